From an optimization exercise on the open Yosys and OpenROAD flow, aimed at small area and a short achievable clock period; shortcuts taken in it are not production practice.
At most, simulation tests tie the RTL to the original design; equivalence was not proved.
Runs are listed by start time; runs that overlapped did not see each other's results, and the first one shown may already differ from the original design.
Some runs may be left out. An edit can pass the tests and still lose a function that they never use.
Only the layout flow was run in runs 2, 3, 12 to 14, 18, 19, 26, 28 to 30 and 33; the RTL was not checked for function there.

==> flow/design.v <==
`timescale 1ns/10ps
module CTE ( clk, reset, op_mode, in_en, yuv_in, rgb_in, busy, out_valid, rgb_out, yuv_out);
input   clk ;
input   reset ;
input   op_mode;
input   in_en;
output  busy;
output  out_valid;
input   [7:0]   yuv_in;
output  [23:0]  rgb_out;
input   [23:0]  rgb_in;
output  [7:0]   yuv_out;
parameter signed [5 -1:0] r_v_coef = 5'b01101;  
parameter signed [5 -1:0] g_u_coef = 5'b11110;  
parameter signed [5 -1:0] g_v_coef = 5'b11010;  
wire signed [13 -1:0] r_nxt;
wire signed [13 -1:0] g_u_nxt;
wire signed [13 -1:0] g_v_nxt;
wire signed [13 -1:0] b_nxt;
wire signed [13 -1:0] r_result, g_result, b_result;
wire [8 -1:0] r_out, g_out, b_out;
reg signed [13 -1:0] y;
reg signed [13 -1:0] r, g, b;
reg [1:0] cnt_yuv2rgb;  
reg busy_reg;
reg out_valid_reg;
assign r_nxt = r_v_coef * $signed(yuv_in);
assign g_u_nxt = g + g_u_coef * $signed(yuv_in);
assign g_v_nxt = g + g_v_coef * $signed(yuv_in);
assign b_nxt = b + $signed({yuv_in, 4'b0000});
assign r_result = r + y;
assign g_result = g + y;
assign b_result = b + y;
assign rgb_out = {r_out, g_out, b_out};
round_bound R_ROUND_BOUND(.x(r_result), .out_x(r_out));
round_bound G_ROUND_BOUND(.x(g_result), .out_x(g_out));
round_bound B_ROUND_BOUND(.x(b_result), .out_x(b_out));
always @(posedge clk or posedge reset) begin
    if (reset) begin
        y <= 0;
        r <= 0;
        g <= 0;
        b <= 0;
        cnt_yuv2rgb <= 0;
        busy_reg <= 0;
        out_valid_reg <= 0;
    end
    else if (~op_mode && busy_reg && out_valid_reg) begin
        busy_reg <= 0;
        out_valid_reg <= 0;
        r <= 0;
        g <= 0;
        b <= 0;
    end
    else if (~op_mode && busy_reg && cnt_yuv2rgb == 2'b00) begin
        out_valid_reg <= 1;
    end
    else if (busy_reg) begin
        busy_reg <= 0;
        out_valid_reg <= 1;
    end
    else if (~op_mode && in_en && cnt_yuv2rgb == 2'b00) begin
        g <= g_u_nxt;
        b <= b_nxt;
        cnt_yuv2rgb <= cnt_yuv2rgb + 1;
    end
    else if (~op_mode && in_en && cnt_yuv2rgb == 2'b01) begin
        y <= {1'b0, yuv_in, 3'b0};
        cnt_yuv2rgb <= cnt_yuv2rgb + 1;
    end
    else if (~op_mode && in_en && cnt_yuv2rgb == 2'b10) begin
        r <= r_nxt;
        g <= g_v_nxt;
        cnt_yuv2rgb <= cnt_yuv2rgb + 1;
        busy_reg <= 1;
    end
    else if (~op_mode && in_en && cnt_yuv2rgb == 2'b11) begin
        y <= {1'b0, yuv_in, 3'b0};
        cnt_yuv2rgb <= cnt_yuv2rgb + 1;
        busy_reg <= 1;
        out_valid_reg <= 0;
    end
end
parameter signed [5 -1:0] coef_1_3 = 5'b01101;
parameter signed [6 -1:0] coef_2_1 = 6'b101000;
parameter signed [7 -1:0] coef_2_2 = 7'b1001100;
parameter signed [8 -1:0] coef_2_3 = 8'b01001100;
parameter signed [8 -1:0] coef_3_1 = 8'b01001000;
parameter signed [8 -1:0] coef_3_2 = 8'b11000000;
parameter signed [5 -1:0] coef_3_3 = 5'b11000;
parameter signed [9 -1:0] divisor_pos  = 9'b010100101;  
parameter signed [9 -1:0] divisor_neg  = 9'b101011011;  
wire signed [8 -1:0] yuv_out_nxt;
wire signed [18 -1:0] y_r_g_nxt;
wire signed [18 -1:0] y_b_nxt;
wire signed [18 -1:0] y_nxt;
wire signed [18 -1:0] u_r_g_nxt;
wire signed [18 -1:0] u_b_nxt;
wire signed [18 -1:0] u_nxt;
wire signed [18 -1:0] v_nxt;
wire signed [9 -1:0] divisor;
wire signed [18 -1:0] yuv_aft;  
reg signed [8 -1:0] yuv_out_reg;
reg [1:0] cnt_rgb2yuv;
reg out_valid_reg_2;
reg busy_reg_2;
reg [23:0] rgb_in_reg;
reg [18 -1:0] u_r_g_reg;
assign y_r_g_nxt = -(u_r_g_reg<<<1);
assign y_b_nxt = coef_1_3 * $signed({1'b0, rgb_in_reg[7 :0]});
assign y_nxt = (y_r_g_nxt + y_b_nxt)<<<1;
assign u_r_g_nxt = coef_2_1 * $signed({1'b0, rgb_in[23 :16]}) + coef_2_2 * $signed({1'b0, rgb_in[15 :8]});
assign u_b_nxt = coef_2_3 * $signed({1'b0, rgb_in[7 :0]});
assign u_nxt = (u_r_g_nxt + u_b_nxt)<<<1;
assign v_nxt = ((coef_3_1 * $signed({1'b0, rgb_in_reg[23 :16]}) + coef_3_2 * $signed({1'b0, rgb_in_reg[15 :8]})) + coef_3_3 * $signed({1'b0, rgb_in_reg[7 :0]}))<<<1;
assign yuv_aft = (cnt_rgb2yuv == 2'b00) ? u_nxt :
                 (cnt_rgb2yuv == 2'b01) ? y_nxt :
                 (cnt_rgb2yuv == 2'b10) ? v_nxt :
                 (cnt_rgb2yuv == 2'b11) ? y_nxt : 18'bx;
assign divisor = (yuv_aft[18 -1]) ? divisor_neg : divisor_pos;
assign yuv_out_nxt = (yuv_aft + divisor) / (divisor_pos<<<1);
assign yuv_out = yuv_out_reg;
assign out_valid = out_valid_reg || out_valid_reg_2;
assign busy = busy_reg || busy_reg_2;
always @(posedge clk or posedge reset) begin
    if (reset) begin
        cnt_rgb2yuv <= 0;
        busy_reg_2 <= 0;
        out_valid_reg_2 <= 0;
        rgb_in_reg <= 0;
        yuv_out_reg <= 0;
    end
    else if (op_mode && in_en && cnt_rgb2yuv == 2'b00) begin
        rgb_in_reg <= rgb_in;
        u_r_g_reg <= u_r_g_nxt;
        cnt_rgb2yuv <= cnt_rgb2yuv + 1;
        out_valid_reg_2 <= 1;
        busy_reg_2 <= 1;
        yuv_out_reg <= yuv_out_nxt;
    end
    else if (op_mode && in_en && cnt_rgb2yuv == 2'b01) begin
        cnt_rgb2yuv <= cnt_rgb2yuv + 1;
        busy_reg_2 <= 0;
        yuv_out_reg <= yuv_out_nxt;
    end
    else if (op_mode && in_en && cnt_rgb2yuv == 2'b10) begin
        rgb_in_reg <= rgb_in;
        u_r_g_reg <= u_r_g_nxt;
        cnt_rgb2yuv <= cnt_rgb2yuv + 1;
        busy_reg_2 <= 1;
        yuv_out_reg <= yuv_out_nxt;
    end
    else if (op_mode && in_en && cnt_rgb2yuv == 2'b11) begin
        cnt_rgb2yuv <= cnt_rgb2yuv + 1;
        busy_reg_2 <= 0;
        yuv_out_reg <= yuv_out_nxt;
    end
end
endmodule
module round_bound (x, out_x);
input signed [13 -1:0] x;
output [8 -1:0] out_x;
wire [13-3 -1:0] x_shift;
wire [13-3 -1:0] rounded_x;
wire carry_bit;
wire sign;
wire upperbound;
assign x_shift = x>>>3;
assign carry_bit = x[3 -1];
assign rounded_x = x_shift + carry_bit;
assign upperbound = rounded_x[9 - 1];  
assign sign = rounded_x[13-3 -1];
assign out_x = (sign) ? 8'b00000000 : 
                (upperbound) ? 8'b11111111 : rounded_x;
endmodule
==> flow/run.sh <==
#!/bin/bash
# synth_recipe.tcl (not shown) runs the flow's synth.tcl, then flattens the netlist and writes it again
# the make line also repeats each setting of config.mk as NAME=value (left out here)
make -C /OpenROAD-flow-scripts/flow DESIGN_CONFIG=/design/flow/config.mk WORK_HOME=/design/flow/orfs CLKGATE_MAP_FILE= SYNTH_SCRIPT=/design/flow/synth_recipe.tcl finish
==> flow/config.mk <==
export PLATFORM = sky130hd
export DESIGN_NAME = CTE
export DESIGN_NICKNAME = CTE
export VERILOG_FILES = /design/flow/design.v
export SDC_FILE = /design/flow/constraint.sdc
export NUM_CORES = 4
export LEC_CHECK = 0
export CAP_MARGIN = 20
export CORE_MARGIN = 2
export CORE_UTILIZATION = 40
export SLEW_MARGIN = 20
==> flow/constraint.sdc <==
create_clock -name core_clock -period 25.0 [get_ports {clk}]
set_input_delay 5.0000 -clock core_clock [delete_from_list [all_inputs] [get_ports {clk}]]
set_output_delay 5.0000 -clock core_clock [all_outputs]
set_load 0.01 [all_outputs]
==> results of run 1 <==
metal layers:
layer  part of all wire  track usage
met2               0.47        0.357
met1               0.48        0.288
met3              0.036       0.0192
met4              0.018       0.0464
met5                  0            0
critical path, delay by kind of cell:
kind,cells,cell delay (ps)
AOI/OAI and AO/OA,29,7770
buffers and inverters,2,930
xor gates and xnor gates,4,1280
and+or+nand+nor,14,4220
muxes,3,960
adders and majority gates,9,3010
cell usage after synthesis, types with 19 or more instances:
library cell	number
ha_1	266
inv_1	227
a21oi_1	181
nand2_1	170
xnor2_1	149
o21ai_0	135
nor2_1	127
dfrtp_1	80
nand3_1	68
xor2_1	58
fa_1	42
o21bai_1	42
nor3_1	39
clkbuf_1	38
a21o_1	37
o21a_1	37
o211ai_1	27
and2_1	25
or3_1	24
a211oi_1	22
a31oi_1	22
mux2i_1	21
nand2b_1	20
mux2_2	19
cell families after synthesis:
kind of cell,share of synthesized area
other cells,0.000210
fa+ha+maj,0.236
simple gates,0.164
flops,0.136
buf+inv,0.0611
xor+xnor,0.102
compound gates,0.274
mux,0.0266
final timing paths:
kind | startpoint | to
min in group asynchronous | reset | rgb_in_reg[6]
min | g[1] | g[1]
min reg2reg | g[1] | g[1]
max in group asynchronous | reset | r[2]
max | rgb_in[13] | yuv_out_reg[4]
max reg2reg | rgb_in_reg[2] | yuv_out_reg[4]
through the flow:
stage / instances / area [µm²] / utilization / setup WS [ps] / hold slack [ps]
global placement: 2854 / 19100 / 0.433 / 2400 / 466
CTS: 2870 / 19500 / 0.441 / 2060 / 501
floorplan: 2239 / 17800 / - / 6030 / 434
detailed placement: 2854 / 19100 / 0.433 / 1740 / 485
global route: 2871 / 19500 / 0.442 / 645 / 512
finish: 2871 / 19500 / 0.442 / 2010 / 494
layout make-up:
cell class / instances / area (µm²) / area share
Inverter: 230 / 865 / 0.0443
Multi-Input combinational cell: 1861 / 14300 / 0.736
Sequential cell: 94 / 2420 / 0.124
Timing Repair Buffer: 78 / 762 / 0.0391
Clock inverter: 4 / 72.6 / 0.00372
Tap cell: 592 / 741 / 0.0380
Clock buffer: 12 / 289 / 0.0148
==> reports/metrics.cfg, run 1 <==
[setup_path]
critPathSlowestCell=o41ai_4
critPathKind=primary input to flip-flop
max_stage_delay_ps=830
cp_common_cell=ha_1
start_kind=primary input
cp.arrival_ps=23220
critPathRequiredTime_ps=25230
cp_max_fo=18
r2r_slack_ps=7780
crit_path_end_kind=flip-flop
reg2reg_depth=59

[detailed_routing]
wl_per_cell_um=16.8
drc=0
drt-initial-drc-count=942
vias=16400
postRouteWirelength_um=48300
drtAntennaViolNets=0
dr.pass1.iters=5
routed_via_density=5.70

[die]
die-area_um2=46300
dieHeight_um=215
start_util=0.404
ios=70
die_w_um=215
core_um2=44100
rows=77

[clocking]
worst_skew_pair.late_latency_ps=360
path_clk_slew_ps=70
numCtsBuffers=9
clock_sinks=94
clockBufferDepth=2
cts.repair.resized=0
postCtsHoldBufs=0
htree_levels=3
cts_setup_buffers=0
cts_tree=built
cts_root_buffer=clkbuf_16

[synth]
ys_seq_elements=94
yosysTopAreaCell=ha_1
syn_area_um2=17800
synth-main-ff-cell=dfrtp_1
ys_seq_area_frac=0.136
synthCells=2239
ys_top_cells_by_area=ha_1, dfrtp_1, xnor2_1
synth.distinct_cells=120
synth_top_area_share=0.186
synth_warnings=1
synth_edf_count=14
syn_avg_cell_area_um2=7.97
async_flop_share=0.851

[layout]
diodes=0
final_nets=2618
fillCellCount=4478
final_cell_mix=ha_1, inv_1, a21oi_1, nand2_1, xnor2_1
final_common_cell=ha_1
drive_gt1_frac=0.0553
largest_register_ffs=24
syn_to_final_growth_pct=9.23

[sta]
fin_crit_sh=0.920
fmax_ghz=0.0435
slew_headroom=0.291
tightest_slew_ps=1060
setup_viol=0
fin_crit_ps=22990
report.final.hold_viol_count=0
slew_violations=0
rsz0062_at_grt=no
finalSetupTns_ps=0
fin_skew_ps=7.67

[min_path]
hold_class=flip-flop to flip-flop
whs_path_depth=2

[grt]
grt_usage=0.210
grt_pass1_vias=16100
antenna_found_initial=0
grt_pass1_wl_um=81000
grt_max_degree=81
grt_overflow=0

[status]
run_status=no timing/DRC/antenna violations

[placement]
dp_hpwl_um=39500
port_buffers=69
gp_congestion=0.917

[job]
drv_cap=0

Power of run 1 is left out: the tool's default activity adds up to more than one toggle a clock period on the data nets, which glitch-free logic cannot reach.
==> inputs of run 2 (changes only) <==
==> flow/design.v (replaced) <==
`timescale 1ns/10ps
module CTE ( clk, reset, op_mode, in_en, yuv_in, rgb_in, busy, out_valid, rgb_out, yuv_out);
input   clk ;
input   reset ;
input   op_mode;
input   in_en;
output  busy;
output  out_valid;
input   [7:0]   yuv_in;
output  [23:0]  rgb_out;
input   [23:0]  rgb_in;
output  [7:0]   yuv_out;
reg [1:0] cnt;
reg busy_r, valid_r;
reg [23:0] d;
reg [7:0] q;
assign busy = busy_r;
assign out_valid = valid_r;
assign yuv_out = q;
CTE_m0 M0 (.yy(q), .uu(d[23:16]), .vv(d[15:8]), .rgb(rgb_out));
wire [23:0] x = (cnt == 2'd0) ? rgb_in : d;
wire [7:0] e_q;
CTE_eng ENG (.xr(x[23:16]), .xg(x[15:8]), .xb(x[7:0]), .su(cnt == 2'd0), .sy(cnt[0]), .sv(cnt == 2'd2), .q(e_q));
always @(posedge clk or posedge reset) begin
    if (reset) begin
        cnt <= 2'd0;
        busy_r <= 1'b0;
        valid_r <= 1'b0;
    end else if (op_mode) begin
        if (in_en) begin
            cnt <= cnt + 2'd1;
            busy_r <= ~cnt[0];
            valid_r <= 1'b1;
        end
    end else begin
        if (busy_r && valid_r) begin
            busy_r <= 1'b0;
            valid_r <= 1'b0;
        end else if (busy_r && cnt == 2'd0) begin
            valid_r <= 1'b1;
        end else if (busy_r) begin
            busy_r <= 1'b0;
            valid_r <= 1'b1;
        end else if (in_en) begin
            cnt <= cnt + 2'd1;
            if (cnt[1]) busy_r <= 1'b1;
            if (cnt == 2'd3) valid_r <= 1'b0;
        end
    end
end
always @(posedge clk) begin
    if (op_mode) begin
        if (in_en && !cnt[0]) d <= rgb_in;
        if (in_en) q <= e_q;
    end else if (in_en && !busy_r) begin
        if (cnt == 2'd0) d[23:16] <= yuv_in;
        if (cnt == 2'd2) d[15:8] <= yuv_in;
        if (cnt[0]) q <= yuv_in;
    end
end
endmodule
module CTE_eng (xr, xg, xb, su, sy, sv, q);
input [7:0] xr, xg, xb;
input su, sy, sv;
output [7:0] q;
wire ea_0 = ((su|sv) & xr[0]);
wire ea_1 = ((su|sv) & xr[1]) | (sy & xr[0]);
wire ea_2 = ((su|sv) & xr[2]) | (sy & xr[1]);
wire ea_3 = ((su|sv) & xr[3]) | (sy & xr[2]);
wire ea_4 = ((su|sv) & xr[4]) | (sy & xr[3]);
wire ea_5 = ((su|sv) & xr[5]) | (sy & xr[4]);
wire ea_6 = ((su|sv) & xr[6]) | (sy & xr[5]);
wire ea_7 = ((su|sv) & xr[7]) | (sy & xr[6]);
wire ea_8 = (sy & xr[7]);
wire ea_9 = (su & ~xr[0]) | (sy & xr[0]);
wire ea_10 = (su & ~xr[1]) | (sy & xr[1]) | (sv & xr[0]);
wire ea_11 = (su & ~xr[2]) | (sy & xr[2]) | (sv & xr[1]);
wire ea_12 = (su & ~xr[3]) | (sy & xr[3]) | (sv & xr[2]);
wire ea_13 = (su & ~xr[4]) | (sy & xr[4]) | (sv & xr[3]);
wire ea_14 = (su & ~xr[5]) | (sy & xr[5]) | (sv & xr[4]);
wire ea_15 = (su & ~xr[6]) | (sy & xr[6]) | (sv & xr[5]);
wire ea_16 = (su & ~xr[7]) | (sy & xr[7]) | (sv & xr[6]);
wire ea_17 = (sv & xr[7]);
wire ea_18 = (sy & xg[0]) | ((su|sv) & ~xg[0]);
wire ea_19 = (sy & xg[1]) | ((su|sv) & ~xg[1]);
wire ea_20 = (sy & xg[2]) | ((su|sv) & ~xg[2]);
wire ea_21 = (sy & xg[3]) | ((su|sv) & ~xg[3]);
wire ea_22 = (sy & xg[4]) | ((su|sv) & ~xg[4]);
wire ea_23 = (sy & xg[5]) | ((su|sv) & ~xg[5]);
wire ea_24 = (sy & xg[6]) | ((su|sv) & ~xg[6]);
wire ea_25 = (sy & xg[7]) | ((su|sv) & ~xg[7]);
wire ea_26 = ((su|sy) & xg[0]);
wire ea_27 = ((su|sy) & xg[1]);
wire ea_28 = ((su|sy) & xg[2]);
wire ea_29 = ((su|sy) & xg[3]);
wire ea_30 = ((su|sy) & xg[4]);
wire ea_31 = ((su|sy) & xg[5]);
wire ea_32 = ((su|sy) & xg[6]);
wire ea_33 = ((su|sy) & xg[7]);
wire ea_34 = (su & xg[0]);
wire ea_35 = (su & xg[1]);
wire ea_36 = (su & xg[2]);
wire ea_37 = (su & xg[3]) | (sy & xg[0]);
wire ea_38 = (su & xg[4]) | (sy & xg[1]);
wire ea_39 = (su & xg[5]) | (sy & xg[2]);
wire ea_40 = (su & xg[6]) | (sy & xg[3]);
wire ea_41 = (su & xg[7]) | (sy & xg[4]);
wire ea_42 = (sy & xg[5]);
wire ea_43 = (sy & xg[6]);
wire ea_44 = (sy & xg[7]);
wire ea_45 = ((su|sy) & xb[0]) | (sv & ~xb[0]);
wire ea_46 = ((su|sy) & xb[1]) | (sv & ~xb[1]);
wire ea_47 = ((su|sy) & xb[2]) | (sv & ~xb[2]);
wire ea_48 = ((su|sy) & xb[3]) | (sv & ~xb[3]);
wire ea_49 = ((su|sy) & xb[4]) | (sv & ~xb[4]);
wire ea_50 = ((su|sy) & xb[5]) | (sv & ~xb[5]);
wire ea_51 = ((su|sy) & xb[6]) | (sv & ~xb[6]);
wire ea_52 = ((su|sy) & xb[7]) | (sv & ~xb[7]);
wire ea_53 = ((su|sy) & xb[0]);
wire ea_54 = ((su|sy) & xb[1]);
wire ea_55 = ((su|sy) & xb[2]);
wire ea_56 = ((su|sy) & xb[3]);
wire ea_57 = ((su|sy) & xb[4]);
wire ea_58 = ((su|sy) & xb[5]);
wire ea_59 = ((su|sy) & xb[6]);
wire ea_60 = ((su|sy) & xb[7]);
wire ea_61 = (sy & xb[0]);
wire ea_62 = (sy & xb[1]);
wire ea_63 = (sy & xb[2]);
wire ea_64 = (sy & xb[3]);
wire ea_65 = (sy & xb[4]);
wire ea_66 = (sy & xb[5]);
wire ea_67 = (su & xb[0]) | (sy & xb[6]);
wire ea_68 = (su & xb[1]) | (sy & xb[7]);
wire ea_69 = (su & xb[2]);
wire ea_70 = (su & xb[3]);
wire ea_71 = (su & xb[4]);
wire ea_72 = (su & xb[5]);
wire ea_73 = (su & xb[6]);
wire ea_74 = (su & xb[7]);
wire ea_75 = sv;
wire ea_76 = su;
wire ea_77 = sy;
wire ea_78 = sy;
wire ea_79 = su|sv;
wire ea_80 = sv;
wire ea_81 = su|sy;
wire ea_82 = su;
wire ea_83 = su|sy;
wire ea_84 = su;
wire ea_85 = ea_0 ^ ea_26;
wire ea_86 = ea_0 & ea_26;
wire ea_87 = 1'b1 ^ ea_1 ^ ea_27;
wire ea_88 = (1'b1 & ea_1) | (1'b1 & ea_27) | (ea_1 & ea_27);
wire ea_89 = ea_2 ^ ea_9 ^ ea_28;
wire ea_90 = (ea_2 & ea_9) | (ea_2 & ea_28) | (ea_9 & ea_28);
wire ea_91 = ea_37 ^ ea_47;
wire ea_92 = ea_37 & ea_47;
wire ea_93 = ea_3 ^ ea_10 ^ ea_18;
wire ea_94 = (ea_3 & ea_10) | (ea_3 & ea_18) | (ea_10 & ea_18);
wire ea_95 = ea_29 ^ ea_38 ^ ea_48;
wire ea_96 = (ea_29 & ea_38) | (ea_29 & ea_48) | (ea_38 & ea_48);
wire ea_97 = ea_57 ^ ea_67;
wire ea_98 = ea_57 & ea_67;
wire ea_99 = ea_4 ^ ea_11 ^ ea_19;
wire ea_100 = (ea_4 & ea_11) | (ea_4 & ea_19) | (ea_11 & ea_19);
wire ea_101 = ea_30 ^ ea_39 ^ ea_49;
wire ea_102 = (ea_30 & ea_39) | (ea_30 & ea_49) | (ea_39 & ea_49);
wire ea_103 = ea_58 ^ ea_68 ^ ea_78;
wire ea_104 = (ea_58 & ea_68) | (ea_58 & ea_78) | (ea_68 & ea_78);
wire ea_105 = ea_5 ^ ea_12 ^ ea_20;
wire ea_106 = (ea_5 & ea_12) | (ea_5 & ea_20) | (ea_12 & ea_20);
wire ea_107 = ea_31 ^ ea_40 ^ ea_50;
wire ea_108 = (ea_31 & ea_40) | (ea_31 & ea_50) | (ea_40 & ea_50);
wire ea_109 = ea_59 ^ ea_69 ^ ea_79;
wire ea_110 = (ea_59 & ea_69) | (ea_59 & ea_79) | (ea_69 & ea_79);
wire ea_111 = 1'b1 ^ ea_6 ^ ea_13;
wire ea_112 = (1'b1 & ea_6) | (1'b1 & ea_13) | (ea_6 & ea_13);
wire ea_113 = ea_21 ^ ea_32 ^ ea_41;
wire ea_114 = (ea_21 & ea_32) | (ea_21 & ea_41) | (ea_32 & ea_41);
wire ea_115 = ea_51 ^ ea_60 ^ ea_70;
wire ea_116 = (ea_51 & ea_60) | (ea_51 & ea_70) | (ea_60 & ea_70);
wire ea_117 = ea_7 ^ ea_14 ^ ea_22;
wire ea_118 = (ea_7 & ea_14) | (ea_7 & ea_22) | (ea_14 & ea_22);
wire ea_119 = ea_33 ^ ea_42 ^ ea_52;
wire ea_120 = (ea_33 & ea_42) | (ea_33 & ea_52) | (ea_42 & ea_52);
wire ea_121 = ea_8 ^ ea_15 ^ ea_23;
wire ea_122 = (ea_8 & ea_15) | (ea_8 & ea_23) | (ea_15 & ea_23);
wire ea_123 = ea_35 ^ ea_45 ^ ea_54;
wire ea_124 = (ea_35 & ea_45) | (ea_35 & ea_54) | (ea_45 & ea_54);
wire ea_125 = ea_36 ^ ea_46 ^ ea_55;
wire ea_126 = (ea_36 & ea_46) | (ea_36 & ea_55) | (ea_46 & ea_55);
wire ea_127 = ea_65 ^ ea_86;
wire ea_128 = ea_65 & ea_86;
wire ea_129 = ea_56 ^ ea_66 ^ ea_76;
wire ea_130 = (ea_56 & ea_66) | (ea_56 & ea_76) | (ea_66 & ea_76);
wire ea_131 = ea_88 ^ ea_89 ^ ea_91;
wire ea_132 = (ea_88 & ea_89) | (ea_88 & ea_91) | (ea_89 & ea_91);
wire ea_133 = ea_77 ^ ea_90 ^ ea_92;
wire ea_134 = (ea_77 & ea_90) | (ea_77 & ea_92) | (ea_90 & ea_92);
wire ea_135 = ea_93 ^ ea_95 ^ ea_97;
wire ea_136 = (ea_93 & ea_95) | (ea_93 & ea_97) | (ea_95 & ea_97);
wire ea_137 = ea_94 ^ ea_96 ^ ea_98;
wire ea_138 = (ea_94 & ea_96) | (ea_94 & ea_98) | (ea_96 & ea_98);
wire ea_139 = ea_99 ^ ea_101 ^ ea_103;
wire ea_140 = (ea_99 & ea_101) | (ea_99 & ea_103) | (ea_101 & ea_103);
wire ea_141 = ea_100 ^ ea_102 ^ ea_104;
wire ea_142 = (ea_100 & ea_102) | (ea_100 & ea_104) | (ea_102 & ea_104);
wire ea_143 = ea_105 ^ ea_107 ^ ea_109;
wire ea_144 = (ea_105 & ea_107) | (ea_105 & ea_109) | (ea_107 & ea_109);
wire ea_145 = ea_106 ^ ea_108 ^ ea_110;
wire ea_146 = (ea_106 & ea_108) | (ea_106 & ea_110) | (ea_108 & ea_110);
wire ea_147 = ea_111 ^ ea_113 ^ ea_115;
wire ea_148 = (ea_111 & ea_113) | (ea_111 & ea_115) | (ea_113 & ea_115);
wire ea_149 = ea_71 ^ ea_112 ^ ea_114;
wire ea_150 = (ea_71 & ea_112) | (ea_71 & ea_114) | (ea_112 & ea_114);
wire ea_151 = ea_116 ^ ea_117 ^ ea_119;
wire ea_152 = (ea_116 & ea_117) | (ea_116 & ea_119) | (ea_117 & ea_119);
wire ea_153 = ea_43 ^ ea_72 ^ ea_80;
wire ea_154 = (ea_43 & ea_72) | (ea_43 & ea_80) | (ea_72 & ea_80);
wire ea_155 = ea_118 ^ ea_120 ^ ea_121;
wire ea_156 = (ea_118 & ea_120) | (ea_118 & ea_121) | (ea_120 & ea_121);
wire ea_157 = ea_16 ^ ea_24 ^ ea_44;
wire ea_158 = (ea_16 & ea_24) | (ea_16 & ea_44) | (ea_24 & ea_44);
wire ea_159 = ea_73 ^ ea_81 ^ ea_122;
wire ea_160 = (ea_73 & ea_81) | (ea_73 & ea_122) | (ea_81 & ea_122);
wire ea_161 = ea_17 ^ ea_25 ^ ea_74;
wire ea_162 = (ea_17 & ea_25) | (ea_17 & ea_74) | (ea_25 & ea_74);
wire ea_163 = ea_64 ^ ea_75;
wire ea_164 = ea_64 & ea_75;
wire ea_165 = ea_124 ^ ea_87 ^ ea_125;
wire ea_166 = (ea_124 & ea_87) | (ea_124 & ea_125) | (ea_87 & ea_125);
wire ea_167 = ea_126 ^ ea_129 ^ ea_128;
wire ea_168 = (ea_126 & ea_129) | (ea_126 & ea_128) | (ea_129 & ea_128);
wire ea_169 = ea_130 ^ ea_132 ^ ea_133;
wire ea_170 = (ea_130 & ea_132) | (ea_130 & ea_133) | (ea_132 & ea_133);
wire ea_171 = ea_134 ^ ea_136 ^ ea_137;
wire ea_172 = (ea_134 & ea_136) | (ea_134 & ea_137) | (ea_136 & ea_137);
wire ea_173 = ea_138 ^ ea_140 ^ ea_141;
wire ea_174 = (ea_138 & ea_140) | (ea_138 & ea_141) | (ea_140 & ea_141);
wire ea_175 = ea_142 ^ ea_144 ^ ea_145;
wire ea_176 = (ea_142 & ea_144) | (ea_142 & ea_145) | (ea_144 & ea_145);
wire ea_177 = ea_146 ^ ea_148 ^ ea_149;
wire ea_178 = (ea_146 & ea_148) | (ea_146 & ea_149) | (ea_148 & ea_149);
wire ea_179 = ea_153 ^ ea_150 ^ ea_152;
wire ea_180 = (ea_153 & ea_150) | (ea_153 & ea_152) | (ea_150 & ea_152);
wire ea_181 = ea_154 ^ ea_157 ^ ea_156;
wire ea_182 = (ea_154 & ea_157) | (ea_154 & ea_156) | (ea_157 & ea_156);
wire ea_183 = ea_82 ^ ea_158 ^ ea_161;
wire ea_184 = (ea_82 & ea_158) | (ea_82 & ea_161) | (ea_158 & ea_161);
wire ea_185 = ea_34 ^ ea_53;
wire ea_186 = ea_34 & ea_53;
wire ea_187 = ea_85 ^ ea_123 ^ ea_163;
wire ea_188 = (ea_85 & ea_123) | (ea_85 & ea_163) | (ea_123 & ea_163);
wire ea_189 = ea_164 ^ ea_127 ^ ea_165;
wire ea_190 = (ea_164 & ea_127) | (ea_164 & ea_165) | (ea_127 & ea_165);
wire ea_191 = ea_166 ^ ea_131 ^ ea_167;
wire ea_192 = (ea_166 & ea_131) | (ea_166 & ea_167) | (ea_131 & ea_167);
wire ea_193 = ea_135 ^ ea_168 ^ ea_169;
wire ea_194 = (ea_135 & ea_168) | (ea_135 & ea_169) | (ea_168 & ea_169);
wire ea_195 = ea_139 ^ ea_170 ^ ea_171;
wire ea_196 = (ea_139 & ea_170) | (ea_139 & ea_171) | (ea_170 & ea_171);
wire ea_197 = ea_143 ^ ea_172 ^ ea_173;
wire ea_198 = (ea_143 & ea_172) | (ea_143 & ea_173) | (ea_172 & ea_173);
wire ea_199 = ea_147 ^ ea_174 ^ ea_175;
wire ea_200 = (ea_147 & ea_174) | (ea_147 & ea_175) | (ea_174 & ea_175);
wire ea_201 = ea_151 ^ ea_176 ^ ea_177;
wire ea_202 = (ea_151 & ea_176) | (ea_151 & ea_177) | (ea_176 & ea_177);
wire ea_203 = ea_155 ^ ea_178 ^ ea_179;
wire ea_204 = (ea_155 & ea_178) | (ea_155 & ea_179) | (ea_178 & ea_179);
wire ea_205 = ea_159 ^ ea_180 ^ ea_181;
wire ea_206 = (ea_159 & ea_180) | (ea_159 & ea_181) | (ea_180 & ea_181);
wire ea_207 = ea_160 ^ ea_183 ^ ea_182;
wire ea_208 = (ea_160 & ea_183) | (ea_160 & ea_182) | (ea_183 & ea_182);
wire ea_209 = ea_83 ^ ea_162 ^ ea_184;
wire ea_210 = (ea_83 & ea_162) | (ea_83 & ea_184) | (ea_162 & ea_184);
wire ea_211 = 1'b1 ^ ea_61;
wire ea_212 = 1'b1 & ea_61;
wire ea_213 = 1'b1 ^ ea_62;
wire ea_214 = 1'b1 & ea_62;
wire ea_215 = ea_63 ^ ea_185;
wire ea_216 = ea_63 & ea_185;
wire ea_217 = ea_186 ^ ea_187;
wire ea_218 = ea_186 & ea_187;
wire ea_219 = ea_188 ^ ea_189;
wire ea_220 = ea_188 & ea_189;
wire ea_221 = ea_190 ^ ea_191;
wire ea_222 = ea_190 & ea_191;
wire ea_223 = ea_192 ^ ea_193;
wire ea_224 = ea_192 & ea_193;
wire ea_225 = ea_194 ^ ea_195;
wire ea_226 = ea_194 & ea_195;
wire ea_227 = ea_196 ^ ea_197;
wire ea_228 = ea_196 & ea_197;
wire ea_229 = ea_198 ^ ea_199;
wire ea_230 = ea_198 & ea_199;
wire ea_231 = ea_200 ^ ea_201;
wire ea_232 = ea_200 & ea_201;
wire ea_233 = ea_202 ^ ea_203;
wire ea_234 = ea_202 & ea_203;
wire ea_235 = ea_204 ^ ea_205;
wire ea_236 = ea_204 & ea_205;
wire ea_237 = ea_206 ^ ea_207;
wire ea_238 = ea_206 & ea_207;
wire ea_239 = ea_208 ^ ea_209;
wire ea_240 = ea_208 & ea_209;
wire ea_241 = ea_210 ^ ea_84;
wire ea_242 = ea_210 & ea_84;
wire ea_243 = ea_214 | (ea_213 & ea_212);
wire ea_244 = ea_213 & ea_211;
wire ea_245 = ea_216 | (ea_215 & ea_214);
wire ea_246 = ea_215 & ea_213;
wire ea_247 = ea_218 | (ea_217 & ea_216);
wire ea_248 = ea_217 & ea_215;
wire ea_249 = ea_220 | (ea_219 & ea_218);
wire ea_250 = ea_219 & ea_217;
wire ea_251 = ea_222 | (ea_221 & ea_220);
wire ea_252 = ea_221 & ea_219;
wire ea_253 = ea_224 | (ea_223 & ea_222);
wire ea_254 = ea_223 & ea_221;
wire ea_255 = ea_226 | (ea_225 & ea_224);
wire ea_256 = ea_225 & ea_223;
wire ea_257 = ea_228 | (ea_227 & ea_226);
wire ea_258 = ea_227 & ea_225;
wire ea_259 = ea_230 | (ea_229 & ea_228);
wire ea_260 = ea_229 & ea_227;
wire ea_261 = ea_232 | (ea_231 & ea_230);
wire ea_262 = ea_231 & ea_229;
wire ea_263 = ea_234 | (ea_233 & ea_232);
wire ea_264 = ea_233 & ea_231;
wire ea_265 = ea_236 | (ea_235 & ea_234);
wire ea_266 = ea_235 & ea_233;
wire ea_267 = ea_238 | (ea_237 & ea_236);
wire ea_268 = ea_237 & ea_235;
wire ea_269 = ea_240 | (ea_239 & ea_238);
wire ea_270 = ea_239 & ea_237;
wire ea_271 = ea_242 | (ea_241 & ea_240);
wire ea_272 = ea_241 & ea_239;
wire ea_273 = ea_245 | (ea_246 & ea_212);
wire ea_274 = ea_246 & ea_211;
wire ea_275 = ea_247 | (ea_248 & ea_243);
wire ea_276 = ea_248 & ea_244;
wire ea_277 = ea_249 | (ea_250 & ea_245);
wire ea_278 = ea_250 & ea_246;
wire ea_279 = ea_251 | (ea_252 & ea_247);
wire ea_280 = ea_252 & ea_248;
wire ea_281 = ea_253 | (ea_254 & ea_249);
wire ea_282 = ea_254 & ea_250;
wire ea_283 = ea_255 | (ea_256 & ea_251);
wire ea_284 = ea_256 & ea_252;
wire ea_285 = ea_257 | (ea_258 & ea_253);
wire ea_286 = ea_258 & ea_254;
wire ea_287 = ea_259 | (ea_260 & ea_255);
wire ea_288 = ea_260 & ea_256;
wire ea_289 = ea_261 | (ea_262 & ea_257);
wire ea_290 = ea_262 & ea_258;
wire ea_291 = ea_263 | (ea_264 & ea_259);
wire ea_292 = ea_264 & ea_260;
wire ea_293 = ea_265 | (ea_266 & ea_261);
wire ea_294 = ea_266 & ea_262;
wire ea_295 = ea_267 | (ea_268 & ea_263);
wire ea_296 = ea_268 & ea_264;
wire ea_297 = ea_269 | (ea_270 & ea_265);
wire ea_298 = ea_270 & ea_266;
wire ea_299 = ea_271 | (ea_272 & ea_267);
wire ea_300 = ea_272 & ea_268;
wire ea_301 = ea_277 | (ea_278 & ea_212);
wire ea_302 = ea_278 & ea_211;
wire ea_303 = ea_279 | (ea_280 & ea_243);
wire ea_304 = ea_280 & ea_244;
wire ea_305 = ea_281 | (ea_282 & ea_273);
wire ea_306 = ea_282 & ea_274;
wire ea_307 = ea_283 | (ea_284 & ea_275);
wire ea_308 = ea_284 & ea_276;
wire ea_309 = ea_285 | (ea_286 & ea_277);
wire ea_310 = ea_286 & ea_278;
wire ea_311 = ea_287 | (ea_288 & ea_279);
wire ea_312 = ea_288 & ea_280;
wire ea_313 = ea_289 | (ea_290 & ea_281);
wire ea_314 = ea_290 & ea_282;
wire ea_315 = ea_291 | (ea_292 & ea_283);
wire ea_316 = ea_292 & ea_284;
wire ea_317 = ea_293 | (ea_294 & ea_285);
wire ea_318 = ea_294 & ea_286;
wire ea_319 = ea_295 | (ea_296 & ea_287);
wire ea_320 = ea_296 & ea_288;
wire ea_321 = ea_297 | (ea_298 & ea_289);
wire ea_322 = ea_298 & ea_290;
wire ea_323 = ea_299 | (ea_300 & ea_291);
wire ea_324 = ea_300 & ea_292;
wire ea_325 = ea_309 | (ea_310 & ea_212);
wire ea_326 = ea_310 & ea_211;
wire ea_327 = ea_311 | (ea_312 & ea_243);
wire ea_328 = ea_312 & ea_244;
wire ea_329 = ea_313 | (ea_314 & ea_273);
wire ea_330 = ea_314 & ea_274;
wire ea_331 = ea_315 | (ea_316 & ea_275);
wire ea_332 = ea_316 & ea_276;
wire ea_333 = ea_317 | (ea_318 & ea_301);
wire ea_334 = ea_318 & ea_302;
wire ea_335 = ea_319 | (ea_320 & ea_303);
wire ea_336 = ea_320 & ea_304;
wire ea_337 = ea_321 | (ea_322 & ea_305);
wire ea_338 = ea_322 & ea_306;
wire ea_339 = ea_323 | (ea_324 & ea_307);
wire ea_340 = ea_324 & ea_308;
wire ea_341 = ea_213 ^ ea_212;
wire ea_342 = ea_215 ^ ea_243;
wire ea_343 = ea_217 ^ ea_273;
wire ea_344 = ea_219 ^ ea_275;
wire ea_345 = ea_221 ^ ea_301;
wire ea_346 = ea_223 ^ ea_303;
wire ea_347 = ea_225 ^ ea_305;
wire ea_348 = ea_227 ^ ea_307;
wire ea_349 = ea_229 ^ ea_325;
wire ea_350 = ea_231 ^ ea_327;
wire ea_351 = ea_233 ^ ea_329;
wire ea_352 = ea_235 ^ ea_331;
wire ea_353 = ea_237 ^ ea_333;
wire ea_354 = ea_239 ^ ea_335;
wire ea_355 = ea_241 ^ ea_337;
wire eb_0 = 1'b1 ^ ea_211;
wire eb_1 = 1'b1 & ea_211;
wire eb_2 = 1'b1 ^ ea_211 ^ ea_341;
wire eb_3 = (1'b1 & ea_211) | (1'b1 & ea_341) | (ea_211 & ea_341);
wire eb_4 = ea_345 ^ ea_346;
wire eb_5 = ea_345 & ea_346;
wire eb_6 = 1'b1 ^ ea_341 ^ ea_342;
wire eb_7 = (1'b1 & ea_341) | (1'b1 & ea_342) | (ea_341 & ea_342);
wire eb_8 = ea_346 ^ ea_347 ^ ea_349;
wire eb_9 = (ea_346 & ea_347) | (ea_346 & ea_349) | (ea_347 & ea_349);
wire eb_10 = 1'b1 ^ ea_342 ^ ea_343;
wire eb_11 = (1'b1 & ea_342) | (1'b1 & ea_343) | (ea_342 & ea_343);
wire eb_12 = ea_347 ^ ea_348 ^ ea_350;
wire eb_13 = (ea_347 & ea_348) | (ea_347 & ea_350) | (ea_348 & ea_350);
wire eb_14 = 1'b1 ^ ea_343 ^ ea_344;
wire eb_15 = (1'b1 & ea_343) | (1'b1 & ea_344) | (ea_343 & ea_344);
wire eb_16 = ea_348 ^ ea_349 ^ ea_351;
wire eb_17 = (ea_348 & ea_349) | (ea_348 & ea_351) | (ea_349 & ea_351);
wire eb_18 = 1'b1 ^ ea_344 ^ ea_345;
wire eb_19 = (1'b1 & ea_344) | (1'b1 & ea_345) | (ea_344 & ea_345);
wire eb_20 = ea_349 ^ ea_350;
wire eb_21 = ea_349 & ea_350;
wire eb_22 = 1'b1 ^ ea_345 ^ ea_346;
wire eb_23 = (1'b1 & ea_345) | (1'b1 & ea_346) | (ea_345 & ea_346);
wire eb_24 = 1'b1 ^ ea_346;
wire eb_25 = 1'b1 & ea_346;
wire eb_26 = 1'b1 ^ ea_347;
wire eb_27 = 1'b1 & ea_347;
wire eb_28 = 1'b1 ^ ea_343 ^ ea_344;
wire eb_29 = (1'b1 & ea_343) | (1'b1 & ea_344) | (ea_343 & ea_344);
wire eb_30 = eb_0 ^ ea_344 ^ ea_345;
wire eb_31 = (eb_0 & ea_344) | (eb_0 & ea_345) | (ea_344 & ea_345);
wire eb_32 = ea_347 ^ ea_350;
wire eb_33 = ea_347 & ea_350;
wire eb_34 = eb_1 ^ eb_2 ^ ea_348;
wire eb_35 = (eb_1 & eb_2) | (eb_1 & ea_348) | (eb_2 & ea_348);
wire eb_36 = ea_351 ^ ea_352 ^ eb_4;
wire eb_37 = (ea_351 & ea_352) | (ea_351 & eb_4) | (ea_352 & eb_4);
wire eb_38 = eb_3 ^ eb_6 ^ eb_5;
wire eb_39 = (eb_3 & eb_6) | (eb_3 & eb_5) | (eb_6 & eb_5);
wire eb_40 = ea_352 ^ ea_353 ^ eb_8;
wire eb_41 = (ea_352 & ea_353) | (ea_352 & eb_8) | (ea_353 & eb_8);
wire eb_42 = eb_7 ^ eb_10 ^ ea_353;
wire eb_43 = (eb_7 & eb_10) | (eb_7 & ea_353) | (eb_10 & ea_353);
wire eb_44 = ea_354 ^ eb_9 ^ eb_12;
wire eb_45 = (ea_354 & eb_9) | (ea_354 & eb_12) | (eb_9 & eb_12);
wire eb_46 = eb_11 ^ eb_14 ^ ea_354;
wire eb_47 = (eb_11 & eb_14) | (eb_11 & ea_354) | (eb_14 & ea_354);
wire eb_48 = ea_355 ^ eb_13 ^ eb_16;
wire eb_49 = (ea_355 & eb_13) | (ea_355 & eb_16) | (eb_13 & eb_16);
wire eb_50 = eb_15 ^ eb_18 ^ ea_352;
wire eb_51 = (eb_15 & eb_18) | (eb_15 & ea_352) | (eb_18 & ea_352);
wire eb_52 = ea_355 ^ eb_17 ^ eb_20;
wire eb_53 = (ea_355 & eb_17) | (ea_355 & eb_20) | (eb_17 & eb_20);
wire eb_54 = eb_19 ^ ea_350 ^ ea_351;
wire eb_55 = (eb_19 & ea_350) | (eb_19 & ea_351) | (ea_350 & ea_351);
wire eb_56 = ea_353 ^ eb_22 ^ eb_21;
wire eb_57 = (ea_353 & eb_22) | (ea_353 & eb_21) | (eb_22 & eb_21);
wire eb_58 = ea_347 ^ eb_23 ^ ea_351;
wire eb_59 = (ea_347 & eb_23) | (ea_347 & ea_351) | (eb_23 & ea_351);
wire eb_60 = ea_352 ^ ea_354 ^ eb_24;
wire eb_61 = (ea_352 & ea_354) | (ea_352 & eb_24) | (ea_354 & eb_24);
wire eb_62 = ea_348 ^ eb_25 ^ ea_352;
wire eb_63 = (ea_348 & eb_25) | (ea_348 & ea_352) | (eb_25 & ea_352);
wire eb_64 = ea_353 ^ ea_355 ^ eb_26;
wire eb_65 = (ea_353 & ea_355) | (ea_353 & eb_26) | (ea_355 & eb_26);
wire eb_66 = 1'b1 ^ ea_348 ^ eb_27;
wire eb_67 = (1'b1 & ea_348) | (1'b1 & eb_27) | (ea_348 & eb_27);
wire eb_68 = ea_349 ^ ea_353 ^ ea_354;
wire eb_69 = (ea_349 & ea_353) | (ea_349 & ea_354) | (ea_353 & ea_354);
wire eb_70 = 1'b1 ^ ea_349 ^ ea_350;
wire eb_71 = (1'b1 & ea_349) | (1'b1 & ea_350) | (ea_349 & ea_350);
wire eb_72 = ea_354 ^ ea_355;
wire eb_73 = ea_354 & ea_355;
wire eb_74 = 1'b1 ^ ea_350 ^ ea_351;
wire eb_75 = (1'b1 & ea_350) | (1'b1 & ea_351) | (ea_350 & ea_351);
wire eb_76 = eb_28 ^ ea_346;
wire eb_77 = eb_28 & ea_346;
wire eb_78 = eb_29 ^ eb_30 ^ ea_351;
wire eb_79 = (eb_29 & eb_30) | (eb_29 & ea_351) | (eb_30 & ea_351);
wire eb_80 = eb_31 ^ eb_34 ^ eb_33;
wire eb_81 = (eb_31 & eb_34) | (eb_31 & eb_33) | (eb_34 & eb_33);
wire eb_82 = eb_35 ^ eb_37 ^ eb_38;
wire eb_83 = (eb_35 & eb_37) | (eb_35 & eb_38) | (eb_37 & eb_38);
wire eb_84 = eb_39 ^ eb_42 ^ eb_41;
wire eb_85 = (eb_39 & eb_42) | (eb_39 & eb_41) | (eb_42 & eb_41);
wire eb_86 = eb_43 ^ eb_46 ^ eb_45;
wire eb_87 = (eb_43 & eb_46) | (eb_43 & eb_45) | (eb_46 & eb_45);
wire eb_88 = eb_47 ^ eb_50 ^ eb_49;
wire eb_89 = (eb_47 & eb_50) | (eb_47 & eb_49) | (eb_50 & eb_49);
wire eb_90 = eb_51 ^ eb_54 ^ eb_53;
wire eb_91 = (eb_51 & eb_54) | (eb_51 & eb_53) | (eb_54 & eb_53);
wire eb_92 = eb_55 ^ eb_58 ^ eb_60;
wire eb_93 = (eb_55 & eb_58) | (eb_55 & eb_60) | (eb_58 & eb_60);
wire eb_94 = eb_59 ^ eb_61 ^ eb_62;
wire eb_95 = (eb_59 & eb_61) | (eb_59 & eb_62) | (eb_61 & eb_62);
wire eb_96 = eb_63 ^ eb_65 ^ eb_66;
wire eb_97 = (eb_63 & eb_65) | (eb_63 & eb_66) | (eb_65 & eb_66);
wire eb_98 = eb_67 ^ eb_69 ^ eb_70;
wire eb_99 = (eb_67 & eb_69) | (eb_67 & eb_70) | (eb_69 & eb_70);
wire eb_100 = ea_355 ^ eb_71 ^ eb_73;
wire eb_101 = (ea_355 & eb_71) | (ea_355 & eb_73) | (eb_71 & eb_73);
wire eb_102 = 1'b1 ^ ea_351 ^ ea_352;
wire eb_103 = (1'b1 & ea_351) | (1'b1 & ea_352) | (ea_351 & ea_352);
wire eb_104 = 1'b1 ^ ea_352;
wire eb_105 = 1'b1 & ea_352;
wire eb_106 = 1'b1 ^ ea_353;
wire eb_107 = 1'b1 & ea_353;
wire eb_108 = 1'b1 ^ ea_354;
wire eb_109 = 1'b1 & ea_354;
wire eb_110 = ea_349 ^ ea_350;
wire eb_111 = ea_349 & ea_350;
wire eb_112 = eb_77 ^ eb_32 ^ eb_78;
wire eb_113 = (eb_77 & eb_32) | (eb_77 & eb_78) | (eb_32 & eb_78);
wire eb_114 = eb_79 ^ eb_36 ^ eb_80;
wire eb_115 = (eb_79 & eb_36) | (eb_79 & eb_80) | (eb_36 & eb_80);
wire eb_116 = eb_81 ^ eb_40 ^ eb_82;
wire eb_117 = (eb_81 & eb_40) | (eb_81 & eb_82) | (eb_40 & eb_82);
wire eb_118 = eb_83 ^ eb_44 ^ eb_84;
wire eb_119 = (eb_83 & eb_44) | (eb_83 & eb_84) | (eb_44 & eb_84);
wire eb_120 = eb_48 ^ eb_85 ^ eb_86;
wire eb_121 = (eb_48 & eb_85) | (eb_48 & eb_86) | (eb_85 & eb_86);
wire eb_122 = eb_52 ^ eb_87 ^ eb_88;
wire eb_123 = (eb_52 & eb_87) | (eb_52 & eb_88) | (eb_87 & eb_88);
wire eb_124 = eb_56 ^ eb_89 ^ eb_90;
wire eb_125 = (eb_56 & eb_89) | (eb_56 & eb_90) | (eb_89 & eb_90);
wire eb_126 = eb_57 ^ eb_92 ^ eb_91;
wire eb_127 = (eb_57 & eb_92) | (eb_57 & eb_91) | (eb_92 & eb_91);
wire eb_128 = eb_64 ^ eb_93 ^ eb_94;
wire eb_129 = (eb_64 & eb_93) | (eb_64 & eb_94) | (eb_93 & eb_94);
wire eb_130 = eb_68 ^ eb_95 ^ eb_96;
wire eb_131 = (eb_68 & eb_95) | (eb_68 & eb_96) | (eb_95 & eb_96);
wire eb_132 = eb_72 ^ eb_97 ^ eb_98;
wire eb_133 = (eb_72 & eb_97) | (eb_72 & eb_98) | (eb_97 & eb_98);
wire eb_134 = eb_74 ^ eb_99 ^ eb_100;
wire eb_135 = (eb_74 & eb_99) | (eb_74 & eb_100) | (eb_99 & eb_100);
wire eb_136 = eb_75 ^ eb_102 ^ eb_101;
wire eb_137 = (eb_75 & eb_102) | (eb_75 & eb_101) | (eb_102 & eb_101);
wire eb_138 = ea_353 ^ eb_103 ^ eb_104;
wire eb_139 = (ea_353 & eb_103) | (ea_353 & eb_104) | (eb_103 & eb_104);
wire eb_140 = ea_354 ^ eb_105 ^ eb_106;
wire eb_141 = (ea_354 & eb_105) | (ea_354 & eb_106) | (eb_105 & eb_106);
wire eb_142 = ea_355 ^ eb_107 ^ eb_108;
wire eb_143 = (ea_355 & eb_107) | (ea_355 & eb_108) | (eb_107 & eb_108);
wire eb_144 = 1'b1 ^ ea_355 ^ eb_109;
wire eb_145 = (1'b1 & ea_355) | (1'b1 & eb_109) | (ea_355 & eb_109);
wire eb_146 = eb_76 ^ eb_110;
wire eb_147 = eb_76 & eb_110;
wire eb_148 = eb_111 ^ eb_112;
wire eb_149 = eb_111 & eb_112;
wire eb_150 = eb_113 ^ eb_114;
wire eb_151 = eb_113 & eb_114;
wire eb_152 = eb_115 ^ eb_116;
wire eb_153 = eb_115 & eb_116;
wire eb_154 = eb_117 ^ eb_118;
wire eb_155 = eb_117 & eb_118;
wire eb_156 = eb_119 ^ eb_120;
wire eb_157 = eb_119 & eb_120;
wire eb_158 = eb_121 ^ eb_122;
wire eb_159 = eb_121 & eb_122;
wire eb_160 = eb_123 ^ eb_124;
wire eb_161 = eb_123 & eb_124;
wire eb_162 = eb_125 ^ eb_126;
wire eb_163 = eb_125 & eb_126;
wire eb_164 = eb_127 ^ eb_128;
wire eb_165 = eb_127 & eb_128;
wire eb_166 = eb_129 ^ eb_130;
wire eb_167 = eb_129 & eb_130;
wire eb_168 = eb_131 ^ eb_132;
wire eb_169 = eb_131 & eb_132;
wire eb_170 = eb_133 ^ eb_134;
wire eb_171 = eb_133 & eb_134;
wire eb_172 = eb_135 ^ eb_136;
wire eb_173 = eb_135 & eb_136;
wire eb_174 = eb_137 ^ eb_138;
wire eb_175 = eb_137 & eb_138;
wire eb_176 = eb_139 ^ eb_140;
wire eb_177 = eb_139 & eb_140;
wire eb_178 = eb_141 ^ eb_142;
wire eb_179 = eb_141 & eb_142;
wire eb_180 = eb_143 ^ eb_144;
wire eb_181 = eb_143 & eb_144;
wire eb_182 = eb_149 | (eb_148 & eb_147);
wire eb_183 = eb_148 & eb_146;
wire eb_184 = eb_151 | (eb_150 & eb_149);
wire eb_185 = eb_150 & eb_148;
wire eb_186 = eb_153 | (eb_152 & eb_151);
wire eb_187 = eb_152 & eb_150;
wire eb_188 = eb_155 | (eb_154 & eb_153);
wire eb_189 = eb_154 & eb_152;
wire eb_190 = eb_157 | (eb_156 & eb_155);
wire eb_191 = eb_156 & eb_154;
wire eb_192 = eb_159 | (eb_158 & eb_157);
wire eb_193 = eb_158 & eb_156;
wire eb_194 = eb_161 | (eb_160 & eb_159);
wire eb_195 = eb_160 & eb_158;
wire eb_196 = eb_163 | (eb_162 & eb_161);
wire eb_197 = eb_162 & eb_160;
wire eb_198 = eb_165 | (eb_164 & eb_163);
wire eb_199 = eb_164 & eb_162;
wire eb_200 = eb_167 | (eb_166 & eb_165);
wire eb_201 = eb_166 & eb_164;
wire eb_202 = eb_169 | (eb_168 & eb_167);
wire eb_203 = eb_168 & eb_166;
wire eb_204 = eb_171 | (eb_170 & eb_169);
wire eb_205 = eb_170 & eb_168;
wire eb_206 = eb_173 | (eb_172 & eb_171);
wire eb_207 = eb_172 & eb_170;
wire eb_208 = eb_175 | (eb_174 & eb_173);
wire eb_209 = eb_174 & eb_172;
wire eb_210 = eb_177 | (eb_176 & eb_175);
wire eb_211 = eb_176 & eb_174;
wire eb_212 = eb_179 | (eb_178 & eb_177);
wire eb_213 = eb_178 & eb_176;
wire eb_214 = eb_181 | (eb_180 & eb_179);
wire eb_215 = eb_180 & eb_178;
wire eb_216 = eb_184 | (eb_185 & eb_147);
wire eb_217 = eb_185 & eb_146;
wire eb_218 = eb_186 | (eb_187 & eb_182);
wire eb_219 = eb_187 & eb_183;
wire eb_220 = eb_188 | (eb_189 & eb_184);
wire eb_221 = eb_189 & eb_185;
wire eb_222 = eb_190 | (eb_191 & eb_186);
wire eb_223 = eb_191 & eb_187;
wire eb_224 = eb_192 | (eb_193 & eb_188);
wire eb_225 = eb_193 & eb_189;
wire eb_226 = eb_194 | (eb_195 & eb_190);
wire eb_227 = eb_195 & eb_191;
wire eb_228 = eb_196 | (eb_197 & eb_192);
wire eb_229 = eb_197 & eb_193;
wire eb_230 = eb_198 | (eb_199 & eb_194);
wire eb_231 = eb_199 & eb_195;
wire eb_232 = eb_200 | (eb_201 & eb_196);
wire eb_233 = eb_201 & eb_197;
wire eb_234 = eb_202 | (eb_203 & eb_198);
wire eb_235 = eb_203 & eb_199;
wire eb_236 = eb_204 | (eb_205 & eb_200);
wire eb_237 = eb_205 & eb_201;
wire eb_238 = eb_206 | (eb_207 & eb_202);
wire eb_239 = eb_207 & eb_203;
wire eb_240 = eb_208 | (eb_209 & eb_204);
wire eb_241 = eb_209 & eb_205;
wire eb_242 = eb_210 | (eb_211 & eb_206);
wire eb_243 = eb_211 & eb_207;
wire eb_244 = eb_212 | (eb_213 & eb_208);
wire eb_245 = eb_213 & eb_209;
wire eb_246 = eb_214 | (eb_215 & eb_210);
wire eb_247 = eb_215 & eb_211;
wire eb_248 = eb_220 | (eb_221 & eb_147);
wire eb_249 = eb_221 & eb_146;
wire eb_250 = eb_222 | (eb_223 & eb_182);
wire eb_251 = eb_223 & eb_183;
wire eb_252 = eb_224 | (eb_225 & eb_216);
wire eb_253 = eb_225 & eb_217;
wire eb_254 = eb_226 | (eb_227 & eb_218);
wire eb_255 = eb_227 & eb_219;
wire eb_256 = eb_228 | (eb_229 & eb_220);
wire eb_257 = eb_229 & eb_221;
wire eb_258 = eb_230 | (eb_231 & eb_222);
wire eb_259 = eb_231 & eb_223;
wire eb_260 = eb_232 | (eb_233 & eb_224);
wire eb_261 = eb_233 & eb_225;
wire eb_262 = eb_234 | (eb_235 & eb_226);
wire eb_263 = eb_235 & eb_227;
wire eb_264 = eb_236 | (eb_237 & eb_228);
wire eb_265 = eb_237 & eb_229;
wire eb_266 = eb_238 | (eb_239 & eb_230);
wire eb_267 = eb_239 & eb_231;
wire eb_268 = eb_240 | (eb_241 & eb_232);
wire eb_269 = eb_241 & eb_233;
wire eb_270 = eb_242 | (eb_243 & eb_234);
wire eb_271 = eb_243 & eb_235;
wire eb_272 = eb_244 | (eb_245 & eb_236);
wire eb_273 = eb_245 & eb_237;
wire eb_274 = eb_246 | (eb_247 & eb_238);
wire eb_275 = eb_247 & eb_239;
wire eb_276 = eb_256 | (eb_257 & eb_147);
wire eb_277 = eb_257 & eb_146;
wire eb_278 = eb_258 | (eb_259 & eb_182);
wire eb_279 = eb_259 & eb_183;
wire eb_280 = eb_260 | (eb_261 & eb_216);
wire eb_281 = eb_261 & eb_217;
wire eb_282 = eb_262 | (eb_263 & eb_218);
wire eb_283 = eb_263 & eb_219;
wire eb_284 = eb_264 | (eb_265 & eb_248);
wire eb_285 = eb_265 & eb_249;
wire eb_286 = eb_266 | (eb_267 & eb_250);
wire eb_287 = eb_267 & eb_251;
wire eb_288 = eb_268 | (eb_269 & eb_252);
wire eb_289 = eb_269 & eb_253;
wire eb_290 = eb_270 | (eb_271 & eb_254);
wire eb_291 = eb_271 & eb_255;
wire eb_292 = eb_272 | (eb_273 & eb_256);
wire eb_293 = eb_273 & eb_257;
wire eb_294 = eb_274 | (eb_275 & eb_258);
wire eb_295 = eb_275 & eb_259;
wire eb_296 = eb_292 | (eb_293 & eb_147);
wire eb_297 = eb_293 & eb_146;
wire eb_298 = eb_294 | (eb_295 & eb_182);
wire eb_299 = eb_295 & eb_183;
wire eb_300 = eb_148 ^ eb_147;
wire eb_301 = eb_150 ^ eb_182;
wire eb_302 = eb_152 ^ eb_216;
wire eb_303 = eb_154 ^ eb_218;
wire eb_304 = eb_156 ^ eb_248;
wire eb_305 = eb_158 ^ eb_250;
wire eb_306 = eb_160 ^ eb_252;
wire eb_307 = eb_162 ^ eb_254;
wire eb_308 = eb_164 ^ eb_276;
wire eb_309 = eb_166 ^ eb_278;
wire eb_310 = eb_168 ^ eb_280;
wire eb_311 = eb_170 ^ eb_282;
wire eb_312 = eb_172 ^ eb_284;
wire eb_313 = eb_174 ^ eb_286;
wire eb_314 = eb_176 ^ eb_288;
wire eb_315 = eb_178 ^ eb_290;
wire eb_316 = eb_180 ^ eb_296;
assign q = {~eb_316, eb_315, eb_314, eb_313, eb_312, eb_311, eb_310, eb_309};
endmodule
module CTE_m0 (yy, uu, vv, rgb);
input [7:0] yy, uu, vv;
output [23:0] rgb;
wire m0_0 = ~vv[7];
wire m0_1 = ~vv[7];
wire m0_2 = ~vv[7];
wire m0_3 = yy[4] ^ vv[4];
wire m0_4 = yy[4] & vv[4];
wire m0_5 = yy[5] ^ vv[5];
wire m0_6 = yy[5] & vv[5];
wire m0_7 = yy[0] ^ vv[0];
wire m0_8 = yy[0] & vv[0];
wire m0_9 = yy[1] ^ vv[1] ^ vv[2];
wire m0_10 = (yy[1] & vv[1]) | (yy[1] & vv[2]) | (vv[1] & vv[2]);
wire m0_11 = yy[2] ^ vv[2] ^ vv[3];
wire m0_12 = (yy[2] & vv[2]) | (yy[2] & vv[3]) | (vv[2] & vv[3]);
wire m0_13 = yy[3] ^ vv[3] ^ vv[4];
wire m0_14 = (yy[3] & vv[3]) | (yy[3] & vv[4]) | (vv[3] & vv[4]);
wire m0_15 = vv[5] ^ m0_2 ^ 1'b1;
wire m0_16 = (vv[5] & m0_2) | (vv[5] & 1'b1) | (m0_2 & 1'b1);
wire m0_17 = vv[6] ^ 1'b1 ^ m0_4;
wire m0_18 = (vv[6] & 1'b1) | (vv[6] & m0_4) | (1'b1 & m0_4);
wire m0_19 = yy[6] ^ vv[6] ^ m0_1;
wire m0_20 = (yy[6] & vv[6]) | (yy[6] & m0_1) | (vv[6] & m0_1);
wire m0_21 = vv[0] ^ vv[2];
wire m0_22 = vv[0] & vv[2];
wire m0_23 = vv[1] ^ vv[3] ^ m0_7;
wire m0_24 = (vv[1] & vv[3]) | (vv[1] & m0_7) | (vv[3] & m0_7);
wire m0_25 = vv[4] ^ m0_8 ^ m0_9;
wire m0_26 = (vv[4] & m0_8) | (vv[4] & m0_9) | (m0_8 & m0_9);
wire m0_27 = vv[5] ^ m0_10 ^ m0_11;
wire m0_28 = (vv[5] & m0_10) | (vv[5] & m0_11) | (m0_10 & m0_11);
wire m0_29 = vv[6] ^ m0_12 ^ m0_13;
wire m0_30 = (vv[6] & m0_12) | (vv[6] & m0_13) | (m0_12 & m0_13);
wire m0_31 = m0_14 ^ m0_3 ^ m0_15;
wire m0_32 = (m0_14 & m0_3) | (m0_14 & m0_15) | (m0_3 & m0_15);
wire m0_33 = m0_16 ^ m0_5 ^ m0_17;
wire m0_34 = (m0_16 & m0_5) | (m0_16 & m0_17) | (m0_5 & m0_17);
wire m0_35 = m0_6 ^ m0_19 ^ m0_18;
wire m0_36 = (m0_6 & m0_19) | (m0_6 & m0_18) | (m0_19 & m0_18);
wire m0_37 = yy[7] ^ m0_0 ^ m0_20;
wire m0_38 = (yy[7] & m0_0) | (yy[7] & m0_20) | (m0_0 & m0_20);
wire m0_39 = 1'b1 ^ m0_21;
wire m0_40 = 1'b1 & m0_21;
wire m0_41 = m0_22 ^ m0_23;
wire m0_42 = m0_22 & m0_23;
wire m0_43 = m0_24 ^ m0_25;
wire m0_44 = m0_24 & m0_25;
wire m0_45 = m0_26 ^ m0_27;
wire m0_46 = m0_26 & m0_27;
wire m0_47 = m0_28 ^ m0_29;
wire m0_48 = m0_28 & m0_29;
wire m0_49 = m0_30 ^ m0_31;
wire m0_50 = m0_30 & m0_31;
wire m0_51 = m0_32 ^ m0_33;
wire m0_52 = m0_32 & m0_33;
wire m0_53 = m0_34 ^ m0_35;
wire m0_54 = m0_34 & m0_35;
wire m0_55 = m0_36 ^ m0_37;
wire m0_56 = m0_36 & m0_37;
wire m0_57 = m0_38 ^ 1'b1;
wire m0_58 = m0_38 & 1'b1;
wire m0_59 = m0_42 | (m0_41 & m0_40);
wire m0_60 = m0_44 | (m0_43 & m0_59);
wire m0_61 = m0_46 | (m0_45 & m0_60);
wire m0_62 = m0_48 | (m0_47 & m0_61);
wire m0_63 = m0_50 | (m0_49 & m0_62);
wire m0_64 = m0_52 | (m0_51 & m0_63);
wire m0_65 = m0_54 | (m0_53 & m0_64);
wire m0_66 = m0_56 | (m0_55 & m0_65);
wire m0_67 = m0_58 | (m0_57 & m0_66);
wire m0_68 = 1'b1 & m0_67;
wire m0_69 = m0_41 ^ m0_40;
wire m0_70 = m0_43 ^ m0_59;
wire m0_71 = m0_45 ^ m0_60;
wire m0_72 = m0_47 ^ m0_61;
wire m0_73 = m0_49 ^ m0_62;
wire m0_74 = m0_51 ^ m0_63;
wire m0_75 = m0_53 ^ m0_64;
wire m0_76 = m0_55 ^ m0_65;
wire m0_77 = m0_57 ^ m0_66;
wire m0_78 = 1'b1 ^ m0_67;
wire m0_79 = ~m0_78 & (m0_77 | m0_69);
wire m0_80 = ~m0_78 & (m0_77 | m0_70);
wire m0_81 = ~m0_78 & (m0_77 | m0_71);
wire m0_82 = ~m0_78 & (m0_77 | m0_72);
wire m0_83 = ~m0_78 & (m0_77 | m0_73);
wire m0_84 = ~m0_78 & (m0_77 | m0_74);
wire m0_85 = ~m0_78 & (m0_77 | m0_75);
wire m0_86 = ~m0_78 & (m0_77 | m0_76);
wire m0_87 = ~uu[0];
wire m0_88 = ~uu[1];
wire m0_89 = ~uu[2];
wire m0_90 = ~uu[3];
wire m0_91 = ~uu[4];
wire m0_92 = ~uu[5];
wire m0_93 = ~uu[6];
wire m0_94 = ~vv[0];
wire m0_95 = ~vv[1];
wire m0_96 = ~vv[2];
wire m0_97 = ~vv[3];
wire m0_98 = ~vv[4];
wire m0_99 = ~vv[5];
wire m0_100 = ~vv[6];
wire m0_101 = ~vv[7];
wire m0_102 = yy[0] ^ m0_89;
wire m0_103 = yy[0] & m0_89;
wire m0_104 = yy[1] ^ m0_90;
wire m0_105 = yy[1] & m0_90;
wire m0_106 = yy[2] ^ m0_91;
wire m0_107 = yy[2] & m0_91;
wire m0_108 = yy[3] ^ m0_92;
wire m0_109 = yy[3] & m0_92;
wire m0_110 = yy[4] ^ m0_93;
wire m0_111 = yy[4] & m0_93;
wire m0_112 = yy[5] ^ uu[7];
wire m0_113 = yy[5] & uu[7];
wire m0_114 = m0_94 ^ vv[2];
wire m0_115 = m0_94 & vv[2];
wire m0_116 = m0_95 ^ vv[3] ^ m0_103;
wire m0_117 = (m0_95 & vv[3]) | (m0_95 & m0_103) | (vv[3] & m0_103);
wire m0_118 = m0_96 ^ vv[4] ^ m0_105;
wire m0_119 = (m0_96 & vv[4]) | (m0_96 & m0_105) | (vv[4] & m0_105);
wire m0_120 = m0_97 ^ vv[5] ^ m0_107;
wire m0_121 = (m0_97 & vv[5]) | (m0_97 & m0_107) | (vv[5] & m0_107);
wire m0_122 = m0_98 ^ vv[6] ^ m0_109;
wire m0_123 = (m0_98 & vv[6]) | (m0_98 & m0_109) | (vv[6] & m0_109);
wire m0_124 = m0_99 ^ m0_101 ^ m0_111;
wire m0_125 = (m0_99 & m0_101) | (m0_99 & m0_111) | (m0_101 & m0_111);
wire m0_126 = yy[6] ^ m0_100 ^ 1'b1;
wire m0_127 = (yy[6] & m0_100) | (yy[6] & 1'b1) | (m0_100 & 1'b1);
wire m0_128 = m0_87 ^ vv[0];
wire m0_129 = m0_87 & vv[0];
wire m0_130 = m0_88 ^ vv[1] ^ 1'b1;
wire m0_131 = (m0_88 & vv[1]) | (m0_88 & 1'b1) | (vv[1] & 1'b1);
wire m0_132 = 1'b1 ^ m0_102 ^ m0_114;
wire m0_133 = (1'b1 & m0_102) | (1'b1 & m0_114) | (m0_102 & m0_114);
wire m0_134 = m0_115 ^ m0_104 ^ m0_116;
wire m0_135 = (m0_115 & m0_104) | (m0_115 & m0_116) | (m0_104 & m0_116);
wire m0_136 = m0_106 ^ m0_117 ^ m0_118;
wire m0_137 = (m0_106 & m0_117) | (m0_106 & m0_118) | (m0_117 & m0_118);
wire m0_138 = m0_108 ^ m0_119 ^ m0_120;
wire m0_139 = (m0_108 & m0_119) | (m0_108 & m0_120) | (m0_119 & m0_120);
wire m0_140 = m0_110 ^ m0_121 ^ m0_122;
wire m0_141 = (m0_110 & m0_121) | (m0_110 & m0_122) | (m0_121 & m0_122);
wire m0_142 = m0_112 ^ m0_123 ^ m0_124;
wire m0_143 = (m0_112 & m0_123) | (m0_112 & m0_124) | (m0_123 & m0_124);
wire m0_144 = m0_113 ^ m0_126 ^ m0_125;
wire m0_145 = (m0_113 & m0_126) | (m0_113 & m0_125) | (m0_126 & m0_125);
wire m0_146 = yy[7] ^ vv[7] ^ m0_127;
wire m0_147 = (yy[7] & vv[7]) | (yy[7] & m0_127) | (vv[7] & m0_127);
wire m0_148 = 1'b1 ^ m0_128;
wire m0_149 = 1'b1 & m0_128;
wire m0_150 = m0_129 ^ m0_130;
wire m0_151 = m0_129 & m0_130;
wire m0_152 = m0_131 ^ m0_132;
wire m0_153 = m0_131 & m0_132;
wire m0_154 = m0_133 ^ m0_134;
wire m0_155 = m0_133 & m0_134;
wire m0_156 = m0_135 ^ m0_136;
wire m0_157 = m0_135 & m0_136;
wire m0_158 = m0_137 ^ m0_138;
wire m0_159 = m0_137 & m0_138;
wire m0_160 = m0_139 ^ m0_140;
wire m0_161 = m0_139 & m0_140;
wire m0_162 = m0_141 ^ m0_142;
wire m0_163 = m0_141 & m0_142;
wire m0_164 = m0_143 ^ m0_144;
wire m0_165 = m0_143 & m0_144;
wire m0_166 = m0_145 ^ m0_146;
wire m0_167 = m0_145 & m0_146;
wire m0_168 = m0_147 ^ 1'b1;
wire m0_169 = m0_147 & 1'b1;
wire m0_170 = m0_151 | (m0_150 & m0_149);
wire m0_171 = m0_153 | (m0_152 & m0_170);
wire m0_172 = m0_155 | (m0_154 & m0_171);
wire m0_173 = m0_157 | (m0_156 & m0_172);
wire m0_174 = m0_159 | (m0_158 & m0_173);
wire m0_175 = m0_161 | (m0_160 & m0_174);
wire m0_176 = m0_163 | (m0_162 & m0_175);
wire m0_177 = m0_165 | (m0_164 & m0_176);
wire m0_178 = m0_167 | (m0_166 & m0_177);
wire m0_179 = m0_169 | (m0_168 & m0_178);
wire m0_180 = 1'b1 & m0_179;
wire m0_181 = m0_150 ^ m0_149;
wire m0_182 = m0_152 ^ m0_170;
wire m0_183 = m0_154 ^ m0_171;
wire m0_184 = m0_156 ^ m0_172;
wire m0_185 = m0_158 ^ m0_173;
wire m0_186 = m0_160 ^ m0_174;
wire m0_187 = m0_162 ^ m0_175;
wire m0_188 = m0_164 ^ m0_176;
wire m0_189 = m0_166 ^ m0_177;
wire m0_190 = m0_168 ^ m0_178;
wire m0_191 = 1'b1 ^ m0_179;
wire m0_192 = ~m0_191 & (m0_190 | m0_182);
wire m0_193 = ~m0_191 & (m0_190 | m0_183);
wire m0_194 = ~m0_191 & (m0_190 | m0_184);
wire m0_195 = ~m0_191 & (m0_190 | m0_185);
wire m0_196 = ~m0_191 & (m0_190 | m0_186);
wire m0_197 = ~m0_191 & (m0_190 | m0_187);
wire m0_198 = ~m0_191 & (m0_190 | m0_188);
wire m0_199 = ~m0_191 & (m0_190 | m0_189);
wire m0_200 = ~uu[7];
wire m0_201 = yy[1] ^ uu[0];
wire m0_202 = yy[1] & uu[0];
wire m0_203 = yy[2] ^ uu[1];
wire m0_204 = yy[2] & uu[1];
wire m0_205 = yy[3] ^ uu[2];
wire m0_206 = yy[3] & uu[2];
wire m0_207 = yy[4] ^ uu[3];
wire m0_208 = yy[4] & uu[3];
wire m0_209 = yy[5] ^ uu[4];
wire m0_210 = yy[5] & uu[4];
wire m0_211 = yy[6] ^ uu[5];
wire m0_212 = yy[6] & uu[5];
wire m0_213 = yy[7] ^ uu[6];
wire m0_214 = yy[7] & uu[6];
wire m0_215 = m0_200 ^ 1'b1;
wire m0_216 = m0_200 & 1'b1;
wire m0_217 = m0_204 | (m0_203 & m0_202);
wire m0_218 = m0_206 | (m0_205 & m0_217);
wire m0_219 = m0_208 | (m0_207 & m0_218);
wire m0_220 = m0_210 | (m0_209 & m0_219);
wire m0_221 = m0_212 | (m0_211 & m0_220);
wire m0_222 = m0_214 | (m0_213 & m0_221);
wire m0_223 = m0_216 | (m0_215 & m0_222);
wire m0_224 = 1'b1 & m0_223;
wire m0_225 = m0_203 ^ m0_202;
wire m0_226 = m0_205 ^ m0_217;
wire m0_227 = m0_207 ^ m0_218;
wire m0_228 = m0_209 ^ m0_219;
wire m0_229 = m0_211 ^ m0_220;
wire m0_230 = m0_213 ^ m0_221;
wire m0_231 = m0_215 ^ m0_222;
wire m0_232 = 1'b1 ^ m0_223;
wire m0_233 = ~m0_232 & (m0_231 | yy[0]);
wire m0_234 = ~m0_232 & (m0_231 | m0_201);
wire m0_235 = ~m0_232 & (m0_231 | m0_225);
wire m0_236 = ~m0_232 & (m0_231 | m0_226);
wire m0_237 = ~m0_232 & (m0_231 | m0_227);
wire m0_238 = ~m0_232 & (m0_231 | m0_228);
wire m0_239 = ~m0_232 & (m0_231 | m0_229);
wire m0_240 = ~m0_232 & (m0_231 | m0_230);
assign rgb = {m0_86, m0_85, m0_84, m0_83, m0_82, m0_81, m0_80, m0_79, m0_199, m0_198, m0_197, m0_196, m0_195, m0_194, m0_193, m0_192, m0_240, m0_239, m0_238, m0_237, m0_236, m0_235, m0_234, m0_233};
endmodule
==> reports/metrics.cfg, run 2 <==
[layout]
syn_to_final_growth_pct=10.6
final_util=0.446
drive_gt1_frac=0.0324
final_cell_mix=inv_1, fa_1, ha_1, nand2_1, a21oi_1
final_common_cell=inv_1
diodes=0
final_nets=1257
layout.cells.non_filler=1269
finish.instance_area_um2=9650
largest_register_ffs=24

[setup_path]
crit_path_end_kind=flip-flop
critPathKind=primary input to flip-flop
reg2reg_depth=28
r2r_slack_ps=15540
cp-startpoint=rgb_in[17]
crit_buf_inv=3
start_kind=primary input
r2r_end=q[3]
max_stage_delay_ps=590
critPathRequiredTime_ps=25130
cp.arrival_ps=13290
cp_max_fo=6
critPathSlowestCell=xor2_1
path_delay_family=adder cells
reg2reg_from=cnt[0]
cp_common_cell=fa_1

[clocking]
cts_root_buffer=clkbuf_16
worst_skew_pair.late_latency_ps=310
cts_tree=built
cts.repair.resized=0
cts_setup_buffers=0
htree_levels=2
clock_sinks=36
path_clk_slew_ps=70
clockBufferDepth=2
numCtsBuffers=5
postCtsHoldBufs=0

[placement]
gp_congestion=0.895
post_dp_cell_area_um2=9500
dp_hpwl_um=19300
post-place-cells=1261
port_buffers=69

[detailed_routing]
wl_per_cell_um=17.7
drc=0
routed_via_density=5.18
vias=6578
drt-initial-drc-count=484
dr.pass1.iters=6
drtAntennaViolNets=0
postRouteWirelength_um=22400

[sta]
fin_skew_ps=13.9
fmax_ghz=0.0760
fin_crit_sh=0.526
report.final.hold_viol_count=0
finalSetupTns_ps=0
rsz0062_at_grt=no
fin_crit_ps=13160
slew_headroom=0.429
slew_violations=0
setup_viol=0
tightest_slew_ps=850

[synth]
yosysTopAreaCell=fa_1
syn_area_um2=8730
async_flop_share=0.111
ys_seq_area_frac=0.122
synth.distinct_cells=69
synth-main-ff-cell=edfxtp_1
synth_warnings=1
ys_seq_elements=36
synth_top_area_share=0.333
netlist_top_cells_count=inv_1, fa_1, ha_1
synth_edf_count=32
syn_avg_cell_area_um2=9.07
synthCells=962
ys_top_cells_by_area=fa_1, ha_1, edfxtp_1
yosysMostFrequentCell=inv_1

[status]
run_status=no timing/DRC/antenna violations

[grt]
grt_max_degree=44
grt_pass1_wl_um=36300
grt_usage=0.208
grt_overflow=0
grt_pass1_vias=6704
antenna_found_initial=0

[min_path]
min_to=cnt[1]
hold_class=flip-flop to flip-flop
whs_path_depth=1
min_from=cnt[1]

[die]
core_um2=21600
ios=70
rows=54
die_w_um=152
dieHeight_um=152
start_util=0.404
die-area_um2=23000

[job]
drv_cap=0

-- run 2: area by class of cell --
type                       instances  area (µm²)
sequential                        36        1060
clock buffer                       5         125
fill                            2167       12000
multi-input combinational        664        6580
clock inverter                     3        21.3
timing repair buffer              76         743
inverter                         205         769
tap                              280         350
-- run 2: kinds of logic after synthesis --
logic type	after synthesis	synth area share
buffers and inverters	262	0.125
adders and majority gates	234	0.460
and+or+nand+nor	193	0.103
AOI/OAI and AO/OA	192	0.142
DFF	36	0.122
xor gates and xnor gates	33	0.0347
muxes	12	0.0140
-- run 2: worst max path at each step --
| stage | end | slack (ps) | cells past startpoint |
|---|---|---|---|
| final | q[3] | 11840 | 27 |
| after global routing | q[5] | 11340 | 27 |
| after CTS | q[3] | 11810 | 27 |
| after detailed placement | q[3] | 11510 | 27 |
| after global placement | q[7] | 11520 | 27 |
| after floorplan | q[5] | 12760 | 23 |
-- run 2: routing by layer --
metal / vias to the layer above / track usage / share of wire
li1: 3130 / - / -
met1: 3226 / 0.304 / 0.46
met2: 203 / 0.333 / 0.47
met3: 19 / 0.0302 / 0.058
met4: 0 / 0.0361 / 0.014
met5: - / 0 / 0
-- run 2: metrics by stage --
step	hold slack [ps]	setup WS [ps]
after CTS	620	11810
after global placement	614	11520
after global routing	674	11340
final	613	11840
after detailed placement	604	11510
after floorplan	559	12760
Power of run 2 is left out for the same reason.
==> inputs of run 3 (changes only) <==
--- a/flow/design.v
+++ b/flow/design.v
@@ -14,12 +14,12 @@
 reg busy_r, valid_r;
 reg [23:0] d;
-reg [7:0] q;
+reg [15:0] np;
 assign busy = busy_r;
 assign out_valid = valid_r;
-assign yuv_out = q;
-CTE_m0 M0 (.yy(q), .uu(d[23:16]), .vv(d[15:8]), .rgb(rgb_out));
+CTE_m0 M0 (.yy(np[7:0]), .uu(d[23:16]), .vv(d[15:8]), .rgb(rgb_out));
 wire [23:0] x = (cnt == 2'd0) ? rgb_in : d;
-wire [7:0] e_q;
-CTE_eng ENG (.xr(x[23:16]), .xg(x[15:8]), .xb(x[7:0]), .su(cnt == 2'd0), .sy(cnt[0]), .sv(cnt == 2'd2), .q(e_q));
+wire [15:0] na;
+CTE_engA ENGA (.xr(x[23:16]), .xg(x[15:8]), .xb(x[7:0]), .su(cnt == 2'd0), .sy(cnt[0]), .sv(cnt == 2'd2), .n(na));
+CTE_engB ENGB (.n(np), .q(yuv_out));
 always @(posedge clk or posedge reset) begin
     if (reset) begin
@@ -52,16 +52,16 @@
     if (op_mode) begin
         if (in_en && !cnt[0]) d <= rgb_in;
-        if (in_en) q <= e_q;
+        if (in_en) np <= na;
     end else if (in_en && !busy_r) begin
         if (cnt == 2'd0) d[23:16] <= yuv_in;
         if (cnt == 2'd2) d[15:8] <= yuv_in;
-        if (cnt[0]) q <= yuv_in;
+        if (cnt[0]) np[7:0] <= yuv_in;
     end
 end
 endmodule
-module CTE_eng (xr, xg, xb, su, sy, sv, q);
+module CTE_engA (xr, xg, xb, su, sy, sv, n);
 input [7:0] xr, xg, xb;
 input su, sy, sv;
-output [7:0] q;
+output [15:0] n;
 wire ea_0 = ((su|sv) & xr[0]);
 wire ea_1 = ((su|sv) & xr[1]) | (sy & xr[0]);
@@ -420,4 +420,25 @@
 wire ea_354 = ea_239 ^ ea_335;
 wire ea_355 = ea_241 ^ ea_337;
+assign n = {ea_355, ea_354, ea_353, ea_352, ea_351, ea_350, ea_349, ea_348, ea_347, ea_346, ea_345, ea_344, ea_343, ea_342, ea_341, ea_211};
+endmodule
+module CTE_engB (n, q);
+input [15:0] n;
+output [7:0] q;
+wire ea_211 = n[0];
+wire ea_341 = n[1];
+wire ea_342 = n[2];
+wire ea_343 = n[3];
+wire ea_344 = n[4];
+wire ea_345 = n[5];
+wire ea_346 = n[6];
+wire ea_347 = n[7];
+wire ea_348 = n[8];
+wire ea_349 = n[9];
+wire ea_350 = n[10];
+wire ea_351 = n[11];
+wire ea_352 = n[12];
+wire ea_353 = n[13];
+wire ea_354 = n[14];
+wire ea_355 = n[15];
 wire eb_0 = 1'b1 ^ ea_211;
 wire eb_1 = 1'b1 & ea_211;
==> reports/metrics.cfg, run 3 <==
[grt]
grt_pass1_vias=6481
grt_overflow=0
grt_max_degree=45
antenna_found_initial=0
grt_pass1_wl_um=33400
grt_usage=0.191

[sta]
slew_headroom=0.410
fmax_ghz=0.0906
slew_violations=0
tightest_slew_ps=875
finalSetupTns_ps=0
fin_crit_sh=0.441
setup_viol=0
fin_crit_ps=11040
report.final.hold_viol_count=0
fin_skew_ps=7.57
rsz0062_at_grt=no

[detailed_routing]
vias=6062
drtAntennaViolNets=0
postRouteWirelength_um=19800
dr_wl_met2_um=9440
top_layer=met4
wl_met3_um=845
wl_per_cell_um=16.0
dr.pass1.iters=6
drt-initial-drc-count=297
drt-met1-wl_um=9170
drc=0
routed_via_density=4.91

[clocking]
clockBufferDepth=2
postCtsHoldBufs=0
path_clk_slew_ps=60
cts_root_buffer=clkbuf_16
cts.repair.resized=0
cts_tree=built
numCtsBuffers=5
worst_skew_pair.late_latency_ps=300
cts_setup_buffers=0
clock_sinks=44
htree_levels=2

[synth]
synth_warnings=1
yosysMostFrequentCell=inv_1
synth-adder-area-share=0.463
ys_top_cells_by_area=fa_1, edfxtp_1, ha_1
yosysTopAreaCell=fa_1
synth_top_family_by_area=adder cells
ys_seq_elements=44
netlist_top_cells_count=inv_1, fa_1, ha_1
synth_top_area_share=0.337
async_flop_share=0.0909
synth-simple-area-share=0.0834
synthXorXnorAreaFrac=0.0335
syn_avg_cell_area_um2=9.22
synthCells=934
synth.distinct_cells=53
ys_seq_area_frac=0.151
synth_compound_area_frac=0.119
syn_area_um2=8620
synth_edf_count=40
synthMuxAreaShare=0.00958
synth-main-ff-cell=edfxtp_1

[placement]
dp_hpwl_um=17000
port_buffers=69
gp_congestion=0.896

[layout]
largest_register_ffs=24
final_nets=1226
final_common_cell=inv_1
diodes=0
multi_input_area_um2=6100
fillCellCount=2081
final_cell_mix=inv_1, fa_1, ha_1, nand2_1, clkdlybuf4s50_1
drive_gt1_frac=0.0261
seq_area_um2=1300
syn_to_final_growth_pct=10.2

[die]
core_um2=21100
rows=53
die_w_um=151
ios=70
die-area_um2=22700
dieHeight_um=151
start_util=0.409

[setup_path]
r2r_end=np[14]
crit_path_end_kind=output pin
reg2reg_depth=20
critPathRequiredTime_ps=20000
cp.arrival_ps=6040
start_kind=flip-flop
reg2reg_from=cnt[0]
critPathKind=flip-flop to output pin
r2r_slack_ps=18100
cp_max_fo=8

[min_path]
whs_path_depth=2
min_from=valid_r
min_to=valid_r
hold_class=flip-flop to flip-flop

[status]
run_status=no timing/DRC/antenna violations

[job]
drv_cap=0

-- run 3: worst max path at each step --
stage | startpoint | to | slack, ps | depth (start not counted)
final | np[0] | rgb_out[23] | 13960 | 16
after global routing | np[0] | rgb_out[23] | 13680 | 16
after CTS | np[0] | rgb_out[23] | 13930 | 16
after detailed placement | np[0] | rgb_out[23] | 14250 | 16
after global placement | np[0] | rgb_out[23] | 14240 | 16
after floorplan | np[0] | rgb_out[16] | 14860 | 17
-- run 3: layout make-up --
class,count,area share
inverter,236,0.0933
timing repair buffer,74,0.0764
multi-input combinational,598,0.642
clock buffer,5,0.0132
clock inverter,2,0.00132
sequential,44,0.137
tap,275,0.0362
-- run 3: cells by family after synthesis --
logic type | Yosys count
AOI/OAI and AO/OA | 164
xor gates and xnor gates | 33
adders and majority gates | 232
buffers and inverters | 292
DFF | 44
muxes | 8
and+or+nand+nor | 161
-- run 3: worst max-delay path, stage by stage (launching register included) --
cell and delay [ps]:
edfxtp_1 530, ha_1 340, inv_1 50, fa_1 520
inv_1 50, fa_1 400, fa_1 390, fa_1 390
fa_1 400, fa_1 420, fa_1 390, fa_1 400
fa_1 370, inv_1 60, ha_1 300, a21oi_1 180
clkdlybuf4s50_1 550
-- run 3: metal layers --
| layer | track usage | vias to the layer above |
|---|---|---|
| li1 | - | 2948 |
| met1 | 0.268 | 2954 |
| met2 | 0.322 | 142 |
| met3 | 0.0185 | 18 |
| met4 | 0.0388 | 0 |
| met5 | 0 | - |
-- run 3: through the flow --
| stage | instances | util | area, µm² | hold slack (ps) | setup WS, ps |
|---|---|---|---|---|---|
| floorplan | 934 | - | 8620 | 559 | 14860 |
| global placement | 1226 | 0.443 | 9350 | 588 | 14240 |
| detailed placement | 1227 | 0.444 | 9360 | 585 | 14250 |
| CTS | 1234 | 0.450 | 9490 | 595 | 13930 |
| global route | 1234 | 0.450 | 9490 | 635 | 13680 |
| finish | 1234 | 0.450 | 9490 | 589 | 13960 |
Power of run 3 is left out for the same reason.
--- run 4: outline of the changes from run 3 ---
flow/design.v: 1007 -> 1055 lines; modules unchanged: 1
  CTE_engA: edited, 362 -> 362 lines, shown in part
  CTE_engB: edited, 338 -> 304 lines, not shown
  CTE_m0: edited, 246 -> 318 lines, not shown
  CTE_fa: new, 5 lines
  CTE_ha: new, 5 lines
==> module CTE_engA as of run 4, first 43 of 362 lines <==
module CTE_engA (xr, xg, xb, su, sy, sv, n);
input [7:0] xr, xg, xb;
input su, sy, sv;
output [15:0] n;
wire ea_0 = ((su|sv) & xr[0]);
wire ea_1 = ((su|sv) & xr[1]) | (sy & xr[0]);
wire ea_2 = ((su|sv) & xr[2]) | (sy & xr[1]);
wire ea_3 = ((su|sv) & xr[3]) | (sy & xr[2]);
wire ea_4 = ((su|sv) & xr[4]) | (sy & xr[3]);
wire ea_5 = ((su|sv) & xr[5]) | (sy & xr[4]);
wire ea_6 = ((su|sv) & xr[6]) | (sy & xr[5]);
wire ea_7 = ((su|sv) & xr[7]) | (sy & xr[6]);
wire ea_8 = (sy & xr[7]);
wire ea_9 = (su & ~xr[0]) | (sy & xr[0]);
wire ea_10 = (su & ~xr[1]) | (sy & xr[1]) | (sv & xr[0]);
wire ea_11 = (su & ~xr[2]) | (sy & xr[2]) | (sv & xr[1]);
wire ea_12 = (su & ~xr[3]) | (sy & xr[3]) | (sv & xr[2]);
wire ea_13 = (su & ~xr[4]) | (sy & xr[4]) | (sv & xr[3]);
wire ea_14 = (su & ~xr[5]) | (sy & xr[5]) | (sv & xr[4]);
wire ea_15 = (su & ~xr[6]) | (sy & xr[6]) | (sv & xr[5]);
wire ea_16 = (su & ~xr[7]) | (sy & xr[7]) | (sv & xr[6]);
wire ea_17 = (sv & xr[7]);
wire ea_18 = (sy & xg[0]) | ((su|sv) & ~xg[0]);
wire ea_19 = (sy & xg[1]) | ((su|sv) & ~xg[1]);
wire ea_20 = (sy & xg[2]) | ((su|sv) & ~xg[2]);
wire ea_21 = (sy & xg[3]) | ((su|sv) & ~xg[3]);
wire ea_22 = (sy & xg[4]) | ((su|sv) & ~xg[4]);
wire ea_23 = (sy & xg[5]) | ((su|sv) & ~xg[5]);
wire ea_24 = (sy & xg[6]) | ((su|sv) & ~xg[6]);
wire ea_25 = (sy & xg[7]) | ((su|sv) & ~xg[7]);
wire ea_26 = ((su|sy) & xg[0]);
wire ea_27 = ((su|sy) & xg[1]);
wire ea_28 = ((su|sy) & xg[2]);
wire ea_29 = ((su|sy) & xg[3]);
wire ea_30 = ((su|sy) & xg[4]);
wire ea_31 = ((su|sy) & xg[5]);
wire ea_32 = ((su|sy) & xg[6]);
wire ea_33 = ((su|sy) & xg[7]);
wire ea_34 = (su & xg[0]);
wire ea_35 = (su & xg[1]);
wire ea_36 = (su & xg[2]);
wire ea_37 = (su & xg[3]) | (sy & xg[0]);
wire ea_38 = (su & xg[4]) | (sy & xg[1]);
==> module CTE_fa as of run 4 <==
module CTE_fa (a, b, c, s, co);
input a, b, c; output s, co;
assign s = a ^ b ^ c;
assign co = (a & b) | (a & c) | (b & c);
endmodule
==> module CTE_ha as of run 4 <==
module CTE_ha (a, b, s, co);
input a, b; output s, co;
assign s = a ^ b;
assign co = a & b;
endmodule
==> reports/metrics.cfg, run 4 <==
[synth]
netlist_top_cells_count=inv_1, fa_1, ha_1
yosysMostFrequentCell=inv_1
synth.distinct_cells=53
synth_top_area_share=0.297
synth_warnings=1
synth_edf_count=40
syn_area_um2=8550
ys_seq_elements=44
synthCells=911
ys_top_cells_by_area=fa_1, ha_1, edfxtp_1
async_flop_share=0.0909
ys_seq_area_frac=0.152
syn_avg_cell_area_um2=9.38
yosysTopAreaCell=fa_1
synth-main-ff-cell=edfxtp_1

[setup_path]
reg2reg_depth=19
critPathKind=flip-flop to output pin
critPathRequiredTime_ps=20000
reg2reg_from=cnt[0]
cp.arrival_ps=5240
cp_max_fo=8
r2r_slack_ps=18210
r2r_end=np[15]
start_kind=flip-flop
crit_path_end_kind=output pin

[placement]
gp_congestion=0.891
dp_hpwl_um=16900
port_buffers=69
post-place-ws_ps=14980

[grt]
grt_max_degree=40
antenna_found_initial=0
grt_overflow=0
grt_pass1_wl_um=32800
grt_pass1_vias=6390
grt_usage=0.188

[detailed_routing]
drtAntennaViolNets=0
wl_per_cell_um=16.2
drt-initial-drc-count=287
drc=0
vias=6093
routed_via_density=5.04
dr.pass1.iters=5
postRouteWirelength_um=19600

[min_path]
hold_class=flip-flop to flip-flop
min_from=cnt[1]
min_to=cnt[1]
whs_path_depth=1

[sta]
slew_violations=0
tightest_slew_ps=1000
fin_crit_sh=0.410
report.final.hold_viol_count=0
finalSetupTns_ps=0
hold_slack_ps=601
fin_crit_ps=10240
fmax_ghz=0.0977
setup_viol=0
layout_setup_ws_ps=14760
slew_headroom=0.329
fin_skew_ps=7.73
rsz0062_at_grt=no

[clocking]
cts_setup_buffers=0
htree_levels=2
postCtsHoldBufs=0
cts_root_buffer=clkbuf_16
clock_sinks=44
clockBufferDepth=2
path_clk_slew_ps=60
cts.repair.resized=0
numCtsBuffers=5
cts_tree=built
worst_skew_pair.late_latency_ps=290

[layout]
final_common_cell=inv_1
final_cell_mix=inv_1, fa_1, ha_1, nand2_1, clkdlybuf4s50_1
syn_to_final_growth_pct=9.97
final_util=0.447
multi_input_area_um2=6260
largest_register_ffs=24
final_nets=1194
drive_gt1_frac=0.0268
seq_area_um2=1300
diodes=0
fillCellCount=2059

[die]
dieHeight_um=150
rows=53
die_w_um=150
core_um2=21000
die-area_um2=22600
start_util=0.407
ios=70

[status]
run_status=no timing/DRC/antenna violations

[job]
drv_cap=0

## run 4: changes by cell type after synthesis, moves of 7 or more
cell      before  now
ha_1          86   98
o21ai_0       26   36
inv_1        235  172
a21oi_1       67   48
maj3_1         1   15
nand2b_1       6   13
fa_1         145  127
## run 4: layout make-up
| type | instances | area share |
|---|---|---|
| timing repair buffer | 72 | 0.0759 |
| multi-input combinational | 637 | 0.666 |
| tap | 275 | 0.0366 |
| sequential | 44 | 0.138 |
| clock buffer | 5 | 0.0133 |
| inverter | 173 | 0.0691 |
| clock inverter | 2 | 0.000799 |
## run 4: logic make-up (layout without fill, tap and decap cells)
logic type	count (synthesis)	in the layout	share of synthesized area
fa+ha+maj	240	240	0.458
buf+inv	230	252	0.116
simple gates	186	186	0.101
compound gates	164	164	0.123
flops	44	44	0.152
xor+xnor	41	41	0.0420
mux	6	6	0.00732
## run 4: worst max path at each step
stage | startpoint | endpoint
2_1_floorplan | rgb_in[10] | np[15]
3_3_place_gp | np[6] | yuv_out[7]
3_5_place_dp | np[6] | yuv_out[7]
4_1_cts | np[6] | yuv_out[7]
5_1_grt | np[6] | yuv_out[7]
6_report | np[6] | yuv_out[7]
## run 4: metrics by stage
stage | std cells | instance area (µm²)
final | 1208 | 9400
after global routing | 1208 | 9400
after CTS | 1208 | 9400
after detailed placement | 1201 | 9270
after global placement | 1201 | 9270
after floorplan | 911 | 8550
## run 4: routing by layer
layer,wire [µm],track usage,share of wire
met1,8850,0.250,0.45
met2,9660,0.331,0.49
met3,698,0.0206,0.036
met4,369,0.0429,0.019
met5,0,0,0
## run 4: worst max-delay path: stages (launching register included)
cell	delay [ps]
edfxtp_1	580
fa_1	570
fa_1	460
fa_1	530
fa_1	410
ha_1	290
inv_1	30
a2111oi_0	590
a31oi_1	310
o21a_1	310
a311oi_1	290
clkdlybuf4s50_1	580
Power of run 4 is left out for the same reason.
==> inputs of run 5 (changes only) <==
==> flow/flow/run.sh (new file) <==
#!/bin/bash
# Standard layout (standard.sh: standard synthesis and ORFS flow), with the
# port buffers made from buf_2 instead of the default delay buffer, and timing repair aiming 15 ns above zero slack.
set -euo pipefail
bash standard.sh "BUFFER_PORTS_ARGS=-buffer_cell sky130_fd_sc_hd__buf_2" "SETUP_SLACK_MARGIN=15" finish > standard_flow.log 2>&1
==> flow/standard.sh (new file) <==
#!/bin/bash
# synth_recipe.tcl (not shown) runs the flow's synth.tcl, then flattens the netlist and writes it again
# the make line also repeats each setting of config.mk as NAME=value (left out here)
make -C /OpenROAD-flow-scripts/flow DESIGN_CONFIG=/design/flow/config.mk WORK_HOME=/design/flow/orfs CLKGATE_MAP_FILE= SYNTH_SCRIPT=/design/flow/synth_recipe.tcl "${@:-finish}"
removed: flow/run.sh
==> reports/metrics.cfg, run 5 <==
[status]
run_status=no timing/DRC/antenna violations

[sta]
fmax_ghz=0.103
report.final.hold_viol_count=0
fin_crit_ps=9720
fin_skew_ps=6.70
tightest_slew_ps=994
finalSetupTns_ps=0
setup_viol=0
slew_headroom=0.337
slew_violations=0
fin_crit_sh=0.389
rsz0062_at_grt=no

[layout]
final_cell_mix=inv_1, fa_1, ha_1, nand2_1, buf_2
seq_area_um2=1300
final_util=0.432
multi_input_area_um2=6260
syn_to_final_growth_pct=6.13
largest_register_ffs=24
drive_gt1_frac=0.104
final_nets=1196
layout.cells.non_filler=1210
diodes=0
fillCellCount=2087
final_common_cell=inv_1

[synth]
synth-main-ff-cell=edfxtp_1
synthMuxAreaShare=0.00732
ys_seq_area_frac=0.152
async_flop_share=0.0909
synth-adder-area-share=0.458
synthCells=911
synth.distinct_cells=53
synth_edf_count=40
yosysTopAreaCell=fa_1
netlist_top_cells_count=inv_1, fa_1, ha_1
synth_warnings=1
ys_seq_elements=44
synth_top_area_share=0.297
yosysMostFrequentCell=inv_1
ys_top_cells_by_area=fa_1, ha_1, edfxtp_1
synth_top_family_by_area=adder cells
synth_compound_area_frac=0.123
syn_area_um2=8550
syn_avg_cell_area_um2=9.38
synthXorXnorAreaFrac=0.0420
synth-simple-area-share=0.101

[die]
ios=70
rows=53
core_um2=21000
start_util=0.407
die-area_um2=22600
die_w_um=150
dieHeight_um=150

[setup_path]
max_stage_delay_ps=580
cp_common_cell=fa_1
start_kind=flip-flop
cp.arrival_ps=4720
critPathRequiredTime_ps=20000
reg2reg_from=cnt[0]
cp_cell_sequence=fa_1, fa_1, fa_1, fa_1, ha_1, a21o_1, a221o_1, a31oi_1, o21a_1, nor4b_1, a311oi_1, buf_2
critPathSlowestCell=fa_1
cp-startpoint=np[6]
r2r_slack_ps=17650
crit_path_end_kind=output pin
cp_max_fo=8
critPathKind=flip-flop to output pin

[placement]
dp_hpwl_um=17100
post-place-cells=1200
gp_congestion=0.878
port_buffers=69

[detailed_routing]
routed_via_density=5.08
vias=6144
postRouteWirelength_um=20000
dr.pass1.iters=5
drt-initial-drc-count=286
drtAntennaViolNets=0
drc=0
wl_per_cell_um=16.5

[grt]
grt_pass1_vias=6276
antenna_found_initial=0
grt_overflow=0
grt_pass1_wl_um=32700
grt_usage=0.188
grt_max_degree=40

[min_path]
min_from=cnt[1]
hold_class=flip-flop to flip-flop

[job]
drv_cap=0

[clocking]
clock_sinks=44
htree_levels=2
numCtsBuffers=5
cts_tree=built
clockBufferDepth=2
path_clk_slew_ps=60
worst_skew_pair.late_latency_ps=290
cts_root_buffer=clkbuf_16

run 5: through the flow:
| stage | hold slack, ps | cell area [µm²] | setup slack [ps] |
|---|---|---|---|
| 5_1_grt | 643 | 9070 | 15010 |
| 3_3_place_gp | 596 | 8910 | 15450 |
| 3_5_place_dp | 595 | 8910 | 15400 |
| 4_1_cts | 611 | 9050 | 15110 |
| 6_report | 605 | 9070 | 15280 |
| 2_1_floorplan | 554 | 8550 | 15830 |
run 5: what timing repair did:
action / CTS / global route
hold buffers: 0 / 0
setup endpoints to repair: 0 / 3
setup buffers: 0 / 3
resized for setup: 0 / 1
run 5: final timing paths:
check,end,cells past startpoint
worst max-delay path,yuv_out[7],12
worst min-delay path,cnt[1],1
worst max register to register,np[15],19
worst min register to register,cnt[1],1
max in group asynchronous,busy_r,2
min in group asynchronous,cnt[1],2
run 5: logic make-up after synthesis:
| kind of cell | after synthesis |
|---|---|
| buffers and inverters | 230 |
| flip-flops | 44 |
| XOR/XNOR | 41 |
| AO/OA/AOI/OAI | 164 |
| multiplexers | 6 |
| adder cells (fa/ha/maj) | 240 |
| AND/OR/NAND/NOR | 186 |
run 5: area by class of cell:
type / instances / area share
Sequential cell: 44 / 0.143
Clock inverter: 1 / 0.000552
Multi-Input combinational cell: 637 / 0.690
Timing Repair Buffer: 74 / 0.0422
Inverter: 173 / 0.0716
Tap cell: 275 / 0.0379
Clock buffer: 6 / 0.0142
run 5: layer usage:
layer | track usage | up-vias | routed length (µm)
met1 | 0.252 | 3010 | 8870
met2 | 0.327 | 126 | 9910
met3 | 0.0188 | 26 | 803
li1 | - | 2982 | -
met4 | 0.0453 | 0 | 392
met5 | 0 | - | 0
run 5: critical path: cells and delay by family (launching register included):
kind | cells | cell delay [ps]
DFF | 1 | 570
buffers and inverters | 1 | 180
and+or+nand+nor | 1 | 80
AOI/OAI and AO/OA | 5 | 1320
adders and majority gates | 5 | 2310
Power of run 5 is left out for the same reason.
==> inputs of run 6 (changes only) <==
==> flow/flow/run.sh (replaced) <==
#!/bin/bash
# Standard layout (standard.sh: standard synthesis and ORFS flow), with the
# port buffers made from buf_2 instead of the default delay buffer.
set -euo pipefail
bash standard.sh "BUFFER_PORTS_ARGS=-buffer_cell sky130_fd_sc_hd__buf_2" finish > standard_flow.log 2>&1
==> reports/metrics.cfg, run 6 <==
[status]
run_status=no timing/DRC/antenna violations

[layout]
largest_register_ffs=24
diodes=0
drive_gt1_frac=0.101
final_cell_mix=inv_1, fa_1, ha_1, nand2_1, buf_2
seq_area_um2=1300
final_common_cell=inv_1
syn_to_final_growth_pct=5.86
fillCellCount=2090
final_nets=1193
multi_input_area_um2=6260

[synth]
netlist_top_cells_count=inv_1, fa_1, ha_1
async_flop_share=0.0909
synth_edf_count=40
synth_top_area_share=0.297
syn_avg_cell_area_um2=9.38
syn_area_um2=8550
synth.distinct_cells=53
yosysMostFrequentCell=inv_1
ys_seq_area_frac=0.152
synthCells=911
yosysTopAreaCell=fa_1
synth_warnings=1
ys_top_cells_by_area=fa_1, ha_1, edfxtp_1
ys_seq_elements=44
synth-main-ff-cell=edfxtp_1

[placement]
dp_hpwl_um=17100
port_buffers=69
gp_congestion=0.878

[setup_path]
start_kind=flip-flop
cp-startpoint=np[6]
cp.arrival_ps=4820
reg2reg_from=cnt[0]
r2r_end=np[15]
r2r_slack_ps=17670
reg2reg_depth=19
critPathRequiredTime_ps=20000
critPathKind=flip-flop to output pin
cp_max_fo=8
crit_path_end_kind=output pin

[min_path]
whs_path_depth=1
min_to=cnt[1]
hold_class=flip-flop to flip-flop
min_from=cnt[1]

[clocking]
numCtsBuffers=5
cts_setup_buffers=0
worst_skew_pair.late_latency_ps=290
htree_levels=2
clock_sinks=44
postCtsHoldBufs=0
cts_root_buffer=clkbuf_16
cts_tree=built
cts.repair.resized=0
path_clk_slew_ps=60
clockBufferDepth=2

[detailed_routing]
routed_via_density=5.08
dr.pass1.iters=5
wl_per_cell_um=16.5
vias=6129
drc=0
drt-initial-drc-count=291
drtAntennaViolNets=0
postRouteWirelength_um=19900

[sta]
slew_headroom=0.332
fin_skew_ps=7.64
fmax_ghz=0.102
tightest_slew_ps=1000
finalSetupTns_ps=0
rsz0062_at_grt=no
fin_crit_ps=9820
setup_viol=0
slew_violations=0
report.final.hold_viol_count=0
fin_crit_sh=0.393

[die]
rows=53
die-area_um2=22600
dieHeight_um=150
core_um2=21000
die_w_um=150
ios=70
start_util=0.407

[grt]
grt_overflow=0
grt_max_degree=40
grt_pass1_vias=6276
grt_usage=0.188
antenna_found_initial=0
grt_pass1_wl_um=32700

[job]
drv_cap=0

-- run 6: cell counts after synthesis --
Identical to the previous run, type by type.
-- run 6: critical path, stage by stage (launching register included) --
cell,delay (ps)
edfxtp_1,570
fa_1,570
fa_1,460
fa_1,540
fa_1,410
ha_1,280
inv_1,30
a2111oi_0,570
a31oi_1,290
o21a_1,320
nor4b_1,260
a311oi_1,80
buf_2,150
-- run 6: layer usage --
layer  vias to the layer above  track usage  share of wire
met5                         -            0              0
met3                        24       0.0188          0.037
li1                       2977            -              -
met2                       115        0.327           0.50
met1                      3013        0.252           0.45
met4                         0       0.0453          0.019
-- run 6: metrics by stage --
step | setup WS (ps) | cells | instance area (µm²) | utilization | hold WS (ps)
2_1_floorplan | 15830 | 911 | 8550 | - | 554
3_3_place_gp | 15450 | 1200 | 8910 | 0.424 | 596
3_5_place_dp | 15400 | 1200 | 8910 | 0.424 | 595
4_1_cts | 15110 | 1207 | 9050 | 0.430 | 611
5_1_grt | 14870 | 1207 | 9050 | 0.430 | 643
6_report | 15180 | 1207 | 9050 | 0.430 | 605
-- run 6: final cells by class --
| cell class | count | share of cell area |
|---|---|---|
| Tap cell | 275 | 0.0380 |
| Multi-Input combinational cell | 637 | 0.692 |
| Clock buffer | 6 | 0.0142 |
| Clock inverter | 1 | 0.000553 |
| Inverter | 173 | 0.0718 |
| Timing Repair Buffer | 71 | 0.0398 |
| Sequential cell | 44 | 0.144 |
-- run 6: worst max-delay path by stage --
| stage | end | slack (ps) | cells past startpoint |
|---|---|---|---|
| floorplan | np[15] | 15830 | 15 |
| global placement | yuv_out[7] | 15450 | 12 |
| detailed placement | np[15] | 15400 | 16 |
| CTS | yuv_out[7] | 15110 | 12 |
| global route | yuv_out[7] | 14870 | 12 |
| finish | yuv_out[7] | 15180 | 12 |
-- run 6: logic make-up after synthesis --
group / after synthesis / synth area share
buf+inv: 230 / 0.116
simple gates: 186 / 0.101
fa+ha+maj: 240 / 0.458
compound gates: 164 / 0.123
mux: 6 / 0.00732
flops: 44 / 0.152
xor+xnor: 41 / 0.0420
Power of run 6 is left out for the same reason.
==> inputs of run 7 (changes only) <==
==> flow/flow/run.sh (replaced) <==
#!/bin/bash
# Standard layout (standard.sh: standard synthesis and ORFS flow), with the
# port buffers made from buf_2 instead of the default delay buffer, and timing repair aiming 18 ns above zero slack.
set -euo pipefail
bash standard.sh "BUFFER_PORTS_ARGS=-buffer_cell sky130_fd_sc_hd__buf_2" "SETUP_SLACK_MARGIN=18" finish > standard_flow.log 2>&1
==> reports/metrics.cfg, run 7 <==
[status]
run_status=no timing/DRC/antenna violations

[synth]
ys_seq_elements=44
netlist_top_cells_count=inv_1, fa_1, ha_1
ys_top_cells_by_area=fa_1, ha_1, edfxtp_1
synth.distinct_cells=53
async_flop_share=0.0909
synth_edf_count=40
synth_warnings=1
syn_area_um2=8550
yosysTopAreaCell=fa_1
synth_top_area_share=0.297
ys_seq_area_frac=0.152
syn_avg_cell_area_um2=9.38
yosysMostFrequentCell=inv_1
synthCells=911
synth-main-ff-cell=edfxtp_1

[setup_path]
start_kind=flip-flop
reg2reg_from=cnt[0]
r2r_end=np[15]
worstSetupPathDepth=13
path_delay_family=adder cells
cp-startpoint=np[3]
cp.arrival_ps=4320
crit_path_end_kind=output pin
r2r_slack_ps=18320
max_stage_delay_ps=550
crit_buf_inv=2
cp_cell_sequence=fa_2, fa_2, fa_1, fa_1, ha_4, and3_4, a221o_1, a31oi_4, o21a_4, buf_6, o21bai_1, a21oi_2, buf_2
reg2reg_depth=20
critPathRequiredTime_ps=20000
critPathSlowestCell=fa_2
critPathKind=flip-flop to output pin
cp_max_fo=4
cp-endpoint=yuv_out[6]

[detailed_routing]
routed_via_density=5.07
drtAntennaViolNets=0
drt-initial-drc-count=214
wl_per_cell_um=16.9
vias=6471
dr.pass1.iters=4
postRouteWirelength_um=21600
drc=0

[clocking]
cts_root_buffer=clkbuf_16
postCtsHoldBufs=0
numCtsBuffers=5
htree_levels=2
cts_tree=built
clockBufferDepth=2
worst_skew_pair.late_latency_ps=300
path_clk_slew_ps=70
clock_sinks=44

[sta]
rsz0062_at_grt=yes
slew_headroom=0.405
fin_crit_ps=9320
finalSetupTns_ps=0
fmax_ghz=0.107
tightest_slew_ps=891
report.final.hold_viol_count=0
fin_skew_ps=10.3
setup_viol=0
fin_crit_sh=0.373
slew_violations=0

[die]
die_w_um=150
dieHeight_um=150
ios=70
core_um2=21000
die-area_um2=22600
start_util=0.407
rows=53

[layout]
largest_register_ffs=24
final_common_cell=inv_1
syn_to_final_growth_pct=26.8
final_cell_mix=inv_1, fa_1, ha_1, nand2_1, buf_4
drive_gt1_frac=0.339
final_nets=1262
diodes=0

[min_path]
hold_class=flip-flop to flip-flop

[grt]
grt_pass1_vias=6930
grt_pass1_wl_um=35100
grt_overflow=0
grt_usage=0.202
grt_max_degree=46
antenna_found_initial=0

[placement]
gp_congestion=0.907
dp_hpwl_um=17400
port_buffers=69

[job]
drv_cap=0

## run 7: kinds of logic after synthesis
group                      synth area share
AOI/OAI and AO/OA                     0.123
xor gates and xnor gates             0.0420
adders and majority gates             0.458
buffers and inverters                 0.116
DFF                                   0.152
muxes                               0.00732
and+or+nand+nor                       0.101
## run 7: metal layers
metal	wire length (µm)	track usage	up-vias
met2	10800	0.350	104
met3	631	0.0191	36
met5	0	0	-
met1	9560	0.267	3203
li1	-	-	3128
met4	596	0.0632	0
## run 7: worst min path at each step
stage	to	slack, ps	startpoint	depth (start not counted)
after floorplan	cnt[1]	550	cnt[1]	1
after global placement	cnt[1]	590	cnt[1]	1
after detailed placement	cnt[1]	590	cnt[1]	1
after CTS	cnt[1]	610	cnt[1]	1
after global routing	cnt[1]	660	cnt[1]	1
final	valid_r	620	valid_r	2
## run 7: metrics by stage
stage / util / hold slack, ps / setup slack (ps) / instances / area, µm²
2_1_floorplan: - / 554 / 16040 / 911 / 8980
3_3_place_gp: 0.441 / 590 / 15570 / 1200 / 9270
3_5_place_dp: 0.441 / 591 / 15530 / 1200 / 9270
4_1_cts: 0.493 / 607 / 15670 / 1255 / 10400
5_1_grt: 0.516 / 662 / 15570 / 1277 / 10800
6_report: 0.516 / 615 / 15680 / 1277 / 10800
## run 7: layout make-up
cell class / instances / area (µm²)
Clock buffer: 6 / 129
Inverter: 173 / 652
Sequential cell: 44 / 1300
Tap cell: 275 / 344
Timing Repair Buffer: 140 / 1070
Multi-Input combinational cell: 637 / 7310
Fill cell: 1909 / 10200
Clock inverter: 2 / 35.0
## run 7: worst reg2reg max path, stage by stage (launching register included)
cell and delay [ps]:
dfrtp_1 360, buf_4 250, inv_1 700, ha_4 770, inv_1 480, buf_16 300
a21oi_4 220, xnor2_1 170, ha_1 200, inv_2 40, fa_1 490, fa_1 500
inv_1 50, fa_1 520, ha_4 210, o21a_1 130, or2_4 250, a32oi_4 230
o21ai_4 90, or4b_1 500, nand3_1 90
## run 7: what timing repair did
action	4_1_cts	5_1_grt
setup buffers	47	21
setup endpoints to repair	45	61
pin swaps	75	40
resized for setup	111	63
Power of run 7 is left out for the same reason.
==> inputs of run 8 (changes only) <==
==> flow/flow/run.sh (replaced) <==
#!/bin/bash
# Standard layout (standard.sh: standard synthesis and ORFS flow), with the
# port buffers made from buf_2 instead of the default delay buffer, and timing repair aiming 16.5 ns above zero slack.
set -euo pipefail
bash standard.sh "BUFFER_PORTS_ARGS=-buffer_cell sky130_fd_sc_hd__buf_2" "SETUP_SLACK_MARGIN=16.5" finish > standard_flow.log 2>&1
==> reports/metrics.cfg, run 8 <==
[layout]
final_cell_mix=inv_1, fa_1, ha_1, nand2_1, buf_2
final_nets=1255
drive_gt1_frac=0.299
largest_register_ffs=24
layout.cells.non_filler=1270
final_util=0.496
diodes=0
syn_to_final_growth_pct=22.1
final_common_cell=inv_1

[die]
rows=53
core_um2=21000
start_util=0.407
die-area_um2=22600
die_w_um=150
dieHeight_um=150
ios=70

[setup_path]
start_kind=flip-flop
cp_max_fo=3
critPathRequiredTime_ps=20000
r2r_slack_ps=17710
crit_path_end_kind=output pin
reg2reg_depth=21
reg2reg_from=cnt[0]
critPathKind=flip-flop to output pin
cp.arrival_ps=4310
r2r_end=np[15]

[sta]
fin_crit_ps=9310
fmax_ghz=0.107
setup_viol=0
hold_slack_ps=602
slew_headroom=0.250
slew_violations=0
report.final.hold_viol_count=0
finalSetupTns_ps=0
tightest_slew_ps=1120
fin_skew_ps=16.7
rsz0062_at_grt=yes
fin_crit_sh=0.372

[placement]
port_buffers=69
dp_hpwl_um=16900
post-place-cells=1201
gp_congestion=0.863

[grt]
grt_pass1_wl_um=35300
grt_max_degree=40
grt_usage=0.203
grt_pass1_vias=6843
grt_overflow=0
antenna_found_initial=0

[synth]
synth_warnings=1
synthCells=911
synth_top_area_share=0.297
ys_seq_area_frac=0.152
ys_top_cells_by_area=fa_1, ha_1, edfxtp_1
yosysTopAreaCell=fa_1
synth_edf_count=40
syn_avg_cell_area_um2=9.38
yosysMostFrequentCell=inv_1
synth-main-ff-cell=edfxtp_1
async_flop_share=0.0909
netlist_top_cells_count=inv_1, fa_1, ha_1
synth.distinct_cells=53
ys_seq_elements=44
syn_area_um2=8550

[clocking]
numCtsBuffers=5
htree_levels=2
postCtsHoldBufs=0
worst_skew_pair.late_latency_ps=310
path_clk_slew_ps=80
clockBufferDepth=2
clock_sinks=44
cts_root_buffer=clkbuf_16
cts_tree=built

[min_path]
hold_class=flip-flop to flip-flop
whs_path_depth=1
min_from=cnt[1]
min_to=cnt[1]

[detailed_routing]
drc=0
drtAntennaViolNets=0
wl_per_cell_um=16.8
routed_via_density=5.06
vias=6421
drt-initial-drc-count=321
dr.pass1.iters=5
postRouteWirelength_um=21400

[job]
drv_cap=0

[status]
run_status=no timing/DRC/antenna violations

-- run 8: cell counts after synthesis --
No cell type changed its count.
-- run 8: routing by layer --
layer / share of wire / up-vias / track usage
li1: - / 3114 / -
met1: 0.44 / 3168 / 0.267
met2: 0.50 / 110 / 0.354
met3: 0.036 / 29 / 0.0267
met4: 0.022 / 0 / 0.0528
met5: 0 / - / 0
-- run 8: cell type report --
| cell class | instances | area [µm²] |
|---|---|---|
| fillers | 1928 | 10600 |
| repair buffers | 133 | 931 |
| flip-flops and latches | 44 | 1300 |
| clock buffers | 5 | 125 |
| multi-input cells | 637 | 7060 |
| well taps | 275 | 344 |
| inverters | 173 | 649 |
| clock inverters | 3 | 18.8 |
-- run 8: worst max-delay path, cell delays in order (launching register included) --
cell	delay, ps
edfxtp_1	460
buf_6	160
ha_4	230
fa_2	570
fa_1	420
fa_1	540
ha_4	180
nor3_4	50
a2111oi_4	420
a31oi_4	160
o21a_2	270
buf_6	130
o21a_1	180
a21oi_2	100
buf_2	140
-- run 8: cells by family (layout without fill, tap and decap cells) --
| logic type | count (synthesis) | count (layout) | share of synthesized area |
|---|---|---|---|
| muxes | 6 | 6 | 0.00732 |
| AOI/OAI and AO/OA | 164 | 164 | 0.123 |
| and+or+nand+nor | 186 | 186 | 0.101 |
| adders and majority gates | 240 | 240 | 0.458 |
| xor gates and xnor gates | 41 | 41 | 0.0420 |
| DFF | 44 | 44 | 0.152 |
| buffers and inverters | 230 | 314 | 0.116 |
-- run 8: worst max path at each step --
| stage | start | cells after the start | slack (ps) | to |
|---|---|---|---|---|
| after detailed placement | rgb_in[22] | 16 | 15590 | np[15] |
| after floorplan | np[7] | 11 | 16040 | yuv_out[7] |
| final | np[0] | 14 | 15690 | yuv_out[6] |
| after global routing | np[0] | 14 | 15510 | yuv_out[6] |
| after CTS | np[3] | 12 | 15660 | yuv_out[7] |
| after global placement | np[4] | 14 | 15610 | yuv_out[7] |
-- run 8: metrics by stage --
step                setup WS, ps  cell area (µm²)
floorplan                  16040             8750
global placement           15610             9130
detailed placement         15590             9130
CTS                        15660            10200
global route               15510            10400
finish                     15690            10400
-- run 8: repair_timing --
item | in CTS | in global routing
pin swaps | 69 | 20
resized for setup | 120 | 40
buffers inserted | 51 | 10
setup endpoints to repair | 32 | 33
Power of run 8 is left out for the same reason.
==> inputs of run 9 (changes only) <==
==> flow/flow/run.sh (replaced) <==
#!/bin/bash
# Standard layout (standard.sh: standard synthesis and ORFS flow), with the
# port buffers made from buf_2 instead of the default delay buffer.
set -euo pipefail
bash standard.sh "BUFFER_PORTS_ARGS=-buffer_cell sky130_fd_sc_hd__buf_2" finish > standard_flow.log 2>&1
--- a/flow/config.mk
+++ b/flow/config.mk
@@ -10,2 +10,3 @@
 export CORE_UTILIZATION = 40
 export SLEW_MARGIN = 20
+export SYNTH_HIERARCHICAL = 1
==> reports/metrics.cfg, run 9 <==
[status]
run_status=no timing/DRC/antenna violations

[clocking]
cts_setup_buffers=0
cts_root_buffer=clkbuf_16
path_clk_slew_ps=60
cts.repair.resized=0
worst_skew_pair.late_latency_ps=290
htree_levels=2
clockBufferDepth=2
clock_sinks=44
postCtsHoldBufs=0
cts_tree=built
numCtsBuffers=5

[sta]
tightest_slew_ps=1020
fin_skew_ps=7.16
fmax_ghz=0.106
setup_viol=0
finalSetupTns_ps=0
slew_headroom=0.317
report.final.hold_viol_count=0
fin_crit_ps=9440
slew_violations=0
fin_crit_sh=0.377
rsz0062_at_grt=no

[setup_path]
start_kind=primary input
critPathKind=primary input to flip-flop
reg2reg_from=cnt[0]
cp-startpoint=rgb_in[5]
cp_max_fo=4
max_stage_delay_ps=530
cp_common_cell=fa_1
cp.arrival_ps=9540
cp_cell_sequence=buf_2, mux2_1, and2_1, or2_2, o21bai_1, fa_1, fa_1, fa_1, fa_1, ha_1, and3_1, and2_1, nand4_1, a31oi_1, nor4_1, a311oi_1
crit_path_end_kind=flip-flop
critPathSlowestCell=fa_1
critPathRequiredTime_ps=25100

[die]
rows=54
dieHeight_um=152
die_w_um=152
die-area_um2=23200
start_util=0.406
core_um2=21700
ios=70

[detailed_routing]
drtAntennaViolNets=0
routed_via_density=5.33
postRouteWirelength_um=19200
drc=0
dr.pass1.iters=4
vias=5972
drt-initial-drc-count=275
wl_per_cell_um=17.2

[synth]
async_flop_share=0.0909
syn_avg_cell_area_um2=10.6
synth_warnings=7
ys_seq_area_frac=0.148
yosysMostFrequentCell=fa_1
syn_area_um2=8800
netlist_top_cells_count=fa_1, ha_1, nand2_1
synth_top_area_share=0.312
yosysTopAreaCell=fa_1
ys_seq_elements=44
synth_edf_count=40
synth.distinct_cells=76
synth-main-ff-cell=edfxtp_1
ys_top_cells_by_area=fa_1, edfxtp_1, ha_1
synthCells=828

[grt]
grt_max_degree=50
grt_pass1_vias=6240
antenna_found_initial=0
grt_pass1_wl_um=32700
grt_overflow=0
grt_usage=0.172

[min_path]
min_from=valid_r
hold_class=flip-flop to flip-flop

[placement]
port_buffers=69
gp_congestion=0.837
dp_hpwl_um=16400

[layout]
final_nets=1099
drive_gt1_frac=0.163
final_cell_mix=fa_1, ha_1, buf_2, nand2_1, inv_1
final_common_cell=fa_1
largest_register_ffs=24
diodes=0
syn_to_final_growth_pct=4.56

[job]
drv_cap=0

==> run 9: changes by cell type after synthesis, sizes merged, moves of 9 or more <==
| cell | change |
|---|---|
| buf | +24 |
| clkbuf | -9 |
| a22o | +14 |
| nor2 | -15 |
| ha | -11 |
| inv | -125 |
| mux2 | +32 |
| nor2b | +24 |
| fa | +10 |
| o21ai | -13 |
| and2 | +13 |
==> run 9: critical path: cells and delay by family <==
| family | cells | cell delay, ps |
|---|---|---|
| compound gates | 3 | 720 |
| buf+inv | 1 | 100 |
| mux | 1 | 340 |
| simple gates | 6 | 1150 |
| fa+ha+maj | 5 | 2220 |
==> run 9: worst paths after layout <==
kind,endpoint,slack [ps],cells after the start
max,np[15],15560,16
min,valid_r,570,2
max reg2reg,np[15],18670,17
min reg2reg,valid_r,570,2
max in group asynchronous,cnt[1],20260,2
min in group asynchronous,cnt[0],4580,2
==> run 9: area by class of cell <==
type	instances	area [µm²]
clock inverters	2	35.0
fillers	2084	12500
well taps	280	350
multi-input cells	669	6850
clock buffers	6	129
inverters	48	180
repair buffers	71	360
flip-flops and latches	44	1300
==> run 9: kinds of logic (layout without fill, tap and decap cells) <==
logic type,Yosys count,in the layout,share of synthesized area
mux,36,36,0.0458
buf+inv,120,127,0.0766
flops,44,44,0.148
compound gates,161,161,0.137
fa+ha+maj,235,235,0.449
simple gates,201,201,0.114
other cells,2,7,0.000853
xor+xnor,29,29,0.0289
==> run 9: Yosys stat by module, one instance, submodules excluded <==
module    flip-flops and latches  cells
CTE_m0                         0    185
CTE_engA                       0    216
CTE_ha                         0      1
CTE_fa                         0      1
CTE                           44    161
CTE_engB                       0    106
==> run 9: through the flow <==
step           cell area (µm²)   util  hold slack [ps]  std cells  setup slack (ps)
3_5_place_dp              9040  0.417              564       1112             15270
4_1_cts                   9200  0.424              573       1120             15550
6_report                  9200  0.424              569       1120             15560
5_1_grt                   9200  0.424              616       1120             15310
2_1_floorplan             8820      -              539        833             15540
3_3_place_gp              9040  0.417              553       1112             15380
==> run 9: routing by layer <==
metal | part of all wire | GRT usage | up-vias
li1 | - | - | 2860
met1 | 0.47 | 0.242 | 2992
met2 | 0.49 | 0.296 | 103
met3 | 0.032 | 0.0148 | 17
met4 | 0.014 | 0.0289 | 0
met5 | 0 | 0 | -
Power of run 9 is left out for the same reason.
==> run 10: too many edits to list; what changed since run 9 <==
flow/design.v: 1055 -> 1046 lines; modules unchanged: 2
  CTE: edited, 60 -> 1035 lines, shown in part
  removed: CTE_engA, CTE_engB, CTE_m0
==> module CTE, changes in run 10, first 43 of 988 lines <==
@@ -16,9 +16,984 @@
 assign busy = busy_r;
 assign out_valid = valid_r;
-CTE_m0 M0 (.yy(np[7:0]), .uu(d[23:16]), .vv(d[15:8]), .rgb(rgb_out));
+wire [7:0] yy = np[7:0], uu = d[23:16], vv = d[15:8];
+wire [23:0] rgb;
+assign rgb_out = rgb;
+wire m0_0 = ~vv[7];
+wire m0_1 = ~vv[7];
+wire m0_2 = ~vv[7];
+wire m0_3, m0_4;
+CTE_ha m0_i5 (.a(yy[4]), .b(vv[4]), .s(m0_3), .co(m0_4));
+wire m0_5, m0_6;
+CTE_ha m0_i7 (.a(yy[5]), .b(vv[5]), .s(m0_5), .co(m0_6));
+wire m0_7, m0_8;
+CTE_ha m0_i9 (.a(yy[0]), .b(vv[0]), .s(m0_7), .co(m0_8));
+wire m0_9, m0_10;
+CTE_fa m0_i11 (.a(yy[1]), .b(vv[1]), .c(vv[2]), .s(m0_9), .co(m0_10));
+wire m0_11, m0_12;
+CTE_fa m0_i13 (.a(yy[2]), .b(vv[2]), .c(vv[3]), .s(m0_11), .co(m0_12));
+wire m0_13, m0_14;
+CTE_fa m0_i15 (.a(yy[3]), .b(vv[3]), .c(vv[4]), .s(m0_13), .co(m0_14));
+wire m0_15, m0_16;
+CTE_fa m0_i17 (.a(vv[5]), .b(m0_2), .c(1'b1), .s(m0_15), .co(m0_16));
+wire m0_17, m0_18;
+CTE_fa m0_i19 (.a(vv[6]), .b(1'b1), .c(m0_4), .s(m0_17), .co(m0_18));
+wire m0_19, m0_20;
+CTE_fa m0_i21 (.a(yy[6]), .b(vv[6]), .c(m0_1), .s(m0_19), .co(m0_20));
+wire m0_21, m0_22;
+CTE_ha m0_i23 (.a(vv[0]), .b(vv[2]), .s(m0_21), .co(m0_22));
+wire m0_23, m0_24;
+CTE_fa m0_i25 (.a(vv[1]), .b(vv[3]), .c(m0_7), .s(m0_23), .co(m0_24));
+wire m0_25, m0_26;
+CTE_fa m0_i27 (.a(vv[4]), .b(m0_8), .c(m0_9), .s(m0_25), .co(m0_26));
+wire m0_27, m0_28;
+CTE_fa m0_i29 (.a(vv[5]), .b(m0_10), .c(m0_11), .s(m0_27), .co(m0_28));
+wire m0_29, m0_30;
+CTE_fa m0_i31 (.a(vv[6]), .b(m0_12), .c(m0_13), .s(m0_29), .co(m0_30));
+wire m0_31, m0_32;
+CTE_fa m0_i33 (.a(m0_14), .b(m0_3), .c(m0_15), .s(m0_31), .co(m0_32));
+wire m0_33, m0_34;
+CTE_fa m0_i35 (.a(m0_16), .b(m0_5), .c(m0_17), .s(m0_33), .co(m0_34));
+wire m0_35, m0_36;
==> reports/metrics.cfg, run 10 <==
[status]
run_status=no timing/DRC/antenna violations

[sta]
fin_crit_sh=0.392
fmax_ghz=0.102
fin_crit_ps=9800
report.final.hold_viol_count=0
slew_violations=0
finalSetupTns_ps=0
rsz0062_at_grt=no
setup_viol=0
tightest_slew_ps=940
slew_headroom=0.373
fin_skew_ps=8.20

[setup_path]
critPathKind=flip-flop to output pin
reg2reg_from=cnt[0]
crit_path_end_kind=output pin
cp_max_fo=8
start_kind=flip-flop
r2r_slack_ps=17400
reg2reg_depth=17
critPathRequiredTime_ps=20000
cp.arrival_ps=4800
r2r_end=np[15]

[die]
core_um2=20100
rows=52
dieHeight_um=147
start_util=0.406
ios=70
die_w_um=147
die-area_um2=21600

[detailed_routing]
drt-initial-drc-count=485
drtAntennaViolNets=0
routed_via_density=5.40
wl_per_cell_um=17.8
vias=6012
dr.pass1.iters=5
drc=0
postRouteWirelength_um=19800

[synth]
yosysTopAreaCell=fa_1
yosysMostFrequentCell=fa_1
synth_warnings=7
async_flop_share=0.0909
ys_top_cells_by_area=fa_1, edfxtp_1, ha_1
ys_seq_elements=44
synth_edf_count=40
ys_seq_area_frac=0.159
synth-main-ff-cell=edfxtp_1
synth_top_area_share=0.336
syn_avg_cell_area_um2=10.0
synthCells=814
syn_area_um2=8170
netlist_top_cells_count=fa_1, ha_1, nand2_1
synth.distinct_cells=57

[min_path]
hold_class=flip-flop to flip-flop
min_to=valid_r
whs_path_depth=2
min_from=valid_r

[clocking]
clockBufferDepth=2
cts_setup_buffers=0
htree_levels=2
cts.repair.resized=0
clock_sinks=44
postCtsHoldBufs=0
cts_root_buffer=clkbuf_16
numCtsBuffers=5
worst_skew_pair.late_latency_ps=300
path_clk_slew_ps=70
cts_tree=built

[layout]
seq_area_um2=1300
syn_to_final_growth_pct=6.44
drive_gt1_frac=0.0985
final_cell_mix=fa_1, nand2_1, ha_1, buf_2, o21ai_0
largest_register_ffs=24
multi_input_area_um2=6400
fillCellCount=1972
diodes=0
final_common_cell=fa_1
final_nets=1103

[placement]
port_buffers=69
dp_hpwl_um=16700
gp_congestion=0.901

[job]
drv_cap=0

[grt]
grt_pass1_vias=6151
grt_usage=0.196
grt_overflow=0
grt_max_degree=35
antenna_found_initial=0
grt_pass1_wl_um=33100

==> run 10: worst max-delay path by stage <==
stage	cells past startpoint	end	slack, ps	startpoint
global placement	15	np[14]	15490	rgb_in[12]
detailed placement	10	yuv_out[4]	15530	np[7]
finish	12	yuv_out[7]	15200	np[7]
CTS	10	yuv_out[4]	15180	np[7]
global route	10	yuv_out[4]	14820	np[7]
floorplan	12	yuv_out[5]	16050	np[7]
==> run 10: area by class of cell <==
| class | instances | share of cell area |
|---|---|---|
| Clock buffer | 7 | 0.0153 |
| Clock inverter | 1 | 0.000432 |
| Inverter | 44 | 0.0190 |
| Multi-Input combinational cell | 677 | 0.736 |
| Sequential cell | 44 | 0.150 |
| Tap cell | 270 | 0.0389 |
| Timing Repair Buffer | 70 | 0.0406 |
==> run 10: layer usage <==
| metal | up-vias | wire [µm] | GRT usage |
|---|---|---|---|
| met5 | - | 0 | 0 |
| met2 | 188 | 8750 | 0.300 |
| met3 | 24 | 1140 | 0.0286 |
| met4 | 0 | 433 | 0.0471 |
| met1 | 2961 | 9510 | 0.294 |
| li1 | 2839 | - | - |
==> run 10: critical path, stage by stage (launching register included) <==
cell and delay, ps:
edfxtp_1 760, fa_1 550, fa_1 400, fa_1 530, fa_1 420, ha_1 300
a21oi_1 190, o211ai_1 100, o21bai_1 200, a221oi_1 530, o21ai_0 210, xnor2_1 170
buf_2 150
==> run 10: stage by stage <==
stage               hold WS (ps)   util  area, µm²  setup WS, ps  cells
detailed placement           612  0.426       8550         15530   1105
CTS                          622  0.432       8690         15180   1113
floorplan                    580      -       8190         16050    820
finish                       619  0.432       8690         15200   1113
global placement             609  0.426       8550         15490   1105
global route                 656  0.432       8690         14820   1113
==> run 10: cells by family (layout without fill, tap and decap cells) <==
group                    after synthesis  count (layout)  synth area share
AND/OR/NAND/NOR                      202             202             0.109
AO/OA/AOI/OAI                        197             197             0.150
buffers and inverters                 99             122            0.0599
flip-flops                            44              44             0.159
XOR/XNOR                              36              36            0.0386
multiplexers                           2               2           0.00260
adder cells (fa/ha/maj)              233             233             0.481
other                                  1               7          0.000459
==> run 10: modules after synthesis, one instance, submodules excluded <==
module / cell area, µm² / cells inside
CTE: 5190 / 654
CTE_fa: 20.0 / 1
CTE_ha: 12.5 / 1
Power of run 10 is left out for the same reason.
==> inputs of run 11 (changes only) <==
--- a/flow/config.mk
+++ b/flow/config.mk
@@ -8,5 +8,5 @@
 export CAP_MARGIN = 20
 export CORE_MARGIN = 2
-export CORE_UTILIZATION = 40
+export CORE_UTILIZATION = 65
 export SLEW_MARGIN = 20
 export SYNTH_HIERARCHICAL = 1
==> reports/metrics.cfg, run 11 <==
[clocking]
clockBufferDepth=2
worst_skew_pair.late_latency_ps=300
cts_setup_buffers=0
cts_root_buffer=clkbuf_16
cts_tree=built
cts.repair.resized=0
htree_levels=2
clock_sinks=44
postCtsHoldBufs=0
numCtsBuffers=5
path_clk_slew_ps=60

[synth]
syn_area_um2=8170
synth.distinct_cells=57
synthCells=814
async_flop_share=0.0909
ys_top_cells_by_area=fa_1, edfxtp_1, ha_1
synth_top_area_share=0.336
synth_warnings=7
netlist_top_cells_count=fa_1, ha_1, nand2_1
ys_seq_area_frac=0.159
synth_edf_count=40
yosysMostFrequentCell=fa_1
synth-main-ff-cell=edfxtp_1
syn_avg_cell_area_um2=10.0
ys_seq_elements=44
yosysTopAreaCell=fa_1

[sta]
finalSetupTns_ps=0
setup_viol=0
fmax_ghz=0.103
slew_headroom=0.417
rsz0062_at_grt=no
fin_skew_ps=8.51
fin_crit_sh=0.390
report.final.hold_viol_count=0
tightest_slew_ps=875
fin_crit_ps=9740
slew_violations=0

[setup_path]
critPathSlowestCell=edfxtp_1
critPathRequiredTime_ps=20000
path_delay_family=adder cells
cp_common_cell=fa_1
reg2reg_depth=17
worstSetupPathDepth=12
critPathKind=flip-flop to output pin
cp_cell_sequence=fa_1, fa_1, fa_1, fa_1, ha_1, a21oi_1, o211ai_1, o21ai_0, o311ai_1, or3_1, o211ai_1, buf_2
start_kind=flip-flop
cp.arrival_ps=4740
max_stage_delay_ps=760
crit_path_end_kind=output pin
crit_buf_inv=1
cp_max_fo=8

[layout]
final_cell_mix=fa_1, nand2_1, ha_1, buf_2, o21ai_0
largest_register_ffs=24
final_common_cell=fa_1
diodes=0
final_nets=1103
syn_to_final_growth_pct=5.26
drive_gt1_frac=0.101

[detailed_routing]
postRouteWirelength_um=19600
drt-initial-drc-count=601
vias=6070
drc=0
drtAntennaViolNets=0
routed_via_density=6.00
dr.pass1.iters=5
wl_per_cell_um=19.4

[grt]
grt_usage=0.315
grt_overflow=0
grt_pass1_wl_um=31900
antenna_found_initial=0
grt_max_degree=34
grt_pass1_vias=6316

[die]
die-area_um2=13500
core_um2=12200
dieHeight_um=116
rows=40
start_util=0.671
ios=70
die_w_um=116

[placement]
port_buffers=69
gp_congestion=0.946
dp_hpwl_um=16700

[min_path]
whs_path_depth=2
hold_class=flip-flop to flip-flop

[status]
run_status=no timing/DRC/antenna violations

[job]
drv_cap=0

## run 11: cell counts after synthesis
Identical to the previous run, type by type.
## run 11: worst paths after layout
path	end	slack, ps	from
worst max-delay path	yuv_out[5]	15260	np[7]
max in group asynchronous	valid_r	20280	reset
worst min register to register	valid_r	630	valid_r
min in group asynchronous	cnt[1]	4570	reset
worst max register to register	np[15]	17500	cnt[0]
worst min-delay path	valid_r	630	valid_r
## run 11: layout make-up
cell class                 count  area (µm²)
clock buffer                   5         125
clock inverter                 3        42.5
fill                         969        3570
inverter                      44         165
multi-input combinational    677        6400
sequential                    44        1300
tap                          168         210
timing repair buffer          70         353
## run 11: routing by layer
metal,GRT usage,routed length [µm]
met1,0.422,8270
met2,0.542,9840
met3,0.0314,881
met4,0.111,635
met5,0,0
## run 11: logic make-up (layout without fill, tap and decap cells)
group | after synthesis | count (layout) | synth area share
other | 1 | 7 | 0.000459
adder cells (fa/ha/maj) | 233 | 233 | 0.481
multiplexers | 2 | 2 | 0.00260
AND/OR/NAND/NOR | 202 | 202 | 0.109
buffers and inverters | 99 | 122 | 0.0599
flip-flops | 44 | 44 | 0.159
AO/OA/AOI/OAI | 197 | 197 | 0.150
XOR/XNOR | 36 | 36 | 0.0386
## run 11: stage by stage
| stage | hold slack, ps | area [µm²] | setup slack [ps] | utilization | std cells |
|---|---|---|---|---|---|
| final | 634 | 8590 | 15260 | 0.707 | 1011 |
| after CTS | 633 | 8590 | 15220 | 0.707 | 1011 |
| after global placement | 590 | 8430 | 15600 | 0.693 | 1003 |
| after global routing | 668 | 8590 | 15040 | 0.707 | 1011 |
| after detailed placement | 623 | 8430 | 15520 | 0.693 | 1003 |
| after floorplan | 580 | 8190 | 16050 | - | 820 |
## run 11: modules after synthesis, one instance, submodules excluded
module	area, µm²	copies in the design
CTE	5190	1
CTE_fa	20.0	130
CTE_ha	12.5	30
## run 11: tightest hold or removal path: cells and delay by family (launching register included)
kind / cells / cell delay, ps
AND/OR/NAND/NOR: 1 / 110
flip-flops: 1 / 420
AO/OA/AOI/OAI: 1 / 70
Power of run 11 is left out for the same reason.
==> inputs of run 12 (changes only) <==
--- a/flow/design.v
+++ b/flow/design.v
@@ -17,5 +17,5 @@
 assign busy = busy_r;
 assign out_valid = valid_r;
-wire [7:0] yy = np[7:0], uu = d[23:16], vv = d[15:8];
+wire [7:0] yy = d[7:0], uu = d[23:16], vv = d[15:8];
 wire [23:0] rgb;
 assign rgb_out = rgb;
@@ -1031,5 +1031,5 @@
         if (cnt == 2'd0) d[23:16] <= yuv_in;
         if (cnt == 2'd2) d[15:8] <= yuv_in;
-        if (cnt[0]) np[7:0] <= yuv_in;
+        if (cnt[0]) d[7:0] <= yuv_in;
     end
 end
--- a/flow/config.mk
+++ b/flow/config.mk
@@ -8,5 +8,5 @@
 export CAP_MARGIN = 20
 export CORE_MARGIN = 2
-export CORE_UTILIZATION = 65
+export CORE_UTILIZATION = 40
 export SLEW_MARGIN = 20
 export SYNTH_HIERARCHICAL = 1
==> reports/metrics.cfg, run 12 <==
[detailed_routing]
routed_via_density=5.29
drt-initial-drc-count=383
wl_per_cell_um=16.5
drc=0
drtAntennaViolNets=0
postRouteWirelength_um=18700
vias=5994
dr.pass1.iters=5

[synth]
synth_top_area_share=0.333
ys_seq_area_frac=0.158
synth_edf_count=40
netlist_top_cells_count=fa_1, nand2_1, ha_1
syn_area_um2=8240
yosysTopAreaCell=fa_1
syn_avg_cell_area_um2=9.90
synth.distinct_cells=51
synth-main-ff-cell=edfxtp_1
ys_top_cells_by_area=fa_1, edfxtp_1, ha_1
synth_warnings=7
synthCells=833
async_flop_share=0.0909
ys_seq_elements=44
yosysMostFrequentCell=fa_1

[sta]
rsz0062_at_grt=no
report.final.hold_viol_count=0
fin_crit_ps=9310
finalSetupTns_ps=0
tightest_slew_ps=1030
fin_crit_sh=0.372
slew_headroom=0.310
fin_skew_ps=8.80
slew_violations=0
fmax_ghz=0.107
setup_viol=0

[clocking]
cts_root_buffer=clkbuf_16
path_clk_slew_ps=60
postCtsHoldBufs=0
cts.repair.resized=0
clockBufferDepth=2
numCtsBuffers=5
worst_skew_pair.late_latency_ps=300
clock_sinks=44
cts_tree=built
cts_setup_buffers=0
htree_levels=2

[layout]
fillCellCount=1981
multi_input_area_um2=6470
syn_to_final_growth_pct=6.82
largest_register_ffs=24
diodes=0
seq_area_um2=1300
final_nets=1123
drive_gt1_frac=0.105
final_common_cell=fa_1
final_cell_mix=fa_1, nand2_1, ha_1, buf_2, a21oi_1

[min_path]
min_to=valid_r
min_from=valid_r
whs_path_depth=2
hold_class=flip-flop to flip-flop

[setup_path]
reg2reg_depth=18
reg2reg_from=cnt[0]
r2r_end=np[15]
cp.arrival_ps=4310
critPathKind=flip-flop to output pin
cp_max_fo=5
r2r_slack_ps=18370
crit_path_end_kind=output pin
start_kind=flip-flop
critPathRequiredTime_ps=20000

[placement]
dp_hpwl_um=15800
port_buffers=69
gp_congestion=0.866

[die]
die-area_um2=21800
core_um2=20200
dieHeight_um=148
start_util=0.407
die_w_um=148
ios=70
rows=52

[job]
drv_cap=0

[grt]
grt_usage=0.181
antenna_found_initial=1
grt_pass1_wl_um=31300
grt_pass1_vias=6012
grt_max_degree=47
grt_overflow=0

[status]
run_status=no timing/DRC/antenna violations

run 12: changes by cell type after synthesis, moves of 6 or more:
cell	previous run	this run
nand2b_1	5	16
nand2_1	88	97
xnor2_1	24	16
a21oi_1	59	66
maj3_2	0	7
o21ai_0	61	54
maj3_1	8	2
run 12: modules after synthesis (local to each module, per instance):
| module | flops+latches | times used | area (µm²) | cells |
|---|---|---|---|---|
| CTE | 44 | 1 | 5270 | 673 |
| CTE_ha | 0 | 30 | 12.5 | 1 |
| CTE_fa | 0 | 130 | 20.0 | 1 |
run 12: cell families (layout without fill, tap and decap cells):
kind of cell               after synthesis  after routing  share of synthesized area
and+or+nand+nor                        233            233                      0.128
DFF                                     44             44                      0.158
muxes                                    5              5                    0.00622
xor gates and xnor gates                32             32                     0.0340
AOI/OAI and AO/OA                      186            186                      0.135
buffers and inverters                   98            122                     0.0597
adders and majority gates              234            234                      0.478
other                                    1              7                   0.000455
run 12: critical path, cell delays in order, from the launching register on:
cell and delay [ps]:
edfxtp_1 530, fa_1 450, fa_1 560, fa_1 430, fa_1 450, ha_1 310
a21oi_1 230, o211ai_1 150, o2111ai_1 130, nand3_1 160, or2_2 330, xor2_1 140
buf_2 130
run 12: through the flow:
step	setup WS, ps	instances	util	hold slack [ps]	area (µm²)
4_1_cts	15650	1133	0.435	626	8800
3_5_place_dp	15680	1125	0.427	616	8640
3_3_place_gp	15770	1125	0.427	615	8640
2_1_floorplan	16100	839	-	580	8270
6_report	15690	1133	0.435	622	8800
5_1_grt	15400	1133	0.435	698	8800
run 12: layer usage:
metal	GRT usage	share of wire	vias up
met5	0	0.00070	-
met4	0.0351	0.011	2
met3	0.0207	0.046	18
met2	0.286	0.46	148
met1	0.272	0.48	2941
li1	-	-	2885
run 12: layout make-up:
cell class,count,area share
Timing Repair Buffer,72,0.0418
Multi-Input combinational cell,697,0.735
Tap cell,270,0.0384
Inverter,42,0.0179
Sequential cell,44,0.148
Clock inverter,3,0.00483
Clock buffer,5,0.0142
run 12: worst max-delay path by stage:
stage / start / to / slack (ps) / depth (start not counted)
after floorplan: rgb_in[4] / np[12] / 16100 / 16
after global placement: rgb_in[9] / np[15] / 15770 / 16
after detailed placement: rgb_in[3] / np[12] / 15680 / 16
after CTS: np[7] / yuv_out[1] / 15650 / 12
after global routing: np[7] / yuv_out[1] / 15400 / 12
final: np[7] / yuv_out[6] / 15690 / 12
Power of run 12 is left out for the same reason.
==> inputs of run 13 (changes only) <==
--- a/flow/design.v
+++ b/flow/design.v
@@ -334,85 +334,85 @@
 wire m0_312 = ~m0_304 & (m0_303 | m0_302);
 assign rgb = {m0_117, m0_116, m0_115, m0_114, m0_113, m0_112, m0_111, m0_110, m0_250, m0_249, m0_248, m0_247, m0_246, m0_245, m0_244, m0_243, m0_312, m0_311, m0_310, m0_309, m0_308, m0_307, m0_306, m0_305};
-wire [23:0] x = (cnt == 2'd0) ? rgb_in : d;
-wire [7:0] xr = x[23:16], xg = x[15:8], xb = x[7:0];
+wire [7:0] ir = rgb_in[23:16], ig = rgb_in[15:8], ib = rgb_in[7:0];
+wire [7:0] dr = d[23:16], dg = d[15:8], db = d[7:0];
 wire su = (cnt == 2'd0), sy = cnt[0], sv = (cnt == 2'd2);
 wire [15:0] na;
 wire [7:0] q;
 assign yuv_out = q;
-wire ea_0 = ((su|sv) & xr[0]);
-wire ea_1 = ((su|sv) & xr[1]) | (sy & xr[0]);
-wire ea_2 = ((su|sv) & xr[2]) | (sy & xr[1]);
-wire ea_3 = ((su|sv) & xr[3]) | (sy & xr[2]);
-wire ea_4 = ((su|sv) & xr[4]) | (sy & xr[3]);
-wire ea_5 = ((su|sv) & xr[5]) | (sy & xr[4]);
-wire ea_6 = ((su|sv) & xr[6]) | (sy & xr[5]);
-wire ea_7 = ((su|sv) & xr[7]) | (sy & xr[6]);
-wire ea_8 = (sy & xr[7]);
-wire ea_9 = (su & ~xr[0]) | (sy & xr[0]);
-wire ea_10 = (su & ~xr[1]) | (sy & xr[1]) | (sv & xr[0]);
-wire ea_11 = (su & ~xr[2]) | (sy & xr[2]) | (sv & xr[1]);
-wire ea_12 = (su & ~xr[3]) | (sy & xr[3]) | (sv & xr[2]);
-wire ea_13 = (su & ~xr[4]) | (sy & xr[4]) | (sv & xr[3]);
-wire ea_14 = (su & ~xr[5]) | (sy & xr[5]) | (sv & xr[4]);
-wire ea_15 = (su & ~xr[6]) | (sy & xr[6]) | (sv & xr[5]);
-wire ea_16 = (su & ~xr[7]) | (sy & xr[7]) | (sv & xr[6]);
-wire ea_17 = (sv & xr[7]);
-wire ea_18 = (sy & xg[0]) | ((su|sv) & ~xg[0]);
-wire ea_19 = (sy & xg[1]) | ((su|sv) & ~xg[1]);
-wire ea_20 = (sy & xg[2]) | ((su|sv) & ~xg[2]);
-wire ea_21 = (sy & xg[3]) | ((su|sv) & ~xg[3]);
-wire ea_22 = (sy & xg[4]) | ((su|sv) & ~xg[4]);
-wire ea_23 = (sy & xg[5]) | ((su|sv) & ~xg[5]);
-wire ea_24 = (sy & xg[6]) | ((su|sv) & ~xg[6]);
-wire ea_25 = (sy & xg[7]) | ((su|sv) & ~xg[7]);
-wire ea_26 = ((su|sy) & xg[0]);
-wire ea_27 = ((su|sy) & xg[1]);
-wire ea_28 = ((su|sy) & xg[2]);
-wire ea_29 = ((su|sy) & xg[3]);
-wire ea_30 = ((su|sy) & xg[4]);
-wire ea_31 = ((su|sy) & xg[5]);
-wire ea_32 = ((su|sy) & xg[6]);
-wire ea_33 = ((su|sy) & xg[7]);
-wire ea_34 = (su & xg[0]);
-wire ea_35 = (su & xg[1]);
-wire ea_36 = (su & xg[2]);
-wire ea_37 = (su & xg[3]) | (sy & xg[0]);
-wire ea_38 = (su & xg[4]) | (sy & xg[1]);
-wire ea_39 = (su & xg[5]) | (sy & xg[2]);
-wire ea_40 = (su & xg[6]) | (sy & xg[3]);
-wire ea_41 = (su & xg[7]) | (sy & xg[4]);
-wire ea_42 = (sy & xg[5]);
-wire ea_43 = (sy & xg[6]);
-wire ea_44 = (sy & xg[7]);
-wire ea_45 = ((su|sy) & xb[0]) | (sv & ~xb[0]);
-wire ea_46 = ((su|sy) & xb[1]) | (sv & ~xb[1]);
-wire ea_47 = ((su|sy) & xb[2]) | (sv & ~xb[2]);
-wire ea_48 = ((su|sy) & xb[3]) | (sv & ~xb[3]);
-wire ea_49 = ((su|sy) & xb[4]) | (sv & ~xb[4]);
-wire ea_50 = ((su|sy) & xb[5]) | (sv & ~xb[5]);
-wire ea_51 = ((su|sy) & xb[6]) | (sv & ~xb[6]);
-wire ea_52 = ((su|sy) & xb[7]) | (sv & ~xb[7]);
-wire ea_53 = ((su|sy) & xb[0]);
-wire ea_54 = ((su|sy) & xb[1]);
-wire ea_55 = ((su|sy) & xb[2]);
-wire ea_56 = ((su|sy) & xb[3]);
-wire ea_57 = ((su|sy) & xb[4]);
-wire ea_58 = ((su|sy) & xb[5]);
-wire ea_59 = ((su|sy) & xb[6]);
-wire ea_60 = ((su|sy) & xb[7]);
-wire ea_61 = (sy & xb[0]);
-wire ea_62 = (sy & xb[1]);
-wire ea_63 = (sy & xb[2]);
-wire ea_64 = (sy & xb[3]);
-wire ea_65 = (sy & xb[4]);
-wire ea_66 = (sy & xb[5]);
-wire ea_67 = (su & xb[0]) | (sy & xb[6]);
-wire ea_68 = (su & xb[1]) | (sy & xb[7]);
-wire ea_69 = (su & xb[2]);
-wire ea_70 = (su & xb[3]);
-wire ea_71 = (su & xb[4]);
-wire ea_72 = (su & xb[5]);
-wire ea_73 = (su & xb[6]);
-wire ea_74 = (su & xb[7]);
+wire ea_0 = (su & ir[0]) | (sv & dr[0]);
+wire ea_1 = (su & ir[1]) | (sv & dr[1]) | (sy & dr[0]);
+wire ea_2 = (su & ir[2]) | (sv & dr[2]) | (sy & dr[1]);
+wire ea_3 = (su & ir[3]) | (sv & dr[3]) | (sy & dr[2]);
+wire ea_4 = (su & ir[4]) | (sv & dr[4]) | (sy & dr[3]);
+wire ea_5 = (su & ir[5]) | (sv & dr[5]) | (sy & dr[4]);
+wire ea_6 = (su & ir[6]) | (sv & dr[6]) | (sy & dr[5]);
+wire ea_7 = (su & ir[7]) | (sv & dr[7]) | (sy & dr[6]);
+wire ea_8 = (sy & dr[7]);
+wire ea_9 = (su & ~ir[0]) | (sy & dr[0]);
+wire ea_10 = (su & ~ir[1]) | (sy & dr[1]) | (sv & dr[0]);
+wire ea_11 = (su & ~ir[2]) | (sy & dr[2]) | (sv & dr[1]);
+wire ea_12 = (su & ~ir[3]) | (sy & dr[3]) | (sv & dr[2]);
+wire ea_13 = (su & ~ir[4]) | (sy & dr[4]) | (sv & dr[3]);
+wire ea_14 = (su & ~ir[5]) | (sy & dr[5]) | (sv & dr[4]);
+wire ea_15 = (su & ~ir[6]) | (sy & dr[6]) | (sv & dr[5]);
+wire ea_16 = (su & ~ir[7]) | (sy & dr[7]) | (sv & dr[6]);
+wire ea_17 = (sv & dr[7]);
+wire ea_18 = (sy & dg[0]) | (su & ~ig[0]) | (sv & ~dg[0]);
+wire ea_19 = (sy & dg[1]) | (su & ~ig[1]) | (sv & ~dg[1]);
+wire ea_20 = (sy & dg[2]) | (su & ~ig[2]) | (sv & ~dg[2]);
+wire ea_21 = (sy & dg[3]) | (su & ~ig[3]) | (sv & ~dg[3]);
+wire ea_22 = (sy & dg[4]) | (su & ~ig[4]) | (sv & ~dg[4]);
+wire ea_23 = (sy & dg[5]) | (su & ~ig[5]) | (sv & ~dg[5]);
+wire ea_24 = (sy & dg[6]) | (su & ~ig[6]) | (sv & ~dg[6]);
+wire ea_25 = (sy & dg[7]) | (su & ~ig[7]) | (sv & ~dg[7]);
+wire ea_26 = (su & ig[0]) | (sy & dg[0]);
+wire ea_27 = (su & ig[1]) | (sy & dg[1]);
+wire ea_28 = (su & ig[2]) | (sy & dg[2]);
+wire ea_29 = (su & ig[3]) | (sy & dg[3]);
+wire ea_30 = (su & ig[4]) | (sy & dg[4]);
+wire ea_31 = (su & ig[5]) | (sy & dg[5]);
+wire ea_32 = (su & ig[6]) | (sy & dg[6]);
+wire ea_33 = (su & ig[7]) | (sy & dg[7]);
+wire ea_34 = (su & ig[0]);
+wire ea_35 = (su & ig[1]);
+wire ea_36 = (su & ig[2]);
+wire ea_37 = (su & ig[3]) | (sy & dg[0]);
+wire ea_38 = (su & ig[4]) | (sy & dg[1]);
+wire ea_39 = (su & ig[5]) | (sy & dg[2]);
+wire ea_40 = (su & ig[6]) | (sy & dg[3]);
+wire ea_41 = (su & ig[7]) | (sy & dg[4]);
+wire ea_42 = (sy & dg[5]);
+wire ea_43 = (sy & dg[6]);
+wire ea_44 = (sy & dg[7]);
+wire ea_45 = (su & ib[0]) | (sy & db[0]) | (sv & ~db[0]);
+wire ea_46 = (su & ib[1]) | (sy & db[1]) | (sv & ~db[1]);
+wire ea_47 = (su & ib[2]) | (sy & db[2]) | (sv & ~db[2]);
+wire ea_48 = (su & ib[3]) | (sy & db[3]) | (sv & ~db[3]);
+wire ea_49 = (su & ib[4]) | (sy & db[4]) | (sv & ~db[4]);
+wire ea_50 = (su & ib[5]) | (sy & db[5]) | (sv & ~db[5]);
+wire ea_51 = (su & ib[6]) | (sy & db[6]) | (sv & ~db[6]);
+wire ea_52 = (su & ib[7]) | (sy & db[7]) | (sv & ~db[7]);
+wire ea_53 = (su & ib[0]) | (sy & db[0]);
+wire ea_54 = (su & ib[1]) | (sy & db[1]);
+wire ea_55 = (su & ib[2]) | (sy & db[2]);
+wire ea_56 = (su & ib[3]) | (sy & db[3]);
+wire ea_57 = (su & ib[4]) | (sy & db[4]);
+wire ea_58 = (su & ib[5]) | (sy & db[5]);
+wire ea_59 = (su & ib[6]) | (sy & db[6]);
+wire ea_60 = (su & ib[7]) | (sy & db[7]);
+wire ea_61 = (sy & db[0]);
+wire ea_62 = (sy & db[1]);
+wire ea_63 = (sy & db[2]);
+wire ea_64 = (sy & db[3]);
+wire ea_65 = (sy & db[4]);
+wire ea_66 = (sy & db[5]);
+wire ea_67 = (su & ib[0]) | (sy & db[6]);
+wire ea_68 = (su & ib[1]) | (sy & db[7]);
+wire ea_69 = (su & ib[2]);
+wire ea_70 = (su & ib[3]);
+wire ea_71 = (su & ib[4]);
+wire ea_72 = (su & ib[5]);
+wire ea_73 = (su & ib[6]);
+wire ea_74 = (su & ib[7]);
 wire ea_75 = sv;
 wire ea_76 = su;
==> reports/metrics.cfg, run 13 <==
[detailed_routing]
vias=5511
wl_per_cell_um=17.4
postRouteWirelength_um=18400
drc=0
dr.pass1.iters=5
routed_via_density=5.21
drt-initial-drc-count=256
drtAntennaViolNets=0

[min_path]
min_from=valid_r
hold_class=flip-flop to flip-flop

[sta]
slew_violations=0
fin_crit_ps=9370
tightest_slew_ps=900
report.final.hold_viol_count=0
rsz0062_at_grt=no
fin_crit_sh=0.375
slew_headroom=0.399
finalSetupTns_ps=0
fin_skew_ps=9.41
fmax_ghz=0.107
setup_viol=0

[grt]
grt_pass1_wl_um=30300
grt_max_degree=40
antenna_found_initial=0
grt_usage=0.179
grt_overflow=0
grt_pass1_vias=5775

[layout]
final_nets=1053
syn_to_final_growth_pct=7.00
fillCellCount=1897
drive_gt1_frac=0.125
final_common_cell=fa_1
diodes=0
final_cell_mix=fa_1, nand2_1, ha_1, buf_2
largest_register_ffs=24

[synth]
syn_avg_cell_area_um2=10.5
synth-main-ff-cell=edfxtp_1
synth.distinct_cells=57
yosysTopAreaCell=fa_1
ys_seq_elements=44
async_flop_share=0.0909
netlist_top_cells_count=fa_1, nand2_1, ha_1
synthCells=759
synth_warnings=7
ys_top_cells_by_area=fa_1, edfxtp_1, ha_1
syn_area_um2=7990
synth_top_area_share=0.343
synth_edf_count=40
yosysMostFrequentCell=fa_1
ys_seq_area_frac=0.163

[clocking]
worst_skew_pair.late_latency_ps=290
cts_root_buffer=clkbuf_16
clockBufferDepth=2
clock_sinks=44
postCtsHoldBufs=0
htree_levels=2
cts.repair.resized=0
path_clk_slew_ps=70
numCtsBuffers=5
cts_setup_buffers=0
cts_tree=built

[setup_path]
critPathRequiredTime_ps=20000
crit_path_end_kind=output pin
reg2reg_from=cnt[0]
cp.arrival_ps=4370
cp-startpoint=np[7]
cp_max_fo=5
critPathKind=flip-flop to output pin
start_kind=flip-flop

[placement]
port_buffers=69
dp_hpwl_um=15800
gp_congestion=0.872

[die]
core_um2=19500
start_util=0.409
die_w_um=145
ios=70
rows=51
die-area_um2=21100
dieHeight_um=145

[status]
run_status=no timing/DRC/antenna violations

[job]
drv_cap=0

## run 13: changes by cell type in the layout (fill, tap and decap cells not counted), sizes merged, moves of 7 or more
cell and change:
nor3 -7, nand2 +16, o21ai -33, a21boi -8
a21oi -25, o221ai +10, nor2 -38
## run 13: final timing paths
check	endpoint	slack [ps]	depth (start not counted)
setup / recovery	yuv_out[7]	15630	12
setup reg to reg	np[13]	18820	16
hold / removal	busy_r	610	2
max in group asynchronous	cnt[0]	20270	2
hold reg to reg	busy_r	610	2
min in group asynchronous	cnt[1]	4580	2
## run 13: per-stage QoR
stage	std cells	worst slack [ps]	utilization	hold WS (ps)	instance area, µm²
after floorplan	765	16080	-	585	8010
after global placement	1050	15800	0.429	593	8380
after detailed placement	1050	15740	0.429	602	8380
after CTS	1058	15610	0.438	610	8540
after global routing	1058	15340	0.438	673	8540
final	1058	15630	0.438	612	8540
## run 13: layer usage
metal,vias to the layer above,share of wire,GRT usage
met2,153,0.48,0.299
met5,-,0,0
li1,2653,-,-
met4,0,0.0072,0.0245
met1,2697,0.47,0.260
met3,8,0.042,0.0179
## run 13: cell families after synthesis
kind of cell             share of synthesized area
AO/OA/AOI/OAI                                0.119
XOR/XNOR                                    0.0384
adder cells (fa/ha/maj)                      0.500
buffers and inverters                       0.0602
flip-flops                                   0.163
multiplexers                               0.00141
other                                     0.000470
AND/OR/NAND/NOR                              0.118
## run 13: modules after synthesis, one instance, submodules excluded
module | flops+latches | times used | cell area [µm²] | cells
CTE_fa | 0 | 130 | 20.0 | 1
CTE_ha | 0 | 30 | 12.5 | 1
CTE | 44 | 1 | 5010 | 599
## run 13: critical path: stages, from the launching register on
cell and delay [ps]:
edfxtp_1 540, fa_1 460, fa_1 560, fa_1 420
fa_1 450, ha_1 300, a211o_1 260, o2111ai_1 120
o21ai_0 180, a211oi_1 290, o21ai_0 160, xnor2_1 180
buf_2 150
## run 13: final cells by class
cell class / count / area [µm²] / area share
timing repair buffer: 71 / 360 / 0.0422
tap: 265 / 332 / 0.0388
clock inverter: 2 / 35.0 / 0.00410
sequential: 44 / 1300 / 0.152
clock buffer: 6 / 129 / 0.0151
inverter: 43 / 161 / 0.0189
multi-input combinational: 627 / 6230 / 0.729
Power of run 13 is left out for the same reason.
--- run 14: outline of the changes from run 13 ---
flow/design.v: 1046 -> 965 lines; modules unchanged: 2
  CTE: edited, 1035 -> 954 lines, shown in part
==> module CTE, changes in run 14, first 53 of 1397 lines <==
@@ -17,323 +17,214 @@
 assign out_valid = valid_r;
 wire [7:0] yy = d[7:0], uu = d[23:16], vv = d[15:8];
+wire [12:0] zz = np[12:0];
 wire [23:0] rgb;
 assign rgb_out = rgb;
-wire m0_0 = ~vv[7];
-wire m0_1 = ~vv[7];
-wire m0_2 = ~vv[7];
-wire m0_3, m0_4;
-CTE_ha m0_i5 (.a(yy[4]), .b(vv[4]), .s(m0_3), .co(m0_4));
-wire m0_5, m0_6;
-CTE_ha m0_i7 (.a(yy[5]), .b(vv[5]), .s(m0_5), .co(m0_6));
-wire m0_7, m0_8;
-CTE_ha m0_i9 (.a(yy[0]), .b(vv[0]), .s(m0_7), .co(m0_8));
-wire m0_9, m0_10;
-CTE_fa m0_i11 (.a(yy[1]), .b(vv[1]), .c(vv[2]), .s(m0_9), .co(m0_10));
-wire m0_11, m0_12;
-CTE_fa m0_i13 (.a(yy[2]), .b(vv[2]), .c(vv[3]), .s(m0_11), .co(m0_12));
-wire m0_13, m0_14;
-CTE_fa m0_i15 (.a(yy[3]), .b(vv[3]), .c(vv[4]), .s(m0_13), .co(m0_14));
-wire m0_15, m0_16;
-CTE_fa m0_i17 (.a(vv[5]), .b(m0_2), .c(1'b1), .s(m0_15), .co(m0_16));
-wire m0_17, m0_18;
-CTE_fa m0_i19 (.a(vv[6]), .b(1'b1), .c(m0_4), .s(m0_17), .co(m0_18));
-wire m0_19, m0_20;
-CTE_fa m0_i21 (.a(yy[6]), .b(vv[6]), .c(m0_1), .s(m0_19), .co(m0_20));
-wire m0_21, m0_22;
-CTE_ha m0_i23 (.a(vv[0]), .b(vv[2]), .s(m0_21), .co(m0_22));
+wire m0_0 = ~zz[12] & (zz[11] | zz[3]);
+wire m0_1 = ~zz[12] & (zz[11] | zz[4]);
+wire m0_2 = ~zz[12] & (zz[11] | zz[5]);
+wire m0_3 = ~zz[12] & (zz[11] | zz[6]);
+wire m0_4 = ~zz[12] & (zz[11] | zz[7]);
+wire m0_5 = ~zz[12] & (zz[11] | zz[8]);
+wire m0_6 = ~zz[12] & (zz[11] | zz[9]);
+wire m0_7 = ~zz[12] & (zz[11] | zz[10]);
+wire m0_8 = ~uu[0];
+wire m0_9 = ~uu[1];
+wire m0_10 = ~uu[2];
+wire m0_11 = ~uu[3];
+wire m0_12 = ~uu[4];
+wire m0_13 = ~uu[5];
+wire m0_14 = ~uu[6];
+wire m0_15 = ~vv[0];
+wire m0_16 = ~vv[1];
+wire m0_17 = ~vv[2];
+wire m0_18 = ~vv[3];
+wire m0_19 = ~vv[4];
+wire m0_20 = ~vv[5];
+wire m0_21 = ~vv[6];
+wire m0_22 = ~vv[7];
 wire m0_23, m0_24;
==> reports/metrics.cfg, run 14 <==
[detailed_routing]
drtAntennaViolNets=0
wl_per_cell_um=17.8
vias=5630
dr.pass1.iters=5
drt-initial-drc-count=456
postRouteWirelength_um=18000
routed_via_density=5.56
drc=0

[clocking]
clockBufferDepth=2
cts_root_buffer=clkbuf_16
worst_skew_pair.late_latency_ps=300
path_clk_slew_ps=70
numCtsBuffers=5
cts.repair.resized=0
postCtsHoldBufs=0
htree_levels=2
clock_sinks=44
cts_tree=built
cts_setup_buffers=0

[synth]
synth_edf_count=16
syn_area_um2=7620
netlist_top_cells_count=fa_1, ha_1, nand2_1
synth.distinct_cells=60
ys_top_cells_by_area=fa_1, ha_1, dfxtp_1
synth_top_area_share=0.336
yosysTopAreaCell=fa_1
synthCells=756
ys_seq_elements=44
yosysMostFrequentCell=fa_1
synth_warnings=7
ys_seq_area_frac=0.139
synth-main-ff-cell=dfxtp_1
syn_avg_cell_area_um2=10.1
async_flop_share=0.0909

[sta]
slew_headroom=0.447
fin_crit_ps=10270
rsz0062_at_grt=no
slew_violations=0
fin_skew_ps=9.08
tightest_slew_ps=829
report.final.hold_viol_count=0
finalSetupTns_ps=0
fin_crit_sh=0.411
setup_viol=0
fmax_ghz=0.0974

[die]
rows=50
ios=70
die-area_um2=20200
die_w_um=142
dieHeight_um=142
core_um2=18700
start_util=0.407

[grt]
grt_max_degree=33
grt_overflow=0
antenna_found_initial=0
grt_pass1_wl_um=30200
grt_pass1_vias=5741
grt_usage=0.191

[setup_path]
reg2reg_from=cnt[0]
cp.arrival_ps=10320
r2r_slack_ps=18520
reg2reg_depth=17
cp_max_fo=32
r2r_end=np[12]
cp-startpoint=op_mode
critPathRequiredTime_ps=25050
start_kind=primary input
crit_path_end_kind=flip-flop
critPathKind=primary input to flip-flop

[placement]
port_buffers=69
gp_congestion=0.912
dp_hpwl_um=14900

[layout]
final_nets=1019
drive_gt1_frac=0.128
syn_to_final_growth_pct=6.24
largest_register_ffs=24
final_cell_mix=fa_1, nand2_1, ha_1, buf_2, nor2_1
final_common_cell=fa_1
diodes=0

[min_path]
whs_path_depth=1
hold_class=flip-flop to flip-flop
min_to=valid_r
min_from=valid_r

[job]
drv_cap=0

[status]
run_status=no timing/DRC/antenna violations

## run 14: cell count changes after synthesis, moves of 9 or more
cell	delta
nor2_1	+27
xor2_1	-9
and3_1	+13
edfxtp_1	-24
dfxtp_1	+24
ha_1	-11
mux2i_1	+24
a211o_1	+9
o21ai_0	+17
nand2_1	-36
fa_1	-9
and2_1	-12
## run 14: area by class of cell
cell class,count,area (µm²)
Clock inverter,2,12.5
Multi-Input combinational cell,621,6090
Sequential cell,44,1060
Inverter,36,135
Tap cell,234,293
Clock buffer,6,150
Timing Repair Buffer,70,353
Fill cell,1825,10600
## run 14: how the worst max path moves through the flow
stage / endpoint / slack, ps
detailed placement: np[12] / 14500
floorplan: np[12] / 15880
finish: np[12] / 14730
global placement: np[15] / 14560
global route: np[12] / 14400
CTS: np[12] / 14800
## run 14: modules after synthesis, one instance, submodules excluded
module  copies in the design  cell area, µm²  cells inside  flip-flops and latches
CTE_ha                    26            12.5             1                       0
CTE                        1            4830           607                      44
CTE_fa                   123            20.0             1                       0
## run 14: kinds of logic after synthesis
kind of cell,after synthesis,synth area share
xor+xnor,31,0.0356
flops,44,0.139
mux,25,0.0330
buf+inv,93,0.0624
other cells,1,0.000492
compound gates,170,0.152
simple gates,180,0.105
fa+ha+maj,212,0.473
## run 14: stage by stage
step / utilization / hold slack, ps / instances / setup slack, ps / cell area, µm²
final: 0.433 / 554 / 1013 / 14730 / 8100
after global routing: 0.433 / 607 / 1013 / 14400 / 8100
after CTS: 0.433 / 554 / 1013 / 14800 / 8100
after detailed placement: 0.424 / 536 / 1005 / 14500 / 7940
after global placement: 0.424 / 545 / 1005 / 14560 / 7940
after floorplan: - / 545 / 758 / 15880 / 7630
## run 14: critical path, stage by stage
cell and delay [ps]:
buf_2 280, nand2_1 540, clkinv_1 780, nand2_1 260
o21ai_0 150, fa_1 480, fa_1 450, fa_1 550
fa_1 430, ha_1 250, a211o_1 260, a31oi_1 220
o211ai_1 180, a31o_1 250, a21oi_2 140, xnor2_1 80
## run 14: metal layers
metal  vias up  GRT usage  part of all wire  routed length, µm
met4         0     0.0505             0.019                348
met5         -          0                 0                  0
met2       149      0.305              0.46               8340
met1      2799      0.275              0.48               8640
li1       2653          -                 -                  -
met3        29     0.0239             0.038                694
Power of run 14 is left out for the same reason.
==> inputs of run 15 (changes only) <==
--- a/flow/design.v
+++ b/flow/design.v
@@ -227,5 +227,6 @@
 wire [7:0] ir = rgb_in[23:16], ig = rgb_in[15:8], ib = rgb_in[7:0];
 wire [7:0] dr = d[23:16], dg = d[15:8], db = d[7:0];
-wire su = op_mode & (cnt == 2'd0), sy = op_mode & cnt[0], sv = op_mode & (cnt == 2'd2), sz = ~op_mode;
+wire sz = ((cnt == 2'd3) & ~(busy_r & valid_r)) | ((cnt == 2'd0) & busy_r);
+wire su = (cnt == 2'd0) & ~busy_r, sy = cnt[0] & ~sz, sv = (cnt == 2'd2);
 wire [15:0] na;
 wire [7:0] q;
@@ -941,11 +942,8 @@
 end
 always @(posedge clk) begin
+    if (in_en || sz) np <= na;
     if (op_mode) begin
         if (in_en && !cnt[0]) d <= rgb_in;
-        if (in_en) np <= na;
-    end else begin
-        np <= na;
-    end
-    if (!op_mode && in_en && !busy_r) begin
+    end else if (in_en && !busy_r) begin
         if (cnt == 2'd0) d[23:16] <= yuv_in;
         if (cnt == 2'd2) d[15:8] <= yuv_in;
==> reports/metrics.cfg, run 15 <==
[status]
run_status=no timing/DRC/antenna violations

[synth]
netlist_top_cells_count=fa_1, nand2_1, ha_1
syn_area_um2=7620
synth_top_area_share=0.336
yosysTopAreaCell=fa_1
synth-main-ff-cell=edfxtp_1
synth_edf_count=40
synth.distinct_cells=55
ys_top_cells_by_area=fa_1, edfxtp_1, ha_1
synth_warnings=7
async_flop_share=0.0909
syn_avg_cell_area_um2=10.3
ys_seq_elements=44
synthCells=738
ys_seq_area_frac=0.171
yosysMostFrequentCell=fa_1

[sta]
layout_setup_ws_ps=15610
rsz0062_at_grt=no
fin_crit_ps=9390
setup_viol=0
fin_crit_sh=0.375
fin_skew_ps=4.76
report.final.hold_viol_count=0
slew_violations=0
tightest_slew_ps=1060
fmax_ghz=0.107
slew_headroom=0.291
finalSetupTns_ps=0

[layout]
final_cell_mix=fa_1, nand2_1, ha_1, buf_2, edfxtp_1
syn_to_final_growth_pct=6.37
seq_area_um2=1300
multi_input_area_um2=5860
final_common_cell=fa_1
final_nets=1006
fillCellCount=1805
drive_gt1_frac=0.111
largest_register_ffs=24
diodes=0
final_util=0.433

[clocking]
clock_sinks=44
cts_root_buffer=clkbuf_16
cts.repair.resized=0
postCtsHoldBufs=0
worst_skew_pair.late_latency_ps=290
cts_tree=built
path_clk_slew_ps=70
htree_levels=2
clockBufferDepth=2
numCtsBuffers=5
cts_setup_buffers=0

[die]
die_w_um=142
ios=70
die-area_um2=20200
dieHeight_um=142
start_util=0.407
rows=50
core_um2=18700

[grt]
grt_pass1_wl_um=28200
grt_busiest_layer=met2
use_met3=0.0242
antenna_found_initial=0
grt_overflow=0
grt_usage=0.177
grt_max_degree=41
met1_usage=0.266
use_met2=0.284
grt_pass1_vias=5402

[detailed_routing]
drc=0
postRouteWirelength_um=17100
dr.pass1.iters=5
routed_via_density=5.35
drt-initial-drc-count=342
drtAntennaViolNets=0
vias=5349
wl_per_cell_um=17.1

[min_path]
hold_class=flip-flop to flip-flop

[placement]
port_buffers=69
post-place-ws_ps=15900
dp_hpwl_um=14400
gp_congestion=0.851

[setup_path]
critPathRequiredTime_ps=20000
cp.arrival_ps=4390
critPathKind=flip-flop to output pin
crit_path_end_kind=output pin
cp_max_fo=6
start_kind=flip-flop

[job]
drv_cap=0

## run 15: cell types whose count changed after synthesis, moves of 8 or more
cell      previous run  this run
nand2_1             77       115
o21ai_0             36         2
dfxtp_1             24         0
edfxtp_1            16        40
mux2i_1             24         0
nor2_1              47        32
and3_1              15         1
and2_1               3        14
nand2b_1             8        17
buf_2                8         0
## run 15: final cells by class
class | count | share of cell area
timing repair buffer | 71 | 0.0445
tap | 234 | 0.0361
clock buffer | 6 | 0.0159
inverter | 40 | 0.0185
clock inverter | 2 | 0.00139
sequential | 44 | 0.161
multi-input combinational | 603 | 0.723
## run 15: cell families after synthesis
family | count (synthesis) | share of synthesized area
AND/OR/NAND/NOR | 215 | 0.126
adder cells (fa/ha/maj) | 212 | 0.472
AO/OA/AOI/OAI | 139 | 0.130
buffers and inverters | 93 | 0.0611
flip-flops | 44 | 0.171
XOR/XNOR | 32 | 0.0368
multiplexers | 2 | 0.00295
other | 1 | 0.000492
## run 15: final timing paths
| check | start | endpoint | slack, ps | cells after the start |
|---|---|---|---|---|
| worst max-delay path | np[8] | yuv_out[7] | 15610 | 12 |
| worst min-delay path | cnt[0] | cnt[0] | 600 | 1 |
| worst max register to register | cnt[0] | np[13] | 18830 | 16 |
| worst min register to register | cnt[0] | cnt[0] | 600 | 1 |
| max in group asynchronous | reset | cnt[1] | 20260 | 2 |
| min in group asynchronous | reset | busy_r | 4590 | 2 |
## run 15: modules after synthesis (local to each module, per instance)
module	cells inside	copies in the design	area (µm²)
CTE_ha	1	26	12.5
CTE	589	1	4830
CTE_fa	1	123	20.0
## run 15: per-stage QoR
step	instance area (µm²)	cells	hold WS [ps]
after floorplan	7630	740	529
after global routing	8110	1000	650
after detailed placement	7970	992	583
after global placement	7970	992	578
final	8110	1000	598
after CTS	8110	1000	592
## run 15: per-layer routing
layer,vias to the layer above,wire length (µm)
li1,2573,-
met1,2635,8200
met2,134,7980
met3,7,818
met4,0,69
met5,-,0
## run 15: critical path: stages (launching register included)
cell and delay (ps):
edfxtp_1 590, fa_1 500, fa_1 400, fa_1 540, fa_1 410, ha_1 320, a21oi_1 130, o21ai_1 90
o21ai_1 280, a21oi_1 160, a2111oi_0 430, a221oi_1 80, buf_2 160
Power of run 15 is left out for the same reason.
==> inputs of run 16 (changes only) <==
--- a/flow/config.mk
+++ b/flow/config.mk
@@ -6,4 +6,5 @@
 export NUM_CORES = 4
 export LEC_CHECK = 0
+export ABC_CLOCK_PERIOD_IN_PS = 4500
 export CAP_MARGIN = 20
 export CORE_MARGIN = 2
==> reports/metrics.cfg, run 16 <==
[layout]
syn_to_final_growth_pct=6.37
final_nets=1006
final_cell_mix=fa_1, nand2_1, ha_1, buf_2, edfxtp_1
drive_gt1_frac=0.111
largest_register_ffs=24
diodes=0
layout.cells.non_filler=1000
final_common_cell=fa_1

[synth]
ys_seq_elements=44
synth-main-ff-cell=edfxtp_1
yosysMostFrequentCell=fa_1
synth_top_family_by_area=adder cells
synth.distinct_cells=55
synth_edf_count=40
synthCells=738
ys_seq_area_frac=0.171
ys_top_cells_by_area=fa_1, edfxtp_1, ha_1
netlist_top_cells_count=fa_1, nand2_1, ha_1
synth_top_area_share=0.336
synthMuxAreaShare=0.00296
syn_avg_cell_area_um2=10.3
yosysTopAreaCell=fa_1
synth_compound_area_frac=0.130
synth-adder-area-share=0.472
synth_warnings=7
synthXorXnorAreaFrac=0.0368
syn_area_um2=7620
async_flop_share=0.0909
synth-simple-area-share=0.126

[sta]
fin_crit_ps=9390
slew_headroom=0.291
fin_crit_sh=0.375
fin_skew_ps=4.76
tightest_slew_ps=1060
rsz0062_at_grt=no
slew_violations=0
fmax_ghz=0.107
finalSetupTns_ps=0
setup_viol=0
report.final.hold_viol_count=0

[clocking]
postCtsHoldBufs=0
cts_tree=built
htree_levels=2
clock_sinks=44
cts_root_buffer=clkbuf_16
cts.repair.resized=0
worst_skew_pair.late_latency_ps=290
clockBufferDepth=2
numCtsBuffers=5
path_clk_slew_ps=70
cts_setup_buffers=0

[grt]
grt_max_degree=41
grt_overflow=0
grt_usage=0.177
grt_pass1_vias=5402
grt_pass1_wl_um=28200
antenna_found_initial=0

[min_path]
hold_class=flip-flop to flip-flop

[detailed_routing]
drtAntennaViolNets=0
drc=0
wl_per_cell_um=17.1
postRouteWirelength_um=17100
drt-initial-drc-count=342
routed_via_density=5.35
dr.pass1.iters=5
vias=5349

[die]
die-area_um2=20200
dieHeight_um=142
rows=50
core_um2=18700
ios=70
start_util=0.407
die_w_um=142

[setup_path]
critPathKind=flip-flop to output pin
crit_path_end_kind=output pin
start_kind=flip-flop
cp_max_fo=6
critPathRequiredTime_ps=20000
cp.arrival_ps=4390

[placement]
port_buffers=69
gp_congestion=0.851
post-place-cells=992
dp_hpwl_um=14400

[status]
run_status=no timing/DRC/antenna violations

[job]
drv_cap=0

-- run 16: path summary, 6_finish.rpt --
path | start | endpoint | slack, ps | cells after the start
min in group asynchronous | reset | busy_r | 4590 | 2
hold reg to reg | cnt[0] | cnt[0] | 600 | 1
setup reg to reg | cnt[0] | np[13] | 18830 | 16
max in group asynchronous | reset | cnt[1] | 20260 | 2
hold / removal | cnt[0] | cnt[0] | 600 | 1
setup / recovery | np[8] | yuv_out[7] | 15610 | 12
-- run 16: area by class of cell --
class / count / area (µm²)
multi-input combinational: 603 / 5860
inverter: 40 / 150
clock inverter: 2 / 11.3
tap: 234 / 293
clock buffer: 6 / 129
timing repair buffer: 71 / 360
fill: 1805 / 10600
sequential: 44 / 1300
-- run 16: kinds of logic after synthesis --
group | after synthesis
other cells | 1
fa+ha+maj | 212
xor+xnor | 32
buf+inv | 93
compound gates | 139
mux | 2
flops | 44
simple gates | 215
-- run 16: critical path: stages, from the launching register on --
cell       delay [ps]
edfxtp_1          590
fa_1              500
fa_1              400
fa_1              540
fa_1              410
ha_1              320
a21oi_1           130
o21ai_1            90
o21ai_1           280
a21oi_1           160
a2111oi_0         430
a221oi_1           80
buf_2             160
-- run 16: routing by layer --
layer	global-route usage	vias to the layer above	wire length (µm)
met3	0.0242	7	818
met1	0.266	2635	8200
met5	0	-	0
met2	0.284	134	7980
met4	0.0184	0	69
li1	-	2573	-
-- run 16: modules after synthesis (local to each module, per instance) --
module  cell area, µm²  times used
CTE_ha            12.5          26
CTE               4830           1
CTE_fa            20.0         123
-- run 16: stage by stage --
step / util / cell area (µm²) / hold slack [ps] / setup WS (ps)
2_1_floorplan: - / 7630 / 529 / 16250
3_3_place_gp: 0.426 / 7970 / 578 / 15990
3_5_place_dp: 0.426 / 7970 / 583 / 15900
4_1_cts: 0.433 / 8110 / 592 / 15550
5_1_grt: 0.433 / 8110 / 650 / 15310
6_report: 0.433 / 8110 / 598 / 15610
Power of run 16 is left out for the same reason.
==> inputs of run 17 (changes only) <==
--- a/flow/config.mk
+++ b/flow/config.mk
@@ -6,5 +6,5 @@
 export NUM_CORES = 4
 export LEC_CHECK = 0
-export ABC_CLOCK_PERIOD_IN_PS = 4500
+export ABC_AREA = 1
 export CAP_MARGIN = 20
 export CORE_MARGIN = 2
==> reports/metrics.cfg, run 17 <==
[die]
core_um2=20000
ios=70
rows=52
start_util=0.405
dieHeight_um=146
die_w_um=146
die-area_um2=21400

[layout]
fillCellCount=2072
final_nets=1212
multi_input_area_um2=6080
largest_register_ffs=24
drive_gt1_frac=0.0977
diodes=0
seq_area_um2=1300
final_common_cell=nand2_1
final_cell_mix=nand2_1, fa_1, inv_1, nor2_1, ha_1
syn_to_final_growth_pct=6.40

[setup_path]
r2r_slack_ps=19360
cp.arrival_ps=4000
cp_max_fo=6
critPathRequiredTime_ps=20000
critPathKind=flip-flop to output pin
crit_path_end_kind=output pin
start_kind=flip-flop

[detailed_routing]
drt-initial-drc-count=438
drtAntennaViolNets=0
drc=0
dr.pass1.iters=5
routed_via_density=5.19
postRouteWirelength_um=20600
vias=6447
wl_per_cell_um=16.6

[grt]
grt_overflow=0
grt_max_degree=44
antenna_found_initial=0
grt_pass1_wl_um=33400
grt_pass1_vias=6323
grt_usage=0.198

[clocking]
numCtsBuffers=5
path_clk_slew_ps=70
clockBufferDepth=2
cts_root_buffer=clkbuf_16
htree_levels=2
cts_tree=built
worst_skew_pair.late_latency_ps=290
cts_setup_buffers=0
clock_sinks=44
postCtsHoldBufs=0
cts.repair.resized=0

[sta]
tightest_slew_ps=1120
report.final.hold_viol_count=0
fin_crit_sh=0.360
slew_violations=0
fin_skew_ps=6.61
setup_viol=0
rsz0062_at_grt=no
slew_headroom=0.256
fmax_ghz=0.111
fin_crit_ps=9000
finalSetupTns_ps=0

[placement]
port_buffers=69
gp_congestion=0.926
dp_hpwl_um=17700

[synth]
async_flop_share=0.0909
ys_seq_elements=44
synth-main-ff-cell=edfxtp_1
ys_seq_area_frac=0.160
yosysMostFrequentCell=nand2_1
synth_warnings=7
synthCells=939
netlist_top_cells_count=nand2_1, fa_1, inv_1
syn_avg_cell_area_um2=8.64
synth.distinct_cells=39
ys_top_cells_by_area=fa_1, edfxtp_1, ha_1
yosysTopAreaCell=fa_1
synth_top_area_share=0.316
syn_area_um2=8110
synth_edf_count=40

[job]
drv_cap=0

[min_path]
hold_class=flip-flop to flip-flop

[status]
run_status=no timing/DRC/antenna violations

-- run 17: per-module statistics from Yosys (local to each module, per instance) --
module | cells inside | area, µm² | copies in the design
CTE | 790 | 5320 | 1
CTE_fa | 1 | 20.0 | 123
CTE_ha | 1 | 12.5 | 26
-- run 17: critical path: stages (launching register included) --
cell      delay (ps)
edfxtp_1         630
fa_1             530
fa_1             410
fa_1             440
fa_1             470
ha_1             320
a21oi_1          230
o21ai_0          150
a21oi_1          230
nand2_1           80
nand2_1           50
nand2_1           40
buf_2            130
-- run 17: worst paths after layout --
kind                          from          to  cells after the start
max in group asynchronous    reset      busy_r                      2
min                        valid_r     valid_r                      1
min in group asynchronous    reset     valid_r                      2
max reg2reg                 cnt[0]      np[11]                     19
min reg2reg                valid_r     valid_r                      1
max                          np[8]  yuv_out[4]                     12
-- run 17: stage by stage --
step / instance area [µm²] / utilization / instances / hold slack, ps / setup slack [ps]
floorplan: 8120 / - / 941 / 568 / 16650
finish: 8630 / 0.431 / 1242 / 568 / 16000
global route: 8630 / 0.431 / 1242 / 584 / 15730
detailed placement: 8490 / 0.424 / 1234 / 556 / 16170
CTS: 8630 / 0.431 / 1242 / 574 / 15980
global placement: 8490 / 0.424 / 1234 / 561 / 16190
-- run 17: cells by family after synthesis --
logic type      count (synthesis)  share of synthesized area
compound gates                149                      0.108
xor+xnor                       17                     0.0184
fa+ha+maj                     205                      0.435
buf+inv                       160                     0.0912
flops                          44                      0.160
other cells                     1                   0.000462
simple gates                  363                      0.187
-- run 17: per-layer routing --
layer	global-route usage	vias to the layer above	share of wire
met5	0	-	0
met3	0.0225	10	0.056
met1	0.298	3141	0.48
li1	-	3116	-
met4	0.0306	0	0.0093
met2	0.316	180	0.46
-- run 17: layout make-up --
type | count | area share
Multi-Input combinational cell | 737 | 0.704
Sequential cell | 44 | 0.151
Inverter | 114 | 0.0496
Timing Repair Buffer | 69 | 0.0400
Tap cell | 270 | 0.0391
Clock buffer | 6 | 0.0149
Clock inverter | 2 | 0.00130
Power of run 17 is left out for the same reason.
==> inputs of run 18 (changes only) <==
--- a/flow/design.v
+++ b/flow/design.v
@@ -68,12 +68,12 @@
 wire m0_45, m0_46;
 CTE_fa m0_i47 (.a(m0_20), .b(m0_22), .c(m0_32), .s(m0_45), .co(m0_46));
-wire m0_47, m0_48;
-CTE_fa m0_i49 (.a(yy[6]), .b(m0_21), .c(1'b1), .s(m0_47), .co(m0_48));
+wire m0_47 = ~(yy[6] ^ m0_21);
+wire m0_48 = yy[6] | m0_21;
 wire m0_49, m0_50;
 CTE_ha m0_i51 (.a(m0_8), .b(vv[0]), .s(m0_49), .co(m0_50));
-wire m0_51, m0_52;
-CTE_fa m0_i53 (.a(m0_9), .b(vv[1]), .c(1'b1), .s(m0_51), .co(m0_52));
-wire m0_53, m0_54;
-CTE_fa m0_i55 (.a(1'b1), .b(m0_23), .c(m0_35), .s(m0_53), .co(m0_54));
+wire m0_51 = ~(m0_9 ^ vv[1]);
+wire m0_52 = m0_9 | vv[1];
+wire m0_53 = ~(m0_23 ^ m0_35);
+wire m0_54 = m0_23 | m0_35;
 wire m0_55, m0_56;
 CTE_fa m0_i57 (.a(m0_36), .b(m0_25), .c(m0_37), .s(m0_55), .co(m0_56));
@@ -502,192 +502,158 @@
 wire ea_268 = ea_239 | (ea_238 & ea_237);
 wire ea_269 = ea_238 & ea_236;
-wire ea_270 = ea_241 | (ea_240 & ea_239);
-wire ea_271 = ea_240 & ea_238;
-wire ea_272 = ea_243 | (ea_242 & ea_241);
-wire ea_273 = ea_242 & ea_240;
-wire ea_274 = ea_245 | (ea_244 & ea_243);
-wire ea_275 = ea_244 & ea_242;
-wire ea_276 = ea_247 | (ea_246 & ea_245);
-wire ea_277 = ea_246 & ea_244;
-wire ea_278 = ea_249 | (ea_248 & ea_247);
-wire ea_279 = ea_248 & ea_246;
-wire ea_280 = ea_251 | (ea_250 & ea_249);
-wire ea_281 = ea_250 & ea_248;
-wire ea_282 = ea_253 | (ea_252 & ea_251);
-wire ea_283 = ea_252 & ea_250;
-wire ea_284 = ea_255 | (ea_254 & ea_253);
-wire ea_285 = ea_254 & ea_252;
-wire ea_286 = ea_257 | (ea_256 & ea_255);
-wire ea_287 = ea_256 & ea_254;
-wire ea_288 = ea_259 | (ea_258 & ea_257);
-wire ea_289 = ea_258 & ea_256;
-wire ea_290 = ea_261 | (ea_260 & ea_259);
-wire ea_291 = ea_260 & ea_258;
-wire ea_292 = ea_263 | (ea_262 & ea_261);
-wire ea_293 = ea_262 & ea_260;
-wire ea_294 = ea_265 | (ea_264 & ea_263);
-wire ea_295 = ea_264 & ea_262;
-wire ea_296 = ea_267 | (ea_266 & ea_265);
-wire ea_297 = ea_266 & ea_264;
-wire ea_298 = ea_270 | (ea_271 & ea_237);
-wire ea_299 = ea_271 & ea_236;
-wire ea_300 = ea_272 | (ea_273 & ea_268);
-wire ea_301 = ea_273 & ea_269;
-wire ea_302 = ea_274 | (ea_275 & ea_270);
-wire ea_303 = ea_275 & ea_271;
-wire ea_304 = ea_276 | (ea_277 & ea_272);
-wire ea_305 = ea_277 & ea_273;
-wire ea_306 = ea_278 | (ea_279 & ea_274);
-wire ea_307 = ea_279 & ea_275;
-wire ea_308 = ea_280 | (ea_281 & ea_276);
-wire ea_309 = ea_281 & ea_277;
-wire ea_310 = ea_282 | (ea_283 & ea_278);
-wire ea_311 = ea_283 & ea_279;
-wire ea_312 = ea_284 | (ea_285 & ea_280);
-wire ea_313 = ea_285 & ea_281;
-wire ea_314 = ea_286 | (ea_287 & ea_282);
-wire ea_315 = ea_287 & ea_283;
-wire ea_316 = ea_288 | (ea_289 & ea_284);
-wire ea_317 = ea_289 & ea_285;
-wire ea_318 = ea_290 | (ea_291 & ea_286);
-wire ea_319 = ea_291 & ea_287;
-wire ea_320 = ea_292 | (ea_293 & ea_288);
-wire ea_321 = ea_293 & ea_289;
-wire ea_322 = ea_294 | (ea_295 & ea_290);
-wire ea_323 = ea_295 & ea_291;
-wire ea_324 = ea_296 | (ea_297 & ea_292);
-wire ea_325 = ea_297 & ea_293;
-wire ea_326 = ea_302 | (ea_303 & ea_237);
-wire ea_327 = ea_303 & ea_236;
-wire ea_328 = ea_304 | (ea_305 & ea_268);
-wire ea_329 = ea_305 & ea_269;
-wire ea_330 = ea_306 | (ea_307 & ea_298);
-wire ea_331 = ea_307 & ea_299;
-wire ea_332 = ea_308 | (ea_309 & ea_300);
-wire ea_333 = ea_309 & ea_301;
-wire ea_334 = ea_310 | (ea_311 & ea_302);
-wire ea_335 = ea_311 & ea_303;
-wire ea_336 = ea_312 | (ea_313 & ea_304);
-wire ea_337 = ea_313 & ea_305;
-wire ea_338 = ea_314 | (ea_315 & ea_306);
-wire ea_339 = ea_315 & ea_307;
-wire ea_340 = ea_316 | (ea_317 & ea_308);
-wire ea_341 = ea_317 & ea_309;
-wire ea_342 = ea_318 | (ea_319 & ea_310);
-wire ea_343 = ea_319 & ea_311;
-wire ea_344 = ea_320 | (ea_321 & ea_312);
-wire ea_345 = ea_321 & ea_313;
-wire ea_346 = ea_322 | (ea_323 & ea_314);
-wire ea_347 = ea_323 & ea_315;
-wire ea_348 = ea_324 | (ea_325 & ea_316);
-wire ea_349 = ea_325 & ea_317;
-wire ea_350 = ea_334 | (ea_335 & ea_237);
-wire ea_351 = ea_335 & ea_236;
-wire ea_352 = ea_336 | (ea_337 & ea_268);
-wire ea_353 = ea_337 & ea_269;
-wire ea_354 = ea_338 | (ea_339 & ea_298);
-wire ea_355 = ea_339 & ea_299;
-wire ea_356 = ea_340 | (ea_341 & ea_300);
-wire ea_357 = ea_341 & ea_301;
-wire ea_358 = ea_342 | (ea_343 & ea_326);
-wire ea_359 = ea_343 & ea_327;
-wire ea_360 = ea_344 | (ea_345 & ea_328);
-wire ea_361 = ea_345 & ea_329;
-wire ea_362 = ea_346 | (ea_347 & ea_330);
-wire ea_363 = ea_347 & ea_331;
-wire ea_364 = ea_348 | (ea_349 & ea_332);
-wire ea_365 = ea_349 & ea_333;
-wire ea_366 = ea_238 ^ ea_237;
-wire ea_367 = ea_240 ^ ea_268;
-wire ea_368 = ea_242 ^ ea_298;
-wire ea_369 = ea_244 ^ ea_300;
-wire ea_370 = ea_246 ^ ea_326;
-wire ea_371 = ea_248 ^ ea_328;
-wire ea_372 = ea_250 ^ ea_330;
-wire ea_373 = ea_252 ^ ea_332;
-wire ea_374 = ea_254 ^ ea_350;
-wire ea_375 = ea_256 ^ ea_352;
-wire ea_376 = ea_258 ^ ea_354;
-wire ea_377 = ea_260 ^ ea_356;
-wire ea_378 = ea_262 ^ ea_358;
-wire ea_379 = ea_264 ^ ea_360;
-wire ea_380 = ea_266 ^ ea_362;
-assign na = {ea_380, ea_379, ea_378, ea_377, ea_376, ea_375, ea_374, ea_373, ea_372, ea_371, ea_370, ea_369, ea_368, ea_367, ea_366, ea_236};
+wire ea_270 = ea_243 | (ea_242 & ea_241);
+wire ea_271 = ea_242 & ea_240;
+wire ea_272 = ea_247 | (ea_246 & ea_245);
+wire ea_273 = ea_246 & ea_244;
+wire ea_274 = ea_251 | (ea_250 & ea_249);
+wire ea_275 = ea_250 & ea_248;
+wire ea_276 = ea_255 | (ea_254 & ea_253);
+wire ea_277 = ea_254 & ea_252;
+wire ea_278 = ea_259 | (ea_258 & ea_257);
+wire ea_279 = ea_258 & ea_256;
+wire ea_280 = ea_263 | (ea_262 & ea_261);
+wire ea_281 = ea_262 & ea_260;
+wire ea_282 = ea_267 | (ea_266 & ea_265);
+wire ea_283 = ea_266 & ea_264;
+wire ea_284 = ea_241 | (ea_240 & ea_268);
+wire ea_285 = ea_240 & ea_269;
+wire ea_286 = ea_270 | (ea_271 & ea_268);
+wire ea_287 = ea_271 & ea_269;
+wire ea_288 = ea_249 | (ea_248 & ea_272);
+wire ea_289 = ea_248 & ea_273;
+wire ea_290 = ea_274 | (ea_275 & ea_272);
+wire ea_291 = ea_275 & ea_273;
+wire ea_292 = ea_257 | (ea_256 & ea_276);
+wire ea_293 = ea_256 & ea_277;
+wire ea_294 = ea_278 | (ea_279 & ea_276);
+wire ea_295 = ea_279 & ea_277;
+wire ea_296 = ea_265 | (ea_264 & ea_280);
+wire ea_297 = ea_264 & ea_281;
+wire ea_298 = ea_282 | (ea_283 & ea_280);
+wire ea_299 = ea_283 & ea_281;
+wire ea_300 = ea_245 | (ea_244 & ea_286);
+wire ea_301 = ea_244 & ea_287;
+wire ea_302 = ea_272 | (ea_273 & ea_286);
+wire ea_303 = ea_273 & ea_287;
+wire ea_304 = ea_288 | (ea_289 & ea_286);
+wire ea_305 = ea_289 & ea_287;
+wire ea_306 = ea_290 | (ea_291 & ea_286);
+wire ea_307 = ea_291 & ea_287;
+wire ea_308 = ea_261 | (ea_260 & ea_294);
+wire ea_309 = ea_260 & ea_295;
+wire ea_310 = ea_280 | (ea_281 & ea_294);
+wire ea_311 = ea_281 & ea_295;
+wire ea_312 = ea_296 | (ea_297 & ea_294);
+wire ea_313 = ea_297 & ea_295;
+wire ea_314 = ea_298 | (ea_299 & ea_294);
+wire ea_315 = ea_299 & ea_295;
+wire ea_316 = ea_253 | (ea_252 & ea_306);
+wire ea_317 = ea_252 & ea_307;
+wire ea_318 = ea_276 | (ea_277 & ea_306);
+wire ea_319 = ea_277 & ea_307;
+wire ea_320 = ea_292 | (ea_293 & ea_306);
+wire ea_321 = ea_293 & ea_307;
+wire ea_322 = ea_294 | (ea_295 & ea_306);
+wire ea_323 = ea_295 & ea_307;
+wire ea_324 = ea_308 | (ea_309 & ea_306);
+wire ea_325 = ea_309 & ea_307;
+wire ea_326 = ea_310 | (ea_311 & ea_306);
+wire ea_327 = ea_311 & ea_307;
+wire ea_328 = ea_312 | (ea_313 & ea_306);
+wire ea_329 = ea_313 & ea_307;
+wire ea_330 = ea_314 | (ea_315 & ea_306);
+wire ea_331 = ea_315 & ea_307;
+wire ea_332 = ea_238 ^ ea_237;
+wire ea_333 = ea_240 ^ ea_268;
+wire ea_334 = ea_242 ^ ea_284;
+wire ea_335 = ea_244 ^ ea_286;
+wire ea_336 = ea_246 ^ ea_300;
+wire ea_337 = ea_248 ^ ea_302;
+wire ea_338 = ea_250 ^ ea_304;
+wire ea_339 = ea_252 ^ ea_306;
+wire ea_340 = ea_254 ^ ea_316;
+wire ea_341 = ea_256 ^ ea_318;
+wire ea_342 = ea_258 ^ ea_320;
+wire ea_343 = ea_260 ^ ea_322;
+wire ea_344 = ea_262 ^ ea_324;
+wire ea_345 = ea_264 ^ ea_326;
+wire ea_346 = ea_266 ^ ea_328;
+assign na = {ea_346, ea_345, ea_344, ea_343, ea_342, ea_341, ea_340, ea_339, ea_338, ea_337, ea_336, ea_335, ea_334, ea_333, ea_332, ea_236};
 wire eb_n236 = np[0];
-wire eb_n366 = np[1];
-wire eb_n367 = np[2];
-wire eb_n368 = np[3];
-wire eb_n369 = np[4];
-wire eb_n370 = np[5];
-wire eb_n371 = np[6];
-wire eb_n372 = np[7];
-wire eb_n373 = np[8];
-wire eb_n374 = np[9];
-wire eb_n375 = np[10];
-wire eb_n376 = np[11];
-wire eb_n377 = np[12];
-wire eb_n378 = np[13];
-wire eb_n379 = np[14];
-wire eb_n380 = np[15];
+wire eb_n332 = np[1];
+wire eb_n333 = np[2];
+wire eb_n334 = np[3];
+wire eb_n335 = np[4];
+wire eb_n336 = np[5];
+wire eb_n337 = np[6];
+wire eb_n338 = np[7];
+wire eb_n339 = np[8];
+wire eb_n340 = np[9];
+wire eb_n341 = np[10];
+wire eb_n342 = np[11];
+wire eb_n343 = np[12];
+wire eb_n344 = np[13];
+wire eb_n345 = np[14];
+wire eb_n346 = np[15];
 wire eb_0, eb_1;
-CTE_ha eb_i2 (.a(eb_n236), .b(eb_n366), .s(eb_0), .co(eb_1));
+CTE_ha eb_i2 (.a(eb_n236), .b(eb_n332), .s(eb_0), .co(eb_1));
 wire eb_2, eb_3;
-CTE_fa eb_i4 (.a(eb_n366), .b(eb_n367), .c(eb_n371), .s(eb_2), .co(eb_3));
+CTE_fa eb_i4 (.a(eb_n332), .b(eb_n333), .c(eb_n337), .s(eb_2), .co(eb_3));
 wire eb_4, eb_5;
-CTE_fa eb_i6 (.a(eb_n367), .b(eb_n368), .c(eb_n372), .s(eb_4), .co(eb_5));
+CTE_fa eb_i6 (.a(eb_n333), .b(eb_n334), .c(eb_n338), .s(eb_4), .co(eb_5));
 wire eb_6, eb_7;
-CTE_fa eb_i8 (.a(eb_n368), .b(eb_n369), .c(eb_n373), .s(eb_6), .co(eb_7));
+CTE_fa eb_i8 (.a(eb_n334), .b(eb_n335), .c(eb_n339), .s(eb_6), .co(eb_7));
 wire eb_8, eb_9;
-CTE_ha eb_i10 (.a(eb_n369), .b(eb_n370), .s(eb_8), .co(eb_9));
+CTE_ha eb_i10 (.a(eb_n335), .b(eb_n336), .s(eb_8), .co(eb_9));
 wire eb_10, eb_11;
-CTE_ha eb_i12 (.a(eb_n368), .b(eb_n369), .s(eb_10), .co(eb_11));
+CTE_ha eb_i12 (.a(eb_n334), .b(eb_n335), .s(eb_10), .co(eb_11));
 wire eb_12, eb_13;
-CTE_fa eb_i14 (.a(eb_n236), .b(eb_n369), .c(eb_n370), .s(eb_12), .co(eb_13));
+CTE_fa eb_i14 (.a(eb_n236), .b(eb_n335), .c(eb_n336), .s(eb_12), .co(eb_13));
 wire eb_14, eb_15;
-CTE_ha eb_i16 (.a(eb_n372), .b(eb_n375), .s(eb_14), .co(eb_15));
+CTE_ha eb_i16 (.a(eb_n338), .b(eb_n341), .s(eb_14), .co(eb_15));
 wire eb_16, eb_17;
-CTE_fa eb_i18 (.a(eb_0), .b(eb_n370), .c(eb_n371), .s(eb_16), .co(eb_17));
+CTE_fa eb_i18 (.a(eb_0), .b(eb_n336), .c(eb_n337), .s(eb_16), .co(eb_17));
 wire eb_18, eb_19;
-CTE_fa eb_i20 (.a(eb_n373), .b(eb_n376), .c(eb_n377), .s(eb_18), .co(eb_19));
+CTE_fa eb_i20 (.a(eb_n339), .b(eb_n342), .c(eb_n343), .s(eb_18), .co(eb_19));
 wire eb_20, eb_21;
-CTE_fa eb_i22 (.a(eb_1), .b(eb_n372), .c(eb_n374), .s(eb_20), .co(eb_21));
+CTE_fa eb_i22 (.a(eb_1), .b(eb_n338), .c(eb_2), .s(eb_20), .co(eb_21));
 wire eb_22, eb_23;
-CTE_fa eb_i24 (.a(eb_n377), .b(eb_n378), .c(eb_2), .s(eb_22), .co(eb_23));
+CTE_fa eb_i24 (.a(eb_n340), .b(eb_n343), .c(eb_n344), .s(eb_22), .co(eb_23));
 wire eb_24, eb_25;
-CTE_fa eb_i26 (.a(eb_n373), .b(eb_3), .c(eb_n375), .s(eb_24), .co(eb_25));
+CTE_fa eb_i26 (.a(eb_3), .b(eb_n339), .c(eb_n341), .s(eb_24), .co(eb_25));
 wire eb_26, eb_27;
-CTE_fa eb_i28 (.a(eb_n378), .b(eb_n379), .c(eb_4), .s(eb_26), .co(eb_27));
+CTE_fa eb_i28 (.a(eb_n344), .b(eb_n345), .c(eb_4), .s(eb_26), .co(eb_27));
 wire eb_28, eb_29;
-CTE_fa eb_i30 (.a(eb_5), .b(eb_n374), .c(eb_n376), .s(eb_28), .co(eb_29));
+CTE_fa eb_i30 (.a(eb_5), .b(eb_n340), .c(eb_n342), .s(eb_28), .co(eb_29));
 wire eb_30, eb_31;
-CTE_fa eb_i32 (.a(eb_n379), .b(eb_n380), .c(eb_6), .s(eb_30), .co(eb_31));
+CTE_fa eb_i32 (.a(eb_n345), .b(eb_n346), .c(eb_6), .s(eb_30), .co(eb_31));
 wire eb_32, eb_33;
-CTE_fa eb_i34 (.a(eb_8), .b(eb_7), .c(eb_n374), .s(eb_32), .co(eb_33));
+CTE_fa eb_i34 (.a(eb_8), .b(eb_7), .c(eb_n340), .s(eb_32), .co(eb_33));
 wire eb_34, eb_35;
-CTE_fa eb_i36 (.a(eb_n375), .b(eb_n377), .c(eb_n380), .s(eb_34), .co(eb_35));
+CTE_fa eb_i36 (.a(eb_n341), .b(eb_n343), .c(eb_n346), .s(eb_34), .co(eb_35));
 wire eb_36, eb_37;
-CTE_fa eb_i38 (.a(eb_n370), .b(eb_9), .c(eb_n371), .s(eb_36), .co(eb_37));
+CTE_fa eb_i38 (.a(eb_n336), .b(eb_n337), .c(eb_9), .s(eb_36), .co(eb_37));
 wire eb_38, eb_39;
-CTE_fa eb_i40 (.a(eb_n375), .b(eb_n376), .c(eb_n378), .s(eb_38), .co(eb_39));
+CTE_fa eb_i40 (.a(eb_n341), .b(eb_n342), .c(eb_n344), .s(eb_38), .co(eb_39));
 wire eb_40, eb_41;
-CTE_fa eb_i42 (.a(eb_n371), .b(eb_n372), .c(eb_n376), .s(eb_40), .co(eb_41));
+CTE_fa eb_i42 (.a(eb_n337), .b(eb_n338), .c(eb_n342), .s(eb_40), .co(eb_41));
 wire eb_42, eb_43;
-CTE_ha eb_i44 (.a(eb_n377), .b(eb_n379), .s(eb_42), .co(eb_43));
+CTE_ha eb_i44 (.a(eb_n343), .b(eb_n345), .s(eb_42), .co(eb_43));
 wire eb_44, eb_45;
-CTE_fa eb_i46 (.a(eb_n372), .b(eb_n373), .c(eb_n377), .s(eb_44), .co(eb_45));
+CTE_fa eb_i46 (.a(eb_n338), .b(eb_n339), .c(eb_n343), .s(eb_44), .co(eb_45));
 wire eb_46, eb_47;
-CTE_ha eb_i48 (.a(eb_n378), .b(eb_n380), .s(eb_46), .co(eb_47));
+CTE_ha eb_i48 (.a(eb_n344), .b(eb_n346), .s(eb_46), .co(eb_47));
 wire eb_48, eb_49;
-CTE_fa eb_i50 (.a(eb_n373), .b(eb_n374), .c(eb_n378), .s(eb_48), .co(eb_49));
+CTE_fa eb_i50 (.a(eb_n339), .b(eb_n340), .c(eb_n344), .s(eb_48), .co(eb_49));
 wire eb_50, eb_51;
-CTE_ha eb_i52 (.a(eb_n374), .b(eb_n375), .s(eb_50), .co(eb_51));
+CTE_ha eb_i52 (.a(eb_n340), .b(eb_n341), .s(eb_50), .co(eb_51));
 wire eb_52, eb_53;
-CTE_ha eb_i54 (.a(eb_10), .b(eb_n371), .s(eb_52), .co(eb_53));
+CTE_ha eb_i54 (.a(eb_n337), .b(eb_10), .s(eb_52), .co(eb_53));
 wire eb_54, eb_55;
-CTE_fa eb_i56 (.a(eb_11), .b(eb_12), .c(eb_n376), .s(eb_54), .co(eb_55));
+CTE_fa eb_i56 (.a(eb_11), .b(eb_12), .c(eb_n342), .s(eb_54), .co(eb_55));
 wire eb_56, eb_57;
 CTE_fa eb_i58 (.a(eb_13), .b(eb_16), .c(eb_15), .s(eb_56), .co(eb_57));
 wire eb_58, eb_59;
-CTE_fa eb_i60 (.a(eb_17), .b(eb_19), .c(eb_20), .s(eb_58), .co(eb_59));
+CTE_fa eb_i60 (.a(eb_17), .b(eb_20), .c(eb_19), .s(eb_58), .co(eb_59));
 wire eb_60, eb_61;
 CTE_fa eb_i62 (.a(eb_21), .b(eb_23), .c(eb_24), .s(eb_60), .co(eb_61));
@@ -703,11 +669,11 @@
 CTE_fa eb_i72 (.a(eb_41), .b(eb_43), .c(eb_44), .s(eb_70), .co(eb_71));
 wire eb_72, eb_73;
-CTE_fa eb_i74 (.a(eb_n379), .b(eb_45), .c(eb_47), .s(eb_72), .co(eb_73));
+CTE_fa eb_i74 (.a(eb_n345), .b(eb_45), .c(eb_47), .s(eb_72), .co(eb_73));
 wire eb_74, eb_75;
-CTE_fa eb_i76 (.a(eb_n379), .b(eb_n380), .c(eb_49), .s(eb_74), .co(eb_75));
+CTE_fa eb_i76 (.a(eb_n345), .b(eb_n346), .c(eb_49), .s(eb_74), .co(eb_75));
 wire eb_76, eb_77;
-CTE_fa eb_i78 (.a(eb_n375), .b(eb_n376), .c(eb_n380), .s(eb_76), .co(eb_77));
+CTE_fa eb_i78 (.a(eb_n341), .b(eb_n342), .c(eb_n346), .s(eb_76), .co(eb_77));
 wire eb_78, eb_79;
-CTE_ha eb_i80 (.a(eb_n374), .b(eb_n375), .s(eb_78), .co(eb_79));
+CTE_ha eb_i80 (.a(eb_52), .b(eb_n340), .s(eb_78), .co(eb_79));
 wire eb_80, eb_81;
 CTE_fa eb_i82 (.a(eb_53), .b(eb_14), .c(eb_54), .s(eb_80), .co(eb_81));
@@ -735,13 +701,13 @@
 CTE_fa eb_i104 (.a(eb_51), .b(eb_76), .c(eb_75), .s(eb_102), .co(eb_103));
 wire eb_104, eb_105;
-CTE_fa eb_i106 (.a(eb_n376), .b(eb_n377), .c(eb_77), .s(eb_104), .co(eb_105));
+CTE_fa eb_i106 (.a(eb_n342), .b(eb_n343), .c(eb_77), .s(eb_104), .co(eb_105));
 wire eb_106, eb_107;
-CTE_ha eb_i108 (.a(eb_n377), .b(eb_n378), .s(eb_106), .co(eb_107));
+CTE_ha eb_i108 (.a(eb_n343), .b(eb_n344), .s(eb_106), .co(eb_107));
 wire eb_108, eb_109;
-CTE_ha eb_i110 (.a(eb_n378), .b(eb_n379), .s(eb_108), .co(eb_109));
+CTE_ha eb_i110 (.a(eb_n344), .b(eb_n345), .s(eb_108), .co(eb_109));
 wire eb_110, eb_111;
-CTE_ha eb_i112 (.a(eb_n379), .b(eb_n380), .s(eb_110), .co(eb_111));
-wire eb_112 = eb_52 ^ eb_78;
-wire eb_113 = eb_52 & eb_78;
+CTE_ha eb_i112 (.a(eb_n345), .b(eb_n346), .s(eb_110), .co(eb_111));
+wire eb_112 = eb_n341 ^ eb_78;
+wire eb_113 = eb_n341 & eb_78;
 wire eb_114 = eb_79 ^ eb_80;
 wire eb_115 = eb_79 & eb_80;
@@ -776,6 +742,6 @@
 wire eb_144 = eb_109 ^ eb_110;
 wire eb_145 = eb_109 & eb_110;
-wire eb_146 = eb_111 ^ eb_n380;
-wire eb_147 = eb_111 & eb_n380;
+wire eb_146 = eb_111 ^ eb_n346;
+wire eb_147 = eb_111 & eb_n346;
 wire eb_148 = eb_115 | (eb_114 & eb_113);
 wire eb_149 = eb_114 & eb_112;
--- a/flow/config.mk
+++ b/flow/config.mk
@@ -6,5 +6,4 @@
 export NUM_CORES = 4
 export LEC_CHECK = 0
-export ABC_AREA = 1
 export CAP_MARGIN = 20
 export CORE_MARGIN = 2
==> reports/metrics.cfg, run 18 <==
[synth]
ys_top_cells_by_area=fa_1, edfxtp_1, ha_1
synthCells=740
synth_edf_count=40
synth_top_area_share=0.342
yosysMostFrequentCell=fa_1
synth.distinct_cells=52
yosysTopAreaCell=fa_1
syn_area_um2=7490
synth_warnings=7
synth-main-ff-cell=edfxtp_1
ys_seq_elements=44
ys_seq_area_frac=0.174
netlist_top_cells_count=fa_1, nand2_1, ha_1
syn_avg_cell_area_um2=10.1
async_flop_share=0.0909

[grt]
antenna_found_initial=0
grt_overflow=0
grt_max_degree=41
grt_pass1_vias=5367
grt_pass1_wl_um=28300
grt_usage=0.183

[layout]
final_cell_mix=fa_1, nand2_1, ha_1, buf_2, inv_1
final_nets=1008
finish.instance_area_um2=8010
syn_to_final_growth_pct=6.98
final_common_cell=fa_1
layout.cells.non_filler=1000
multi_input_area_um2=5640
largest_register_ffs=24
diodes=0
drive_gt1_frac=0.110
seq_area_um2=1300
fillCellCount=1831

[die]
die-area_um2=19800
dieHeight_um=141
die_w_um=141
rows=50
ios=70
core_um2=18500
start_util=0.404

[sta]
layout_setup_ws_ps=15290
fin_skew_ps=3.74
fmax_ghz=0.103
slew_headroom=0.460
fin_crit_ps=9710
setup_viol=0
tightest_slew_ps=808
finalSetupTns_ps=0
fin_crit_sh=0.388
report.final.hold_viol_count=0
rsz0062_at_grt=no
slew_violations=0

[detailed_routing]
top_layer=met4
wl_per_cell_um=17.5
drt-met1-wl_um=7730
dr_wl_met2_um=8280
drt-initial-drc-count=275
wl_met3_um=928
drtAntennaViolNets=0
dr.pass1.iters=5
vias=5222
postRouteWirelength_um=17500
routed_via_density=5.22
drc=0

[status]
run_status=no timing/DRC/antenna violations

[clocking]
cts_tree=built
cts.repair.resized=0
htree_levels=2
numCtsBuffers=5
worst_skew_pair.late_latency_ps=290
path_clk_slew_ps=60
cts_setup_buffers=0
clockBufferDepth=2
postCtsHoldBufs=0
cts_root_buffer=clkbuf_16
clock_sinks=44

[min_path]
whs_path_depth=1
hold_class=flip-flop to flip-flop

[placement]
post-place-ws_ps=15570
post-place-cells=992
dp_hpwl_um=15000
port_buffers=69
post_dp_cell_area_um2=7820
gp_congestion=0.930

[setup_path]
reg2reg_depth=14
critPathKind=flip-flop to output pin
cp_max_fo=6
cp.arrival_ps=4710
r2r_slack_ps=18750
critPathRequiredTime_ps=20000
start_kind=flip-flop
crit_path_end_kind=output pin

[job]
drv_cap=0

## run 18: cell count changes after synthesis, sizes merged, moves of 15 or more
cell	before	now
nand2b	0	16
nand3	38	12
a21oi	54	39
o21ai	48	13
nand2	219	120
inv	114	61
nor2	83	40
xnor2	4	23
## run 18: metrics by stage
stage                util  hold WS, ps
floorplan               -          529
global placement    0.422          595
detailed placement  0.422          595
CTS                 0.433          612
global route        0.433          624
finish              0.433          608
## run 18: final timing paths
| kind | startpoint | endpoint |
|---|---|---|
| min in group asynchronous | reset | busy_r |
| worst max register to register | cnt[0] | np[15] |
| max in group asynchronous | reset | cnt[1] |
| worst min-delay path | cnt[1] | cnt[1] |
| worst min register to register | cnt[1] | cnt[1] |
| worst max-delay path | np[6] | yuv_out[7] |
## run 18: area by class of cell
class                   instances  area share
multi-input cells             582       0.704
clock buffers                   6      0.0161
well taps                     234      0.0365
clock inverters                 2     0.00750
inverters                      62      0.0290
repair buffers                 70      0.0440
flip-flops and latches         44       0.162
## run 18: modules after synthesis (local to each module, per instance)
module / flip-flops and latches / cells / cell area [µm²] / times used
CTE_ha: 0 / 1 / 12.5 / 26
CTE_fa: 0 / 1 / 20.0 / 120
CTE: 44 / 594 / 4760 / 1
## run 18: kinds of logic after synthesis
kind of cell	count (synthesis)	share of synthesized area
AND/OR/NAND/NOR	221	0.129
adder cells (fa/ha/maj)	211	0.480
AO/OA/AOI/OAI	118	0.108
buffers and inverters	114	0.0727
flip-flops	44	0.174
XOR/XNOR	31	0.0363
multiplexers	1	0.00150
## run 18: per-layer routing
metal / vias to the layer above / global-route usage
li1: 2506 / -
met1: 2521 / 0.250
met4: 0 / 0.0568
met5: - / 0
met2: 165 / 0.309
met3: 30 / 0.0194
## run 18: critical path: stages (launching register included)
cell      delay, ps
edfxtp_1        530
fa_1            550
fa_1            430
fa_1            550
fa_1            430
ha_1            210
nor3_1          180
a22oi_1         120
a221o_1         380
a21oi_1         250
nand2_1         150
a221oi_1        330
xnor2_1         150
buf_2           140
Power of run 18 is left out for the same reason.
==> inputs of run 19 (changes only) <==
--- a/flow/design.v
+++ b/flow/design.v
@@ -746,138 +746,90 @@
 wire eb_148 = eb_115 | (eb_114 & eb_113);
 wire eb_149 = eb_114 & eb_112;
-wire eb_150 = eb_117 | (eb_116 & eb_115);
-wire eb_151 = eb_116 & eb_114;
-wire eb_152 = eb_119 | (eb_118 & eb_117);
-wire eb_153 = eb_118 & eb_116;
-wire eb_154 = eb_121 | (eb_120 & eb_119);
-wire eb_155 = eb_120 & eb_118;
-wire eb_156 = eb_123 | (eb_122 & eb_121);
-wire eb_157 = eb_122 & eb_120;
-wire eb_158 = eb_125 | (eb_124 & eb_123);
-wire eb_159 = eb_124 & eb_122;
-wire eb_160 = eb_127 | (eb_126 & eb_125);
-wire eb_161 = eb_126 & eb_124;
-wire eb_162 = eb_129 | (eb_128 & eb_127);
-wire eb_163 = eb_128 & eb_126;
-wire eb_164 = eb_131 | (eb_130 & eb_129);
-wire eb_165 = eb_130 & eb_128;
-wire eb_166 = eb_133 | (eb_132 & eb_131);
-wire eb_167 = eb_132 & eb_130;
-wire eb_168 = eb_135 | (eb_134 & eb_133);
-wire eb_169 = eb_134 & eb_132;
-wire eb_170 = eb_137 | (eb_136 & eb_135);
-wire eb_171 = eb_136 & eb_134;
-wire eb_172 = eb_139 | (eb_138 & eb_137);
-wire eb_173 = eb_138 & eb_136;
-wire eb_174 = eb_141 | (eb_140 & eb_139);
-wire eb_175 = eb_140 & eb_138;
-wire eb_176 = eb_143 | (eb_142 & eb_141);
-wire eb_177 = eb_142 & eb_140;
-wire eb_178 = eb_145 | (eb_144 & eb_143);
-wire eb_179 = eb_144 & eb_142;
-wire eb_180 = eb_147 | (eb_146 & eb_145);
-wire eb_181 = eb_146 & eb_144;
-wire eb_182 = eb_150 | (eb_151 & eb_113);
-wire eb_183 = eb_151 & eb_112;
-wire eb_184 = eb_152 | (eb_153 & eb_148);
-wire eb_185 = eb_153 & eb_149;
-wire eb_186 = eb_154 | (eb_155 & eb_150);
-wire eb_187 = eb_155 & eb_151;
-wire eb_188 = eb_156 | (eb_157 & eb_152);
-wire eb_189 = eb_157 & eb_153;
-wire eb_190 = eb_158 | (eb_159 & eb_154);
-wire eb_191 = eb_159 & eb_155;
-wire eb_192 = eb_160 | (eb_161 & eb_156);
-wire eb_193 = eb_161 & eb_157;
-wire eb_194 = eb_162 | (eb_163 & eb_158);
-wire eb_195 = eb_163 & eb_159;
-wire eb_196 = eb_164 | (eb_165 & eb_160);
-wire eb_197 = eb_165 & eb_161;
-wire eb_198 = eb_166 | (eb_167 & eb_162);
-wire eb_199 = eb_167 & eb_163;
-wire eb_200 = eb_168 | (eb_169 & eb_164);
-wire eb_201 = eb_169 & eb_165;
-wire eb_202 = eb_170 | (eb_171 & eb_166);
-wire eb_203 = eb_171 & eb_167;
-wire eb_204 = eb_172 | (eb_173 & eb_168);
-wire eb_205 = eb_173 & eb_169;
-wire eb_206 = eb_174 | (eb_175 & eb_170);
-wire eb_207 = eb_175 & eb_171;
-wire eb_208 = eb_176 | (eb_177 & eb_172);
-wire eb_209 = eb_177 & eb_173;
-wire eb_210 = eb_178 | (eb_179 & eb_174);
-wire eb_211 = eb_179 & eb_175;
-wire eb_212 = eb_180 | (eb_181 & eb_176);
-wire eb_213 = eb_181 & eb_177;
-wire eb_214 = eb_186 | (eb_187 & eb_113);
-wire eb_215 = eb_187 & eb_112;
-wire eb_216 = eb_188 | (eb_189 & eb_148);
-wire eb_217 = eb_189 & eb_149;
-wire eb_218 = eb_190 | (eb_191 & eb_182);
-wire eb_219 = eb_191 & eb_183;
-wire eb_220 = eb_192 | (eb_193 & eb_184);
-wire eb_221 = eb_193 & eb_185;
-wire eb_222 = eb_194 | (eb_195 & eb_186);
-wire eb_223 = eb_195 & eb_187;
-wire eb_224 = eb_196 | (eb_197 & eb_188);
-wire eb_225 = eb_197 & eb_189;
-wire eb_226 = eb_198 | (eb_199 & eb_190);
-wire eb_227 = eb_199 & eb_191;
-wire eb_228 = eb_200 | (eb_201 & eb_192);
-wire eb_229 = eb_201 & eb_193;
-wire eb_230 = eb_202 | (eb_203 & eb_194);
-wire eb_231 = eb_203 & eb_195;
-wire eb_232 = eb_204 | (eb_205 & eb_196);
-wire eb_233 = eb_205 & eb_197;
-wire eb_234 = eb_206 | (eb_207 & eb_198);
-wire eb_235 = eb_207 & eb_199;
-wire eb_236 = eb_208 | (eb_209 & eb_200);
-wire eb_237 = eb_209 & eb_201;
-wire eb_238 = eb_210 | (eb_211 & eb_202);
-wire eb_239 = eb_211 & eb_203;
-wire eb_240 = eb_212 | (eb_213 & eb_204);
-wire eb_241 = eb_213 & eb_205;
-wire eb_242 = eb_222 | (eb_223 & eb_113);
-wire eb_243 = eb_223 & eb_112;
-wire eb_244 = eb_224 | (eb_225 & eb_148);
-wire eb_245 = eb_225 & eb_149;
-wire eb_246 = eb_226 | (eb_227 & eb_182);
-wire eb_247 = eb_227 & eb_183;
-wire eb_248 = eb_228 | (eb_229 & eb_184);
-wire eb_249 = eb_229 & eb_185;
-wire eb_250 = eb_230 | (eb_231 & eb_214);
-wire eb_251 = eb_231 & eb_215;
-wire eb_252 = eb_232 | (eb_233 & eb_216);
-wire eb_253 = eb_233 & eb_217;
-wire eb_254 = eb_234 | (eb_235 & eb_218);
-wire eb_255 = eb_235 & eb_219;
-wire eb_256 = eb_236 | (eb_237 & eb_220);
-wire eb_257 = eb_237 & eb_221;
-wire eb_258 = eb_238 | (eb_239 & eb_222);
-wire eb_259 = eb_239 & eb_223;
-wire eb_260 = eb_240 | (eb_241 & eb_224);
-wire eb_261 = eb_241 & eb_225;
-wire eb_262 = eb_258 | (eb_259 & eb_113);
-wire eb_263 = eb_259 & eb_112;
-wire eb_264 = eb_260 | (eb_261 & eb_148);
-wire eb_265 = eb_261 & eb_149;
-wire eb_266 = eb_114 ^ eb_113;
-wire eb_267 = eb_116 ^ eb_148;
-wire eb_268 = eb_118 ^ eb_182;
-wire eb_269 = eb_120 ^ eb_184;
-wire eb_270 = eb_122 ^ eb_214;
-wire eb_271 = eb_124 ^ eb_216;
-wire eb_272 = eb_126 ^ eb_218;
-wire eb_273 = eb_128 ^ eb_220;
-wire eb_274 = eb_130 ^ eb_242;
-wire eb_275 = eb_132 ^ eb_244;
-wire eb_276 = eb_134 ^ eb_246;
-wire eb_277 = eb_136 ^ eb_248;
-wire eb_278 = eb_138 ^ eb_250;
-wire eb_279 = eb_140 ^ eb_252;
-wire eb_280 = eb_142 ^ eb_254;
-wire eb_281 = eb_144 ^ eb_256;
-wire eb_282 = eb_146 ^ eb_262;
-assign q = {~eb_282, eb_281, eb_280, eb_279, eb_278, eb_277, eb_276, eb_275};
+wire eb_150 = eb_119 | (eb_118 & eb_117);
+wire eb_151 = eb_118 & eb_116;
+wire eb_152 = eb_123 | (eb_122 & eb_121);
+wire eb_153 = eb_122 & eb_120;
+wire eb_154 = eb_127 | (eb_126 & eb_125);
+wire eb_155 = eb_126 & eb_124;
+wire eb_156 = eb_131 | (eb_130 & eb_129);
+wire eb_157 = eb_130 & eb_128;
+wire eb_158 = eb_135 | (eb_134 & eb_133);
+wire eb_159 = eb_134 & eb_132;
+wire eb_160 = eb_139 | (eb_138 & eb_137);
+wire eb_161 = eb_138 & eb_136;
+wire eb_162 = eb_143 | (eb_142 & eb_141);
+wire eb_163 = eb_142 & eb_140;
+wire eb_164 = eb_147 | (eb_146 & eb_145);
+wire eb_165 = eb_146 & eb_144;
+wire eb_166 = eb_117 | (eb_116 & eb_148);
+wire eb_167 = eb_116 & eb_149;
+wire eb_168 = eb_150 | (eb_151 & eb_148);
+wire eb_169 = eb_151 & eb_149;
+wire eb_170 = eb_125 | (eb_124 & eb_152);
+wire eb_171 = eb_124 & eb_153;
+wire eb_172 = eb_154 | (eb_155 & eb_152);
+wire eb_173 = eb_155 & eb_153;
+wire eb_174 = eb_133 | (eb_132 & eb_156);
+wire eb_175 = eb_132 & eb_157;
+wire eb_176 = eb_158 | (eb_159 & eb_156);
+wire eb_177 = eb_159 & eb_157;
+wire eb_178 = eb_141 | (eb_140 & eb_160);
+wire eb_179 = eb_140 & eb_161;
+wire eb_180 = eb_162 | (eb_163 & eb_160);
+wire eb_181 = eb_163 & eb_161;
+wire eb_182 = eb_121 | (eb_120 & eb_168);
+wire eb_183 = eb_120 & eb_169;
+wire eb_184 = eb_152 | (eb_153 & eb_168);
+wire eb_185 = eb_153 & eb_169;
+wire eb_186 = eb_170 | (eb_171 & eb_168);
+wire eb_187 = eb_171 & eb_169;
+wire eb_188 = eb_172 | (eb_173 & eb_168);
+wire eb_189 = eb_173 & eb_169;
+wire eb_190 = eb_137 | (eb_136 & eb_176);
+wire eb_191 = eb_136 & eb_177;
+wire eb_192 = eb_160 | (eb_161 & eb_176);
+wire eb_193 = eb_161 & eb_177;
+wire eb_194 = eb_178 | (eb_179 & eb_176);
+wire eb_195 = eb_179 & eb_177;
+wire eb_196 = eb_180 | (eb_181 & eb_176);
+wire eb_197 = eb_181 & eb_177;
+wire eb_198 = eb_129 | (eb_128 & eb_188);
+wire eb_199 = eb_128 & eb_189;
+wire eb_200 = eb_156 | (eb_157 & eb_188);
+wire eb_201 = eb_157 & eb_189;
+wire eb_202 = eb_174 | (eb_175 & eb_188);
+wire eb_203 = eb_175 & eb_189;
+wire eb_204 = eb_176 | (eb_177 & eb_188);
+wire eb_205 = eb_177 & eb_189;
+wire eb_206 = eb_190 | (eb_191 & eb_188);
+wire eb_207 = eb_191 & eb_189;
+wire eb_208 = eb_192 | (eb_193 & eb_188);
+wire eb_209 = eb_193 & eb_189;
+wire eb_210 = eb_194 | (eb_195 & eb_188);
+wire eb_211 = eb_195 & eb_189;
+wire eb_212 = eb_196 | (eb_197 & eb_188);
+wire eb_213 = eb_197 & eb_189;
+wire eb_214 = eb_145 | (eb_144 & eb_212);
+wire eb_215 = eb_144 & eb_213;
+wire eb_216 = eb_164 | (eb_165 & eb_212);
+wire eb_217 = eb_165 & eb_213;
+wire eb_218 = eb_114 ^ eb_113;
+wire eb_219 = eb_116 ^ eb_148;
+wire eb_220 = eb_118 ^ eb_166;
+wire eb_221 = eb_120 ^ eb_168;
+wire eb_222 = eb_122 ^ eb_182;
+wire eb_223 = eb_124 ^ eb_184;
+wire eb_224 = eb_126 ^ eb_186;
+wire eb_225 = eb_128 ^ eb_188;
+wire eb_226 = eb_130 ^ eb_198;
+wire eb_227 = eb_132 ^ eb_200;
+wire eb_228 = eb_134 ^ eb_202;
+wire eb_229 = eb_136 ^ eb_204;
+wire eb_230 = eb_138 ^ eb_206;
+wire eb_231 = eb_140 ^ eb_208;
+wire eb_232 = eb_142 ^ eb_210;
+wire eb_233 = eb_144 ^ eb_212;
+wire eb_234 = eb_146 ^ eb_214;
+assign q = {~eb_234, eb_233, eb_232, eb_231, eb_230, eb_229, eb_228, eb_227};
 always @(posedge clk or posedge reset) begin
     if (reset) begin
==> reports/metrics.cfg, run 19 <==
[grt]
grt_max_degree=41
grt_usage=0.187
grt_pass1_wl_um=28800
grt_pass1_vias=5541
grt_overflow=0
antenna_found_initial=0

[synth]
yosysMostFrequentCell=fa_1
synth_edf_count=40
ys_top_cells_by_area=fa_1, edfxtp_1, ha_1
ys_seq_area_frac=0.173
netlist_top_cells_count=fa_1, nand2_1, ha_1
async_flop_share=0.0909
ys_seq_elements=44
syn_avg_cell_area_um2=10.3
synth_top_area_share=0.344
synth-main-ff-cell=edfxtp_1
synthCells=728
yosysTopAreaCell=fa_1
syn_area_um2=7500
synth_warnings=7
synth.distinct_cells=55

[sta]
fin_crit_sh=0.391
report.final.hold_viol_count=0
finalSetupTns_ps=0
hold_slack_ps=590
tightest_slew_ps=1070
fmax_ghz=0.102
setup_viol=0
fin_crit_ps=9780
slew_violations=0
fin_skew_ps=12.7
rsz0062_at_grt=no
slew_headroom=0.289

[clocking]
cts_setup_buffers=0
clockBufferDepth=2
postCtsHoldBufs=0
worst_skew_pair.late_latency_ps=310
cts.repair.resized=0
cts_root_buffer=clkbuf_16
numCtsBuffers=5
clock_sinks=44
cts_tree=built
path_clk_slew_ps=70
htree_levels=2

[die]
core_um2=18600
die-area_um2=19900
die_w_um=141
rows=50
start_util=0.404
ios=70
dieHeight_um=141

[layout]
fillCellCount=1802
largest_register_ffs=24
seq_area_um2=1300
multi_input_area_um2=5660
final_common_cell=fa_1
syn_to_final_growth_pct=6.72
layout.cells.non_filler=988
final_nets=996
drive_gt1_frac=0.123
final_cell_mix=fa_1, nand2_1, ha_1, buf_2, inv_1
finish.instance_area_um2=8010
diodes=0

[setup_path]
critPathKind=flip-flop to output pin
critPathSlowestCell=edfxtp_1
cp_common_cell=fa_1
cp-startpoint=np[7]
crit_buf_inv=1
reg2reg_from=cnt[0]
crit_path_end_kind=output pin
cp_cell_sequence=fa_1, fa_1, fa_1, fa_1, ha_1, a211oi_1, o21ai_0, o211ai_1, a21oi_1, nand2b_1, a211o_1, fa_1, xnor2_1, buf_2
cp_max_fo=6
path_delay_family=adder cells
cp.arrival_ps=4780
max_stage_delay_ps=540
start_kind=flip-flop
critPathRequiredTime_ps=20000

[min_path]
min_from=cnt[0]
hold_class=flip-flop to flip-flop

[job]
drv_cap=0

[detailed_routing]
routed_via_density=5.30
postRouteWirelength_um=17500
wl_per_cell_um=17.7
vias=5237
drt-initial-drc-count=286
drc=0
drtAntennaViolNets=0
dr.pass1.iters=5

[placement]
dp_hpwl_um=14900
post-place-cells=980
post_dp_cell_area_um2=7840
gp_congestion=0.903
port_buffers=69

[status]
run_status=no timing/DRC/antenna violations

==> run 19: cell types whose count changed in the layout (fill, tap and decap cells not counted), sizes merged, moves of 2 or more <==
cell	before	now
nand2	120	112
maj3	4	7
o22ai	1	3
o21a	1	7
o211ai	14	17
o21ai	13	10
nand2b	16	19
a21oi	39	29
xnor2	23	20
a31oi	0	2
nand3	12	7
==> run 19: cell type report <==
| type | count | area share |
|---|---|---|
| clock buffer | 5 | 0.0156 |
| clock inverter | 3 | 0.00578 |
| inverter | 61 | 0.0286 |
| multi-input combinational | 571 | 0.707 |
| sequential | 44 | 0.162 |
| tap | 234 | 0.0366 |
| timing repair buffer | 70 | 0.0441 |
==> run 19: worst reg2reg max path, cell delays in order, from the launching register on <==
cell and delay, ps:
dfrtp_1 450, inv_1 320, ha_1 280, nand2_1 410
inv_1 960, nand2_1 270, o211ai_1 210, fa_1 490
fa_1 450, fa_1 530, fa_1 410, ha_1 200
or4_1 540, o21ai_1 290, a21boi_1 190, a31oi_1 240
xnor2_1 90
==> run 19: worst paths after layout <==
| kind | end | slack (ps) | cells after the start |
|---|---|---|---|
| setup reg to reg | np[13] | 18430 | 16 |
| setup / recovery | yuv_out[7] | 15220 | 14 |
| min in group asynchronous | busy_r | 4560 | 2 |
| max in group asynchronous | cnt[0] | 20290 | 2 |
| hold reg to reg | cnt[0] | 590 | 1 |
| hold / removal | cnt[0] | 590 | 1 |
==> run 19: cell families (layout without fill, tap and decap cells) <==
family          count (synthesis)  after routing  synth area share
flops                          44             44             0.173
fa+ha+maj                     214            214             0.485
buf+inv                       113            139            0.0722
compound gates                115            115             0.109
xor+xnor                       28             28            0.0327
simple gates                  213            213             0.127
mux                             1              1           0.00150
==> run 19: through the flow <==
| stage | worst slack (ps) | util |
|---|---|---|
| floorplan | 15810 | - |
| global placement | 15570 | 0.422 |
| detailed placement | 15510 | 0.422 |
| CTS | 15180 | 0.431 |
| global route | 14920 | 0.431 |
| finish | 15220 | 0.431 |
==> run 19: metal layers <==
| layer | share of wire | up-vias | global-route usage | routed length, µm |
|---|---|---|---|---|
| met5 | 0 | - | 0 | 0 |
| met4 | 0.023 | 0 | 0.0542 | 405 |
| met3 | 0.048 | 22 | 0.0228 | 850 |
| met2 | 0.50 | 159 | 0.325 | 8730 |
| met1 | 0.43 | 2585 | 0.246 | 7540 |
| li1 | - | 2471 | - | - |
==> run 19: per-module statistics from Yosys (local to each module, per instance) <==
| module | flip-flops and latches | cells |
|---|---|---|
| CTE | 44 | 582 |
| CTE_fa | 0 | 1 |
| CTE_ha | 0 | 1 |
Power of run 19 is left out for the same reason.
==> inputs of run 20 (changes only) <==
==> flow/design.v: back to that of run 15 <==
==> flow/flow/run.sh (replaced) <==
#!/bin/bash
# Standard layout (standard.sh: standard synthesis and ORFS flow), with the
# port buffers made from buf_2 instead of the default delay buffer.
set -euo pipefail
bash standard.sh "BUFFER_PORTS_ARGS=-buffer_cell sky130_fd_sc_hd__buf_2" "SETUP_SLACK_MARGIN=15.8" finish > standard_flow.log 2>&1
==> reports/metrics.cfg, run 20 <==
[detailed_routing]
dr_wl_met2_um=8180
routed_via_density=5.37
drc=0
wl_per_cell_um=17.1
drt-met1-wl_um=8350
postRouteWirelength_um=17300
vias=5461
top_layer=met4
drt-initial-drc-count=431
drtAntennaViolNets=0
dr.pass1.iters=5
wl_met3_um=735

[sta]
slew_violations=0
hold_slack_ps=598
slew_headroom=0.297
tightest_slew_ps=1050
fin_crit_ps=9100
setup_viol=0
fin_crit_sh=0.364
fin_skew_ps=2.91
report.final.hold_viol_count=0
rsz0062_at_grt=yes
fmax_ghz=0.110
finalSetupTns_ps=0

[synth]
yosysMostFrequentCell=fa_1
netlist_top_cells_count=fa_1, nand2_1, ha_1
syn_area_um2=7620
yosysTopAreaCell=fa_1
synth.distinct_cells=55
ys_seq_area_frac=0.171
syn_avg_cell_area_um2=10.3
synthCells=738
ys_top_cells_by_area=fa_1, edfxtp_1, ha_1
synth-main-ff-cell=edfxtp_1
synth_warnings=7
ys_seq_elements=44
async_flop_share=0.0909
synth_top_area_share=0.336
synth_edf_count=40

[setup_path]
crit_path_end_kind=output pin
start_kind=flip-flop
cp.arrival_ps=4100
cp_max_fo=3
critPathKind=flip-flop to output pin
critPathRequiredTime_ps=20000

[layout]
final_common_cell=fa_1
diodes=0
final_nets=1023
largest_register_ffs=24
drive_gt1_frac=0.146
final_cell_mix=fa_1, nand2_1, ha_1, buf_2, edfxtp_1
syn_to_final_growth_pct=9.13

[clocking]
worst_skew_pair.late_latency_ps=290
clockBufferDepth=2
clock_sinks=44
numCtsBuffers=5
cts_tree=built
cts_root_buffer=clkbuf_16
postCtsHoldBufs=0
path_clk_slew_ps=70
htree_levels=2

[die]
core_um2=18700
start_util=0.407
die_w_um=142
rows=50
ios=70
dieHeight_um=142
die-area_um2=20200

[grt]
grt_overflow=0
grt_max_degree=41
grt_usage=0.179
grt_pass1_vias=5447
grt_pass1_wl_um=28500
antenna_found_initial=0

[placement]
port_buffers=69
dp_hpwl_um=14400
gp_congestion=0.851

[job]
drv_cap=0

[status]
run_status=no timing/DRC/antenna violations

[min_path]
hold_class=flip-flop to flip-flop

==> run 20: cell count changes after synthesis, moves of 6 or more <==
| cell | previous run | this run |
|---|---|---|
| maj3_1 | 0 | 7 |
| a21oi_1 | 28 | 39 |
| inv_1 | 60 | 37 |
| a21o_1 | 13 | 22 |
| maj3_2 | 7 | 0 |
| xor2_1 | 8 | 14 |
| nor2_1 | 39 | 32 |
| o21ai_0 | 9 | 2 |
| o21ai_1 | 1 | 11 |
==> run 20: final timing paths <==
kind                            startpoint  depth (start not counted)          to  slack (ps)
worst max-delay path                 np[8]                         13  yuv_out[4]       15900
worst min-delay path                cnt[0]                          1      cnt[0]         600
worst max register to register      cnt[0]                         16      np[13]       18820
worst min register to register      cnt[0]                          1      cnt[0]         600
max in group asynchronous            reset                          2      cnt[1]       20260
min in group asynchronous            reset                          2      busy_r        4590
==> run 20: per-stage QoR <==
step                      instance area, µm²  utilization  setup WS (ps)  instances
final                                   8320        0.445          15900       1017
after global routing                    8320        0.445          15720       1017
after CTS                               8190        0.438          15780       1009
after detailed placement                7970        0.426          15900        992
after global placement                  7970        0.426          15990        992
after floorplan                         7630            -          16250        740
==> run 20: layer usage <==
metal / vias to the layer above / global-route usage
li1: 2609 / -
met1: 2710 / 0.269
met2: 133 / 0.288
met3: 9 / 0.0242
met4: 0 / 0.0184
met5: - / 0
==> run 20: repair_timing <==
item | in CTS | in global routing
setup buffers | 9 | 8
gates resized for setup | 4 | 10
setup endpoints to repair | 3 | 6
pin swaps | 1 | 12
==> run 20: layout make-up <==
cell class | count | area [µm²]
well taps | 234 | 293
clock inverters | 2 | 11.3
multi-input cells | 603 | 5930
clock buffers | 6 | 129
flip-flops and latches | 44 | 1300
fillers | 1792 | 10400
repair buffers | 88 | 500
inverters | 40 | 150
==> run 20: cells by family (layout without fill, tap and decap cells) <==
family | after synthesis | in the layout | share of synthesized area
buffers and inverters | 93 | 136 | 0.0611
and+or+nand+nor | 215 | 215 | 0.126
adders and majority gates | 212 | 212 | 0.472
DFF | 44 | 44 | 0.171
xor gates and xnor gates | 32 | 32 | 0.0368
AOI/OAI and AO/OA | 139 | 139 | 0.130
muxes | 2 | 2 | 0.00295
other | 1 | 3 | 0.000492
==> run 20: Yosys stat by module (local to each module, per instance) <==
| module | cells | flops+latches | copies in the design | area [µm²] |
|---|---|---|---|---|
| CTE | 589 | 44 | 1 | 4830 |
| CTE_fa | 1 | 0 | 123 | 20.0 |
| CTE_ha | 1 | 0 | 26 | 12.5 |
==> run 20: critical path, cell delays in order, from the launching register on <==
cell	delay (ps)
edfxtp_1	430
fa_2	410
fa_1	530
fa_1	440
fa_1	510
ha_4	300
nand4_1	120
a21oi_2	180
o21ai_2	100
buf_4	150
o211ai_1	210
buf_4	160
xor2_1	130
buf_2	140
Power of run 20 is left out for the same reason.
==> inputs of run 21 (changes only) <==
==> flow/flow/run.sh (replaced) <==
#!/bin/bash
# Standard layout (standard.sh: standard synthesis and ORFS flow), with the
# port buffers made from buf_2 instead of the default delay buffer.
set -euo pipefail
bash standard.sh "BUFFER_PORTS_ARGS=-buffer_cell sky130_fd_sc_hd__buf_2" "SETUP_SLACK_MARGIN=16.1" finish > standard_flow.log 2>&1
==> reports/metrics.cfg, run 21 <==
[setup_path]
reg2reg_from=cnt[0]
critPathKind=flip-flop to output pin
start_kind=flip-flop
crit_path_end_kind=output pin
critPathRequiredTime_ps=20000
cp.arrival_ps=4130
r2r_end=np[12]
cp_max_fo=3
reg2reg_depth=14
r2r_slack_ps=18910

[grt]
grt_max_degree=41
grt_pass1_wl_um=28500
grt_overflow=0
grt_usage=0.179
grt_pass1_vias=5464
antenna_found_initial=0

[clocking]
cts_root_buffer=clkbuf_16
numCtsBuffers=5
worst_skew_pair.late_latency_ps=290
postCtsHoldBufs=0
path_clk_slew_ps=70
clock_sinks=44
cts_tree=built
htree_levels=2
clockBufferDepth=2

[sta]
fin_crit_ps=9130
fmax_ghz=0.109
rsz0062_at_grt=yes
fin_skew_ps=2.30
hold_slack_ps=589
slew_violations=0
finalSetupTns_ps=0
tightest_slew_ps=1060
fin_crit_sh=0.365
setup_viol=0
slew_headroom=0.295
report.final.hold_viol_count=0

[detailed_routing]
routed_via_density=5.35
wl_per_cell_um=17.0
wl_met3_um=805
drc=0
top_layer=met4
drtAntennaViolNets=0
dr_wl_met2_um=8260
drt-met1-wl_um=8300
vias=5491
dr.pass1.iters=6
postRouteWirelength_um=17400
drt-initial-drc-count=342

[layout]
syn_to_final_growth_pct=10.9
diodes=0
largest_register_ffs=24
layout.cells.non_filler=1026
fillCellCount=1786
drive_gt1_frac=0.178
final_cell_mix=fa_1, nand2_1, ha_1, buf_2, edfxtp_1
final_nets=1032
final_util=0.452
final_common_cell=fa_1

[synth]
synth_edf_count=40
yosysTopAreaCell=fa_1
netlist_top_cells_count=fa_1, nand2_1, ha_1
async_flop_share=0.0909
syn_area_um2=7620
synth.distinct_cells=55
syn_avg_cell_area_um2=10.3
synth_top_area_share=0.336
ys_seq_elements=44
synthCells=738
ys_top_cells_by_area=fa_1, edfxtp_1, ha_1
ys_seq_area_frac=0.171
synth_warnings=7
yosysMostFrequentCell=fa_1
synth-main-ff-cell=edfxtp_1

[min_path]
min_from=cnt[0]
min_to=cnt[0]
hold_class=flip-flop to flip-flop
whs_path_depth=1

[die]
core_um2=18700
die-area_um2=20200
start_util=0.407
die_w_um=142
rows=50
dieHeight_um=142
ios=70

[placement]
gp_congestion=0.851
dp_hpwl_um=14400
port_buffers=69
post-place-cells=992

[job]
drv_cap=0

[status]
run_status=no timing/DRC/antenna violations

run 21: cell types whose count changed in the layout (fill, tap and decap cells not counted), sizes merged:
cell / change
buf: +9
run 21: what timing repair did:
action,CTS,global route
hold endpoints to repair,0,0
pin swaps,12,12
buffers inserted,11,15
gates resized for setup,15,20
endpoints found under the setup margin,8,18
run 21: per-stage QoR:
stage	setup WS [ps]	cell area, µm²
after floorplan	16250	7630
after global routing	15730	8450
after detailed placement	15900	7970
after CTS	15890	8250
final	15870	8450
after global placement	15990	7970
run 21: critical path: stages, from the launching register on:
cell	delay, ps
edfxtp_1	470
fa_2	420
fa_2	540
fa_1	440
fa_1	510
ha_4	290
nand4_1	100
a21oi_2	190
o21ai_2	110
buf_6	130
o211ai_1	210
buf_4	150
xor2_1	140
buf_2	140
run 21: how the worst max path moves through the flow:
stage                     start  slack [ps]  depth (start not counted)          to
after global placement    np[7]       15990                         12  yuv_out[7]
after CTS                 np[8]       15890                         13  yuv_out[5]
after detailed placement  np[8]       15900                         12  yuv_out[7]
after floorplan           np[7]       16250                         11  yuv_out[7]
after global routing      np[3]       15730                         13  yuv_out[4]
final                     np[3]       15870                         13  yuv_out[4]
run 21: cells by family (layout without fill, tap and decap cells):
kind of cell / after synthesis / in the layout / synth area share
simple gates: 215 / 215 / 0.126
buf+inv: 93 / 145 / 0.0611
xor+xnor: 32 / 32 / 0.0368
other cells: 1 / 3 / 0.000492
fa+ha+maj: 212 / 212 / 0.472
compound gates: 139 / 139 / 0.130
flops: 44 / 44 / 0.171
mux: 2 / 2 / 0.00295
run 21: modules after synthesis (local to each module, per instance):
module | cells | area, µm² | flip-flops and latches
CTE | 589 | 4830 | 44
CTE_fa | 1 | 20.0 | 0
CTE_ha | 1 | 12.5 | 0
run 21: layout make-up:
cell class	instances	area, µm²	share of cell area
Tap cell	234	293	0.0346
Inverter	40	150	0.0178
Multi-Input combinational cell	603	6010	0.711
Timing Repair Buffer	97	559	0.0662
Clock inverter	2	11.3	0.00133
Clock buffer	6	129	0.0152
Sequential cell	44	1300	0.154
run 21: per-layer routing:
layer  vias to the layer above  track usage
met5                         -            0
met4                         0       0.0184
met3                         7       0.0242
met2                       129        0.288
met1                      2738        0.269
li1                       2617            -
Power of run 21 is left out for the same reason.
==> run 22: too many edits to list; what changed since run 21 <==
flow/design.v: 963 -> 994 lines; modules unchanged: 2
  CTE: edited, 952 -> 983 lines, shown in part
==> module CTE, changes in run 22, first 45 of 1368 lines <==
@@ -13,5 +13,5 @@
 reg busy_r, valid_r;
 reg [23:0] d;
-reg [15:0] np;
+reg [18:0] np;
 assign busy = busy_r;
 assign out_valid = valid_r;
@@ -67,12 +67,12 @@
 wire m0_45, m0_46;
 CTE_fa m0_i47 (.a(m0_20), .b(m0_22), .c(m0_32), .s(m0_45), .co(m0_46));
-wire m0_47, m0_48;
-CTE_fa m0_i49 (.a(yy[6]), .b(m0_21), .c(1'b1), .s(m0_47), .co(m0_48));
+wire m0_47 = ~(yy[6] ^ m0_21);
+wire m0_48 = yy[6] | m0_21;
 wire m0_49, m0_50;
 CTE_ha m0_i51 (.a(m0_8), .b(vv[0]), .s(m0_49), .co(m0_50));
-wire m0_51, m0_52;
-CTE_fa m0_i53 (.a(m0_9), .b(vv[1]), .c(1'b1), .s(m0_51), .co(m0_52));
-wire m0_53, m0_54;
-CTE_fa m0_i55 (.a(1'b1), .b(m0_23), .c(m0_35), .s(m0_53), .co(m0_54));
+wire m0_51 = ~(m0_9 ^ vv[1]);
+wire m0_52 = m0_9 | vv[1];
+wire m0_53 = ~(m0_23 ^ m0_35);
+wire m0_54 = m0_23 | m0_35;
 wire m0_55, m0_56;
 CTE_fa m0_i57 (.a(m0_36), .b(m0_25), .c(m0_37), .s(m0_55), .co(m0_56));
@@ -228,689 +228,720 @@
 wire sz = ((cnt == 2'd3) & ~(busy_r & valid_r)) | ((cnt == 2'd0) & busy_r);
 wire su = (cnt == 2'd0) & ~busy_r, sy = cnt[0] & ~sz, sv = (cnt == 2'd2);
-wire [15:0] na;
+wire [18:0] na;
 wire [7:0] q;
 assign yuv_out = q;
-wire ea_0 = (su & ir[0]) | (sv & dr[0]);
-wire ea_1 = (su & ir[1]) | (sv & dr[1]) | (sy & dr[0]);
-wire ea_2 = (su & ir[2]) | (sv & dr[2]) | (sy & dr[1]);
-wire ea_3 = (su & ir[3]) | (sv & dr[3]) | (sy & dr[2]);
-wire ea_4 = (su & ir[4]) | (sv & dr[4]) | (sy & dr[3]);
-wire ea_5 = (su & ir[5]) | (sv & dr[5]) | (sy & dr[4]);
-wire ea_6 = (su & ir[6]) | (sv & dr[6]) | (sy & dr[5]);
-wire ea_7 = (su & ir[7]) | (sv & dr[7]) | (sy & dr[6]);
-wire ea_8 = (sy & dr[7]);
-wire ea_9 = (su & ~ir[0]) | (sy & dr[0]);
-wire ea_10 = (su & ~ir[1]) | (sy & dr[1]) | (sv & dr[0]);
-wire ea_11 = (su & ~ir[2]) | (sy & dr[2]) | (sv & dr[1]);
==> flow/flow/run.sh (replaced) <==
#!/bin/bash
# Standard layout (standard.sh: standard synthesis and ORFS flow), with the
# port buffers made from buf_2 instead of the default delay buffer.
set -euo pipefail
bash standard.sh "BUFFER_PORTS_ARGS=-buffer_cell sky130_fd_sc_hd__buf_2" finish > standard_flow.log 2>&1
==> reports/metrics.cfg, run 22 <==
[setup_path]
cp_cell_sequence=buf_2, nand2_1, o21ai_0, fa_1, fa_1, fa_1, fa_1, fa_1, ha_1, nand2_1, nor2_1, a221o_1, a31oi_4, a2111o_1, o311ai_2
reg2reg_from=cnt[0]
crit_path_end_kind=flip-flop
r2r_slack_ps=18170
crit_buf_inv=1
critPathSlowestCell=fa_1
max_stage_delay_ps=570
cp_max_fo=4
cp_common_cell=fa_1
critPathKind=primary input to flip-flop
r2r_end=np[15]
critPathRequiredTime_ps=25130
reg2reg_depth=20
start_kind=primary input
cp.arrival_ps=9030
path_delay_family=adder cells

[clocking]
cts_setup_buffers=0
cts_root_buffer=clkbuf_16
cts.repair.resized=0
postCtsHoldBufs=0
worst_skew_pair.late_latency_ps=300
clockBufferDepth=2
cts_tree=built
htree_levels=2
clock_sinks=46
path_clk_slew_ps=70
numCtsBuffers=5

[sta]
finalSetupTns_ps=0
fin_skew_ps=4.06
hold_slack_ps=608
slew_violations=0
report.final.hold_viol_count=0
tightest_slew_ps=1000
fin_crit_ps=8900
slew_headroom=0.332
fin_crit_sh=0.356
fmax_ghz=0.112
setup_viol=0
rsz0062_at_grt=no

[synth]
synth.distinct_cells=60
syn_area_um2=7710
synthCells=813
ys_seq_elements=46
yosysMostFrequentCell=fa_1
ys_top_cells_by_area=fa_1, edfxtp_1, ha_1
synth_edf_count=42
ys_seq_area_frac=0.176
netlist_top_cells_count=fa_1, nand2_1, ha_1
synth-main-ff-cell=edfxtp_1
yosysTopAreaCell=fa_1
synth_top_area_share=0.283
async_flop_share=0.0870
syn_avg_cell_area_um2=9.49
synth_warnings=7

[layout]
final_cell_mix=fa_1, nand2_1, ha_1, inv_1, buf_2
final_common_cell=fa_1
diodes=0
final_nets=1068
final_util=0.438
syn_to_final_growth_pct=6.93
largest_register_ffs=24
drive_gt1_frac=0.118

[min_path]
min_to=valid_r
whs_path_depth=2
hold_class=flip-flop to flip-flop
min_from=valid_r

[detailed_routing]
wl_per_cell_um=17.7
routed_via_density=5.39
dr.pass1.iters=6
vias=5933
drt-initial-drc-count=452
drtAntennaViolNets=0
drc=0
postRouteWirelength_um=19400

[grt]
use_met3=0.0386
antenna_found_initial=0
grt_pass1_vias=6065
grt_busiest_layer=met2
grt_overflow=0
use_met2=0.332
grt_usage=0.202
grt_max_degree=40
met1_usage=0.266
grt_pass1_wl_um=31500

[die]
die-area_um2=20400
die_w_um=143
core_um2=18800
rows=50
dieHeight_um=143
start_util=0.410
ios=70

[placement]
gp_congestion=0.964
port_buffers=69
dp_hpwl_um=16300

[job]
drv_cap=0

[status]
run_status=no timing/DRC/antenna violations

## run 22: cell types whose count changed after synthesis, moves of 9 or more
cell,previous run,this run
o22ai_1,1,10
nor2_1,32,67
a21oi_1,39,57
inv_1,37,76
nand2_1,115,94
o21ai_1,11,0
fa_1,128,109
o21ai_0,2,48
## run 22: how the worst max path moves through the flow
stage                    start          to  slack, ps  depth (start not counted)
global placement    rgb_in[22]      np[15]      15860                         15
detailed placement  rgb_in[22]      np[15]      15830                         15
floorplan           rgb_in[22]      np[15]      16160                         14
finish              rgb_in[22]      np[15]      16100                         15
global route            np[12]  yuv_out[1]      15900                         11
CTS                     np[12]  yuv_out[1]      16130                         11
## run 22: routing by layer
metal | wire, µm | part of all wire
met2 | 8840 | 0.45
met3 | 1410 | 0.072
met5 | 0 | 0
met1 | 8440 | 0.43
met4 | 747 | 0.038
## run 22: worst reg2reg max path: stages (launching register included)
cell	delay, ps
dfrtp_1	510
inv_2	200
ha_1	340
a21oi_2	160
buf_4	280
inv_2	190
nor2_2	590
nor2_2	330
nor2_1	240
fa_1	460
fa_1	550
fa_1	440
fa_1	530
fa_1	410
ha_1	360
nand2_1	80
nor2_1	220
a221o_1	240
a31oi_4	60
a2111o_1	390
o311ai_2	70
## run 22: logic make-up after synthesis
family                   synth area share
adder cells (fa/ha/maj)             0.419
flip-flops                          0.176
AO/OA/AOI/OAI                       0.157
multiplexers                      0.00146
AND/OR/NAND/NOR                     0.130
buffers and inverters              0.0801
XOR/XNOR                           0.0363
## run 22: cell type report
type	instances	area (µm²)
inverters	78	293
fillers	1827	10600
clock inverters	2	37.5
repair buffers	72	368
multi-input cells	636	5740
flip-flops and latches	46	1360
well taps	260	325
clock buffers	6	129
## run 22: through the flow
stage               worst slack [ps]  std cells  cell area (µm²)
floorplan                      16160        813             7710
global placement               15860       1092             8080
detailed placement             15830       1092             8080
CTS                            16130       1100             8250
global route                   15900       1100             8250
finish                         16100       1100             8250
## run 22: modules after synthesis (local to each module, per instance)
module,cells inside,flops+latches,copies in the design
CTE_ha,1,0,22
CTE,687,46,1
CTE_fa,1,0,104
Power of run 22 is left out for the same reason.
==> inputs of run 23 (changes only) <==
--- a/flow/design.v
+++ b/flow/design.v
@@ -345,77 +345,77 @@
 wire ea_111 = su|sz;
 wire ea_112, ea_113;
-CTE_ha ea_i114 (.a(ea_28), .b(ea_101), .s(ea_112), .co(ea_113));
+CTE_ha ea_i114 (.a(ea_5), .b(ea_9), .s(ea_112), .co(ea_113));
 wire ea_114, ea_115;
-CTE_fa ea_i116 (.a(ea_29), .b(ea_102), .c(ea_6), .s(ea_114), .co(ea_115));
+CTE_fa ea_i116 (.a(ea_6), .b(ea_10), .c(ea_17), .s(ea_114), .co(ea_115));
 wire ea_116, ea_117;
-CTE_fa ea_i118 (.a(ea_30), .b(ea_40), .c(ea_75), .s(ea_116), .co(ea_117));
+CTE_fa ea_i118 (.a(ea_7), .b(ea_11), .c(ea_18), .s(ea_116), .co(ea_117));
 wire ea_118, ea_119;
-CTE_ha ea_i120 (.a(ea_24), .b(ea_44), .s(ea_118), .co(ea_119));
+CTE_ha ea_i120 (.a(ea_1), .b(ea_24), .s(ea_118), .co(ea_119));
 wire ea_120, ea_121;
-CTE_fa ea_i122 (.a(ea_25), .b(ea_45), .c(ea_62), .s(ea_120), .co(ea_121));
+CTE_fa ea_i122 (.a(ea_2), .b(ea_25), .c(ea_35), .s(ea_120), .co(ea_121));
 wire ea_122, ea_123;
-CTE_ha ea_i124 (.a(ea_76), .b(ea_99), .s(ea_122), .co(ea_123));
+CTE_ha ea_i124 (.a(ea_45), .b(ea_62), .s(ea_122), .co(ea_123));
 wire ea_124, ea_125;
-CTE_fa ea_i126 (.a(ea_26), .b(ea_46), .c(ea_63), .s(ea_124), .co(ea_125));
+CTE_fa ea_i126 (.a(ea_3), .b(ea_26), .c(ea_36), .s(ea_124), .co(ea_125));
 wire ea_126, ea_127;
-CTE_ha ea_i128 (.a(ea_77), .b(ea_3), .s(ea_126), .co(ea_127));
+CTE_ha ea_i128 (.a(ea_46), .b(ea_63), .s(ea_126), .co(ea_127));
 wire ea_128, ea_129;
-CTE_fa ea_i130 (.a(ea_27), .b(ea_47), .c(ea_64), .s(ea_128), .co(ea_129));
+CTE_fa ea_i130 (.a(ea_4), .b(ea_8), .c(ea_27), .s(ea_128), .co(ea_129));
 wire ea_130, ea_131;
-CTE_fa ea_i132 (.a(ea_100), .b(ea_4), .c(ea_8), .s(ea_130), .co(ea_131));
+CTE_fa ea_i132 (.a(ea_37), .b(ea_47), .c(ea_64), .s(ea_130), .co(ea_131));
 wire ea_132, ea_133;
-CTE_ha ea_i134 (.a(ea_37), .b(ea_72), .s(ea_132), .co(ea_133));
+CTE_ha ea_i134 (.a(ea_72), .b(ea_78), .s(ea_132), .co(ea_133));
 wire ea_134, ea_135;
-CTE_fa ea_i136 (.a(ea_112), .b(ea_5), .c(ea_9), .s(ea_134), .co(ea_135));
+CTE_fa ea_i136 (.a(ea_16), .b(ea_28), .c(ea_38), .s(ea_134), .co(ea_135));
 wire ea_136, ea_137;
-CTE_fa ea_i138 (.a(ea_16), .b(ea_38), .c(ea_48), .s(ea_136), .co(ea_137));
+CTE_fa ea_i138 (.a(ea_48), .b(ea_73), .c(ea_79), .s(ea_136), .co(ea_137));
 wire ea_138, ea_139;
-CTE_fa ea_i140 (.a(ea_73), .b(ea_79), .c(ea_86), .s(ea_138), .co(ea_139));
+CTE_fa ea_i140 (.a(ea_86), .b(ea_101), .c(ea_112), .s(ea_138), .co(ea_139));
 wire ea_140, ea_141;
-CTE_fa ea_i142 (.a(ea_113), .b(ea_10), .c(ea_17), .s(ea_140), .co(ea_141));
+CTE_fa ea_i142 (.a(ea_29), .b(ea_39), .c(ea_49), .s(ea_140), .co(ea_141));
 wire ea_142, ea_143;
-CTE_fa ea_i144 (.a(ea_39), .b(ea_49), .c(ea_74), .s(ea_142), .co(ea_143));
+CTE_fa ea_i144 (.a(ea_74), .b(ea_80), .c(ea_87), .s(ea_142), .co(ea_143));
 wire ea_144, ea_145;
-CTE_fa ea_i146 (.a(ea_80), .b(ea_87), .c(ea_114), .s(ea_144), .co(ea_145));
+CTE_fa ea_i146 (.a(ea_102), .b(ea_113), .c(ea_114), .s(ea_144), .co(ea_145));
 wire ea_146, ea_147;
-CTE_fa ea_i148 (.a(ea_103), .b(ea_116), .c(ea_7), .s(ea_146), .co(ea_147));
+CTE_fa ea_i148 (.a(ea_30), .b(ea_40), .c(ea_50), .s(ea_146), .co(ea_147));
 wire ea_148, ea_149;
-CTE_fa ea_i150 (.a(ea_11), .b(ea_18), .c(ea_50), .s(ea_148), .co(ea_149));
+CTE_fa ea_i150 (.a(ea_75), .b(ea_81), .c(ea_88), .s(ea_148), .co(ea_149));
 wire ea_150, ea_151;
-CTE_fa ea_i152 (.a(ea_81), .b(ea_88), .c(ea_115), .s(ea_150), .co(ea_151));
+CTE_fa ea_i152 (.a(ea_103), .b(ea_115), .c(ea_116), .s(ea_150), .co(ea_151));
 wire ea_152, ea_153;
-CTE_fa ea_i154 (.a(ea_31), .b(ea_41), .c(ea_104), .s(ea_152), .co(ea_153));
+CTE_fa ea_i154 (.a(ea_12), .b(ea_19), .c(ea_31), .s(ea_152), .co(ea_153));
 wire ea_154, ea_155;
-CTE_fa ea_i156 (.a(ea_117), .b(ea_12), .c(ea_19), .s(ea_154), .co(ea_155));
+CTE_fa ea_i156 (.a(ea_41), .b(ea_51), .c(ea_82), .s(ea_154), .co(ea_155));
 wire ea_156, ea_157;
-CTE_fa ea_i158 (.a(ea_51), .b(ea_82), .c(ea_89), .s(ea_156), .co(ea_157));
+CTE_fa ea_i158 (.a(ea_89), .b(ea_104), .c(ea_117), .s(ea_156), .co(ea_157));
 wire ea_158, ea_159;
-CTE_fa ea_i160 (.a(ea_42), .b(ea_105), .c(ea_13), .s(ea_158), .co(ea_159));
+CTE_fa ea_i160 (.a(ea_13), .b(ea_20), .c(ea_42), .s(ea_158), .co(ea_159));
 wire ea_160, ea_161;
-CTE_fa ea_i162 (.a(ea_20), .b(ea_52), .c(ea_83), .s(ea_160), .co(ea_161));
+CTE_fa ea_i162 (.a(ea_52), .b(ea_83), .c(ea_90), .s(ea_160), .co(ea_161));
 wire ea_162, ea_163;
-CTE_fa ea_i164 (.a(ea_43), .b(ea_106), .c(ea_14), .s(ea_162), .co(ea_163));
+CTE_fa ea_i164 (.a(ea_14), .b(ea_21), .c(ea_43), .s(ea_162), .co(ea_163));
 wire ea_164, ea_165;
-CTE_ha ea_i166 (.a(ea_21), .b(ea_53), .s(ea_164), .co(ea_165));
+CTE_ha ea_i166 (.a(ea_53), .b(ea_84), .s(ea_164), .co(ea_165));
 wire ea_166, ea_167;
-CTE_fa ea_i168 (.a(ea_107), .b(ea_15), .c(ea_22), .s(ea_166), .co(ea_167));
+CTE_fa ea_i168 (.a(ea_15), .b(ea_22), .c(ea_54), .s(ea_166), .co(ea_167));
 wire ea_168, ea_169;
-CTE_ha ea_i170 (.a(ea_60), .b(ea_97), .s(ea_168), .co(ea_169));
+CTE_ha ea_i170 (.a(ea_0), .b(ea_33), .s(ea_168), .co(ea_169));
 wire ea_170, ea_171;
-CTE_fa ea_i172 (.a(ea_61), .b(ea_98), .c(ea_118), .s(ea_170), .co(ea_171));
+CTE_fa ea_i172 (.a(ea_34), .b(ea_44), .c(ea_61), .s(ea_170), .co(ea_171));
 wire ea_172, ea_173;
-CTE_ha ea_i174 (.a(ea_1), .b(ea_34), .s(ea_172), .co(ea_173));
+CTE_ha ea_i174 (.a(ea_69), .b(ea_98), .s(ea_172), .co(ea_173));
 wire ea_174, ea_175;
-CTE_fa ea_i176 (.a(ea_119), .b(ea_120), .c(ea_122), .s(ea_174), .co(ea_175));
+CTE_fa ea_i176 (.a(ea_70), .b(ea_76), .c(ea_99), .s(ea_174), .co(ea_175));
 wire ea_176, ea_177;
-CTE_fa ea_i178 (.a(ea_2), .b(ea_35), .c(ea_70), .s(ea_176), .co(ea_177));
+CTE_fa ea_i178 (.a(ea_119), .b(ea_120), .c(ea_122), .s(ea_176), .co(ea_177));
 wire ea_178, ea_179;
-CTE_fa ea_i180 (.a(ea_121), .b(ea_123), .c(ea_124), .s(ea_178), .co(ea_179));
+CTE_fa ea_i180 (.a(ea_71), .b(ea_77), .c(ea_121), .s(ea_178), .co(ea_179));
 wire ea_180, ea_181;
-CTE_fa ea_i182 (.a(ea_36), .b(ea_71), .c(ea_126), .s(ea_180), .co(ea_181));
+CTE_fa ea_i182 (.a(ea_123), .b(ea_124), .c(ea_126), .s(ea_180), .co(ea_181));
 wire ea_182, ea_183;
-CTE_fa ea_i184 (.a(ea_125), .b(ea_128), .c(ea_78), .s(ea_182), .co(ea_183));
+CTE_fa ea_i184 (.a(ea_100), .b(ea_125), .c(ea_127), .s(ea_182), .co(ea_183));
 wire ea_184, ea_185;
-CTE_fa ea_i186 (.a(ea_127), .b(ea_130), .c(ea_132), .s(ea_184), .co(ea_185));
+CTE_fa ea_i186 (.a(ea_128), .b(ea_130), .c(ea_132), .s(ea_184), .co(ea_185));
 wire ea_186, ea_187;
 CTE_fa ea_i188 (.a(ea_129), .b(ea_131), .c(ea_133), .s(ea_186), .co(ea_187));
@@ -423,7 +423,7 @@
 CTE_fa ea_i190 (.a(ea_134), .b(ea_136), .c(ea_138), .s(ea_188), .co(ea_189));
 wire ea_190, ea_191;
-CTE_fa ea_i192 (.a(ea_135), .b(ea_137), .c(ea_139), .s(ea_190), .co(ea_191));
+CTE_fa ea_i192 (.a(ea_135), .b(ea_137), .c(ea_140), .s(ea_190), .co(ea_191));
 wire ea_192, ea_193;
-CTE_fa ea_i194 (.a(ea_140), .b(ea_142), .c(ea_144), .s(ea_192), .co(ea_193));
+CTE_fa ea_i194 (.a(ea_142), .b(ea_139), .c(ea_144), .s(ea_192), .co(ea_193));
 wire ea_194, ea_195;
 CTE_fa ea_i196 (.a(ea_141), .b(ea_143), .c(ea_146), .s(ea_194), .co(ea_195));
@@ -431,39 +431,39 @@
 CTE_fa ea_i198 (.a(ea_148), .b(ea_145), .c(ea_150), .s(ea_196), .co(ea_197));
 wire ea_198, ea_199;
-CTE_fa ea_i200 (.a(ea_152), .b(ea_147), .c(ea_149), .s(ea_198), .co(ea_199));
+CTE_fa ea_i200 (.a(ea_147), .b(ea_149), .c(ea_152), .s(ea_198), .co(ea_199));
 wire ea_200, ea_201;
-CTE_fa ea_i202 (.a(ea_154), .b(ea_156), .c(ea_151), .s(ea_200), .co(ea_201));
+CTE_fa ea_i202 (.a(ea_154), .b(ea_151), .c(ea_156), .s(ea_200), .co(ea_201));
 wire ea_202, ea_203;
-CTE_fa ea_i204 (.a(ea_153), .b(ea_90), .c(ea_155), .s(ea_202), .co(ea_203));
+CTE_fa ea_i204 (.a(ea_105), .b(ea_153), .c(ea_155), .s(ea_202), .co(ea_203));
 wire ea_204, ea_205;
-CTE_fa ea_i206 (.a(ea_157), .b(ea_158), .c(ea_160), .s(ea_204), .co(ea_205));
+CTE_fa ea_i206 (.a(ea_158), .b(ea_160), .c(ea_157), .s(ea_204), .co(ea_205));
 wire ea_206, ea_207;
-CTE_fa ea_i208 (.a(ea_84), .b(ea_91), .c(ea_159), .s(ea_206), .co(ea_207));
+CTE_fa ea_i208 (.a(ea_91), .b(ea_106), .c(ea_159), .s(ea_206), .co(ea_207));
 wire ea_208, ea_209;
 CTE_fa ea_i210 (.a(ea_161), .b(ea_162), .c(ea_164), .s(ea_208), .co(ea_209));
 wire ea_210, ea_211;
-CTE_fa ea_i212 (.a(ea_54), .b(ea_85), .c(ea_92), .s(ea_210), .co(ea_211));
+CTE_fa ea_i212 (.a(ea_85), .b(ea_92), .c(ea_107), .s(ea_210), .co(ea_211));
 wire ea_212, ea_213;
 CTE_fa ea_i214 (.a(ea_163), .b(ea_165), .c(ea_166), .s(ea_212), .co(ea_213));
 wire ea_214, ea_215;
-CTE_fa ea_i216 (.a(ea_108), .b(ea_23), .c(ea_55), .s(ea_214), .co(ea_215));
+CTE_fa ea_i216 (.a(ea_23), .b(ea_55), .c(ea_93), .s(ea_214), .co(ea_215));
 wire ea_216, ea_217;
-CTE_ha ea_i218 (.a(ea_93), .b(ea_167), .s(ea_216), .co(ea_217));
+CTE_ha ea_i218 (.a(ea_108), .b(ea_167), .s(ea_216), .co(ea_217));
 wire ea_218, ea_219;
-CTE_ha ea_i220 (.a(ea_59), .b(ea_96), .s(ea_218), .co(ea_219));
+CTE_ha ea_i220 (.a(ea_32), .b(ea_59), .s(ea_218), .co(ea_219));
 wire ea_220, ea_221;
-CTE_fa ea_i222 (.a(ea_168), .b(ea_0), .c(ea_33), .s(ea_220), .co(ea_221));
+CTE_fa ea_i222 (.a(ea_60), .b(ea_68), .c(ea_97), .s(ea_220), .co(ea_221));
 wire ea_222, ea_223;
-CTE_fa ea_i224 (.a(ea_169), .b(ea_170), .c(ea_69), .s(ea_222), .co(ea_223));
+CTE_fa ea_i224 (.a(ea_169), .b(ea_118), .c(ea_170), .s(ea_222), .co(ea_223));
 wire ea_224, ea_225;
-CTE_fa ea_i226 (.a(ea_171), .b(ea_174), .c(ea_173), .s(ea_224), .co(ea_225));
+CTE_fa ea_i226 (.a(ea_171), .b(ea_173), .c(ea_174), .s(ea_224), .co(ea_225));
 wire ea_226, ea_227;
-CTE_fa ea_i228 (.a(ea_175), .b(ea_178), .c(ea_177), .s(ea_226), .co(ea_227));
+CTE_fa ea_i228 (.a(ea_175), .b(ea_177), .c(ea_178), .s(ea_226), .co(ea_227));
 wire ea_228, ea_229;
-CTE_fa ea_i230 (.a(ea_179), .b(ea_182), .c(ea_181), .s(ea_228), .co(ea_229));
+CTE_fa ea_i230 (.a(ea_179), .b(ea_181), .c(ea_182), .s(ea_228), .co(ea_229));
 wire ea_230, ea_231;
 CTE_fa ea_i232 (.a(ea_183), .b(ea_185), .c(ea_186), .s(ea_230), .co(ea_231));
 wire ea_232, ea_233;
-CTE_fa ea_i234 (.a(ea_187), .b(ea_189), .c(ea_190), .s(ea_232), .co(ea_233));
+CTE_fa ea_i234 (.a(ea_187), .b(ea_190), .c(ea_189), .s(ea_232), .co(ea_233));
 wire ea_234, ea_235;
 CTE_fa ea_i236 (.a(ea_191), .b(ea_194), .c(ea_193), .s(ea_234), .co(ea_235));
@@ -471,7 +471,7 @@
 CTE_fa ea_i238 (.a(ea_195), .b(ea_198), .c(ea_197), .s(ea_236), .co(ea_237));
 wire ea_238, ea_239;
-CTE_fa ea_i240 (.a(ea_199), .b(ea_202), .c(ea_204), .s(ea_238), .co(ea_239));
+CTE_fa ea_i240 (.a(ea_199), .b(ea_202), .c(ea_201), .s(ea_238), .co(ea_239));
 wire ea_240, ea_241;
-CTE_fa ea_i242 (.a(ea_203), .b(ea_205), .c(ea_206), .s(ea_240), .co(ea_241));
+CTE_fa ea_i242 (.a(ea_203), .b(ea_206), .c(ea_208), .s(ea_240), .co(ea_241));
 wire ea_242, ea_243;
 CTE_fa ea_i244 (.a(ea_210), .b(ea_207), .c(ea_209), .s(ea_242), .co(ea_243));
@@ -485,7 +485,7 @@
 CTE_fa ea_i252 (.a(ea_58), .b(ea_66), .c(ea_95), .s(ea_250), .co(ea_251));
 wire ea_252, ea_253;
-CTE_fa ea_i254 (.a(ea_218), .b(ea_32), .c(ea_67), .s(ea_252), .co(ea_253));
+CTE_fa ea_i254 (.a(ea_67), .b(ea_96), .c(ea_218), .s(ea_252), .co(ea_253));
 wire ea_254, ea_255;
-CTE_fa ea_i256 (.a(ea_219), .b(ea_68), .c(ea_220), .s(ea_254), .co(ea_255));
+CTE_fa ea_i256 (.a(ea_219), .b(ea_168), .c(ea_220), .s(ea_254), .co(ea_255));
 wire ea_256, ea_257;
 CTE_fa ea_i258 (.a(ea_221), .b(ea_172), .c(ea_222), .s(ea_256), .co(ea_257));
@@ -495,17 +495,17 @@
 CTE_fa ea_i262 (.a(ea_225), .b(ea_180), .c(ea_226), .s(ea_260), .co(ea_261));
 wire ea_262, ea_263;
-CTE_fa ea_i264 (.a(ea_227), .b(ea_184), .c(ea_228), .s(ea_262), .co(ea_263));
+CTE_fa ea_i264 (.a(ea_184), .b(ea_227), .c(ea_228), .s(ea_262), .co(ea_263));
 wire ea_264, ea_265;
-CTE_fa ea_i266 (.a(ea_188), .b(ea_229), .c(ea_230), .s(ea_264), .co(ea_265));
+CTE_fa ea_i266 (.a(ea_229), .b(ea_188), .c(ea_230), .s(ea_264), .co(ea_265));
 wire ea_266, ea_267;
 CTE_fa ea_i268 (.a(ea_231), .b(ea_192), .c(ea_232), .s(ea_266), .co(ea_267));
 wire ea_268, ea_269;
-CTE_fa ea_i270 (.a(ea_233), .b(ea_196), .c(ea_234), .s(ea_268), .co(ea_269));
+CTE_fa ea_i270 (.a(ea_196), .b(ea_233), .c(ea_234), .s(ea_268), .co(ea_269));
 wire ea_270, ea_271;
 CTE_fa ea_i272 (.a(ea_200), .b(ea_235), .c(ea_236), .s(ea_270), .co(ea_271));
 wire ea_272, ea_273;
-CTE_fa ea_i274 (.a(ea_201), .b(ea_238), .c(ea_237), .s(ea_272), .co(ea_273));
+CTE_fa ea_i274 (.a(ea_204), .b(ea_237), .c(ea_238), .s(ea_272), .co(ea_273));
 wire ea_274, ea_275;
-CTE_fa ea_i276 (.a(ea_208), .b(ea_239), .c(ea_240), .s(ea_274), .co(ea_275));
+CTE_fa ea_i276 (.a(ea_205), .b(ea_240), .c(ea_239), .s(ea_274), .co(ea_275));
 wire ea_276, ea_277;
 CTE_fa ea_i278 (.a(ea_212), .b(ea_241), .c(ea_242), .s(ea_276), .co(ea_277));
@@ -766,7 +766,7 @@
 CTE_fa eb_i45 (.a(eb_20), .b(eb_n457), .c(eb_21), .s(eb_43), .co(eb_44));
 wire eb_45, eb_46;
-CTE_fa eb_i47 (.a(eb_22), .b(eb_23), .c(eb_n458), .s(eb_45), .co(eb_46));
+CTE_fa eb_i47 (.a(eb_22), .b(eb_n458), .c(eb_23), .s(eb_45), .co(eb_46));
 wire eb_47, eb_48;
-CTE_fa eb_i49 (.a(eb_24), .b(eb_n459), .c(eb_25), .s(eb_47), .co(eb_48));
+CTE_fa eb_i49 (.a(eb_24), .b(eb_25), .c(eb_n459), .s(eb_47), .co(eb_48));
 wire eb_49, eb_50;
 CTE_fa eb_i51 (.a(eb_26), .b(eb_n460), .c(eb_27), .s(eb_49), .co(eb_50));
@@ -774,5 +774,5 @@
 CTE_fa eb_i53 (.a(eb_28), .b(eb_n461), .c(eb_29), .s(eb_51), .co(eb_52));
 wire eb_53, eb_54;
-CTE_fa eb_i55 (.a(eb_30), .b(eb_n462), .c(eb_31), .s(eb_53), .co(eb_54));
+CTE_fa eb_i55 (.a(eb_n462), .b(eb_30), .c(eb_31), .s(eb_53), .co(eb_54));
 wire eb_55, eb_56;
 CTE_fa eb_i57 (.a(eb_n461), .b(eb_n463), .c(eb_32), .s(eb_55), .co(eb_56));
==> reports/metrics.cfg, run 23 <==
[status]
run_status=no timing/DRC/antenna violations

[layout]
final_cell_mix=fa_1, nand2_1, ha_1, inv_1, buf_2
final_nets=1067
syn_to_final_growth_pct=6.62
largest_register_ffs=24
fillCellCount=1872
multi_input_area_um2=5740
diodes=0
seq_area_um2=1360
finish.instance_area_um2=8230
drive_gt1_frac=0.118
final_common_cell=fa_1

[grt]
grt_max_degree=40
antenna_found_initial=0
grt_usage=0.206
grt_pass1_wl_um=32200
grt_pass1_vias=6059
grt_overflow=0

[synth]
yosysTopAreaCell=fa_1
netlist_top_cells_count=fa_1, nand2_1, ha_1
synth.distinct_cells=60
async_flop_share=0.0870
synth_compound_area_frac=0.157
synth-adder-area-share=0.419
ys_seq_elements=46
synth-main-ff-cell=edfxtp_1
synth_warnings=7
synth_top_family_by_area=adder cells
synthMuxAreaShare=0.00146
synth_edf_count=42
synthXorXnorAreaFrac=0.0363
synth_top_area_share=0.283
yosysMostFrequentCell=fa_1
synthCells=813
syn_avg_cell_area_um2=9.49
ys_top_cells_by_area=fa_1, edfxtp_1, ha_1
ys_seq_area_frac=0.176
synth-simple-area-share=0.130
syn_area_um2=7710

[detailed_routing]
dr_wl_met2_um=8960
drt-initial-drc-count=565
routed_via_density=5.47
top_layer=met4
dr.pass1.iters=5
drt-met1-wl_um=8800
postRouteWirelength_um=19800
wl_met3_um=1520
vias=6016
drtAntennaViolNets=0
drc=0
wl_per_cell_um=18.0

[job]
drv_cap=0

[placement]
post_dp_cell_area_um2=8080
dp_hpwl_um=16400
gp_congestion=0.963
port_buffers=69

[die]
rows=50
start_util=0.410
core_um2=18800
die-area_um2=20400
die_w_um=143
dieHeight_um=143
ios=70

[sta]
finalSetupTns_ps=0
fin_crit_sh=0.361
fmax_ghz=0.111
fin_crit_ps=9020
fin_skew_ps=10.5
slew_headroom=0.270
slew_violations=0
setup_viol=0
report.final.hold_viol_count=0
rsz0062_at_grt=no
tightest_slew_ps=1090

[setup_path]
crit_path_end_kind=flip-flop
critPathRequiredTime_ps=25130
cp_max_fo=6
critPathKind=primary input to flip-flop
start_kind=primary input
cp.arrival_ps=9150

[clocking]
htree_levels=2
clockBufferDepth=2
cts_root_buffer=clkbuf_16
path_clk_slew_ps=70
worst_skew_pair.late_latency_ps=300
clock_sinks=46
postCtsHoldBufs=0
cts_tree=built
numCtsBuffers=5
cts.repair.resized=0
cts_setup_buffers=0

[min_path]
hold_class=flip-flop to flip-flop

==> run 23: cell counts after synthesis <==
Identical to the previous run, type by type.
==> run 23: cell type report <==
type	count	share of cell area
well taps	260	0.0395
clock inverters	3	0.00304
multi-input cells	636	0.697
inverters	78	0.0356
repair buffers	71	0.0438
flip-flops and latches	46	0.166
clock buffers	5	0.0152
==> run 23: path summary, 6_finish.rpt <==
path,startpoint,cells after the start,to,slack (ps)
min reg2reg,valid_r,2,valid_r,610
max,rgb_in[13],15,np[15],15980
min,valid_r,2,valid_r,610
min in group asynchronous,reset,2,valid_r,4560
max in group asynchronous,reset,2,busy_r,20300
max reg2reg,cnt[0],20,np[15],18220
==> run 23: per-module statistics from Yosys, one instance, submodules excluded <==
module  cells inside  flip-flops and latches  times used
CTE              687                      46           1
CTE_ha             1                       0          22
CTE_fa             1                       0         104
==> run 23: stage by stage <==
step           hold slack (ps)   util  instances  setup slack, ps
3_3_place_gp               598  0.429       1091            15760
6_report                   614  0.437       1099            15980
3_5_place_dp               607  0.429       1091            15720
4_1_cts                    618  0.437       1099            16030
5_1_grt                    657  0.437       1099            15810
2_1_floorplan              533      -        813            16080
==> run 23: worst max-delay path, cell delays in order <==
cell and delay (ps):
buf_2 100, nor2_1 50, a21oi_1 250, o211ai_1 220
fa_1 530, fa_1 430, fa_1 530, fa_1 410
ha_1 370, a21oi_1 190, o21bai_1 90, a221o_1 380
a31oi_4 220, a21oi_2 110, o311ai_2 250
==> run 23: metal layers <==
metal  up-vias  GRT usage
met4         0     0.0610
li1       2799          -
met3        41     0.0335
met1      2919      0.291
met2       257      0.325
met5         -          0
==> run 23: kinds of logic after synthesis <==
family                   after synthesis
AND/OR/NAND/NOR                      225
adder cells (fa/ha/maj)              193
AO/OA/AOI/OAI                        185
buffers and inverters                131
flip-flops                            46
XOR/XNOR                              32
multiplexers                           1
Power of run 23 is left out for the same reason.
==> inputs of run 24 (changes only) <==
==> flow/design.v: back to that of run 22 <==
==> flow/flow/run.sh (replaced) <==
#!/bin/bash
# Standard layout (standard.sh: standard synthesis and ORFS flow), with the
# port buffers made from buf_1 instead of the default delay buffer.
set -euo pipefail
bash standard.sh "BUFFER_PORTS_ARGS=-buffer_cell sky130_fd_sc_hd__buf_1" finish > standard_flow.log 2>&1
==> reports/metrics.cfg, run 24 <==
[status]
run_status=no timing/DRC/antenna violations

[grt]
grt_pass1_wl_um=31800
met1_usage=0.266
grt_busiest_layer=met2
grt_usage=0.203
antenna_found_initial=0
grt_overflow=0
grt_pass1_vias=6141
use_met2=0.341
grt_max_degree=40
use_met3=0.0392

[die]
dieHeight_um=143
rows=50
die_w_um=143
start_util=0.410
die-area_um2=20400
ios=70
core_um2=18800

[synth]
synthCells=813
yosysMostFrequentCell=fa_1
synth_top_area_share=0.283
ys_top_cells_by_area=fa_1, edfxtp_1, ha_1
synth_top_family_by_area=adder cells
syn_avg_cell_area_um2=9.49
ys_seq_area_frac=0.176
synth_compound_area_frac=0.157
yosysTopAreaCell=fa_1
ys_seq_elements=46
async_flop_share=0.0870
synthXorXnorAreaFrac=0.0363
syn_area_um2=7710
synth_warnings=7
synth_edf_count=42
synth-simple-area-share=0.130
synthMuxAreaShare=0.00146
synth-adder-area-share=0.419
synth.distinct_cells=60
netlist_top_cells_count=fa_1, nand2_1, ha_1
synth-main-ff-cell=edfxtp_1

[clocking]
htree_levels=2
cts_root_buffer=clkbuf_16
cts.repair.resized=0
clockBufferDepth=2
cts_setup_buffers=0
cts_tree=built
numCtsBuffers=5
worst_skew_pair.late_latency_ps=300
clock_sinks=46
path_clk_slew_ps=70
postCtsHoldBufs=0

[sta]
hold_slack_ps=619
fin_skew_ps=9.61
tightest_slew_ps=1010
finalSetupTns_ps=0
setup_viol=0
slew_headroom=0.329
fin_crit_ps=8910
rsz0062_at_grt=no
report.final.hold_viol_count=0
fmax_ghz=0.112
fin_crit_sh=0.356
slew_violations=0

[detailed_routing]
routed_via_density=5.42
drc=0
dr.pass1.iters=6
drt-initial-drc-count=354
wl_per_cell_um=17.6
vias=5963
postRouteWirelength_um=19400
drtAntennaViolNets=0

[setup_path]
max_stage_delay_ps=540
reg2reg_from=cnt[0]
cp_max_fo=5
start_kind=primary input
critPathKind=primary input to flip-flop
cp-startpoint=rgb_in[14]
critPathSlowestCell=fa_1
cp_cell_sequence=buf_1, nor2_1, a21oi_1, o211ai_1, fa_1, fa_1, fa_1, fa_1, ha_1, inv_1, o21bai_1, a221o_1, a31oi_4, a21oi_2, o311ai_2
critPathRequiredTime_ps=25120
crit_path_end_kind=flip-flop
cp.arrival_ps=9030
cp_common_cell=fa_1

[layout]
drive_gt1_frac=0.0357
syn_to_final_growth_pct=5.53
final_cell_mix=fa_1, nand2_1, ha_1, inv_1, buf_1
final_nets=1069
largest_register_ffs=24
layout.cells.non_filler=1101
fillCellCount=1897
final_common_cell=fa_1
diodes=0

[placement]
dp_hpwl_um=16400
gp_congestion=0.949
post-place-cells=1093
port_buffers=69

[job]
drv_cap=0

[min_path]
hold_class=flip-flop to flip-flop
min_from=valid_r

[run 24: cell types whose count changed in the layout (fill, tap and decap cells not counted)]
cell	change
buf_1	+69
buf_2	-69
buf_4	+2
clkbuf_1	+1
clkinv_1	+1
clkinv_2	+1
clkinv_4	-1
clkinvlp_4	-1
inv_6	-1
[run 24: final cells by class]
class | instances | area, µm² | share of cell area
Timing Repair Buffer | 73 | 289 | 0.0355
Multi-Input combinational cell | 636 | 5740 | 0.704
Clock inverter | 2 | 8.76 | 0.00108
Clock buffer | 6 | 129 | 0.0158
Tap cell | 260 | 325 | 0.0400
Sequential cell | 46 | 1360 | 0.167
Inverter | 78 | 293 | 0.0360
[run 24: layer usage]
layer  vias to the layer above  part of all wire
met1                      2875              0.44
met2                       229              0.46
met3                        44             0.062
li1                       2815                 -
met4                         0             0.031
met5                         -                 0
[run 24: cell families (layout without fill, tap and decap cells)]
kind of cell / count (synthesis) / count (layout)
AOI/OAI and AO/OA: 185 / 185
buffers and inverters: 131 / 159
xor gates and xnor gates: 32 / 32
DFF: 46 / 46
muxes: 1 / 1
adders and majority gates: 193 / 193
and+or+nand+nor: 225 / 225
[run 24: Yosys stat by module (local to each module, per instance)]
| module | times used | flip-flops and latches |
|---|---|---|
| CTE | 1 | 46 |
| CTE_fa | 104 | 0 |
| CTE_ha | 22 | 0 |
[run 24: final timing paths]
path	endpoint	slack, ps	depth (start not counted)
max	np[15]	16090	15
min	valid_r	620	2
max reg2reg	np[15]	18220	20
min reg2reg	valid_r	620	2
max in group asynchronous	busy_r	20320	2
min in group asynchronous	valid_r	4540	2
[run 24: through the flow]
stage,setup WS (ps),util,area (µm²)
2_1_floorplan,16160,-,7710
3_3_place_gp,15860,0.425,8000
3_5_place_dp,15810,0.425,8000
4_1_cts,16110,0.432,8140
5_1_grt,15850,0.432,8140
6_report,16090,0.432,8140
[run 24: worst max-delay path: cells and delay by family]
kind	cells	cell delay [ps]
buffers and inverters	2	210
AOI/OAI and AO/OA	7	1540
adders and majority gates	5	2230
and+or+nand+nor	1	60
Power of run 24 is left out for the same reason.
==> inputs of run 25 (changes only) <==
==> flow/flow/run.sh (replaced) <==
#!/bin/bash
# Standard layout (standard.sh: standard synthesis and ORFS flow), with the
# port buffers made from buf_1 instead of the default delay buffer, and timing repair aiming 16.25 ns above zero slack.
set -euo pipefail
bash standard.sh "BUFFER_PORTS_ARGS=-buffer_cell sky130_fd_sc_hd__buf_1" "SETUP_SLACK_MARGIN=16.25" finish > standard_flow.log 2>&1
==> reports/metrics.cfg, run 25 <==
[layout]
final_cell_mix=fa_1, nand2_1, ha_1, inv_1, nor2_1
layout.cells.non_filler=1123
syn_to_final_growth_pct=10.1
final_nets=1091
drive_gt1_frac=0.104
diodes=0
largest_register_ffs=24
final_common_cell=fa_1

[sta]
rsz0062_at_grt=yes
tightest_slew_ps=1230
finalSetupTns_ps=0
layout_setup_ws_ps=16180
fin_skew_ps=17.8
slew_headroom=0.178
fin_crit_sh=0.353
fmax_ghz=0.113
report.final.hold_viol_count=0
setup_viol=0
slew_violations=0
fin_crit_ps=8820

[placement]
port_buffers=69
dp_hpwl_um=16500
post-place-cells=1092
post-place-ws_ps=15840
gp_congestion=0.942

[grt]
grt_pass1_vias=6136
grt_usage=0.204
antenna_found_initial=0
grt_pass1_wl_um=32200
grt_max_degree=40
grt_overflow=0

[synth]
yosysTopAreaCell=fa_1
syn_avg_cell_area_um2=9.49
ys_top_cells_by_area=fa_1, edfxtp_1, ha_1
yosysMostFrequentCell=fa_1
synth-main-ff-cell=edfxtp_1
ys_seq_area_frac=0.176
synth_edf_count=42
synth_top_area_share=0.283
ys_seq_elements=46
synth.distinct_cells=60
synthCells=813
synth_warnings=7
syn_area_um2=7710
async_flop_share=0.0870
netlist_top_cells_count=fa_1, nand2_1, ha_1

[die]
core_um2=18800
ios=70
rows=50
die-area_um2=20400
dieHeight_um=143
die_w_um=143
start_util=0.410

[setup_path]
start_kind=primary input
r2r_slack_ps=18230
cp.arrival_ps=8940
max_stage_delay_ps=570
critPathRequiredTime_ps=25130
reg2reg_depth=20
r2r_end=np[15]
cp_max_fo=4
cp_cell_sequence=buf_1, nor2_1, a21oi_2, o211ai_1, fa_2, fa_1, fa_1, fa_1, ha_4, inv_2, o21bai_1, a221o_1, a31oi_4, a21oi_4, o311ai_2
crit_path_end_kind=flip-flop
cp-endpoint=np[15]
critPathSlowestCell=fa_1
cp_common_cell=fa_1
cp-startpoint=rgb_in[14]
critPathKind=primary input to flip-flop
reg2reg_from=cnt[0]

[detailed_routing]
drt-initial-drc-count=613
postRouteWirelength_um=20000
drc=0
routed_via_density=5.45
vias=6115
dr.pass1.iters=6
wl_per_cell_um=17.8
drtAntennaViolNets=0

[clocking]
worst_skew_pair.late_latency_ps=310
clock_sinks=46
cts_root_buffer=clkbuf_16
cts_tree=built
path_clk_slew_ps=80
numCtsBuffers=5
clockBufferDepth=2
htree_levels=2

[min_path]
hold_class=flip-flop to flip-flop
min_from=cnt[0]

[status]
run_status=no timing/DRC/antenna violations

[job]
drv_cap=0

==> run 25: cell counts after synthesis <==
No cell type changed its count.
==> run 25: metal layers <==
metal	GRT usage	vias up	part of all wire
li1	-	2856	-
met1	0.275	2925	0.44
met2	0.336	280	0.46
met3	0.0366	54	0.072
met4	0.0631	0	0.029
met5	0	-	0
==> run 25: Yosys stat by module, one instance, submodules excluded <==
module,cells,times used
CTE_ha,1,22
CTE,687,1
CTE_fa,1,104
==> run 25: logic make-up (layout without fill, tap and decap cells) <==
logic type	Yosys count	in the layout	share of synthesized area
fa+ha+maj	193	193	0.419
buf+inv	131	181	0.0801
simple gates	225	225	0.130
compound gates	185	185	0.157
mux	1	1	0.00146
xor+xnor	32	32	0.0363
flops	46	46	0.176
==> run 25: area by class of cell <==
cell class	instances	area (µm²)
clock buffer	5	125
clock inverter	3	21.3
fill	1806	10300
inverter	78	293
multi-input combinational	636	5890
sequential	46	1360
tap	260	325
timing repair buffer	95	473
==> run 25: metrics by stage <==
| stage | hold WS [ps] | instance area (µm²) | utilization |
|---|---|---|---|
| floorplan | 533 | 7730 | - |
| global placement | 594 | 8010 | 0.426 |
| detailed placement | 601 | 8010 | 0.426 |
| CTS | 612 | 8210 | 0.436 |
| global route | 648 | 8490 | 0.451 |
| finish | 606 | 8490 | 0.451 |
==> run 25: critical path, delay by kind of cell <==
family	cells	cell delay (ps)
adders and majority gates	5	2200
AOI/OAI and AO/OA	7	1480
buffers and inverters	2	190
and+or+nand+nor	1	80
==> run 25: what timing repair did <==
item,CTS,global route
pin swaps,1,15
setup buffers,5,18
resized for setup,5,47
hold buffers,0,0
endpoints found under the setup margin,7,20
==> run 25: how the worst min path moves through the flow <==
| stage | endpoint | slack [ps] | depth (start not counted) |
|---|---|---|---|
| 4_1_cts | valid_r | 610 | 2 |
| 3_5_place_dp | valid_r | 600 | 2 |
| 5_1_grt | cnt[0] | 650 | 1 |
| 3_3_place_gp | valid_r | 590 | 2 |
| 6_report | cnt[0] | 610 | 1 |
| 2_1_floorplan | cnt[0] | 530 | 1 |
Power of run 25 is left out for the same reason.
## Run 26: large edit since run 25, in outline
flow/design.v: 994 -> 987 lines; modules unchanged: 2
  CTE: edited, 983 -> 976 lines, shown in part
==> module CTE, changes in run 26, first 53 of 927 lines <==
@@ -326,195 +326,195 @@
 wire ea_93 = (su & ib[7]);
 wire ea_94 = su|sy|sv;
-wire ea_95 = su|sy|sv;
-wire ea_96 = su|sy|sv;
-wire ea_97 = sy|sv|sz;
-wire ea_98 = sv;
-wire ea_99 = su|sy;
-wire ea_100 = sv|sz;
-wire ea_101 = sv|sz;
+wire ea_95 = sy|sv|sz;
+wire ea_96 = su|sy;
+wire ea_97 = su|sy|sv;
+wire ea_98 = su|sy|sz;
+wire ea_99 = sz;
+wire ea_100 = sy;
+wire ea_101 = su|sv|sz;
 wire ea_102 = sy|sv;
-wire ea_103 = sy|sv|sz;
-wire ea_104 = su|sy|sv;
-wire ea_105 = su|sv|sz;
-wire ea_106 = sz;
-wire ea_107 = sz;
-wire ea_108 = su|sy|sz;
-wire ea_109 = su|sy|sz;
-wire ea_110 = su|sz;
-wire ea_111 = su|sz;
+wire ea_103 = sy|sz;
+wire ea_104 = sy|sz;
+wire ea_105 = sy|sz;
+wire ea_106 = su|sz;
+wire ea_107 = su|sy|sz;
+wire ea_108 = su|sz;
+wire ea_109 = su|sz;
+wire ea_110, ea_111;
+CTE_ha ea_i112 (.a(ea_28), .b(ea_99), .s(ea_110), .co(ea_111));
 wire ea_112, ea_113;
-CTE_ha ea_i114 (.a(ea_28), .b(ea_101), .s(ea_112), .co(ea_113));
+CTE_fa ea_i114 (.a(ea_29), .b(ea_100), .c(ea_6), .s(ea_112), .co(ea_113));
 wire ea_114, ea_115;
-CTE_fa ea_i116 (.a(ea_29), .b(ea_102), .c(ea_6), .s(ea_114), .co(ea_115));
+CTE_fa ea_i116 (.a(ea_30), .b(ea_40), .c(ea_75), .s(ea_114), .co(ea_115));
 wire ea_116, ea_117;
-CTE_fa ea_i118 (.a(ea_30), .b(ea_40), .c(ea_75), .s(ea_116), .co(ea_117));
+CTE_ha ea_i118 (.a(ea_24), .b(ea_44), .s(ea_116), .co(ea_117));
 wire ea_118, ea_119;
-CTE_ha ea_i120 (.a(ea_24), .b(ea_44), .s(ea_118), .co(ea_119));
+CTE_fa ea_i120 (.a(ea_25), .b(ea_45), .c(ea_62), .s(ea_118), .co(ea_119));
 wire ea_120, ea_121;
-CTE_fa ea_i122 (.a(ea_25), .b(ea_45), .c(ea_62), .s(ea_120), .co(ea_121));
+CTE_fa ea_i122 (.a(ea_26), .b(ea_46), .c(ea_63), .s(ea_120), .co(ea_121));
 wire ea_122, ea_123;
-CTE_ha ea_i124 (.a(ea_76), .b(ea_99), .s(ea_122), .co(ea_123));
==> flow/flow/run.sh (replaced) <==
#!/bin/bash
# Standard layout (standard.sh: standard synthesis and ORFS flow), with the
# port buffers made from buf_1 instead of the default delay buffer.
set -euo pipefail
bash standard.sh "BUFFER_PORTS_ARGS=-buffer_cell sky130_fd_sc_hd__buf_1" finish > standard_flow.log 2>&1
==> reports/metrics.cfg, run 26 <==
[layout]
largest_register_ffs=24
final_common_cell=fa_1
syn_to_final_growth_pct=5.39
drive_gt1_frac=0.0311
final_nets=1061
diodes=0
final_cell_mix=fa_1, nand2_1, ha_1, buf_1

[detailed_routing]
vias=5889
drtAntennaViolNets=0
drc=0
postRouteWirelength_um=19500
drt-initial-drc-count=521
routed_via_density=5.51
wl_per_cell_um=18.3
dr.pass1.iters=5

[clocking]
cts.repair.resized=0
cts_tree=built
worst_skew_pair.late_latency_ps=310
htree_levels=2
cts_setup_buffers=0
numCtsBuffers=5
path_clk_slew_ps=70
cts_root_buffer=clkbuf_16
clockBufferDepth=2
clock_sinks=46
postCtsHoldBufs=0

[synth]
synth_compound_area_frac=0.160
yosysMostFrequentCell=fa_1
synth.distinct_cells=57
syn_area_um2=7690
synthMuxAreaShare=0.00147
ys_seq_elements=46
syn_avg_cell_area_um2=9.49
async_flop_share=0.0870
synth_top_area_share=0.279
synthCells=810
synth-main-ff-cell=edfxtp_1
ys_top_cells_by_area=fa_1, edfxtp_1, ha_1
synth-simple-area-share=0.128
synth-adder-area-share=0.418
synthXorXnorAreaFrac=0.0387
synth_edf_count=42
synth_top_family_by_area=adder cells
yosysTopAreaCell=fa_1
synth_warnings=7
ys_seq_area_frac=0.177
netlist_top_cells_count=fa_1, nand2_1, ha_1

[setup_path]
critPathRequiredTime_ps=25050
cp_max_fo=8
start_kind=primary input
cp.arrival_ps=9170
crit_path_end_kind=flip-flop
reg2reg_depth=19
critPathKind=primary input to flip-flop

[grt]
grt_overflow=0
grt_pass1_vias=5999
grt_usage=0.204
antenna_found_initial=0
grt_pass1_wl_um=31700
grt_max_degree=41

[sta]
fin_crit_sh=0.365
finalSetupTns_ps=0
slew_violations=0
fin_skew_ps=14.3
rsz0062_at_grt=no
hold_slack_ps=622
tightest_slew_ps=925
fmax_ghz=0.110
fin_crit_ps=9110
report.final.hold_viol_count=0
setup_viol=0
slew_headroom=0.383

[die]
ios=70
dieHeight_um=143
start_util=0.410
core_um2=18800
die_w_um=143
die-area_um2=20300
rows=50

[min_path]
hold_class=flip-flop to flip-flop
whs_path_depth=1

[placement]
port_buffers=69
dp_hpwl_um=16300
gp_congestion=0.935

[status]
run_status=no timing/DRC/antenna violations

[job]
drv_cap=0

==> run 26: cell types whose count changed after synthesis, moves of 3 or more <==
cell,previous run,this run
and4_1,1,4
o21ai_0,48,52
o21ai_1,0,3
inv_1,76,63
a31oi_1,7,1
clkbuf_1,16,21
nor2b_1,3,7
nor2_1,67,64
a21oi_1,57,64
nand4_1,8,5
==> run 26: per-layer routing <==
layer,routed length (µm),up-vias,track usage
met5,0,-,0
met2,8970,227,0.334
li1,-,2794,-
met3,1290,33,0.0292
met4,558,0,0.0657
met1,8700,2835,0.279
==> run 26: cell type report <==
type,instances,area [µm²]
well taps,234,293
clock buffers,6,129
flip-flops and latches,46,1360
multi-input cells,641,5740
fillers,1851,10700
inverters,66,248
clock inverters,2,37.5
repair buffers,74,297
==> run 26: critical path, stage by stage <==
cell and delay, ps:
buf_1 140, nand2_1 80, o21ai_0 140, fa_1 490, fa_1 460, fa_1 400, fa_1 510, fa_1 410
ha_1 390, a21oi_1 270, o21ai_0 170, or4_1 490, and4_1 220
==> run 26: Yosys stat by module (local to each module, per instance) <==
module,flops+latches,cell area [µm²],cells inside
CTE_ha,0,12.5,1
CTE,46,5310,681
CTE_fa,0,20.0,1
==> run 26: cell families (layout without fill, tap and decap cells) <==
logic type | count (synthesis) | count (layout)
multiplexers | 1 | 1
XOR/XNOR | 34 | 34
adder cells (fa/ha/maj) | 193 | 193
AND/OR/NAND/NOR | 220 | 220
AO/OA/AOI/OAI | 193 | 193
buffers and inverters | 123 | 148
flip-flops | 46 | 46
==> run 26: final timing paths <==
| check | startpoint | end | slack (ps) |
|---|---|---|---|
| worst min register to register | cnt[1] | cnt[1] | 620 |
| worst min-delay path | cnt[1] | cnt[1] | 620 |
| worst max-delay path | rgb_in[22] | np[17] | 15890 |
| worst max register to register | cnt[0] | np[17] | 18070 |
| min in group asynchronous | reset | busy_r | 4530 |
| max in group asynchronous | reset | cnt[1] | 20310 |
==> run 26: metrics by stage <==
stage / cells / worst slack, ps / util / instance area [µm²]
global placement: 1061 / 15670 / 0.423 / 7930
finish: 1069 / 15890 / 0.432 / 8100
detailed placement: 1061 / 15590 / 0.423 / 7930
global route: 1069 / 15590 / 0.432 / 8100
CTS: 1069 / 15900 / 0.432 / 8100
floorplan: 810 / 15950 / - / 7690
Power of run 26 is left out for the same reason.
==> inputs of run 27 (changes only) <==
==> flow/design.v: back to that of run 22 <==
--- a/flow/config.mk
+++ b/flow/config.mk
@@ -9,4 +9,5 @@
 export CORE_MARGIN = 2
 export CORE_UTILIZATION = 40
+export CTS_BUF_LIST = sky130_fd_sc_hd__clkbuf_8
 export SLEW_MARGIN = 20
 export SYNTH_HIERARCHICAL = 1
==> reports/metrics.cfg, run 27 <==
[status]
run_status=no timing/DRC/antenna violations

[synth]
synth_warnings=7
syn_area_um2=7710
yosysTopAreaCell=fa_1
yosysMostFrequentCell=fa_1
synth.distinct_cells=60
synth_edf_count=42
async_flop_share=0.0870
ys_top_cells_by_area=fa_1, edfxtp_1, ha_1
netlist_top_cells_count=fa_1, nand2_1, ha_1
ys_seq_elements=46
ys_seq_area_frac=0.176
synthCells=813
synth-main-ff-cell=edfxtp_1
syn_avg_cell_area_um2=9.49
synth_top_area_share=0.283

[detailed_routing]
postRouteWirelength_um=19400
vias=5966
drc=0
routed_via_density=5.42
dr.pass1.iters=5
drtAntennaViolNets=0
wl_per_cell_um=17.7
drt-initial-drc-count=455

[die]
rows=50
dieHeight_um=143
start_util=0.410
ios=70
die-area_um2=20400
die_w_um=143
core_um2=18800

[clocking]
cts_setup_buffers=0
numCtsBuffers=5
worst_skew_pair.late_latency_ps=330
clockBufferDepth=2
postCtsHoldBufs=0
htree_levels=2
cts_tree=built
path_clk_slew_ps=90
clock_sinks=46
cts_root_buffer=clkbuf_8
cts.repair.resized=0

[sta]
hold_slack_ps=622
tightest_slew_ps=988
rsz0062_at_grt=no
slew_headroom=0.341
slew_violations=0
fin_skew_ps=13.3
fin_crit_sh=0.355
fin_crit_ps=8880
finalSetupTns_ps=0
report.final.hold_viol_count=0
setup_viol=0
fmax_ghz=0.113

[layout]
layout.cells.non_filler=1101
final_cell_mix=fa_1, nand2_1, ha_1, inv_1, buf_1
fillCellCount=1900
multi_input_area_um2=5740
seq_area_um2=1360
syn_to_final_growth_pct=4.80
final_common_cell=fa_1
final_nets=1069
drive_gt1_frac=0.0357
final_util=0.429
diodes=0
largest_register_ffs=24

[setup_path]
reg2reg_from=cnt[0]
r2r_slack_ps=18210
r2r_end=np[15]
crit_path_end_kind=flip-flop
cp_common_cell=fa_1
cp.arrival_ps=9030
critPathRequiredTime_ps=25160
critPathSlowestCell=fa_1
cp_cell_sequence=buf_1, nand2_1, o21ai_0, fa_1, fa_1, fa_1, fa_1, fa_1, ha_1, nand2_1, nor2_1, a221o_1, a31oi_4, a2111o_1, o311ai_2
worstSetupPathDepth=15
path_delay_family=adder cells
start_kind=primary input
cp-startpoint=rgb_in[22]
max_stage_delay_ps=570
cp_max_fo=4
crit_buf_inv=1
reg2reg_depth=20
critPathKind=primary input to flip-flop
cp-endpoint=np[15]

[grt]
antenna_found_initial=0
grt_pass1_wl_um=31800
grt_overflow=0
grt_max_degree=40
grt_pass1_vias=6141
grt_usage=0.202

[placement]
port_buffers=69
dp_hpwl_um=16400
gp_congestion=0.949
post-place-cells=1093

[min_path]
hold_class=flip-flop to flip-flop

[job]
drv_cap=0

-- run 27: kinds of logic (layout without fill, tap and decap cells) --
group | after synthesis | after routing | synth area share
DFF | 46 | 46 | 0.176
adders and majority gates | 193 | 193 | 0.419
AOI/OAI and AO/OA | 185 | 185 | 0.157
buffers and inverters | 131 | 159 | 0.0801
and+or+nand+nor | 225 | 225 | 0.130
xor gates and xnor gates | 32 | 32 | 0.0363
muxes | 1 | 1 | 0.00146
-- run 27: tightest hold or removal path: stages, from the launching register on --
cell and delay [ps]:
dfrtp_1 460, inv_1 80, a21oi_1 50
-- run 27: worst min-delay path by stage --
stage / startpoint / endpoint / cells after the start
3_5_place_dp: cnt[1] / cnt[1] / 1
3_3_place_gp: valid_r / valid_r / 2
2_1_floorplan: cnt[0] / cnt[0] / 1
4_1_cts: valid_r / valid_r / 2
6_report: valid_r / valid_r / 2
5_1_grt: cnt[0] / cnt[0] / 1
-- run 27: area by class of cell --
type	instances	area share
Multi-Input combinational cell	636	0.709
Sequential cell	46	0.168
Tap cell	260	0.0402
Inverter	78	0.0362
Timing Repair Buffer	73	0.0357
Clock buffer	5	0.00851
Clock inverter	3	0.00155
-- run 27: per-stage QoR --
stage / instance area (µm²) / setup slack, ps
3_3_place_gp: 8000 / 15860
3_5_place_dp: 8000 / 15810
5_1_grt: 8090 / 15820
2_1_floorplan: 7710 / 16160
6_report: 8090 / 16120
4_1_cts: 8090 / 16080
-- run 27: routing by layer --
layer / vias to the layer above / wire, µm / global-route usage
met3: 31 / 1440 / 0.0372
met1: 2870 / 8390 / 0.266
met5: - / 0 / 0
li1: 2815 / - / -
met4: 0 / 466 / 0.0584
met2: 250 / 9160 / 0.343
-- run 27: modules after synthesis, one instance, submodules excluded --
module / copies in the design / cells
CTE_ha: 22 / 1
CTE: 1 / 687
CTE_fa: 104 / 1
Power of run 27 is left out for the same reason.
==> inputs of run 28 (changes only) <==
==> flow/design.v: back to that of run 26 <==
==> reports/metrics.cfg, run 28 <==
[status]
run_status=no timing/DRC/antenna violations

[layout]
drive_gt1_frac=0.0311
largest_register_ffs=24
final_util=0.429
multi_input_area_um2=5740
fillCellCount=1860
diodes=0
finish.instance_area_um2=8040
final_nets=1061
final_cell_mix=fa_1, nand2_1, ha_1, buf_1
seq_area_um2=1360
final_common_cell=fa_1
syn_to_final_growth_pct=4.66

[clocking]
path_clk_slew_ps=90
numCtsBuffers=5
postCtsHoldBufs=0
clockBufferDepth=2
cts_tree=built
worst_skew_pair.late_latency_ps=330
cts_setup_buffers=0
clock_sinks=46
htree_levels=2
cts.repair.resized=0
cts_root_buffer=clkbuf_8

[synth]
ys_seq_elements=46
synthMuxAreaShare=0.00147
synth_compound_area_frac=0.160
yosysTopAreaCell=fa_1
synthCells=810
synth.distinct_cells=57
synth_top_area_share=0.279
synthXorXnorAreaFrac=0.0387
synth_warnings=7
ys_seq_area_frac=0.177
syn_avg_cell_area_um2=9.49
synth_edf_count=42
yosysMostFrequentCell=fa_1
synth-main-ff-cell=edfxtp_1
netlist_top_cells_count=fa_1, nand2_1, ha_1
synth-adder-area-share=0.418
async_flop_share=0.0870
synth_top_family_by_area=adder cells
synth-simple-area-share=0.128
ys_top_cells_by_area=fa_1, edfxtp_1, ha_1
syn_area_um2=7690

[sta]
fin_crit_sh=0.363
rsz0062_at_grt=no
fin_skew_ps=16.6
slew_headroom=0.388
report.final.hold_viol_count=0
layout_setup_ws_ps=15920
finalSetupTns_ps=0
setup_viol=0
slew_violations=0
tightest_slew_ps=919
fmax_ghz=0.110
fin_crit_ps=9080

[die]
rows=50
dieHeight_um=143
start_util=0.410
die-area_um2=20300
die_w_um=143
core_um2=18800
ios=70

[setup_path]
critPathSlowestCell=fa_1
path_delay_family=adder cells
cp_common_cell=fa_1
reg2reg_from=cnt[0]
reg2reg_depth=19
start_kind=primary input
r2r_slack_ps=18060
crit_path_end_kind=flip-flop
critPathKind=primary input to flip-flop
r2r_end=np[17]
cp_cell_sequence=buf_1, nand2_1, o21ai_0, fa_1, fa_1, fa_1, fa_1, fa_1, ha_1, a21oi_1, o21ai_0, or4_1, and4_1
critPathRequiredTime_ps=25080
cp_max_fo=8
crit_buf_inv=1
max_stage_delay_ps=510
cp.arrival_ps=9160

[detailed_routing]
routed_via_density=5.50
drc=0
vias=5880
drt-initial-drc-count=503
postRouteWirelength_um=19500
wl_per_cell_um=18.2
drtAntennaViolNets=0
dr.pass1.iters=5

[min_path]
hold_class=flip-flop to flip-flop
whs_path_depth=1
min_from=cnt[1]
min_to=cnt[1]

[grt]
grt_max_degree=41
grt_overflow=0
grt_pass1_vias=6014
grt_pass1_wl_um=31700
grt_usage=0.204
antenna_found_initial=0

[placement]
gp_congestion=0.935
post_dp_cell_area_um2=7930
dp_hpwl_um=16300
port_buffers=69
post-place-ws_ps=15590

[job]
drv_cap=0

==> run 28: cell count changes after synthesis, sizes merged, moves of 3 or more <==
cell / change
nand4: -3
clkbuf: +5
a31oi: -7
nor2b: +4
o21ai: +7
a21oi: +7
inv: -12
nor2: -4
and4: +3
==> run 28: layout make-up <==
class	count	share of cell area
Clock buffer	5	0.00855
Clock inverter	3	0.00513
Inverter	66	0.0308
Multi-Input combinational cell	641	0.713
Sequential cell	46	0.169
Tap cell	234	0.0364
Timing Repair Buffer	74	0.0369
==> run 28: per-stage QoR <==
step	hold WS, ps	cells
5_1_grt	667	1069
4_1_cts	632	1069
3_5_place_dp	612	1061
6_report	630	1069
2_1_floorplan	555	810
3_3_place_gp	603	1061
==> run 28: logic make-up (layout without fill, tap and decap cells) <==
group	Yosys count	count (layout)
muxes	1	1
and+or+nand+nor	220	220
AOI/OAI and AO/OA	193	193
buffers and inverters	123	148
DFF	46	46
adders and majority gates	193	193
xor gates and xnor gates	34	34
==> run 28: worst max-delay path by stage <==
stage	from	end	slack, ps	cells past startpoint
2_1_floorplan	rgb_in[22]	np[17]	15950	13
3_3_place_gp	rgb_in[22]	np[18]	15670	15
3_5_place_dp	rgb_in[22]	np[17]	15590	13
4_1_cts	rgb_in[22]	np[17]	15940	13
5_1_grt	rgb_in[22]	np[17]	15640	13
6_report	rgb_in[22]	np[17]	15920	13
==> run 28: layer usage <==
| layer | track usage | vias up | wire, µm |
|---|---|---|---|
| li1 | - | 2791 | - |
| met1 | 0.277 | 2830 | 8630 |
| met2 | 0.335 | 233 | 8980 |
| met3 | 0.0315 | 26 | 1390 |
| met4 | 0.0651 | 0 | 501 |
| met5 | 0 | - | 0 |
==> run 28: Yosys stat by module, one instance, submodules excluded <==
module  flops+latches  times used
CTE_fa              0         102
CTE_ha              0          27
CTE                46           1
Power of run 28 is left out for the same reason.
==> run 29: too many edits to list; what changed since run 28 <==
flow/design.v: 987 -> 986 lines; modules unchanged: 2
  CTE: edited, 976 -> 975 lines, shown in part
==> module CTE as of run 29, first 59 of 975 lines <==
module CTE ( clk, reset, op_mode, in_en, yuv_in, rgb_in, busy, out_valid, rgb_out, yuv_out);
input   clk ;
input   reset ;
input   op_mode;
input   in_en;
output  busy;
output  out_valid;
input   [7:0]   yuv_in;
output  [23:0]  rgb_out;
input   [23:0]  rgb_in;
output  [7:0]   yuv_out;
reg [1:0] cnt;
reg busy_r, valid_r;
reg [23:0] d;
reg [18:0] np;
assign busy = busy_r;
assign out_valid = valid_r;
wire [7:0] yy = d[7:0], uu = d[23:16], vv = d[15:8];
wire [12:0] zz = np[12:0];
wire [23:0] rgb;
assign rgb_out = rgb;
wire m0_0 = ~zz[12] & (zz[11] | zz[3]);
wire m0_1 = ~zz[12] & (zz[11] | zz[4]);
wire m0_2 = ~zz[12] & (zz[11] | zz[5]);
wire m0_3 = ~zz[12] & (zz[11] | zz[6]);
wire m0_4 = ~zz[12] & (zz[11] | zz[7]);
wire m0_5 = ~zz[12] & (zz[11] | zz[8]);
wire m0_6 = ~zz[12] & (zz[11] | zz[9]);
wire m0_7 = ~zz[12] & (zz[11] | zz[10]);
wire m0_8 = ~uu[0];
wire m0_9 = ~uu[1];
wire m0_10 = ~uu[2];
wire m0_11 = ~uu[3];
wire m0_12 = ~uu[4];
wire m0_13 = ~uu[5];
wire m0_14 = ~uu[6];
wire m0_15 = ~vv[0];
wire m0_16 = ~vv[1];
wire m0_17 = ~vv[2];
wire m0_18 = ~vv[3];
wire m0_19 = ~vv[4];
wire m0_20 = ~vv[5];
wire m0_21 = ~vv[6];
wire m0_22 = ~vv[7];
wire m0_23, m0_24;
CTE_ha m0_i25 (.a(yy[0]), .b(m0_10), .s(m0_23), .co(m0_24));
wire m0_25, m0_26;
CTE_ha m0_i27 (.a(yy[1]), .b(m0_11), .s(m0_25), .co(m0_26));
wire m0_27, m0_28;
CTE_ha m0_i29 (.a(yy[2]), .b(m0_12), .s(m0_27), .co(m0_28));
wire m0_29, m0_30;
CTE_ha m0_i31 (.a(yy[3]), .b(m0_13), .s(m0_29), .co(m0_30));
wire m0_31, m0_32;
CTE_ha m0_i33 (.a(yy[4]), .b(m0_14), .s(m0_31), .co(m0_32));
wire m0_33, m0_34;
CTE_ha m0_i35 (.a(yy[5]), .b(uu[7]), .s(m0_33), .co(m0_34));
wire m0_35, m0_36;
CTE_ha m0_i37 (.a(m0_15), .b(vv[2]), .s(m0_35), .co(m0_36));
wire m0_37, m0_38;
==> reports/metrics.cfg, run 29 <==
[status]
run_status=no timing/DRC/antenna violations

[sta]
finalSetupTns_ps=0
fin_skew_ps=25.9
report.final.hold_viol_count=0
fmax_ghz=0.103
slew_headroom=0.446
tightest_slew_ps=831
fin_crit_ps=9730
slew_violations=0
setup_viol=0
layout_setup_ws_ps=15270
rsz0062_at_grt=no
fin_crit_sh=0.389

[job]
drv_cap=0

[setup_path]
max_stage_delay_ps=550
r2r_slack_ps=17990
critPathSlowestCell=xor2_1
crit_buf_inv=2
cp-startpoint=d[21]
cp_cell_sequence=inv_1, ha_1, fa_1, fa_1, ha_1, a41o_1, a21oi_1, o31ai_1, a21o_1, a21o_1, fa_1, xor2_1, nand2b_1, a21oi_1, a311oi_1, buf_1
critPathKind=flip-flop to output pin
reg2reg_from=cnt[0]
cp_max_fo=9
path_delay_family=adder cells
cp_common_cell=fa_1
crit_path_end_kind=output pin
worstSetupPathDepth=16
cp.arrival_ps=4730
start_kind=flip-flop
critPathRequiredTime_ps=20000
reg2reg_depth=20
r2r_end=np[17]
cp-endpoint=rgb_out[14]

[clocking]
cts_tree=built
htree_levels=2
path_clk_slew_ps=110
clockBufferDepth=2
clock_sinks=46
cts_setup_buffers=0
cts.repair.resized=0
postCtsHoldBufs=0
worst_skew_pair.late_latency_ps=330
numCtsBuffers=5
cts_root_buffer=clkbuf_8

[synth]
synthXorXnorAreaFrac=0.0387
synth_warnings=7
yosysTopAreaCell=fa_1
ys_top_cells_by_area=fa_1, edfxtp_1, ha_1
synthMuxAreaShare=0.00146
yosysMostFrequentCell=fa_1
ys_seq_area_frac=0.177
synth-main-ff-cell=edfxtp_1
netlist_top_cells_count=fa_1, nand2_1, ha_1
synth_compound_area_frac=0.163
synth_top_area_share=0.292
synth_edf_count=42
syn_area_um2=7690
syn_avg_cell_area_um2=9.71
synthCells=792
ys_seq_elements=46
async_flop_share=0.0870
synth.distinct_cells=56
synth_top_family_by_area=adder cells
synth-adder-area-share=0.428
synth-simple-area-share=0.112

[placement]
post_dp_cell_area_um2=7950
gp_congestion=0.903
port_buffers=69
post-place-ws_ps=15540
dp_hpwl_um=16800

[grt]
use_met2=0.338
use_met3=0.0379
met1_usage=0.268
grt_pass1_wl_um=31300
grt_max_degree=41
grt_overflow=0
grt_usage=0.203
antenna_found_initial=0
grt_busiest_layer=met2
grt_pass1_vias=5813

[die]
die_w_um=143
rows=50
dieHeight_um=143
die-area_um2=20300
ios=70
start_util=0.410
core_um2=18800

[detailed_routing]
postRouteWirelength_um=19700
drtAntennaViolNets=0
dr.pass1.iters=6
vias=5813
wl_per_cell_um=18.7
drc=0
routed_via_density=5.52
drt-initial-drc-count=348

[layout]
largest_register_ffs=24
finish.instance_area_um2=8040
final_nets=1050
diodes=0
drive_gt1_frac=0.0317
syn_to_final_growth_pct=4.59
final_common_cell=fa_1
final_cell_mix=fa_1, nand2_1, ha_1, inv_1, buf_1

[min_path]
hold_class=flip-flop to flip-flop

run 29: changes by cell type after synthesis, sizes merged, moves of 4 or more:
cell | before | now
o21ai | 55 | 33
inv | 66 | 76
o211ai | 9 | 5
a31oi | 1 | 6
nor2 | 65 | 54
nand3b | 5 | 0
fa | 107 | 112
run 29: stage by stage:
stage	hold WS, ps	utilization	instances
4_1_cts	635	0.428	1053
6_report	633	0.428	1053
2_1_floorplan	555	-	792
3_3_place_gp	591	0.423	1045
5_1_grt	649	0.428	1053
3_5_place_dp	610	0.423	1045
run 29: how the worst min path moves through the flow:
| stage | startpoint | cells past startpoint | end | slack, ps |
|---|---|---|---|---|
| detailed placement | cnt[1] | 1 | cnt[1] | 610 |
| finish | cnt[1] | 1 | cnt[1] | 630 |
| global route | cnt[1] | 1 | cnt[1] | 650 |
| CTS | cnt[1] | 1 | cnt[1] | 630 |
| floorplan | cnt[1] | 1 | cnt[1] | 550 |
| global placement | cnt[1] | 1 | cnt[1] | 590 |
run 29: modules after synthesis, one instance, submodules excluded:
module,copies in the design,cell area [µm²],cells
CTE_fa,104,20.0,1
CTE,1,5330,666
CTE_ha,22,12.5,1
run 29: cell type report:
| type | count | area [µm²] |
|---|---|---|
| clock buffers | 5 | 68.8 |
| clock inverters | 3 | 23.8 |
| fillers | 1889 | 10700 |
| inverters | 76 | 285 |
| multi-input cells | 615 | 5710 |
| flip-flops and latches | 46 | 1360 |
| well taps | 234 | 293 |
| repair buffers | 74 | 297 |
run 29: worst register-to-register path, delay by kind of cell (launching register included):
family                     cells  cell delay [ps]
AOI/OAI and AO/OA              4              850
xor gates and xnor gates       1              140
adders and majority gates      7             3090
buffers and inverters          3              660
DFF                            1              520
and+or+nand+nor                5             1510
run 29: cell families (layout without fill, tap and decap cells):
logic type	count (synthesis)	after routing
xor+xnor	34	34
mux	1	1
simple gates	197	197
buf+inv	131	158
flops	46	46
fa+ha+maj	196	196
compound gates	187	187
run 29: routing by layer:
metal | part of all wire | vias up | wire [µm]
met4 | 0.035 | 0 | 686
met1 | 0.43 | 2787 | 8510
met2 | 0.46 | 243 | 9070
met3 | 0.071 | 35 | 1410
li1 | - | 2748 | -
met5 | 0 | - | 0
Power of run 29 is left out for the same reason.
==> inputs of run 30 (changes only) <==
==> flow/design.v (replaced) <==
`timescale 1ns/10ps
module CTE ( clk, reset, op_mode, in_en, yuv_in, rgb_in, busy, out_valid, rgb_out, yuv_out);
input   clk ;
input   reset ;
input   op_mode;
input   in_en;
output  busy;
output  out_valid;
input   [7:0]   yuv_in;
output  [23:0]  rgb_out;
input   [23:0]  rgb_in;
output  [7:0]   yuv_out;
reg [1:0] cnt;
reg busy_r, valid_r;
reg [23:0] d;
reg [18:0] np;
assign busy = busy_r;
assign out_valid = valid_r;
wire [7:0] yy = d[7:0], uu = d[23:16], vv = d[15:8];
wire [12:0] zz = np[12:0];
wire [23:0] rgb;
assign rgb_out = rgb;
wire m0_0 = ~zz[12] & (zz[11] | zz[3]);
wire m0_1 = ~zz[12] & (zz[11] | zz[4]);
wire m0_2 = ~zz[12] & (zz[11] | zz[5]);
wire m0_3 = ~zz[12] & (zz[11] | zz[6]);
wire m0_4 = ~zz[12] & (zz[11] | zz[7]);
wire m0_5 = ~zz[12] & (zz[11] | zz[8]);
wire m0_6 = ~zz[12] & (zz[11] | zz[9]);
wire m0_7 = ~zz[12] & (zz[11] | zz[10]);
wire m0_8 = ~uu[0];
wire m0_9 = ~uu[1];
wire m0_10 = ~uu[2];
wire m0_11 = ~uu[3];
wire m0_12 = ~uu[4];
wire m0_13 = ~uu[5];
wire m0_14 = ~uu[6];
wire m0_15 = ~vv[0];
wire m0_16 = ~vv[1];
wire m0_17 = ~vv[2];
wire m0_18 = ~vv[3];
wire m0_19 = ~vv[4];
wire m0_20 = ~vv[5];
wire m0_21 = ~vv[6];
wire m0_22 = ~vv[7];
wire m0_23, m0_24;
CTE_ha m0_i25 (.a(yy[0]), .b(m0_10), .s(m0_23), .co(m0_24));
wire m0_25, m0_26;
CTE_ha m0_i27 (.a(yy[1]), .b(m0_11), .s(m0_25), .co(m0_26));
wire m0_27, m0_28;
CTE_ha m0_i29 (.a(yy[2]), .b(m0_12), .s(m0_27), .co(m0_28));
wire m0_29, m0_30;
CTE_ha m0_i31 (.a(yy[3]), .b(m0_13), .s(m0_29), .co(m0_30));
wire m0_31, m0_32;
CTE_ha m0_i33 (.a(yy[4]), .b(m0_14), .s(m0_31), .co(m0_32));
wire m0_33, m0_34;
CTE_ha m0_i35 (.a(yy[5]), .b(uu[7]), .s(m0_33), .co(m0_34));
wire m0_35, m0_36;
CTE_ha m0_i37 (.a(m0_15), .b(vv[2]), .s(m0_35), .co(m0_36));
wire m0_37, m0_38;
CTE_fa m0_i39 (.a(m0_16), .b(vv[3]), .c(m0_24), .s(m0_37), .co(m0_38));
wire m0_39, m0_40;
CTE_fa m0_i41 (.a(m0_17), .b(vv[4]), .c(m0_26), .s(m0_39), .co(m0_40));
wire m0_41, m0_42;
CTE_fa m0_i43 (.a(m0_18), .b(vv[5]), .c(m0_28), .s(m0_41), .co(m0_42));
wire m0_43, m0_44;
CTE_fa m0_i45 (.a(m0_19), .b(vv[6]), .c(m0_30), .s(m0_43), .co(m0_44));
wire m0_45, m0_46;
CTE_fa m0_i47 (.a(m0_20), .b(m0_22), .c(m0_32), .s(m0_45), .co(m0_46));
wire m0_47 = ~(yy[6] ^ m0_21);
wire m0_48 = yy[6] | m0_21;
wire m0_49, m0_50;
CTE_ha m0_i51 (.a(m0_8), .b(vv[0]), .s(m0_49), .co(m0_50));
wire m0_51 = ~(m0_9 ^ vv[1]);
wire m0_52 = m0_9 | vv[1];
wire m0_53 = ~(m0_23 ^ m0_35);
wire m0_54 = m0_23 | m0_35;
wire m0_55, m0_56;
CTE_fa m0_i57 (.a(m0_36), .b(m0_25), .c(m0_37), .s(m0_55), .co(m0_56));
wire m0_57, m0_58;
CTE_fa m0_i59 (.a(m0_27), .b(m0_38), .c(m0_39), .s(m0_57), .co(m0_58));
wire m0_59, m0_60;
CTE_fa m0_i61 (.a(m0_29), .b(m0_40), .c(m0_41), .s(m0_59), .co(m0_60));
wire m0_61, m0_62;
CTE_fa m0_i63 (.a(m0_31), .b(m0_42), .c(m0_43), .s(m0_61), .co(m0_62));
wire m0_63, m0_64;
CTE_fa m0_i65 (.a(m0_33), .b(m0_44), .c(m0_45), .s(m0_63), .co(m0_64));
wire m0_65, m0_66;
CTE_fa m0_i67 (.a(m0_34), .b(m0_47), .c(m0_46), .s(m0_65), .co(m0_66));
wire m0_67, m0_68;
CTE_fa m0_i69 (.a(yy[7]), .b(vv[7]), .c(m0_48), .s(m0_67), .co(m0_68));
wire m0_69 = 1'b1 ^ m0_49;
wire m0_70 = 1'b1 & m0_49;
wire m0_71 = m0_50 ^ m0_51;
wire m0_72 = m0_50 & m0_51;
wire m0_73 = m0_52 ^ m0_53;
wire m0_74 = m0_52 & m0_53;
wire m0_75 = m0_54 ^ m0_55;
wire m0_76 = m0_54 & m0_55;
wire m0_77 = m0_56 ^ m0_57;
wire m0_78 = m0_56 & m0_57;
wire m0_79 = m0_58 ^ m0_59;
wire m0_80 = m0_58 & m0_59;
wire m0_81 = m0_60 ^ m0_61;
wire m0_82 = m0_60 & m0_61;
wire m0_83 = m0_62 ^ m0_63;
wire m0_84 = m0_62 & m0_63;
wire m0_85 = m0_64 ^ m0_65;
wire m0_86 = m0_64 & m0_65;
wire m0_87 = m0_66 ^ m0_67;
wire m0_88 = m0_66 & m0_67;
wire m0_89 = m0_68 ^ 1'b1;
wire m0_90 = m0_68 & 1'b1;
wire m0_91 = m0_74 | (m0_73 & m0_72);
wire m0_92 = m0_73 & m0_71;
wire m0_93 = m0_78 | (m0_77 & m0_76);
wire m0_94 = m0_77 & m0_75;
wire m0_95 = m0_82 | (m0_81 & m0_80);
wire m0_96 = m0_81 & m0_79;
wire m0_97 = m0_86 | (m0_85 & m0_84);
wire m0_98 = m0_85 & m0_83;
wire m0_99 = m0_90 | (m0_89 & m0_88);
wire m0_100 = m0_89 & m0_87;
wire m0_101 = m0_72 | (m0_71 & m0_70);
wire m0_102 = m0_91 | (m0_92 & m0_70);
wire m0_103 = m0_80 | (m0_79 & m0_93);
wire m0_104 = m0_79 & m0_94;
wire m0_105 = m0_95 | (m0_96 & m0_93);
wire m0_106 = m0_96 & m0_94;
wire m0_107 = m0_88 | (m0_87 & m0_97);
wire m0_108 = m0_87 & m0_98;
wire m0_109 = m0_99 | (m0_100 & m0_97);
wire m0_110 = m0_100 & m0_98;
wire m0_111 = m0_76 | (m0_75 & m0_102);
wire m0_112 = m0_93 | (m0_94 & m0_102);
wire m0_113 = m0_103 | (m0_104 & m0_102);
wire m0_114 = m0_105 | (m0_106 & m0_102);
wire m0_115 = 1'b1 & m0_109;
wire m0_116 = 1'b1 & m0_110;
wire m0_117 = m0_84 | (m0_83 & m0_114);
wire m0_118 = m0_97 | (m0_98 & m0_114);
wire m0_119 = m0_107 | (m0_108 & m0_114);
wire m0_120 = m0_109 | (m0_110 & m0_114);
wire m0_121 = m0_115 | (m0_116 & m0_114);
wire m0_122 = m0_71 ^ m0_70;
wire m0_123 = m0_73 ^ m0_101;
wire m0_124 = m0_75 ^ m0_102;
wire m0_125 = m0_77 ^ m0_111;
wire m0_126 = m0_79 ^ m0_112;
wire m0_127 = m0_81 ^ m0_113;
wire m0_128 = m0_83 ^ m0_114;
wire m0_129 = m0_85 ^ m0_117;
wire m0_130 = m0_87 ^ m0_118;
wire m0_131 = m0_89 ^ m0_119;
wire m0_132 = 1'b1 ^ m0_120;
wire m0_133 = ~m0_132 & (m0_131 | m0_123);
wire m0_134 = ~m0_132 & (m0_131 | m0_124);
wire m0_135 = ~m0_132 & (m0_131 | m0_125);
wire m0_136 = ~m0_132 & (m0_131 | m0_126);
wire m0_137 = ~m0_132 & (m0_131 | m0_127);
wire m0_138 = ~m0_132 & (m0_131 | m0_128);
wire m0_139 = ~m0_132 & (m0_131 | m0_129);
wire m0_140 = ~m0_132 & (m0_131 | m0_130);
wire m0_141 = ~uu[7];
wire m0_142 = yy[1] ^ uu[0];
wire m0_143 = yy[1] & uu[0];
wire m0_144 = yy[2] ^ uu[1];
wire m0_145 = yy[2] & uu[1];
wire m0_146 = yy[3] ^ uu[2];
wire m0_147 = yy[3] & uu[2];
wire m0_148 = yy[4] ^ uu[3];
wire m0_149 = yy[4] & uu[3];
wire m0_150 = yy[5] ^ uu[4];
wire m0_151 = yy[5] & uu[4];
wire m0_152 = yy[6] ^ uu[5];
wire m0_153 = yy[6] & uu[5];
wire m0_154 = yy[7] ^ uu[6];
wire m0_155 = yy[7] & uu[6];
wire m0_156 = m0_141 ^ 1'b1;
wire m0_157 = m0_141 & 1'b1;
wire m0_158 = m0_142 & yy[0];
wire m0_159 = m0_147 | (m0_146 & m0_145);
wire m0_160 = m0_146 & m0_144;
wire m0_161 = m0_151 | (m0_150 & m0_149);
wire m0_162 = m0_150 & m0_148;
wire m0_163 = m0_155 | (m0_154 & m0_153);
wire m0_164 = m0_154 & m0_152;
wire m0_165 = 1'b1 & m0_157;
wire m0_166 = 1'b1 & m0_156;
wire m0_167 = m0_145 | (m0_144 & m0_143);
wire m0_168 = m0_144 & m0_158;
wire m0_169 = m0_159 | (m0_160 & m0_143);
wire m0_170 = m0_160 & m0_158;
wire m0_171 = m0_153 | (m0_152 & m0_161);
wire m0_172 = m0_152 & m0_162;
wire m0_173 = m0_163 | (m0_164 & m0_161);
wire m0_174 = m0_164 & m0_162;
wire m0_175 = m0_149 | (m0_148 & m0_169);
wire m0_176 = m0_148 & m0_170;
wire m0_177 = m0_161 | (m0_162 & m0_169);
wire m0_178 = m0_162 & m0_170;
wire m0_179 = m0_171 | (m0_172 & m0_169);
wire m0_180 = m0_172 & m0_170;
wire m0_181 = m0_173 | (m0_174 & m0_169);
wire m0_182 = m0_174 & m0_170;
wire m0_183 = m0_157 | (m0_156 & m0_181);
wire m0_184 = m0_156 & m0_182;
wire m0_185 = m0_165 | (m0_166 & m0_181);
wire m0_186 = m0_166 & m0_182;
wire m0_187 = m0_144 ^ m0_143;
wire m0_188 = m0_146 ^ m0_167;
wire m0_189 = m0_148 ^ m0_169;
wire m0_190 = m0_150 ^ m0_175;
wire m0_191 = m0_152 ^ m0_177;
wire m0_192 = m0_154 ^ m0_179;
wire m0_193 = m0_156 ^ m0_181;
wire m0_194 = 1'b1 ^ m0_183;
wire m0_195 = ~m0_194 & (m0_193 | yy[0]);
wire m0_196 = ~m0_194 & (m0_193 | m0_142);
wire m0_197 = ~m0_194 & (m0_193 | m0_187);
wire m0_198 = ~m0_194 & (m0_193 | m0_188);
wire m0_199 = ~m0_194 & (m0_193 | m0_189);
wire m0_200 = ~m0_194 & (m0_193 | m0_190);
wire m0_201 = ~m0_194 & (m0_193 | m0_191);
wire m0_202 = ~m0_194 & (m0_193 | m0_192);
assign rgb = {m0_7, m0_6, m0_5, m0_4, m0_3, m0_2, m0_1, m0_0, m0_140, m0_139, m0_138, m0_137, m0_136, m0_135, m0_134, m0_133, m0_202, m0_201, m0_200, m0_199, m0_198, m0_197, m0_196, m0_195};
wire [7:0] ir = rgb_in[23:16], ig = rgb_in[15:8], ib = rgb_in[7:0];
wire [7:0] dr = d[23:16], dg = d[15:8], db = d[7:0];
wire sz = ((cnt == 2'd3) & ~(busy_r & valid_r)) | ((cnt == 2'd0) & busy_r);
wire su = (cnt == 2'd0) & ~busy_r, sy = cnt[0] & ~sz, sv = (cnt == 2'd2);
wire [18:0] na;
wire [7:0] q;
assign yuv_out = q;
wire ea_0 = (su|sv) | (sy & db[0]) | (sz & dg[0]);
wire ea_1 = sy;
wire ea_2 = (su|sv) | (sy & db[1]) | (sz & dg[1]);
wire ea_3 = sy;
wire ea_4 = (su & ~ib[0]) | (sy & db[2]) | sv | (sz & dg[2]);
wire ea_5 = (su & ~ig[0]) | sy | (sz & ~dg[0]);
wire ea_6 = su;
wire ea_7 = (su & ir[0]) | (sy & db[3]) | (sv & dr[0]) | (sz & db[0]);
wire ea_8 = (su & ~ib[1]) | (sy & dg[0]) | (sv & ~db[0]) | (sz & dg[3]);
wire ea_9 = (su & ~ig[1]) | sy | (sz & ~dg[1]);
wire ea_10 = sz;
wire ea_11 = (su & ir[1]) | (sy & db[4]) | (sv & dr[1]) | (sz & db[1]);
wire ea_12 = (su & ~ib[2]) | (sy & dg[1]) | (sv & ~db[1]) | (sz & dg[0]);
wire ea_13 = (su & ~ig[2]) | (sy & ~dr[0]) | (sz & dg[4]);
wire ea_14 = (sz & ~dg[2]);
wire ea_15 = (su & ir[2]) | (sy & db[5]) | (sv & dr[2]) | (sz & db[2]);
wire ea_16 = (su & ~ib[3]) | (sy & dg[2]) | (sv & ~db[0]) | (sz & dg[1]);
wire ea_17 = (su & ~ig[3]) | (sy & ~dr[1]) | (sv & ~db[2]) | (sz & dg[5]);
wire ea_18 = (su|sy) | (sv & ~dr[0]) | (sz & ~dg[3]);
wire ea_19 = sv;
wire ea_20 = (su & ir[3]) | (sy & db[0]) | (sv & dr[3]) | (sz & db[3]);
wire ea_21 = (su & ~ib[4]) | (sy & db[6]) | (sv & ~db[1]) | (sz & dg[2]);
wire ea_22 = (su & ~ig[4]) | (sy & dg[3]) | (sv & ~db[3]) | (sz & dg[6]);
wire ea_23 = (sy & ~dr[2]) | (sv & ~dg[0]) | (sz & ~dg[4]);
wire ea_24 = (sv & ~dr[1]);
wire ea_25 = (su & ir[4]) | (sy & db[1]) | (sv & dr[4]) | (sz & db[4]);
wire ea_26 = (su & ~ib[0]) | (sy & db[7]) | (sv & ~db[2]) | (sz & dg[3]);
wire ea_27 = (su & ~ib[5]) | (sy & dg[4]) | (sv & ~db[4]) | (sz & ~dg[5]);
wire ea_28 = (su & ~ig[5]) | (sy & ~dr[3]) | (sv & ~dg[1]) | (sz & ~dg[7]);
wire ea_29 = (su & ~ir[0]) | (sv & ~dr[0]) | sz;
wire ea_30 = (sv & ~dr[2]);
wire ea_31 = (su & ir[5]) | (sy & db[2]) | (sv & dr[5]) | (sz & db[5]);
wire ea_32 = (su & ~ib[1]) | (sy & dg[5]) | (sv & ~db[3]) | (sz & dg[4]);
wire ea_33 = (su & ~ib[6]) | (sy & dr[0]) | (sv & ~db[5]) | (sz & ~dg[6]);
wire ea_34 = (su & ~ig[0]) | (sy & ~dr[4]) | (sv & ~dg[0]) | sz;
wire ea_35 = (su & ~ig[6]) | (sv & ~dg[2]);
wire ea_36 = (su & ~ir[1]) | (sv & ~dr[1]);
wire ea_37 = (sv & ~dr[3]);
wire ea_38 = (su & ib[0]) | (sy & db[3]) | (sv & dr[0]) | (sz & db[6]);
wire ea_39 = (su & ir[6]) | (sy & dg[0]) | (sv & dr[6]) | (sz & dg[5]);
wire ea_40 = (su & ~ib[2]) | (sy & dg[6]) | (sv & ~db[4]) | (sz & dg[7]);
wire ea_41 = (su & ~ib[7]) | (sy & dr[1]) | (sv & ~db[6]);
wire ea_42 = (su & ~ig[1]) | (sy & ~dr[5]) | (sv & ~dg[1]);
wire ea_43 = (su & ~ig[7]) | sy | (sv & ~dg[3]);
wire ea_44 = (su & ~ir[2]) | (sv & ~dr[2]);
wire ea_45 = (sv & ~dr[4]);
wire ea_46 = (su & ib[1]) | (sy & db[4]) | (sv & dr[1]) | (sz & db[7]);
wire ea_47 = (su & ir[7]) | (sy & dg[1]) | (sv & dr[7]) | (sz & dg[6]);
wire ea_48 = (su & ~ib[3]) | (sy & dg[7]) | (sv & ~db[5]) | sz;
wire ea_49 = (su & ~ig[2]) | (sy & dr[2]) | (sv & ~db[7]);
wire ea_50 = (su & ~ir[3]) | (sy & ~dr[6]) | (sv & ~dg[2]);
wire ea_51 = sy | (sv & ~dg[4]);
wire ea_52 = (sv & ~dr[3]);
wire ea_53 = (sv & ~dr[5]);
wire ea_54 = (su & ib[2]) | (sy & db[5]) | (sv & dr[2]) | (sz & ~dg[7]);
wire ea_55 = (su & ~ib[4]) | (sy & dg[2]) | (sv & ~db[6]);
wire ea_56 = (su & ~ig[3]) | (sy & dr[3]) | (sv & ~dg[3]);
wire ea_57 = (su & ~ir[4]) | (sy & ~dr[7]) | (sv & ~dg[5]);
wire ea_58 = (su|sy) | (sv & ~dr[4]);
wire ea_59 = (sv & ~dr[6]);
wire ea_60 = sv;
wire ea_61 = (su & ib[3]) | (sy & db[6]) | (sv & dr[3]) | sz;
wire ea_62 = (su & ~ib[5]) | (sy & dg[3]) | (sv & ~db[7]);
wire ea_63 = (su & ~ig[4]) | (sy & dr[4]) | (sv & ~dg[4]);
wire ea_64 = (su & ~ir[5]) | (sv & ~dg[6]);
wire ea_65 = su | (sv & ~dr[5]);
wire ea_66 = (sv & ~dr[7]);
wire ea_67 = sv;
wire ea_68 = (su & ib[4]) | (sy & db[7]) | (sv & dr[4]) | sz;
wire ea_69 = (su & ~ib[6]) | (sy & dg[4]) | (sv & ~dg[5]);
wire ea_70 = (su & ~ig[5]) | (sy & dr[5]) | (sv & ~dg[7]);
wire ea_71 = (su & ~ir[6]) | (sv & ~dr[6]);
wire ea_72 = (su & ib[5]) | (sy & dg[5]) | (sv & dr[5]) | sz;
wire ea_73 = (su & ~ib[7]) | (sy & dr[6]) | (sv & ~dg[6]);
wire ea_74 = (su & ~ig[6]) | (sv & ~dr[7]);
wire ea_75 = (su & ~ir[7]);
wire ea_76 = (su & ib[6]) | (sy & dg[6]) | (sv & dr[6]) | sz;
wire ea_77 = (su & ~ig[7]) | (sy & dr[7]) | (sv & ~dg[7]);
wire ea_78 = (su|sy|sv);
wire ea_79 = (su & ib[7]) | (sy & dg[7]) | (sv & dr[7]) | sz;
wire ea_80 = (su|sy|sv);
wire ea_81 = (su|sv|sz);
wire ea_82 = (su|sv|sz);
wire ea_83, ea_84;
CTE_ha ea_i85 (.a(ea_37), .b(ea_31), .s(ea_83), .co(ea_84));
wire ea_85, ea_86;
CTE_fa ea_i87 (.a(ea_45), .b(ea_38), .c(ea_39), .s(ea_85), .co(ea_86));
wire ea_87, ea_88;
CTE_ha ea_i89 (.a(ea_40), .b(ea_41), .s(ea_87), .co(ea_88));
wire ea_89, ea_90;
CTE_fa ea_i91 (.a(ea_51), .b(ea_52), .c(ea_53), .s(ea_89), .co(ea_90));
wire ea_91, ea_92;
CTE_fa ea_i93 (.a(ea_46), .b(ea_47), .c(ea_48), .s(ea_91), .co(ea_92));
wire ea_93, ea_94;
CTE_fa ea_i95 (.a(ea_58), .b(ea_59), .c(ea_60), .s(ea_93), .co(ea_94));
wire ea_95, ea_96;
CTE_ha ea_i97 (.a(ea_54), .b(ea_55), .s(ea_95), .co(ea_96));
wire ea_97, ea_98;
CTE_fa ea_i99 (.a(ea_65), .b(ea_66), .c(ea_67), .s(ea_97), .co(ea_98));
wire ea_99, ea_100;
CTE_ha ea_i101 (.a(ea_61), .b(ea_62), .s(ea_99), .co(ea_100));
wire ea_101, ea_102;
CTE_ha ea_i103 (.a(ea_18), .b(ea_19), .s(ea_101), .co(ea_102));
wire ea_103, ea_104;
CTE_fa ea_i105 (.a(ea_23), .b(ea_24), .c(ea_20), .s(ea_103), .co(ea_104));
wire ea_105, ea_106;
CTE_fa ea_i107 (.a(ea_30), .b(ea_25), .c(ea_26), .s(ea_105), .co(ea_106));
wire ea_107, ea_108;
CTE_ha ea_i109 (.a(ea_27), .b(ea_28), .s(ea_107), .co(ea_108));
wire ea_109, ea_110;
CTE_fa ea_i111 (.a(ea_32), .b(ea_33), .c(ea_34), .s(ea_109), .co(ea_110));
wire ea_111, ea_112;
CTE_fa ea_i113 (.a(ea_35), .b(ea_36), .c(ea_83), .s(ea_111), .co(ea_112));
wire ea_113, ea_114;
CTE_fa ea_i115 (.a(ea_42), .b(ea_43), .c(ea_44), .s(ea_113), .co(ea_114));
wire ea_115, ea_116;
CTE_fa ea_i117 (.a(ea_84), .b(ea_85), .c(ea_87), .s(ea_115), .co(ea_116));
wire ea_117, ea_118;
CTE_fa ea_i119 (.a(ea_89), .b(ea_49), .c(ea_50), .s(ea_117), .co(ea_118));
wire ea_119, ea_120;
CTE_fa ea_i121 (.a(ea_86), .b(ea_88), .c(ea_91), .s(ea_119), .co(ea_120));
wire ea_121, ea_122;
CTE_fa ea_i123 (.a(ea_90), .b(ea_93), .c(ea_56), .s(ea_121), .co(ea_122));
wire ea_123, ea_124;
CTE_fa ea_i125 (.a(ea_57), .b(ea_92), .c(ea_95), .s(ea_123), .co(ea_124));
wire ea_125, ea_126;
CTE_fa ea_i127 (.a(ea_94), .b(ea_97), .c(ea_63), .s(ea_125), .co(ea_126));
wire ea_127, ea_128;
CTE_fa ea_i129 (.a(ea_64), .b(ea_96), .c(ea_99), .s(ea_127), .co(ea_128));
wire ea_129, ea_130;
CTE_fa ea_i131 (.a(ea_98), .b(ea_68), .c(ea_69), .s(ea_129), .co(ea_130));
wire ea_131, ea_132;
CTE_fa ea_i133 (.a(ea_70), .b(ea_71), .c(ea_100), .s(ea_131), .co(ea_132));
wire ea_133, ea_134;
CTE_fa ea_i135 (.a(ea_72), .b(ea_73), .c(ea_74), .s(ea_133), .co(ea_134));
wire ea_135, ea_136;
CTE_ha ea_i137 (.a(ea_10), .b(ea_7), .s(ea_135), .co(ea_136));
wire ea_137, ea_138;
CTE_fa ea_i139 (.a(ea_14), .b(ea_11), .c(ea_12), .s(ea_137), .co(ea_138));
wire ea_139, ea_140;
CTE_fa ea_i141 (.a(ea_101), .b(ea_15), .c(ea_16), .s(ea_139), .co(ea_140));
wire ea_141, ea_142;
CTE_fa ea_i143 (.a(ea_102), .b(ea_21), .c(ea_22), .s(ea_141), .co(ea_142));
wire ea_143, ea_144;
CTE_fa ea_i145 (.a(ea_29), .b(ea_104), .c(ea_105), .s(ea_143), .co(ea_144));
wire ea_145, ea_146;
CTE_fa ea_i147 (.a(ea_106), .b(ea_108), .c(ea_109), .s(ea_145), .co(ea_146));
wire ea_147, ea_148;
CTE_fa ea_i149 (.a(ea_110), .b(ea_113), .c(ea_112), .s(ea_147), .co(ea_148));
wire ea_149, ea_150;
CTE_fa ea_i151 (.a(ea_114), .b(ea_117), .c(ea_116), .s(ea_149), .co(ea_150));
wire ea_151, ea_152;
CTE_fa ea_i153 (.a(ea_118), .b(ea_121), .c(ea_120), .s(ea_151), .co(ea_152));
wire ea_153, ea_154;
CTE_fa ea_i155 (.a(ea_122), .b(ea_125), .c(ea_124), .s(ea_153), .co(ea_154));
wire ea_155, ea_156;
CTE_fa ea_i157 (.a(ea_126), .b(ea_129), .c(ea_128), .s(ea_155), .co(ea_156));
wire ea_157, ea_158;
CTE_fa ea_i159 (.a(ea_75), .b(ea_130), .c(ea_133), .s(ea_157), .co(ea_158));
wire ea_159, ea_160;
CTE_fa ea_i161 (.a(ea_78), .b(ea_76), .c(ea_77), .s(ea_159), .co(ea_160));
wire ea_161, ea_162;
CTE_ha ea_i163 (.a(ea_6), .b(ea_4), .s(ea_161), .co(ea_162));
wire ea_163, ea_164;
CTE_fa ea_i165 (.a(ea_8), .b(ea_9), .c(ea_135), .s(ea_163), .co(ea_164));
wire ea_165, ea_166;
CTE_fa ea_i167 (.a(ea_13), .b(ea_136), .c(ea_137), .s(ea_165), .co(ea_166));
wire ea_167, ea_168;
CTE_fa ea_i169 (.a(ea_17), .b(ea_138), .c(ea_139), .s(ea_167), .co(ea_168));
wire ea_169, ea_170;
CTE_fa ea_i171 (.a(ea_140), .b(ea_103), .c(ea_141), .s(ea_169), .co(ea_170));
wire ea_171, ea_172;
CTE_fa ea_i173 (.a(ea_142), .b(ea_107), .c(ea_143), .s(ea_171), .co(ea_172));
wire ea_173, ea_174;
CTE_fa ea_i175 (.a(ea_144), .b(ea_111), .c(ea_145), .s(ea_173), .co(ea_174));
wire ea_175, ea_176;
CTE_fa ea_i177 (.a(ea_146), .b(ea_115), .c(ea_147), .s(ea_175), .co(ea_176));
wire ea_177, ea_178;
CTE_fa ea_i179 (.a(ea_119), .b(ea_148), .c(ea_149), .s(ea_177), .co(ea_178));
wire ea_179, ea_180;
CTE_fa ea_i181 (.a(ea_123), .b(ea_150), .c(ea_151), .s(ea_179), .co(ea_180));
wire ea_181, ea_182;
CTE_fa ea_i183 (.a(ea_127), .b(ea_152), .c(ea_153), .s(ea_181), .co(ea_182));
wire ea_183, ea_184;
CTE_fa ea_i185 (.a(ea_131), .b(ea_154), .c(ea_155), .s(ea_183), .co(ea_184));
wire ea_185, ea_186;
CTE_fa ea_i187 (.a(ea_132), .b(ea_157), .c(ea_156), .s(ea_185), .co(ea_186));
wire ea_187, ea_188;
CTE_fa ea_i189 (.a(ea_134), .b(ea_159), .c(ea_158), .s(ea_187), .co(ea_188));
wire ea_189, ea_190;
CTE_fa ea_i191 (.a(ea_80), .b(ea_79), .c(ea_160), .s(ea_189), .co(ea_190));
wire ea_191 = ea_0 ^ ea_1;
wire ea_192 = ea_0 & ea_1;
wire ea_193 = ea_2 ^ ea_3;
wire ea_194 = ea_2 & ea_3;
wire ea_195 = ea_5 ^ ea_161;
wire ea_196 = ea_5 & ea_161;
wire ea_197 = ea_162 ^ ea_163;
wire ea_198 = ea_162 & ea_163;
wire ea_199 = ea_164 ^ ea_165;
wire ea_200 = ea_164 & ea_165;
wire ea_201 = ea_166 ^ ea_167;
wire ea_202 = ea_166 & ea_167;
wire ea_203 = ea_168 ^ ea_169;
wire ea_204 = ea_168 & ea_169;
wire ea_205 = ea_170 ^ ea_171;
wire ea_206 = ea_170 & ea_171;
wire ea_207 = ea_172 ^ ea_173;
wire ea_208 = ea_172 & ea_173;
wire ea_209 = ea_174 ^ ea_175;
wire ea_210 = ea_174 & ea_175;
wire ea_211 = ea_176 ^ ea_177;
wire ea_212 = ea_176 & ea_177;
wire ea_213 = ea_178 ^ ea_179;
wire ea_214 = ea_178 & ea_179;
wire ea_215 = ea_180 ^ ea_181;
wire ea_216 = ea_180 & ea_181;
wire ea_217 = ea_182 ^ ea_183;
wire ea_218 = ea_182 & ea_183;
wire ea_219 = ea_184 ^ ea_185;
wire ea_220 = ea_184 & ea_185;
wire ea_221 = ea_186 ^ ea_187;
wire ea_222 = ea_186 & ea_187;
wire ea_223 = ea_188 ^ ea_189;
wire ea_224 = ea_188 & ea_189;
wire ea_225 = ea_190 ^ ea_81;
wire ea_226 = ea_190 & ea_81;
wire ea_227 = ea_194 | (ea_193 & ea_192);
wire ea_228 = ea_193 & ea_191;
wire ea_229 = ea_196 | (ea_195 & ea_194);
wire ea_230 = ea_195 & ea_193;
wire ea_231 = ea_198 | (ea_197 & ea_196);
wire ea_232 = ea_197 & ea_195;
wire ea_233 = ea_200 | (ea_199 & ea_198);
wire ea_234 = ea_199 & ea_197;
wire ea_235 = ea_202 | (ea_201 & ea_200);
wire ea_236 = ea_201 & ea_199;
wire ea_237 = ea_204 | (ea_203 & ea_202);
wire ea_238 = ea_203 & ea_201;
wire ea_239 = ea_206 | (ea_205 & ea_204);
wire ea_240 = ea_205 & ea_203;
wire ea_241 = ea_208 | (ea_207 & ea_206);
wire ea_242 = ea_207 & ea_205;
wire ea_243 = ea_210 | (ea_209 & ea_208);
wire ea_244 = ea_209 & ea_207;
wire ea_245 = ea_212 | (ea_211 & ea_210);
wire ea_246 = ea_211 & ea_209;
wire ea_247 = ea_214 | (ea_213 & ea_212);
wire ea_248 = ea_213 & ea_211;
wire ea_249 = ea_216 | (ea_215 & ea_214);
wire ea_250 = ea_215 & ea_213;
wire ea_251 = ea_218 | (ea_217 & ea_216);
wire ea_252 = ea_217 & ea_215;
wire ea_253 = ea_220 | (ea_219 & ea_218);
wire ea_254 = ea_219 & ea_217;
wire ea_255 = ea_222 | (ea_221 & ea_220);
wire ea_256 = ea_221 & ea_219;
wire ea_257 = ea_224 | (ea_223 & ea_222);
wire ea_258 = ea_223 & ea_221;
wire ea_259 = ea_226 | (ea_225 & ea_224);
wire ea_260 = ea_225 & ea_223;
wire ea_261 = ea_82 & ea_226;
wire ea_262 = ea_82 & ea_225;
wire ea_263 = ea_229 | (ea_230 & ea_192);
wire ea_264 = ea_230 & ea_191;
wire ea_265 = ea_231 | (ea_232 & ea_227);
wire ea_266 = ea_232 & ea_228;
wire ea_267 = ea_233 | (ea_234 & ea_229);
wire ea_268 = ea_234 & ea_230;
wire ea_269 = ea_235 | (ea_236 & ea_231);
wire ea_270 = ea_236 & ea_232;
wire ea_271 = ea_237 | (ea_238 & ea_233);
wire ea_272 = ea_238 & ea_234;
wire ea_273 = ea_239 | (ea_240 & ea_235);
wire ea_274 = ea_240 & ea_236;
wire ea_275 = ea_241 | (ea_242 & ea_237);
wire ea_276 = ea_242 & ea_238;
wire ea_277 = ea_243 | (ea_244 & ea_239);
wire ea_278 = ea_244 & ea_240;
wire ea_279 = ea_245 | (ea_246 & ea_241);
wire ea_280 = ea_246 & ea_242;
wire ea_281 = ea_247 | (ea_248 & ea_243);
wire ea_282 = ea_248 & ea_244;
wire ea_283 = ea_249 | (ea_250 & ea_245);
wire ea_284 = ea_250 & ea_246;
wire ea_285 = ea_251 | (ea_252 & ea_247);
wire ea_286 = ea_252 & ea_248;
wire ea_287 = ea_253 | (ea_254 & ea_249);
wire ea_288 = ea_254 & ea_250;
wire ea_289 = ea_255 | (ea_256 & ea_251);
wire ea_290 = ea_256 & ea_252;
wire ea_291 = ea_257 | (ea_258 & ea_253);
wire ea_292 = ea_258 & ea_254;
wire ea_293 = ea_259 | (ea_260 & ea_255);
wire ea_294 = ea_260 & ea_256;
wire ea_295 = ea_261 | (ea_262 & ea_257);
wire ea_296 = ea_262 & ea_258;
wire ea_297 = ea_267 | (ea_268 & ea_192);
wire ea_298 = ea_268 & ea_191;
wire ea_299 = ea_269 | (ea_270 & ea_227);
wire ea_300 = ea_270 & ea_228;
wire ea_301 = ea_271 | (ea_272 & ea_263);
wire ea_302 = ea_272 & ea_264;
wire ea_303 = ea_273 | (ea_274 & ea_265);
wire ea_304 = ea_274 & ea_266;
wire ea_305 = ea_275 | (ea_276 & ea_267);
wire ea_306 = ea_276 & ea_268;
wire ea_307 = ea_277 | (ea_278 & ea_269);
wire ea_308 = ea_278 & ea_270;
wire ea_309 = ea_279 | (ea_280 & ea_271);
wire ea_310 = ea_280 & ea_272;
wire ea_311 = ea_281 | (ea_282 & ea_273);
wire ea_312 = ea_282 & ea_274;
wire ea_313 = ea_283 | (ea_284 & ea_275);
wire ea_314 = ea_284 & ea_276;
wire ea_315 = ea_285 | (ea_286 & ea_277);
wire ea_316 = ea_286 & ea_278;
wire ea_317 = ea_287 | (ea_288 & ea_279);
wire ea_318 = ea_288 & ea_280;
wire ea_319 = ea_289 | (ea_290 & ea_281);
wire ea_320 = ea_290 & ea_282;
wire ea_321 = ea_291 | (ea_292 & ea_283);
wire ea_322 = ea_292 & ea_284;
wire ea_323 = ea_293 | (ea_294 & ea_285);
wire ea_324 = ea_294 & ea_286;
wire ea_325 = ea_295 | (ea_296 & ea_287);
wire ea_326 = ea_296 & ea_288;
wire ea_327 = ea_305 | (ea_306 & ea_192);
wire ea_328 = ea_306 & ea_191;
wire ea_329 = ea_307 | (ea_308 & ea_227);
wire ea_330 = ea_308 & ea_228;
wire ea_331 = ea_309 | (ea_310 & ea_263);
wire ea_332 = ea_310 & ea_264;
wire ea_333 = ea_311 | (ea_312 & ea_265);
wire ea_334 = ea_312 & ea_266;
wire ea_335 = ea_313 | (ea_314 & ea_297);
wire ea_336 = ea_314 & ea_298;
wire ea_337 = ea_315 | (ea_316 & ea_299);
wire ea_338 = ea_316 & ea_300;
wire ea_339 = ea_317 | (ea_318 & ea_301);
wire ea_340 = ea_318 & ea_302;
wire ea_341 = ea_319 | (ea_320 & ea_303);
wire ea_342 = ea_320 & ea_304;
wire ea_343 = ea_321 | (ea_322 & ea_305);
wire ea_344 = ea_322 & ea_306;
wire ea_345 = ea_323 | (ea_324 & ea_307);
wire ea_346 = ea_324 & ea_308;
wire ea_347 = ea_325 | (ea_326 & ea_309);
wire ea_348 = ea_326 & ea_310;
wire ea_349 = ea_343 | (ea_344 & ea_192);
wire ea_350 = ea_344 & ea_191;
wire ea_351 = ea_345 | (ea_346 & ea_227);
wire ea_352 = ea_346 & ea_228;
wire ea_353 = ea_347 | (ea_348 & ea_263);
wire ea_354 = ea_348 & ea_264;
wire ea_355 = ea_193 ^ ea_192;
wire ea_356 = ea_195 ^ ea_227;
wire ea_357 = ea_197 ^ ea_263;
wire ea_358 = ea_199 ^ ea_265;
wire ea_359 = ea_201 ^ ea_297;
wire ea_360 = ea_203 ^ ea_299;
wire ea_361 = ea_205 ^ ea_301;
wire ea_362 = ea_207 ^ ea_303;
wire ea_363 = ea_209 ^ ea_327;
wire ea_364 = ea_211 ^ ea_329;
wire ea_365 = ea_213 ^ ea_331;
wire ea_366 = ea_215 ^ ea_333;
wire ea_367 = ea_217 ^ ea_335;
wire ea_368 = ea_219 ^ ea_337;
wire ea_369 = ea_221 ^ ea_339;
wire ea_370 = ea_223 ^ ea_341;
wire ea_371 = ea_225 ^ ea_349;
wire ea_372 = ea_82 ^ ea_351;
assign na = {ea_372, ea_371, ea_370, ea_369, ea_368, ea_367, ea_366, ea_365, ea_364, ea_363, ea_362, ea_361, ea_360, ea_359, ea_358, ea_357, ea_356, ea_355, ea_191};
wire eb_n191 = np[0];
wire eb_n355 = np[1];
wire eb_n356 = np[2];
wire eb_n357 = np[3];
wire eb_n358 = np[4];
wire eb_n359 = np[5];
wire eb_n360 = np[6];
wire eb_n361 = np[7];
wire eb_n362 = np[8];
wire eb_n363 = np[9];
wire eb_n364 = np[10];
wire eb_n365 = np[11];
wire eb_n366 = np[12];
wire eb_n367 = np[13];
wire eb_n368 = np[14];
wire eb_n369 = np[15];
wire eb_n370 = np[16];
wire eb_n371 = np[17];
wire eb_n372 = np[18];
wire eb_0 = ~eb_n362;
wire eb_1 = ~eb_n363;
wire eb_2 = ~eb_n364;
wire eb_3 = ~eb_n365;
wire eb_4 = ~eb_n366;
wire eb_5 = ~eb_n367;
wire eb_6 = ~eb_n368;
wire eb_7 = ~eb_n369;
wire eb_8 = ~eb_n370;
wire eb_9 = ~eb_n371;
wire eb_10 = ~eb_n372;
wire eb_11, eb_12;
CTE_ha eb_i13 (.a(eb_0), .b(eb_3), .s(eb_11), .co(eb_12));
wire eb_13, eb_14;
CTE_fa eb_i15 (.a(eb_1), .b(eb_4), .c(eb_n356), .s(eb_13), .co(eb_14));
wire eb_15, eb_16;
CTE_fa eb_i17 (.a(eb_2), .b(eb_5), .c(eb_n357), .s(eb_15), .co(eb_16));
wire eb_17, eb_18;
CTE_fa eb_i19 (.a(eb_3), .b(eb_6), .c(eb_n358), .s(eb_17), .co(eb_18));
wire eb_19, eb_20;
CTE_fa eb_i21 (.a(eb_4), .b(eb_7), .c(eb_n359), .s(eb_19), .co(eb_20));
wire eb_21, eb_22;
CTE_fa eb_i23 (.a(eb_5), .b(eb_8), .c(eb_n360), .s(eb_21), .co(eb_22));
wire eb_23, eb_24;
CTE_fa eb_i25 (.a(eb_6), .b(eb_9), .c(eb_n361), .s(eb_23), .co(eb_24));
wire eb_25, eb_26;
CTE_fa eb_i27 (.a(eb_7), .b(eb_10), .c(eb_n362), .s(eb_25), .co(eb_26));
wire eb_27 = ~(eb_8 ^ eb_n363);
wire eb_28 = eb_8 | eb_n363;
wire eb_29 = ~(eb_9 ^ eb_n364);
wire eb_30 = eb_9 | eb_n364;
wire eb_31 = ~(eb_10 ^ eb_n365);
wire eb_32 = eb_10 | eb_n365;
wire eb_33, eb_34;
CTE_ha eb_i35 (.a(eb_11), .b(eb_n355), .s(eb_33), .co(eb_34));
wire eb_35, eb_36;
CTE_fa eb_i37 (.a(eb_12), .b(eb_13), .c(eb_n358), .s(eb_35), .co(eb_36));
wire eb_37, eb_38;
CTE_fa eb_i39 (.a(eb_14), .b(eb_15), .c(eb_n359), .s(eb_37), .co(eb_38));
wire eb_39, eb_40;
CTE_fa eb_i41 (.a(eb_16), .b(eb_n360), .c(eb_17), .s(eb_39), .co(eb_40));
wire eb_41, eb_42;
CTE_fa eb_i43 (.a(eb_18), .b(eb_n361), .c(eb_19), .s(eb_41), .co(eb_42));
wire eb_43, eb_44;
CTE_fa eb_i45 (.a(eb_20), .b(eb_n362), .c(eb_21), .s(eb_43), .co(eb_44));
wire eb_45, eb_46;
CTE_fa eb_i47 (.a(eb_22), .b(eb_23), .c(eb_n363), .s(eb_45), .co(eb_46));
wire eb_47, eb_48;
CTE_fa eb_i49 (.a(eb_24), .b(eb_25), .c(eb_n364), .s(eb_47), .co(eb_48));
wire eb_49, eb_50;
CTE_fa eb_i51 (.a(eb_26), .b(eb_n365), .c(eb_27), .s(eb_49), .co(eb_50));
wire eb_51, eb_52;
CTE_fa eb_i53 (.a(eb_28), .b(eb_n366), .c(eb_29), .s(eb_51), .co(eb_52));
wire eb_53, eb_54;
CTE_fa eb_i55 (.a(eb_n367), .b(eb_30), .c(eb_31), .s(eb_53), .co(eb_54));
wire eb_55, eb_56;
CTE_fa eb_i57 (.a(eb_n366), .b(eb_n368), .c(eb_32), .s(eb_55), .co(eb_56));
wire eb_57 = ~(eb_n367 ^ eb_n369);
wire eb_58 = eb_n367 | eb_n369;
wire eb_59 = ~(eb_n368 ^ eb_n370);
wire eb_60 = eb_n368 | eb_n370;
wire eb_61 = ~(eb_n369 ^ eb_n371);
wire eb_62 = eb_n369 | eb_n371;
wire eb_63 = ~(eb_n370 ^ eb_n372);
wire eb_64 = eb_n370 | eb_n372;
wire eb_65 = ~eb_n371;
wire eb_66 = eb_n357 ^ eb_33;
wire eb_67 = eb_n357 & eb_33;
wire eb_68 = eb_34 ^ eb_35;
wire eb_69 = eb_34 & eb_35;
wire eb_70 = eb_36 ^ eb_37;
wire eb_71 = eb_36 & eb_37;
wire eb_72 = eb_38 ^ eb_39;
wire eb_73 = eb_38 & eb_39;
wire eb_74 = eb_40 ^ eb_41;
wire eb_75 = eb_40 & eb_41;
wire eb_76 = eb_42 ^ eb_43;
wire eb_77 = eb_42 & eb_43;
wire eb_78 = eb_44 ^ eb_45;
wire eb_79 = eb_44 & eb_45;
wire eb_80 = eb_46 ^ eb_47;
wire eb_81 = eb_46 & eb_47;
wire eb_82 = eb_48 ^ eb_49;
wire eb_83 = eb_48 & eb_49;
wire eb_84 = eb_50 ^ eb_51;
wire eb_85 = eb_50 & eb_51;
wire eb_86 = eb_52 ^ eb_53;
wire eb_87 = eb_52 & eb_53;
wire eb_88 = eb_54 ^ eb_55;
wire eb_89 = eb_54 & eb_55;
wire eb_90 = eb_56 ^ eb_57;
wire eb_91 = eb_56 & eb_57;
wire eb_92 = eb_58 ^ eb_59;
wire eb_93 = eb_58 & eb_59;
wire eb_94 = eb_60 ^ eb_61;
wire eb_95 = eb_60 & eb_61;
wire eb_96 = eb_62 ^ eb_63;
wire eb_97 = eb_62 & eb_63;
wire eb_98 = eb_64 ^ eb_65;
wire eb_99 = eb_64 & eb_65;
wire eb_100 = eb_69 | (eb_68 & eb_67);
wire eb_101 = eb_68 & eb_66;
wire eb_102 = eb_71 | (eb_70 & eb_69);
wire eb_103 = eb_70 & eb_68;
wire eb_104 = eb_73 | (eb_72 & eb_71);
wire eb_105 = eb_72 & eb_70;
wire eb_106 = eb_75 | (eb_74 & eb_73);
wire eb_107 = eb_74 & eb_72;
wire eb_108 = eb_77 | (eb_76 & eb_75);
wire eb_109 = eb_76 & eb_74;
wire eb_110 = eb_79 | (eb_78 & eb_77);
wire eb_111 = eb_78 & eb_76;
wire eb_112 = eb_81 | (eb_80 & eb_79);
wire eb_113 = eb_80 & eb_78;
wire eb_114 = eb_83 | (eb_82 & eb_81);
wire eb_115 = eb_82 & eb_80;
wire eb_116 = eb_85 | (eb_84 & eb_83);
wire eb_117 = eb_84 & eb_82;
wire eb_118 = eb_87 | (eb_86 & eb_85);
wire eb_119 = eb_86 & eb_84;
wire eb_120 = eb_89 | (eb_88 & eb_87);
wire eb_121 = eb_88 & eb_86;
wire eb_122 = eb_91 | (eb_90 & eb_89);
wire eb_123 = eb_90 & eb_88;
wire eb_124 = eb_93 | (eb_92 & eb_91);
wire eb_125 = eb_92 & eb_90;
wire eb_126 = eb_95 | (eb_94 & eb_93);
wire eb_127 = eb_94 & eb_92;
wire eb_128 = eb_97 | (eb_96 & eb_95);
wire eb_129 = eb_96 & eb_94;
wire eb_130 = eb_99 | (eb_98 & eb_97);
wire eb_131 = eb_98 & eb_96;
wire eb_132 = eb_102 | (eb_103 & eb_67);
wire eb_133 = eb_103 & eb_66;
wire eb_134 = eb_104 | (eb_105 & eb_100);
wire eb_135 = eb_105 & eb_101;
wire eb_136 = eb_106 | (eb_107 & eb_102);
wire eb_137 = eb_107 & eb_103;
wire eb_138 = eb_108 | (eb_109 & eb_104);
wire eb_139 = eb_109 & eb_105;
wire eb_140 = eb_110 | (eb_111 & eb_106);
wire eb_141 = eb_111 & eb_107;
wire eb_142 = eb_112 | (eb_113 & eb_108);
wire eb_143 = eb_113 & eb_109;
wire eb_144 = eb_114 | (eb_115 & eb_110);
wire eb_145 = eb_115 & eb_111;
wire eb_146 = eb_116 | (eb_117 & eb_112);
wire eb_147 = eb_117 & eb_113;
wire eb_148 = eb_118 | (eb_119 & eb_114);
wire eb_149 = eb_119 & eb_115;
wire eb_150 = eb_120 | (eb_121 & eb_116);
wire eb_151 = eb_121 & eb_117;
wire eb_152 = eb_122 | (eb_123 & eb_118);
wire eb_153 = eb_123 & eb_119;
wire eb_154 = eb_124 | (eb_125 & eb_120);
wire eb_155 = eb_125 & eb_121;
wire eb_156 = eb_126 | (eb_127 & eb_122);
wire eb_157 = eb_127 & eb_123;
wire eb_158 = eb_128 | (eb_129 & eb_124);
wire eb_159 = eb_129 & eb_125;
wire eb_160 = eb_130 | (eb_131 & eb_126);
wire eb_161 = eb_131 & eb_127;
wire eb_162 = eb_136 | (eb_137 & eb_67);
wire eb_163 = eb_137 & eb_66;
wire eb_164 = eb_138 | (eb_139 & eb_100);
wire eb_165 = eb_139 & eb_101;
wire eb_166 = eb_140 | (eb_141 & eb_132);
wire eb_167 = eb_141 & eb_133;
wire eb_168 = eb_142 | (eb_143 & eb_134);
wire eb_169 = eb_143 & eb_135;
wire eb_170 = eb_144 | (eb_145 & eb_136);
wire eb_171 = eb_145 & eb_137;
wire eb_172 = eb_146 | (eb_147 & eb_138);
wire eb_173 = eb_147 & eb_139;
wire eb_174 = eb_148 | (eb_149 & eb_140);
wire eb_175 = eb_149 & eb_141;
wire eb_176 = eb_150 | (eb_151 & eb_142);
wire eb_177 = eb_151 & eb_143;
wire eb_178 = eb_152 | (eb_153 & eb_144);
wire eb_179 = eb_153 & eb_145;
wire eb_180 = eb_154 | (eb_155 & eb_146);
wire eb_181 = eb_155 & eb_147;
wire eb_182 = eb_156 | (eb_157 & eb_148);
wire eb_183 = eb_157 & eb_149;
wire eb_184 = eb_158 | (eb_159 & eb_150);
wire eb_185 = eb_159 & eb_151;
wire eb_186 = eb_160 | (eb_161 & eb_152);
wire eb_187 = eb_161 & eb_153;
wire eb_188 = eb_170 | (eb_171 & eb_67);
wire eb_189 = eb_171 & eb_66;
wire eb_190 = eb_172 | (eb_173 & eb_100);
wire eb_191 = eb_173 & eb_101;
wire eb_192 = eb_174 | (eb_175 & eb_132);
wire eb_193 = eb_175 & eb_133;
wire eb_194 = eb_176 | (eb_177 & eb_134);
wire eb_195 = eb_177 & eb_135;
wire eb_196 = eb_178 | (eb_179 & eb_162);
wire eb_197 = eb_179 & eb_163;
wire eb_198 = eb_180 | (eb_181 & eb_164);
wire eb_199 = eb_181 & eb_165;
wire eb_200 = eb_182 | (eb_183 & eb_166);
wire eb_201 = eb_183 & eb_167;
wire eb_202 = eb_184 | (eb_185 & eb_168);
wire eb_203 = eb_185 & eb_169;
wire eb_204 = eb_186 | (eb_187 & eb_170);
wire eb_205 = eb_187 & eb_171;
wire eb_206 = eb_204 | (eb_205 & eb_67);
wire eb_207 = eb_205 & eb_66;
wire eb_208 = eb_68 ^ eb_67;
wire eb_209 = eb_70 ^ eb_100;
wire eb_210 = eb_72 ^ eb_132;
wire eb_211 = eb_74 ^ eb_134;
wire eb_212 = eb_76 ^ eb_162;
wire eb_213 = eb_78 ^ eb_164;
wire eb_214 = eb_80 ^ eb_166;
wire eb_215 = eb_82 ^ eb_168;
wire eb_216 = eb_84 ^ eb_188;
wire eb_217 = eb_86 ^ eb_190;
wire eb_218 = eb_88 ^ eb_192;
wire eb_219 = eb_90 ^ eb_194;
wire eb_220 = eb_92 ^ eb_196;
wire eb_221 = eb_94 ^ eb_198;
wire eb_222 = eb_96 ^ eb_200;
wire eb_223 = eb_98 ^ eb_202;
assign q = {~eb_223, eb_222, eb_221, eb_220, eb_219, eb_218, eb_217, eb_216};
always @(posedge clk or posedge reset) begin
    if (reset) begin
        cnt <= 2'd0;
        busy_r <= 1'b0;
        valid_r <= 1'b0;
    end else if (op_mode) begin
        if (in_en) begin
            cnt <= cnt + 2'd1;
            busy_r <= ~cnt[0];
            valid_r <= 1'b1;
        end
    end else begin
        if (busy_r && valid_r) begin
            busy_r <= 1'b0;
            valid_r <= 1'b0;
        end else if (busy_r && cnt == 2'd0) begin
            valid_r <= 1'b1;
        end else if (busy_r) begin
            busy_r <= 1'b0;
            valid_r <= 1'b1;
        end else if (in_en) begin
            cnt <= cnt + 2'd1;
            if (cnt[1]) busy_r <= 1'b1;
            if (cnt == 2'd3) valid_r <= 1'b0;
        end
    end
end
always @(posedge clk) begin
    if (in_en || sz) np <= na;
    if (op_mode) begin
        if (in_en && !cnt[0]) d <= rgb_in;
    end else if (in_en && !busy_r) begin
        if (cnt == 2'd0) d[23:16] <= yuv_in;
        if (cnt == 2'd2) d[15:8] <= yuv_in;
        if (cnt[0]) d[7:0] <= yuv_in;
    end
end
endmodule
module CTE_fa (a, b, c, s, co);
input a, b, c; output s, co;
assign s = a ^ b ^ c;
assign co = (a & b) | (a & c) | (b & c);
endmodule
module CTE_ha (a, b, s, co);
input a, b; output s, co;
assign s = a ^ b;
assign co = a & b;
endmodule
==> reports/metrics.cfg, run 30 <==
[setup_path]
critPathRequiredTime_ps=20000
critPathKind=flip-flop to output pin
crit_path_end_kind=output pin
cp_max_fo=7
start_kind=flip-flop
cp.arrival_ps=4550

[synth]
syn_area_um2=7160
ys_top_cells_by_area=fa_1, edfxtp_1, ha_1
async_flop_share=0.0870
synthCells=772
synth-main-ff-cell=edfxtp_1
synth_edf_count=42
netlist_top_cells_count=nand2_1, fa_1, ha_1
synth.distinct_cells=63
yosysTopAreaCell=fa_1
ys_seq_area_frac=0.190
syn_avg_cell_area_um2=9.27
synth_warnings=7
ys_seq_elements=46
yosysMostFrequentCell=nand2_1
synth_top_area_share=0.227

[layout]
diodes=0
final_nets=991
final_cell_mix=nand2_1, fa_1, ha_1, buf_1, inv_1
final_common_cell=nand2_1
fillCellCount=1781
drive_gt1_frac=0.0239
syn_to_final_growth_pct=4.37
largest_register_ffs=24

[placement]
gp_congestion=0.960
port_buffers=69
dp_hpwl_um=15800

[sta]
slew_violations=0
tightest_slew_ps=1050
fmax_ghz=0.105
setup_viol=0
fin_crit_sh=0.382
finalSetupTns_ps=0
hold_slack_ps=614
report.final.hold_viol_count=0
slew_headroom=0.297
fin_skew_ps=11.3
fin_crit_ps=9550
rsz0062_at_grt=no

[detailed_routing]
wl_met3_um=1580
dr_wl_met2_um=8600
dr.pass1.iters=6
wl_per_cell_um=19.7
drt-initial-drc-count=680
vias=5831
drtAntennaViolNets=0
postRouteWirelength_um=20100
drt-met1-wl_um=9340
routed_via_density=5.72
top_layer=met4
drc=0

[grt]
grt_max_degree=45
grt_usage=0.224
grt_overflow=0
grt_pass1_wl_um=32000
antenna_found_initial=0
grt_pass1_vias=5757

[clocking]
cts_root_buffer=clkbuf_8
cts_tree=built
numCtsBuffers=5
worst_skew_pair.late_latency_ps=340
clock_sinks=46
postCtsHoldBufs=0
path_clk_slew_ps=90
cts_setup_buffers=0
htree_levels=2
cts.repair.resized=0
clockBufferDepth=2

[die]
ios=70
start_util=0.411
core_um2=17400
dieHeight_um=138
die_w_um=138
rows=48
die-area_um2=19000

[status]
run_status=no timing/DRC/antenna violations

[job]
drv_cap=0

[min_path]
hold_class=flip-flop to flip-flop

run 30: cell count changes after synthesis, sizes merged, moves of 8 or more:
cell	delta
fa	-31
nand2	+17
a21oi	-16
a21o	-8
inv	-8
run 30: layer usage:
layer,vias up,track usage
met5,-,0
met4,0,0.0743
met3,44,0.0427
met2,240,0.337
met1,2805,0.325
li1,2742,-
run 30: cell families after synthesis:
group                      synth area share
adders and majority gates             0.366
buffers and inverters                0.0853
AOI/OAI and AO/OA                     0.178
and+or+nand+nor                       0.135
DFF                                   0.190
muxes                               0.00297
xor gates and xnor gates             0.0416
run 30: per-module statistics from Yosys (local to each module, per instance):
module / copies in the design / cells inside / area (µm²) / flops+latches
CTE_ha: 18 / 1 / 12.5 / 0
CTE: 1 / 678 / 5410 / 46
CTE_fa: 76 / 1 / 20.0 / 0
run 30: through the flow:
stage               setup slack [ps]  std cells  utilization  cell area [µm²]
finish                         15450       1020        0.429             7470
global route                   15110       1020        0.429             7470
CTS                            15500       1020        0.429             7470
detailed placement             15530       1012        0.424             7380
global placement               15620       1012        0.424             7380
floorplan                      16040        772            -             7160
run 30: worst paths after layout:
kind / from / end / slack, ps / cells past startpoint
min in group asynchronous: reset / busy_r / 4500 / 2
worst max register to register: cnt[0] / np[18] / 17860 / 16
worst min-delay path: cnt[1] / cnt[1] / 610 / 1
max in group asynchronous: reset / cnt[1] / 20340 / 2
worst min register to register: cnt[1] / cnt[1] / 610 / 1
worst max-delay path: d[19] / rgb_out[10] / 15450 / 11
run 30: layout make-up:
cell class,instances,area [µm²],share of cell area
timing repair buffer,73,289,0.0387
clock inverter,3,16.3,0.00218
clock buffer,5,68.8,0.00921
tap,225,282,0.0377
sequential,46,1360,0.182
inverter,71,268,0.0359
multi-input combinational,597,5180,0.694
run 30: worst max-delay path, cell delays in order, from the launching register on:
cell and delay (ps):
edfxtp_1 630, inv_1 120, ha_1 220, fa_1 500
fa_1 420, ha_1 350, or4_1 540, o2111ai_1 160
o21ai_0 210, a211oi_1 710, o21ai_0 200, buf_1 160
Power of run 30 is left out for the same reason.
==> inputs of run 31 (changes only) <==
--- a/flow/design.v
+++ b/flow/design.v
@@ -112,117 +112,161 @@
 wire m0_89 = m0_68 ^ 1'b1;
 wire m0_90 = m0_68 & 1'b1;
-wire m0_91 = m0_74 | (m0_73 & m0_72);
-wire m0_92 = m0_73 & m0_71;
-wire m0_93 = m0_78 | (m0_77 & m0_76);
-wire m0_94 = m0_77 & m0_75;
-wire m0_95 = m0_82 | (m0_81 & m0_80);
-wire m0_96 = m0_81 & m0_79;
-wire m0_97 = m0_86 | (m0_85 & m0_84);
-wire m0_98 = m0_85 & m0_83;
-wire m0_99 = m0_90 | (m0_89 & m0_88);
-wire m0_100 = m0_89 & m0_87;
-wire m0_101 = m0_72 | (m0_71 & m0_70);
-wire m0_102 = m0_91 | (m0_92 & m0_70);
-wire m0_103 = m0_80 | (m0_79 & m0_93);
-wire m0_104 = m0_79 & m0_94;
-wire m0_105 = m0_95 | (m0_96 & m0_93);
-wire m0_106 = m0_96 & m0_94;
-wire m0_107 = m0_88 | (m0_87 & m0_97);
-wire m0_108 = m0_87 & m0_98;
-wire m0_109 = m0_99 | (m0_100 & m0_97);
-wire m0_110 = m0_100 & m0_98;
-wire m0_111 = m0_76 | (m0_75 & m0_102);
-wire m0_112 = m0_93 | (m0_94 & m0_102);
-wire m0_113 = m0_103 | (m0_104 & m0_102);
-wire m0_114 = m0_105 | (m0_106 & m0_102);
-wire m0_115 = 1'b1 & m0_109;
-wire m0_116 = 1'b1 & m0_110;
-wire m0_117 = m0_84 | (m0_83 & m0_114);
-wire m0_118 = m0_97 | (m0_98 & m0_114);
-wire m0_119 = m0_107 | (m0_108 & m0_114);
-wire m0_120 = m0_109 | (m0_110 & m0_114);
-wire m0_121 = m0_115 | (m0_116 & m0_114);
-wire m0_122 = m0_71 ^ m0_70;
-wire m0_123 = m0_73 ^ m0_101;
-wire m0_124 = m0_75 ^ m0_102;
-wire m0_125 = m0_77 ^ m0_111;
-wire m0_126 = m0_79 ^ m0_112;
-wire m0_127 = m0_81 ^ m0_113;
-wire m0_128 = m0_83 ^ m0_114;
-wire m0_129 = m0_85 ^ m0_117;
-wire m0_130 = m0_87 ^ m0_118;
-wire m0_131 = m0_89 ^ m0_119;
-wire m0_132 = 1'b1 ^ m0_120;
-wire m0_133 = ~m0_132 & (m0_131 | m0_123);
-wire m0_134 = ~m0_132 & (m0_131 | m0_124);
-wire m0_135 = ~m0_132 & (m0_131 | m0_125);
-wire m0_136 = ~m0_132 & (m0_131 | m0_126);
-wire m0_137 = ~m0_132 & (m0_131 | m0_127);
-wire m0_138 = ~m0_132 & (m0_131 | m0_128);
-wire m0_139 = ~m0_132 & (m0_131 | m0_129);
-wire m0_140 = ~m0_132 & (m0_131 | m0_130);
-wire m0_141 = ~uu[7];
-wire m0_142 = yy[1] ^ uu[0];
-wire m0_143 = yy[1] & uu[0];
-wire m0_144 = yy[2] ^ uu[1];
-wire m0_145 = yy[2] & uu[1];
-wire m0_146 = yy[3] ^ uu[2];
-wire m0_147 = yy[3] & uu[2];
-wire m0_148 = yy[4] ^ uu[3];
-wire m0_149 = yy[4] & uu[3];
-wire m0_150 = yy[5] ^ uu[4];
-wire m0_151 = yy[5] & uu[4];
-wire m0_152 = yy[6] ^ uu[5];
-wire m0_153 = yy[6] & uu[5];
-wire m0_154 = yy[7] ^ uu[6];
-wire m0_155 = yy[7] & uu[6];
-wire m0_156 = m0_141 ^ 1'b1;
-wire m0_157 = m0_141 & 1'b1;
-wire m0_158 = m0_142 & yy[0];
-wire m0_159 = m0_147 | (m0_146 & m0_145);
-wire m0_160 = m0_146 & m0_144;
-wire m0_161 = m0_151 | (m0_150 & m0_149);
-wire m0_162 = m0_150 & m0_148;
-wire m0_163 = m0_155 | (m0_154 & m0_153);
-wire m0_164 = m0_154 & m0_152;
-wire m0_165 = 1'b1 & m0_157;
-wire m0_166 = 1'b1 & m0_156;
-wire m0_167 = m0_145 | (m0_144 & m0_143);
-wire m0_168 = m0_144 & m0_158;
-wire m0_169 = m0_159 | (m0_160 & m0_143);
-wire m0_170 = m0_160 & m0_158;
-wire m0_171 = m0_153 | (m0_152 & m0_161);
-wire m0_172 = m0_152 & m0_162;
-wire m0_173 = m0_163 | (m0_164 & m0_161);
-wire m0_174 = m0_164 & m0_162;
-wire m0_175 = m0_149 | (m0_148 & m0_169);
-wire m0_176 = m0_148 & m0_170;
-wire m0_177 = m0_161 | (m0_162 & m0_169);
-wire m0_178 = m0_162 & m0_170;
-wire m0_179 = m0_171 | (m0_172 & m0_169);
-wire m0_180 = m0_172 & m0_170;
-wire m0_181 = m0_173 | (m0_174 & m0_169);
-wire m0_182 = m0_174 & m0_170;
-wire m0_183 = m0_157 | (m0_156 & m0_181);
-wire m0_184 = m0_156 & m0_182;
-wire m0_185 = m0_165 | (m0_166 & m0_181);
-wire m0_186 = m0_166 & m0_182;
-wire m0_187 = m0_144 ^ m0_143;
-wire m0_188 = m0_146 ^ m0_167;
-wire m0_189 = m0_148 ^ m0_169;
-wire m0_190 = m0_150 ^ m0_175;
-wire m0_191 = m0_152 ^ m0_177;
-wire m0_192 = m0_154 ^ m0_179;
-wire m0_193 = m0_156 ^ m0_181;
-wire m0_194 = 1'b1 ^ m0_183;
-wire m0_195 = ~m0_194 & (m0_193 | yy[0]);
-wire m0_196 = ~m0_194 & (m0_193 | m0_142);
-wire m0_197 = ~m0_194 & (m0_193 | m0_187);
-wire m0_198 = ~m0_194 & (m0_193 | m0_188);
-wire m0_199 = ~m0_194 & (m0_193 | m0_189);
-wire m0_200 = ~m0_194 & (m0_193 | m0_190);
-wire m0_201 = ~m0_194 & (m0_193 | m0_191);
-wire m0_202 = ~m0_194 & (m0_193 | m0_192);
-assign rgb = {m0_7, m0_6, m0_5, m0_4, m0_3, m0_2, m0_1, m0_0, m0_140, m0_139, m0_138, m0_137, m0_136, m0_135, m0_134, m0_133, m0_202, m0_201, m0_200, m0_199, m0_198, m0_197, m0_196, m0_195};
+wire m0_91 = m0_72 | (m0_71 & m0_70);
+wire m0_92 = m0_71 & m0_69;
+wire m0_93 = m0_74 | (m0_73 & m0_72);
+wire m0_94 = m0_73 & m0_71;
+wire m0_95 = m0_76 | (m0_75 & m0_74);
+wire m0_96 = m0_75 & m0_73;
+wire m0_97 = m0_78 | (m0_77 & m0_76);
+wire m0_98 = m0_77 & m0_75;
+wire m0_99 = m0_80 | (m0_79 & m0_78);
+wire m0_100 = m0_79 & m0_77;
+wire m0_101 = m0_82 | (m0_81 & m0_80);
+wire m0_102 = m0_81 & m0_79;
+wire m0_103 = m0_84 | (m0_83 & m0_82);
+wire m0_104 = m0_83 & m0_81;
+wire m0_105 = m0_86 | (m0_85 & m0_84);
+wire m0_106 = m0_85 & m0_83;
+wire m0_107 = m0_88 | (m0_87 & m0_86);
+wire m0_108 = m0_87 & m0_85;
+wire m0_109 = m0_90 | (m0_89 & m0_88);
+wire m0_110 = m0_89 & m0_87;
+wire m0_111 = 1'b1 & m0_90;
+wire m0_112 = 1'b1 & m0_89;
+wire m0_113 = m0_93 | (m0_94 & m0_70);
+wire m0_114 = m0_95 | (m0_96 & m0_91);
+wire m0_115 = m0_96 & m0_92;
+wire m0_116 = m0_97 | (m0_98 & m0_93);
+wire m0_117 = m0_98 & m0_94;
+wire m0_118 = m0_99 | (m0_100 & m0_95);
+wire m0_119 = m0_100 & m0_96;
+wire m0_120 = m0_101 | (m0_102 & m0_97);
+wire m0_121 = m0_102 & m0_98;
+wire m0_122 = m0_103 | (m0_104 & m0_99);
+wire m0_123 = m0_104 & m0_100;
+wire m0_124 = m0_105 | (m0_106 & m0_101);
+wire m0_125 = m0_106 & m0_102;
+wire m0_126 = m0_107 | (m0_108 & m0_103);
+wire m0_127 = m0_108 & m0_104;
+wire m0_128 = m0_109 | (m0_110 & m0_105);
+wire m0_129 = m0_110 & m0_106;
+wire m0_130 = m0_111 | (m0_112 & m0_107);
+wire m0_131 = m0_112 & m0_108;
+wire m0_132 = m0_116 | (m0_117 & m0_70);
+wire m0_133 = m0_118 | (m0_119 & m0_91);
+wire m0_134 = m0_120 | (m0_121 & m0_113);
+wire m0_135 = m0_122 | (m0_123 & m0_114);
+wire m0_136 = m0_123 & m0_115;
+wire m0_137 = m0_124 | (m0_125 & m0_116);
+wire m0_138 = m0_125 & m0_117;
+wire m0_139 = m0_126 | (m0_127 & m0_118);
+wire m0_140 = m0_127 & m0_119;
+wire m0_141 = m0_128 | (m0_129 & m0_120);
+wire m0_142 = m0_129 & m0_121;
+wire m0_143 = m0_130 | (m0_131 & m0_122);
+wire m0_144 = m0_131 & m0_123;
+wire m0_145 = m0_137 | (m0_138 & m0_70);
+wire m0_146 = m0_139 | (m0_140 & m0_91);
+wire m0_147 = m0_141 | (m0_142 & m0_113);
+wire m0_148 = m0_143 | (m0_144 & m0_114);
+wire m0_149 = m0_71 ^ m0_70;
+wire m0_150 = m0_73 ^ m0_91;
+wire m0_151 = m0_75 ^ m0_113;
+wire m0_152 = m0_77 ^ m0_114;
+wire m0_153 = m0_79 ^ m0_132;
+wire m0_154 = m0_81 ^ m0_133;
+wire m0_155 = m0_83 ^ m0_134;
+wire m0_156 = m0_85 ^ m0_135;
+wire m0_157 = m0_87 ^ m0_145;
+wire m0_158 = m0_89 ^ m0_146;
+wire m0_159 = 1'b1 ^ m0_147;
+wire m0_160 = ~m0_159 & (m0_158 | m0_150);
+wire m0_161 = ~m0_159 & (m0_158 | m0_151);
+wire m0_162 = ~m0_159 & (m0_158 | m0_152);
+wire m0_163 = ~m0_159 & (m0_158 | m0_153);
+wire m0_164 = ~m0_159 & (m0_158 | m0_154);
+wire m0_165 = ~m0_159 & (m0_158 | m0_155);
+wire m0_166 = ~m0_159 & (m0_158 | m0_156);
+wire m0_167 = ~m0_159 & (m0_158 | m0_157);
+wire m0_168 = ~uu[7];
+wire m0_169 = yy[1] ^ uu[0];
+wire m0_170 = yy[1] & uu[0];
+wire m0_171 = yy[2] ^ uu[1];
+wire m0_172 = yy[2] & uu[1];
+wire m0_173 = yy[3] ^ uu[2];
+wire m0_174 = yy[3] & uu[2];
+wire m0_175 = yy[4] ^ uu[3];
+wire m0_176 = yy[4] & uu[3];
+wire m0_177 = yy[5] ^ uu[4];
+wire m0_178 = yy[5] & uu[4];
+wire m0_179 = yy[6] ^ uu[5];
+wire m0_180 = yy[6] & uu[5];
+wire m0_181 = yy[7] ^ uu[6];
+wire m0_182 = yy[7] & uu[6];
+wire m0_183 = m0_168 ^ 1'b1;
+wire m0_184 = m0_168 & 1'b1;
+wire m0_185 = m0_169 & yy[0];
+wire m0_186 = m0_172 | (m0_171 & m0_170);
+wire m0_187 = m0_171 & m0_169;
+wire m0_188 = m0_174 | (m0_173 & m0_172);
+wire m0_189 = m0_173 & m0_171;
+wire m0_190 = m0_176 | (m0_175 & m0_174);
+wire m0_191 = m0_175 & m0_173;
+wire m0_192 = m0_178 | (m0_177 & m0_176);
+wire m0_193 = m0_177 & m0_175;
+wire m0_194 = m0_180 | (m0_179 & m0_178);
+wire m0_195 = m0_179 & m0_177;
+wire m0_196 = m0_182 | (m0_181 & m0_180);
+wire m0_197 = m0_181 & m0_179;
+wire m0_198 = m0_184 | (m0_183 & m0_182);
+wire m0_199 = m0_183 & m0_181;
+wire m0_200 = 1'b1 & m0_184;
+wire m0_201 = 1'b1 & m0_183;
+wire m0_202 = m0_187 & yy[0];
+wire m0_203 = m0_188 | (m0_189 & m0_170);
+wire m0_204 = m0_189 & m0_185;
+wire m0_205 = m0_190 | (m0_191 & m0_186);
+wire m0_206 = m0_191 & m0_187;
+wire m0_207 = m0_192 | (m0_193 & m0_188);
+wire m0_208 = m0_193 & m0_189;
+wire m0_209 = m0_194 | (m0_195 & m0_190);
+wire m0_210 = m0_195 & m0_191;
+wire m0_211 = m0_196 | (m0_197 & m0_192);
+wire m0_212 = m0_197 & m0_193;
+wire m0_213 = m0_198 | (m0_199 & m0_194);
+wire m0_214 = m0_199 & m0_195;
+wire m0_215 = m0_200 | (m0_201 & m0_196);
+wire m0_216 = m0_201 & m0_197;
+wire m0_217 = m0_206 & yy[0];
+wire m0_218 = m0_207 | (m0_208 & m0_170);
+wire m0_219 = m0_208 & m0_185;
+wire m0_220 = m0_209 | (m0_210 & m0_186);
+wire m0_221 = m0_210 & m0_202;
+wire m0_222 = m0_211 | (m0_212 & m0_203);
+wire m0_223 = m0_212 & m0_204;
+wire m0_224 = m0_213 | (m0_214 & m0_205);
+wire m0_225 = m0_214 & m0_206;
+wire m0_226 = m0_215 | (m0_216 & m0_207);
+wire m0_227 = m0_216 & m0_208;
+wire m0_228 = m0_225 & yy[0];
+wire m0_229 = m0_226 | (m0_227 & m0_170);
+wire m0_230 = m0_227 & m0_185;
+wire m0_231 = m0_171 ^ m0_170;
+wire m0_232 = m0_173 ^ m0_186;
+wire m0_233 = m0_175 ^ m0_203;
+wire m0_234 = m0_177 ^ m0_205;
+wire m0_235 = m0_179 ^ m0_218;
+wire m0_236 = m0_181 ^ m0_220;
+wire m0_237 = m0_183 ^ m0_222;
+wire m0_238 = 1'b1 ^ m0_224;
+wire m0_239 = ~m0_238 & (m0_237 | yy[0]);
+wire m0_240 = ~m0_238 & (m0_237 | m0_169);
+wire m0_241 = ~m0_238 & (m0_237 | m0_231);
+wire m0_242 = ~m0_238 & (m0_237 | m0_232);
+wire m0_243 = ~m0_238 & (m0_237 | m0_233);
+wire m0_244 = ~m0_238 & (m0_237 | m0_234);
+wire m0_245 = ~m0_238 & (m0_237 | m0_235);
+wire m0_246 = ~m0_238 & (m0_237 | m0_236);
+assign rgb = {m0_7, m0_6, m0_5, m0_4, m0_3, m0_2, m0_1, m0_0, m0_167, m0_166, m0_165, m0_164, m0_163, m0_162, m0_161, m0_160, m0_246, m0_245, m0_244, m0_243, m0_242, m0_241, m0_240, m0_239};
 wire [7:0] ir = rgb_in[23:16], ig = rgb_in[15:8], ib = rgb_in[7:0];
 wire [7:0] dr = d[23:16], dg = d[15:8], db = d[7:0];
==> reports/metrics.cfg, run 31 <==
[clocking]
cts_root_buffer=clkbuf_8
postCtsHoldBufs=0
clock_sinks=46
cts_setup_buffers=0
path_clk_slew_ps=110
cts_tree=built
worst_skew_pair.late_latency_ps=330
numCtsBuffers=5
cts.repair.resized=0
clockBufferDepth=2
htree_levels=2

[grt]
grt_overflow=0
antenna_found_initial=0
grt_usage=0.205
grt_pass1_vias=5928
grt_max_degree=42
grt_pass1_wl_um=31400

[layout]
diodes=0
finish.instance_area_um2=7570
syn_to_final_growth_pct=4.82
layout.cells.non_filler=1047
drive_gt1_frac=0.0330
largest_register_ffs=24
final_nets=1010
final_common_cell=nand2_1
final_cell_mix=nand2_1, inv_1, ha_1, fa_1, buf_1

[sta]
fin_crit_sh=0.363
fin_crit_ps=9090
hold_slack_ps=626
fin_skew_ps=13.5
fmax_ghz=0.110
slew_headroom=0.282
slew_violations=0
tightest_slew_ps=1060
finalSetupTns_ps=0
report.final.hold_viol_count=0
setup_viol=0
rsz0062_at_grt=no

[synth]
netlist_top_cells_count=nand2_1, inv_1, ha_1
synth_edf_count=42
ys_top_cells_by_area=fa_1, edfxtp_1, ha_1
synth_warnings=7
async_flop_share=0.0870
syn_area_um2=7220
synthCells=795
ys_seq_area_frac=0.189
ys_seq_elements=46
syn_avg_cell_area_um2=9.08
synth_top_area_share=0.216
synth-main-ff-cell=edfxtp_1
yosysMostFrequentCell=nand2_1
synth.distinct_cells=70
yosysTopAreaCell=fa_1

[detailed_routing]
dr.pass1.iters=6
vias=6060
drt-initial-drc-count=706
drc=0
routed_via_density=5.79
wl_per_cell_um=18.4
drtAntennaViolNets=0
postRouteWirelength_um=19300

[die]
start_util=0.405
die-area_um2=19100
core_um2=17800
dieHeight_um=138
rows=49
ios=70
die_w_um=138

[placement]
post_dp_cell_area_um2=7450
post-place-cells=1039
gp_congestion=0.974
port_buffers=69
dp_hpwl_um=15300

[setup_path]
critPathKind=flip-flop to output pin
max_stage_delay_ps=620
crit_path_end_kind=output pin
start_kind=flip-flop
cp_max_fo=11
cp_cell_sequence=inv_1, fa_1, fa_1, ha_1, a31o_1, a211oi_1, or3_1, a31o_2, o21ai_0, a2111oi_0, nor3_1, buf_1
cp_common_cell=fa_1
critPathRequiredTime_ps=20000
critPathSlowestCell=edfxtp_1
cp.arrival_ps=4090

[job]
drv_cap=0

[min_path]
hold_class=flip-flop to flip-flop

[status]
run_status=no timing/DRC/antenna violations

-- run 31: cell types whose count changed after synthesis, sizes merged, moves of 7 or more --
cell,change
nor3,+9
a211oi,-7
nand3,+7
a21oi,+9
inv,+15
-- run 31: cell families (layout without fill, tap and decap cells) --
logic type               count (synthesis)  after routing  synth area share
buffers and inverters                  141            164            0.0903
multiplexers                             4              4           0.00572
flip-flops                              46             46             0.189
adder cells (fa/ha/maj)                157            157             0.353
AND/OR/NAND/NOR                        219            219             0.136
AO/OA/AOI/OAI                          197            197             0.188
XOR/XNOR                                31             31            0.0386
-- run 31: area by class of cell --
| class | instances | area (µm²) |
|---|---|---|
| Inverter | 84 | 315 |
| Fill cell | 1808 | 10300 |
| Sequential cell | 46 | 1360 |
| Multi-Input combinational cell | 608 | 5210 |
| Clock inverter | 3 | 47.5 |
| Timing Repair Buffer | 72 | 282 |
| Clock buffer | 5 | 68.8 |
| Tap cell | 229 | 287 |
-- run 31: modules after synthesis (local to each module, per instance) --
module,cell area (µm²),times used
CTE,5470,1
CTE_ha,12.5,18
CTE_fa,20.0,76
-- run 31: stage by stage --
stage,util,setup WS (ps)
final,0.424,15910
after floorplan,-,16290
after global routing,0.424,15620
after detailed placement,0.418,15890
after CTS,0.424,15870
after global placement,0.418,15930
-- run 31: worst paths after layout --
check | from | end | slack [ps] | cells after the start
max | np[12] | yuv_out[4] | 15910 | 12
min | cnt[1] | cnt[1] | 630 | 1
max reg2reg | cnt[0] | np[17] | 18480 | 19
min reg2reg | cnt[1] | cnt[1] | 630 | 1
max in group asynchronous | reset | cnt[0] | 20340 | 2
min in group asynchronous | reset | busy_r | 4500 | 2
-- run 31: layer usage --
layer  vias to the layer above  GRT usage  wire length, µm
met1                      2914      0.288             8550
met4                         0     0.0548              440
met5                         -          0                0
li1                       2812          -                -
met2                       294      0.329             8750
met3                        40     0.0353             1570
-- run 31: critical path, delay by kind of cell, from the launching register on --
kind                       cells  cell delay (ps)
buffers and inverters          2              310
adders and majority gates      3             1270
and+or+nand+nor                2              270
AOI/OAI and AO/OA              5             1290
DFF                            1              620
Power of run 31 is left out for the same reason.
==> inputs of run 32 (changes only) <==
==> flow/flow/run.sh (replaced) <==
#!/bin/bash
# Standard layout (standard.sh: standard synthesis and ORFS flow), with the
# port buffers made from buf_1 instead of the default delay buffer, and timing repair aiming 16.05 ns above zero slack.
set -euo pipefail
bash standard.sh "BUFFER_PORTS_ARGS=-buffer_cell sky130_fd_sc_hd__buf_1" "SETUP_SLACK_MARGIN=16.05" finish > standard_flow.log 2>&1
==> reports/metrics.cfg, run 32 <==
[job]
drv_cap=0

[min_path]
hold_class=flip-flop to flip-flop

[layout]
syn_to_final_growth_pct=6.03
drive_gt1_frac=0.0483
final_nets=1020
final_cell_mix=nand2_1, inv_1, ha_1, fa_1, buf_1
layout.cells.non_filler=1057
final_common_cell=nand2_1
diodes=0
fillCellCount=1805
largest_register_ffs=24

[setup_path]
max_stage_delay_ps=580
cp_max_fo=6
crit_path_end_kind=output pin
cp_cell_sequence=inv_1, fa_1, fa_1, ha_1, a31o_1, a211oi_1, or3_1, a31o_2, a21bo_2, a211o_1, o311ai_1, buf_1
critPathKind=flip-flop to output pin
cp_common_cell=fa_1
cp.arrival_ps=3790
critPathRequiredTime_ps=20000
start_kind=flip-flop
critPathSlowestCell=fa_1

[synth]
synth.distinct_cells=70
ys_seq_elements=46
synthCells=795
yosysTopAreaCell=fa_1
synth_warnings=7
ys_seq_area_frac=0.189
synth_top_area_share=0.216
syn_avg_cell_area_um2=9.08
async_flop_share=0.0870
yosysMostFrequentCell=nand2_1
syn_area_um2=7220
ys_top_cells_by_area=fa_1, edfxtp_1, ha_1
netlist_top_cells_count=nand2_1, inv_1, ha_1
synth_edf_count=42
synth-main-ff-cell=edfxtp_1

[clocking]
cts_root_buffer=clkbuf_8
postCtsHoldBufs=0
clock_sinks=46
path_clk_slew_ps=110
htree_levels=2
cts_tree=built
worst_skew_pair.late_latency_ps=330
numCtsBuffers=5
clockBufferDepth=2

[detailed_routing]
vias=6073
dr.pass1.iters=6
wl_per_cell_um=18.4
drtAntennaViolNets=0
drc=0
drt-initial-drc-count=664
postRouteWirelength_um=19500
routed_via_density=5.75

[grt]
grt_pass1_wl_um=31500
use_met3=0.0353
grt_max_degree=42
grt_busiest_layer=met2
use_met2=0.329
antenna_found_initial=0
grt_overflow=0
grt_usage=0.205
met1_usage=0.289
grt_pass1_vias=5935

[placement]
gp_congestion=0.974
port_buffers=69
post-place-cells=1039
dp_hpwl_um=15300

[die]
core_um2=17800
dieHeight_um=138
rows=49
die_w_um=138
die-area_um2=19100
ios=70
start_util=0.405

[sta]
report.final.hold_viol_count=0
setup_viol=0
rsz0062_at_grt=no
fin_crit_sh=0.351
finalSetupTns_ps=0
fin_skew_ps=14.9
slew_headroom=0.313
tightest_slew_ps=1020
fin_crit_ps=8790
fmax_ghz=0.114
slew_violations=0

[status]
run_status=no timing/DRC/antenna violations

[run 32: layout make-up]
class | instances | area [µm²] | share of cell area
multi-input cells | 608 | 5220 | 0.682
repair buffers | 82 | 357 | 0.0466
clock inverters | 3 | 47.5 | 0.00621
clock buffers | 5 | 68.8 | 0.00899
well taps | 229 | 287 | 0.0374
inverters | 84 | 315 | 0.0412
flip-flops and latches | 46 | 1360 | 0.178
[run 32: cells by family after synthesis]
logic type                 Yosys count  share of synthesized area
adders and majority gates          157                      0.353
DFF                                 46                      0.189
AOI/OAI and AO/OA                  197                      0.188
and+or+nand+nor                    219                      0.136
buffers and inverters              141                     0.0903
xor gates and xnor gates            31                     0.0386
muxes                                4                    0.00572
[run 32: worst paths after layout]
kind,start,to,slack (ps),depth (start not counted)
max,np[9],yuv_out[6],16210,12
min,cnt[1],cnt[1],630,1
max reg2reg,cnt[0],np[17],18540,19
max in group asynchronous,reset,cnt[0],20340,2
min in group asynchronous,reset,cnt[1],4500,2
min reg2reg,cnt[1],cnt[1],630,1
[run 32: worst max-delay path: cells and delay by family (launching register included)]
family                     cells  cell delay (ps)
AOI/OAI and AO/OA              6             1130
adders and majority gates      3             1290
buffers and inverters          2              290
DFF                            1              400
and+or+nand+nor                1              340
[run 32: timing repair]
item	in CTS	in global routing
resized for setup	0	6
buffers inserted	2	8
pin swaps	0	3
setup endpoints to repair	4	9
[run 32: modules after synthesis, one instance, submodules excluded]
| module | times used | flops+latches |
|---|---|---|
| CTE_fa | 76 | 0 |
| CTE_ha | 18 | 0 |
| CTE | 1 | 46 |
[run 32: per-layer routing]
metal	wire length, µm	vias to the layer above
met5	0	-
met4	421	0
met3	1580	36
met2	8860	291
met1	8590	2918
li1	-	2828
[run 32: metrics by stage]
| stage | area [µm²] | hold WS [ps] | setup slack [ps] | utilization |
|---|---|---|---|---|
| final | 7650 | 632 | 16210 | 0.429 |
| after global routing | 7650 | 668 | 16050 | 0.429 |
| after CTS | 7580 | 632 | 16080 | 0.425 |
| after detailed placement | 7450 | 606 | 15890 | 0.418 |
| after global placement | 7450 | 600 | 15930 | 0.418 |
| after floorplan | 7220 | 555 | 16290 | - |
Power of run 32 is left out for the same reason.
--- run 33: outline of the changes from run 32 ---
flow/design.v: 943 -> 935 lines; modules unchanged: 2
  CTE: edited, 932 -> 924 lines, shown in part
==> module CTE as of run 33, first 59 of 924 lines <==
module CTE ( clk, reset, op_mode, in_en, yuv_in, rgb_in, busy, out_valid, rgb_out, yuv_out);
input   clk ;
input   reset ;
input   op_mode;
input   in_en;
output  busy;
output  out_valid;
input   [7:0]   yuv_in;
output  [23:0]  rgb_out;
input   [23:0]  rgb_in;
output  [7:0]   yuv_out;
reg [1:0] cnt;
reg busy_r, valid_r;
reg [23:0] d;
reg [18:0] np;
assign busy = busy_r;
assign out_valid = valid_r;
wire [7:0] yy = d[7:0], uu = d[23:16], vv = d[15:8];
wire [12:0] zz = np[12:0];
wire [23:0] rgb;
assign rgb_out = rgb;
wire m0_0 = ~zz[12] & (zz[11] | zz[3]);
wire m0_1 = ~zz[12] & (zz[11] | zz[4]);
wire m0_2 = ~zz[12] & (zz[11] | zz[5]);
wire m0_3 = ~zz[12] & (zz[11] | zz[6]);
wire m0_4 = ~zz[12] & (zz[11] | zz[7]);
wire m0_5 = ~zz[12] & (zz[11] | zz[8]);
wire m0_6 = ~zz[12] & (zz[11] | zz[9]);
wire m0_7 = ~zz[12] & (zz[11] | zz[10]);
wire m0_8 = ~uu[0];
wire m0_9 = ~uu[1];
wire m0_10 = ~uu[2];
wire m0_11 = ~uu[3];
wire m0_12 = ~uu[4];
wire m0_13 = ~uu[5];
wire m0_14 = ~uu[6];
wire m0_15 = ~vv[0];
wire m0_16 = ~vv[1];
wire m0_17 = ~vv[2];
wire m0_18 = ~vv[3];
wire m0_19 = ~vv[4];
wire m0_20 = ~vv[5];
wire m0_21 = ~vv[6];
wire m0_22 = ~vv[7];
wire m0_23, m0_24;
CTE_ha m0_i25 (.a(yy[0]), .b(m0_10), .s(m0_23), .co(m0_24));
wire m0_25, m0_26;
CTE_ha m0_i27 (.a(yy[1]), .b(m0_11), .s(m0_25), .co(m0_26));
wire m0_27, m0_28;
CTE_ha m0_i29 (.a(yy[2]), .b(m0_12), .s(m0_27), .co(m0_28));
wire m0_29, m0_30;
CTE_ha m0_i31 (.a(yy[3]), .b(m0_13), .s(m0_29), .co(m0_30));
wire m0_31, m0_32;
CTE_ha m0_i33 (.a(yy[4]), .b(m0_14), .s(m0_31), .co(m0_32));
wire m0_33, m0_34;
CTE_ha m0_i35 (.a(yy[5]), .b(uu[7]), .s(m0_33), .co(m0_34));
wire m0_35, m0_36;
CTE_ha m0_i37 (.a(m0_15), .b(vv[2]), .s(m0_35), .co(m0_36));
wire m0_37, m0_38;
==> reports/metrics.cfg, run 33 <==
[synth]
synth_warnings=7
synth.distinct_cells=67
yosysTopAreaCell=fa_1
async_flop_share=0.0870
netlist_top_cells_count=nand2_1, ha_1, fa_1
yosysMostFrequentCell=nand2_1
ys_seq_elements=46
synthCells=776
syn_area_um2=7130
synth_top_area_share=0.213
synth-main-ff-cell=edfxtp_1
synth_edf_count=42
syn_avg_cell_area_um2=9.19
ys_seq_area_frac=0.191
ys_top_cells_by_area=fa_1, edfxtp_1, ha_1

[setup_path]
cp_cell_sequence=inv_1, fa_1, fa_1, ha_1, o21ai_1, nor2_1, o41a_1, a41o_1, o21a_2, o21ai_4, a21oi_1, buf_1
max_stage_delay_ps=470
reg2reg_from=cnt[0]
cp_max_fo=7
crit_path_end_kind=output pin
reg2reg_depth=21
critPathKind=flip-flop to output pin
start_kind=flip-flop
r2r_end=np[15]
r2r_slack_ps=18010
crit_buf_inv=2
critPathRequiredTime_ps=20000
cp.arrival_ps=3810
critPathSlowestCell=fa_1
cp_common_cell=fa_1
path_delay_family=compound AO/OA/AOI/OAI gates

[placement]
post-place-cells=1015
port_buffers=69
gp_congestion=0.958
dp_hpwl_um=15300
post-place-ws_ps=15790

[die]
die-area_um2=18900
rows=48
start_util=0.411
die_w_um=138
dieHeight_um=138
core_um2=17400
ios=70

[min_path]
min_from=valid_r
whs_path_depth=2
hold_class=flip-flop to flip-flop
min_to=valid_r

[detailed_routing]
postRouteWirelength_um=19500
wl_per_cell_um=18.7
drc=0
vias=6013
dr.pass1.iters=7
drt-initial-drc-count=698
drtAntennaViolNets=0
routed_via_density=5.77

[sta]
setup_viol=0
rsz0062_at_grt=yes
fin_crit_sh=0.353
fin_skew_ps=6.85
fin_crit_ps=8810
finalSetupTns_ps=0
report.final.hold_viol_count=0
slew_headroom=0.310
layout_setup_ws_ps=16190
fmax_ghz=0.113
tightest_slew_ps=1030
slew_violations=0

[layout]
layout.cells.non_filler=1042
largest_register_ffs=24
final_cell_mix=nand2_1, ha_1, fa_1, buf_1, a21oi_1
syn_to_final_growth_pct=7.65
final_common_cell=nand2_1
drive_gt1_frac=0.0723
seq_area_um2=1360
final_nets=1006
multi_input_area_um2=5290
fillCellCount=1715

[clocking]
worst_skew_pair.late_latency_ps=330
htree_levels=2
path_clk_slew_ps=100
cts_tree=built
cts_root_buffer=clkbuf_8
numCtsBuffers=5
clock_sinks=46
postCtsHoldBufs=0
clockBufferDepth=2

[status]
run_status=no timing/DRC/antenna violations

[grt]
grt_max_degree=44
grt_usage=0.215
antenna_found_initial=0
grt_pass1_vias=6012
grt_pass1_wl_um=31100
grt_overflow=0

[job]
drv_cap=0

## run 33: cell types whose count changed in the layout (fill, tap and decap cells not counted), moves of 4 or more
cell,previous run,this run
a21oi_1,55,59
a22oi_1,6,2
buf_4,13,23
inv_1,81,56
nand2_1,105,109
nand3_1,12,6
nor2b_1,6,10
nor3_1,12,7
o21ai_0,31,39
o21bai_1,7,3
o22ai_1,5,1
xnor2_1,16,24
xor2_1,14,10
## run 33: worst max-delay path by stage
| stage | from | to | slack, ps | depth (start not counted) |
|---|---|---|---|---|
| finish | d[9] | rgb_out[13] | 16190 | 12 |
| global route | d[9] | rgb_out[13] | 16030 | 12 |
| CTS | d[18] | rgb_out[13] | 16080 | 13 |
| detailed placement | rgb_in[21] | np[16] | 15790 | 14 |
| global placement | rgb_in[21] | np[16] | 15810 | 14 |
| floorplan | rgb_in[21] | np[16] | 16230 | 13 |
## run 33: worst register-to-register path: cells and delay by family (launching register included)
family                   cells  cell delay (ps)
flip-flops                   1              770
AO/OA/AOI/OAI                4              890
adder cells (fa/ha/maj)      6             2480
XOR/XNOR                     1              100
AND/OR/NAND/NOR              7             1500
buffers and inverters        3             1020
## run 33: stage by stage
| stage | area (µm²) | utilization | hold WS, ps |
|---|---|---|---|
| global placement | 7360 | 0.424 | 598 |
| floorplan | 7130 | - | 554 |
| detailed placement | 7360 | 0.424 | 598 |
| CTS | 7490 | 0.431 | 620 |
| finish | 7680 | 0.442 | 616 |
| global route | 7670 | 0.442 | 628 |
## run 33: logic make-up (layout without fill, tap and decap cells)
| group | after synthesis | after routing | share of synthesized area |
|---|---|---|---|
| buffers and inverters | 118 | 158 | 0.0802 |
| AOI/OAI and AO/OA | 202 | 202 | 0.196 |
| adders and majority gates | 155 | 155 | 0.352 |
| DFF | 46 | 46 | 0.191 |
| and+or+nand+nor | 219 | 219 | 0.136 |
| other | 0 | 1 | 0 |
| muxes | 2 | 2 | 0.00298 |
| xor gates and xnor gates | 34 | 34 | 0.0418 |
## run 33: routing by layer
metal / share of wire / up-vias / track usage
met5: 0 / - / 0
met4: 0.026 / 0 / 0.0750
met3: 0.090 / 54 / 0.0526
met2: 0.44 / 297 / 0.337
met1: 0.44 / 2873 / 0.290
li1: - / 2789 / -
## run 33: layout make-up
class | instances | share of cell area
antenna | 1 | 0.000326
timing repair buffer | 92 | 0.0566
sequential | 46 | 0.177
clock inverter | 3 | 0.00244
inverter | 58 | 0.0284
tap | 225 | 0.0367
clock buffer | 5 | 0.00896
multi-input combinational | 612 | 0.689
## run 33: per-module statistics from Yosys, one instance, submodules excluded
module | times used | flops+latches
CTE | 1 | 46
CTE_ha | 23 | 0
CTE_fa | 75 | 0
## run 33: repair_timing
action,CTS,global route
buffers inserted,4,14
pin swaps,1,15
endpoints found under the setup margin,10,12
gates resized for setup,2,20
Power of run 33 is left out for the same reason.

==> what the ideal ports hide <==
The flow's constraints put no driver on any port. The routed layouts listed below were extracted and timed again, unchanged, in two steps. Step 1, drivers: a clkbuf_16 drives clk and a buf_2 each remaining input, both assumed. Step 2 times the ports against the registers' clock, not the clock port: input delays grow and output delays shrink by t, the midpoint of the rising clock arrivals with the driver on. a / b / c = ideal ports / drivers / drivers and shift; a / b = the first two.
run | shift t [ns] | setup slack, ns | hold slack, ns | worst setup path after step 2
run 1 | 0.409 | 2.007 / 2.034 / 1.625 | 0.494 / 0.494 / 0.494 | input to register
run 2 | 0.338 | 11.841 / 11.847 / 11.509 | 0.613 / 0.613 / 0.613 | input to register
run 3 | 0.329 | 13.965 / 13.927 / 14.256 | 0.589 / 0.589 / 0.589 | register to output
run 4 | 0.325 | 14.760 / 14.724 / 15.038 | 0.601 / 0.601 / 0.601 | input to register
run 5 | 0.326 | 15.278 / 15.239 / 15.380 | 0.605 / 0.605 / 0.605 | input to register
run 6 | 0.326 | 15.182 / 15.143 / 15.358 | 0.605 / 0.605 / 0.605 | input to register
run 7 | 0.329 | 15.677 / 15.638 / 15.838 | 0.615 / 0.615 / 0.615 | input to register
run 8 | 0.339 | 15.690 / 15.649 / 15.813 | 0.602 / 0.602 / 0.602 | input to register
run 9 | 0.320 | 15.564 / 15.584 / 15.264 | 0.569 / 0.569 / 0.569 | input to register
run 10 | 0.328 | 15.200 / 15.163 / 15.467 | 0.619 / 0.619 / 0.619 | input to register
run 11 | 0.331 | 15.256 / 15.218 / 15.511 | 0.634 / 0.634 / 0.634 | input to register
run 12 | 0.333 | 15.689 / 15.651 / 15.665 | 0.622 / 0.622 / 0.622 | input to register
run 13 | 0.330 | 15.634 / 15.592 / 15.721 | 0.612 / 0.612 / 0.612 | input to register
run 14 | 0.334 | 14.730 / 14.751 / 14.418 | 0.554 / 0.554 / 0.554 | input to register
run 15 | 0.327 | 15.614 / 15.576 / 15.903 | 0.598 / 0.598 / 0.598 | register to output
run 16 | 0.327 | 15.614 / 15.576 / 15.903 | 0.598 / 0.598 / 0.598 | register to output
run 17 | 0.332 | 16.001 / 15.960 / 16.176 | 0.568 / 0.568 / 0.568 | input to register
run 18 | 0.321 | 15.292 / 15.259 / 15.580 | 0.608 / 0.608 / 0.608 | register to output
run 19 | 0.342 | 15.223 / 15.183 / 15.525 | 0.590 / 0.590 / 0.590 | register to output
run 20 | 0.328 | 15.904 / 15.866 / 15.930 | 0.598 / 0.598 / 0.598 | input to register
run 21 | 0.329 | 15.867 / 15.829 / 16.013 | 0.589 / 0.589 / 0.589 | input to register
run 22 | 0.337 | 16.099 / 16.104 / 15.782 | 0.608 / 0.608 / 0.608 | input to register
run 23 | 0.335 | 15.976 / 15.994 / 15.659 | 0.614 / 0.614 / 0.614 | input to register
run 24 | 0.336 | 16.092 / 16.109 / 15.773 | 0.619 / 0.619 / 0.619 | input to register
run 25 | 0.337 | 16.184 / 16.203 / 15.866 | 0.606 / 0.606 / 0.606 | input to register
run 26 | 0.348 | 15.886 / 15.910 / 15.562 | 0.622 / 0.622 / 0.622 | input to register
run 27 | 0.358 | 16.121 / 16.087 / 15.778 | 0.622 / 0.622 / 0.622 | input to register
run 28 | 0.367 | 15.921 / 15.927 / 15.573 | 0.630 / 0.630 / 0.630 | input to register
run 29 | 0.358 | 15.275 / 15.236 / 15.516 | 0.633 / 0.633 / 0.633 | input to register
run 30 | 0.365 | 15.454 / 15.420 / 15.546 | 0.614 / 0.614 / 0.614 | input to register
run 31 | 0.361 | 15.913 / 15.879 / 15.873 | 0.626 / 0.626 / 0.626 | input to register
run 32 | 0.360 | 16.213 / 16.178 / 15.951 | 0.632 / 0.632 / 0.632 | input to register
run 33 | 0.362 | 16.186 / 16.152 / 15.905 | 0.616 / 0.616 / 0.616 | input to register
After both steps setup and hold are still met in every run listed. The setup slack of run 1, which loses most, moves by +0.027 ns with the drivers and by -0.382 ns with both steps.
